Source: an optimization exercise on an open RTL-to-GDS flow (aim: small area, a short achievable clock period and few clock cycles per item). Production flows keep margins and buffers that such runs may drop.
Only simulation tests tie the RTL to the original design; equivalence was not proved.
Order is by start time. A run may have started before the one above it ended, and the first run may already hold edits.
Not every run is shown, and edits may drop behaviour that the tests do not exercise.

--- flow/run.sh ---
#!/bin/bash
# synth_recipe.tcl (not shown) runs the flow's synth.tcl, then flattens the netlist and writes it again
# the make line also repeats each setting of config.mk as NAME=value (left out here)
make -C /OpenROAD-flow-scripts/flow DESIGN_CONFIG=/design/flow/config.mk WORK_HOME=/design/flow/orfs CLKGATE_MAP_FILE= SYNTH_SCRIPT=/design/flow/synth_recipe.tcl finish
--- flow/config.mk ---
export PLATFORM = sky130hd
export DESIGN_NAME = ntt_core
export DESIGN_NICKNAME = ntt_core
export VERILOG_FILES = /design/flow/design.v
export SDC_FILE = /design/flow/constraint.sdc
export NUM_CORES = 4
export LEC_CHECK = 0
export CAP_MARGIN = 20
export CORE_MARGIN = 2
export CORE_UTILIZATION = 40
export PLACE_DENSITY = 0.6
export SLEW_MARGIN = 20
--- flow/constraint.sdc ---
create_clock -name core_clock -period 10.0 [get_ports {clk}]
set_input_delay 2.0000 -clock core_clock [delete_from_list [all_inputs] [get_ports {clk}]]
set_output_delay 2.0000 -clock core_clock [all_outputs]
set_load 0.01 [all_outputs]
--- flow/design.v ---
`timescale 1ns / 1ps
module mod_add #(
    parameter WIDTH = 24
)(
    input  wire [WIDTH-1:0] a,
    input  wire [WIDTH-1:0] b,
    input  wire [WIDTH-1:0] q,
    output wire [WIDTH-1:0] res
);
    wire [WIDTH:0] sum;
    assign sum = a + b;
    assign res = (sum >= q) ? (sum - q) : sum[WIDTH-1:0];
endmodule
`timescale 1ns / 1ps
module mod_sub #(
    parameter WIDTH = 24
)(
    input  wire [WIDTH-1:0] a,
    input  wire [WIDTH-1:0] b,
    input  wire [WIDTH-1:0] q,
    output wire [WIDTH-1:0] res
);
    wire [WIDTH:0] sub_res;
    assign sub_res = (a >= b) ? (a - b) : (a + q - b);
    assign res = sub_res[WIDTH-1:0];
endmodule
`timescale 1ns / 1ps
(* use_dsp48="no" *)
module g1_rom(
    g1,
    mid,
    clk
);
    output reg [23:0] g1;
    input      [8:0]  mid;
    input             clk;
    reg [23:0] lut_val;
    always @(*) begin
        case(mid)
            9'd1:   lut_val = 24'd8380416; 
            9'd2:   lut_val = 24'd4808194;   
            9'd4:   lut_val = 24'd3765607; 
            9'd8:   lut_val = 24'd5178923;  
            9'd16:  lut_val = 24'd7778734; 
            9'd32:  lut_val = 24'd5010068; 
            9'd64:  lut_val = 24'd3602218; 
            9'd128: lut_val = 24'd3073009; 
            default: lut_val = 24'd1;
        endcase
    end
    always @(posedge clk) begin
        g1 <= lut_val;
    end
endmodule
`timescale 1ns / 1ps
module Barrett_reduce #(
    parameter WIDTH = 24
)(
    input  wire               clk,
    input  wire [2*WIDTH-1:0] prod,
    input  wire [WIDTH-1:0]   q,
    input  wire [WIDTH+1:0]   mu,
    output reg  [WIDTH-1:0]   res
);
    (* use_dsp = "yes" *) reg [3*WIDTH+1:0] r1_big_prod;
    reg [2*WIDTH-1:0] r1_prod;
    reg [WIDTH-1:0]   r1_q;
    always @(posedge clk) begin
        r1_big_prod <= prod * mu;
        r1_prod     <= prod;
        r1_q        <= q;
    end
    (* use_dsp = "yes" *) reg [WIDTH+2:0] r2_q_times_qhat;
    reg [WIDTH+2:0]   r2_prod_low;
    reg [WIDTH-1:0]   r2_q;
    wire [WIDTH+2:0] q_hat;
    assign q_hat = r1_big_prod >> 48; 
    always @(posedge clk) begin
        r2_q_times_qhat <= q_hat * r1_q;
        r2_prod_low     <= r1_prod[WIDTH+2:0]; 
        r2_q            <= r1_q;
    end
    wire [WIDTH+2:0] r_raw;
    wire [WIDTH+2:0] r_corr;
    wire [WIDTH-1:0] r_final;
    assign r_raw = r2_prod_low - r2_q_times_qhat;
    assign r_corr  = (r_raw >= r2_q) ? (r_raw - r2_q) : r_raw;
    assign r_final = (r_corr >= r2_q) ? (r_corr - r2_q) : r_corr[WIDTH-1:0];
    always @(posedge clk) begin
        res <= r_final;
    end
endmodule
`timescale 1ns / 1ps
module ntt_core #(
    parameter WIDTH = 24
)(
    input  wire          clk,
    input  wire          rst_n,
    input  wire          start,
    output reg           done,
    output reg  [7:0]    ram_addr_a,
    output reg           ram_we_a,
    output reg  [WIDTH-1:0] ram_wdata_a,
    input  wire [WIDTH-1:0] ram_rdata_a,
    output reg  [7:0]    ram_addr_b,
    output reg           ram_we_b,
    output reg  [WIDTH-1:0] ram_wdata_b,
    input  wire [WIDTH-1:0] ram_rdata_b
);
    localparam [WIDTH-1:0] Q = 24'd8380417;
    localparam [WIDTH-1:0] G = 24'd1753;
    localparam [25:0]      MU = 26'd33587228;
    localparam [2:0]       MUL_LATENCY = 3'd5;
    localparam S_IDLE           = 6'd0;
    localparam S_PRE_READ       = 6'd1;
    localparam S_PRE_READ_WAIT  = 6'd2;
    localparam S_PRE_MUL_DAT    = 6'd3;
    localparam S_PRE_WAIT_DAT   = 6'd4;
    localparam S_PRE_MUL_G      = 6'd5;
    localparam S_PRE_WAIT_G     = 6'd6;
    localparam S_BR_CHECK       = 6'd7;
    localparam S_BR_READ_AB     = 6'd8;
    localparam S_BR_WAIT_AB     = 6'd9;
    localparam S_BR_WRITE_AB    = 6'd10;
    localparam S_STAGE_INIT     = 6'd11;
    localparam S_STAGE_INIT_WAIT= 6'd12;
    localparam S_LOOP_I         = 6'd13;
    localparam S_LOOP_J         = 6'd14;
    localparam S_READ_UV        = 6'd15;
    localparam S_READ_UV_WAIT   = 6'd16;
    localparam S_CALC_MUL_REQ   = 6'd17;
    localparam S_CALC_MUL_WAIT  = 6'd18;
    localparam S_CALC_ADD       = 6'd19;
    localparam S_WRITE_UV       = 6'd20;
    localparam S_UPD_GK_REQ     = 6'd21;
    localparam S_UPD_GK_WAIT    = 6'd22;
    localparam S_DONE           = 6'd23;
    reg [5:0] state;
    reg [2:0] wait_cnt;
    reg [8:0] cnt;
    reg [WIDTH-1:0] g_pow;
    reg [7:0] idx_u, idx_rev;
    reg [8:0] mid;
    reg [8:0] i, j;
    reg [WIDTH-1:0] g1, gk;
    reg [WIDTH-1:0] val_u, val_v, prod_y, res_u, res_v;
    reg [WIDTH-1:0] pre_cal_data;
    wire [WIDTH-1:0] mod_add_out, mod_sub_out;
    mod_add #( .WIDTH(WIDTH) ) u_mod_add ( .a(val_u), .b(prod_y), .q(Q), .res(mod_add_out) );
    mod_sub #( .WIDTH(WIDTH) ) u_mod_sub ( .a(val_u), .b(prod_y), .q(Q), .res(mod_sub_out) );
    wire [WIDTH-1:0] g1_rom_out;
    g1_rom u_g1_rom ( .clk(clk), .mid(mid), .g1(g1_rom_out) );
    reg  [WIDTH-1:0] mul_op1, mul_op2;
    wire [WIDTH-1:0] mul_res;
    (* use_dsp = "yes" *) reg [47:0] prod_reg;
    always @(posedge clk) prod_reg <= mul_op1 * mul_op2;
    Barrett_reduce #( .WIDTH(WIDTH) ) u_barrett (
        .clk(clk), .prod(prod_reg), .q(Q), .mu(MU), .res(mul_res)
    );
    function [7:0] bit_reverse(input [7:0] in);
        integer k;
        begin
            for (k = 0; k < 8; k = k + 1) bit_reverse[k] = in[7-k];
        end
    endfunction
    always @(posedge clk or negedge rst_n) begin
        if (!rst_n) begin
            state <= S_IDLE;
            done <= 0;
            ram_we_a <= 0; ram_addr_a <= 0; ram_wdata_a <= 0;
            ram_we_b <= 0; ram_addr_b <= 0; ram_wdata_b <= 0;
            cnt <= 0; g_pow <= 1;
            mid <= 1; mul_op1 <= 0; mul_op2 <= 0;
            val_u <= 0; val_v <= 0;
        end else begin
            case (state)
                S_IDLE: begin
                    done <= 0;
                    ram_we_a <= 0; ram_we_b <= 0;
                    if (start) begin
                        cnt <= 0;
                        g_pow <= 24'd1; 
                        state <= S_PRE_READ;
                    end
                end
                S_PRE_READ: begin
                    ram_we_a <= 0;
                    ram_addr_a <= cnt[7:0];
                    state <= S_PRE_READ_WAIT;
                end
                S_PRE_READ_WAIT: begin
                    state <= S_PRE_MUL_DAT;
                end
                S_PRE_MUL_DAT: begin
                    mul_op1 <= ram_rdata_a;
                    mul_op2 <= g_pow; 
                    wait_cnt <= MUL_LATENCY;
                    state <= S_PRE_WAIT_DAT;
                end
                S_PRE_WAIT_DAT: begin
                    if (wait_cnt == 0) begin
                        pre_cal_data <= mul_res;
                        mul_op1 <= g_pow; mul_op2 <= G;
                        wait_cnt <= MUL_LATENCY;
                        state <= S_PRE_MUL_G;
                    end else wait_cnt <= wait_cnt - 1;
                end
                S_PRE_MUL_G: begin
                    ram_we_a <= 1;
                    ram_addr_a <= cnt[7:0];
                    ram_wdata_a <= pre_cal_data;
                    state <= S_PRE_WAIT_G;
                end
                S_PRE_WAIT_G: begin
                    ram_we_a <= 0;
                    if (wait_cnt == 0) begin
                        g_pow <= mul_res;
                        cnt <= cnt + 1;
                        if (cnt == 255) begin
                            cnt <= 0;
                            state <= S_BR_CHECK; 
                        end else state <= S_PRE_READ;
                    end else wait_cnt <= wait_cnt - 1;
                end
                S_BR_CHECK: begin
                    ram_we_a <= 0; ram_we_b <= 0;
                    if (cnt > 255) begin
                        mid <= 1;
                        state <= S_STAGE_INIT;
                    end else begin
                        idx_u = cnt[7:0];
                        idx_rev = bit_reverse(idx_u);
                        if (idx_u < idx_rev) begin
                            state <= S_BR_READ_AB;
                        end else begin
                            cnt <= cnt + 1;
                            state <= S_BR_CHECK;
                        end
                    end
                end
                S_BR_READ_AB: begin
                    ram_addr_a <= idx_u;
                    ram_addr_b <= idx_rev;
                    state <= S_BR_WAIT_AB;
                end
                S_BR_WAIT_AB: begin
                    state <= S_BR_WRITE_AB;
                end
                S_BR_WRITE_AB: begin
                    ram_we_a <= 1;
                    ram_addr_a <= idx_u;
                    ram_wdata_a <= ram_rdata_b;
                    ram_we_b <= 1;
                    ram_addr_b <= idx_rev;
                    ram_wdata_b <= ram_rdata_a;
                    cnt <= cnt + 1;
                    state <= S_BR_CHECK;
                end
                S_STAGE_INIT: begin
                    ram_we_a <= 0; ram_we_b <= 0;
                    if (mid < 256) state <= S_STAGE_INIT_WAIT;
                    else state <= S_DONE;
                end
                S_STAGE_INIT_WAIT: begin
                    g1 <= g1_rom_out;
                    i <= 0;
                    state <= S_LOOP_I;
                end
                S_LOOP_I: begin
                    if (i < 256) begin
                        gk <= 24'd1;
                        j <= 0; state <= S_LOOP_J;
                    end else begin
                        mid <= mid << 1;
                        state <= S_STAGE_INIT;
                    end
                end
                S_LOOP_J: begin
                    if (j < mid) state <= S_READ_UV;
                    else begin 
                        i <= i + (mid << 1); 
                        state <= S_LOOP_I;
                    end
                end
                S_READ_UV: begin
                    ram_addr_a <= i + j;
                    ram_addr_b <= i + j + mid;
                    state <= S_READ_UV_WAIT;
                end
                S_READ_UV_WAIT: begin
                    state <= S_CALC_MUL_REQ;
                end
                S_CALC_MUL_REQ: begin
                    val_u <= ram_rdata_a;
                    val_v <= ram_rdata_b;
                    mul_op1 <= ram_rdata_b; 
                    mul_op2 <= gk; 
                    wait_cnt <= MUL_LATENCY;
                    state <= S_CALC_MUL_WAIT;
                end
                S_CALC_MUL_WAIT: begin
                    if (wait_cnt == 0) begin
                        prod_y <= mul_res;
                        state <= S_CALC_ADD;
                    end else wait_cnt <= wait_cnt - 1;
                end
                S_CALC_ADD: begin
                    res_u <= mod_add_out;
                    res_v <= mod_sub_out;
                    state <= S_WRITE_UV;
                end
                S_WRITE_UV: begin
                    ram_we_a <= 1;
                    ram_addr_a <= i + j;
                    ram_wdata_a <= res_u;
                    ram_we_b <= 1;
                    ram_addr_b <= i + j + mid;
                    ram_wdata_b <= res_v;
                    state <= S_UPD_GK_REQ;
                end
                S_UPD_GK_REQ: begin
                    ram_we_a <= 0; ram_we_b <= 0;
                    mul_op1 <= gk; mul_op2 <= g1; 
                    wait_cnt <= MUL_LATENCY;
                    state <= S_UPD_GK_WAIT;
                end
                S_UPD_GK_WAIT: begin
                    if (wait_cnt == 0) begin
                        gk <= mul_res;
                        j <= j + 1;
                        state <= S_LOOP_J;
                    end else wait_cnt <= wait_cnt - 1;
                end
                S_DONE: begin
                    done <= 1;
                    if (start == 0) state <= S_IDLE;
                end
                default: state <= S_IDLE;
            endcase
        end
    end
endmodule
==> results.json, run 1 <==
{
  "dp_hpwl_um": 118000,
  "hold_violations": 0,
  "fin_util_pct": 44.3,
  "synth_common_cells": "inv_1, fa_1, ha_1, nand2_1, and2_1",
  "slowest_stage": "dfrtp_1",
  "grt_pass1_vias": 40500,
  "via_per_inst": 5.34,
  "worstPathRequired_ns": 10.57,
  "ant_nets": 0,
  "regArea_um2": 13800,
  "critPathBufInv": 5,
  "io_buffers": 117,
  "cpLargestDelayFamily": "adder cells",
  "post_cts_buffers": 0,
  "syn-cell-area_um2": 54600,
  "coreArea_um2": 135000,
  "cap_viol_max_count": 0,
  "yosysWarnings": 3,
  "design.die.area_um2": 139000,
  "finish.net_count": 6930,
  "track_usage_pct": 21.8,
  "start_kind": "flip-flop",
  "die_h_um": 373,
  "synth-seq-area-share_pct": 25.4,
  "drt_iter0_drc": 3077,
  "critical_path.max_fanout": 25,
  "cts_tree": "done",
  "clock_path_buffers": 3,
  "tns_ns": 0,
  "largest_reg_flops": 48,
  "num-fill-cells": 13000,
  "htreeDepth": 3,
  "drive_gt1_share_pct": 4.31,
  "ys_seq_elements": 559,
  "clock_latency_ns": 0.65,
  "max_freq_mhz": 116,
  "place.gp.congestion": 0.891,
  "grt_max_degree": 75,
  "clkSinkCount": 559,
  "layout_worst_path_cycle_share_pct": 86.0,
  "synth.avg_cell_area_um2": 9.72,
  "worstSetupPathType": "reg -> reg",
  "initial_core_util_pct": 40.3,
  "yosys.cell_count.top_type": "inv_1",
  "yosys-top-cells-area": "fa_1, ha_1, edfxtp_1, dfrtp_1, dfxtp_1",
  "setup_viol": 0,
  "synth_top_area_share_pct": 24.3,
  "grt_pass1_wl_um": 236000,
  "cts-buffers-inserted": 67,
  "dieWidth_um": 373,
  "area_growth_pct": 9.93,
  "clock-root-buffer": "clkbuf_16",
  "relSlewSlack_pct": 26.3,
  "async_flop_share_pct": 33.3,
  "post_drt_wl_per_cell_um": 20.1,
  "yosysUniqueCellTypes": 103,
  "worstHoldPathType": "reg -> reg",
  "synth_cells": 5614,
  "drc": 0,
  "cp_data_arrival_time_ns": 9.17,
  "vias": 39800,
  "rsz0062_at_grt": "no",
  "routed_wl_um": 150000,
  "worst-slew-pin-transition_ns": 1.10,
  "critical_path.most_common_cell": "fa_1",
  "synth-edff-count": 171,
  "post-route-min-period_ns": 8.60,
  "crit_path_end_kind": "flip-flop",
  "pin_count": 118,
  "synth_top_area_cell": "fa_1",
  "drt-pass1-iter-count": 8,
  "hold_buffers": 0,
  "outcome": "finished clean",
  "ys.flop_type": "dfxtp_1",
  "cts_resized": 0,
  "drv_slew": 0,
  "row_count": 135,
  "path_clk_slew_ns": 0.07,
  "skew_ns": 0.0254,
  "overflow": 0,
  "cpPeakStageDelay_ns": 1.06,
  "antenna_found_initial": 10,
  "multiInputGateArea_um2": 36600
}
worst register-to-register path, delay by kind of cell, from the launching register on:
kind	cells	cell delay (ns)
buffers and inverters	5	0.26
AO/OA/AOI/OAI	13	2.93
adder cells (fa/ha/maj)	8	3.87
AND/OR/NAND/NOR	2	0.27
flip-flops	1	1.06
XOR/XNOR	1	0.13
kinds of logic after synthesis:
family / count (synthesis) / synth area share (%)
xor+xnor: 272 / 4.42
simple gates: 1527 / 13.6
mux: 11 / 0.213
fa+ha+maj: 1250 / 37.8
buf+inv: 1120 / 7.74
flops: 559 / 25.4
compound gates: 875 / 10.9
stage by stage:
stage	cell area [um^2]	setup slack (ns)	hold WS [ns]	std cells
3_3_place_gp	57600	1.52	0.311	7340
5_1_grt	60000	0.913	0.332	7463
4_1_cts	60000	1.43	0.326	7463
6_report	60000	1.40	0.324	7465
3_5_place_dp	57700	1.44	0.312	7341
2_1_floorplan	54600	2.51	0.310	5614
final cells by class:
cell class,instances,share of cell area [%]
inverters,892,5.58
multi-input cells,3935,61.1
well taps,1781,3.71
repair buffers,174,2.68
clock buffers,84,3.05
flip-flops and latches,559,23.1
diodes,2,0.00834
clock inverters,38,0.826
cells in the final DEF (no fill, tap or decap), drive strengths merged, types with 67 or more instances in the layout:
cell / Yosys / final
a21o: 80 / 80
a21oi: 211 / 211
a31oi: 67 / 67
and2: 323 / 323
clkbuf: 202 / 85
clkdlybuf4s50: 0 / 116
dfrtp: 184 / 184
dfxtp: 202 / 202
edfxtp: 171 / 171
fa: 661 / 661
ha: 589 / 589
inv: 891 / 901
nand2: 578 / 578
nor2: 255 / 255
nor3: 80 / 80
o21ai: 168 / 168
xnor2: 193 / 193
xor2: 79 / 79
path summary, 6_finish.rpt:
kind / end / cells after the start / slack (ns) / from
setup / recovery: prod_reg[45] / 29 / 1.40 / mul_op2[9]
hold / removal: u_barrett.r2_prod_low[24] / 0 / 0.32 / u_barrett.r1_prod[24]
setup reg to reg: prod_reg[45] / 29 / 1.40 / mul_op2[9]
hold reg to reg: u_barrett.r2_prod_low[24] / 0 / 0.32 / u_barrett.r1_prod[24]
max in group asynchronous: mul_op2[20] / 3 / 6.58 / rst_n
min in group asynchronous: ram_wdata_b[4] / 1 / 1.39 / rst_n
routing by layer:
layer | wire length (um) | global-route usage, % | share of wire [%] | vias up
li1 | - | - | - | 18400
met1 | 66100 | 30.2 | 44 | 20000
met2 | 69100 | 34.7 | 46 | 1167
met3 | 10500 | 4.13 | 7.0 | 246
met4 | 4520 | 6.24 | 3.0 | 11
met5 | 65 | 0 | 0.043 | -
Testbench counts, summed over its fixed seeds: cycles 592,992, transforms 24.
Power of run 1 is not shown: default switching activity piles up to over one toggle a cycle in this logic, so the estimate is an artifact.
==> inputs of run 2 (changes only) <==
==> flow/design.v (replaced) <==
`timescale 1ns / 1ps
module mod_add #(
    parameter WIDTH = 23
)(
    input  wire [WIDTH-1:0] a,
    input  wire [WIDTH-1:0] b,
    input  wire [WIDTH-1:0] q,
    output wire [WIDTH-1:0] res
);
    wire [WIDTH:0]   sum = {1'b0, a} + {1'b0, b};
    wire [WIDTH+1:0] red = {1'b0, sum} - {2'b0, q};
    assign res = red[WIDTH+1] ? sum[WIDTH-1:0] : red[WIDTH-1:0];
endmodule
`timescale 1ns / 1ps
module mod_sub #(
    parameter WIDTH = 23
)(
    input  wire [WIDTH-1:0] a,
    input  wire [WIDTH-1:0] b,
    input  wire [WIDTH-1:0] q,
    output wire [WIDTH-1:0] res
);
    wire [WIDTH:0] dif = {1'b0, a} - {1'b0, b};
    wire [WIDTH:0] cor = dif + {1'b0, q};
    assign res = dif[WIDTH] ? cor[WIDTH-1:0] : dif[WIDTH-1:0];
endmodule
`timescale 1ns / 1ps
module g1_rom(
    input  wire        clk,
    input  wire [7:0]  k,
    output reg  [22:0] z
);
    reg [22:0] z0;
    always @(*) begin
        case (k[6:0])
            7'd0: z0 = 23'd8191;
            7'd1: z0 = 23'd4337571;
            7'd2: z0 = 23'd4152377;
            7'd3: z0 = 23'd4140091;
            7'd4: z0 = 23'd7267856;
            7'd5: z0 = 23'd3795857;
            7'd6: z0 = 23'd3533777;
            7'd7: z0 = 23'd7792080;
            7'd8: z0 = 23'd7680160;
            7'd9: z0 = 23'd3490981;
            7'd10: z0 = 23'd5548051;
            7'd11: z0 = 23'd6297595;
            7'd12: z0 = 23'd6471454;
            7'd13: z0 = 23'd4037262;
            7'd14: z0 = 23'd7191630;
            7'd15: z0 = 23'd3557091;
            7'd16: z0 = 23'd6945356;
            7'd17: z0 = 23'd6549201;
            7'd18: z0 = 23'd1503747;
            7'd19: z0 = 23'd1971164;
            7'd20: z0 = 23'd1832143;
            7'd21: z0 = 23'd5759350;
            7'd22: z0 = 23'd2493053;
            7'd23: z0 = 23'd2172826;
            7'd24: z0 = 23'd683319;
            7'd25: z0 = 23'd4591870;
            7'd26: z0 = 23'd4334787;
            7'd27: z0 = 23'd5886079;
            7'd28: z0 = 23'd7516345;
            7'd29: z0 = 23'd7823867;
            7'd30: z0 = 23'd8371882;
            7'd31: z0 = 23'd966259;
            7'd32: z0 = 23'd6699798;
            7'd33: z0 = 23'd7856828;
            7'd34: z0 = 23'd5030987;
            7'd35: z0 = 23'd5162816;
            7'd36: z0 = 23'd4137859;
            7'd37: z0 = 23'd7653209;
            7'd38: z0 = 23'd715236;
            7'd39: z0 = 23'd5523664;
            7'd40: z0 = 23'd2005723;
            7'd41: z0 = 23'd6344840;
            7'd42: z0 = 23'd5932198;
            7'd43: z0 = 23'd7310896;
            7'd44: z0 = 23'd6914;
            7'd45: z0 = 23'd7119494;
            7'd46: z0 = 23'd5831596;
            7'd47: z0 = 23'd2666931;
            7'd48: z0 = 23'd7378650;
            7'd49: z0 = 23'd4874454;
            7'd50: z0 = 23'd7896224;
            7'd51: z0 = 23'd2725992;
            7'd52: z0 = 23'd7356083;
            7'd53: z0 = 23'd7999772;
            7'd54: z0 = 23'd6871435;
            7'd55: z0 = 23'd1905914;
            7'd56: z0 = 23'd1441970;
            7'd57: z0 = 23'd1670574;
            7'd58: z0 = 23'd2260648;
            7'd59: z0 = 23'd7029453;
            7'd60: z0 = 23'd3346691;
            7'd61: z0 = 23'd7589759;
            7'd62: z0 = 23'd2819343;
            7'd63: z0 = 23'd3448184;
            7'd64: z0 = 23'd4624468;
            7'd65: z0 = 23'd6265959;
            7'd66: z0 = 23'd794849;
            7'd67: z0 = 23'd7965277;
            7'd68: z0 = 23'd6855356;
            7'd69: z0 = 23'd301413;
            7'd70: z0 = 23'd937227;
            7'd71: z0 = 23'd1126296;
            7'd72: z0 = 23'd2272696;
            7'd73: z0 = 23'd2328044;
            7'd74: z0 = 23'd6506489;
            7'd75: z0 = 23'd4351935;
            7'd76: z0 = 23'd6279082;
            7'd77: z0 = 23'd5526218;
            7'd78: z0 = 23'd4706889;
            7'd79: z0 = 23'd884120;
            7'd80: z0 = 23'd4426025;
            7'd81: z0 = 23'd6201552;
            7'd82: z0 = 23'd7468004;
            7'd83: z0 = 23'd5783208;
            7'd84: z0 = 23'd1516428;
            7'd85: z0 = 23'd7145603;
            7'd86: z0 = 23'd6595502;
            7'd87: z0 = 23'd8228267;
            7'd88: z0 = 23'd6251266;
            7'd89: z0 = 23'd3876817;
            7'd90: z0 = 23'd7414660;
            7'd91: z0 = 23'd144757;
            7'd92: z0 = 23'd572134;
            7'd93: z0 = 23'd722827;
            7'd94: z0 = 23'd2573395;
            7'd95: z0 = 23'd6773559;
            7'd96: z0 = 23'd369934;
            7'd97: z0 = 23'd4452614;
            7'd98: z0 = 23'd8004947;
            7'd99: z0 = 23'd1970211;
            7'd100: z0 = 23'd4190295;
            7'd101: z0 = 23'd5268348;
            7'd102: z0 = 23'd3078951;
            7'd103: z0 = 23'd2724820;
            7'd104: z0 = 23'd876598;
            7'd105: z0 = 23'd6318032;
            7'd106: z0 = 23'd3014941;
            7'd107: z0 = 23'd1041205;
            7'd108: z0 = 23'd2427131;
            7'd109: z0 = 23'd539732;
            7'd110: z0 = 23'd5746653;
            7'd111: z0 = 23'd8246901;
            7'd112: z0 = 23'd6613043;
            7'd113: z0 = 23'd8242533;
            7'd114: z0 = 23'd5211196;
            7'd115: z0 = 23'd160064;
            7'd116: z0 = 23'd5969615;
            7'd117: z0 = 23'd4713638;
            7'd118: z0 = 23'd4110938;
            7'd119: z0 = 23'd1803100;
            7'd120: z0 = 23'd7777312;
            7'd121: z0 = 23'd4710889;
            7'd122: z0 = 23'd3075597;
            7'd123: z0 = 23'd8344869;
            7'd124: z0 = 23'd5722904;
            7'd125: z0 = 23'd1629220;
            7'd126: z0 = 23'd6949313;
            7'd127: z0 = 23'd645852;
            default: z0 = 23'd0;
        endcase
    end
    reg [22:0] z1;
    always @(*) begin
        case (k[6:0])
            7'd0: z1 = 23'd5978406;
            7'd1: z1 = 23'd2723744;
            7'd2: z1 = 23'd4914925;
            7'd3: z1 = 23'd138401;
            7'd4: z1 = 23'd2317728;
            7'd5: z1 = 23'd86223;
            7'd6: z1 = 23'd1582918;
            7'd7: z1 = 23'd7816947;
            7'd8: z1 = 23'd4370778;
            7'd9: z1 = 23'd1985283;
            7'd10: z1 = 23'd4449683;
            7'd11: z1 = 23'd2674846;
            7'd12: z1 = 23'd5754661;
            7'd13: z1 = 23'd4248338;
            7'd14: z1 = 23'd2780222;
            7'd15: z1 = 23'd550275;
            7'd16: z1 = 23'd6843584;
            7'd17: z1 = 23'd7958480;
            7'd18: z1 = 23'd4617553;
            7'd19: z1 = 23'd2718688;
            7'd20: z1 = 23'd2046968;
            7'd21: z1 = 23'd6118482;
            7'd22: z1 = 23'd4124652;
            7'd23: z1 = 23'd4254660;
            7'd24: z1 = 23'd7838993;
            7'd25: z1 = 23'd4347790;
            7'd26: z1 = 23'd6223809;
            7'd27: z1 = 23'd2003160;
            7'd28: z1 = 23'd2137261;
            7'd29: z1 = 23'd4876639;
            7'd30: z1 = 23'd1798979;
            7'd31: z1 = 23'd1007793;
            7'd32: z1 = 23'd3781677;
            7'd33: z1 = 23'd3994353;
            7'd34: z1 = 23'd3121527;
            7'd35: z1 = 23'd7946505;
            7'd36: z1 = 23'd4606122;
            7'd37: z1 = 23'd7408177;
            7'd38: z1 = 23'd5126575;
            7'd39: z1 = 23'd3601357;
            7'd40: z1 = 23'd4637696;
            7'd41: z1 = 23'd1691161;
            7'd42: z1 = 23'd7426014;
            7'd43: z1 = 23'd2343095;
            7'd44: z1 = 23'd3739825;
            7'd45: z1 = 23'd2032069;
            7'd46: z1 = 23'd7059465;
            7'd47: z1 = 23'd7237774;
            7'd48: z1 = 23'd3790019;
            7'd49: z1 = 23'd5272939;
            7'd50: z1 = 23'd6012205;
            7'd51: z1 = 23'd1826286;
            7'd52: z1 = 23'd6132153;
            7'd53: z1 = 23'd3162675;
            7'd54: z1 = 23'd2966326;
            7'd55: z1 = 23'd5661276;
            7'd56: z1 = 23'd5267893;
            7'd57: z1 = 23'd3750689;
            7'd58: z1 = 23'd7359120;
            7'd59: z1 = 23'd3418119;
            7'd60: z1 = 23'd457423;
            7'd61: z1 = 23'd5125748;
            7'd62: z1 = 23'd6242666;
            7'd63: z1 = 23'd2385895;
            7'd64: z1 = 23'd2829165;
            7'd65: z1 = 23'd5879857;
            7'd66: z1 = 23'd2221075;
            7'd67: z1 = 23'd1355859;
            7'd68: z1 = 23'd8301507;
            7'd69: z1 = 23'd410718;
            7'd70: z1 = 23'd397199;
            7'd71: z1 = 23'd4998893;
            7'd72: z1 = 23'd3338013;
            7'd73: z1 = 23'd8178470;
            7'd74: z1 = 23'd127680;
            7'd75: z1 = 23'd2762585;
            7'd76: z1 = 23'd3743225;
            7'd77: z1 = 23'd8078519;
            7'd78: z1 = 23'd4846089;
            7'd79: z1 = 23'd7865632;
            7'd80: z1 = 23'd6936100;
            7'd81: z1 = 23'd1919807;
            7'd82: z1 = 23'd1199658;
            7'd83: z1 = 23'd6039471;
            7'd84: z1 = 23'd1706095;
            7'd85: z1 = 23'd5899061;
            7'd86: z1 = 23'd5319963;
            7'd87: z1 = 23'd1454394;
            7'd88: z1 = 23'd5264279;
            7'd89: z1 = 23'd7922431;
            7'd90: z1 = 23'd8252630;
            7'd91: z1 = 23'd2346511;
            7'd92: z1 = 23'd5681279;
            7'd93: z1 = 23'd1672764;
            7'd94: z1 = 23'd2497089;
            7'd95: z1 = 23'd7378455;
            7'd96: z1 = 23'd3202193;
            7'd97: z1 = 23'd3264115;
            7'd98: z1 = 23'd3854033;
            7'd99: z1 = 23'd1048079;
            7'd100: z1 = 23'd4341843;
            7'd101: z1 = 23'd194510;
            7'd102: z1 = 23'd412555;
            7'd103: z1 = 23'd8152187;
            7'd104: z1 = 23'd3059983;
            7'd105: z1 = 23'd4979239;
            7'd106: z1 = 23'd5528863;
            7'd107: z1 = 23'd6681876;
            7'd108: z1 = 23'd5889224;
            7'd109: z1 = 23'd7543492;
            7'd110: z1 = 23'd621475;
            7'd111: z1 = 23'd598128;
            7'd112: z1 = 23'd2547668;
            7'd113: z1 = 23'd1321441;
            7'd114: z1 = 23'd572058;
            7'd115: z1 = 23'd4038431;
            7'd116: z1 = 23'd5974679;
            7'd117: z1 = 23'd8296669;
            7'd118: z1 = 23'd7696111;
            7'd119: z1 = 23'd1417091;
            7'd120: z1 = 23'd7069894;
            7'd121: z1 = 23'd3477672;
            7'd122: z1 = 23'd2913410;
            7'd123: z1 = 23'd4727692;
            7'd124: z1 = 23'd891563;
            7'd125: z1 = 23'd6680880;
            7'd126: z1 = 23'd5399788;
            7'd127: z1 = 23'd822261;
            default: z1 = 23'd0;
        endcase
    end
    always @(posedge clk) z <= k[7] ? z1 : z0;
endmodule
`timescale 1ns / 1ps
module mont_mul (
    input  wire        clk,
    input  wire [22:0] a,
    input  wire [22:0] b,
    output reg  [22:0] res
);
    localparam [23:0] Q = 24'd8380417;
    reg [34:0] pl;
    reg [33:0] ph;
    always @(posedge clk) begin
        pl <= a * b[11:0];
        ph <= a * b[22:12];
    end
    wire [45:0] p  = {11'd0, pl} + {ph, 12'd0};
    wire [22:0] lo = p[22:0];
    wire [22:0] m  = 23'd0 - lo - {lo[9:0], 13'd0};
    wire [23:0] lm = {1'b0, lo} + {1'b0, m};
    reg [22:0] hi_r, m_r;
    reg        c_r;
    always @(posedge clk) begin
        hi_r <= p[45:23];
        m_r  <= m;
        c_r  <= lm[23];
    end
    wire [23:0] t  = {1'b0, hi_r} + {1'b0, m_r} - {11'd0, m_r[22:10]} + {23'd0, c_r};
    wire [24:0] t2 = {1'b0, t} - {1'b0, Q};
    always @(posedge clk) res <= t2[24] ? t[22:0] : t2[22:0];
endmodule
`timescale 1ns / 1ps
module ntt_core #(
    parameter WIDTH = 24
)(
    input  wire          clk,
    input  wire          rst_n,
    input  wire          start,
    output reg           done,
    output reg  [7:0]    ram_addr_a,
    output reg           ram_we_a,
    output wire [WIDTH-1:0] ram_wdata_a,
    input  wire [WIDTH-1:0] ram_rdata_a,
    output reg  [7:0]    ram_addr_b,
    output reg           ram_we_b,
    output wire [WIDTH-1:0] ram_wdata_b,
    input  wire [WIDTH-1:0] ram_rdata_b
);
    localparam [22:0] Q = 23'd8380417;
    localparam [10:0] PERM_RD = 11'd1036;    
    localparam [10:0] PERM_WR = 11'd1040;    
    localparam [10:0] LAST    = 11'd1279;    
    localparam [1:0] S_IDLE = 2'd0, S_RUN = 2'd1, S_DONE = 2'd2;
    reg [1:0]  state;
    reg [10:0] cyc;
    function [7:0] bitrev8(input [7:0] x);
        integer i;
        begin
            for (i = 0; i < 8; i = i + 1) bitrev8[i] = x[7-i];
        end
    endfunction
    function [7:0] elem(input [7:0] G, input [1:0] t);
        begin
            case (G[7:6])
                2'd0: elem = {t, G[5:0]};
                2'd1: elem = {G[5:4], t, G[3:0]};
                2'd2: elem = {G[5:2], t, G[1:0]};
                default: elem = {G[5:0], t};
            endcase
        end
    endfunction
    function [7:0] zk1(input [7:0] G);
        begin
            case (G[7:6])
                2'd0: zk1 = 8'd1;
                2'd1: zk1 = {5'd0, 1'b1, G[5:4]};
                2'd2: zk1 = {3'd0, 1'b1, G[5:2]};
                default: zk1 = {1'b0, 1'b1, G[5:0]};
            endcase
        end
    endfunction
    function [7:0] pair_lo(input [6:0] i);
        reg [6:0] j;
        begin
            if (!i[6]) begin
                pair_lo = {1'b0, i[5:0], 1'b1};
            end else if (!i[5]) begin
                j = i - 7'd64;
                pair_lo = {j[4], 1'b0, j[3:0], 1'b1, j[4]};
            end else if (!i[4]) begin
                j = i - 7'd96;
                pair_lo = {j[3], j[2], 1'b0, j[1], j[0], 1'b1, j[2], j[3]};
            end else begin
                j = i - 7'd112;
                pair_lo = {j[2], j[1], j[0], 1'b0, 1'b1, j[0], j[1], j[2]};
            end
        end
    endfunction
    wire        going = (state == S_RUN) || (state == S_IDLE && start);
    wire [10:0] x     = (state == S_RUN) ? cyc + 11'd1 : 11'd1;
    wire [8:0]  xk    = x[10:2];
    wire [1:0]  xph   = x[1:0];
    wire [8:0]  xk1   = xk - 9'd1;
    wire [8:0]  xk3   = xk - 9'd3;
    wire [8:0]  xg    = (xph == 2'd1) ? xk : (xph == 2'd0) ? xk1 : xk3;
    wire [1:0]  tA    = {x[0], 1'b0};
    wire [1:0]  tB    = {x[0], 1'b1};
    wire        r4_rd = (xph == 2'd1) ? (xk <= 9'd255) :
                        (xph == 2'd0) ? (xk >= 9'd1 && xk <= 9'd256) : 1'b0;
    wire        r4_wr = (xph[1]) && (xk >= 9'd3) && (xk <= 9'd258);
    wire [10:0] prd   = x - PERM_RD;
    wire [10:0] pwr   = x - PERM_WR;
    wire        p_wr  = (x >= PERM_WR) && (x <= LAST);
    wire [7:0]  prd_k = pair_lo(prd[7:1]);
    wire [7:0]  pwr_k = pair_lo(pwr[7:1]);
    wire [7:0]  prd_a = prd[0] ? bitrev8(prd_k) : prd_k;
    wire [7:0]  pwr_a = pwr[0] ? pwr_k : bitrev8(pwr_k);
    wire        perm_x = (x >= PERM_RD);
    always @(posedge clk or negedge rst_n) begin
        if (!rst_n) begin
            ram_addr_a <= 8'd0;
            ram_addr_b <= 8'd0;
            ram_we_a   <= 1'b0;
            ram_we_b   <= 1'b0;
        end else begin
            if (perm_x) begin
                ram_addr_a <= pwr_a;
                ram_addr_b <= prd_a;
                ram_we_a   <= going && p_wr;
                ram_we_b   <= 1'b0;
            end else begin
                ram_addr_a <= elem(xg[7:0], tA);
                ram_addr_b <= elem(xg[7:0], tB);
                ram_we_a   <= going && r4_wr;
                ram_we_b   <= going && r4_wr;
            end
        end
    end
    always @(posedge clk or negedge rst_n) begin
        if (!rst_n) begin
            state <= S_IDLE;
            cyc   <= 11'd0;
            done  <= 1'b0;
        end else begin
            case (state)
                S_IDLE: begin
                    done <= 1'b0;
                    if (start) begin
                        state <= S_RUN;
                        cyc   <= 11'd1;
                    end
                end
                S_RUN: begin
                    cyc <= cyc + 11'd1;
                    if (cyc == LAST) begin
                        state <= S_DONE;
                        done  <= 1'b1;
                    end
                end
                default: begin
                    if (!start) begin
                        state <= S_IDLE;
                        done  <= 1'b0;
                    end
                end
            endcase
        end
    end
    wire [8:0]  zg   = x[1] ? (xk - 9'd2) : xk1;
    wire [7:0]  z1k  = zk1(zg[7:0]);
    wire [7:0]  zidx = x[1] ? {z1k[6:0], x[0]} : z1k;
    wire [22:0] zreg;
    g1_rom u_rom (.clk(clk), .k(zidx), .z(zreg));
    wire [1:0] ph   = cyc[1:0];
    wire       perm = (cyc >= PERM_RD);
    reg [22:0] rA, rB, dA, dB;
    reg [22:0] H1, H3, H0a, H0b, H2a, H2b;
    reg [22:0] wdA, wdB;
    assign ram_wdata_a = {1'b0, wdA};
    assign ram_wdata_b = {1'b0, wdB};
    always @(posedge clk) begin
        if (perm || ph == 2'd1 || ph == 2'd2) begin
            rA <= ram_rdata_a[22:0];
            rB <= ram_rdata_b[22:0];
        end
        if (perm || ph == 2'd2) begin
            dA <= rA;
            dB <= rB;
        end
        if (ph == 2'd1) begin
            H1 <= wdA;
            H3 <= wdB;
        end
        if (ph == 2'd0) begin
            H0a <= wdA;
            H2a <= wdB;
            H0b <= H0a;
            H2b <= H2a;
        end
    end
    reg [22:0] mop;
    always @(*) begin
        case (ph)
            2'd0: mop = rA;
            2'd1: mop = rB;
            2'd2: mop = H1;
            default: mop = H3;
        endcase
    end
    wire [22:0] mp;
    mont_mul u_mul (.clk(clk), .a(mop), .b(zreg), .res(mp));
    reg [22:0] bu;
    always @(*) begin
        if (perm) bu = dB;
        else case (ph)
            2'd0: bu = dB;
            2'd1: bu = H0b;
            2'd2: bu = H2b;
            default: bu = dA;
        endcase
    end
    wire [22:0] bv = perm ? 23'd0 : mp;
    wire [22:0] bsum, bdif;
    mod_add #(.WIDTH(23)) u_add (.a(bu), .b(bv), .q(Q), .res(bsum));
    mod_sub #(.WIDTH(23)) u_sub (.a(bu), .b(bv), .q(Q), .res(bdif));
    always @(posedge clk) begin
        wdA <= bsum;
        wdB <= bdif;
    end
endmodule
==> results.json, run 2 <==
{
  "outcome": "finished clean",
  "final_cell_mix": "inv_1, nand2_1, fa_1, ha_1, buf_4",
  "synth_top_area_cell": "fa_1",
  "synth_cells": 5458,
  "stdcell_count": 7198,
  "coreArea_um2": 118000,
  "hold_violations": 0,
  "htreeDepth": 2,
  "clock-root-buffer": "clkbuf_16",
  "yosysWarnings": 3,
  "design.die.area_um2": 122000,
  "max_freq_mhz": 110,
  "hold_buffers": 0,
  "async_flop_share_pct": 6.81,
  "worst-slew-pin-transition_ns": 1.25,
  "vias": 43400,
  "cts_tree": "done",
  "final_common_cell": "inv_1",
  "track_usage_pct": 32.0,
  "setup_viol": 0,
  "drive_gt1_share_pct": 9.35,
  "drt_iter0_drc": 5012,
  "synth-edff-count": 230,
  "finish.net_count": 6418,
  "relSlewSlack_pct": 15.9,
  "yosysUniqueCellTypes": 113,
  "dieWidth_um": 349,
  "area_growth_pct": 13.1,
  "initial_core_util_pct": 40.4,
  "worstSetupPathType": "reg -> reg",
  "drc": 0,
  "tns_ns": 0,
  "dp_hpwl_um": 148000,
  "synth_top_area_share_pct": 17.4,
  "die_h_um": 349,
  "grt_max_degree": 119,
  "worstPathRequired_ns": 10.54,
  "ant_nets": 0,
  "worstHoldPathType": "reg -> reg",
  "grt_pass1_wl_um": 290000,
  "clkSinkCount": 470,
  "synth-seq-area-share_pct": 24.9,
  "post_cts_buffers": 0,
  "place.gp.congestion": 1.08,
  "slowest_stage": "a211oi_1",
  "io_buffers": 113,
  "syn-cell-area_um2": 47700,
  "cts-buffers-inserted": 52,
  "synth_common_cells": "inv_1, nand2_1, fa_1, ha_1, a21oi_1",
  "cpPeakStageDelay_ns": 0.71,
  "ys_seq_elements": 470,
  "start_kind": "flip-flop",
  "layout_worst_path_cycle_share_pct": 90.9,
  "antenna_found_initial": 10,
  "critical_path.max_fanout": 24,
  "rsz0062_at_grt": "no",
  "reg2reg_depth": 29,
  "pin_count": 118,
  "reg_top3": "u_mul.pl: 35 flops, u_mul.ph: 34 flops",
  "dp.cells": 7094,
  "yosys.cell_count.top_type": "inv_1",
  "fin_util_pct": 45.7,
  "yosys-top-cells-area": "fa_1, edfxtp_1, ha_1, dfxtp_1, inv_1",
  "crit_path_end_kind": "flip-flop",
  "clock_path_buffers": 3,
  "cap_viol_max_count": 0,
  "clock_latency_ns": 0.67,
  "post_drt_wl_per_cell_um": 27.3,
  "overflow": 0,
  "largest_reg_flops": 35,
  "path_clk_slew_ns": 0.06,
  "grt_pass1_vias": 42700,
  "post-route-min-period_ns": 9.09,
  "row_count": 126,
  "via_per_inst": 6.04,
  "cts_resized": 0,
  "synth.avg_cell_area_um2": 8.74,
  "min_path_cells": 0,
  "drt-pass1-iter-count": 8,
  "drv_slew": 0,
  "skew_ns": 0.0574,
  "cp_data_arrival_time_ns": 9.63,
  "ys.flop_type": "edfxtp_1",
  "routed_wl_um": 197000
}
run 2: logic make-up after synthesis:
family | synth area share, %
compound gates | 19.0
flops | 24.9
other cells | 0.00786
buf+inv | 8.29
xor+xnor | 4.45
simple gates | 16.3
mux | 0.774
fa+ha+maj | 26.3
run 2: path summary, 6_finish.rpt:
path / startpoint / end / slack (ns)
hold reg to reg: u_mul.pl[0] / u_mul.m_r[0] / 0.40
max in group asynchronous: rst_n / cyc[1] / 7.90
min in group asynchronous: rst_n / ram_addr_a[1] / 1.75
setup reg to reg: cyc[0] / u_mul.pl[34] / 0.91
hold / removal: u_mul.pl[0] / u_mul.m_r[0] / 0.40
setup / recovery: cyc[0] / u_mul.pl[34] / 0.91
run 2: per-layer routing:
layer | vias up | GRT usage, % | routed length, um
li1 | 19200 | - | -
met3 | 641 | 6.37 | 16800
met5 | - | 0 | 77
met4 | 12 | 18.1 | 13400
met2 | 2159 | 50.2 | 87500
met1 | 21500 | 41.3 | 79000
run 2: worst max-delay path, delay by kind of cell (launching register included):
kind | cells | cell delay [ns]
multiplexers | 1 | 0.30
buffers and inverters | 7 | 1.27
XOR/XNOR | 1 | 0.08
AND/OR/NAND/NOR | 4 | 0.88
flip-flops | 1 | 0.36
adder cells (fa/ha/maj) | 7 | 3.34
AO/OA/AOI/OAI | 9 | 2.73
run 2: stage by stage:
stage / hold slack (ns) / area [um^2] / setup slack [ns]
after detailed placement: 0.399 / 52100 / 1.01
after global placement: 0.398 / 52100 / 1.06
final: 0.404 / 54000 / 0.915
after floorplan: 0.364 / 47700 / 0.512
after CTS: 0.407 / 54000 / 0.996
after global routing: 0.415 / 54000 / 0.561
run 2: cell type report:
cell class	instances	area [um^2]
clock inverter	27	303
sequential	470	11900
antenna	6	15.0
clock buffer	71	1510
timing repair buffer	431	3710
fill	11500	64300
tap	1536	1920
multi-input combinational	3990	32100
inverter	667	2510
Testbench counts for the RTL of run 2, summed over its fixed seeds: cycles 30,744, transforms 24.
Power of run 2 is left out for the same reason.
==> inputs of run 3 (changes only) <==
--- a/flow/design.v
+++ b/flow/design.v
@@ -308,22 +308,68 @@
     output reg  [22:0] res
 );
     localparam [23:0] Q = 24'd8380417;
-    reg [34:0] pl;
-    reg [33:0] ph;
+    localparam [45:0] K = 46'h2AAAAB000000;
+    wire [24:0] bx = {1'b0, b, 1'b0};
+    wire [45:0] row [0:12];
+    wire [11:0] neg;
+    genvar i;
+    generate
+        for (i = 0; i < 12; i = i + 1) begin : g_pp
+            wire b2 = bx[2*i+2];
+            wire b1 = bx[2*i+1];
+            wire b0 = bx[2*i];
+            wire one = b1 ^ b0;
+            wire two = (b2 & ~b1 & ~b0) | (~b2 & b1 & b0);
+            wire [23:0] mag = ({24{one}} & {1'b0, a}) | ({24{two}} & {a, 1'b0});
+            wire [23:0] y = mag ^ {24{b2}};
+            wire [24:0] r = {~b2, y};
+            assign neg[i] = b2;
+            if (i == 0) begin : g_r0
+                assign row[i] = {21'd0, r};
+            end else begin : g_ri
+                wire [46+2*i:0] sh = {21'd0, r, 1'b0, neg[i-1], {(2*i-2){1'b0}}};
+                assign row[i] = sh[45:0];
+            end
+        end
+    endgenerate
+    assign row[12] = K | ({45'd0, neg[11]} << 22);
+    function [91:0] csa(input [45:0] x, input [45:0] y, input [45:0] z);
+        reg [45:0] s, c;
+        begin
+            s = x ^ y ^ z;
+            c = (x & y) | (x & z) | (y & z);
+            csa = {s, c[44:0], 1'b0};
+        end
+    endfunction
+    wire [91:0] l1a = csa(row[0], row[1], row[2]);
+    wire [91:0] l1b = csa(row[3], row[4], row[5]);
+    wire [91:0] l1c = csa(row[6], row[7], row[8]);
+    wire [91:0] l1d = csa(row[9], row[10], row[11]);
+    wire [91:0] l2a = csa(l1a[91:46], l1a[45:0], l1b[91:46]);
+    wire [91:0] l2b = csa(l1b[45:0], l1c[91:46], l1c[45:0]);
+    wire [91:0] l2c = csa(l1d[91:46], l1d[45:0], row[12]);
+    wire [91:0] l3a = csa(l2a[91:46], l2a[45:0], l2b[91:46]);
+    wire [91:0] l3b = csa(l2b[45:0], l2c[91:46], l2c[45:0]);
+    wire [91:0] l4a = csa(l3a[91:46], l3a[45:0], l3b[91:46]);
+    wire [91:0] l5a = csa(l4a[91:46], l4a[45:0], l3b[45:0]);
+    reg [45:0] ps, pc;
     always @(posedge clk) begin
-        pl <= a * b[11:0];
-        ph <= a * b[22:12];
+        ps <= l5a[91:46];
+        pc <= l5a[45:0];
     end
-    wire [45:0] p  = {11'd0, pl} + {ph, 12'd0};
+    wire [45:0] p  = ps + pc;
     wire [22:0] lo = p[22:0];
-    wire [22:0] m  = 23'd0 - lo - {lo[9:0], 13'd0};
-    wire [23:0] lm = {1'b0, lo} + {1'b0, m};
+    wire [9:0]  sh = lo[22:13] + lo[9:0];             
+    wire [10:0] shc = {1'b0, lo[22:13]} + {1'b0, lo[9:0]};
+    wire [22:0] m  = 23'd0 - {sh, lo[12:0]};           
+    wire        s_zero = (lo[12:0] == 13'd0) && (sh == 10'd0);
+    wire        c  = !s_zero && (shc[10] || lo[9:0] == 10'd0);
     reg [22:0] hi_r, m_r;
     reg        c_r;
     always @(posedge clk) begin
         hi_r <= p[45:23];
         m_r  <= m;
-        c_r  <= lm[23];
+        c_r  <= c;
     end
     wire [23:0] t  = {1'b0, hi_r} + {1'b0, m_r} - {11'd0, m_r[22:10]} + {23'd0, c_r};
     wire [24:0] t2 = {1'b0, t} - {1'b0, Q};
@@ -466,59 +512,55 @@
             endcase
         end
     end
-    wire [8:0]  zg   = x[1] ? (xk - 9'd2) : xk1;
+    wire [10:0] x2   = cyc + 11'd2;
+    wire [8:0]  zg   = x2[1] ? (x2[10:2] - 9'd2) : (x2[10:2] - 9'd1);
     wire [7:0]  z1k  = zk1(zg[7:0]);
-    wire [7:0]  zidx = x[1] ? {z1k[6:0], x[0]} : z1k;
+    reg  [7:0]  zidx;
+    always @(posedge clk) zidx <= x2[1] ? {z1k[6:0], x2[0]} : z1k;
     wire [22:0] zreg;
     g1_rom u_rom (.clk(clk), .k(zidx), .z(zreg));
-    wire [1:0] ph   = cyc[1:0];
-    wire       perm = (cyc >= PERM_RD);
+    reg [3:0] ph;
+    reg       perm;
+    always @(posedge clk or negedge rst_n) begin
+        if (!rst_n) begin
+            ph   <= 4'b0001;
+            perm <= 1'b0;
+        end else if (state != S_RUN) begin
+            ph   <= 4'b0010;
+            perm <= 1'b0;
+        end else begin
+            ph   <= {ph[2:0], ph[3]};
+            if (cyc == PERM_RD - 11'd1) perm <= 1'b1;
+        end
+    end
     reg [22:0] rA, rB, dA, dB;
     reg [22:0] H1, H3, H0a, H0b, H2a, H2b;
     reg [22:0] wdA, wdB;
     assign ram_wdata_a = {1'b0, wdA};
     assign ram_wdata_b = {1'b0, wdB};
     always @(posedge clk) begin
-        if (perm || ph == 2'd1 || ph == 2'd2) begin
+        if (perm || ph[1] || ph[2]) begin
             rA <= ram_rdata_a[22:0];
             rB <= ram_rdata_b[22:0];
         end
-        if (perm || ph == 2'd2) begin
-            dA <= rA;
-            dB <= rB;
-        end
-        if (ph == 2'd1) begin
-            H1 <= wdA;
-            H3 <= wdB;
-        end
-        if (ph == 2'd0) begin
+        dA <= rA;
+        if (perm || ph[2]) dB <= rB;
+        H1 <= wdA;
+        if (ph[1]) H3 <= wdB;
+        if (ph[0]) begin
             H0a <= wdA;
             H2a <= wdB;
             H0b <= H0a;
             H2b <= H2a;
         end
     end
-    reg [22:0] mop;
-    always @(*) begin
-        case (ph)
-            2'd0: mop = rA;
-            2'd1: mop = rB;
-            2'd2: mop = H1;
-            default: mop = H3;
-        endcase
-    end
+    wire [22:0] mop = ({23{ph[0]}} & rA) | ({23{ph[1]}} & rB) |
+                      ({23{ph[2]}} & H1) | ({23{ph[3]}} & H3);
     wire [22:0] mp;
     mont_mul u_mul (.clk(clk), .a(mop), .b(zreg), .res(mp));
-    reg [22:0] bu;
-    always @(*) begin
-        if (perm) bu = dB;
-        else case (ph)
-            2'd0: bu = dB;
-            2'd1: bu = H0b;
-            2'd2: bu = H2b;
-            default: bu = dA;
-        endcase
-    end
+    wire [22:0] bu = perm ? dB :
+                     (({23{ph[0]}} & dB) | ({23{ph[1]}} & H0b) |
+                      ({23{ph[2]}} & H2b) | ({23{ph[3]}} & dA));
     wire [22:0] bv = perm ? 23'd0 : mp;
     wire [22:0] bsum, bdif;
     mod_add #(.WIDTH(23)) u_add (.a(bu), .b(bv), .q(Q), .res(bsum));
--- a/flow/config.mk
+++ b/flow/config.mk
@@ -9,4 +9,5 @@
 export CORE_MARGIN = 2
 export CORE_UTILIZATION = 40
 export PLACE_DENSITY = 0.6
+export SETUP_SLACK_MARGIN = 5
 export SLEW_MARGIN = 20
==> results.json, run 3 <==
{
  "setup_viol": 0,
  "skew_ns": 0.0758,
  "cap_viol_max_count": 0,
  "synth_top_area_cell": "dfxtp_1",
  "cpPeakStageDelay_ns": 0.49,
  "drt_iter0_drc": 6389,
  "synth.avg_cell_area_um2": 8.12,
  "tns_ns": 0,
  "rsz0062_at_grt": "yes",
  "coreArea_um2": 118000,
  "async_flop_share_pct": 6.86,
  "synth-edff-count": 184,
  "hold_buffers": 0,
  "ys_seq_elements": 539,
  "fin_util_pct": 47.4,
  "worst-slew-pin-transition_ns": 1.09,
  "layout_worst_path_cycle_share_pct": 50.1,
  "track_usage_pct": 35.4,
  "clock_latency_ns": 0.72,
  "path_clk_slew_ns": 0.06,
  "worstPathRequired_ns": 10.55,
  "routed_wl_um": 229000,
  "dp_hpwl_um": 150000,
  "via_per_inst": 6.48,
  "dieWidth_um": 349,
  "yosysUniqueCellTypes": 121,
  "reg2reg_depth": 19,
  "largest_reg_flops": 46,
  "antenna_found_initial": 15,
  "cts-buffers-inserted": 67,
  "min_path_cells": 0,
  "initial_core_util_pct": 40.4,
  "finish.net_count": 6364,
  "grt_pass1_wl_um": 318000,
  "num-fill-cells": 11500,
  "drive_gt1_share_pct": 14.4,
  "cp_data_arrival_time_ns": 5.55,
  "ys.flop_type": "dfxtp_1",
  "die_h_um": 349,
  "drv_slew": 0,
  "area_growth_pct": 17.5,
  "yosys.cell_count.top_type": "nand2_1",
  "grt_pass1_vias": 43800,
  "yosys-top-cells-area": "dfxtp_1, edfxtp_1, fa_1, ha_1, a21oi_1",
  "critical_path.max_fanout": 65,
  "grt_max_degree": 123,
  "relSlewSlack_pct": 27.4,
  "max_freq_mhz": 200,
  "vias": 48000,
  "pin_count": 118,
  "outcome": "finished clean",
  "synth_cells": 5878,
  "clkSinkCount": 539,
  "final_cell_mix": "a21oi_1, nand2_1, nor2_1, inv_1, o21ai_0",
  "slowest_stage": "dfrtp_4",
  "clock_path_buffers": 3,
  "syn-cell-area_um2": 47700,
  "worstHoldPathType": "reg -> reg",
  "synth-seq-area-share_pct": 26.9,
  "worstSetupPathType": "reg -> reg",
  "final_common_cell": "a21oi_1",
  "crit_chain": "ha_4 > xor2_2 > inv_2 > ha_1 > nand3_1 > nand2_2 > nand4b_1 > buf_4 > o211ai_1 > mux2i_1 > a221oi_4 > a32o_4 > clkinv_16 > nand2_2 > buf_4 > nor2_1 > o311ai_2 > o21ai_0 > a22oi_1",
  "post_drt_wl_per_cell_um": 30.9,
  "reg_top3": "u_mul.ps: 46 flops, u_mul.pc: 40 flops",
  "clock-root-buffer": "clkbuf_16",
  "htreeDepth": 3,
  "yosysWarnings": 3,
  "synth_top_area_share_pct": 13.3,
  "hold_violations": 0,
  "row_count": 126,
  "drc": 0,
  "ant_nets": 0,
  "place.gp.congestion": 1.03,
  "synth_common_cells": "nand2_1, a21oi_1, nor2_1, inv_1, o21ai_0",
  "crit_path_end_kind": "flip-flop",
  "cts_tree": "done",
  "start_kind": "flip-flop",
  "post-route-min-period_ns": 5.01,
  "drt-pass1-iter-count": 9,
  "design.die.area_um2": 122000,
  "overflow": 0,
  "io_buffers": 113
}
-- run 3: cell types whose count changed after synthesis, sizes merged, moves of 73 or more --
cell / previous run / this run
a22oi: 55 / 214
and2: 216 / 68
fa: 415 / 235
clkbuf: 220 / 404
nor2: 289 / 482
o22ai: 27 / 215
inv: 665 / 439
nand2: 640 / 503
ha: 340 / 267
dfxtp: 208 / 318
a21oi: 294 / 490
o21ai: 290 / 441
-- run 3: routing by layer --
layer  up-vias  routed length [um]  GRT usage [%]
li1      21000                   -              -
met5         -                  49              0
met1     23400               88900           46.1
met2      2898               99200           53.7
met3       736               22800           7.56
met4         8               17900           21.7
-- run 3: repair_timing --
action,CTS,global route
setup endpoints to repair,178,128
pin swaps,27,71
buffers inserted,57,76
cloned,12,17
resized for setup,254,243
-- run 3: layout make-up --
type	instances	area, um^2	share of cell area [%]
sequential	539	12900	22.9
clock inverter	40	409	0.730
antenna	12	30.0	0.0536
timing repair inverter	1	5.00	0.00893
timing repair buffer	393	4160	7.41
multi-input combinational	4366	33100	59.1
tap	1536	1920	3.43
clock buffer	83	1830	3.26
inverter	443	1710	3.05
-- run 3: cell families (layout without fill, tap and decap cells) --
family,Yosys count,in the layout,synth area share (%)
other,1,14,0.00786
AND/OR/NAND/NOR,1512,1518,14.5
flip-flops,539,539,26.9
XOR/XNOR,263,263,4.90
buffers and inverters,985,960,8.13
multiplexers,40,40,0.923
AO/OA/AOI/OAI,1993,1998,27.0
adder cells (fa/ha/maj),545,545,17.8
-- run 3: stage by stage --
stage | hold WS (ns) | setup WS, ns | area, um^2 | cells
floorplan | 0.349 | 4.84 | 48200 | 5879
CTS | 0.342 | 4.94 | 53900 | 7308
global placement | 0.355 | 2.77 | 50000 | 7116
global route | 0.375 | 4.86 | 56100 | 7407
finish | 0.359 | 4.99 | 56100 | 7413
detailed placement | 0.356 | 2.80 | 50000 | 7116
-- run 3: worst paths after layout --
path / start / endpoint / slack [ns]
worst min-delay path: rA[10] / dA[10] / 0.36
worst max register to register: cyc[1] / u_rom.z1[2] / 4.99
worst max-delay path: cyc[1] / u_rom.z1[2] / 4.99
max in group asynchronous: rst_n / ph[2] / 7.96
worst min register to register: rA[10] / dA[10] / 0.36
min in group asynchronous: rst_n / cyc[6] / 1.43
-- run 3: worst max-delay path, delay by kind of cell (launching register included) --
kind,cells,cell delay (ns)
simple gates,5,0.86
flops,1,0.49
compound gates,6,1.94
buf+inv,4,0.84
mux,1,0.13
fa+ha+maj,2,0.40
xor+xnor,1,0.19
Testbench counts for the RTL of run 3, summed over its fixed seeds: cycles 30,744, transforms 24.
Power of run 3 is left out for the same reason.
==> inputs of run 4 (changes only) <==
--- a/flow/design.v
+++ b/flow/design.v
@@ -28,7 +28,7 @@
 module g1_rom(
     input  wire        clk,
     input  wire [7:0]  k,
-    output reg  [22:0] z
+    output reg  [35:0] bd
 );
     reg [22:0] z0;
     always @(*) begin
@@ -298,32 +298,39 @@
             default: z1 = 23'd0;
         endcase
     end
-    always @(posedge clk) z <= k[7] ? z1 : z0;
+    wire [22:0] z = k[7] ? z1 : z0;
+    wire [24:0] bx = {1'b0, z, 1'b0};
+    integer i;
+    reg [35:0] enc;
+    always @(*) begin
+        for (i = 0; i < 12; i = i + 1) begin
+            enc[i]    = bx[2*i+1] ^ bx[2*i];
+            enc[12+i] = (bx[2*i+2] & ~bx[2*i+1] & ~bx[2*i]) | (~bx[2*i+2] & bx[2*i+1] & bx[2*i]);
+            enc[24+i] = bx[2*i+2];
+        end
+    end
+    always @(posedge clk) bd <= enc;
 endmodule
 `timescale 1ns / 1ps
 module mont_mul (
     input  wire        clk,
     input  wire [22:0] a,
-    input  wire [22:0] b,
+    input  wire [35:0] bd,       
     output reg  [22:0] res
 );
     localparam [23:0] Q = 24'd8380417;
     localparam [45:0] K = 46'h2AAAAB000000;
-    wire [24:0] bx = {1'b0, b, 1'b0};
     wire [45:0] row [0:12];
     wire [11:0] neg;
     genvar i;
     generate
         for (i = 0; i < 12; i = i + 1) begin : g_pp
-            wire b2 = bx[2*i+2];
-            wire b1 = bx[2*i+1];
-            wire b0 = bx[2*i];
-            wire one = b1 ^ b0;
-            wire two = (b2 & ~b1 & ~b0) | (~b2 & b1 & b0);
+            wire one = bd[i];
+            wire two = bd[12+i];
             wire [23:0] mag = ({24{one}} & {1'b0, a}) | ({24{two}} & {a, 1'b0});
-            wire [23:0] y = mag ^ {24{b2}};
-            wire [24:0] r = {~b2, y};
-            assign neg[i] = b2;
+            wire [23:0] y = mag ^ {24{neg[i]}};
+            wire [24:0] r = {~neg[i], y};
+            assign neg[i] = bd[24+i];
             if (i == 0) begin : g_r0
                 assign row[i] = {21'd0, r};
             end else begin : g_ri
@@ -371,8 +378,8 @@
         m_r  <= m;
         c_r  <= c;
     end
-    wire [23:0] t  = {1'b0, hi_r} + {1'b0, m_r} - {11'd0, m_r[22:10]} + {23'd0, c_r};
-    wire [24:0] t2 = {1'b0, t} - {1'b0, Q};
+    wire [24:0] t  = {2'b0, hi_r} + {2'b0, m_r} - {12'd0, m_r[22:10]} + {24'd0, c_r};
+    wire [24:0] t2 = {2'b0, hi_r} + {2'b0, m_r} - {12'd0, m_r[22:10]} + {24'd0, c_r} - {1'b0, Q};
     always @(posedge clk) res <= t2[24] ? t[22:0] : t2[22:0];
 endmodule
 `timescale 1ns / 1ps
@@ -393,95 +400,75 @@
     input  wire [WIDTH-1:0] ram_rdata_b
 );
     localparam [22:0] Q = 23'd8380417;
-    localparam [10:0] PERM_RD = 11'd1036;    
-    localparam [10:0] PERM_WR = 11'd1040;    
-    localparam [10:0] LAST    = 11'd1279;    
+    localparam [10:0] LAST    = 11'd1035;    
     localparam [1:0] S_IDLE = 2'd0, S_RUN = 2'd1, S_DONE = 2'd2;
     reg [1:0]  state;
     reg [10:0] cyc;
-    function [7:0] bitrev8(input [7:0] x);
-        integer i;
+    function [7:0] arr(input [7:0] G, input [1:0] t);
+        reg [5:0] n;
         begin
-            for (i = 0; i < 8; i = i + 1) bitrev8[i] = x[7-i];
+            n = G[5:0];
+            case (G[7:6])
+                2'd0: arr = {t, n};
+                2'd1: arr = {n[5], n[4], t, n[3], n[0], n[2], n[1]};
+                2'd2: arr = {n[5], n[4], n[3], n[0], t, n[2], n[1]};
+                default: arr = {n[5], n[0], n[4], n[3], n[2], n[1], t};
+            endcase
         end
     endfunction
-    function [7:0] elem(input [7:0] G, input [1:0] t);
+    function [7:0] maddr(input [2:0] s, input [7:0] j);
         begin
-            case (G[7:6])
-                2'd0: elem = {t, G[5:0]};
-                2'd1: elem = {G[5:4], t, G[3:0]};
-                2'd2: elem = {G[5:2], t, G[1:0]};
-                default: elem = {G[5:0], t};
+            case (s)
+                3'd0: maddr = j;
+                3'd1: maddr = {j[6], j[0], j[5], j[4], j[3], j[2], j[1], j[7]};
+                3'd2: maddr = {j[6], j[0], j[4], j[2], j[3], j[5], j[1], j[7]};
+                3'd3: maddr = {j[6], j[0], j[2], j[3], j[4], j[5], j[1], j[7]};
+                default: maddr = {j[0], j[1], j[2], j[3], j[4], j[5], j[6], j[7]};
             endcase
         end
     endfunction
     function [7:0] zk1(input [7:0] G);
+        reg [7:0] j;
         begin
+            j = arr(G, 2'd0);
             case (G[7:6])
                 2'd0: zk1 = 8'd1;
-                2'd1: zk1 = {5'd0, 1'b1, G[5:4]};
-                2'd2: zk1 = {3'd0, 1'b1, G[5:2]};
-                default: zk1 = {1'b0, 1'b1, G[5:0]};
+                2'd1: zk1 = {5'd0, 1'b1, j[7:6]};
+                2'd2: zk1 = {3'd0, 1'b1, j[7:4]};
+                default: zk1 = {1'b0, 1'b1, j[7:2]};
             endcase
         end
     endfunction
-    function [7:0] pair_lo(input [6:0] i);
-        reg [6:0] j;
-        begin
-            if (!i[6]) begin
-                pair_lo = {1'b0, i[5:0], 1'b1};
-            end else if (!i[5]) begin
-                j = i - 7'd64;
-                pair_lo = {j[4], 1'b0, j[3:0], 1'b1, j[4]};
-            end else if (!i[4]) begin
-                j = i - 7'd96;
-                pair_lo = {j[3], j[2], 1'b0, j[1], j[0], 1'b1, j[2], j[3]};
-            end else begin
-                j = i - 7'd112;
-                pair_lo = {j[2], j[1], j[0], 1'b0, 1'b1, j[0], j[1], j[2]};
-            end
-        end
-    endfunction
-    wire        going = (state == S_RUN) || (state == S_IDLE && start);
-    wire [10:0] x     = (state == S_RUN) ? cyc + 11'd1 : 11'd1;
-    wire [8:0]  xk    = x[10:2];
-    wire [1:0]  xph   = x[1:0];
-    wire [8:0]  xk1   = xk - 9'd1;
-    wire [8:0]  xk3   = xk - 9'd3;
-    wire [8:0]  xg    = (xph == 2'd1) ? xk : (xph == 2'd0) ? xk1 : xk3;
-    wire [1:0]  tA    = {x[0], 1'b0};
-    wire [1:0]  tB    = {x[0], 1'b1};
-    wire        r4_rd = (xph == 2'd1) ? (xk <= 9'd255) :
-                        (xph == 2'd0) ? (xk >= 9'd1 && xk <= 9'd256) : 1'b0;
+    wire [10:0] xa    = (state == S_RUN) ? cyc + 11'd2 : (start ? 11'd2 : 11'd1);
+    wire [8:0]  xk    = xa[10:2];
+    wire [1:0]  xph   = xa[1:0];
+    wire [8:0]  xg    = (xph == 2'd1) ? xk : (xph == 2'd0) ? xk - 9'd1 : xk - 9'd3;
+    wire [1:0]  tA    = {xa[0], 1'b0};
+    wire [1:0]  tB    = {xa[0], 1'b1};
     wire        r4_wr = (xph[1]) && (xk >= 9'd3) && (xk <= 9'd258);
-    wire [10:0] prd   = x - PERM_RD;
-    wire [10:0] pwr   = x - PERM_WR;
-    wire        p_wr  = (x >= PERM_WR) && (x <= LAST);
-    wire [7:0]  prd_k = pair_lo(prd[7:1]);
-    wire [7:0]  pwr_k = pair_lo(pwr[7:1]);
-    wire [7:0]  prd_a = prd[0] ? bitrev8(prd_k) : prd_k;
-    wire [7:0]  pwr_a = pwr[0] ? pwr_k : bitrev8(pwr_k);
-    wire        perm_x = (x >= PERM_RD);
+    reg  [7:0]  jA, jB;
+    reg  [2:0]  js;
+    reg         jwe;
     always @(posedge clk or negedge rst_n) begin
         if (!rst_n) begin
+            jwe        <= 1'b0;
             ram_addr_a <= 8'd0;
             ram_addr_b <= 8'd0;
             ram_we_a   <= 1'b0;
             ram_we_b   <= 1'b0;
         end else begin
-            if (perm_x) begin
-                ram_addr_a <= pwr_a;
-                ram_addr_b <= prd_a;
-                ram_we_a   <= going && p_wr;
-                ram_we_b   <= 1'b0;
-            end else begin
-                ram_addr_a <= elem(xg[7:0], tA);
-                ram_addr_b <= elem(xg[7:0], tB);
-                ram_we_a   <= going && r4_wr;
-                ram_we_b   <= going && r4_wr;
-            end
+            jwe        <= (state == S_RUN) && r4_wr;
+            ram_addr_a <= maddr(js, jA);
+            ram_addr_b <= maddr(js, jB);
+            ram_we_a   <= jwe && (state == S_RUN);
+            ram_we_b   <= jwe && (state == S_RUN);
         end
     end
+    always @(posedge clk) begin
+        jA <= arr(xg[7:0], tA);
+        jB <= arr(xg[7:0], tB);
+        js <= {1'b0, xg[7:6]} + {2'b0, xph[1]};    
+    end
     always @(posedge clk or negedge rst_n) begin
         if (!rst_n) begin
             state <= S_IDLE;
@@ -512,59 +499,55 @@
             endcase
         end
     end
-    wire [10:0] x2   = cyc + 11'd2;
-    wire [8:0]  zg   = x2[1] ? (x2[10:2] - 9'd2) : (x2[10:2] - 9'd1);
-    wire [7:0]  z1k  = zk1(zg[7:0]);
-    reg  [7:0]  zidx;
-    always @(posedge clk) zidx <= x2[1] ? {z1k[6:0], x2[0]} : z1k;
-    wire [22:0] zreg;
-    g1_rom u_rom (.clk(clk), .k(zidx), .z(zreg));
+    reg  [7:0]  zG;
+    reg  [1:0]  zph;
+    always @(posedge clk) begin
+        zG  <= xph[1] ? xk[7:0] - 8'd2 : xk[7:0] - 8'd1;
+        zph <= xph;
+    end
+    wire [7:0]  z1k  = zk1(zG);
+    wire [7:0]  zidx = zph[1] ? {z1k[6:0], zph[0]} : z1k;
+    wire [35:0] zbd;
+    g1_rom u_rom (.clk(clk), .k(zidx), .bd(zbd));
     reg [3:0] ph;
-    reg       perm;
     always @(posedge clk or negedge rst_n) begin
-        if (!rst_n) begin
-            ph   <= 4'b0001;
-            perm <= 1'b0;
-        end else if (state != S_RUN) begin
-            ph   <= 4'b0010;
-            perm <= 1'b0;
-        end else begin
-            ph   <= {ph[2:0], ph[3]};
-            if (cyc == PERM_RD - 11'd1) perm <= 1'b1;
-        end
+        if (!rst_n)
+            ph <= 4'b0001;
+        else if (state != S_RUN)
+            ph <= 4'b0010;
+        else
+            ph <= {ph[2:0], ph[3]};
     end
-    reg [22:0] rA, rB, dA, dB;
-    reg [22:0] H1, H3, H0a, H0b, H2a, H2b;
+    reg [22:0] rA, rB, dB;
+    reg [22:0] H3, H0a, H2a, H2b;
+    reg [22:0] mop, bu;
     reg [22:0] wdA, wdB;
     assign ram_wdata_a = {1'b0, wdA};
     assign ram_wdata_b = {1'b0, wdB};
     always @(posedge clk) begin
-        if (perm || ph[1] || ph[2]) begin
+        if (ph[1] || ph[2]) begin
             rA <= ram_rdata_a[22:0];
             rB <= ram_rdata_b[22:0];
         end
-        dA <= rA;
-        if (perm || ph[2]) dB <= rB;
-        H1 <= wdA;
+        if (ph[2]) dB <= rB;
         if (ph[1]) H3 <= wdB;
         if (ph[0]) begin
             H0a <= wdA;
             H2a <= wdB;
-            H0b <= H0a;
             H2b <= H2a;
         end
     end
-    wire [22:0] mop = ({23{ph[0]}} & rA) | ({23{ph[1]}} & rB) |
-                      ({23{ph[2]}} & H1) | ({23{ph[3]}} & H3);
+    always @(posedge clk) begin
+        mop <= ({23{ph[3]}} & rA) | ({23{ph[0]}} & rB) |
+               ({23{ph[1]}} & wdA) | ({23{ph[2]}} & H3);
+        bu  <= ({23{ph[3]}} & dB) | ({23{ph[0]}} & H0a) |
+               ({23{ph[1]}} & H2b) | ({23{ph[2]}} & rA);
+    end
     wire [22:0] mp;
-    mont_mul u_mul (.clk(clk), .a(mop), .b(zreg), .res(mp));
-    wire [22:0] bu = perm ? dB :
-                     (({23{ph[0]}} & dB) | ({23{ph[1]}} & H0b) |
-                      ({23{ph[2]}} & H2b) | ({23{ph[3]}} & dA));
-    wire [22:0] bv = perm ? 23'd0 : mp;
+    mont_mul u_mul (.clk(clk), .a(mop), .bd(zbd), .res(mp));
     wire [22:0] bsum, bdif;
-    mod_add #(.WIDTH(23)) u_add (.a(bu), .b(bv), .q(Q), .res(bsum));
-    mod_sub #(.WIDTH(23)) u_sub (.a(bu), .b(bv), .q(Q), .res(bdif));
+    mod_add #(.WIDTH(23)) u_add (.a(bu), .b(mp), .q(Q), .res(bsum));
+    mod_sub #(.WIDTH(23)) u_sub (.a(bu), .b(mp), .q(Q), .res(bdif));
     always @(posedge clk) begin
         wdA <= bsum;
         wdB <= bdif;
==> results.json, run 4 <==
{
  "syn-cell-area_um2": 42600,
  "synth-seq-area-share_pct": 28.0,
  "relSlewSlack_pct": 12.2,
  "synth_top_area_cell": "dfxtp_1",
  "place.gp.congestion": 1.07,
  "vias": 39000,
  "grt_pass1_wl_um": 262000,
  "outcome": "finished clean",
  "crit_path_end_kind": "flip-flop",
  "dieWidth_um": 330,
  "worstHoldPathType": "reg -> reg",
  "pin_count": 118,
  "grt_pass1_vias": 37100,
  "yosysWarnings": 3,
  "coreArea_um2": 105000,
  "reg2reg_setup_slack_ns": 4.83,
  "yosysUniqueCellTypes": 92,
  "drc": 0,
  "synth-edff-count": 161,
  "gr-usage-met3_pct": 6.92,
  "cap_viol_max_count": 0,
  "start_kind": "flip-flop",
  "post_drt_wl_per_cell_um": 29.2,
  "row_count": 119,
  "htreeDepth": 2,
  "grt_max_degree": 131,
  "path_clk_slew_ns": 0.06,
  "synth_common_cells": "inv_1, xnor2_1, a22oi_1, nand2_1, dfxtp_1",
  "worstPathRequired_ns": 10.48,
  "worstSetupPathType": "reg -> reg",
  "hold_buffers": 0,
  "final_common_cell": "inv_1",
  "track_usage_pct": 32.7,
  "n_antenna_cell": 0,
  "dp_hpwl_um": 128000,
  "synth_cells": 4842,
  "tns_ns": 0,
  "cts_tree": "done",
  "grt-busiest-layer": "met2",
  "ys_seq_elements": 505,
  "fin_util_pct": 46.0,
  "max_freq_mhz": 193,
  "via_per_inst": 6.23,
  "drv_slew": 0,
  "final_cell_mix": "inv_1, xnor2_1, a22oi_1, nand2_1, dfxtp_1",
  "rsz0062_at_grt": "yes",
  "synth_top_area_share_pct": 14.5,
  "critical_path.max_fanout": 108,
  "antenna_found_initial": 3,
  "layout_worst_path_cycle_share_pct": 51.7,
  "clkSinkCount": 505,
  "worst-slew-pin-transition_ns": 1.31,
  "cp_data_arrival_time_ns": 5.66,
  "io_buffers": 113,
  "post-route-min-period_ns": 5.17,
  "use_met2_pct": 48.9,
  "yosys.cell_count.top_type": "inv_1",
  "ys.flop_type": "dfxtp_1",
  "async_flop_share_pct": 7.13,
  "hold_violations": 0,
  "die_h_um": 330,
  "cts-buffers-inserted": 55,
  "initial_core_util_pct": 40.4,
  "area_growth_pct": 13.9,
  "drive_gt1_share_pct": 9.51,
  "ant_nets": 0,
  "finish.net_count": 5383,
  "yosys-top-cells-area": "dfxtp_1, edfxtp_1, fa_1, ha_1, xnor2_1",
  "grt_use_met1_pct": 44.0,
  "drt_iter0_drc": 4998,
  "drt-pass1-iter-count": 19,
  "skew_ns": 0.0586,
  "overflow": 0,
  "clock_path_buffers": 3,
  "design.die.area_um2": 109000,
  "reg_top3": "u_mul.ps: 46 flops, u_mul.pc: 40 flops, u_rom.bd: 35 flops",
  "synth.avg_cell_area_um2": 8.79,
  "routed_wl_um": 183000,
  "largest_reg_flops": 46,
  "clock-root-buffer": "clkbuf_16",
  "clock_latency_ns": 0.66,
  "setup_viol": 0
}
==> run 4: what timing repair did <==
item                       CTS  global route
setup endpoints to repair   55            60
setup buffers                6            17
gates cloned                 2             4
pin swaps                    3            15
hold endpoints to repair     0             0
resized for setup          117           119
==> run 4: per-stage QoR <==
stage	cells	setup WS [ns]	hold slack, ns	cell area (um^2)
2_1_floorplan	4843	5.05	0.368	42600
3_3_place_gp	6127	3.45	0.401	45200
3_5_place_dp	6129	3.38	0.406	45200
4_1_cts	6240	4.95	0.419	47700
5_1_grt	6262	4.94	0.423	48500
6_report	6262	4.83	0.417	48500
==> run 4: final cells by class <==
type | count | area [um^2]
inverters | 445 | 1720
flip-flops and latches | 505 | 11900
fillers | 10300 | 56900
repair inverters | 1 | 11.3
well taps | 1391 | 1740
clock buffers | 71 | 1560
multi-input cells | 3548 | 28600
clock inverters | 32 | 405
repair buffers | 269 | 2560
==> run 4: kinds of logic (layout without fill, tap and decap cells) <==
logic type | count (synthesis) | after routing | share of synthesized area [%]
other | 1 | 2 | 0.00881
adder cells (fa/ha/maj) | 507 | 507 | 19.0
buffers and inverters | 791 | 818 | 7.10
XOR/XNOR | 477 | 477 | 9.82
flip-flops | 505 | 505 | 28.0
multiplexers | 50 | 51 | 1.25
AO/OA/AOI/OAI | 1400 | 1400 | 22.6
AND/OR/NAND/NOR | 1111 | 1111 | 12.3
==> run 4: critical path: stages, from the launching register on <==
cell and delay, ns:
dfxtp_1 0.40, ha_4 0.33, buf_4 0.40, inv_1 0.07, buf_4 0.25, o31a_4 0.48
buf_12 0.22, xnor2_1 1.01, nand2_1 0.17, o21ai_0 0.12, a311oi_1 0.12, a311oi_1 0.42
a21oi_1 0.14, o21ai_2 0.36, ha_1 0.31
==> run 4: per-layer routing <==
metal	vias to the layer above	part of all wire [%]
met2	2207	43
met4	6	6.6
met1	19100	41
met3	545	9.6
li1	17200	-
met5	-	0.025
==> run 4: path summary, 6_finish.rpt <==
kind,start,endpoint,depth (start not counted)
max reg2reg,zG[7],u_rom.bd[11],14
max,zG[7],u_rom.bd[11],14
max in group asynchronous,rst_n,ph[1],1
min reg2reg,u_mul.ps[0],u_mul.m_r[0],0
min in group asynchronous,rst_n,ram_addr_b[5],1
min,u_mul.ps[0],u_mul.m_r[0],0
Testbench counts for the RTL of run 4, summed over its fixed seeds: cycles 24,888, transforms 24.
Power of run 4 is left out for the same reason.
==> inputs of run 5 (changes only) <==
--- a/flow/design.v
+++ b/flow/design.v
@@ -7,8 +7,13 @@
     input  wire [WIDTH-1:0] q,
     output wire [WIDTH-1:0] res
 );
-    wire [WIDTH:0]   sum = {1'b0, a} + {1'b0, b};
-    wire [WIDTH+1:0] red = {1'b0, sum} - {2'b0, q};
+    wire [WIDTH+1:0] x = {2'b0, a};
+    wire [WIDTH+1:0] y = {2'b0, b};
+    wire [WIDTH+1:0] z = ~{2'b0, q};                     
+    wire [WIDTH+1:0] cs = x ^ y ^ z;
+    wire [WIDTH+1:0] cc = (x & y) | (x & z) | (y & z);
+    wire [WIDTH+1:0] sum = x + y;
+    wire [WIDTH+1:0] red = cs + {cc[WIDTH:0], 1'b1};     
     assign res = red[WIDTH+1] ? sum[WIDTH-1:0] : red[WIDTH-1:0];
 endmodule
 `timescale 1ns / 1ps
@@ -20,9 +25,14 @@
     input  wire [WIDTH-1:0] q,
     output wire [WIDTH-1:0] res
 );
-    wire [WIDTH:0] dif = {1'b0, a} - {1'b0, b};
-    wire [WIDTH:0] cor = dif + {1'b0, q};
-    assign res = dif[WIDTH] ? cor[WIDTH-1:0] : dif[WIDTH-1:0];
+    wire [WIDTH+1:0] x = {2'b0, a};
+    wire [WIDTH+1:0] y = ~{2'b0, b};                     
+    wire [WIDTH+1:0] z = {2'b0, q};
+    wire [WIDTH+1:0] cs = x ^ y ^ z;
+    wire [WIDTH+1:0] cc = (x & y) | (x & z) | (y & z);
+    wire [WIDTH+1:0] dif = x - {2'b0, b};
+    wire [WIDTH+1:0] cor = cs + {cc[WIDTH:0], 1'b1};     
+    assign res = dif[WIDTH+1] ? cor[WIDTH-1:0] : dif[WIDTH-1:0];
 endmodule
 `timescale 1ns / 1ps
 module g1_rom(
@@ -364,23 +374,29 @@
         ps <= l5a[91:46];
         pc <= l5a[45:0];
     end
-    wire [45:0] p  = ps + pc;
-    wire [22:0] lo = p[22:0];
-    wire [9:0]  sh = lo[22:13] + lo[9:0];             
+    wire [45:0] p   = ps + pc;
+    wire [22:0] lo  = p[22:0];
     wire [10:0] shc = {1'b0, lo[22:13]} + {1'b0, lo[9:0]};
-    wire [22:0] m  = 23'd0 - {sh, lo[12:0]};           
-    wire        s_zero = (lo[12:0] == 13'd0) && (sh == 10'd0);
-    wire        c  = !s_zero && (shc[10] || lo[9:0] == 10'd0);
-    reg [22:0] hi_r, m_r;
-    reg        c_r;
+    reg [22:0] hi_r, s_r;
+    reg        e_r;
     always @(posedge clk) begin
         hi_r <= p[45:23];
-        m_r  <= m;
-        c_r  <= c;
+        s_r  <= {shc[9:0], lo[12:0]};
+        e_r  <= shc[10] & (lo[9:0] != 10'd0);
     end
-    wire [24:0] t  = {2'b0, hi_r} + {2'b0, m_r} - {12'd0, m_r[22:10]} + {24'd0, c_r};
-    wire [24:0] t2 = {2'b0, hi_r} + {2'b0, m_r} - {12'd0, m_r[22:10]} + {24'd0, c_r} - {1'b0, Q};
-    always @(posedge clk) res <= t2[24] ? t[22:0] : t2[22:0];
+    function [49:0] csa25(input [24:0] x, input [24:0] y, input [24:0] z);
+        reg [24:0] c;
+        begin
+            c = (x & y) | (x & z) | (y & z);
+            csa25 = {x ^ y ^ z, c[23:0], 1'b0};
+        end
+    endfunction
+    wire [49:0] u1 = csa25({2'd0, hi_r}, {12'd0, s_r[22:10]}, ~{2'd0, s_r});
+    wire [49:0] u2 = csa25(u1[49:25], u1[24:0], {23'd0, e_r, ~e_r});
+    wire [49:0] v1 = csa25(u2[49:25], u2[24:0], {2'd0, Q[22:0]});
+    wire [24:0] u  = u2[49:25] + u2[24:0];
+    wire [24:0] v  = v1[49:25] + v1[24:0];
+    always @(posedge clk) res <= u[24] ? v[22:0] : u[22:0];
 endmodule
 `timescale 1ns / 1ps
 module ntt_core #(
@@ -403,7 +419,6 @@
     localparam [10:0] LAST    = 11'd1035;    
     localparam [1:0] S_IDLE = 2'd0, S_RUN = 2'd1, S_DONE = 2'd2;
     reg [1:0]  state;
-    reg [10:0] cyc;
     function [7:0] arr(input [7:0] G, input [1:0] t);
         reg [5:0] n;
         begin
@@ -439,13 +454,14 @@
             endcase
         end
     endfunction
-    wire [10:0] xa    = (state == S_RUN) ? cyc + 11'd2 : (start ? 11'd2 : 11'd1);
-    wire [8:0]  xk    = xa[10:2];
-    wire [1:0]  xph   = xa[1:0];
-    wire [8:0]  xg    = (xph == 2'd1) ? xk : (xph == 2'd0) ? xk - 9'd1 : xk - 9'd3;
-    wire [1:0]  tA    = {xa[0], 1'b0};
-    wire [1:0]  tB    = {xa[0], 1'b1};
-    wire        r4_wr = (xph[1]) && (xk >= 9'd3) && (xk <= 9'd258);
+    reg  [10:0] cx;
+    reg  [8:0]  kq0, kq1, kq2, kq3;
+    wire        run   = (state == S_RUN);
+    wire [1:0]  xph   = run ? cx[1:0] : 2'd1;
+    wire [8:0]  xg    = !run ? 9'd0 : (xph == 2'd1) ? kq0 : (xph == 2'd0) ? kq1 : kq3;
+    wire [1:0]  tA    = {xph[0], 1'b0};
+    wire [1:0]  tB    = {xph[0], 1'b1};
+    wire        r4_wr = xph[1] && !kq3[8];
     reg  [7:0]  jA, jB;
     reg  [2:0]  js;
     reg         jwe;
@@ -457,40 +473,57 @@
             ram_we_a   <= 1'b0;
             ram_we_b   <= 1'b0;
         end else begin
-            jwe        <= (state == S_RUN) && r4_wr;
+            jwe        <= run && r4_wr;
             ram_addr_a <= maddr(js, jA);
             ram_addr_b <= maddr(js, jB);
-            ram_we_a   <= jwe && (state == S_RUN);
-            ram_we_b   <= jwe && (state == S_RUN);
+            ram_we_a   <= jwe && run;
+            ram_we_b   <= jwe && run;
         end
     end
     always @(posedge clk) begin
         jA <= arr(xg[7:0], tA);
         jB <= arr(xg[7:0], tB);
-        js <= {1'b0, xg[7:6]} + {2'b0, xph[1]};    
+        js <= xph[1] ? {1'b0, kq3[7:6]} + 3'd1 : {1'b0, xg[7:6]};    
     end
     always @(posedge clk or negedge rst_n) begin
         if (!rst_n) begin
             state <= S_IDLE;
-            cyc   <= 11'd0;
+            cx    <= 11'd2;
+            kq0   <= 9'd0;
+            kq1   <= 9'h1FF;
+            kq2   <= 9'h1FE;
+            kq3   <= 9'h1FD;
             done  <= 1'b0;
         end else begin
             case (state)
                 S_IDLE: begin
                     done <= 1'b0;
-                    if (start) begin
-                        state <= S_RUN;
-                        cyc   <= 11'd1;
-                    end
+                    cx   <= 11'd2;
+                    kq0  <= 9'd0;
+                    kq1  <= 9'h1FF;
+                    kq2  <= 9'h1FE;
+                    kq3  <= 9'h1FD;
+                    if (start) state <= S_RUN;
                 end
                 S_RUN: begin
-                    cyc <= cyc + 11'd1;
-                    if (cyc == LAST) begin
+                    cx <= cx + 11'd1;
+                    if (cx[1:0] == 2'd3) begin
+                        kq0 <= kq0 + 9'd1;
+                        kq1 <= kq1 + 9'd1;
+                        kq2 <= kq2 + 9'd1;
+                        kq3 <= kq3 + 9'd1;
+                    end
+                    if (cx == LAST + 11'd2) begin
                         state <= S_DONE;
                         done  <= 1'b1;
                     end
                 end
                 default: begin
+                    cx   <= 11'd2;
+                    kq0  <= 9'd0;
+                    kq1  <= 9'h1FF;
+                    kq2  <= 9'h1FE;
+                    kq3  <= 9'h1FD;
                     if (!start) begin
                         state <= S_IDLE;
                         done  <= 1'b0;
@@ -499,14 +532,13 @@
             endcase
         end
     end
-    reg  [7:0]  zG;
+    reg  [7:0]  zK;
     reg  [1:0]  zph;
     always @(posedge clk) begin
-        zG  <= xph[1] ? xk[7:0] - 8'd2 : xk[7:0] - 8'd1;
+        zK  <= zk1(xph[1] ? kq2[7:0] : kq1[7:0]);
         zph <= xph;
     end
-    wire [7:0]  z1k  = zk1(zG);
-    wire [7:0]  zidx = zph[1] ? {z1k[6:0], zph[0]} : z1k;
+    wire [7:0]  zidx = zph[1] ? {zK[6:0], zph[0]} : zK;
     wire [35:0] zbd;
     g1_rom u_rom (.clk(clk), .k(zidx), .bd(zbd));
     reg [3:0] ph;
@@ -514,7 +546,7 @@
         if (!rst_n)
             ph <= 4'b0001;
         else if (state != S_RUN)
-            ph <= 4'b0010;
+            ph <= 4'b0001;
         else
             ph <= {ph[2:0], ph[3]};
     end
==> results.json, run 5 <==
{
  "critical_path.max_fanout": 51,
  "relSlewSlack_pct": 14.1,
  "io_buffers": 113,
  "synth_top_area_cell": "dfxtp_1",
  "overflow": 0,
  "worstSetupPathType": "reg -> reg",
  "routed_wl_um": 174000,
  "cpPeakStageDelay_ns": 1.04,
  "drt-pass1-iter-count": 10,
  "min_path_cells": 0,
  "grt_max_degree": 162,
  "hold_violations": 0,
  "path_clk_slew_ns": 0.06,
  "yosys.cell_count.top_type": "inv_1",
  "pin_count": 118,
  "final_cell_mix": "inv_1, nand2_1, ha_1, a22oi_1, xnor2_1",
  "place.gp.congestion": 1.04,
  "track_usage_pct": 28.2,
  "htreeDepth": 2,
  "area_growth_pct": 10.6,
  "crit_path_end_kind": "flip-flop",
  "synth.avg_cell_area_um2": 8.89,
  "worst-slew-pin-transition_ns": 1.29,
  "skew_ns": 0.0539,
  "cts-buffers-inserted": 61,
  "row_count": 125,
  "slowest_stage": "nor2_2",
  "crit_chain": "mux2_4 > buf_4 > nor2_2 > nand3_1 > o21ai_0 > nor4_1 > a211oi_1 > a21oi_1 > or3_1 > nand2_1",
  "yosysWarnings": 3,
  "dp_hpwl_um": 121000,
  "finish.net_count": 5887,
  "critPathBufInv": 1,
  "worstHoldPathType": "reg -> reg",
  "dieWidth_um": 346,
  "syn-cell-area_um2": 46800,
  "hold_buffers": 0,
  "setup_viol": 0,
  "vias": 41100,
  "clock_latency_ns": 0.69,
  "largest_reg_flops": 46,
  "cp.depth": 10,
  "grt_pass1_wl_um": 257000,
  "async_flop_share_pct": 12.8,
  "synth-seq-area-share_pct": 27.2,
  "initial_core_util_pct": 40.3,
  "ys.flop_type": "dfxtp_1",
  "synth_cells": 5259,
  "reg_top3": "u_mul.ps: 46 flops, u_mul.pc: 40 flops, u_rom.bd: 35 flops",
  "yosys-top-cells-area": "dfxtp_1, fa_1, edfxtp_1, ha_1, xnor2_1",
  "synth_common_cells": "inv_1, nand2_1, ha_1, a22oi_1, xnor2_1",
  "clock-root-buffer": "clkbuf_16",
  "yosysUniqueCellTypes": 99,
  "rsz0062_at_grt": "yes",
  "final_common_cell": "inv_1",
  "cp_data_arrival_time_ns": 5.73,
  "drv_slew": 0,
  "die_h_um": 346,
  "cpLargestDelayFamily": "simple AND/OR/NAND/NOR gates",
  "clock_path_buffers": 3,
  "cap_viol_max_count": 0,
  "post-route-min-period_ns": 5.13,
  "coreArea_um2": 116000,
  "post_drt_wl_per_cell_um": 25.8,
  "outcome": "finished clean",
  "grt_pass1_vias": 39400,
  "via_per_inst": 6.07,
  "antenna_found_initial": 6,
  "drc": 0,
  "max_freq_mhz": 195,
  "tns_ns": 0,
  "clkSinkCount": 537,
  "synth_top_area_share_pct": 13.1,
  "worstPathRequired_ns": 10.61,
  "ant_nets": 0,
  "drt_iter0_drc": 5029,
  "layout_worst_path_cycle_share_pct": 51.3,
  "cts_tree": "done",
  "drive_gt1_share_pct": 7.01,
  "synth-edff-count": 161,
  "design.die.area_um2": 120000,
  "ys_seq_elements": 537,
  "start_kind": "flip-flop",
  "reg2reg_depth": 10
}
## run 5: changes by cell type after synthesis, sizes merged, moves of 21 or more
cell	previous run	this run
fa	234	271
o311ai	21	43
o21ai	216	250
a211oi	41	77
ha	273	383
dfstp	1	25
nor4	32	7
inv	441	546
nand2	348	396
buf	89	129
a21oi	265	308
nand2b	53	32
## run 5: cell families (layout without fill, tap and decap cells)
kind of cell | Yosys count | after routing | share of synthesized area, %
compound gates | 1545 | 1545 | 22.5
xor+xnor | 448 | 448 | 8.41
fa+ha+maj | 654 | 654 | 21.8
buf+inv | 915 | 890 | 7.71
flops | 537 | 537 | 27.2
mux | 79 | 79 | 1.89
other cells | 1 | 7 | 0.00802
simple gates | 1080 | 1080 | 10.4
## run 5: per-layer routing
layer | global-route usage, % | share of wire (%) | vias to the layer above
met2 | 43.6 | 44 | 2220
met4 | 13.3 | 5.8 | 2
met1 | 36.9 | 41 | 19900
met3 | 6.85 | 9.8 | 583
li1 | - | - | 18400
met5 | 0 | 0.0086 | -
## run 5: worst paths after layout
kind | from | end | slack (ns)
setup reg to reg | zK[4] | u_rom.bd[19] | 4.87
hold reg to reg | u_mul.ps[2] | u_mul.s_r[2] | 0.38
min in group asynchronous | rst_n | cx[0] | 1.51
max in group asynchronous | rst_n | ph[2] | 7.89
setup / recovery | zK[4] | u_rom.bd[19] | 4.87
hold / removal | u_mul.ps[2] | u_mul.s_r[2] | 0.38
## run 5: layout make-up
type / instances / area (um^2)
clock buffer: 75 / 1680
tap: 1524 / 1910
antenna: 5 / 12.5
clock inverter: 41 / 639
multi-input combinational: 3808 / 30700
timing repair buffer: 225 / 2000
fill: 11400 / 64300
sequential: 537 / 12700
inverter: 549 / 2070
## run 5: worst register-to-register path, cell delays in order (launching register included)
cell	delay, ns
dfxtp_1	0.65
mux2_4	0.69
buf_4	0.43
nor2_2	1.05
nand3_1	0.67
o21ai_0	0.46
nor4_1	0.15
a211oi_1	0.27
a21oi_1	0.19
or3_1	0.43
nand2_1	0.07
## run 5: metrics by stage
step / utilization (%) / instance area [um^2] / instances / hold slack (ns) / worst slack (ns)
floorplan: - / 46800 / 5260 / 0.355 / 6.03
global placement: 42.4 / 49200 / 6637 / 0.390 / 4.39
detailed placement: 42.4 / 49200 / 6637 / 0.380 / 4.46
CTS: 44.4 / 51600 / 6753 / 0.388 / 4.90
global route: 44.6 / 51700 / 6759 / 0.404 / 4.94
finish: 44.6 / 51700 / 6764 / 0.384 / 4.87
## run 5: what timing repair did
item,in CTS,in global routing
setup endpoints to repair,27,59
gates resized for setup,17,31
buffers inserted,0,5
pin swaps,0,1
Testbench counts for the RTL of run 5, summed over its fixed seeds: cycles 24,912, transforms 24.
Power of run 5 is left out for the same reason.
==> inputs of run 6 (changes only) <==
==> flow/flow/run.sh (new file) <==
#!/bin/bash
# The standard layout (standard.sh: standard synthesis, floorplan, place,
# CTS, route, finish), with the repair steps aiming at a setup slack margin of
# 6.3 ns instead of 0, so that they also work on paths shorter than the clock
# period. The constraints (constraint.sdc) are unchanged.
set -euo pipefail
bash standard.sh SETUP_SLACK_MARGIN=6.3 finish > standard.log 2>&1
==> flow/standard.sh (new file) <==
#!/bin/bash
# synth_recipe.tcl (not shown) runs the flow's synth.tcl, then flattens the netlist and writes it again
# the make line also repeats each setting of config.mk as NAME=value (left out here)
make -C /OpenROAD-flow-scripts/flow DESIGN_CONFIG=/design/flow/config.mk WORK_HOME=/design/flow/orfs CLKGATE_MAP_FILE= SYNTH_SCRIPT=/design/flow/synth_recipe.tcl "${@:-finish}"
--- a/flow/config.mk
+++ b/flow/config.mk
@@ -9,5 +9,4 @@
 export CORE_MARGIN = 2
 export CORE_UTILIZATION = 40
 export PLACE_DENSITY = 0.6
-export SETUP_SLACK_MARGIN = 5
 export SLEW_MARGIN = 20
removed: flow/run.sh
==> results.json, run 6 <==
{
  "outcome": "finished clean",
  "critPathLaunch": "u_mul.hi_r[1]",
  "htreeDepth": 2,
  "post_drt_wl_per_cell_um": 27.0,
  "worst-slew-pin-transition_ns": 1.03,
  "crit_path_end_kind": "flip-flop",
  "reg_top3": "u_mul.ps: 46 flops, u_mul.pc: 40 flops, u_rom.bd: 35 flops",
  "dp_hpwl_um": 121000,
  "rsz0062_at_grt": "yes",
  "io_buffers": 113,
  "row_count": 125,
  "relSlewSlack_pct": 31.6,
  "cts-buffers-inserted": 59,
  "drt_iter0_drc": 5674,
  "worstHoldPathType": "reg -> reg",
  "ys_seq_elements": 537,
  "clock_path_buffers": 3,
  "hold_start": "u_mul.ps[0]",
  "cap_viol_max_count": 0,
  "yosys-top-cells-area": "dfxtp_1, fa_1, edfxtp_1, ha_1, xnor2_1",
  "track_usage_pct": 29.3,
  "max_freq_mhz": 242,
  "stdcell_count": 6994,
  "layout_worst_path_cycle_share_pct": 41.4,
  "largest_reg_flops": 46,
  "setup_viol": 0,
  "synth_top_area_cell": "dfxtp_1",
  "area_growth_pct": 23.1,
  "final_common_cell": "inv_1",
  "drt-pass1-iter-count": 10,
  "yosys.cell_count.top_type": "inv_1",
  "ys.flop_type": "dfxtp_1",
  "reg2reg_setup_slack_ns": 5.86,
  "die_h_um": 346,
  "synth_top_family_by_area": "compound AO/OA/AOI/OAI gates",
  "cts_tree": "done",
  "design.die.area_um2": 120000,
  "worstPathRequired_ns": 10.56,
  "skew_ns": 0.0759,
  "reg2reg_depth": 15,
  "grt_pass1_vias": 40900,
  "synth-edff-count": 161,
  "critPathBufInv": 1,
  "drc": 0,
  "coreArea_um2": 116000,
  "cp.depth": 15,
  "synth_xor_area_share_pct": 8.41,
  "drive_gt1_share_pct": 18.1,
  "via_per_inst": 6.22,
  "async_flop_share_pct": 12.8,
  "critPathCapture": "u_mul.res[21]",
  "path_clk_slew_ns": 0.06,
  "clock-root-buffer": "clkbuf_16",
  "critical_path.max_fanout": 2,
  "hold_buffers": 0,
  "cpLargestDelayFamily": "adder cells",
  "antenna_found_initial": 12,
  "synth_top_area_share_pct": 13.1,
  "clock_latency_ns": 0.68,
  "r2r_end": "u_mul.res[21]",
  "r2r_start": "u_mul.hi_r[1]",
  "clkSinkCount": 537,
  "crit_chain": "fa_1 > fa_2 > ha_4 > ha_4 > inv_2 > fa_2 > nor2b_2 > o211ai_1 > a21oi_2 > o211ai_1 > a2111oi_2 > a2111o_1 > a31oi_1 > xor2_1 > mux2i_2",
  "synthAdderAreaFrac_pct": 21.8,
  "synth_compound_area_share_pct": 22.5,
  "place.gp.congestion": 1.05,
  "tns_ns": 0,
  "synth_cells": 5259,
  "hold_violations": 0,
  "muxShareOfSynthArea_pct": 1.89,
  "syn-cell-area_um2": 46800,
  "cpPeakStageDelay_ns": 0.58,
  "grt_max_degree": 140,
  "yosysWarnings": 3,
  "final_cell_mix": "inv_1, nand2_1, ha_1, xnor2_1, a22oi_1",
  "grt_pass1_wl_um": 268000,
  "routed_wl_um": 189000,
  "worstSetupPathType": "reg -> reg",
  "synthSimpleGateAreaFrac_pct": 10.4,
  "post-route-min-period_ns": 4.14,
  "vias": 43500,
  "cp_data_arrival_time_ns": 4.69,
  "synth.avg_cell_area_um2": 8.89,
  "slowest_stage": "fa_1",
  "dieWidth_um": 346,
  "synth-seq-area-share_pct": 27.2,
  "start_kind": "flip-flop",
  "drv_slew": 0,
  "synth_common_cells": "inv_1, nand2_1, ha_1, a22oi_1, xnor2_1",
  "overflow": 0,
  "pin_count": 118,
  "ant_nets": 0,
  "finish.net_count": 6122,
  "dp.cells": 6642,
  "initial_core_util_pct": 40.3,
  "yosysUniqueCellTypes": 99
}
## run 6: cell counts after synthesis
Identical to the previous run, type by type.
## run 6: worst min-delay path by stage
stage	to	slack (ns)	cells past startpoint
2_1_floorplan	u_mul.s_r[4]	0.35	0
3_3_place_gp	u_mul.s_r[0]	0.39	0
3_5_place_dp	u_mul.s_r[3]	0.38	0
4_1_cts	u_mul.s_r[0]	0.35	0
5_1_grt	u_mul.s_r[0]	0.37	0
6_report	u_mul.s_r[0]	0.37	0
## run 6: cells by family after synthesis
group,after synthesis
buffers and inverters,915
AOI/OAI and AO/OA,1545
xor gates and xnor gates,448
other,1
muxes,79
adders and majority gates,654
DFF,537
and+or+nand+nor,1080
## run 6: what timing repair did
item	4_1_cts	5_1_grt
pin swaps	61	127
resized for setup	423	451
buffers inserted	100	97
endpoints found under the setup margin	178	116
cloned	21	19
## run 6: cell type report
class | instances | area [um^2]
fill | 10800 | 58500
multi-input combinational | 3815 | 33000
sequential | 537 | 12900
timing repair buffer | 455 | 5550
inverter | 549 | 2100
tap | 1524 | 1910
clock buffer | 71 | 1560
clock inverter | 37 | 460
antenna | 6 | 15.0
## run 6: layer usage
| metal | global-route usage (%) | share of wire, % |
|---|---|---|
| met5 | 0 | 0.077 |
| met4 | 14.8 | 7.3 |
| met3 | 8.73 | 11 |
| met2 | 44.7 | 43 |
| met1 | 37.6 | 38 |
## run 6: metrics by stage
step / setup WS [ns] / utilization, % / cell area [um^2] / hold slack (ns)
2_1_floorplan: 6.25 / - / 46900 / 0.355
3_3_place_gp: 4.39 / 42.5 / 49300 / 0.387
3_5_place_dp: 4.40 / 42.5 / 49300 / 0.379
4_1_cts: 5.83 / 46.8 / 54300 / 0.350
5_1_grt: 5.69 / 49.6 / 57600 / 0.369
6_report: 5.86 / 49.6 / 57600 / 0.368
Power of run 6 is left out for the same reason.
==> inputs of run 7 (changes only) <==
--- a/flow/config.mk
+++ b/flow/config.mk
@@ -7,6 +7,6 @@
 export LEC_CHECK = 0
 export CAP_MARGIN = 20
 export CORE_MARGIN = 2
-export CORE_UTILIZATION = 40
-export PLACE_DENSITY = 0.6
+export CORE_UTILIZATION = 60
+export PLACE_DENSITY = 0.75
 export SLEW_MARGIN = 20
==> results.json, run 7 <==
{
  "outcome": "finished clean",
  "yosysWarnings": 3,
  "dp.cells": 6146,
  "coreArea_um2": 77300,
  "htreeDepth": 2,
  "post-route-min-period_ns": 4.11,
  "post_drt_wl_per_cell_um": 29.0,
  "synth.avg_cell_area_um2": 8.89,
  "crit_chain": "inv_2 > fa_1 > fa_2 > ha_4 > ha_4 > inv_2 > fa_2 > nor2b_4 > o211ai_1 > a21oi_2 > o211ai_1 > a2111oi_4 > a2111o_1 > a21oi_2 > xor2_1 > mux2i_1",
  "reg2reg_depth": 16,
  "routed_wl_um": 188000,
  "drt_iter0_drc": 7172,
  "hold_violations": 0,
  "worstPathRequired_ns": 10.56,
  "synth_top_family_by_area": "compound AO/OA/AOI/OAI gates",
  "synth_cells": 5259,
  "async_flop_share_pct": 12.8,
  "crit_path_end_kind": "flip-flop",
  "r2r_start": "u_mul.s_r[1]",
  "final_common_cell": "inv_1",
  "reg_top3": "u_mul.ps: 46 flops, u_mul.pc: 40 flops, u_rom.bd: 35 flops",
  "grt_max_degree": 140,
  "syn-cell-area_um2": 46800,
  "antenna_found_initial": 8,
  "synth-edff-count": 161,
  "synth_top_area_share_pct": 13.1,
  "via_per_inst": 6.93,
  "synthAdderAreaFrac_pct": 21.8,
  "worstSetupPathType": "reg -> reg",
  "hold_start": "u_mul.ps[4]",
  "ant_nets": 0,
  "dieWidth_um": 283,
  "drive_gt1_share_pct": 17.6,
  "slowest_stage": "fa_1",
  "relSlewSlack_pct": 23.3,
  "synthSimpleGateAreaFrac_pct": 10.4,
  "skew_ns": 0.0665,
  "overflow": 0,
  "place.gp.congestion": 1.09,
  "finish.net_count": 6096,
  "design.die.area_um2": 80200,
  "synth_top_area_cell": "dfxtp_1",
  "muxShareOfSynthArea_pct": 1.89,
  "track_usage_pct": 43.4,
  "row_count": 102,
  "min_path_cells": 0,
  "reg2reg_setup_slack_ns": 5.89,
  "grt_pass1_wl_um": 266000,
  "largest_reg_flops": 46,
  "synth_xor_area_share_pct": 8.41,
  "rsz0062_at_grt": "yes",
  "synth_compound_area_share_pct": 22.5,
  "initial_core_util_pct": 60.5,
  "yosysUniqueCellTypes": 99,
  "synth_common_cells": "inv_1, nand2_1, ha_1, a22oi_1, xnor2_1",
  "yosys.cell_count.top_type": "inv_1",
  "cts-buffers-inserted": 57,
  "final_cell_area_um2": 56300,
  "clock_path_buffers": 3,
  "critPathBufInv": 2,
  "max_freq_mhz": 243,
  "drv_slew": 0,
  "dpl_cell_area_um2": 48600,
  "stdcell_count": 6483,
  "worst-slew-pin-transition_ns": 1.15,
  "cts_tree": "done",
  "tns_ns": 0,
  "dp_hpwl_um": 117000,
  "pin_count": 118,
  "area_growth_pct": 20.4,
  "ys_seq_elements": 537,
  "final_cell_mix": "inv_1, nand2_1, ha_1, xnor2_1, a22oi_1",
  "layout_worst_path_cycle_share_pct": 41.1,
  "worstHoldPathType": "reg -> reg",
  "synth-seq-area-share_pct": 27.2,
  "path_clk_slew_ns": 0.06,
  "ys.flop_type": "dfxtp_1",
  "r2r_end": "u_mul.res[19]",
  "clock-root-buffer": "clkbuf_16",
  "die_h_um": 283,
  "clock_latency_ns": 0.67,
  "cpLargestDelayFamily": "adder cells",
  "yosys-top-cells-area": "dfxtp_1, fa_1, edfxtp_1, ha_1, xnor2_1",
  "grt_pass1_vias": 41800,
  "io_buffers": 113,
  "hold_ws_ns": 0.393,
  "drt-pass1-iter-count": 13,
  "drc": 0,
  "start_kind": "flip-flop",
  "whs_endpoint": "u_mul.s_r[4]",
  "vias": 44900,
  "cap_viol_max_count": 0,
  "cpPeakStageDelay_ns": 0.58,
  "clkSinkCount": 537,
  "critical_path.max_fanout": 3,
  "setup_viol": 0,
  "cp_data_arrival_time_ns": 4.67
}
[run 7: cell type report]
cell class / instances / area, um^2
multi-input cells: 3811 / 32700
inverters: 549 / 2120
flip-flops and latches: 537 / 12900
repair buffers: 434 / 5120
clock buffers: 76 / 1640
clock inverters: 32 / 432
fillers: 5527 / 21000
repair inverters: 1 / 7.51
well taps: 1040 / 1300
diodes: 3 / 7.51
[run 7: how the worst max path moves through the flow]
| stage | from | to | cells after the start |
|---|---|---|---|
| final | u_mul.s_r[1] | u_mul.res[19] | 16 |
| after detailed placement | zph[1] | u_rom.bd[21] | 15 |
| after floorplan | u_mul.s_r[1] | u_mul.res[22] | 15 |
| after global routing | u_mul.s_r[1] | u_mul.res[19] | 16 |
| after global placement | zph[1] | u_rom.bd[21] | 15 |
| after CTS | u_mul.s_r[11] | u_mul.res[21] | 15 |
[run 7: cells by family after synthesis]
| group | Yosys count |
|---|---|
| buffers and inverters | 915 |
| adder cells (fa/ha/maj) | 654 |
| AND/OR/NAND/NOR | 1080 |
| other | 1 |
| flip-flops | 537 |
| XOR/XNOR | 448 |
| multiplexers | 79 |
| AO/OA/AOI/OAI | 1545 |
[run 7: metal layers]
layer	wire [um]	GRT usage (%)	part of all wire (%)
met2	77100	62.8	41
met4	16500	25.5	8.8
met3	26600	15.1	14
met1	67800	56.0	36
met5	274	1.37	0.15
[run 7: metrics by stage]
step	util (%)	worst slack [ns]
CTS	69.1	6.02
global placement	62.8	4.36
global route	72.8	5.74
finish	72.8	5.89
detailed placement	62.8	4.37
floorplan	-	6.25
[run 7: what timing repair did]
action / CTS / global route
buffers inserted: 94 / 94
setup endpoints to repair: 182 / 125
endpoints found under the hold margin: 0 / 0
gates resized for setup: 410 / 384
hold buffers: 0 / 0
pin swaps: 58 / 153
gates cloned: 22 / 15
Power of run 7 is left out for the same reason.
==> inputs of run 8 (changes only) <==
--- a/flow/design.v
+++ b/flow/design.v
@@ -392,11 +392,11 @@
         end
     endfunction
     wire [49:0] u1 = csa25({2'd0, hi_r}, {12'd0, s_r[22:10]}, ~{2'd0, s_r});
-    wire [49:0] u2 = csa25(u1[49:25], u1[24:0], {23'd0, e_r, ~e_r});
-    wire [49:0] v1 = csa25(u2[49:25], u2[24:0], {2'd0, Q[22:0]});
-    wire [24:0] u  = u2[49:25] + u2[24:0];
-    wire [24:0] v  = v1[49:25] + v1[24:0];
-    always @(posedge clk) res <= u[24] ? v[22:0] : u[22:0];
+    wire [24:0] uc = {u1[24:1], e_r};
+    wire [49:0] v1 = csa25(u1[49:25], uc, {2'd0, Q[22:0]});
+    wire [25:0] u  = {u1[49:25], 1'b1} + {uc, 1'b1};
+    wire [25:0] v  = {v1[49:25], 1'b1} + {v1[24:0], 1'b1};
+    always @(posedge clk) res <= u[25] ? v[23:1] : u[23:1];
 endmodule
 `timescale 1ns / 1ps
 module ntt_core #(
==> flow/flow/run.sh (replaced) <==
#!/bin/bash
# The standard layout (standard.sh: standard synthesis, floorplan, place,
# CTS, route, finish), with the repair steps aiming at a setup slack margin of
# 6.5 ns instead of 0, so that they also work on paths shorter than the clock
# period. The constraints (constraint.sdc) are unchanged.
set -euo pipefail
bash standard.sh SETUP_SLACK_MARGIN=6.5 finish > standard.log 2>&1
--- a/flow/config.mk
+++ b/flow/config.mk
@@ -7,6 +7,6 @@
 export LEC_CHECK = 0
 export CAP_MARGIN = 20
 export CORE_MARGIN = 2
-export CORE_UTILIZATION = 60
-export PLACE_DENSITY = 0.75
+export CORE_UTILIZATION = 40
+export PLACE_DENSITY = 0.6
 export SLEW_MARGIN = 20
==> results.json, run 8 <==
{
  "start_kind": "flip-flop",
  "synth_cells": 5205,
  "overflow": 0,
  "hold_violations": 0,
  "crit_chain": "buf_12 > mux2i_1 > buf_6 > clkinvlp_4 > buf_4 > ha_1 > buf_6 > nand2_1 > a21oi_1 > o311ai_0 > o21ai_1 > a21oi_2 > o21ai_2 > ha_1",
  "synth_top_area_cell": "dfxtp_1",
  "finish.net_count": 6122,
  "post-route-min-period_ns": 3.78,
  "grt_pass1_vias": 42000,
  "yosysUniqueCellTypes": 101,
  "design.die.area_um2": 119000,
  "drt_iter0_drc": 5747,
  "antenna_found_initial": 11,
  "yosys-top-cells-area": "dfxtp_1, fa_1, edfxtp_1, ha_1, xnor2_1",
  "skew_ns": 0.0402,
  "critPathBufInv": 5,
  "dieWidth_um": 345,
  "final_cell_mix": "inv_1, nand2_1, xnor2_1, ha_1, a22oi_1",
  "path_clk_slew_ns": 0.06,
  "hold_ws_ns": 0.409,
  "coreArea_um2": 116000,
  "hold_buffers": 0,
  "cap_viol_max_count": 0,
  "cts-buffers-inserted": 58,
  "async_flop_share_pct": 12.8,
  "tns_ns": 0,
  "synth-edff-count": 161,
  "relSlewSlack_pct": 23.6,
  "final_common_cell": "inv_1",
  "pin_count": 118,
  "synth-seq-area-share_pct": 27.4,
  "synth_top_area_share_pct": 13.2,
  "crit_path_end_kind": "flip-flop",
  "outcome": "finished clean",
  "htreeDepth": 2,
  "critical_path.max_fanout": 19,
  "worstPathRequired_ns": 10.55,
  "post_drt_wl_per_cell_um": 27.7,
  "setup_viol": 0,
  "drt-pass1-iter-count": 10,
  "dp_hpwl_um": 121000,
  "routed_wl_um": 195000,
  "layout_worst_path_cycle_share_pct": 37.8,
  "track_usage_pct": 30.3,
  "yosys.cell_count.top_type": "inv_1",
  "via_per_inst": 6.26,
  "max_freq_mhz": 265,
  "ys_seq_elements": 537,
  "drive_gt1_share_pct": 24.8,
  "row_count": 125,
  "io_buffers": 113,
  "synth_common_cells": "inv_1, nand2_1, a22oi_1, ha_1, xnor2_1",
  "cp_data_arrival_time_ns": 4.33,
  "cpLargestDelayFamily": "compound AO/OA/AOI/OAI gates",
  "syn-cell-area_um2": 46500,
  "ys.flop_type": "dfxtp_1",
  "slowest_stage": "nand2_1",
  "ant_nets": 0,
  "area_growth_pct": 27.9,
  "cts_tree": "done",
  "num-fill-cells": 10300,
  "largest_reg_flops": 46,
  "grt_max_degree": 72,
  "reg_top3": "u_mul.ps: 46 flops, u_mul.pc: 40 flops, u_rom.bd: 35 flops",
  "clock_latency_ns": 0.66,
  "synth.avg_cell_area_um2": 8.94,
  "drv_slew": 0,
  "vias": 43900,
  "clock-root-buffer": "clkbuf_16",
  "clkSinkCount": 537,
  "worst-slew-pin-transition_ns": 1.15,
  "grt_pass1_wl_um": 274000,
  "drc": 0,
  "worstSetupPathType": "reg -> reg",
  "yosysWarnings": 3,
  "cpPeakStageDelay_ns": 0.44,
  "place.gp.congestion": 1.06,
  "rsz0062_at_grt": "yes",
  "worstHoldPathType": "reg -> reg",
  "initial_core_util_pct": 40.2,
  "clock_path_buffers": 3,
  "die_h_um": 345
}
[run 8: cells by family (layout without fill, tap and decap cells)]
kind of cell / Yosys count / after routing / share of synthesized area [%]
other: 1 / 8 / 0.00806
AOI/OAI and AO/OA: 1540 / 1547 / 22.5
and+or+nand+nor: 1064 / 1064 / 10.4
DFF: 537 / 537 / 27.4
muxes: 71 / 72 / 1.77
adders and majority gates: 632 / 632 / 21.4
xor gates and xnor gates: 461 / 461 / 8.68
buffers and inverters: 899 / 1174 / 7.86
[run 8: area by class of cell]
cell class | instances | area [um^2] | share of cell area (%)
antenna | 6 | 15.0 | 0.0252
tap | 1524 | 1910 | 3.20
multi-input combinational | 3778 | 34100 | 57.4
inverter | 528 | 2050 | 3.44
clock buffer | 70 | 1600 | 2.69
sequential | 537 | 13000 | 21.8
timing repair buffer | 536 | 6480 | 10.9
clock inverter | 40 | 355 | 0.597
[run 8: metrics by stage]
| step | util (%) | std cells | worst slack [ns] | area, um^2 |
|---|---|---|---|---|
| 2_1_floorplan | - | 5206 | 6.48 | 46700 |
| 3_3_place_gp | 42.2 | 6573 | 4.74 | 48800 |
| 3_5_place_dp | 42.2 | 6573 | 4.74 | 48800 |
| 4_1_cts | 48.2 | 6880 | 6.28 | 55800 |
| 5_1_grt | 51.4 | 7014 | 6.17 | 59500 |
| 6_report | 51.4 | 7019 | 6.22 | 59500 |
[run 8: path summary, 6_finish.rpt]
check                             start           end  slack (ns)  depth (start not counted)
worst max-delay path             zph[1]  u_rom.bd[11]        6.22                         14
worst min-delay path            H2a[11]       H2b[11]        0.41                          0
worst max register to register   zph[1]  u_rom.bd[11]        6.22                         14
worst min register to register  H2a[11]       H2b[11]        0.41                          0
max in group asynchronous         rst_n         ph[2]        7.83                          2
min in group asynchronous         rst_n         cx[4]        1.56                          2
[run 8: per-layer routing]
metal  vias to the layer above  part of all wire, %  GRT usage, %
li1                      18900                    -             -
met1                     21200                   37          37.6
met2                      2920                   44          46.8
met3                       908                   11          8.55
met4                         6                  8.0          18.2
met5                         -                0.021             0
[run 8: repair_timing]
item | CTS | global route
resized for setup | 821 | 503
endpoints found under the setup margin | 240 | 152
pin swaps | 209 | 281
buffers inserted | 161 | 115
gates cloned | 36 | 18
Testbench counts for the RTL of run 8, summed over its fixed seeds: cycles 24,912, transforms 24.
Power of run 8 is left out for the same reason.
==> inputs of run 9 (changes only) <==
--- a/flow/config.mk
+++ b/flow/config.mk
@@ -10,3 +10,4 @@
 export CORE_UTILIZATION = 40
 export PLACE_DENSITY = 0.6
 export SLEW_MARGIN = 20
+export TNS_END_PERCENT = 10
==> results.json, run 9 <==
{
  "path_clk_slew_ns": 0.07,
  "drive_gt1_share_pct": 14.9,
  "cpLargestDelayFamily": "adder cells",
  "track_usage_pct": 29.9,
  "hold_violations": 0,
  "antenna_found_initial": 4,
  "worstPathRequired_ns": 10.52,
  "grt_pass1_wl_um": 272000,
  "cp_data_arrival_time_ns": 4.37,
  "final_cell_mix": "inv_1, a22oi_1, nand2_1, xnor2_1, ha_1",
  "dpl_cell_area_um2": 48800,
  "pin_count": 118,
  "outcome": "finished clean",
  "r2r_end": "u_mul.ps[22]",
  "min_path_cells": 0,
  "synth-seq-area-share_pct": 27.4,
  "async_flop_share_pct": 12.8,
  "drt-pass1-iter-count": 9,
  "htreeDepth": 2,
  "largest_reg_flops": 46,
  "coreArea_um2": 116000,
  "reg2reg_setup_slack_ns": 6.14,
  "final_cell_area_um2": 55200,
  "final_common_cell": "inv_1",
  "grt_pass1_vias": 40900,
  "hold_start": "H2a[15]",
  "max_freq_mhz": 259,
  "post_drt_wl_per_cell_um": 27.0,
  "ys_seq_elements": 537,
  "setup_viol": 0,
  "clock_latency_ns": 0.68,
  "drt_iter0_drc": 5417,
  "ys.flop_type": "dfxtp_1",
  "fin_util_pct": 47.7,
  "whs_endpoint": "H2b[15]",
  "critPathBufInv": 2,
  "cts_tree": "done",
  "die_h_um": 345,
  "dp_hpwl_um": 122000,
  "via_per_inst": 6.18,
  "worstHoldPathType": "reg -> reg",
  "finish.net_count": 5978,
  "cts-buffers-inserted": 61,
  "syn-cell-area_um2": 46500,
  "critical_path.most_common_cell": "fa_1",
  "clock-root-buffer": "clkbuf_16",
  "layout_worst_path_cycle_share_pct": 38.6,
  "crit_chain": "a22oi_1 > xnor2_1 > fa_1 > inv_1 > fa_1 > fa_1 > fa_1 > inv_1 > fa_1",
  "crit_path_end_kind": "flip-flop",
  "clock_path_buffers": 3,
  "place.gp.congestion": 1.07,
  "drv_slew": 0,
  "hold_ws_ns": 0.393,
  "relSlewSlack_pct": 31.7,
  "io_buffers": 113,
  "synth_common_cells": "inv_1, nand2_1, a22oi_1, ha_1, xnor2_1",
  "synth_cells": 5205,
  "design.die.area_um2": 119000,
  "cpPeakStageDelay_ns": 0.70,
  "area_growth_pct": 18.6,
  "worstSetupPathType": "reg -> reg",
  "slowest_stage": "dfxtp_2",
  "synth-edff-count": 161,
  "tns_ns": 0,
  "rsz0062_at_grt": "yes",
  "row_count": 125,
  "yosysUniqueCellTypes": 101,
  "clkSinkCount": 537,
  "synth_top_area_cell": "dfxtp_1",
  "initial_core_util_pct": 40.2,
  "grt_max_degree": 84,
  "yosysWarnings": 3,
  "synth.avg_cell_area_um2": 8.94,
  "post-route-min-period_ns": 3.86,
  "ant_nets": 0,
  "yosys-top-cells-area": "dfxtp_1, fa_1, edfxtp_1, ha_1, xnor2_1",
  "yosys.cell_count.top_type": "inv_1",
  "start_kind": "flip-flop",
  "dieWidth_um": 345,
  "worst-slew-pin-transition_ns": 1.02,
  "reg_top3": "u_mul.ps: 46 flops, u_mul.pc: 40 flops, u_rom.bd: 35 flops",
  "routed_wl_um": 185000,
  "overflow": 0,
  "drc": 0,
  "r2r_start": "u_rom.bd[4]",
  "reg2reg_depth": 9,
  "cap_viol_max_count": 0,
  "vias": 42500,
  "synth_top_area_share_pct": 13.2,
  "skew_ns": 0.0489,
  "critical_path.max_fanout": 23
}
-- run 9: layout make-up --
class / instances / area [um^2]
Multi-Input combinational cell: 3777 / 32000
Inverter: 528 / 2030
Fill cell: 10900 / 60500
Clock buffer: 75 / 1680
Timing Repair Buffer: 390 / 4170
Sequential cell: 537 / 12900
Tap cell: 1524 / 1910
Antenna cell: 1 / 2.50
Clock inverter: 41 / 601
-- run 9: worst max-delay path by stage --
stage,from,end,slack (ns),depth (start not counted)
finish,u_rom.bd[4],u_mul.ps[22],6.14,9
global route,u_mul.ps[5],u_mul.e_r,6.06,20
CTS,u_rom.bd[15],u_mul.ps[22],6.22,9
detailed placement,zph[1],u_rom.bd[20],4.27,12
global placement,zph[1],u_rom.bd[20],4.23,12
floorplan,mop[7],u_mul.ps[23],6.38,11
-- run 9: logic make-up (layout without fill, tap and decap cells) --
family	count (synthesis)	in the layout	synth area share [%]
AND/OR/NAND/NOR	1064	1064	10.4
buffers and inverters	899	1034	7.86
adder cells (fa/ha/maj)	632	632	21.4
XOR/XNOR	461	461	8.68
flip-flops	537	537	27.4
AO/OA/AOI/OAI	1540	1547	22.5
other	1	3	0.00806
multiplexers	71	71	1.77
-- run 9: repair_timing --
item	CTS	global route
pin swaps	64	56
setup endpoints to repair	243	222
resized for setup	431	142
hold buffers	0	0
gates cloned	18	4
setup buffers	127	27
-- run 9: worst register-to-register path, stage by stage, from the launching register on --
cell and delay (ns):
dfxtp_2 0.70, a22oi_1 0.20, xnor2_1 0.19, fa_1 0.59, inv_1 0.10, fa_1 0.56, fa_1 0.44, fa_1 0.49
inv_1 0.05, fa_1 0.41
-- run 9: per-layer routing --
layer / vias to the layer above / GRT usage, % / wire length, um
met5: - / 0 / 13
met4: 2 / 16.6 / 12400
met3: 732 / 7.95 / 20400
met2: 2596 / 46.0 / 80600
met1: 20600 / 38.1 / 71900
li1: 18600 / - / -
-- run 9: through the flow --
step / setup WS, ns / std cells
after global placement: 4.23 / 6580
after floorplan: 6.38 / 5206
after CTS: 6.22 / 6841
after detailed placement: 4.27 / 6580
final: 6.14 / 6873
after global routing: 6.06 / 6873
Power of run 9 is left out for the same reason.
==> inputs of run 10 (changes only) <==
==> flow/design.v (replaced) <==
`timescale 1ns / 1ps
module mod_add #(
    parameter WIDTH = 23
)(
    input  wire [WIDTH-1:0] a,
    input  wire [WIDTH-1:0] b,
    input  wire [WIDTH-1:0] q,
    output wire [WIDTH-1:0] res
);
    wire [WIDTH+1:0] x = {2'b0, a};
    wire [WIDTH+1:0] y = {2'b0, b};
    wire [WIDTH+1:0] z = ~{2'b0, q};                     
    wire [WIDTH+1:0] cs = x ^ y ^ z;
    wire [WIDTH+1:0] cc = (x & y) | (x & z) | (y & z);
    wire [WIDTH+1:0] sum = x + y;
    wire [WIDTH+1:0] red = cs + {cc[WIDTH:0], 1'b1};     
    assign res = red[WIDTH+1] ? sum[WIDTH-1:0] : red[WIDTH-1:0];
endmodule
`timescale 1ns / 1ps
module mod_sub #(
    parameter WIDTH = 23
)(
    input  wire [WIDTH-1:0] a,
    input  wire [WIDTH-1:0] b,
    input  wire [WIDTH-1:0] q,
    output wire [WIDTH-1:0] res
);
    wire [WIDTH+1:0] x = {2'b0, a};
    wire [WIDTH+1:0] y = ~{2'b0, b};                     
    wire [WIDTH+1:0] z = {2'b0, q};
    wire [WIDTH+1:0] cs = x ^ y ^ z;
    wire [WIDTH+1:0] cc = (x & y) | (x & z) | (y & z);
    wire [WIDTH+1:0] dif = x - {2'b0, b};
    wire [WIDTH+1:0] cor = cs + {cc[WIDTH:0], 1'b1};     
    assign res = dif[WIDTH+1] ? cor[WIDTH-1:0] : dif[WIDTH-1:0];
endmodule
`timescale 1ns / 1ps
module g1_rom(
    input  wire        clk,
    input  wire [7:0]  k,
    output reg  [35:0] bd
);
    wire [22:0] z =
        k[7] ?
            k[6] ?
                k[5] ?
                    k[4] ?
                        (k[3] ? (k[2] ? (k[1] ? (k[0] ? 23'd822261 : 23'd5399788) : (k[0] ? 23'd6680880 : 23'd891563)) : (k[1] ? (k[0] ? 23'd4727692 : 23'd2913410) : (k[0] ? 23'd3477672 : 23'd7069894))) : (k[2] ? (k[1] ? (k[0] ? 23'd1417091 : 23'd7696111) : (k[0] ? 23'd8296669 : 23'd5974679)) : (k[1] ? (k[0] ? 23'd4038431 : 23'd572058) : (k[0] ? 23'd1321441 : 23'd2547668))))
                      :
                        (k[3] ? (k[2] ? (k[1] ? (k[0] ? 23'd598128 : 23'd621475) : (k[0] ? 23'd7543492 : 23'd5889224)) : (k[1] ? (k[0] ? 23'd6681876 : 23'd5528863) : (k[0] ? 23'd4979239 : 23'd3059983))) : (k[2] ? (k[1] ? (k[0] ? 23'd8152187 : 23'd412555) : (k[0] ? 23'd194510 : 23'd4341843)) : (k[1] ? (k[0] ? 23'd1048079 : 23'd3854033) : (k[0] ? 23'd3264115 : 23'd3202193))))
                  :
                    k[4] ?
                        (k[3] ? (k[2] ? (k[1] ? (k[0] ? 23'd7378455 : 23'd2497089) : (k[0] ? 23'd1672764 : 23'd5681279)) : (k[1] ? (k[0] ? 23'd2346511 : 23'd8252630) : (k[0] ? 23'd7922431 : 23'd5264279))) : (k[2] ? (k[1] ? (k[0] ? 23'd1454394 : 23'd5319963) : (k[0] ? 23'd5899061 : 23'd1706095)) : (k[1] ? (k[0] ? 23'd6039471 : 23'd1199658) : (k[0] ? 23'd1919807 : 23'd6936100))))
                      :
                        (k[3] ? (k[2] ? (k[1] ? (k[0] ? 23'd7865632 : 23'd4846089) : (k[0] ? 23'd8078519 : 23'd3743225)) : (k[1] ? (k[0] ? 23'd2762585 : 23'd127680) : (k[0] ? 23'd8178470 : 23'd3338013))) : (k[2] ? (k[1] ? (k[0] ? 23'd4998893 : 23'd397199) : (k[0] ? 23'd410718 : 23'd8301507)) : (k[1] ? (k[0] ? 23'd1355859 : 23'd2221075) : (k[0] ? 23'd5879857 : 23'd2829165))))
              :
                k[5] ?
                    k[4] ?
                        (k[3] ? (k[2] ? (k[1] ? (k[0] ? 23'd2385895 : 23'd6242666) : (k[0] ? 23'd5125748 : 23'd457423)) : (k[1] ? (k[0] ? 23'd3418119 : 23'd7359120) : (k[0] ? 23'd3750689 : 23'd5267893))) : (k[2] ? (k[1] ? (k[0] ? 23'd5661276 : 23'd2966326) : (k[0] ? 23'd3162675 : 23'd6132153)) : (k[1] ? (k[0] ? 23'd1826286 : 23'd6012205) : (k[0] ? 23'd5272939 : 23'd3790019))))
                      :
                        (k[3] ? (k[2] ? (k[1] ? (k[0] ? 23'd7237774 : 23'd7059465) : (k[0] ? 23'd2032069 : 23'd3739825)) : (k[1] ? (k[0] ? 23'd2343095 : 23'd7426014) : (k[0] ? 23'd1691161 : 23'd4637696))) : (k[2] ? (k[1] ? (k[0] ? 23'd3601357 : 23'd5126575) : (k[0] ? 23'd7408177 : 23'd4606122)) : (k[1] ? (k[0] ? 23'd7946505 : 23'd3121527) : (k[0] ? 23'd3994353 : 23'd3781677))))
                  :
                    k[4] ?
                        (k[3] ? (k[2] ? (k[1] ? (k[0] ? 23'd1007793 : 23'd1798979) : (k[0] ? 23'd4876639 : 23'd2137261)) : (k[1] ? (k[0] ? 23'd2003160 : 23'd6223809) : (k[0] ? 23'd4347790 : 23'd7838993))) : (k[2] ? (k[1] ? (k[0] ? 23'd4254660 : 23'd4124652) : (k[0] ? 23'd6118482 : 23'd2046968)) : (k[1] ? (k[0] ? 23'd2718688 : 23'd4617553) : (k[0] ? 23'd7958480 : 23'd6843584))))
                      :
                        (k[3] ? (k[2] ? (k[1] ? (k[0] ? 23'd550275 : 23'd2780222) : (k[0] ? 23'd4248338 : 23'd5754661)) : (k[1] ? (k[0] ? 23'd2674846 : 23'd4449683) : (k[0] ? 23'd1985283 : 23'd4370778))) : (k[2] ? (k[1] ? (k[0] ? 23'd7816947 : 23'd1582918) : (k[0] ? 23'd86223 : 23'd2317728)) : (k[1] ? (k[0] ? 23'd138401 : 23'd4914925) : (k[0] ? 23'd2723744 : 23'd5978406))))
          :
            k[6] ?
                k[5] ?
                    k[4] ?
                        (k[3] ? (k[2] ? (k[1] ? (k[0] ? 23'd645852 : 23'd6949313) : (k[0] ? 23'd1629220 : 23'd5722904)) : (k[1] ? (k[0] ? 23'd8344869 : 23'd3075597) : (k[0] ? 23'd4710889 : 23'd7777312))) : (k[2] ? (k[1] ? (k[0] ? 23'd1803100 : 23'd4110938) : (k[0] ? 23'd4713638 : 23'd5969615)) : (k[1] ? (k[0] ? 23'd160064 : 23'd5211196) : (k[0] ? 23'd8242533 : 23'd6613043))))
                      :
                        (k[3] ? (k[2] ? (k[1] ? (k[0] ? 23'd8246901 : 23'd5746653) : (k[0] ? 23'd539732 : 23'd2427131)) : (k[1] ? (k[0] ? 23'd1041205 : 23'd3014941) : (k[0] ? 23'd6318032 : 23'd876598))) : (k[2] ? (k[1] ? (k[0] ? 23'd2724820 : 23'd3078951) : (k[0] ? 23'd5268348 : 23'd4190295)) : (k[1] ? (k[0] ? 23'd1970211 : 23'd8004947) : (k[0] ? 23'd4452614 : 23'd369934))))
                  :
                    k[4] ?
                        (k[3] ? (k[2] ? (k[1] ? (k[0] ? 23'd6773559 : 23'd2573395) : (k[0] ? 23'd722827 : 23'd572134)) : (k[1] ? (k[0] ? 23'd144757 : 23'd7414660) : (k[0] ? 23'd3876817 : 23'd6251266))) : (k[2] ? (k[1] ? (k[0] ? 23'd8228267 : 23'd6595502) : (k[0] ? 23'd7145603 : 23'd1516428)) : (k[1] ? (k[0] ? 23'd5783208 : 23'd7468004) : (k[0] ? 23'd6201552 : 23'd4426025))))
                      :
                        (k[3] ? (k[2] ? (k[1] ? (k[0] ? 23'd884120 : 23'd4706889) : (k[0] ? 23'd5526218 : 23'd6279082)) : (k[1] ? (k[0] ? 23'd4351935 : 23'd6506489) : (k[0] ? 23'd2328044 : 23'd2272696))) : (k[2] ? (k[1] ? (k[0] ? 23'd1126296 : 23'd937227) : (k[0] ? 23'd301413 : 23'd6855356)) : (k[1] ? (k[0] ? 23'd7965277 : 23'd794849) : (k[0] ? 23'd6265959 : 23'd4624468))))
              :
                k[5] ?
                    k[4] ?
                        (k[3] ? (k[2] ? (k[1] ? (k[0] ? 23'd3448184 : 23'd2819343) : (k[0] ? 23'd7589759 : 23'd3346691)) : (k[1] ? (k[0] ? 23'd7029453 : 23'd2260648) : (k[0] ? 23'd1670574 : 23'd1441970))) : (k[2] ? (k[1] ? (k[0] ? 23'd1905914 : 23'd6871435) : (k[0] ? 23'd7999772 : 23'd7356083)) : (k[1] ? (k[0] ? 23'd2725992 : 23'd7896224) : (k[0] ? 23'd4874454 : 23'd7378650))))
                      :
                        (k[3] ? (k[2] ? (k[1] ? (k[0] ? 23'd2666931 : 23'd5831596) : (k[0] ? 23'd7119494 : 23'd6914)) : (k[1] ? (k[0] ? 23'd7310896 : 23'd5932198) : (k[0] ? 23'd6344840 : 23'd2005723))) : (k[2] ? (k[1] ? (k[0] ? 23'd5523664 : 23'd715236) : (k[0] ? 23'd7653209 : 23'd4137859)) : (k[1] ? (k[0] ? 23'd5162816 : 23'd5030987) : (k[0] ? 23'd7856828 : 23'd6699798))))
                  :
                    k[4] ?
                        (k[3] ? (k[2] ? (k[1] ? (k[0] ? 23'd966259 : 23'd8371882) : (k[0] ? 23'd7823867 : 23'd7516345)) : (k[1] ? (k[0] ? 23'd5886079 : 23'd4334787) : (k[0] ? 23'd4591870 : 23'd683319))) : (k[2] ? (k[1] ? (k[0] ? 23'd2172826 : 23'd2493053) : (k[0] ? 23'd5759350 : 23'd1832143)) : (k[1] ? (k[0] ? 23'd1971164 : 23'd1503747) : (k[0] ? 23'd6549201 : 23'd6945356))))
                      :
                        (k[3] ? (k[2] ? (k[1] ? (k[0] ? 23'd3557091 : 23'd7191630) : (k[0] ? 23'd4037262 : 23'd6471454)) : (k[1] ? (k[0] ? 23'd6297595 : 23'd5548051) : (k[0] ? 23'd3490981 : 23'd7680160))) : (k[2] ? (k[1] ? (k[0] ? 23'd7792080 : 23'd3533777) : (k[0] ? 23'd3795857 : 23'd7267856)) : (k[1] ? (k[0] ? 23'd4140091 : 23'd4152377) : (k[0] ? 23'd4337571 : 23'd8191))));
    wire [24:0] bx = {1'b0, z, 1'b0};
    integer i;
    reg [35:0] enc;
    always @(*) begin
        for (i = 0; i < 12; i = i + 1) begin
            enc[i]    = bx[2*i+1] ^ bx[2*i];
            enc[12+i] = (bx[2*i+2] & ~bx[2*i+1] & ~bx[2*i]) | (~bx[2*i+2] & bx[2*i+1] & bx[2*i]);
            enc[24+i] = bx[2*i+2];
        end
    end
    always @(posedge clk) bd <= enc;
endmodule
`timescale 1ns / 1ps
module mont_mul (
    input  wire        clk,
    input  wire [22:0] a,
    input  wire [35:0] bd,       
    output reg  [22:0] res
);
    localparam [23:0] Q = 24'd8380417;
    localparam [45:0] K = 46'h2AAAAB000000;
    wire [45:0] row [0:12];
    wire [11:0] neg;
    genvar i;
    generate
        for (i = 0; i < 12; i = i + 1) begin : g_pp
            wire one = bd[i];
            wire two = bd[12+i];
            wire [23:0] mag = ({24{one}} & {1'b0, a}) | ({24{two}} & {a, 1'b0});
            wire [23:0] y = mag ^ {24{neg[i]}};
            wire [24:0] r = {~neg[i], y};
            assign neg[i] = bd[24+i];
            if (i == 0) begin : g_r0
                assign row[i] = {21'd0, r};
            end else begin : g_ri
                wire [46+2*i:0] sh = {21'd0, r, 1'b0, neg[i-1], {(2*i-2){1'b0}}};
                assign row[i] = sh[45:0];
            end
        end
    endgenerate
    assign row[12] = K | ({45'd0, neg[11]} << 22);
    function [91:0] csa(input [45:0] x, input [45:0] y, input [45:0] z);
        reg [45:0] s, c;
        begin
            s = x ^ y ^ z;
            c = (x & y) | (x & z) | (y & z);
            csa = {s, c[44:0], 1'b0};
        end
    endfunction
    wire [91:0] l1a = csa(row[0], row[1], row[2]);
    wire [91:0] l1b = csa(row[3], row[4], row[5]);
    wire [91:0] l1c = csa(row[6], row[7], row[8]);
    wire [91:0] l1d = csa(row[9], row[10], row[11]);
    wire [91:0] l2a = csa(l1a[91:46], l1a[45:0], l1b[91:46]);
    wire [91:0] l2b = csa(l1b[45:0], l1c[91:46], l1c[45:0]);
    wire [91:0] l2c = csa(l1d[91:46], l1d[45:0], row[12]);
    wire [91:0] l3a = csa(l2a[91:46], l2a[45:0], l2b[91:46]);
    wire [91:0] l3b = csa(l2b[45:0], l2c[91:46], l2c[45:0]);
    wire [91:0] l4a = csa(l3a[91:46], l3a[45:0], l3b[91:46]);
    wire [91:0] l5a = csa(l4a[91:46], l4a[45:0], l3b[45:0]);
    reg [45:0] ps, pc;
    always @(posedge clk) begin
        ps <= l5a[91:46];
        pc <= l5a[45:0];
    end
    wire [45:0] p   = ps + pc;
    wire [22:0] lo  = p[22:0];
    wire [10:0] shc = {1'b0, lo[22:13]} + {1'b0, lo[9:0]};
    reg [22:0] hi_r, s_r;
    reg        e_r;
    always @(posedge clk) begin
        hi_r <= p[45:23];
        s_r  <= {shc[9:0], lo[12:0]};
        e_r  <= shc[10] & (lo[9:0] != 10'd0);
    end
    function [49:0] csa25(input [24:0] x, input [24:0] y, input [24:0] z);
        reg [24:0] c;
        begin
            c = (x & y) | (x & z) | (y & z);
            csa25 = {x ^ y ^ z, c[23:0], 1'b0};
        end
    endfunction
    wire [49:0] u1 = csa25({2'd0, hi_r}, {12'd0, s_r[22:10]}, ~{2'd0, s_r});
    wire [24:0] uc = {u1[24:1], e_r};
    wire [49:0] v1 = csa25(u1[49:25], uc, {2'd0, Q[22:0]});
    wire [25:0] u  = {u1[49:25], 1'b1} + {uc, 1'b1};
    wire [25:0] v  = {v1[49:25], 1'b1} + {v1[24:0], 1'b1};
    always @(posedge clk) res <= u[25] ? v[23:1] : u[23:1];
endmodule
`timescale 1ns / 1ps
module ntt_core #(
    parameter WIDTH = 24
)(
    input  wire          clk,
    input  wire          rst_n,
    input  wire          start,
    output reg           done,
    output reg  [7:0]    ram_addr_a,
    output reg           ram_we_a,
    output wire [WIDTH-1:0] ram_wdata_a,
    input  wire [WIDTH-1:0] ram_rdata_a,
    output reg  [7:0]    ram_addr_b,
    output reg           ram_we_b,
    output wire [WIDTH-1:0] ram_wdata_b,
    input  wire [WIDTH-1:0] ram_rdata_b
);
    localparam [22:0] Q = 23'd8380417;
    localparam [10:0] LAST    = 11'd1035;    
    localparam [1:0] S_IDLE = 2'd0, S_RUN = 2'd1, S_DONE = 2'd2;
    reg [1:0]  state;
    function [7:0] arr(input [7:0] G, input [1:0] t);
        reg [5:0] n;
        begin
            n = G[5:0];
            case (G[7:6])
                2'd0: arr = {t, n};
                2'd1: arr = {n[5], n[4], t, n[3], n[0], n[2], n[1]};
                2'd2: arr = {n[5], n[4], n[3], n[0], t, n[2], n[1]};
                default: arr = {n[5], n[0], n[4], n[3], n[2], n[1], t};
            endcase
        end
    endfunction
    function [7:0] maddr(input [2:0] s, input [7:0] j);
        begin
            case (s)
                3'd0: maddr = j;
                3'd1: maddr = {j[6], j[0], j[5], j[4], j[3], j[2], j[1], j[7]};
                3'd2: maddr = {j[6], j[0], j[4], j[2], j[3], j[5], j[1], j[7]};
                3'd3: maddr = {j[6], j[0], j[2], j[3], j[4], j[5], j[1], j[7]};
                default: maddr = {j[0], j[1], j[2], j[3], j[4], j[5], j[6], j[7]};
            endcase
        end
    endfunction
    function [7:0] zk1(input [7:0] G);
        reg [7:0] j;
        begin
            j = arr(G, 2'd0);
            case (G[7:6])
                2'd0: zk1 = 8'd1;
                2'd1: zk1 = {5'd0, 1'b1, j[7:6]};
                2'd2: zk1 = {3'd0, 1'b1, j[7:4]};
                default: zk1 = {1'b0, 1'b1, j[7:2]};
            endcase
        end
    endfunction
    reg  [10:0] cx;
    reg  [8:0]  kq0, kq1, kq2, kq3;
    wire        run   = (state == S_RUN);
    wire [1:0]  xph   = run ? cx[1:0] : 2'd1;
    wire [8:0]  xg    = !run ? 9'd0 : (xph == 2'd1) ? kq0 : (xph == 2'd0) ? kq1 : kq3;
    wire [1:0]  tA    = {xph[0], 1'b0};
    wire [1:0]  tB    = {xph[0], 1'b1};
    wire        r4_wr = xph[1] && !kq3[8];
    reg  [7:0]  jA, jB;
    reg  [2:0]  js;
    reg         jwe;
    always @(posedge clk or negedge rst_n) begin
        if (!rst_n) begin
            jwe        <= 1'b0;
            ram_addr_a <= 8'd0;
            ram_addr_b <= 8'd0;
            ram_we_a   <= 1'b0;
            ram_we_b   <= 1'b0;
        end else begin
            jwe        <= run && r4_wr;
            ram_addr_a <= maddr(js, jA);
            ram_addr_b <= maddr(js, jB);
            ram_we_a   <= jwe && run;
            ram_we_b   <= jwe && run;
        end
    end
    always @(posedge clk) begin
        jA <= arr(xg[7:0], tA);
        jB <= arr(xg[7:0], tB);
        js <= xph[1] ? {1'b0, kq3[7:6]} + 3'd1 : {1'b0, xg[7:6]};    
    end
    always @(posedge clk or negedge rst_n) begin
        if (!rst_n) begin
            state <= S_IDLE;
            cx    <= 11'd2;
            kq0   <= 9'd0;
            kq1   <= 9'h1FF;
            kq2   <= 9'h1FE;
            kq3   <= 9'h1FD;
            done  <= 1'b0;
        end else begin
            case (state)
                S_IDLE: begin
                    done <= 1'b0;
                    cx   <= 11'd2;
                    kq0  <= 9'd0;
                    kq1  <= 9'h1FF;
                    kq2  <= 9'h1FE;
                    kq3  <= 9'h1FD;
                    if (start) state <= S_RUN;
                end
                S_RUN: begin
                    cx <= cx + 11'd1;
                    if (cx[1:0] == 2'd3) begin
                        kq0 <= kq0 + 9'd1;
                        kq1 <= kq1 + 9'd1;
                        kq2 <= kq2 + 9'd1;
                        kq3 <= kq3 + 9'd1;
                    end
                    if (cx == LAST + 11'd2) begin
                        state <= S_DONE;
                        done  <= 1'b1;
                    end
                end
                default: begin
                    cx   <= 11'd2;
                    kq0  <= 9'd0;
                    kq1  <= 9'h1FF;
                    kq2  <= 9'h1FE;
                    kq3  <= 9'h1FD;
                    if (!start) begin
                        state <= S_IDLE;
                        done  <= 1'b0;
                    end
                end
            endcase
        end
    end
    wire [7:0]  z1k  = zk1(xph[1] ? kq2[7:0] : kq1[7:0]);
    reg  [7:0]  zidx;
    always @(posedge clk) zidx <= xph[1] ? {z1k[6:0], xph[0]} : z1k;
    wire [35:0] zbd;
    g1_rom u_rom (.clk(clk), .k(zidx), .bd(zbd));
    reg [3:0] ph;
    always @(posedge clk or negedge rst_n) begin
        if (!rst_n)
            ph <= 4'b0001;
        else if (state != S_RUN)
            ph <= 4'b0001;
        else
            ph <= {ph[2:0], ph[3]};
    end
    reg [22:0] rA, rB, dB;
    reg [22:0] H3, H0a, H2a, H2b;
    reg [22:0] mop, bu;
    reg [22:0] wdA, wdB;
    assign ram_wdata_a = {1'b0, wdA};
    assign ram_wdata_b = {1'b0, wdB};
    always @(posedge clk) begin
        if (ph[1] || ph[2]) begin
            rA <= ram_rdata_a[22:0];
            rB <= ram_rdata_b[22:0];
        end
        if (ph[2]) dB <= rB;
        if (ph[1]) H3 <= wdB;
        if (ph[0]) begin
            H0a <= wdA;
            H2a <= wdB;
            H2b <= H2a;
        end
    end
    always @(posedge clk) begin
        mop <= ({23{ph[3]}} & rA) | ({23{ph[0]}} & rB) |
               ({23{ph[1]}} & wdA) | ({23{ph[2]}} & H3);
        bu  <= ({23{ph[3]}} & dB) | ({23{ph[0]}} & H0a) |
               ({23{ph[1]}} & H2b) | ({23{ph[2]}} & rA);
    end
    wire [22:0] mp;
    mont_mul u_mul (.clk(clk), .a(mop), .bd(zbd), .res(mp));
    wire [22:0] bsum, bdif;
    mod_add #(.WIDTH(23)) u_add (.a(bu), .b(mp), .q(Q), .res(bsum));
    mod_sub #(.WIDTH(23)) u_sub (.a(bu), .b(mp), .q(Q), .res(bdif));
    always @(posedge clk) begin
        wdA <= bsum;
        wdB <= bdif;
    end
endmodule
==> results.json, run 10 <==
{
  "routed_wl_um": 168000,
  "fin_ws_ns": 5.90,
  "reg2reg_depth": 17,
  "cap_viol_max_count": 0,
  "antenna_found_initial": 9,
  "final_cell_mix": "inv_1, nand2_1, ha_1, a22oi_1, xnor2_1",
  "min_path_cells": 0,
  "dpl_cell_area_um2": 48100,
  "hold_violations": 0,
  "finish.net_count": 5789,
  "post_drt_wl_per_cell_um": 25.2,
  "row_count": 124,
  "reg2reg_setup_slack_ns": 5.90,
  "synth_cells": 5081,
  "yosysUniqueCellTypes": 96,
  "preCtsSetupSlack_ns": 5.08,
  "drt-pass1-iter-count": 6,
  "track_usage_pct": 27.2,
  "ys.flop_type": "dfxtp_1",
  "design.die.area_um2": 117000,
  "slowest_stage": "fa_1",
  "crit_path_end_kind": "flip-flop",
  "syn-cell-area_um2": 45800,
  "grt_max_degree": 88,
  "r2r_end": "u_mul.res[2]",
  "htreeDepth": 2,
  "reg_top3": "u_mul.ps: 46 flops, u_mul.pc: 40 flops, u_rom.bd: 35 flops",
  "largest_reg_flops": 46,
  "crit_chain": "fa_1 > inv_2 > ha_4 > fa_2 > and3b_2 > nor4_4 > o31a_1 > o31a_1 > o211ai_2 > a211oi_2 > o21bai_2 > a21oi_2 > o31ai_4 > buf_6 > buf_6 > buf_16 > mux2i_4",
  "vias": 39800,
  "yosys-top-cells-area": "dfxtp_1, fa_1, edfxtp_1, ha_1, xnor2_1",
  "yosys.cell_count.top_type": "inv_1",
  "io_buffers": 113,
  "cts_tree": "done",
  "synth-seq-area-share_pct": 27.8,
  "synth_top_area_share_pct": 13.4,
  "worst-slew-pin-transition_ns": 1.13,
  "drv_slew": 0,
  "ant_nets": 0,
  "place.gp.congestion": 1.04,
  "rsz0062_at_grt": "yes",
  "cp.depth": 17,
  "worstPathRequired_ns": 10.53,
  "area_growth_pct": 16.2,
  "initial_core_util_pct": 40.2,
  "synth_common_cells": "inv_1, ha_1, nand2_1, a22oi_1, xnor2_1",
  "skew_ns": 0.0323,
  "die_h_um": 342,
  "r2r_start": "u_mul.s_r[10]",
  "layout_worst_path_cycle_share_pct": 41.0,
  "clock-root-buffer": "clkbuf_16",
  "drive_gt1_share_pct": 13.0,
  "clkSinkCount": 536,
  "cp_data_arrival_time_ns": 4.63,
  "post-route-min-period_ns": 4.10,
  "critPathBufInv": 4,
  "yosysWarnings": 3,
  "drt_iter0_drc": 4374,
  "coreArea_um2": 114000,
  "worstSetupPathType": "reg -> reg",
  "dp_hpwl_um": 114000,
  "outcome": "finished clean",
  "num-fill-cells": 10800,
  "clock_latency_ns": 0.66,
  "max_freq_mhz": 244,
  "drc": 0,
  "whs_endpoint": "u_mul.s_r[3]",
  "tns_ns": 0,
  "pin_count": 118,
  "grt_pass1_vias": 38000,
  "synth.avg_cell_area_um2": 9.02,
  "setup_viol": 0,
  "dieWidth_um": 342,
  "final_cell_area_um2": 53300,
  "via_per_inst": 5.97,
  "relSlewSlack_pct": 23.7,
  "final_common_cell": "inv_1",
  "cpPeakStageDelay_ns": 0.52,
  "cts-buffers-inserted": 58,
  "async_flop_share_pct": 12.9,
  "critical_path.max_fanout": 5,
  "start_kind": "flip-flop",
  "hold_buffers": 0,
  "worstHoldPathType": "reg -> reg",
  "synth_top_area_cell": "dfxtp_1",
  "overflow": 0,
  "grt_pass1_wl_um": 243000,
  "clock_path_buffers": 3,
  "hold_start": "u_mul.ps[3]",
  "ys_seq_elements": 536,
  "synth-edff-count": 161,
  "cpLargestDelayFamily": "compound AO/OA/AOI/OAI gates",
  "path_clk_slew_ns": 0.06
}
-- run 10: final cells by class --
| class | count | area, um^2 | share of cell area [%] |
|---|---|---|---|
| antenna | 1 | 2.50 | 0.00470 |
| clock buffer | 68 | 1550 | 2.91 |
| clock inverter | 42 | 542 | 1.02 |
| inverter | 525 | 2000 | 3.75 |
| multi-input combinational | 3668 | 30800 | 57.9 |
| sequential | 536 | 12900 | 24.2 |
| tap | 1512 | 1890 | 3.55 |
| timing repair buffer | 305 | 3530 | 6.62 |
-- run 10: stage by stage --
step / utilization [%] / std cells / hold slack [ns]
after floorplan: - / 5082 / 0.355
after global placement: 42.2 / 6437 / 0.370
after detailed placement: 42.2 / 6438 / 0.367
after CTS: 45.2 / 6596 / 0.372
after global routing: 46.7 / 6656 / 0.366
final: 46.7 / 6657 / 0.365
-- run 10: worst max path at each step --
stage                        startpoint             to  slack, ns
after floorplan           u_mul.s_r[11]  u_mul.res[22]       6.36
after global placement          zidx[1]   u_rom.bd[11]       5.00
after detailed placement        zidx[0]    u_rom.bd[8]       5.08
after CTS                 u_mul.s_r[11]  u_mul.res[22]       5.86
after global routing        u_mul.pc[5]      u_mul.e_r       5.81
final                     u_mul.s_r[10]   u_mul.res[2]       5.90
-- run 10: cell families after synthesis --
logic type	after synthesis	share of synthesized area, %
flops	536	27.8
buf+inv	881	7.55
xor+xnor	451	8.62
other cells	1	0.00818
simple gates	1006	9.98
mux	100	2.93
compound gates	1461	21.1
fa+ha+maj	645	22.0
-- run 10: what timing repair did --
action / in CTS / in global routing
pin swaps: 32 / 65
buffers inserted: 40 / 48
cloned: 8 / 12
endpoints found under the setup margin: 244 / 239
gates resized for setup: 205 / 262
-- run 10: layer usage --
layer	up-vias	routed length, um	GRT usage, %	share of wire [%]
li1	17800	-	-	-
met1	19300	68100	36.6	41
met2	2124	73800	41.6	44
met3	528	15400	5.23	9.2
met4	8	10700	13.6	6.4
met5	-	50	0	0.030
-- run 10: worst reg2reg max path: cells and delay by family, from the launching register on --
| family | cells | cell delay (ns) |
|---|---|---|
| compound gates | 7 | 1.42 |
| fa+ha+maj | 3 | 1.02 |
| buf+inv | 4 | 0.48 |
| flops | 1 | 0.35 |
| mux | 1 | 0.36 |
| simple gates | 2 | 0.35 |
Testbench counts for the RTL of run 10, summed over its fixed seeds: cycles 24,912, transforms 24.
Power of run 10 is left out for the same reason.
==> inputs of run 11 (changes only) <==
--- a/flow/config.mk
+++ b/flow/config.mk
@@ -10,4 +10,4 @@
 export CORE_UTILIZATION = 40
 export PLACE_DENSITY = 0.6
 export SLEW_MARGIN = 20
-export TNS_END_PERCENT = 10
+export TNS_END_PERCENT = 3
==> results.json, run 11 <==
{
  "outcome": "finished clean",
  "synth-seq-area-share_pct": 27.8,
  "setup_viol": 0,
  "preCtsSetupSlack_ns": 4.92,
  "drive_gt1_share_pct": 11.2,
  "grt_pass1_wl_um": 241000,
  "clock-root-buffer": "clkbuf_16",
  "synthAdderAreaFrac_pct": 22.0,
  "cap_viol_max_count": 0,
  "place.gp.congestion": 1.01,
  "max_freq_mhz": 241,
  "clkSinkCount": 536,
  "cts_tree": "done",
  "drt_iter0_drc": 4180,
  "crit_path_end_kind": "flip-flop",
  "coreArea_um2": 114000,
  "routed_wl_um": 163000,
  "drv_slew": 0,
  "via_per_inst": 5.87,
  "multiInputGateArea_um2": 30700,
  "grt_pass1_vias": 37500,
  "layout_worst_path_cycle_share_pct": 41.5,
  "ant_nets": 0,
  "synth-edff-count": 161,
  "grt_max_degree": 161,
  "vias": 38900,
  "ys_seq_elements": 536,
  "synth_top_family_by_area": "adder cells",
  "area_growth_pct": 13.4,
  "worstPathRequired_ns": 10.53,
  "synth_top_area_cell": "dfxtp_1",
  "synth_xor_area_share_pct": 8.62,
  "start_kind": "flip-flop",
  "finish.net_count": 5755,
  "num-fill-cells": 11000,
  "worstHoldPathType": "reg -> reg",
  "synth.avg_cell_area_um2": 9.02,
  "hold_violations": 0,
  "pin_count": 118,
  "die_h_um": 342,
  "yosysWarnings": 3,
  "htreeDepth": 2,
  "relSlewSlack_pct": 25.4,
  "yosys-top-cells-area": "dfxtp_1, fa_1, edfxtp_1, ha_1, xnor2_1",
  "design.die.area_um2": 117000,
  "synthSimpleGateAreaFrac_pct": 9.98,
  "cp_data_arrival_time_ns": 4.68,
  "r2r_start": "zidx[0]",
  "largest_reg_flops": 46,
  "drt-pass1-iter-count": 6,
  "clock_latency_ns": 0.69,
  "row_count": 124,
  "dieWidth_um": 342,
  "critPathLaunch": "zidx[0]",
  "clock_path_buffers": 3,
  "final_cell_mix": "inv_1, a22oi_1, nand2_1, xnor2_1, ha_1",
  "cpLargestDelayFamily": "compound AO/OA/AOI/OAI gates",
  "drc": 0,
  "worst-slew-pin-transition_ns": 1.12,
  "ys.flop_type": "dfxtp_1",
  "io_buffers": 113,
  "async_flop_share_pct": 12.9,
  "synth_common_cells": "inv_1, ha_1, nand2_1, a22oi_1, xnor2_1",
  "antenna_found_initial": 6,
  "rsz0062_at_grt": "yes",
  "muxShareOfSynthArea_pct": 2.93,
  "synth_cells": 5081,
  "regArea_um2": 12800,
  "initial_core_util_pct": 40.2,
  "fin_ws_ns": 5.85,
  "overflow": 0,
  "cts-buffers-inserted": 60,
  "syn-cell-area_um2": 45800,
  "yosysUniqueCellTypes": 96,
  "path_clk_slew_ns": 0.06,
  "crit_chain": "buf_12 > inv_1 > buf_4 > ha_1 > buf_6 > inv_1 > nor2_1 > a21oi_1 > o21ai_0 > a211oi_1 > a211oi_1 > a31oi_1 > or2_1 > and2_1",
  "post_drt_wl_per_cell_um": 24.5,
  "reg_top3": "u_mul.ps: 46 flops, u_mul.pc: 40 flops, u_rom.bd: 35 flops",
  "synth_top_area_share_pct": 13.4,
  "synth_compound_area_share_pct": 21.1,
  "post-route-min-period_ns": 4.15,
  "cpPeakStageDelay_ns": 0.77,
  "dp_hpwl_um": 113000,
  "tns_ns": 0,
  "critical_path.max_fanout": 14,
  "final_common_cell": "inv_1",
  "slowest_stage": "nor2_1",
  "hold_start": "u_mul.ps[0]",
  "track_usage_pct": 27.0,
  "skew_ns": 0.0520,
  "yosys.cell_count.top_type": "inv_1",
  "critPathBufInv": 5,
  "hold_buffers": 0,
  "worstSetupPathType": "reg -> reg"
}
run 11: cell counts after synthesis:
No cell type changed its count.
run 11: final cells by class:
| class | count | share of cell area (%) |
|---|---|---|
| diodes | 4 | 0.0193 |
| well taps | 1512 | 3.64 |
| inverters | 525 | 3.86 |
| clock inverters | 35 | 0.672 |
| repair buffers | 270 | 4.92 |
| flip-flops and latches | 536 | 24.7 |
| clock buffers | 79 | 3.20 |
| multi-input cells | 3667 | 59.0 |
run 11: logic make-up after synthesis:
group	Yosys count
buffers and inverters	881
flip-flops	536
other	1
AND/OR/NAND/NOR	1006
AO/OA/AOI/OAI	1461
multiplexers	100
XOR/XNOR	451
adder cells (fa/ha/maj)	645
run 11: final timing paths:
| kind | cells after the start | end | slack (ns) |
|---|---|---|---|
| min reg2reg | 0 | u_mul.s_r[0] | 0.38 |
| min in group asynchronous | 2 | kq2[0] | 1.54 |
| max reg2reg | 14 | u_rom.bd[2] | 5.85 |
| min | 0 | u_mul.s_r[0] | 0.38 |
| max in group asynchronous | 2 | ph[3] | 7.81 |
| max | 14 | u_rom.bd[2] | 5.85 |
run 11: worst reg2reg max path: cells and delay by family (launching register included):
kind | cells | cell delay, ns
compound gates | 5 | 1.29
fa+ha+maj | 1 | 0.32
buf+inv | 5 | 0.84
flops | 1 | 0.38
simple gates | 3 | 1.20
run 11: stage by stage:
stage	cell area, um^2	hold slack (ns)	cells	utilization, %
floorplan	45900	0.355	5082	-
global placement	48100	0.374	6436	42.2
detailed placement	48100	0.371	6436	42.2
CTS	51200	0.380	6588	44.9
global route	52000	0.386	6624	45.6
finish	52000	0.380	6628	45.6
run 11: timing repair:
item | CTS | global route
buffers inserted | 33 | 35
gates resized for setup | 187 | 118
pin swaps | 35 | 37
setup endpoints to repair | 243 | 247
gates cloned | 5 | 1
run 11: routing by layer:
layer / track usage, % / wire [um] / up-vias
met5: 0 / 13 / -
met4: 13.1 / 8580 / 2
met3: 4.19 / 13500 / 422
met2: 42.1 / 72500 / 1919
met1: 36.5 / 68000 / 18800
li1: - / - / 17700
Power of run 11 is left out for the same reason.
==> inputs of run 12 (changes only) <==
--- a/flow/design.v
+++ b/flow/design.v
@@ -233,7 +233,10 @@
         end
     endfunction
     reg  [10:0] cx;
-    reg  [8:0]  kq0, kq1, kq2, kq3;
+    reg  [8:0]  kq0;
+    wire [8:0]  kq1   = kq0 - 9'd1;
+    wire [8:0]  kq2   = kq0 - 9'd2;
+    wire [8:0]  kq3   = kq0 - 9'd3;
     wire        run   = (state == S_RUN);
     wire [1:0]  xph   = run ? cx[1:0] : 2'd1;
     wire [8:0]  xg    = !run ? 9'd0 : (xph == 2'd1) ? kq0 : (xph == 2'd0) ? kq1 : kq3;
@@ -246,19 +249,17 @@
     always @(posedge clk or negedge rst_n) begin
         if (!rst_n) begin
             jwe        <= 1'b0;
-            ram_addr_a <= 8'd0;
-            ram_addr_b <= 8'd0;
             ram_we_a   <= 1'b0;
             ram_we_b   <= 1'b0;
         end else begin
             jwe        <= run && r4_wr;
-            ram_addr_a <= maddr(js, jA);
-            ram_addr_b <= maddr(js, jB);
             ram_we_a   <= jwe && run;
             ram_we_b   <= jwe && run;
         end
     end
     always @(posedge clk) begin
+        ram_addr_a <= maddr(js, jA);
+        ram_addr_b <= maddr(js, jB);
         jA <= arr(xg[7:0], tA);
         jB <= arr(xg[7:0], tB);
         js <= xph[1] ? {1'b0, kq3[7:6]} + 3'd1 : {1'b0, xg[7:6]};    
@@ -268,9 +269,6 @@
             state <= S_IDLE;
             cx    <= 11'd2;
             kq0   <= 9'd0;
-            kq1   <= 9'h1FF;
-            kq2   <= 9'h1FE;
-            kq3   <= 9'h1FD;
             done  <= 1'b0;
         end else begin
             case (state)
@@ -278,18 +276,12 @@
                     done <= 1'b0;
                     cx   <= 11'd2;
                     kq0  <= 9'd0;
-                    kq1  <= 9'h1FF;
-                    kq2  <= 9'h1FE;
-                    kq3  <= 9'h1FD;
                     if (start) state <= S_RUN;
                 end
                 S_RUN: begin
                     cx <= cx + 11'd1;
                     if (cx[1:0] == 2'd3) begin
                         kq0 <= kq0 + 9'd1;
-                        kq1 <= kq1 + 9'd1;
-                        kq2 <= kq2 + 9'd1;
-                        kq3 <= kq3 + 9'd1;
                     end
                     if (cx == LAST + 11'd2) begin
                         state <= S_DONE;
@@ -299,9 +291,6 @@
                 default: begin
                     cx   <= 11'd2;
                     kq0  <= 9'd0;
-                    kq1  <= 9'h1FF;
-                    kq2  <= 9'h1FE;
-                    kq3  <= 9'h1FD;
                     if (!start) begin
                         state <= S_IDLE;
                         done  <= 1'b0;
@@ -331,12 +320,10 @@
     assign ram_wdata_a = {1'b0, wdA};
     assign ram_wdata_b = {1'b0, wdB};
     always @(posedge clk) begin
-        if (ph[1] || ph[2]) begin
-            rA <= ram_rdata_a[22:0];
-            rB <= ram_rdata_b[22:0];
-        end
-        if (ph[2]) dB <= rB;
-        if (ph[1]) H3 <= wdB;
+        rA <= ram_rdata_a[22:0];
+        rB <= ram_rdata_b[22:0];
+        dB <= rB;
+        H3 <= wdB;
         if (ph[0]) begin
             H0a <= wdA;
             H2a <= wdB;
@@ -344,7 +331,7 @@
         end
     end
     always @(posedge clk) begin
-        mop <= ({23{ph[3]}} & rA) | ({23{ph[0]}} & rB) |
+        mop <= ({23{ph[3]}} & rA) | ({23{ph[0]}} & dB) |
                ({23{ph[1]}} & wdA) | ({23{ph[2]}} & H3);
         bu  <= ({23{ph[3]}} & dB) | ({23{ph[0]}} & H0a) |
                ({23{ph[1]}} & H2b) | ({23{ph[2]}} & rA);
--- a/flow/config.mk
+++ b/flow/config.mk
@@ -10,4 +10,4 @@
 export CORE_UTILIZATION = 40
 export PLACE_DENSITY = 0.6
 export SLEW_MARGIN = 20
-export TNS_END_PERCENT = 3
+export TNS_END_PERCENT = 10
==> results.json, run 12 <==
{
  "outcome": "finished clean",
  "htreeDepth": 2,
  "antenna_found_initial": 9,
  "place.gp.congestion": 1.05,
  "ant_nets": 0,
  "cp_data_arrival_time_ns": 1.71,
  "multiInputGateArea_um2": 31300,
  "hold_buffers": 0,
  "worstSetupPathType": "reg -> out",
  "regArea_um2": 11300,
  "cpLargestDelayFamily": "buffers and inverters",
  "grt_pass1_vias": 37600,
  "synth_top_area_cell": "dfxtp_1",
  "track_usage_pct": 27.0,
  "drc": 0,
  "cap_viol_max_count": 0,
  "grt_pass1_wl_um": 235000,
  "layout_worst_path_cycle_share_pct": 37.1,
  "hold_violations": 0,
  "clkSinkCount": 512,
  "synth.avg_cell_area_um2": 8.81,
  "dp_hpwl_um": 108000,
  "n_antenna_cell": 0,
  "initial_core_util_pct": 40.2,
  "worstHoldPathType": "reg -> reg",
  "post_drt_wl_per_cell_um": 25.1,
  "async_flop_share_pct": 5.66,
  "worstPathRequired_ns": 8.00,
  "slowest_stage": "clkdlybuf4s50_1",
  "critical_path.max_fanout": 3,
  "cts-buffers-inserted": 54,
  "cpPeakStageDelay_ns": 0.60,
  "path_clk_slew_ns": 0.07,
  "ys_seq_elements": 512,
  "preCtsSetupSlack_ns": 5.38,
  "final_common_cell": "inv_1",
  "yosys.cell_count.top_type": "inv_1",
  "critPathBufInv": 1,
  "setup_viol": 0,
  "crit_path_end_kind": "primary output",
  "skew_ns": 0.0260,
  "num-fill-cells": 10500,
  "max_freq_mhz": 269,
  "io_buffers": 113,
  "tns_ns": 0,
  "dieWidth_um": 337,
  "drt_iter0_drc": 5114,
  "clock_latency_ns": 0.64,
  "largest_reg_flops": 46,
  "ys.flop_type": "dfxtp_1",
  "worst-slew-pin-transition_ns": 0.893,
  "via_per_inst": 6.00,
  "crit_chain": "clkdlybuf4s50_1",
  "reg_top3": "u_mul.ps: 46 flops, u_mul.pc: 40 flops, u_rom.bd: 35 flops",
  "yosys-top-cells-area": "dfxtp_1, fa_1, ha_1, xnor2_1, a22oi_1",
  "synth_top_area_share_pct": 18.7,
  "yosysWarnings": 3,
  "cts_tree": "done",
  "rsz0062_at_grt": "yes",
  "synth-seq-area-share_pct": 25.0,
  "drv_slew": 0,
  "overflow": 0,
  "final_cell_mix": "inv_1, dfxtp_1, a22oi_1, xnor2_1, ha_1",
  "synth_cells": 5029,
  "synth-edff-count": 69,
  "syn-cell-area_um2": 44300,
  "synth_common_cells": "inv_1, dfxtp_1, ha_1, a22oi_1, xnor2_1",
  "coreArea_um2": 110000,
  "clock_path_buffers": 3,
  "yosysUniqueCellTypes": 100,
  "grt_max_degree": 97,
  "routed_wl_um": 166000,
  "fin_ws_ns": 6.29,
  "area_growth_pct": 18.0,
  "die_h_um": 337,
  "vias": 39600,
  "start_kind": "flip-flop",
  "post-route-min-period_ns": 3.71,
  "clock-root-buffer": "clkbuf_16",
  "row_count": 122,
  "drt-pass1-iter-count": 8,
  "finish.net_count": 5760,
  "relSlewSlack_pct": 40.0,
  "design.die.area_um2": 113000,
  "drive_gt1_share_pct": 14.5,
  "pin_count": 118
}
## run 12: changes by cell type after synthesis, moves of 26 or more
| cell | before | now |
|---|---|---|
| a21oi_1 | 296 | 270 |
| buf_2 | 67 | 100 |
| o21ai_0 | 306 | 227 |
| edfxtp_1 | 161 | 69 |
| nand2_1 | 358 | 322 |
| dfxtp_1 | 306 | 414 |
## run 12: what timing repair did
action | 4_1_cts | 5_1_grt
setup buffers | 31 | 104
endpoints found under the setup margin | 226 | 220
gates cloned | 6 | 17
pin swaps | 32 | 88
resized for setup | 264 | 325
## run 12: kinds of logic (layout without fill, tap and decap cells)
family	count (synthesis)	count (layout)	synth area share, %
flops	512	512	25.0
mux	93	93	2.84
xor+xnor	460	460	9.10
fa+ha+maj	647	647	22.9
compound gates	1412	1412	21.6
other cells	1	2	0.00847
buf+inv	888	965	7.96
simple gates	1016	1016	10.6
## run 12: final cells by class
class                           instances  area share (%)
Multi-Input combinational cell       3630            59.9
Sequential cell                       512            21.6
Timing Repair Buffer                  349            7.62
Inverter                              516            3.78
Tap cell                             1488            3.56
Clock buffer                           74            2.94
Clock inverter                         26           0.610
## run 12: worst paths after layout
path	cells past startpoint	slack, ns	from	endpoint
max in group asynchronous	2	7.86	rst_n	ph[0]
hold reg to reg	0	0.33	rB[16]	dB[16]
hold / removal	0	0.33	rB[16]	dB[16]
setup / recovery	1	6.29	wdA[5]	ram_wdata_a[5]
min in group asynchronous	2	1.81	rst_n	ram_we_b
setup reg to reg	11	6.31	mop[11]	u_mul.ps[23]
## run 12: stage by stage
step	hold WS (ns)	area, um^2	std cells	util [%]
floorplan	0.310	44400	5030	-
finish	0.325	52300	6595	47.4
detailed placement	0.312	46400	6337	42.1
global route	0.335	52300	6595	47.4
global placement	0.311	46400	6337	42.1
CTS	0.326	49700	6474	45.1
## run 12: layer usage
| layer | GRT usage [%] | vias up | part of all wire (%) | wire length [um] |
|---|---|---|---|---|
| li1 | - | 17600 | - | - |
| met1 | 36.1 | 19100 | 40 | 66800 |
| met2 | 40.9 | 2306 | 43 | 71100 |
| met3 | 6.30 | 588 | 10 | 17400 |
| met4 | 13.5 | 6 | 6.2 | 10300 |
| met5 | 0 | - | 0.024 | 40 |
Testbench counts for the RTL of run 12, summed over its fixed seeds: cycles 24,912, transforms 24.
Power of run 12 is left out for the same reason.
==> inputs of run 13 (changes only) <==
--- a/flow/config.mk
+++ b/flow/config.mk
@@ -7,7 +7,8 @@
 export LEC_CHECK = 0
 export CAP_MARGIN = 20
 export CORE_MARGIN = 2
-export CORE_UTILIZATION = 40
-export PLACE_DENSITY = 0.6
+export CORE_UTILIZATION = 55
+export CTS_BUF_LIST = sky130_fd_sc_hd__clkbuf_8
+export PLACE_DENSITY = 0.7
 export SLEW_MARGIN = 20
 export TNS_END_PERCENT = 10
==> results.json, run 13 <==
{
  "reg_top3": "u_mul.ps: 46 flops, u_mul.pc: 40 flops, u_rom.bd: 35 flops",
  "place.gp.congestion": 1.08,
  "hold_start": "rB[19]",
  "yosysUniqueCellTypes": 100,
  "cpLargestDelayFamily": "adder cells",
  "die_h_um": 288,
  "reg2reg_depth": 14,
  "synthAdderAreaFrac_pct": 22.9,
  "r2r_start": "u_mul.hi_r[0]",
  "overflow": 0,
  "area_growth_pct": 15.2,
  "cts_tree": "done",
  "drt_iter0_drc": 5067,
  "clock_path_buffers": 3,
  "worstHoldPathType": "reg -> reg",
  "hold_violations": 0,
  "synth_top_area_share_pct": 18.7,
  "ant_nets": 0,
  "synth-edff-count": 69,
  "outcome": "finished clean",
  "layout_worst_path_cycle_share_pct": 37.7,
  "finish.net_count": 5748,
  "crit_path_end_kind": "flip-flop",
  "crit_chain": "fa_1 > inv_2 > ha_4 > fa_2 > nand3b_1 > nor4b_4 > o31a_1 > o21ai_2 > a2bb2oi_4 > o2bb2ai_4 > o31ai_4 > buf_6 > buf_12 > mux2i_4",
  "cpPeakStageDelay_ns": 0.55,
  "async_flop_share_pct": 5.66,
  "cap_viol_max_count": 0,
  "via_per_inst": 6.37,
  "path_clk_slew_ns": 0.06,
  "relSlewSlack_pct": 28.0,
  "critical_path.max_fanout": 5,
  "drv_slew": 0,
  "muxShareOfSynthArea_pct": 2.84,
  "yosys-top-cells-area": "dfxtp_1, fa_1, ha_1, xnor2_1, a22oi_1",
  "min_path_cells": 0,
  "drc": 0,
  "synth_top_family_by_area": "adder cells",
  "coreArea_um2": 80200,
  "htreeDepth": 3,
  "clock-root-buffer": "clkbuf_8",
  "synth_cells": 5029,
  "post_drt_wl_per_cell_um": 25.6,
  "slowest_stage": "fa_1",
  "dieWidth_um": 288,
  "hold_ws_ns": 0.305,
  "pin_count": 118,
  "track_usage_pct": 36.8,
  "critPathLaunch": "u_mul.hi_r[0]",
  "dp_hpwl_um": 106000,
  "cp.depth": 14,
  "initial_core_util_pct": 55.3,
  "skew_ns": 0.0560,
  "routed_wl_um": 159000,
  "final_common_cell": "inv_1",
  "rsz0062_at_grt": "yes",
  "clock_latency_ns": 0.71,
  "worst-slew-pin-transition_ns": 1.07,
  "start_kind": "flip-flop",
  "design.die.area_um2": 82800,
  "cp_data_arrival_time_ns": 4.31,
  "clkSinkCount": 512,
  "synth_xor_area_share_pct": 9.10,
  "final_cell_mix": "inv_1, dfxtp_1, xnor2_1, ha_1, a22oi_1",
  "synthSimpleGateAreaFrac_pct": 10.6,
  "drt-pass1-iter-count": 9,
  "yosys.cell_count.top_type": "inv_1",
  "row_count": 104,
  "grt_max_degree": 164,
  "hold_buffers": 0,
  "io_buffers": 113,
  "largest_reg_flops": 46,
  "ys_seq_elements": 512,
  "synth_compound_area_share_pct": 21.6,
  "setup_viol": 0,
  "critPathBufInv": 3,
  "synth_common_cells": "inv_1, dfxtp_1, ha_1, a22oi_1, xnor2_1",
  "grt_pass1_vias": 38200,
  "antenna_found_initial": 5,
  "vias": 39400,
  "tns_ns": 0,
  "post-route-min-period_ns": 3.77,
  "yosysWarnings": 3,
  "worstSetupPathType": "reg -> reg",
  "synth.avg_cell_area_um2": 8.81,
  "cts-buffers-inserted": 87,
  "syn-cell-area_um2": 44300,
  "worstPathRequired_ns": 10.54,
  "grt_pass1_wl_um": 233000,
  "synth_top_area_cell": "dfxtp_1",
  "drive_gt1_share_pct": 13.4,
  "ys.flop_type": "dfxtp_1",
  "max_freq_mhz": 265,
  "synth-seq-area-share_pct": 25.0
}
-- run 13: cell counts after synthesis --
No cell type changed its count.
-- run 13: cells by family after synthesis --
| group | after synthesis |
|---|---|
| AOI/OAI and AO/OA | 1412 |
| other | 1 |
| muxes | 93 |
| adders and majority gates | 647 |
| xor gates and xnor gates | 460 |
| DFF | 512 |
| buffers and inverters | 888 |
| and+or+nand+nor | 1016 |
-- run 13: area by class of cell --
class	instances	area (um^2)
Antenna cell	3	7.51
Clock buffer	101	1390
Clock inverter	61	559
Fill cell	6589	29100
Inverter	516	1960
Multi-Input combinational cell	3630	31000
Sequential cell	512	11300
Tap cell	1060	1330
Timing Repair Buffer	302	3530
Timing Repair inverter	2	15.0
-- run 13: timing repair --
item | 4_1_cts | 5_1_grt
pin swaps | 71 | 63
setup endpoints to repair | 226 | 214
buffers inserted | 59 | 34
cloned | 17 | 5
gates resized for setup | 350 | 144
-- run 13: worst register-to-register path: stages (launching register included) --
cell and delay (ns):
dfxtp_2 0.32, fa_1 0.55, inv_2 0.05, ha_4 0.16, fa_2 0.39, nand3b_1 0.21, nor4b_4 0.17, o31a_1 0.34
o21ai_2 0.26, a2bb2oi_4 0.11, o2bb2ai_4 0.15, o31ai_4 0.18, buf_6 0.19, buf_12 0.15, mux2i_4 0.37
-- run 13: path summary, 6_finish.rpt --
| check | to | slack [ns] |
|---|---|---|
| min in group asynchronous | kq0[1] | 1.69 |
| max in group asynchronous | cx[1] | 7.97 |
| max reg2reg | u_mul.res[1] | 6.23 |
| max | u_mul.res[1] | 6.23 |
| min reg2reg | dB[19] | 0.31 |
| min | dB[19] | 0.31 |
-- run 13: metrics by stage --
step | std cells | util (%) | area [um^2] | worst slack (ns)
2_1_floorplan | 5030 | - | 44400 | 6.38
3_3_place_gp | 5907 | 57.1 | 45800 | 5.49
3_5_place_dp | 5907 | 57.1 | 45800 | 5.47
4_1_cts | 6145 | 62.4 | 50000 | 6.26
5_1_grt | 6185 | 63.7 | 51000 | 6.15
6_report | 6187 | 63.7 | 51100 | 6.23
-- run 13: routing by layer --
metal / share of wire (%) / global-route usage [%] / vias up
met4: 7.2 / 21.5 / 4
met3: 12 / 11.3 / 639
met5: 0.013 / 0 / -
met2: 43 / 55.1 / 2422
li1: - / - / 17500
met1: 39 / 46.9 / 18800
Power of run 13 is left out for the same reason.
==> inputs of run 14 (changes only) <==
--- a/flow/design.v
+++ b/flow/design.v
@@ -38,7 +38,7 @@
 module g1_rom(
     input  wire        clk,
     input  wire [7:0]  k,
-    output reg  [35:0] bd
+    output reg  [39:0] bd
 );
     wire [22:0] z =
         k[7] ?
@@ -89,12 +89,16 @@
                         (k[3] ? (k[2] ? (k[1] ? (k[0] ? 23'd3557091 : 23'd7191630) : (k[0] ? 23'd4037262 : 23'd6471454)) : (k[1] ? (k[0] ? 23'd6297595 : 23'd5548051) : (k[0] ? 23'd3490981 : 23'd7680160))) : (k[2] ? (k[1] ? (k[0] ? 23'd7792080 : 23'd3533777) : (k[0] ? 23'd3795857 : 23'd7267856)) : (k[1] ? (k[0] ? 23'd4140091 : 23'd4152377) : (k[0] ? 23'd4337571 : 23'd8191))));
     wire [24:0] bx = {1'b0, z, 1'b0};
     integer i;
-    reg [35:0] enc;
+    reg [39:0] enc;
+    reg [2:0]  y;
     always @(*) begin
-        for (i = 0; i < 12; i = i + 1) begin
-            enc[i]    = bx[2*i+1] ^ bx[2*i];
-            enc[12+i] = (bx[2*i+2] & ~bx[2*i+1] & ~bx[2*i]) | (~bx[2*i+2] & bx[2*i+1] & bx[2*i]);
-            enc[24+i] = bx[2*i+2];
+        for (i = 0; i < 8; i = i + 1) begin
+            y = {bx[3*i+2], bx[3*i+1], bx[3*i]} ^ {3{bx[3*i+3]}};
+            enc[i]    = ~y[2] & (y[1] ^ y[0]);
+            enc[8+i]  = (~y[2] & y[1] & y[0]) | (y[2] & ~y[1] & ~y[0]);
+            enc[16+i] = y[2] & (y[1] ^ y[0]);
+            enc[24+i] = y[2] & y[1] & y[0];
+            enc[32+i] = bx[3*i+3];
         end
     end
     always @(posedge clk) bd <= enc;
@@ -103,31 +107,32 @@
 module mont_mul (
     input  wire        clk,
     input  wire [22:0] a,
-    input  wire [35:0] bd,       
+    input  wire [24:0] a3,       
+    input  wire [39:0] bd,       
     output reg  [22:0] res
 );
     localparam [23:0] Q = 24'd8380417;
-    localparam [45:0] K = 46'h2AAAAB000000;
-    wire [45:0] row [0:12];
-    wire [11:0] neg;
+    localparam [45:0] K = 46'h36DB6E000000;
+    wire [45:0] row [0:8];
+    wire [7:0]  neg = bd[39:32];
     genvar i;
     generate
-        for (i = 0; i < 12; i = i + 1) begin : g_pp
-            wire one = bd[i];
-            wire two = bd[12+i];
-            wire [23:0] mag = ({24{one}} & {1'b0, a}) | ({24{two}} & {a, 1'b0});
-            wire [23:0] y = mag ^ {24{neg[i]}};
-            wire [24:0] r = {~neg[i], y};
-            assign neg[i] = bd[24+i];
+        for (i = 0; i < 8; i = i + 1) begin : g_pp
+            wire [24:0] mag = ({25{bd[i]}}    & {2'b0, a})       |
+                              ({25{bd[8+i]}}  & {1'b0, a, 1'b0}) |
+                              ({25{bd[16+i]}} & a3)              |
+                              ({25{bd[24+i]}} & {a, 2'b0});
+            wire [24:0] y = mag ^ {25{neg[i]}};
+            wire [25:0] r = {~neg[i], y};
             if (i == 0) begin : g_r0
-                assign row[i] = {21'd0, r};
+                assign row[i] = {20'd0, r};
             end else begin : g_ri
-                wire [46+2*i:0] sh = {21'd0, r, 1'b0, neg[i-1], {(2*i-2){1'b0}}};
+                wire [46+3*i:0] sh = {20'd0, r, 2'b0, neg[i-1], {(3*i-3){1'b0}}};
                 assign row[i] = sh[45:0];
             end
         end
     endgenerate
-    assign row[12] = K | ({45'd0, neg[11]} << 22);
+    assign row[8] = K | ({45'd0, neg[7]} << 21);
     function [91:0] csa(input [45:0] x, input [45:0] y, input [45:0] z);
         reg [45:0] s, c;
         begin
@@ -139,18 +144,14 @@
     wire [91:0] l1a = csa(row[0], row[1], row[2]);
     wire [91:0] l1b = csa(row[3], row[4], row[5]);
     wire [91:0] l1c = csa(row[6], row[7], row[8]);
-    wire [91:0] l1d = csa(row[9], row[10], row[11]);
     wire [91:0] l2a = csa(l1a[91:46], l1a[45:0], l1b[91:46]);
     wire [91:0] l2b = csa(l1b[45:0], l1c[91:46], l1c[45:0]);
-    wire [91:0] l2c = csa(l1d[91:46], l1d[45:0], row[12]);
     wire [91:0] l3a = csa(l2a[91:46], l2a[45:0], l2b[91:46]);
-    wire [91:0] l3b = csa(l2b[45:0], l2c[91:46], l2c[45:0]);
-    wire [91:0] l4a = csa(l3a[91:46], l3a[45:0], l3b[91:46]);
-    wire [91:0] l5a = csa(l4a[91:46], l4a[45:0], l3b[45:0]);
+    wire [91:0] l4a = csa(l3a[91:46], l3a[45:0], l2b[45:0]);
     reg [45:0] ps, pc;
     always @(posedge clk) begin
-        ps <= l5a[91:46];
-        pc <= l5a[45:0];
+        ps <= l4a[91:46];
+        pc <= l4a[45:0];
     end
     wire [45:0] p   = ps + pc;
     wire [22:0] lo  = p[22:0];
@@ -302,7 +303,7 @@
     wire [7:0]  z1k  = zk1(xph[1] ? kq2[7:0] : kq1[7:0]);
     reg  [7:0]  zidx;
     always @(posedge clk) zidx <= xph[1] ? {z1k[6:0], xph[0]} : z1k;
-    wire [35:0] zbd;
+    wire [39:0] zbd;
     g1_rom u_rom (.clk(clk), .k(zidx), .bd(zbd));
     reg [3:0] ph;
     always @(posedge clk or negedge rst_n) begin
@@ -316,6 +317,7 @@
     reg [22:0] rA, rB, dB;
     reg [22:0] H3, H0a, H2a, H2b;
     reg [22:0] mop, bu;
+    reg [24:0] mop3;
     reg [22:0] wdA, wdB;
     assign ram_wdata_a = {1'b0, wdA};
     assign ram_wdata_b = {1'b0, wdB};
@@ -330,14 +332,16 @@
             H2b <= H2a;
         end
     end
+    wire [22:0] mopn = ({23{ph[3]}} & rA) | ({23{ph[0]}} & dB) |
+                       ({23{ph[1]}} & wdA) | ({23{ph[2]}} & H3);
     always @(posedge clk) begin
-        mop <= ({23{ph[3]}} & rA) | ({23{ph[0]}} & dB) |
-               ({23{ph[1]}} & wdA) | ({23{ph[2]}} & H3);
+        mop  <= mopn;
+        mop3 <= {2'b0, mopn} + {1'b0, mopn, 1'b0};
         bu  <= ({23{ph[3]}} & dB) | ({23{ph[0]}} & H0a) |
                ({23{ph[1]}} & H2b) | ({23{ph[2]}} & rA);
     end
     wire [22:0] mp;
-    mont_mul u_mul (.clk(clk), .a(mop), .bd(zbd), .res(mp));
+    mont_mul u_mul (.clk(clk), .a(mop), .a3(mop3), .bd(zbd), .res(mp));
     wire [22:0] bsum, bdif;
     mod_add #(.WIDTH(23)) u_add (.a(bu), .b(mp), .q(Q), .res(bsum));
     mod_sub #(.WIDTH(23)) u_sub (.a(bu), .b(mp), .q(Q), .res(bdif));
--- a/flow/config.mk
+++ b/flow/config.mk
@@ -7,8 +7,7 @@
 export LEC_CHECK = 0
 export CAP_MARGIN = 20
 export CORE_MARGIN = 2
-export CORE_UTILIZATION = 55
-export CTS_BUF_LIST = sky130_fd_sc_hd__clkbuf_8
-export PLACE_DENSITY = 0.7
+export CORE_UTILIZATION = 40
+export PLACE_DENSITY = 0.6
 export SLEW_MARGIN = 20
 export TNS_END_PERCENT = 10
==> results.json, run 14 <==
{
  "initial_core_util_pct": 40.3,
  "drv_slew": 0,
  "met1_length_um": 70500,
  "htreeDepth": 2,
  "final_common_cell": "dfxtp_1",
  "finish.net_count": 5648,
  "post-route-min-period_ns": 3.81,
  "synth_top_area_cell": "dfxtp_1",
  "worst-slew-pin-transition_ns": 1.11,
  "reg_top3": "u_mul.ps: 46 flops, u_mul.pc: 40 flops, u_rom.bd: 39 flops",
  "crit_chain": "inv_2 > fa_1 > inv_1 > ha_4 > fa_2 > and3_4 > o2111ai_1 > a21o_1 > a31o_4 > a21oi_4 > a41oi_2 > a21oi_2 > xor2_2 > mux2_4 > a21o_4",
  "drc": 0,
  "pin_count": 118,
  "drt_iter0_drc": 5277,
  "grt_pass1_wl_um": 246000,
  "cpLargestDelayFamily": "compound AO/OA/AOI/OAI gates",
  "vias": 40300,
  "num-fill-cells": 10400,
  "ys_seq_elements": 540,
  "ys.flop_type": "dfxtp_1",
  "drt-pass1-iter-count": 9,
  "async_flop_share_pct": 5.37,
  "io_buffers": 113,
  "dp_hpwl_um": 117000,
  "synth.avg_cell_area_um2": 8.65,
  "max_freq_mhz": 262,
  "critical_path.max_fanout": 3,
  "setup_viol": 0,
  "syn-cell-area_um2": 43900,
  "path_clk_slew_ns": 0.06,
  "routed_wl_um": 169000,
  "clock_path_buffers": 3,
  "synth_cells": 5067,
  "routed.top_layer": "met5",
  "dieWidth_um": 335,
  "grt_pass1_vias": 37900,
  "wl_met3_um": 17600,
  "slowest_stage": "fa_2",
  "yosys.cell_count.top_type": "dfxtp_1",
  "met2_length_um": 71600,
  "antenna_found_initial": 7,
  "drive_gt1_share_pct": 13.8,
  "worstHoldPathType": "reg -> reg",
  "regArea_um2": 11700,
  "clkSinkCount": 540,
  "cp_data_arrival_time_ns": 4.34,
  "via_per_inst": 6.20,
  "grt_max_degree": 90,
  "crit_path_end_kind": "flip-flop",
  "skew_ns": 0.0493,
  "hold_buffers": 0,
  "place.gp.congestion": 1.04,
  "yosysWarnings": 3,
  "overflow": 0,
  "clock_latency_ns": 0.66,
  "largest_reg_flops": 46,
  "ant_nets": 0,
  "clock-root-buffer": "clkbuf_16",
  "worstSetupPathType": "reg -> reg",
  "yosysUniqueCellTypes": 93,
  "synth_top_area_share_pct": 20.2,
  "post_drt_wl_per_cell_um": 26.0,
  "rsz0062_at_grt": "yes",
  "synth_common_cells": "dfxtp_1, inv_1, ha_1, nand2_1, nor2_1",
  "cts_tree": "done",
  "cts-buffers-inserted": 57,
  "tns_ns": 0,
  "area_growth_pct": 16.5,
  "critPathBufInv": 2,
  "cap_viol_max_count": 0,
  "design.die.area_um2": 112000,
  "outcome": "finished clean",
  "cpPeakStageDelay_ns": 0.55,
  "layout_worst_path_cycle_share_pct": 38.1,
  "coreArea_um2": 109000,
  "start_kind": "flip-flop",
  "yosys-top-cells-area": "dfxtp_1, ha_1, fa_1, xnor2_1, edfxtp_1",
  "multiInputGateArea_um2": 30700,
  "row_count": 121,
  "synth-seq-area-share_pct": 26.6,
  "track_usage_pct": 28.7,
  "hold_violations": 0,
  "relSlewSlack_pct": 25.6,
  "die_h_um": 335,
  "synth-edff-count": 69,
  "worstPathRequired_ns": 10.53,
  "final_cell_mix": "dfxtp_1, inv_1, nand2_1, ha_1, xnor2_1"
}
-- run 14: cell types whose count changed in the layout (fill, tap and decap cells not counted), moves of 41 or more --
cell	delta
a22oi_1	-217
a221oi_1	+158
a22o_1	+158
inv_1	-119
clkbuf_8	-96
fa_1	-87
clkbuf_16	+61
dfxtp_1	+60
nor2_1	+46
buf_4	+41
-- run 14: kinds of logic after synthesis --
kind of cell               share of synthesized area (%)
AOI/OAI and AO/OA                                   24.9
and+or+nand+nor                                     11.1
buffers and inverters                               7.56
adders and majority gates                           19.1
DFF                                                 26.6
xor gates and xnor gates                            8.17
muxes                                               2.69
other                                            0.00855
-- run 14: worst paths after layout --
| check | from | to | slack, ns | cells past startpoint |
|---|---|---|---|---|
| setup / recovery | u_mul.s_r[18] | u_mul.res[22] | 6.19 | 15 |
| hold / removal | rB[10] | dB[10] | 0.33 | 0 |
| setup reg to reg | u_mul.s_r[18] | u_mul.res[22] | 6.19 | 15 |
| hold reg to reg | rB[10] | dB[10] | 0.33 | 0 |
| max in group asynchronous | rst_n | ph[0] | 7.88 | 2 |
| min in group asynchronous | rst_n | kq0[7] | 1.79 | 2 |
-- run 14: per-stage QoR --
stage          util (%)  setup WS (ns)  cells  instance area, um^2  hold slack, ns
2_1_floorplan         -           6.37   5068                44000           0.310
3_3_place_gp       42.1           4.98   6274                45900           0.312
5_1_grt            46.9           6.08   6498                51100           0.329
4_1_cts            45.7           6.28   6452                49800           0.327
3_5_place_dp       42.1           5.13   6274                45900           0.312
6_report           46.9           6.19   6499                51100           0.327
-- run 14: cell type report --
cell class | instances | area share (%)
clock buffer | 71 | 3.04
inverter | 435 | 3.27
tap | 1414 | 3.46
sequential | 540 | 22.9
timing repair buffer | 305 | 6.30
antenna | 1 | 0.00490
clock inverter | 36 | 0.958
multi-input combinational | 3697 | 60.0
-- run 14: per-layer routing --
metal | GRT usage [%] | up-vias
li1 | - | 18000
met1 | 39.4 | 19400
met2 | 42.9 | 2315
met3 | 5.99 | 506
met4 | 13.4 | 10
met5 | 0 | -
-- run 14: worst register-to-register path: stages (launching register included) --
cell and delay (ns):
dfxtp_1 0.33, inv_2 0.05, fa_1 0.50, inv_1 0.10, ha_4 0.19, fa_2 0.55
and3_4 0.21, o2111ai_1 0.12, a21o_1 0.22, a31o_4 0.28, a21oi_4 0.15, a41oi_2 0.15
a21oi_2 0.20, xor2_2 0.11, mux2_4 0.28, a21o_4 0.25
-- run 14: timing repair --
item                       in CTS  in global routing
setup endpoints to repair     243                228
cloned                          8                 11
gates resized for setup       316                170
setup buffers                  63                 35
pin swaps                      43                 66
Testbench counts for the RTL of run 14, summed over its fixed seeds: cycles 24,912, transforms 24.
Power of run 14 is left out for the same reason.
==> inputs of run 15 (changes only) <==
--- a/flow/design.v
+++ b/flow/design.v
@@ -268,14 +268,14 @@
     always @(posedge clk or negedge rst_n) begin
         if (!rst_n) begin
             state <= S_IDLE;
-            cx    <= 11'd2;
+            cx    <= 11'd3;
             kq0   <= 9'd0;
             done  <= 1'b0;
         end else begin
             case (state)
                 S_IDLE: begin
                     done <= 1'b0;
-                    cx   <= 11'd2;
+                    cx   <= 11'd3;
                     kq0  <= 9'd0;
                     if (start) state <= S_RUN;
                 end
@@ -290,7 +290,7 @@
                     end
                 end
                 default: begin
-                    cx   <= 11'd2;
+                    cx   <= 11'd3;
                     kq0  <= 9'd0;
                     if (!start) begin
                         state <= S_IDLE;
@@ -310,7 +310,7 @@
         if (!rst_n)
             ph <= 4'b0001;
         else if (state != S_RUN)
-            ph <= 4'b0001;
+            ph <= 4'b0010;
         else
             ph <= {ph[2:0], ph[3]};
     end
==> results.json, run 15 <==
{
  "yosysWarnings": 3,
  "worst-slew-pin-transition_ns": 1.19,
  "ys.flop_type": "dfxtp_1",
  "critical_path.most_common_cell": "o21ai_0",
  "design.die.area_um2": 114000,
  "synth-edff-count": 69,
  "pin_count": 118,
  "track_usage_pct": 29.0,
  "place.gp.congestion": 1.07,
  "tns_ns": 0,
  "yosys.cell_count.top_type": "dfxtp_1",
  "critical_path.max_fanout": 43,
  "worstSetupPathType": "reg -> reg",
  "start_kind": "flip-flop",
  "antenna_found_initial": 3,
  "yosys-top-cells-area": "dfxtp_1, ha_1, fa_1, xnor2_1, edfxtp_1",
  "relSlewSlack_pct": 19.5,
  "crit_path_end_kind": "flip-flop",
  "cts_tree": "done",
  "coreArea_um2": 110000,
  "layout_worst_path_cycle_share_pct": 38.5,
  "setup_viol": 0,
  "htreeDepth": 2,
  "synth_top_area_share_pct": 19.9,
  "synth_common_cells": "dfxtp_1, inv_1, ha_1, nand2_1, xnor2_1",
  "clock-root-buffer": "clkbuf_16",
  "die_h_um": 337,
  "fin_ws_ns": 6.15,
  "skew_ns": 0.0505,
  "ant_nets": 0,
  "syn-cell-area_um2": 44400,
  "hold_buffers": 0,
  "max_freq_mhz": 259,
  "dp_hpwl_um": 119000,
  "drv_slew": 0,
  "multiInputGateArea_um2": 30800,
  "clock_path_buffers": 3,
  "post_drt_wl_per_cell_um": 26.1,
  "reg_top3": "u_mul.ps: 46 flops, u_mul.pc: 40 flops, u_rom.bd: 39 flops",
  "critPathBufInv": 3,
  "worstHoldPathType": "reg -> reg",
  "drt_iter0_drc": 4930,
  "largest_reg_flops": 46,
  "async_flop_share_pct": 5.37,
  "overflow": 0,
  "ys_seq_elements": 540,
  "rsz0062_at_grt": "yes",
  "area_growth_pct": 15.2,
  "final_common_cell": "inv_1",
  "clock_latency_ns": 0.69,
  "drt-pass1-iter-count": 7,
  "dp.cells": 6366,
  "path_clk_slew_ns": 0.06,
  "vias": 40600,
  "stdcell_count": 6579,
  "grt_pass1_vias": 38100,
  "regArea_um2": 11900,
  "synth.avg_cell_area_um2": 8.73,
  "worstPathRequired_ns": 10.55,
  "drive_gt1_share_pct": 13.5,
  "cap_viol_max_count": 0,
  "yosysUniqueCellTypes": 105,
  "slowest_stage": "mux4_2",
  "synth-seq-area-share_pct": 26.2,
  "cpLargestDelayFamily": "simple AND/OR/NAND/NOR gates",
  "final_cell_mix": "inv_1, dfxtp_1, ha_1, nand2_1, xnor2_1",
  "synth_top_area_cell": "dfxtp_1",
  "io_buffers": 113,
  "crit_chain": "buf_12 > inv_2 > buf_6 > ha_2 > nand2b_1 > o21ai_0 > o21ai_0 > nor2_2 > a21oi_1 > mux4_2 > or4b_1 > o31ai_1",
  "hold_ws_ns": 0.327,
  "row_count": 122,
  "num-fill-cells": 10700,
  "preCtsSetupSlack_ns": 4.96,
  "hold_violations": 0,
  "synth_cells": 5088,
  "finish.net_count": 5651,
  "clkSinkCount": 540,
  "cpPeakStageDelay_ns": 0.64,
  "grt_max_degree": 86,
  "via_per_inst": 6.17,
  "routed_wl_um": 172000,
  "post-route-min-period_ns": 3.85,
  "cts-buffers-inserted": 59,
  "drc": 0,
  "cp_data_arrival_time_ns": 4.41,
  "grt_pass1_wl_um": 250000,
  "dieWidth_um": 337,
  "initial_core_util_pct": 40.2,
  "outcome": "finished clean"
}
[run 15: layer usage]
metal | vias up | wire length (um) | global-route usage, %
met2 | 2394 | 74300 | 45.0
met1 | 19400 | 69600 | 38.2
met5 | - | 7 | 0
met3 | 591 | 17900 | 6.42
met4 | 2 | 10200 | 14.1
li1 | 18200 | - | -
[run 15: layout make-up]
type	instances	share of cell area [%]
inverter	433	3.23
antenna	1	0.00489
sequential	540	23.2
timing repair buffer	288	5.77
tap	1488	3.64
clock inverter	39	0.917
multi-input combinational	3717	60.1
clock buffer	73	3.14
[run 15: what timing repair did]
| action | in CTS | in global routing |
|---|---|---|
| setup buffers | 55 | 37 |
| gates cloned | 5 | 3 |
| setup endpoints to repair | 236 | 227 |
| gates resized for setup | 267 | 199 |
| pin swaps | 29 | 45 |
[run 15: worst reg2reg max path, delay by kind of cell (launching register included)]
kind / cells / cell delay, ns
fa+ha+maj: 1 / 0.44
buf+inv: 3 / 0.71
mux: 1 / 0.65
simple gates: 3 / 1.05
compound gates: 4 / 0.58
flops: 1 / 0.33
[run 15: worst paths after layout]
path | depth (start not counted) | start | to | slack, ns
setup reg to reg | 12 | zidx[2] | u_rom.bd[30] | 6.15
max in group asynchronous | 2 | rst_n | ph[1] | 7.92
hold reg to reg | 0 | rB[13] | dB[13] | 0.33
setup / recovery | 12 | zidx[2] | u_rom.bd[30] | 6.15
hold / removal | 0 | rB[13] | dB[13] | 0.33
min in group asynchronous | 2 | rst_n | kq0[8] | 1.72
[run 15: cell families after synthesis]
kind of cell	synth area share [%]
buffers and inverters	7.50
and+or+nand+nor	11.6
adders and majority gates	18.8
other	0.00844
muxes	2.98
AOI/OAI and AO/OA	24.9
DFF	26.2
xor gates and xnor gates	7.99
[run 15: metrics by stage]
stage | util [%] | area [um^2]
4_1_cts | 45.4 | 50100
2_1_floorplan | - | 44400
3_3_place_gp | 42.0 | 46300
3_5_place_dp | 42.0 | 46300
5_1_grt | 46.4 | 51200
6_report | 46.4 | 51200
Testbench counts for the RTL of run 15, summed over its fixed seeds: cycles 24,888, transforms 24.
Power of run 15 is left out for the same reason.
==> inputs of run 16 (changes only) <==
==> flow/flow/run.sh (replaced) <==
#!/bin/bash
# The standard layout (standard.sh: standard synthesis, floorplan, place,
# CTS, route, finish) with two changes to how it is made:
#  - the repair steps aim at a setup slack margin of 6.5 ns instead of 0, so that
#    they also work on paths shorter than the clock period;
#  - the port buffers that the standard flow inserts are buf_2 cells.
# The constraints (constraint.sdc) are unchanged.
set -euo pipefail
bash standard.sh SETUP_SLACK_MARGIN=6.5 "BUFFER_PORTS_ARGS=-buffer_cell sky130_fd_sc_hd__buf_2" finish > standard.log 2>&1
==> results.json, run 16 <==
{
  "synth-seq-area-share_pct": 26.2,
  "initial_core_util_pct": 40.2,
  "yosysUniqueCellTypes": 105,
  "yosys.cell_count.top_type": "dfxtp_1",
  "synth.avg_cell_area_um2": 8.73,
  "worstHoldPathType": "reg -> reg",
  "gr-usage-met3_pct": 6.41,
  "clock_latency_ns": 0.66,
  "cts-buffers-inserted": 58,
  "ys.flop_type": "dfxtp_1",
  "drive_gt1_share_pct": 15.4,
  "overflow": 0,
  "cp_data_arrival_time_ns": 4.31,
  "htreeDepth": 2,
  "io_buffers": 113,
  "worstPathRequired_ns": 10.58,
  "via_per_inst": 6.15,
  "row_count": 122,
  "synth_cells": 5088,
  "path_clk_slew_ns": 0.06,
  "final_common_cell": "inv_1",
  "final_cell_mix": "inv_1, dfxtp_1, ha_1, nand2_1, xnor2_1",
  "vias": 40400,
  "area_growth_pct": 13.7,
  "crit_path_end_kind": "flip-flop",
  "grt_pass1_vias": 38400,
  "design.die.area_um2": 114000,
  "post-route-min-period_ns": 3.73,
  "routed_wl_um": 171000,
  "synth-edff-count": 69,
  "cts_tree": "done",
  "hold_violations": 0,
  "synth_common_cells": "dfxtp_1, inv_1, ha_1, nand2_1, xnor2_1",
  "hold_buffers": 0,
  "fin_ws_ns": 6.27,
  "dp_hpwl_um": 118000,
  "ys_seq_elements": 540,
  "grt_pass1_wl_um": 250000,
  "setup_viol": 0,
  "clock-root-buffer": "clkbuf_16",
  "dp.cells": 6367,
  "finish.net_count": 5650,
  "drc": 0,
  "max_freq_mhz": 268,
  "cap_viol_max_count": 0,
  "drt-pass1-iter-count": 8,
  "clkSinkCount": 540,
  "clock_path_buffers": 3,
  "ant_nets": 0,
  "async_flop_share_pct": 5.37,
  "tns_ns": 0,
  "grt-busiest-layer": "met2",
  "yosysWarnings": 3,
  "dieWidth_um": 337,
  "critical_path.max_fanout": 19,
  "place.gp.congestion": 1.05,
  "track_usage_pct": 28.9,
  "start_kind": "flip-flop",
  "post_drt_wl_per_cell_um": 25.9,
  "synth_top_area_share_pct": 19.9,
  "drv_slew": 0,
  "relSlewSlack_pct": 26.1,
  "grt_use_met1_pct": 38.0,
  "synth_top_area_cell": "dfxtp_1",
  "rsz0062_at_grt": "yes",
  "antenna_found_initial": 7,
  "skew_ns": 0.0341,
  "worst-slew-pin-transition_ns": 1.10,
  "drt_iter0_drc": 4845,
  "yosys-top-cells-area": "dfxtp_1, ha_1, fa_1, xnor2_1, edfxtp_1",
  "grt_max_degree": 84,
  "layout_worst_path_cycle_share_pct": 37.3,
  "worstSetupPathType": "reg -> reg",
  "reg_top3": "u_mul.ps: 46 flops, u_mul.pc: 40 flops, u_rom.bd: 39 flops",
  "preCtsSetupSlack_ns": 4.85,
  "pin_count": 118,
  "use_met2_pct": 44.1,
  "largest_reg_flops": 46,
  "die_h_um": 337,
  "coreArea_um2": 110000,
  "stdcell_count": 6577,
  "hold_ws_ns": 0.328,
  "outcome": "finished clean",
  "syn-cell-area_um2": 44400
}
## run 16: cell count changes in the layout (fill, tap and decap cells not counted), sizes merged
cell | before | now
buf | 169 | 282
bufbuf | 3 | 2
bufinv | 6 | 1
clkbuf | 76 | 84
clkdlybuf4s50 | 112 | 0
clkinv | 23 | 20
clkinvlp | 9 | 10
diode | 1 | 3
dlygate4sd2 | 1 | 0
inv | 434 | 430
## run 16: kinds of logic after synthesis
family	count (synthesis)	synth area share [%]
AND/OR/NAND/NOR	1096	11.6
multiplexers	92	2.98
XOR/XNOR	405	7.99
flip-flops	540	26.2
buffers and inverters	832	7.50
adder cells (fa/ha/maj)	561	18.8
AO/OA/AOI/OAI	1561	24.9
other	1	0.00844
## run 16: metal layers
layer | share of wire, % | wire [um]
met4 | 6.4 | 10900
met1 | 41 | 69500
met5 | 0.016 | 27
met3 | 9.9 | 16800
met2 | 43 | 73400
## run 16: cell type report
type / count / area, um^2
Antenna cell: 3 / 7.51
Clock inverter: 28 / 282
Sequential cell: 540 / 11800
Fill cell: 10600 / 59900
Clock buffer: 80 / 1670
Multi-Input combinational cell: 3717 / 30800
Timing Repair Buffer: 288 / 2440
Inverter: 433 / 1660
Tap cell: 1488 / 1860
## run 16: what timing repair did
item / in CTS / in global routing
setup buffers: 54 / 37
setup endpoints to repair: 161 / 163
pin swaps: 37 / 57
resized for setup: 250 / 217
gates cloned: 4 / 4
## run 16: path summary, 6_finish.rpt
| path | slack (ns) | start | endpoint | cells after the start |
|---|---|---|---|---|
| min in group asynchronous | 1.38 | rst_n | cx[4] | 1 |
| setup reg to reg | 6.27 | zidx[0] | u_rom.bd[26] | 13 |
| hold / removal | 0.33 | rB[4] | dB[4] | 0 |
| setup / recovery | 6.27 | zidx[0] | u_rom.bd[26] | 13 |
| max in group asynchronous | 8.13 | rst_n | ph[3] | 1 |
| hold reg to reg | 0.33 | rB[4] | dB[4] | 0 |
## run 16: critical path: stages, from the launching register on
cell and delay [ns]:
dfxtp_4 0.39, buf_12 0.15, clkinvlp_4 0.18, ha_1 0.37
buf_8 0.18, a21o_2 0.34, nor2_1 0.52, a31oi_1 0.09
o221a_2 0.31, a21oi_1 0.12, mux4_2 0.44, nand2_1 0.16
or3_1 0.32, o21ai_1 0.08
## run 16: per-stage QoR
step	area [um^2]	util [%]
6_report	50500	45.8
5_1_grt	50500	45.8
3_5_place_dp	45800	41.5
2_1_floorplan	44400	-
4_1_cts	49300	44.7
3_3_place_gp	45800	41.5
Power of run 16 is left out for the same reason.
==> inputs of run 17 (changes only) <==
--- a/flow/design.v
+++ b/flow/design.v
@@ -172,10 +172,11 @@
     endfunction
     wire [49:0] u1 = csa25({2'd0, hi_r}, {12'd0, s_r[22:10]}, ~{2'd0, s_r});
     wire [24:0] uc = {u1[24:1], e_r};
-    wire [49:0] v1 = csa25(u1[49:25], uc, {2'd0, Q[22:0]});
     wire [25:0] u  = {u1[49:25], 1'b1} + {uc, 1'b1};
-    wire [25:0] v  = {v1[49:25], 1'b1} + {v1[24:0], 1'b1};
-    always @(posedge clk) res <= u[25] ? v[23:1] : u[23:1];
+    reg  [24:0] u_r;
+    always @(posedge clk) u_r <= u[25:1];
+    wire [24:0] v  = u_r + {2'd0, Q[22:0]};
+    always @(posedge clk) res <= u_r[24] ? v[22:0] : u_r[22:0];
 endmodule
 `timescale 1ns / 1ps
 module ntt_core #(
@@ -195,7 +196,7 @@
     input  wire [WIDTH-1:0] ram_rdata_b
 );
     localparam [22:0] Q = 23'd8380417;
-    localparam [10:0] LAST    = 11'd1035;    
+    localparam [10:0] LAST    = 11'd1039;    
     localparam [1:0] S_IDLE = 2'd0, S_RUN = 2'd1, S_DONE = 2'd2;
     reg [1:0]  state;
     function [7:0] arr(input [7:0] G, input [1:0] t);
@@ -238,14 +239,17 @@
     wire [8:0]  kq1   = kq0 - 9'd1;
     wire [8:0]  kq2   = kq0 - 9'd2;
     wire [8:0]  kq3   = kq0 - 9'd3;
+    wire [8:0]  kq4   = kq0 - 9'd4;
     wire        run   = (state == S_RUN);
     wire [1:0]  xph   = run ? cx[1:0] : 2'd1;
-    wire [8:0]  xg    = !run ? 9'd0 : (xph == 2'd1) ? kq0 : (xph == 2'd0) ? kq1 : kq3;
-    wire [1:0]  tA    = {xph[0], 1'b0};
-    wire [1:0]  tB    = {xph[0], 1'b1};
-    wire        r4_wr = xph[1] && !kq3[8];
+    wire        xrd   = (xph == 2'd1) || (xph == 2'd2);
+    wire [8:0]  gA    = !run ? 9'd0 : xrd ? kq1 : kq4;
+    wire [8:0]  gB    = !run ? 9'd0 : xrd ? kq0 : kq4;
+    wire [1:0]  tA    = {xph == 2'd3, xph == 2'd2};
+    wire [1:0]  tB    = {xph != 2'd0, xph != 2'd1};
+    wire        wr    = !xrd && !kq4[8];
     reg  [7:0]  jA, jB;
-    reg  [2:0]  js;
+    reg  [2:0]  jsA, jsB;
     reg         jwe;
     always @(posedge clk or negedge rst_n) begin
         if (!rst_n) begin
@@ -253,29 +257,30 @@
             ram_we_a   <= 1'b0;
             ram_we_b   <= 1'b0;
         end else begin
-            jwe        <= run && r4_wr;
+            jwe        <= run && wr;
             ram_we_a   <= jwe && run;
             ram_we_b   <= jwe && run;
         end
     end
     always @(posedge clk) begin
-        ram_addr_a <= maddr(js, jA);
-        ram_addr_b <= maddr(js, jB);
-        jA <= arr(xg[7:0], tA);
-        jB <= arr(xg[7:0], tB);
-        js <= xph[1] ? {1'b0, kq3[7:6]} + 3'd1 : {1'b0, xg[7:6]};    
+        ram_addr_a <= maddr(jsA, jA);
+        ram_addr_b <= maddr(jsB, jB);
+        jA  <= arr(gA[7:0], tA);
+        jB  <= arr(gB[7:0], tB);
+        jsA <= {1'b0, gA[7:6]} + {2'b0, !xrd};
+        jsB <= {1'b0, gB[7:6]} + {2'b0, !xrd};
     end
     always @(posedge clk or negedge rst_n) begin
         if (!rst_n) begin
             state <= S_IDLE;
-            cx    <= 11'd3;
+            cx    <= 11'd2;
             kq0   <= 9'd0;
             done  <= 1'b0;
         end else begin
             case (state)
                 S_IDLE: begin
                     done <= 1'b0;
-                    cx   <= 11'd3;
+                    cx   <= 11'd2;
                     kq0  <= 9'd0;
                     if (start) state <= S_RUN;
                 end
@@ -290,7 +295,7 @@
                     end
                 end
                 default: begin
-                    cx   <= 11'd3;
+                    cx   <= 11'd2;
                     kq0  <= 9'd0;
                     if (!start) begin
                         state <= S_IDLE;
@@ -300,9 +305,9 @@
             endcase
         end
     end
-    wire [7:0]  z1k  = zk1(xph[1] ? kq2[7:0] : kq1[7:0]);
+    wire [7:0]  z1k  = zk1(xph == 2'd3 ? kq2[7:0] : xph == 2'd2 ? kq3[7:0] : kq1[7:0]);
     reg  [7:0]  zidx;
-    always @(posedge clk) zidx <= xph[1] ? {z1k[6:0], xph[0]} : z1k;
+    always @(posedge clk) zidx <= xph[1] ? {z1k[6:0], ~xph[0]} : z1k;
     wire [39:0] zbd;
     g1_rom u_rom (.clk(clk), .k(zidx), .bd(zbd));
     reg [3:0] ph;
@@ -310,12 +315,12 @@
         if (!rst_n)
             ph <= 4'b0001;
         else if (state != S_RUN)
-            ph <= 4'b0010;
+            ph <= 4'b0001;
         else
             ph <= {ph[2:0], ph[3]};
     end
-    reg [22:0] rA, rB, dB;
-    reg [22:0] H3, H0a, H2a, H2b;
+    reg [22:0] rA, rB;
+    reg [22:0] H3, H0a, H0b, H2a, H2b;
     reg [22:0] mop, bu;
     reg [24:0] mop3;
     reg [22:0] wdA, wdB;
@@ -324,21 +329,21 @@
     always @(posedge clk) begin
         rA <= ram_rdata_a[22:0];
         rB <= ram_rdata_b[22:0];
-        dB <= rB;
-        H3 <= wdB;
-        if (ph[0]) begin
-            H0a <= wdA;
-            H2a <= wdB;
+        if (ph[2]) H3 <= wdB;                
+        if (ph[1]) begin
+            H0a <= wdA;                      
+            H0b <= H0a;
+            H2a <= wdB;                      
             H2b <= H2a;
         end
     end
-    wire [22:0] mopn = ({23{ph[3]}} & rA) | ({23{ph[0]}} & dB) |
-                       ({23{ph[1]}} & wdA) | ({23{ph[2]}} & H3);
+    wire [22:0] mopn = ({23{ph[3]}} & rB) | ({23{ph[0]}} & rB) |
+                       ({23{ph[1]}} & H3) | ({23{ph[2]}} & wdA);
     always @(posedge clk) begin
         mop  <= mopn;
         mop3 <= {2'b0, mopn} + {1'b0, mopn, 1'b0};
-        bu  <= ({23{ph[3]}} & dB) | ({23{ph[0]}} & H0a) |
-               ({23{ph[1]}} & H2b) | ({23{ph[2]}} & rA);
+        bu   <= ({23{ph[3]}} & rA)  | ({23{ph[0]}} & rA) |
+                ({23{ph[1]}} & H2b) | ({23{ph[2]}} & H0b);
     end
     wire [22:0] mp;
     mont_mul u_mul (.clk(clk), .a(mop), .a3(mop3), .bd(zbd), .res(mp));
==> results.json, run 17 <==
{
  "synthSimpleGateAreaFrac_pct": 10.8,
  "worstSetupPathType": "reg -> reg",
  "yosysWarnings": 3,
  "relSlewSlack_pct": 25.2,
  "max_freq_mhz": 243,
  "track_usage_pct": 28.2,
  "area_growth_pct": 15.0,
  "reg2reg_depth": 17,
  "largest_reg_flops": 46,
  "drc": 0,
  "r2r_start": "ph[3]",
  "grt_pass1_wl_um": 243000,
  "vias": 39500,
  "slowest_stage": "a222oi_1",
  "clkSinkCount": 571,
  "critical_path.most_common_cell": "a21oi_4",
  "yosysUniqueCellTypes": 96,
  "drt-pass1-iter-count": 9,
  "grt_pass1_vias": 37500,
  "synthAdderAreaFrac_pct": 17.9,
  "synth_top_area_cell": "dfxtp_1",
  "critical_path.max_fanout": 5,
  "row_count": 121,
  "synth_top_family_by_area": "compound AO/OA/AOI/OAI gates",
  "via_per_inst": 6.18,
  "ant_nets": 0,
  "clock_latency_ns": 0.68,
  "r2r_end": "mop3[17]",
  "drt_iter0_drc": 5007,
  "critPathLaunch": "ph[3]",
  "die_h_um": 335,
  "cap_viol_max_count": 0,
  "post_drt_wl_per_cell_um": 25.8,
  "ys_seq_elements": 571,
  "design.die.area_um2": 112000,
  "synth_common_cells": "inv_1, dfxtp_1, ha_1, nor2_1",
  "drv_slew": 0,
  "synth_xor_area_share_pct": 8.02,
  "hold_buffers": 0,
  "syn-cell-area_um2": 43900,
  "finish.net_count": 5506,
  "grt_max_degree": 97,
  "drive_gt1_share_pct": 15.6,
  "final_common_cell": "inv_1",
  "worstPathRequired_ns": 10.56,
  "yosys-top-cells-area": "dfxtp_1, ha_1, edfxtp_1, fa_1, xnor2_1",
  "io_buffers": 113,
  "final_cell_mix": "inv_1, dfxtp_1, xnor2_1, ha_1, nor2_1",
  "yosys.cell_count.top_type": "inv_1",
  "clock-root-buffer": "clkbuf_16",
  "reg2reg_setup_slack_ns": 5.89,
  "routed_wl_um": 165000,
  "synth-edff-count": 115,
  "antenna_found_initial": 11,
  "synth.avg_cell_area_um2": 8.88,
  "num-fill-cells": 10400,
  "cts-buffers-inserted": 61,
  "dp_hpwl_um": 110000,
  "start_kind": "flip-flop",
  "worst-slew-pin-transition_ns": 1.09,
  "path_clk_slew_ns": 0.06,
  "dieWidth_um": 335,
  "coreArea_um2": 109000,
  "tns_ns": 0,
  "cp_data_arrival_time_ns": 4.67,
  "pin_count": 118,
  "place.gp.congestion": 1.03,
  "critPathCapture": "mop3[17]",
  "worstHoldPathType": "reg -> reg",
  "layout_worst_path_cycle_share_pct": 41.1,
  "synth_compound_area_share_pct": 23.5,
  "htreeDepth": 2,
  "crit_chain": "or2_4 > buf_12 > a222oi_1 > inv_1 > ha_4 > fa_2 > a21o_1 > a21oi_2 > nor2b_2 > o31ai_4 > a21oi_4 > buf_4 > buf_6 > a21oi_4 > o21bai_1 > a21oi_1 > xnor2_1",
  "overflow": 0,
  "min_path_cells": 0,
  "outcome": "finished clean",
  "muxShareOfSynthArea_pct": 3.38,
  "initial_core_util_pct": 40.3,
  "cpPeakStageDelay_ns": 0.67,
  "setup_viol": 0,
  "reg_top3": "u_mul.ps: 46 flops, u_mul.pc: 40 flops, u_rom.bd: 39 flops",
  "synth_top_area_share_pct": 19.5,
  "crit_path_end_kind": "flip-flop",
  "hold_violations": 0,
  "clock_path_buffers": 3,
  "post-route-min-period_ns": 4.11,
  "ys.flop_type": "dfxtp_1",
  "skew_ns": 0.0362,
  "synth_cells": 4947,
  "synth-seq-area-share_pct": 29.0,
  "rsz0062_at_grt": "yes",
  "async_flop_share_pct": 5.08,
  "cts_tree": "done"
}
## run 17: cell types whose count changed in the layout (fill, tap and decap cells not counted), sizes merged, moves of 21 or more
cell    before  now
edfxtp      69  115
a222oi      16   62
a22oi      123   41
a21o        69   45
ha         381  360
o21ai      245  321
a211oi      68   45
nand2      339  298
## run 17: final cells by class
cell class                 count  area [um^2]  share of cell area, %
sequential                   571        12800                   25.4
tap                         1414         1770                   3.50
inverter                     454         1730                   3.43
multi-input combinational   3533        29200                   57.9
clock buffer                  85         1800                   3.57
timing repair buffer         307         2650                   5.25
antenna                        2         5.00                0.00991
clock inverter                30          478                  0.946
## run 17: how the worst min path moves through the flow
stage | slack [ns] | start | to
finish | 0.39 | u_mul.ps[0] | u_mul.s_r[0]
global route | 0.41 | u_mul.ps[2] | u_mul.s_r[2]
CTS | 0.40 | u_mul.ps[0] | u_mul.s_r[0]
detailed placement | 0.39 | u_mul.ps[0] | u_mul.s_r[0]
global placement | 0.39 | u_mul.ps[0] | u_mul.s_r[0]
floorplan | 0.35 | u_mul.ps[2] | u_mul.s_r[2]
## run 17: metrics by stage
step / cell area [um^2] / hold WS, ns / setup WS (ns) / cells / utilization [%]
2_1_floorplan: 44000 / 0.350 / 6.30 / 4948 / -
3_3_place_gp: 45300 / 0.386 / 5.04 / 6149 / 41.6
3_5_place_dp: 45300 / 0.390 / 5.03 / 6149 / 41.6
4_1_cts: 49400 / 0.398 / 5.98 / 6336 / 45.4
5_1_grt: 50500 / 0.413 / 5.76 / 6394 / 46.4
6_report: 50500 / 0.394 / 5.89 / 6396 / 46.4
## run 17: logic make-up after synthesis
family,after synthesis
muxes,92
and+or+nand+nor,1027
AOI/OAI and AO/OA,1477
adders and majority gates,528
other,1
buffers and inverters,849
xor gates and xnor gates,402
DFF,571
## run 17: repair_timing
action / CTS / global route
cloned: 12 / 4
resized for setup: 232 / 162
buffers inserted: 60 / 53
endpoints found under the setup margin: 182 / 189
pin swaps: 27 / 58
## run 17: layer usage
metal | GRT usage [%] | wire length (um)
met1 | 37.4 | 67100
met2 | 43.4 | 71500
met3 | 6.35 | 16900
met4 | 13.8 | 9320
met5 | 0 | 69
## run 17: worst max-delay path: cells and delay by family (launching register included)
| family | cells | cell delay [ns] |
|---|---|---|
| xor+xnor | 1 | 0.15 |
| flops | 1 | 0.40 |
| simple gates | 2 | 0.35 |
| compound gates | 8 | 1.83 |
| fa+ha+maj | 2 | 0.64 |
| buf+inv | 4 | 0.62 |
Testbench counts for the RTL of run 17, summed over its fixed seeds: cycles 25,008, transforms 24.
Power of run 17 is left out for the same reason.
==> inputs of run 18 (changes only) <==
--- a/flow/design.v
+++ b/flow/design.v
@@ -40,7 +40,7 @@
     input  wire [7:0]  k,
     output reg  [39:0] bd
 );
-    wire [22:0] z =
+    wire [22:0] zt =
         k[7] ?
             k[6] ?
                 k[5] ?
@@ -87,6 +87,8 @@
                         (k[3] ? (k[2] ? (k[1] ? (k[0] ? 23'd966259 : 23'd8371882) : (k[0] ? 23'd7823867 : 23'd7516345)) : (k[1] ? (k[0] ? 23'd5886079 : 23'd4334787) : (k[0] ? 23'd4591870 : 23'd683319))) : (k[2] ? (k[1] ? (k[0] ? 23'd2172826 : 23'd2493053) : (k[0] ? 23'd5759350 : 23'd1832143)) : (k[1] ? (k[0] ? 23'd1971164 : 23'd1503747) : (k[0] ? 23'd6549201 : 23'd6945356))))
                       :
                         (k[3] ? (k[2] ? (k[1] ? (k[0] ? 23'd3557091 : 23'd7191630) : (k[0] ? 23'd4037262 : 23'd6471454)) : (k[1] ? (k[0] ? 23'd6297595 : 23'd5548051) : (k[0] ? 23'd3490981 : 23'd7680160))) : (k[2] ? (k[1] ? (k[0] ? 23'd7792080 : 23'd3533777) : (k[0] ? 23'd3795857 : 23'd7267856)) : (k[1] ? (k[0] ? 23'd4140091 : 23'd4152377) : (k[0] ? 23'd4337571 : 23'd8191))));
+    reg  [22:0] z;
+    always @(posedge clk) z <= zt;
     wire [24:0] bx = {1'b0, z, 1'b0};
     integer i;
     reg [39:0] enc;
@@ -172,11 +174,10 @@
     endfunction
     wire [49:0] u1 = csa25({2'd0, hi_r}, {12'd0, s_r[22:10]}, ~{2'd0, s_r});
     wire [24:0] uc = {u1[24:1], e_r};
+    wire [49:0] v1 = csa25(u1[49:25], uc, {2'd0, Q[22:0]});
     wire [25:0] u  = {u1[49:25], 1'b1} + {uc, 1'b1};
-    reg  [24:0] u_r;
-    always @(posedge clk) u_r <= u[25:1];
-    wire [24:0] v  = u_r + {2'd0, Q[22:0]};
-    always @(posedge clk) res <= u_r[24] ? v[22:0] : u_r[22:0];
+    wire [25:0] v  = {v1[49:25], 1'b1} + {v1[24:0], 1'b1};
+    always @(posedge clk) res <= u[25] ? v[23:1] : u[23:1];
 endmodule
 `timescale 1ns / 1ps
 module ntt_core #(
@@ -196,7 +197,7 @@
     input  wire [WIDTH-1:0] ram_rdata_b
 );
     localparam [22:0] Q = 23'd8380417;
-    localparam [10:0] LAST    = 11'd1039;    
+    localparam [10:0] LAST    = 11'd1035;    
     localparam [1:0] S_IDLE = 2'd0, S_RUN = 2'd1, S_DONE = 2'd2;
     reg [1:0]  state;
     function [7:0] arr(input [7:0] G, input [1:0] t);
@@ -239,17 +240,14 @@
     wire [8:0]  kq1   = kq0 - 9'd1;
     wire [8:0]  kq2   = kq0 - 9'd2;
     wire [8:0]  kq3   = kq0 - 9'd3;
-    wire [8:0]  kq4   = kq0 - 9'd4;
     wire        run   = (state == S_RUN);
     wire [1:0]  xph   = run ? cx[1:0] : 2'd1;
-    wire        xrd   = (xph == 2'd1) || (xph == 2'd2);
-    wire [8:0]  gA    = !run ? 9'd0 : xrd ? kq1 : kq4;
-    wire [8:0]  gB    = !run ? 9'd0 : xrd ? kq0 : kq4;
-    wire [1:0]  tA    = {xph == 2'd3, xph == 2'd2};
-    wire [1:0]  tB    = {xph != 2'd0, xph != 2'd1};
-    wire        wr    = !xrd && !kq4[8];
+    wire [8:0]  xg    = !run ? 9'd0 : (xph == 2'd1) ? kq0 : (xph == 2'd0) ? kq1 : kq3;
+    wire [1:0]  tA    = {xph[0], 1'b0};
+    wire [1:0]  tB    = {xph[0], 1'b1};
+    wire        r4_wr = xph[1] && !kq3[8];
     reg  [7:0]  jA, jB;
-    reg  [2:0]  jsA, jsB;
+    reg  [2:0]  js;
     reg         jwe;
     always @(posedge clk or negedge rst_n) begin
         if (!rst_n) begin
@@ -257,30 +255,29 @@
             ram_we_a   <= 1'b0;
             ram_we_b   <= 1'b0;
         end else begin
-            jwe        <= run && wr;
+            jwe        <= run && r4_wr;
             ram_we_a   <= jwe && run;
             ram_we_b   <= jwe && run;
         end
     end
     always @(posedge clk) begin
-        ram_addr_a <= maddr(jsA, jA);
-        ram_addr_b <= maddr(jsB, jB);
-        jA  <= arr(gA[7:0], tA);
-        jB  <= arr(gB[7:0], tB);
-        jsA <= {1'b0, gA[7:6]} + {2'b0, !xrd};
-        jsB <= {1'b0, gB[7:6]} + {2'b0, !xrd};
+        ram_addr_a <= maddr(js, jA);
+        ram_addr_b <= maddr(js, jB);
+        jA <= arr(xg[7:0], tA);
+        jB <= arr(xg[7:0], tB);
+        js <= xph[1] ? {1'b0, kq3[7:6]} + 3'd1 : {1'b0, xg[7:6]};    
     end
     always @(posedge clk or negedge rst_n) begin
         if (!rst_n) begin
             state <= S_IDLE;
-            cx    <= 11'd2;
+            cx    <= 11'd3;
             kq0   <= 9'd0;
             done  <= 1'b0;
         end else begin
             case (state)
                 S_IDLE: begin
                     done <= 1'b0;
-                    cx   <= 11'd2;
+                    cx   <= 11'd3;
                     kq0  <= 9'd0;
                     if (start) state <= S_RUN;
                 end
@@ -295,7 +292,7 @@
                     end
                 end
                 default: begin
-                    cx   <= 11'd2;
+                    cx   <= 11'd3;
                     kq0  <= 9'd0;
                     if (!start) begin
                         state <= S_IDLE;
@@ -305,9 +302,11 @@
             endcase
         end
     end
-    wire [7:0]  z1k  = zk1(xph == 2'd3 ? kq2[7:0] : xph == 2'd2 ? kq3[7:0] : kq1[7:0]);
+    wire [1:0]  zph  = xph + 2'd1;
+    wire [8:0]  zg   = (xph == 2'd3) ? kq0 : (xph == 2'd0) ? kq1 : kq2;
+    wire [7:0]  z1k  = zk1(zg[7:0]);
     reg  [7:0]  zidx;
-    always @(posedge clk) zidx <= xph[1] ? {z1k[6:0], ~xph[0]} : z1k;
+    always @(posedge clk) zidx <= zph[1] ? {z1k[6:0], zph[0]} : z1k;
     wire [39:0] zbd;
     g1_rom u_rom (.clk(clk), .k(zidx), .bd(zbd));
     reg [3:0] ph;
@@ -315,12 +314,12 @@
         if (!rst_n)
             ph <= 4'b0001;
         else if (state != S_RUN)
-            ph <= 4'b0001;
+            ph <= 4'b0010;
         else
             ph <= {ph[2:0], ph[3]};
     end
-    reg [22:0] rA, rB;
-    reg [22:0] H3, H0a, H0b, H2a, H2b;
+    reg [22:0] rA, rB, dB;
+    reg [22:0] H3, H0a, H2a, H2b;
     reg [22:0] mop, bu;
     reg [24:0] mop3;
     reg [22:0] wdA, wdB;
@@ -329,21 +328,21 @@
     always @(posedge clk) begin
         rA <= ram_rdata_a[22:0];
         rB <= ram_rdata_b[22:0];
-        if (ph[2]) H3 <= wdB;                
-        if (ph[1]) begin
-            H0a <= wdA;                      
-            H0b <= H0a;
-            H2a <= wdB;                      
+        dB <= rB;
+        H3 <= wdB;
+        if (ph[0]) begin
+            H0a <= wdA;
+            H2a <= wdB;
             H2b <= H2a;
         end
     end
-    wire [22:0] mopn = ({23{ph[3]}} & rB) | ({23{ph[0]}} & rB) |
-                       ({23{ph[1]}} & H3) | ({23{ph[2]}} & wdA);
+    wire [22:0] mopn = ({23{ph[3]}} & rA) | ({23{ph[0]}} & dB) |
+                       ({23{ph[1]}} & wdA) | ({23{ph[2]}} & H3);
     always @(posedge clk) begin
         mop  <= mopn;
         mop3 <= {2'b0, mopn} + {1'b0, mopn, 1'b0};
-        bu   <= ({23{ph[3]}} & rA)  | ({23{ph[0]}} & rA) |
-                ({23{ph[1]}} & H2b) | ({23{ph[2]}} & H0b);
+        bu  <= ({23{ph[3]}} & dB) | ({23{ph[0]}} & H0a) |
+               ({23{ph[1]}} & H2b) | ({23{ph[2]}} & rA);
     end
     wire [22:0] mp;
     mont_mul u_mul (.clk(clk), .a(mop), .a3(mop3), .bd(zbd), .res(mp));
==> results.json, run 18 <==
{
  "outcome": "finished clean",
  "synthSimpleGateAreaFrac_pct": 11.4,
  "layout_worst_path_cycle_share_pct": 38.1,
  "largest_reg_flops": 46,
  "drt-pass1-iter-count": 8,
  "critical_path.max_fanout": 25,
  "drc": 0,
  "hold_violations": 0,
  "worst-slew-pin-transition_ns": 1.30,
  "synth.avg_cell_area_um2": 8.61,
  "hold_buffers": 0,
  "slowest_stage": "nor3_1",
  "cts-buffers-inserted": 59,
  "dp_hpwl_um": 122000,
  "syn-cell-area_um2": 44400,
  "grt_pass1_wl_um": 251000,
  "yosys-top-cells-area": "dfxtp_1, ha_1, fa_1, xnor2_1, edfxtp_1",
  "setup_viol": 0,
  "final_cell_area_um2": 50000,
  "worstPathRequired_ns": 10.48,
  "finish.net_count": 5675,
  "skew_ns": 0.0647,
  "crit_path_end_kind": "flip-flop",
  "synth_top_family_by_area": "compound AO/OA/AOI/OAI gates",
  "area_growth_pct": 12.7,
  "critPathBufInv": 3,
  "reg2reg_depth": 12,
  "cpPeakStageDelay_ns": 0.77,
  "yosys.cell_count.top_type": "dfxtp_1",
  "overflow": 0,
  "vias": 41000,
  "start_kind": "flip-flop",
  "clock_path_buffers": 3,
  "ys_seq_elements": 563,
  "drive_gt1_share_pct": 13.7,
  "reg_top3": "u_mul.ps: 46 flops, u_mul.pc: 40 flops, u_rom.bd: 39 flops",
  "relSlewSlack_pct": 13.3,
  "synthAdderAreaFrac_pct": 18.5,
  "max_freq_mhz": 262,
  "antenna_found_initial": 7,
  "rsz0062_at_grt": "yes",
  "drt_iter0_drc": 5020,
  "dieWidth_um": 337,
  "dpl_cell_area_um2": 46000,
  "cp.depth": 12,
  "clock_latency_ns": 0.68,
  "initial_core_util_pct": 40.2,
  "io_buffers": 113,
  "design.die.area_um2": 114000,
  "row_count": 122,
  "post-route-min-period_ns": 3.81,
  "crit_chain": "buf_6 > clkinvlp_4 > ha_1 > buf_4 > and2_1 > nor3_1 > o21ai_0 > o21ai_0 > o21ai_0 > o21ai_0 > nor2_1 > a21oi_1",
  "ant_nets": 0,
  "muxShareOfSynthArea_pct": 1.91,
  "drv_slew": 0,
  "synth_xor_area_share_pct": 7.91,
  "tns_ns": 0,
  "synth_common_cells": "dfxtp_1, inv_1, ha_1, nand2_1, nor2_1",
  "worstHoldPathType": "reg -> reg",
  "synth_compound_area_share_pct": 25.8,
  "critical_path.most_common_cell": "o21ai_0",
  "synth_top_area_share_pct": 21.0,
  "coreArea_um2": 110000,
  "htreeDepth": 2,
  "reg2reg_setup_slack_ns": 6.19,
  "cp_data_arrival_time_ns": 4.29,
  "via_per_inst": 6.19,
  "final_common_cell": "inv_1",
  "num-fill-cells": 10700,
  "ys.flop_type": "dfxtp_1",
  "hold_ws_ns": 0.323,
  "async_flop_share_pct": 5.15,
  "cap_viol_max_count": 0,
  "die_h_um": 337,
  "grt_pass1_vias": 38300,
  "yosysUniqueCellTypes": 100,
  "routed_wl_um": 172000,
  "worstSetupPathType": "reg -> reg",
  "preCtsSetupSlack_ns": 5.57,
  "min_path_cells": 0,
  "final_cell_mix": "inv_1, dfxtp_1, nand2_1, nor2_1, ha_1",
  "clock-root-buffer": "clkbuf_16",
  "cpLargestDelayFamily": "compound AO/OA/AOI/OAI gates",
  "track_usage_pct": 29.0,
  "synth-seq-area-share_pct": 27.3,
  "place.gp.congestion": 1.05,
  "post_drt_wl_per_cell_um": 26.0,
  "fin_ws_ns": 6.19,
  "synth_top_area_cell": "dfxtp_1",
  "clkSinkCount": 563,
  "synth-edff-count": 69,
  "path_clk_slew_ns": 0.06,
  "pin_count": 118,
  "synth_cells": 5159,
  "cts_tree": "done",
  "grt_max_degree": 181,
  "yosysWarnings": 3
}
-- run 18: changes by cell type after synthesis, sizes merged, moves of 24 or more --
| cell | previous run | this run |
|---|---|---|
| a222oi | 62 | 16 |
| a21oi | 288 | 322 |
| a22oi | 41 | 122 |
| nand2 | 298 | 347 |
| clkbuf | 283 | 338 |
| buf | 112 | 62 |
| edfxtp | 115 | 69 |
| mux4 | 43 | 15 |
| dfxtp | 427 | 465 |
| a21o | 45 | 69 |
-- run 18: metrics by stage --
step / cells / utilization, %
floorplan: 5160 / -
global placement: 6440 / 41.7
detailed placement: 6440 / 41.7
CTS: 6584 / 44.5
global route: 6614 / 45.3
finish: 6615 / 45.3
-- run 18: kinds of logic (layout without fill, tap and decap cells) --
| kind of cell | after synthesis | count (layout) |
|---|---|---|
| other | 1 | 3 |
| AO/OA/AOI/OAI | 1650 | 1655 |
| XOR/XNOR | 401 | 401 |
| buffers and inverters | 838 | 798 |
| AND/OR/NAND/NOR | 1094 | 1095 |
| adder cells (fa/ha/maj) | 548 | 548 |
| flip-flops | 563 | 563 |
| multiplexers | 64 | 64 |
-- run 18: what timing repair did --
action / in CTS / in global routing
buffers inserted: 27 / 27
setup endpoints to repair: 158 / 176
pin swaps: 32 / 62
hold endpoints to repair: 0 / 0
resized for setup: 173 / 183
cloned: 6 / 3
-- run 18: path summary, 6_finish.rpt --
path	from	to
setup / recovery	zidx[0]	u_rom.z[16]
hold / removal	rB[15]	dB[15]
setup reg to reg	zidx[0]	u_rom.z[16]
hold reg to reg	rB[15]	dB[15]
max in group asynchronous	rst_n	ph[2]
min in group asynchronous	rst_n	state[0]
-- run 18: cell type report --
cell class	count	area, um^2	share of cell area [%]
clock buffers	84	1710	3.42
repair buffers	249	1840	3.68
inverters	438	1660	3.32
diodes	1	2.50	0.00500
flip-flops and latches	563	12200	24.4
clock inverters	27	367	0.733
multi-input cells	3765	30400	60.7
well taps	1488	1860	3.72
-- run 18: layer usage --
| metal | global-route usage [%] | vias up | share of wire [%] |
|---|---|---|---|
| met5 | 0 | - | 0.027 |
| met4 | 13.7 | 8 | 5.7 |
| met3 | 5.55 | 532 | 9.5 |
| met2 | 44.1 | 2288 | 43 |
| met1 | 39.6 | 19800 | 42 |
| li1 | - | 18300 | - |
-- run 18: worst reg2reg max path, stage by stage (launching register included) --
cell	delay [ns]
dfxtp_1	0.32
buf_6	0.33
clkinvlp_4	0.27
ha_1	0.24
buf_4	0.23
and2_1	0.30
nor3_1	0.78
o21ai_0	0.19
o21ai_0	0.11
o21ai_0	0.21
o21ai_0	0.24
nor2_1	0.06
a21oi_1	0.40
Testbench counts for the RTL of run 18, summed over its fixed seeds: cycles 24,888, transforms 24.
Power of run 18 is left out for the same reason.
==> inputs of run 19 (changes only) <==
--- a/flow/design.v
+++ b/flow/design.v
@@ -40,7 +40,7 @@
     input  wire [7:0]  k,
     output reg  [39:0] bd
 );
-    wire [22:0] zt =
+    wire [22:0] z =
         k[7] ?
             k[6] ?
                 k[5] ?
@@ -87,8 +87,6 @@
                         (k[3] ? (k[2] ? (k[1] ? (k[0] ? 23'd966259 : 23'd8371882) : (k[0] ? 23'd7823867 : 23'd7516345)) : (k[1] ? (k[0] ? 23'd5886079 : 23'd4334787) : (k[0] ? 23'd4591870 : 23'd683319))) : (k[2] ? (k[1] ? (k[0] ? 23'd2172826 : 23'd2493053) : (k[0] ? 23'd5759350 : 23'd1832143)) : (k[1] ? (k[0] ? 23'd1971164 : 23'd1503747) : (k[0] ? 23'd6549201 : 23'd6945356))))
                       :
                         (k[3] ? (k[2] ? (k[1] ? (k[0] ? 23'd3557091 : 23'd7191630) : (k[0] ? 23'd4037262 : 23'd6471454)) : (k[1] ? (k[0] ? 23'd6297595 : 23'd5548051) : (k[0] ? 23'd3490981 : 23'd7680160))) : (k[2] ? (k[1] ? (k[0] ? 23'd7792080 : 23'd3533777) : (k[0] ? 23'd3795857 : 23'd7267856)) : (k[1] ? (k[0] ? 23'd4140091 : 23'd4152377) : (k[0] ? 23'd4337571 : 23'd8191))));
-    reg  [22:0] z;
-    always @(posedge clk) z <= zt;
     wire [24:0] bx = {1'b0, z, 1'b0};
     integer i;
     reg [39:0] enc;
@@ -302,11 +300,9 @@
             endcase
         end
     end
-    wire [1:0]  zph  = xph + 2'd1;
-    wire [8:0]  zg   = (xph == 2'd3) ? kq0 : (xph == 2'd0) ? kq1 : kq2;
-    wire [7:0]  z1k  = zk1(zg[7:0]);
+    wire [7:0]  z1k  = zk1(xph[1] ? kq2[7:0] : kq1[7:0]);
     reg  [7:0]  zidx;
-    always @(posedge clk) zidx <= zph[1] ? {z1k[6:0], zph[0]} : z1k;
+    always @(posedge clk) zidx <= xph[1] ? {z1k[6:0], xph[0]} : z1k;
     wire [39:0] zbd;
     g1_rom u_rom (.clk(clk), .k(zidx), .bd(zbd));
     reg [3:0] ph;
--- a/flow/config.mk
+++ b/flow/config.mk
@@ -10,4 +10,4 @@
 export CORE_UTILIZATION = 40
 export PLACE_DENSITY = 0.6
 export SLEW_MARGIN = 20
-export TNS_END_PERCENT = 10
+export TNS_END_PERCENT = 25
==> results.json, run 19 <==
{
  "outcome": "finished clean",
  "skew_ns": 0.0523,
  "synth.avg_cell_area_um2": 8.73,
  "io_buffers": 113,
  "synth_common_cells": "dfxtp_1, inv_1, ha_1, nand2_1, xnor2_1",
  "worstSetupPathType": "reg -> reg",
  "finish.net_count": 5664,
  "drv_slew": 0,
  "track_usage_pct": 28.4,
  "coreArea_um2": 110000,
  "synth_top_area_cell": "dfxtp_1",
  "worst-slew-pin-transition_ns": 1.05,
  "cp_data_arrival_time_ns": 4.23,
  "yosysUniqueCellTypes": 105,
  "cap_viol_max_count": 0,
  "fin_ws_ns": 6.32,
  "hold_buffers": 0,
  "place.gp.congestion": 1.04,
  "synth_cells": 5088,
  "start_kind": "flip-flop",
  "rsz0062_at_grt": "yes",
  "antenna_found_initial": 10,
  "row_count": 122,
  "synth-edff-count": 69,
  "syn-cell-area_um2": 44400,
  "ant_nets": 0,
  "dp_hpwl_um": 116000,
  "tns_ns": 0,
  "drive_gt1_share_pct": 16.8,
  "vias": 40500,
  "grt_use_met1_pct": 36.9,
  "gr-usage-met3_pct": 7.27,
  "die_h_um": 337,
  "hold_ws_ns": 0.326,
  "initial_core_util_pct": 40.2,
  "hold_violations": 0,
  "yosys.cell_count.top_type": "dfxtp_1",
  "critical_path.max_fanout": 7,
  "clkSinkCount": 540,
  "crit_path_end_kind": "flip-flop",
  "reg_top3": "u_mul.ps: 46 flops, u_mul.pc: 40 flops, u_rom.bd: 39 flops",
  "largest_reg_flops": 46,
  "num-fill-cells": 10600,
  "post_drt_wl_per_cell_um": 25.5,
  "async_flop_share_pct": 5.37,
  "cts-buffers-inserted": 58,
  "relSlewSlack_pct": 28.7,
  "final_cell_mix": "inv_1, dfxtp_1, ha_1, xnor2_1, nand2_1",
  "layout_worst_path_cycle_share_pct": 36.8,
  "ys.flop_type": "dfxtp_1",
  "preCtsSetupSlack_ns": 4.98,
  "drc": 0,
  "use_met2_pct": 43.4,
  "dieWidth_um": 337,
  "post-route-min-period_ns": 3.68,
  "clock-root-buffer": "clkbuf_16",
  "worstHoldPathType": "reg -> reg",
  "via_per_inst": 6.14,
  "cts_tree": "done",
  "setup_viol": 0,
  "yosys-top-cells-area": "dfxtp_1, ha_1, fa_1, xnor2_1, edfxtp_1",
  "grt_pass1_vias": 37800,
  "grt-busiest-layer": "met2",
  "drt_iter0_drc": 4738,
  "overflow": 0,
  "max_freq_mhz": 272,
  "pin_count": 118,
  "grt_pass1_wl_um": 245000,
  "routed_wl_um": 168000,
  "design.die.area_um2": 114000,
  "htreeDepth": 2,
  "ys_seq_elements": 540,
  "synth_top_area_share_pct": 19.9,
  "clock_path_buffers": 3,
  "area_growth_pct": 15.0,
  "synth-seq-area-share_pct": 26.2,
  "yosysWarnings": 3,
  "worstPathRequired_ns": 10.55,
  "path_clk_slew_ns": 0.07,
  "drt-pass1-iter-count": 9,
  "grt_max_degree": 176,
  "clock_latency_ns": 0.70,
  "final_common_cell": "inv_1"
}
==> run 19: changes by cell type in the layout (fill, tap and decap cells not counted), moves of 20 or more <==
cell / delta
nor2_1: -32
a21oi_1: -33
o21ai_0: -73
dfxtp_4: +22
buf_4: +28
xnor2_1: +20
dfxtp_1: -35
==> run 19: per-layer routing <==
layer	share of wire (%)	wire, um
met2	43	72700
met5	0.058	97
met4	6.0	10100
met1	40	66700
met3	11	18200
==> run 19: metrics by stage <==
step	util [%]	instances	cell area [um^2]
after floorplan	-	5089	44400
after global placement	41.4	6356	45700
after detailed placement	41.4	6356	45700
after CTS	44.9	6533	49500
after global routing	46.3	6590	51100
final	46.3	6591	51100
==> run 19: what timing repair did <==
item	in CTS	in global routing
gates resized for setup	283	271
endpoints found under the setup margin	162	157
setup buffers	64	56
gates cloned	3	1
pin swaps	37	72
==> run 19: cell type report <==
class / count / area (um^2) / area share, %
timing repair buffer: 302 / 2480 / 4.86
clock inverter: 38 / 477 / 0.934
sequential: 540 / 11800 / 23.2
antenna: 1 / 2.50 / 0.00490
multi-input combinational: 3717 / 31100 / 61.0
tap: 1488 / 1860 / 3.65
clock buffer: 72 / 1600 / 3.12
inverter: 433 / 1660 / 3.26
==> run 19: path summary, 6_finish.rpt <==
check / slack [ns] / depth (start not counted) / to / from
worst max-delay path: 6.32 / 15 / u_mul.res[3] / u_mul.s_r[11]
worst min-delay path: 0.33 / 0 / dB[0] / rB[0]
worst max register to register: 6.32 / 15 / u_mul.res[3] / u_mul.s_r[11]
worst min register to register: 0.33 / 0 / dB[0] / rB[0]
max in group asynchronous: 8.17 / 1 / ph[3] / rst_n
min in group asynchronous: 1.32 / 1 / cx[9] / rst_n
==> run 19: worst max-delay path, stage by stage, from the launching register on <==
cell and delay [ns]:
dfxtp_4 0.38, inv_2 0.04, fa_1 0.48, buf_4 0.17
fa_2 0.40, inv_2 0.08, a31oi_4 0.10, o21ai_2 0.21
a21o_1 0.22, a21oi_2 0.10, a21o_1 0.20, a21o_1 0.22
o31ai_4 0.35, buf_6 0.17, buf_16 0.14, mux2i_4 0.30
==> run 19: logic make-up after synthesis <==
family | share of synthesized area [%]
AO/OA/AOI/OAI | 24.9
AND/OR/NAND/NOR | 11.6
buffers and inverters | 7.50
adder cells (fa/ha/maj) | 18.8
flip-flops | 26.2
XOR/XNOR | 7.99
multiplexers | 2.98
other | 0.00844
Testbench counts for the RTL of run 19, summed over its fixed seeds: cycles 24,888, transforms 24.
Power of run 19 is left out for the same reason.
==> inputs of run 20 (changes only) <==
--- a/flow/design.v
+++ b/flow/design.v
@@ -40,7 +40,7 @@
     input  wire [7:0]  k,
     output reg  [39:0] bd
 );
-    wire [22:0] z =
+    wire [22:0] zt =
         k[7] ?
             k[6] ?
                 k[5] ?
@@ -87,6 +87,8 @@
                         (k[3] ? (k[2] ? (k[1] ? (k[0] ? 23'd966259 : 23'd8371882) : (k[0] ? 23'd7823867 : 23'd7516345)) : (k[1] ? (k[0] ? 23'd5886079 : 23'd4334787) : (k[0] ? 23'd4591870 : 23'd683319))) : (k[2] ? (k[1] ? (k[0] ? 23'd2172826 : 23'd2493053) : (k[0] ? 23'd5759350 : 23'd1832143)) : (k[1] ? (k[0] ? 23'd1971164 : 23'd1503747) : (k[0] ? 23'd6549201 : 23'd6945356))))
                       :
                         (k[3] ? (k[2] ? (k[1] ? (k[0] ? 23'd3557091 : 23'd7191630) : (k[0] ? 23'd4037262 : 23'd6471454)) : (k[1] ? (k[0] ? 23'd6297595 : 23'd5548051) : (k[0] ? 23'd3490981 : 23'd7680160))) : (k[2] ? (k[1] ? (k[0] ? 23'd7792080 : 23'd3533777) : (k[0] ? 23'd3795857 : 23'd7267856)) : (k[1] ? (k[0] ? 23'd4140091 : 23'd4152377) : (k[0] ? 23'd4337571 : 23'd8191))));
+    reg  [22:0] z;
+    always @(posedge clk) z <= zt;
     wire [24:0] bx = {1'b0, z, 1'b0};
     integer i;
     reg [39:0] enc;
@@ -300,9 +302,11 @@
             endcase
         end
     end
-    wire [7:0]  z1k  = zk1(xph[1] ? kq2[7:0] : kq1[7:0]);
+    wire [1:0]  zph  = xph + 2'd1;
+    wire [8:0]  zg   = (xph == 2'd3) ? kq0 : (xph == 2'd0) ? kq1 : kq2;
+    wire [7:0]  z1k  = zk1(zg[7:0]);
     reg  [7:0]  zidx;
-    always @(posedge clk) zidx <= xph[1] ? {z1k[6:0], xph[0]} : z1k;
+    always @(posedge clk) zidx <= zph[1] ? {z1k[6:0], zph[0]} : z1k;
     wire [39:0] zbd;
     g1_rom u_rom (.clk(clk), .k(zidx), .bd(zbd));
     reg [3:0] ph;
--- a/flow/config.mk
+++ b/flow/config.mk
@@ -8,6 +8,7 @@
 export CAP_MARGIN = 20
 export CORE_MARGIN = 2
 export CORE_UTILIZATION = 40
+export CTS_BUF_LIST = sky130_fd_sc_hd__clkbuf_8
 export PLACE_DENSITY = 0.6
 export SLEW_MARGIN = 20
-export TNS_END_PERCENT = 25
+export TNS_END_PERCENT = 10
==> results.json, run 20 <==
{
  "cts-buffers-inserted": 92,
  "syn-cell-area_um2": 44400,
  "coreArea_um2": 110000,
  "synth_compound_area_share_pct": 25.8,
  "yosys-top-cells-area": "dfxtp_1, ha_1, fa_1, xnor2_1, edfxtp_1",
  "multiInputGateArea_um2": 30200,
  "clkSinkCount": 563,
  "r2r_start": "zidx[0]",
  "ys.flop_type": "dfxtp_1",
  "finish.net_count": 5696,
  "critPathLaunch": "zidx[0]",
  "hold_buffers": 0,
  "stdcell_count": 6662,
  "synth_top_area_cell": "dfxtp_1",
  "max_freq_mhz": 269,
  "path_clk_slew_ns": 0.06,
  "cp_data_arrival_time_ns": 4.29,
  "critical_path.max_fanout": 25,
  "routed_wl_um": 172000,
  "drt-pass1-iter-count": 9,
  "rsz0062_at_grt": "yes",
  "track_usage_pct": 29.1,
  "setup_viol": 0,
  "io_buffers": 113,
  "worstSetupPathType": "reg -> reg",
  "final_common_cell": "inv_1",
  "ys_seq_elements": 563,
  "hold_violations": 0,
  "worstHoldPathType": "reg -> reg",
  "num-fill-cells": 10800,
  "dp_hpwl_um": 122000,
  "synth.avg_cell_area_um2": 8.61,
  "post_drt_wl_per_cell_um": 25.8,
  "relSlewSlack_pct": 14.5,
  "dp.cells": 6440,
  "final_cell_area_um2": 49800,
  "drive_gt1_share_pct": 13.8,
  "cap_viol_max_count": 0,
  "reg2reg_setup_slack_ns": 6.29,
  "tns_ns": 0,
  "synth_top_area_share_pct": 21.0,
  "skew_ns": 0.0469,
  "worst-slew-pin-transition_ns": 1.28,
  "synth_xor_area_share_pct": 7.91,
  "grt_pass1_vias": 38500,
  "drv_slew": 0,
  "grt_pass1_wl_um": 251000,
  "clock_path_buffers": 3,
  "worstPathRequired_ns": 10.57,
  "yosysUniqueCellTypes": 100,
  "layout_worst_path_cycle_share_pct": 37.1,
  "drc": 0,
  "synth_common_cells": "dfxtp_1, inv_1, ha_1, nand2_1, nor2_1",
  "die_h_um": 337,
  "place.gp.congestion": 1.05,
  "initial_core_util_pct": 40.2,
  "outcome": "finished clean",
  "final_cell_mix": "inv_1, dfxtp_1, nand2_1, nor2_1, ha_1",
  "start_kind": "flip-flop",
  "via_per_inst": 6.15,
  "design.die.area_um2": 114000,
  "antenna_found_initial": 9,
  "synth-seq-area-share_pct": 27.3,
  "async_flop_share_pct": 5.15,
  "vias": 41000,
  "dpl_cell_area_um2": 46000,
  "yosysWarnings": 3,
  "clock_latency_ns": 0.73,
  "synthAdderAreaFrac_pct": 18.5,
  "cts_tree": "done",
  "synthSimpleGateAreaFrac_pct": 11.4,
  "fin_ws_ns": 6.29,
  "pin_count": 118,
  "largest_reg_flops": 46,
  "post-route-min-period_ns": 3.71,
  "r2r_end": "u_rom.z[16]",
  "synth_top_family_by_area": "compound AO/OA/AOI/OAI gates",
  "drt_iter0_drc": 4916,
  "regArea_um2": 12200,
  "yosys.cell_count.top_type": "dfxtp_1",
  "htreeDepth": 3,
  "ant_nets": 0,
  "reg2reg_depth": 13,
  "crit_path_end_kind": "flip-flop",
  "overflow": 0,
  "muxShareOfSynthArea_pct": 1.91,
  "area_growth_pct": 12.2,
  "clock-root-buffer": "clkbuf_8",
  "critPathCapture": "u_rom.z[16]",
  "grt_max_degree": 181,
  "dieWidth_um": 337,
  "synth-edff-count": 69,
  "synth_cells": 5159,
  "preCtsSetupSlack_ns": 5.57,
  "reg_top3": "u_mul.ps: 46 flops, u_mul.pc: 40 flops, u_rom.bd: 39 flops",
  "row_count": 122
}
==> run 20: changes by cell type after synthesis, moves of 15 or more <==
cell and change:
buf_2 -62, buf_4 -18, nor3_1 -15, a21oi_1 +34, mux4_2 -15, clkbuf_1 +73, dfxtp_1 +23, nor2_1 +25
o211ai_1 -15, o21a_1 -17, a31oi_1 +15, o21ai_0 +84, o21bai_1 -19, xnor2_1 -18
==> run 20: worst min path at each step <==
stage,from,end,cells past startpoint
after detailed placement,rB[19],dB[19],0
after global placement,rB[6],dB[6],0
after global routing,rB[17],dB[17],0
after CTS,rB[19],dB[19],0
after floorplan,rB[0],dB[0],0
final,rB[21],dB[21],0
==> run 20: worst max-delay path: stages (launching register included) <==
cell	delay (ns)
dfxtp_1	0.33
buf_8	0.29
clkinvlp_4	0.24
ha_1	0.24
buf_4	0.23
and2_1	0.30
buf_4	0.22
nor2_2	0.49
nand2_1	0.11
a31oi_1	0.42
o211ai_1	0.13
o21ai_0	0.13
nor2_1	0.06
a21oi_1	0.38
==> run 20: logic make-up after synthesis <==
kind of cell | count (synthesis)
buffers and inverters | 838
other | 1
XOR/XNOR | 401
flip-flops | 563
AND/OR/NAND/NOR | 1094
multiplexers | 64
AO/OA/AOI/OAI | 1650
adder cells (fa/ha/maj) | 548
==> run 20: metrics by stage <==
stage          hold slack (ns)  util, %
6_report                 0.324     45.1
3_5_place_dp             0.312     41.7
5_1_grt                  0.329     45.1
4_1_cts                  0.326     44.3
2_1_floorplan            0.310        -
3_3_place_gp             0.313     41.7
==> run 20: routing by layer <==
| layer | share of wire (%) | GRT usage, % | wire length [um] | vias to the layer above |
|---|---|---|---|---|
| met4 | 5.9 | 14.6 | 10200 | 8 |
| met1 | 42 | 39.3 | 72000 | 19700 |
| li1 | - | - | - | 18400 |
| met2 | 43 | 43.6 | 73200 | 2329 |
| met5 | 0.028 | 0 | 48 | - |
| met3 | 9.6 | 6.25 | 16600 | 559 |
==> run 20: final cells by class <==
type | count | area share [%]
diodes | 3 | 0.0151
clock buffers | 115 | 3.18
clock inverters | 53 | 0.922
inverters | 438 | 3.32
multi-input cells | 3763 | 60.7
flip-flops and latches | 563 | 24.5
well taps | 1488 | 3.74
repair buffers | 239 | 3.55
==> run 20: repair_timing <==
action | CTS | global route
resized for setup | 142 | 193
endpoints found under the setup margin | 164 | 180
gates cloned | 6 | 1
pin swaps | 21 | 62
buffers inserted | 22 | 22
Testbench counts for the RTL of run 20, summed over its fixed seeds: cycles 24,888, transforms 24.
Power of run 20 is left out for the same reason.
==> inputs of run 21 (changes only) <==
--- a/flow/design.v
+++ b/flow/design.v
@@ -40,7 +40,7 @@
     input  wire [7:0]  k,
     output reg  [39:0] bd
 );
-    wire [22:0] zt =
+    wire [22:0] z =
         k[7] ?
             k[6] ?
                 k[5] ?
@@ -87,8 +87,6 @@
                         (k[3] ? (k[2] ? (k[1] ? (k[0] ? 23'd966259 : 23'd8371882) : (k[0] ? 23'd7823867 : 23'd7516345)) : (k[1] ? (k[0] ? 23'd5886079 : 23'd4334787) : (k[0] ? 23'd4591870 : 23'd683319))) : (k[2] ? (k[1] ? (k[0] ? 23'd2172826 : 23'd2493053) : (k[0] ? 23'd5759350 : 23'd1832143)) : (k[1] ? (k[0] ? 23'd1971164 : 23'd1503747) : (k[0] ? 23'd6549201 : 23'd6945356))))
                       :
                         (k[3] ? (k[2] ? (k[1] ? (k[0] ? 23'd3557091 : 23'd7191630) : (k[0] ? 23'd4037262 : 23'd6471454)) : (k[1] ? (k[0] ? 23'd6297595 : 23'd5548051) : (k[0] ? 23'd3490981 : 23'd7680160))) : (k[2] ? (k[1] ? (k[0] ? 23'd7792080 : 23'd3533777) : (k[0] ? 23'd3795857 : 23'd7267856)) : (k[1] ? (k[0] ? 23'd4140091 : 23'd4152377) : (k[0] ? 23'd4337571 : 23'd8191))));
-    reg  [22:0] z;
-    always @(posedge clk) z <= zt;
     wire [24:0] bx = {1'b0, z, 1'b0};
     integer i;
     reg [39:0] enc;
@@ -302,11 +300,9 @@
             endcase
         end
     end
-    wire [1:0]  zph  = xph + 2'd1;
-    wire [8:0]  zg   = (xph == 2'd3) ? kq0 : (xph == 2'd0) ? kq1 : kq2;
-    wire [7:0]  z1k  = zk1(zg[7:0]);
+    wire [7:0]  z1k  = zk1(xph[1] ? kq2[7:0] : kq1[7:0]);
     reg  [7:0]  zidx;
-    always @(posedge clk) zidx <= zph[1] ? {z1k[6:0], zph[0]} : z1k;
+    always @(posedge clk) zidx <= xph[1] ? {z1k[6:0], xph[0]} : z1k;
     wire [39:0] zbd;
     g1_rom u_rom (.clk(clk), .k(zidx), .bd(zbd));
     reg [3:0] ph;
--- a/flow/config.mk
+++ b/flow/config.mk
@@ -7,8 +7,8 @@
 export LEC_CHECK = 0
 export CAP_MARGIN = 20
 export CORE_MARGIN = 2
-export CORE_UTILIZATION = 40
+export CORE_UTILIZATION = 55
 export CTS_BUF_LIST = sky130_fd_sc_hd__clkbuf_8
-export PLACE_DENSITY = 0.6
+export PLACE_DENSITY = 0.7
 export SLEW_MARGIN = 20
 export TNS_END_PERCENT = 10
==> results.json, run 21 <==
{
  "drv_slew": 0,
  "critical_path.max_fanout": 25,
  "setup_viol": 0,
  "yosysUniqueCellTypes": 105,
  "syn-cell-area_um2": 44400,
  "reg2reg_depth": 9,
  "synth.avg_cell_area_um2": 8.73,
  "place.gp.congestion": 1.07,
  "post-route-min-period_ns": 3.88,
  "synth_top_area_cell": "dfxtp_1",
  "async_flop_share_pct": 5.37,
  "grt_max_degree": 182,
  "via_per_inst": 6.64,
  "cpPeakStageDelay_ns": 1.02,
  "start_kind": "flip-flop",
  "tns_ns": 0,
  "reg_top3": "u_mul.ps: 46 flops, u_mul.pc: 40 flops, u_rom.bd: 39 flops",
  "ys.flop_type": "dfxtp_1",
  "largest_reg_flops": 46,
  "r2r_end": "u_mul.ps[25]",
  "clock_path_buffers": 3,
  "drt-pass1-iter-count": 10,
  "critPathBufInv": 2,
  "coreArea_um2": 80300,
  "critPathCapture": "u_mul.ps[25]",
  "crit_path_end_kind": "flip-flop",
  "routed_wl_um": 171000,
  "cts-buffers-inserted": 86,
  "vias": 41200,
  "critPathLaunch": "u_rom.bd[21]",
  "min_path_cells": 0,
  "final_cell_mix": "inv_1, dfxtp_1, ha_1, nand2_1, xnor2_1",
  "finish.net_count": 5682,
  "track_usage_pct": 39.6,
  "htreeDepth": 3,
  "ant_nets": 0,
  "crit_chain": "a22o_1 > a221oi_1 > xnor2_1 > fa_1 > inv_1 > fa_1 > fa_1 > inv_1 > fa_1",
  "area_growth_pct": 11.8,
  "antenna_found_initial": 11,
  "die_h_um": 288,
  "cp.depth": 9,
  "cp_data_arrival_time_ns": 4.46,
  "synth-edff-count": 69,
  "yosysWarnings": 3,
  "overflow": 0,
  "drt_iter0_drc": 5645,
  "worstSetupPathType": "reg -> reg",
  "io_buffers": 113,
  "path_clk_slew_ns": 0.06,
  "pin_count": 118,
  "ys_seq_elements": 540,
  "critical_path.most_common_cell": "fa_1",
  "synth_cells": 5088,
  "rsz0062_at_grt": "yes",
  "synth-seq-area-share_pct": 26.2,
  "final_common_cell": "inv_1",
  "yosys.cell_count.top_type": "dfxtp_1",
  "worstPathRequired_ns": 10.59,
  "worst-slew-pin-transition_ns": 1.16,
  "grt_pass1_vias": 39000,
  "relSlewSlack_pct": 20.8,
  "synth_common_cells": "dfxtp_1, inv_1, ha_1, nand2_1, xnor2_1",
  "design.die.area_um2": 83000,
  "post_drt_wl_per_cell_um": 27.5,
  "synth_top_area_share_pct": 19.9,
  "worstHoldPathType": "reg -> reg",
  "row_count": 104,
  "dieWidth_um": 288,
  "clkSinkCount": 540,
  "drc": 0,
  "clock-root-buffer": "clkbuf_8",
  "initial_core_util_pct": 55.3,
  "cpLargestDelayFamily": "adder cells",
  "clock_latency_ns": 0.75,
  "max_freq_mhz": 258,
  "layout_worst_path_cycle_share_pct": 38.8,
  "reg2reg_setup_slack_ns": 6.12,
  "dp_hpwl_um": 118000,
  "r2r_start": "u_rom.bd[21]",
  "drive_gt1_share_pct": 14.8,
  "cap_viol_max_count": 0,
  "slowest_stage": "dfxtp_1",
  "cts_tree": "done",
  "outcome": "finished clean",
  "hold_violations": 0,
  "yosys-top-cells-area": "dfxtp_1, ha_1, fa_1, xnor2_1, edfxtp_1",
  "grt_pass1_wl_um": 247000,
  "skew_ns": 0.0389
}
[run 21: area by class of cell]
class	instances	area, um^2
Tap cell	1060	1330
Antenna cell	4	10.0
Sequential cell	540	11700
Fill cell	6986	30600
Inverter	433	1660
Timing Repair Buffer	292	2340
Multi-Input combinational cell	3717	30700
Clock inverter	56	562
Clock buffer	99	1360
[run 21: repair_timing]
action                                 in CTS  in global routing
pin swaps                                  22                 39
buffers inserted                           49                 46
setup endpoints to repair                 174                167
endpoints found under the hold margin       0                  0
hold buffers                                0                  0
gates cloned                                3                  4
resized for setup                         216                154
[run 21: cell families after synthesis]
kind of cell    count (synthesis)  synth area share, %
fa+ha+maj                     561                 18.8
buf+inv                       832                 7.50
flops                         540                 26.2
simple gates                 1096                 11.6
xor+xnor                      405                 7.99
mux                            92                 2.98
compound gates               1561                 24.9
other cells                     1              0.00844
[run 21: worst register-to-register path, stage by stage, from the launching register on]
cell      delay [ns]
dfxtp_1         1.02
a22o_1          0.28
a221oi_1        0.06
xnor2_1         0.21
fa_1            0.56
inv_1           0.08
fa_1            0.50
fa_1            0.49
inv_1           0.05
fa_1            0.47
[run 21: worst min path at each step]
stage | slack [ns] | startpoint | endpoint
after floorplan | 0.31 | rB[0] | dB[0]
after global placement | 0.31 | rB[21] | dB[21]
after detailed placement | 0.31 | rB[1] | dB[1]
after CTS | 0.33 | rB[16] | dB[16]
after global routing | 0.33 | rB[21] | dB[21]
final | 0.32 | rB[16] | dB[16]
[run 21: metrics by stage]
step | instance area, um^2 | util (%) | hold WS [ns] | instances | worst slack [ns]
5_1_grt | 49600 | 61.8 | 0.332 | 6199 | 6.06
4_1_cts | 48500 | 60.4 | 0.326 | 6147 | 6.22
3_5_place_dp | 45300 | 56.4 | 0.312 | 5940 | 4.80
2_1_floorplan | 44400 | - | 0.310 | 5089 | 6.33
3_3_place_gp | 45300 | 56.4 | 0.311 | 5940 | 4.76
6_report | 49600 | 61.8 | 0.325 | 6201 | 6.12
[run 21: routing by layer]
| metal | vias up | share of wire (%) | track usage (%) |
|---|---|---|---|
| li1 | 18200 | - | - |
| met1 | 19600 | 39 | 51.2 |
| met2 | 2679 | 42 | 58.9 |
| met3 | 697 | 12 | 11.3 |
| met4 | 10 | 6.8 | 23.3 |
| met5 | - | 0.033 | 0 |
Testbench counts for the RTL of run 21, summed over its fixed seeds: cycles 24,888, transforms 24.
Power of run 21 is left out for the same reason.
==> inputs of run 22 (changes only) <==
--- a/flow/design.v
+++ b/flow/design.v
@@ -38,9 +38,10 @@
 module g1_rom(
     input  wire        clk,
     input  wire [7:0]  k,
-    output reg  [39:0] bd
+    output reg  [22:0] z,
+    output reg  [24:0] z3
 );
-    wire [22:0] z =
+    wire [22:0] zt =
         k[7] ?
             k[6] ?
                 k[5] ?
@@ -87,41 +88,32 @@
                         (k[3] ? (k[2] ? (k[1] ? (k[0] ? 23'd966259 : 23'd8371882) : (k[0] ? 23'd7823867 : 23'd7516345)) : (k[1] ? (k[0] ? 23'd5886079 : 23'd4334787) : (k[0] ? 23'd4591870 : 23'd683319))) : (k[2] ? (k[1] ? (k[0] ? 23'd2172826 : 23'd2493053) : (k[0] ? 23'd5759350 : 23'd1832143)) : (k[1] ? (k[0] ? 23'd1971164 : 23'd1503747) : (k[0] ? 23'd6549201 : 23'd6945356))))
                       :
                         (k[3] ? (k[2] ? (k[1] ? (k[0] ? 23'd3557091 : 23'd7191630) : (k[0] ? 23'd4037262 : 23'd6471454)) : (k[1] ? (k[0] ? 23'd6297595 : 23'd5548051) : (k[0] ? 23'd3490981 : 23'd7680160))) : (k[2] ? (k[1] ? (k[0] ? 23'd7792080 : 23'd3533777) : (k[0] ? 23'd3795857 : 23'd7267856)) : (k[1] ? (k[0] ? 23'd4140091 : 23'd4152377) : (k[0] ? 23'd4337571 : 23'd8191))));
-    wire [24:0] bx = {1'b0, z, 1'b0};
-    integer i;
-    reg [39:0] enc;
-    reg [2:0]  y;
-    always @(*) begin
-        for (i = 0; i < 8; i = i + 1) begin
-            y = {bx[3*i+2], bx[3*i+1], bx[3*i]} ^ {3{bx[3*i+3]}};
-            enc[i]    = ~y[2] & (y[1] ^ y[0]);
-            enc[8+i]  = (~y[2] & y[1] & y[0]) | (y[2] & ~y[1] & ~y[0]);
-            enc[16+i] = y[2] & (y[1] ^ y[0]);
-            enc[24+i] = y[2] & y[1] & y[0];
-            enc[32+i] = bx[3*i+3];
-        end
+    reg  [22:0] zr;
+    always @(posedge clk) begin
+        zr <= zt;
+        z  <= zr;
+        z3 <= {2'b0, zr} + {1'b0, zr, 1'b0};
     end
-    always @(posedge clk) bd <= enc;
 endmodule
 `timescale 1ns / 1ps
 module mont_mul (
     input  wire        clk,
-    input  wire [22:0] a,
-    input  wire [24:0] a3,       
-    input  wire [39:0] bd,       
+    input  wire [39:0] ad,       
+    input  wire [22:0] b,
+    input  wire [24:0] b3,       
     output reg  [22:0] res
 );
     localparam [23:0] Q = 24'd8380417;
     localparam [45:0] K = 46'h36DB6E000000;
     wire [45:0] row [0:8];
-    wire [7:0]  neg = bd[39:32];
+    wire [7:0]  neg = ad[39:32];
     genvar i;
     generate
         for (i = 0; i < 8; i = i + 1) begin : g_pp
-            wire [24:0] mag = ({25{bd[i]}}    & {2'b0, a})       |
-                              ({25{bd[8+i]}}  & {1'b0, a, 1'b0}) |
-                              ({25{bd[16+i]}} & a3)              |
-                              ({25{bd[24+i]}} & {a, 2'b0});
+            wire [24:0] mag = ({25{ad[i]}}    & {2'b0, b})       |
+                              ({25{ad[8+i]}}  & {1'b0, b, 1'b0}) |
+                              ({25{ad[16+i]}} & b3)              |
+                              ({25{ad[24+i]}} & {b, 2'b0});
             wire [24:0] y = mag ^ {25{neg[i]}};
             wire [25:0] r = {~neg[i], y};
             if (i == 0) begin : g_r0
@@ -172,10 +164,11 @@
     endfunction
     wire [49:0] u1 = csa25({2'd0, hi_r}, {12'd0, s_r[22:10]}, ~{2'd0, s_r});
     wire [24:0] uc = {u1[24:1], e_r};
-    wire [49:0] v1 = csa25(u1[49:25], uc, {2'd0, Q[22:0]});
     wire [25:0] u  = {u1[49:25], 1'b1} + {uc, 1'b1};
-    wire [25:0] v  = {v1[49:25], 1'b1} + {v1[24:0], 1'b1};
-    always @(posedge clk) res <= u[25] ? v[23:1] : u[23:1];
+    reg  [24:0] u_r;
+    always @(posedge clk) u_r <= u[25:1];
+    wire [24:0] v  = u_r + {2'd0, Q[22:0]};
+    always @(posedge clk) res <= u_r[24] ? v[22:0] : u_r[22:0];
 endmodule
 `timescale 1ns / 1ps
 module ntt_core #(
@@ -195,7 +188,7 @@
     input  wire [WIDTH-1:0] ram_rdata_b
 );
     localparam [22:0] Q = 23'd8380417;
-    localparam [10:0] LAST    = 11'd1035;    
+    localparam [10:0] LAST    = 11'd1039;    
     localparam [1:0] S_IDLE = 2'd0, S_RUN = 2'd1, S_DONE = 2'd2;
     reg [1:0]  state;
     function [7:0] arr(input [7:0] G, input [1:0] t);
@@ -238,14 +231,17 @@
     wire [8:0]  kq1   = kq0 - 9'd1;
     wire [8:0]  kq2   = kq0 - 9'd2;
     wire [8:0]  kq3   = kq0 - 9'd3;
+    wire [8:0]  kq4   = kq0 - 9'd4;
     wire        run   = (state == S_RUN);
     wire [1:0]  xph   = run ? cx[1:0] : 2'd1;
-    wire [8:0]  xg    = !run ? 9'd0 : (xph == 2'd1) ? kq0 : (xph == 2'd0) ? kq1 : kq3;
-    wire [1:0]  tA    = {xph[0], 1'b0};
-    wire [1:0]  tB    = {xph[0], 1'b1};
-    wire        r4_wr = xph[1] && !kq3[8];
+    wire        xrd   = (xph == 2'd1) || (xph == 2'd2);
+    wire [8:0]  gA    = !run ? 9'd0 : xrd ? kq1 : kq4;
+    wire [8:0]  gB    = !run ? 9'd0 : xrd ? kq0 : kq4;
+    wire [1:0]  tA    = {xph == 2'd3, xph == 2'd2};
+    wire [1:0]  tB    = {xph != 2'd0, xph != 2'd1};
+    wire        wr    = !xrd && !kq4[8];
     reg  [7:0]  jA, jB;
-    reg  [2:0]  js;
+    reg  [2:0]  jsA, jsB;
     reg         jwe;
     always @(posedge clk or negedge rst_n) begin
         if (!rst_n) begin
@@ -253,29 +249,30 @@
             ram_we_a   <= 1'b0;
             ram_we_b   <= 1'b0;
         end else begin
-            jwe        <= run && r4_wr;
+            jwe        <= run && wr;
             ram_we_a   <= jwe && run;
             ram_we_b   <= jwe && run;
         end
     end
     always @(posedge clk) begin
-        ram_addr_a <= maddr(js, jA);
-        ram_addr_b <= maddr(js, jB);
-        jA <= arr(xg[7:0], tA);
-        jB <= arr(xg[7:0], tB);
-        js <= xph[1] ? {1'b0, kq3[7:6]} + 3'd1 : {1'b0, xg[7:6]};    
+        ram_addr_a <= maddr(jsA, jA);
+        ram_addr_b <= maddr(jsB, jB);
+        jA  <= arr(gA[7:0], tA);
+        jB  <= arr(gB[7:0], tB);
+        jsA <= {1'b0, gA[7:6]} + {2'b0, !xrd};
+        jsB <= {1'b0, gB[7:6]} + {2'b0, !xrd};
     end
     always @(posedge clk or negedge rst_n) begin
         if (!rst_n) begin
             state <= S_IDLE;
-            cx    <= 11'd3;
+            cx    <= 11'd2;
             kq0   <= 9'd0;
             done  <= 1'b0;
         end else begin
             case (state)
                 S_IDLE: begin
                     done <= 1'b0;
-                    cx   <= 11'd3;
+                    cx   <= 11'd2;
                     kq0  <= 9'd0;
                     if (start) state <= S_RUN;
                 end
@@ -290,7 +287,7 @@
                     end
                 end
                 default: begin
-                    cx   <= 11'd3;
+                    cx   <= 11'd2;
                     kq0  <= 9'd0;
                     if (!start) begin
                         state <= S_IDLE;
@@ -300,48 +297,69 @@
             endcase
         end
     end
-    wire [7:0]  z1k  = zk1(xph[1] ? kq2[7:0] : kq1[7:0]);
+    reg  [8:0]  zg;
+    reg  [1:0]  zp;
+    always @(posedge clk) begin
+        zg <= (xph == 2'd0) ? kq3 : (xph == 2'd1) ? kq2 : kq0;
+        zp <= xph + 2'd1;
+    end
+    wire [7:0]  z1k  = zk1(zg[7:0]);
     reg  [7:0]  zidx;
-    always @(posedge clk) zidx <= xph[1] ? {z1k[6:0], xph[0]} : z1k;
-    wire [39:0] zbd;
-    g1_rom u_rom (.clk(clk), .k(zidx), .bd(zbd));
+    always @(posedge clk)
+        zidx <= (zp == 2'd1) ? {z1k[6:0], 1'b1} : (zp == 2'd2) ? {z1k[6:0], 1'b0} : z1k;
+    wire [22:0] zv;
+    wire [24:0] zv3;
+    g1_rom u_rom (.clk(clk), .k(zidx), .z(zv), .z3(zv3));
     reg [3:0] ph;
     always @(posedge clk or negedge rst_n) begin
         if (!rst_n)
             ph <= 4'b0001;
         else if (state != S_RUN)
-            ph <= 4'b0010;
+            ph <= 4'b0001;
         else
             ph <= {ph[2:0], ph[3]};
     end
-    reg [22:0] rA, rB, dB;
-    reg [22:0] H3, H0a, H2a, H2b;
-    reg [22:0] mop, bu;
-    reg [24:0] mop3;
+    reg [22:0] rA, rB;
+    reg [22:0] H3, H0a, H0b, H2a, H2b;
+    reg [39:0] mad;
+    reg [22:0] bu;
     reg [22:0] wdA, wdB;
     assign ram_wdata_a = {1'b0, wdA};
     assign ram_wdata_b = {1'b0, wdB};
     always @(posedge clk) begin
         rA <= ram_rdata_a[22:0];
         rB <= ram_rdata_b[22:0];
-        dB <= rB;
-        H3 <= wdB;
-        if (ph[0]) begin
-            H0a <= wdA;
-            H2a <= wdB;
+        if (ph[2]) H3 <= wdB;                
+        if (ph[1]) begin
+            H0a <= wdA;                      
+            H0b <= H0a;
+            H2a <= wdB;                      
             H2b <= H2a;
         end
     end
-    wire [22:0] mopn = ({23{ph[3]}} & rA) | ({23{ph[0]}} & dB) |
-                       ({23{ph[1]}} & wdA) | ({23{ph[2]}} & H3);
+    wire [22:0] mopn = ({23{ph[3]}} & rB) | ({23{ph[0]}} & rB) |
+                       ({23{ph[1]}} & H3) | ({23{ph[2]}} & wdA);
+    wire [24:0] mx = {1'b0, mopn, 1'b0};
+    reg  [39:0] menc;
+    reg  [2:0]  my;
+    integer di;
+    always @(*) begin
+        for (di = 0; di < 8; di = di + 1) begin
+            my = {mx[3*di+2], mx[3*di+1], mx[3*di]} ^ {3{mx[3*di+3]}};
+            menc[di]    = ~my[2] & (my[1] ^ my[0]);
+            menc[8+di]  = (~my[2] & my[1] & my[0]) | (my[2] & ~my[1] & ~my[0]);
+            menc[16+di] = my[2] & (my[1] ^ my[0]);
+            menc[24+di] = my[2] & my[1] & my[0];
+            menc[32+di] = mx[3*di+3];
+        end
+    end
     always @(posedge clk) begin
-        mop  <= mopn;
-        mop3 <= {2'b0, mopn} + {1'b0, mopn, 1'b0};
-        bu  <= ({23{ph[3]}} & dB) | ({23{ph[0]}} & H0a) |
-               ({23{ph[1]}} & H2b) | ({23{ph[2]}} & rA);
+        mad <= menc;
+        bu  <= ({23{ph[3]}} & rA)  | ({23{ph[0]}} & rA) |
+               ({23{ph[1]}} & H2b) | ({23{ph[2]}} & H0b);
     end
     wire [22:0] mp;
-    mont_mul u_mul (.clk(clk), .a(mop), .a3(mop3), .bd(zbd), .res(mp));
+    mont_mul u_mul (.clk(clk), .ad(mad), .b(zv), .b3(zv3), .res(mp));
     wire [22:0] bsum, bdif;
     mod_add #(.WIDTH(23)) u_add (.a(bu), .b(mp), .q(Q), .res(bsum));
     mod_sub #(.WIDTH(23)) u_sub (.a(bu), .b(mp), .q(Q), .res(bdif));
--- a/flow/config.mk
+++ b/flow/config.mk
@@ -7,8 +7,7 @@
 export LEC_CHECK = 0
 export CAP_MARGIN = 20
 export CORE_MARGIN = 2
-export CORE_UTILIZATION = 55
-export CTS_BUF_LIST = sky130_fd_sc_hd__clkbuf_8
-export PLACE_DENSITY = 0.7
+export CORE_UTILIZATION = 40
+export PLACE_DENSITY = 0.6
 export SLEW_MARGIN = 20
 export TNS_END_PERCENT = 10
==> results.json, run 22 <==
{
  "synth_common_cells": "dfxtp_1, inv_1, nand2_1, ha_1, nor2_1",
  "grt_max_degree": 142,
  "synth-seq-area-share_pct": 29.9,
  "grt_pass1_vias": 37900,
  "synth-edff-count": 115,
  "skew_ns": 0.0711,
  "reg2reg_setup_slack_ns": 6.36,
  "cpLargestDelayFamily": "compound AO/OA/AOI/OAI gates",
  "start_kind": "flip-flop",
  "critical_path.max_fanout": 21,
  "tns_ns": 0,
  "coreArea_um2": 111000,
  "io_buffers": 113,
  "n_antenna_cell": 0,
  "layout_worst_path_cycle_share_pct": 36.4,
  "cts_tree": "done",
  "drive_gt1_share_pct": 13.0,
  "critPathBufInv": 3,
  "die_h_um": 339,
  "drt_iter0_drc": 4881,
  "area_growth_pct": 12.2,
  "clock_path_buffers": 3,
  "num-fill-cells": 10800,
  "hold_start": "u_rom.zr[9]",
  "crit_path_end_kind": "flip-flop",
  "htreeDepth": 3,
  "synth_top_area_share_pct": 20.5,
  "pin_count": 118,
  "initial_core_util_pct": 40.4,
  "largest_reg_flops": 46,
  "overflow": 0,
  "multiInputGateArea_um2": 29100,
  "clock-root-buffer": "clkbuf_16",
  "ys_seq_elements": 604,
  "cap_viol_max_count": 0,
  "min_path_cells": 0,
  "grt_pass1_wl_um": 244000,
  "final_cell_area_um2": 50300,
  "drv_slew": 0,
  "relSlewSlack_pct": 22.9,
  "max_freq_mhz": 274,
  "r2r_start": "zidx[0]",
  "drt-pass1-iter-count": 9,
  "synth_cells": 5114,
  "design.die.area_um2": 115000,
  "clkSinkCount": 604,
  "yosysUniqueCellTypes": 102,
  "preCtsSetupSlack_ns": 5.44,
  "dpl_cell_area_um2": 46300,
  "track_usage_pct": 27.5,
  "hold_violations": 0,
  "final_cell_mix": "inv_1, dfxtp_1, nand2_1, nor2_1, xnor2_1",
  "ant_nets": 0,
  "worst-slew-pin-transition_ns": 1.15,
  "cp_data_arrival_time_ns": 4.16,
  "cpPeakStageDelay_ns": 0.57,
  "rsz0062_at_grt": "yes",
  "reg2reg_depth": 11,
  "yosys-top-cells-area": "dfxtp_1, ha_1, edfxtp_1, fa_1, xnor2_1",
  "regArea_um2": 13500,
  "worstPathRequired_ns": 10.52,
  "ys.flop_type": "dfxtp_1",
  "yosys.cell_count.top_type": "dfxtp_1",
  "row_count": 122,
  "stdcell_count": 6569,
  "crit_chain": "buf_8 > clkinv_2 > buf_4 > ha_1 > nor2_1 > nor2_1 > o21ai_0 > a211oi_1 > a211oi_2 > a21oi_1 > a21o_1",
  "synth.avg_cell_area_um2": 8.77,
  "yosysWarnings": 3,
  "final_common_cell": "inv_1",
  "dp_hpwl_um": 117000,
  "dieWidth_um": 339,
  "dp.cells": 6387,
  "synth_top_area_cell": "dfxtp_1",
  "slowest_stage": "nor2_1",
  "vias": 39800,
  "outcome": "finished clean",
  "setup_viol": 0,
  "reg_top3": "u_mul.ps: 46 flops, u_mul.pc: 40 flops, mad: 39 flops",
  "r2r_end": "u_rom.zr[21]",
  "finish.net_count": 5591,
  "antenna_found_initial": 3,
  "critical_path.most_common_cell": "nor2_1",
  "worstSetupPathType": "reg -> reg",
  "fin_ws_ns": 6.36,
  "place.gp.congestion": 1.04,
  "post_drt_wl_per_cell_um": 24.9,
  "via_per_inst": 6.05,
  "clock_latency_ns": 0.66,
  "async_flop_share_pct": 4.80,
  "cts-buffers-inserted": 68,
  "path_clk_slew_ns": 0.06,
  "post-route-min-period_ns": 3.64,
  "routed_wl_um": 164000,
  "whs_endpoint": "u_rom.z[9]",
  "syn-cell-area_um2": 44800,
  "drc": 0,
  "worstHoldPathType": "reg -> reg"
}
## run 22: changes by cell type after synthesis, moves of 46 or more
cell      delta
edfxtp_1    +46
a22oi_1     -80
o21ai_0     +80
a21oi_1     +49
buf_2       -53
clkbuf_1    +58
## run 22: per-layer routing
| metal | GRT usage (%) | part of all wire [%] | up-vias |
|---|---|---|---|
| met4 | 13.5 | 5.8 | 4 |
| li1 | - | - | 18200 |
| met3 | 5.14 | 9.1 | 508 |
| met2 | 43.0 | 44 | 2093 |
| met1 | 36.4 | 41 | 19000 |
| met5 | 0 | 0.017 | - |
## run 22: how the worst max path moves through the flow
stage | from | to | cells after the start
global route | u_mul.s_r[11] | u_mul.u_r[19] | 13
detailed placement | zidx[0] | u_rom.zr[12] | 13
floorplan | mad[37] | u_mul.ps[21] | 9
global placement | zidx[0] | u_rom.zr[12] | 13
finish | zidx[0] | u_rom.zr[21] | 11
CTS | mad[3] | u_mul.ps[25] | 8
## run 22: final cells by class
class | instances | area share [%]
Multi-Input combinational cell | 3668 | 57.8
Sequential cell | 604 | 26.8
Clock buffer | 84 | 3.72
Tap cell | 1488 | 3.70
Timing Repair Buffer | 257 | 3.69
Inverter | 429 | 3.25
Clock inverter | 39 | 1.01
## run 22: timing repair
| action | 4_1_cts | 5_1_grt |
|---|---|---|
| setup buffers | 15 | 35 |
| gates cloned | 4 | 0 |
| hold buffers | 0 | 0 |
| resized for setup | 123 | 162 |
| endpoints found under the setup margin | 117 | 144 |
| pin swaps | 14 | 29 |
## run 22: cells by family after synthesis
group | Yosys count | share of synthesized area, %
xor gates and xnor gates | 413 | 8.07
DFF | 604 | 29.9
other | 1 | 0.00837
AOI/OAI and AO/OA | 1610 | 25.2
muxes | 58 | 1.78
and+or+nand+nor | 1072 | 10.8
adders and majority gates | 513 | 17.1
buffers and inverters | 843 | 7.22
## run 22: worst reg2reg max path, delay by kind of cell (launching register included)
kind / cells / cell delay, ns
AO/OA/AOI/OAI: 5 / 1.26
AND/OR/NAND/NOR: 2 / 0.92
buffers and inverters: 3 / 0.68
flip-flops: 1 / 0.34
adder cells (fa/ha/maj): 1 / 0.31
## run 22: per-stage QoR
step	utilization, %	hold slack, ns
2_1_floorplan	-	0.337
3_3_place_gp	41.7	0.370
3_5_place_dp	41.7	0.374
4_1_cts	44.5	0.354
5_1_grt	45.3	0.358
6_report	45.3	0.342
Testbench counts for the RTL of run 22, summed over its fixed seeds: cycles 25,008, transforms 24.
Power of run 22 is left out for the same reason.
==> inputs of run 23 (changes only) <==
--- a/flow/config.mk
+++ b/flow/config.mk
@@ -8,6 +8,7 @@
 export CAP_MARGIN = 20
 export CORE_MARGIN = 2
 export CORE_UTILIZATION = 40
+export CTS_BUF_LIST = sky130_fd_sc_hd__clkbuf_8
 export PLACE_DENSITY = 0.6
 export SLEW_MARGIN = 20
 export TNS_END_PERCENT = 10
==> results.json, run 23 <==
{
  "synth-edff-count": 115,
  "worstSetupPathType": "reg -> reg",
  "antenna_found_initial": 6,
  "rsz0062_at_grt": "yes",
  "synthSimpleGateAreaFrac_pct": 10.8,
  "muxShareOfSynthArea_pct": 1.78,
  "ant_nets": 0,
  "layout_worst_path_cycle_share_pct": 36.9,
  "worstPathRequired_ns": 10.56,
  "via_per_inst": 6.03,
  "clock-root-buffer": "clkbuf_8",
  "ys.flop_type": "dfxtp_1",
  "grt_pass1_wl_um": 244000,
  "place.gp.congestion": 1.04,
  "yosysWarnings": 3,
  "path_clk_slew_ns": 0.06,
  "clock_path_buffers": 3,
  "die_h_um": 339,
  "synthAdderAreaFrac_pct": 17.1,
  "grt_max_degree": 142,
  "pin_count": 118,
  "vias": 39900,
  "routed_wl_um": 163000,
  "io_buffers": 113,
  "clkSinkCount": 604,
  "tns_ns": 0,
  "synth_compound_area_share_pct": 25.2,
  "design.die.area_um2": 115000,
  "worstHoldPathType": "reg -> reg",
  "synth_common_cells": "dfxtp_1, inv_1, nand2_1, ha_1, nor2_1",
  "track_usage_pct": 27.5,
  "drive_gt1_share_pct": 12.9,
  "critical_path.max_fanout": 21,
  "post_drt_wl_per_cell_um": 24.7,
  "post-route-min-period_ns": 3.69,
  "largest_reg_flops": 46,
  "area_growth_pct": 11.4,
  "setup_viol": 0,
  "overflow": 0,
  "htreeDepth": 3,
  "syn-cell-area_um2": 44800,
  "start_kind": "flip-flop",
  "skew_ns": 0.0883,
  "finish.net_count": 5606,
  "synth.avg_cell_area_um2": 8.77,
  "crit_path_end_kind": "flip-flop",
  "drt-pass1-iter-count": 7,
  "final_common_cell": "inv_1",
  "coreArea_um2": 111000,
  "yosys-top-cells-area": "dfxtp_1, ha_1, edfxtp_1, fa_1, xnor2_1",
  "async_flop_share_pct": 4.80,
  "dieWidth_um": 339,
  "worst-slew-pin-transition_ns": 1.21,
  "reg_top3": "u_mul.ps: 46 flops, u_mul.pc: 40 flops, mad: 39 flops",
  "drc": 0,
  "grt_pass1_vias": 38200,
  "final_cell_mix": "inv_1, dfxtp_1, nand2_1, xnor2_1, nor2_1",
  "yosysUniqueCellTypes": 102,
  "dp_hpwl_um": 117000,
  "cts-buffers-inserted": 102,
  "hold_violations": 0,
  "cts_tree": "done",
  "relSlewSlack_pct": 19.2,
  "outcome": "finished clean",
  "synth_cells": 5114,
  "max_freq_mhz": 271,
  "yosys.cell_count.top_type": "dfxtp_1",
  "synth_xor_area_share_pct": 8.07,
  "cap_viol_max_count": 0,
  "drt_iter0_drc": 4685,
  "initial_core_util_pct": 40.4,
  "synth-seq-area-share_pct": 29.9,
  "synth_top_area_share_pct": 20.5,
  "row_count": 122,
  "synth_top_area_cell": "dfxtp_1",
  "clock_latency_ns": 0.78,
  "drv_slew": 0,
  "cp_data_arrival_time_ns": 4.24,
  "synth_top_family_by_area": "compound AO/OA/AOI/OAI gates",
  "ys_seq_elements": 604
}
## run 23: cell counts after synthesis
Identical to the previous run, type by type.
## run 23: worst max-delay path, stage by stage (launching register included)
cell and delay, ns:
dfxtp_1 0.32, buf_8 0.19, clkinv_2 0.12, buf_4 0.26
ha_1 0.18, buf_4 0.27, nor2b_1 0.52, nor2_1 0.23
nand2_1 0.24, nand2_1 0.22, a21oi_1 0.39, o21ai_0 0.13
o211ai_1 0.29, o31ai_1 0.13
## run 23: final timing paths
| kind | from | end | slack [ns] | depth (start not counted) |
|---|---|---|---|---|
| min in group asynchronous | rst_n | kq0[2] | 1.31 | 1 |
| worst max-delay path | zidx[0] | u_rom.zr[9] | 6.31 | 13 |
| worst min register to register | u_rom.zr[14] | u_rom.z[14] | 0.36 | 0 |
| worst max register to register | zidx[0] | u_rom.zr[9] | 6.31 | 13 |
| max in group asynchronous | rst_n | ph[1] | 8.17 | 1 |
| worst min-delay path | u_rom.zr[14] | u_rom.z[14] | 0.36 | 0 |
## run 23: per-layer routing
layer / routed length [um] / track usage [%] / vias to the layer above
met5: 40 / 0 / -
met4: 9700 / 14.1 / 6
met3: 14600 / 5.29 / 519
met2: 71800 / 42.8 / 2096
met1: 67100 / 36.1 / 19100
li1: - / - / 18200
## run 23: cells by family (layout without fill, tap and decap cells)
group           Yosys count  count (layout)
compound gates         1610            1610
simple gates           1072            1072
buf+inv                 843             856
flops                   604             604
fa+ha+maj               513             513
xor+xnor                413             413
mux                      58              58
other cells               1               6
## run 23: final cells by class
cell class	count	area, um^2
multi-input cells	3668	29000
fillers	10900	61100
well taps	1488	1860
flip-flops and latches	604	13500
inverters	429	1620
clock inverters	71	663
repair buffers	238	1700
clock buffers	118	1620
diodes	4	10.0
## run 23: repair_timing
action                                  4_1_cts  5_1_grt
pin swaps                                    13       24
endpoints found under the setup margin      115      146
hold buffers                                  0        0
gates resized for setup                     119      123
gates cloned                                  2        1
setup buffers                                19       13
## run 23: per-stage QoR
stage,hold WS (ns),util [%],instances,instance area [um^2],worst slack (ns)
global route,0.377,45.0,6617,49900,6.37
global placement,0.370,41.7,6387,46300,5.38
floorplan,0.337,-,5115,44800,6.53
finish,0.363,45.0,6620,49900,6.31
CTS,0.372,44.4,6597,49300,6.32
detailed placement,0.374,41.7,6387,46300,5.44
Power of run 23 is left out for the same reason.
==> inputs of run 24 (changes only) <==
==> flow/flow/run.sh (replaced) <==
#!/bin/bash
# The standard layout (standard.sh: standard synthesis, floorplan, place,
# CTS, route, finish) with two changes to how it is made:
#  - the repair steps aim at a setup slack margin of 6.8 ns instead of 0, so that
#    they also work on paths shorter than the clock period;
#  - the port buffers that the standard flow inserts are buf_2 cells.
# The constraints (constraint.sdc) are unchanged.
set -euo pipefail
bash standard.sh SETUP_SLACK_MARGIN=6.8 "BUFFER_PORTS_ARGS=-buffer_cell sky130_fd_sc_hd__buf_2" finish > standard.log 2>&1
==> results.json, run 24 <==
{
  "vias": 40300,
  "rsz0062_at_grt": "yes",
  "synth-seq-area-share_pct": 29.9,
  "syn-cell-area_um2": 44800,
  "ys.flop_type": "dfxtp_1",
  "post_drt_wl_per_cell_um": 25.1,
  "crit_path_end_kind": "flip-flop",
  "ys_seq_elements": 604,
  "critical_path.most_common_cell": "o211ai_1",
  "worstSetupPathType": "reg -> reg",
  "clkSinkCount": 604,
  "synth_cells": 5114,
  "synth-edff-count": 115,
  "reg_top3": "u_mul.ps: 46 flops, u_mul.pc: 40 flops, mad: 39 flops",
  "design.die.area_um2": 115000,
  "track_usage_pct": 27.7,
  "drv_slew": 0,
  "overflow": 0,
  "yosys-top-cells-area": "dfxtp_1, ha_1, edfxtp_1, fa_1, xnor2_1",
  "drive_gt1_share_pct": 17.0,
  "finish.net_count": 5659,
  "critPathBufInv": 2,
  "cts_tree": "done",
  "path_clk_slew_ns": 0.07,
  "pin_count": 118,
  "start_kind": "flip-flop",
  "cts-buffers-inserted": 102,
  "slowest_stage": "nand2_1",
  "cpLargestDelayFamily": "simple AND/OR/NAND/NOR gates",
  "htreeDepth": 3,
  "grt_pass1_vias": 37800,
  "worst-slew-pin-transition_ns": 1.23,
  "die_h_um": 339,
  "crit_chain": "inv_1 > buf_4 > nand2_1 > and3_1 > a211o_1 > o311ai_0 > o211ai_1 > o211ai_1 > o21ai_2",
  "routed_wl_um": 167000,
  "clock-root-buffer": "clkbuf_8",
  "clock_path_buffers": 3,
  "drt_iter0_drc": 4702,
  "synth_top_area_share_pct": 20.5,
  "antenna_found_initial": 3,
  "drt-pass1-iter-count": 9,
  "worstHoldPathType": "reg -> reg",
  "grt_pass1_wl_um": 245000,
  "place.gp.congestion": 1.03,
  "area_growth_pct": 14.6,
  "yosysUniqueCellTypes": 102,
  "tns_ns": 0,
  "grt_max_degree": 193,
  "coreArea_um2": 111000,
  "max_freq_mhz": 293,
  "yosys.cell_count.top_type": "dfxtp_1",
  "yosysWarnings": 3,
  "cap_viol_max_count": 0,
  "fin_ws_ns": 6.59,
  "setup_viol": 0,
  "synth.avg_cell_area_um2": 8.77,
  "ant_nets": 0,
  "preCtsSetupSlack_ns": 4.87,
  "synth_top_area_cell": "dfxtp_1",
  "clock_latency_ns": 0.77,
  "post-route-min-period_ns": 3.41,
  "num-fill-cells": 10800,
  "largest_reg_flops": 46,
  "row_count": 122,
  "synth_common_cells": "dfxtp_1, inv_1, nand2_1, ha_1, nor2_1",
  "worstPathRequired_ns": 10.56,
  "io_buffers": 113,
  "layout_worst_path_cycle_share_pct": 34.1,
  "initial_core_util_pct": 40.4,
  "hold_buffers": 0,
  "final_cell_area_um2": 51400,
  "async_flop_share_pct": 4.80,
  "dpl_cell_area_um2": 46400,
  "relSlewSlack_pct": 17.1,
  "dieWidth_um": 339,
  "drc": 0,
  "cpPeakStageDelay_ns": 0.69,
  "outcome": "finished clean",
  "final_common_cell": "inv_1",
  "critical_path.max_fanout": 47,
  "via_per_inst": 6.03,
  "dp_hpwl_um": 118000,
  "final_cell_mix": "inv_1, dfxtp_1, nand2_1, xnor2_1, nor2_1",
  "cp_data_arrival_time_ns": 3.97,
  "hold_violations": 0,
  "skew_ns": 0.0776
}
run 24: cell count changes in the layout (fill, tap and decap cells not counted), sizes merged:
| cell | previous run | this run |
|---|---|---|
| buf | 233 | 287 |
| bufinv | 10 | 13 |
| clkbuf | 122 | 119 |
| clkinv | 27 | 35 |
| clkinvlp | 9 | 13 |
| diode | 4 | 2 |
| inv | 454 | 442 |
run 24: repair_timing:
action                                  in CTS  in global routing
gates cloned                                 2                  4
pin swaps                                   29                 84
gates resized for setup                    270                231
setup buffers                               23                 63
endpoints found under the setup margin     224                222
run 24: layout make-up:
cell class	instances	area, um^2	area share, %
clock inverter	74	762	1.48
antenna	2	5.00	0.00975
clock buffer	116	1600	3.11
tap	1488	1860	3.63
timing repair buffer	291	2200	4.29
inverter	429	1670	3.25
multi-input combinational	3668	29600	57.7
sequential	604	13600	26.5
run 24: metal layers:
layer  GRT usage (%)  up-vias  wire [um]
met4            13.8        4       9570
met3            5.22      503      14700
li1                -    18300          -
met2            42.7     2010      73800
met1            37.2    19400      69400
met5               0        -         22
run 24: logic make-up after synthesis:
group | Yosys count | share of synthesized area (%)
compound gates | 1610 | 25.2
xor+xnor | 413 | 8.07
fa+ha+maj | 513 | 17.1
buf+inv | 843 | 7.22
flops | 604 | 29.9
mux | 58 | 1.78
other cells | 1 | 0.00837
simple gates | 1072 | 10.8
run 24: worst paths after layout:
path                             start           end  slack (ns)  cells past startpoint
max                            zidx[2]  u_rom.zr[19]        6.59                      9
min                        u_mul.ps[2]  u_mul.s_r[2]        0.33                      0
max reg2reg                    zidx[2]  u_rom.zr[19]        6.59                      9
min reg2reg                u_mul.ps[2]  u_mul.s_r[2]        0.33                      0
max in group asynchronous        rst_n         ph[2]        8.16                      1
min in group asynchronous        rst_n        kq0[0]        1.28                      1
run 24: through the flow:
stage                     util [%]  hold slack [ns]  instances
final                         46.3            0.327       6672
after global routing          46.3            0.340       6671
after CTS                     45.0            0.329       6602
after detailed placement      41.8            0.378       6387
after global placement        41.8            0.364       6385
after floorplan                  -            0.337       5115
Power of run 24 is left out for the same reason.
==> inputs of run 25 (changes only) <==
==> flow/flow/run.sh (replaced) <==
#!/bin/bash
# The standard layout (standard.sh: standard synthesis, floorplan, place,
# CTS, route, finish) with two changes to how it is made:
#  - the repair steps aim at a setup slack margin of 7.1 ns instead of 0, so that
#    they also work on paths shorter than the clock period;
#  - the port buffers that the standard flow inserts are buf_2 cells.
# The constraints (constraint.sdc) are unchanged.
set -euo pipefail
bash standard.sh SETUP_SLACK_MARGIN=7.1 "BUFFER_PORTS_ARGS=-buffer_cell sky130_fd_sc_hd__buf_2" finish > standard.log 2>&1
==> results.json, run 25 <==
{
  "routed_wl_um": 169000,
  "clock-root-buffer": "clkbuf_8",
  "critPathBufInv": 2,
  "finish.net_count": 5711,
  "crit_path_end_kind": "flip-flop",
  "post-route-min-period_ns": 3.45,
  "hold_violations": 0,
  "final_cell_mix": "inv_1, dfxtp_1, nand2_1, xnor2_1, nor2_1",
  "io_buffers": 113,
  "dp_hpwl_um": 117000,
  "initial_core_util_pct": 40.4,
  "ys_seq_elements": 604,
  "drive_gt1_share_pct": 19.4,
  "vias": 40800,
  "overflow": 0,
  "stdcell_count": 6721,
  "synth_top_area_cell": "dfxtp_1",
  "cpPeakStageDelay_ns": 0.57,
  "place.gp.congestion": 1.05,
  "fin_util_pct": 47.3,
  "largest_reg_flops": 46,
  "grt_pass1_wl_um": 249000,
  "synthSimpleGateAreaFrac_pct": 10.8,
  "yosys-top-cells-area": "dfxtp_1, ha_1, edfxtp_1, fa_1, xnor2_1",
  "reg_top3": "u_mul.ps: 46 flops, u_mul.pc: 40 flops, mad: 39 flops",
  "skew_ns": 0.0511,
  "drc": 0,
  "grt_pass1_vias": 38700,
  "drt_iter0_drc": 4724,
  "reg2reg_setup_slack_ns": 6.55,
  "final_common_cell": "inv_1",
  "design.die.area_um2": 115000,
  "htreeDepth": 3,
  "grt_max_degree": 108,
  "ys.flop_type": "dfxtp_1",
  "synth_compound_area_share_pct": 25.2,
  "critical_path.most_common_cell": "a21oi_2",
  "post_drt_wl_per_cell_um": 25.2,
  "min_path_cells": 0,
  "worst-slew-pin-transition_ns": 1.19,
  "drv_slew": 0,
  "die_h_um": 339,
  "crit_chain": "inv_4 > ha_4 > inv_2 > fa_2 > nor2b_4 > or4_4 > o211ai_1 > a21oi_2 > a211o_1 > a311o_1 > a21oi_2 > or4b_1 > nand4_1",
  "setup_viol": 0,
  "synth_xor_area_share_pct": 8.07,
  "regArea_um2": 13600,
  "antenna_found_initial": 5,
  "path_clk_slew_ns": 0.06,
  "num-fill-cells": 10600,
  "clock_latency_ns": 0.74,
  "multiInputGateArea_um2": 30000,
  "via_per_inst": 6.07,
  "cpLargestDelayFamily": "compound AO/OA/AOI/OAI gates",
  "slowest_stage": "fa_2",
  "row_count": 122,
  "start_kind": "flip-flop",
  "synth_top_area_share_pct": 20.5,
  "area_growth_pct": 17.1,
  "relSlewSlack_pct": 20.9,
  "clkSinkCount": 604,
  "synth_common_cells": "dfxtp_1, inv_1, nand2_1, ha_1, nor2_1",
  "synth-edff-count": 115,
  "worstSetupPathType": "reg -> reg",
  "clock_path_buffers": 3,
  "syn-cell-area_um2": 44800,
  "drt-pass1-iter-count": 7,
  "cts-buffers-inserted": 99,
  "yosysWarnings": 3,
  "outcome": "finished clean",
  "cp.depth": 13,
  "worstPathRequired_ns": 10.59,
  "max_freq_mhz": 290,
  "dp.cells": 6392,
  "synth.avg_cell_area_um2": 8.77,
  "rsz0062_at_grt": "yes",
  "critPathLaunch": "u_mul.res[5]",
  "pin_count": 118,
  "yosysUniqueCellTypes": 102,
  "hold_buffers": 0,
  "synthAdderAreaFrac_pct": 17.1,
  "synth-seq-area-share_pct": 29.9,
  "r2r_start": "u_mul.res[5]",
  "tns_ns": 0,
  "yosys.cell_count.top_type": "dfxtp_1",
  "synth_cells": 5114,
  "cp_data_arrival_time_ns": 4.05,
  "worstHoldPathType": "reg -> reg",
  "r2r_end": "wdB[19]",
  "critPathCapture": "wdB[19]",
  "track_usage_pct": 28.1,
  "dieWidth_um": 339,
  "layout_worst_path_cycle_share_pct": 34.5,
  "async_flop_share_pct": 4.80,
  "cts_tree": "done",
  "ant_nets": 0,
  "muxShareOfSynthArea_pct": 1.78,
  "synth_top_family_by_area": "compound AO/OA/AOI/OAI gates",
  "cap_viol_max_count": 0,
  "critical_path.max_fanout": 4,
  "reg2reg_depth": 13,
  "coreArea_um2": 111000
}
## run 25: area by class of cell
cell class	instances	area share, %
multi-input cells	3668	57.2
flip-flops and latches	604	26.0
repair buffers	346	5.66
well taps	1488	3.55
clock buffers	126	3.30
inverters	429	3.18
clock inverters	57	1.12
diodes	3	0.0143
## run 25: routing by layer
metal / global-route usage (%) / up-vias / routed length (um)
li1: - / 18500 / -
met1: 36.9 / 19500 / 68300
met2: 43.3 / 2250 / 74100
met3: 6.21 / 583 / 16500
met4: 14.2 / 8 / 10400
met5: 0 / - / 59
## run 25: worst min path at each step
stage                           start          to  slack (ns)
after floorplan           u_rom.zr[0]  u_rom.z[0]        0.34
after global placement    u_rom.zr[4]  u_rom.z[4]        0.37
after detailed placement  u_rom.zr[4]  u_rom.z[4]        0.37
after CTS                 u_rom.zr[4]  u_rom.z[4]        0.38
after global routing      u_rom.zr[4]  u_rom.z[4]        0.39
final                     u_rom.zr[4]  u_rom.z[4]        0.38
## run 25: worst reg2reg max path, stage by stage, from the launching register on
cell and delay, ns:
dfxtp_4 0.37, inv_4 0.09, ha_4 0.14, inv_2 0.04, fa_2 0.57, nor2b_4 0.05
or4_4 0.42, o211ai_1 0.35, a21oi_2 0.13, a211o_1 0.38, a311o_1 0.40, a21oi_2 0.18
or4b_1 0.14, nand4_1 0.10
## run 25: kinds of logic after synthesis
kind of cell | count (synthesis)
muxes | 58
buffers and inverters | 843
other | 1
and+or+nand+nor | 1072
DFF | 604
adders and majority gates | 513
AOI/OAI and AO/OA | 1610
xor gates and xnor gates | 413
## run 25: timing repair
item	4_1_cts	5_1_grt
cloned	6	5
setup endpoints to repair	255	264
pin swaps	58	74
setup buffers	78	52
resized for setup	418	193
## run 25: metrics by stage
step           hold WS [ns]  instance area (um^2)  setup WS (ns)
4_1_cts               0.381                 51200           6.62
3_5_place_dp          0.372                 46600           4.96
5_1_grt               0.390                 52500           6.47
6_report              0.380                 52500           6.55
3_3_place_gp          0.374                 46600           4.92
2_1_floorplan         0.337                 45100           6.71
Power of run 25 is left out for the same reason.
==> inputs of run 26 (changes only) <==
--- a/flow/design.v
+++ b/flow/design.v
@@ -41,58 +41,61 @@
     output reg  [22:0] z,
     output reg  [24:0] z3
 );
-    wire [22:0] zt =
-        k[7] ?
-            k[6] ?
-                k[5] ?
-                    k[4] ?
-                        (k[3] ? (k[2] ? (k[1] ? (k[0] ? 23'd822261 : 23'd5399788) : (k[0] ? 23'd6680880 : 23'd891563)) : (k[1] ? (k[0] ? 23'd4727692 : 23'd2913410) : (k[0] ? 23'd3477672 : 23'd7069894))) : (k[2] ? (k[1] ? (k[0] ? 23'd1417091 : 23'd7696111) : (k[0] ? 23'd8296669 : 23'd5974679)) : (k[1] ? (k[0] ? 23'd4038431 : 23'd572058) : (k[0] ? 23'd1321441 : 23'd2547668))))
-                      :
-                        (k[3] ? (k[2] ? (k[1] ? (k[0] ? 23'd598128 : 23'd621475) : (k[0] ? 23'd7543492 : 23'd5889224)) : (k[1] ? (k[0] ? 23'd6681876 : 23'd5528863) : (k[0] ? 23'd4979239 : 23'd3059983))) : (k[2] ? (k[1] ? (k[0] ? 23'd8152187 : 23'd412555) : (k[0] ? 23'd194510 : 23'd4341843)) : (k[1] ? (k[0] ? 23'd1048079 : 23'd3854033) : (k[0] ? 23'd3264115 : 23'd3202193))))
-                  :
-                    k[4] ?
-                        (k[3] ? (k[2] ? (k[1] ? (k[0] ? 23'd7378455 : 23'd2497089) : (k[0] ? 23'd1672764 : 23'd5681279)) : (k[1] ? (k[0] ? 23'd2346511 : 23'd8252630) : (k[0] ? 23'd7922431 : 23'd5264279))) : (k[2] ? (k[1] ? (k[0] ? 23'd1454394 : 23'd5319963) : (k[0] ? 23'd5899061 : 23'd1706095)) : (k[1] ? (k[0] ? 23'd6039471 : 23'd1199658) : (k[0] ? 23'd1919807 : 23'd6936100))))
-                      :
-                        (k[3] ? (k[2] ? (k[1] ? (k[0] ? 23'd7865632 : 23'd4846089) : (k[0] ? 23'd8078519 : 23'd3743225)) : (k[1] ? (k[0] ? 23'd2762585 : 23'd127680) : (k[0] ? 23'd8178470 : 23'd3338013))) : (k[2] ? (k[1] ? (k[0] ? 23'd4998893 : 23'd397199) : (k[0] ? 23'd410718 : 23'd8301507)) : (k[1] ? (k[0] ? 23'd1355859 : 23'd2221075) : (k[0] ? 23'd5879857 : 23'd2829165))))
+    wire [22:0] zt0 =
+        k[6] ?
+            k[5] ?
+                k[4] ?
+                    (k[3] ? (k[2] ? (k[1] ? (k[0] ? 23'd645852 : 23'd6949313) : (k[0] ? 23'd1629220 : 23'd5722904)) : (k[1] ? (k[0] ? 23'd8344869 : 23'd3075597) : (k[0] ? 23'd4710889 : 23'd7777312))) : (k[2] ? (k[1] ? (k[0] ? 23'd1803100 : 23'd4110938) : (k[0] ? 23'd4713638 : 23'd5969615)) : (k[1] ? (k[0] ? 23'd160064 : 23'd5211196) : (k[0] ? 23'd8242533 : 23'd6613043))))
+                  :
+                    (k[3] ? (k[2] ? (k[1] ? (k[0] ? 23'd8246901 : 23'd5746653) : (k[0] ? 23'd539732 : 23'd2427131)) : (k[1] ? (k[0] ? 23'd1041205 : 23'd3014941) : (k[0] ? 23'd6318032 : 23'd876598))) : (k[2] ? (k[1] ? (k[0] ? 23'd2724820 : 23'd3078951) : (k[0] ? 23'd5268348 : 23'd4190295)) : (k[1] ? (k[0] ? 23'd1970211 : 23'd8004947) : (k[0] ? 23'd4452614 : 23'd369934))))
               :
-                k[5] ?
-                    k[4] ?
-                        (k[3] ? (k[2] ? (k[1] ? (k[0] ? 23'd2385895 : 23'd6242666) : (k[0] ? 23'd5125748 : 23'd457423)) : (k[1] ? (k[0] ? 23'd3418119 : 23'd7359120) : (k[0] ? 23'd3750689 : 23'd5267893))) : (k[2] ? (k[1] ? (k[0] ? 23'd5661276 : 23'd2966326) : (k[0] ? 23'd3162675 : 23'd6132153)) : (k[1] ? (k[0] ? 23'd1826286 : 23'd6012205) : (k[0] ? 23'd5272939 : 23'd3790019))))
-                      :
-                        (k[3] ? (k[2] ? (k[1] ? (k[0] ? 23'd7237774 : 23'd7059465) : (k[0] ? 23'd2032069 : 23'd3739825)) : (k[1] ? (k[0] ? 23'd2343095 : 23'd7426014) : (k[0] ? 23'd1691161 : 23'd4637696))) : (k[2] ? (k[1] ? (k[0] ? 23'd3601357 : 23'd5126575) : (k[0] ? 23'd7408177 : 23'd4606122)) : (k[1] ? (k[0] ? 23'd7946505 : 23'd3121527) : (k[0] ? 23'd3994353 : 23'd3781677))))
-                  :
-                    k[4] ?
-                        (k[3] ? (k[2] ? (k[1] ? (k[0] ? 23'd1007793 : 23'd1798979) : (k[0] ? 23'd4876639 : 23'd2137261)) : (k[1] ? (k[0] ? 23'd2003160 : 23'd6223809) : (k[0] ? 23'd4347790 : 23'd7838993))) : (k[2] ? (k[1] ? (k[0] ? 23'd4254660 : 23'd4124652) : (k[0] ? 23'd6118482 : 23'd2046968)) : (k[1] ? (k[0] ? 23'd2718688 : 23'd4617553) : (k[0] ? 23'd7958480 : 23'd6843584))))
-                      :
-                        (k[3] ? (k[2] ? (k[1] ? (k[0] ? 23'd550275 : 23'd2780222) : (k[0] ? 23'd4248338 : 23'd5754661)) : (k[1] ? (k[0] ? 23'd2674846 : 23'd4449683) : (k[0] ? 23'd1985283 : 23'd4370778))) : (k[2] ? (k[1] ? (k[0] ? 23'd7816947 : 23'd1582918) : (k[0] ? 23'd86223 : 23'd2317728)) : (k[1] ? (k[0] ? 23'd138401 : 23'd4914925) : (k[0] ? 23'd2723744 : 23'd5978406))))
+                k[4] ?
+                    (k[3] ? (k[2] ? (k[1] ? (k[0] ? 23'd6773559 : 23'd2573395) : (k[0] ? 23'd722827 : 23'd572134)) : (k[1] ? (k[0] ? 23'd144757 : 23'd7414660) : (k[0] ? 23'd3876817 : 23'd6251266))) : (k[2] ? (k[1] ? (k[0] ? 23'd8228267 : 23'd6595502) : (k[0] ? 23'd7145603 : 23'd1516428)) : (k[1] ? (k[0] ? 23'd5783208 : 23'd7468004) : (k[0] ? 23'd6201552 : 23'd4426025))))
+                  :
+                    (k[3] ? (k[2] ? (k[1] ? (k[0] ? 23'd884120 : 23'd4706889) : (k[0] ? 23'd5526218 : 23'd6279082)) : (k[1] ? (k[0] ? 23'd4351935 : 23'd6506489) : (k[0] ? 23'd2328044 : 23'd2272696))) : (k[2] ? (k[1] ? (k[0] ? 23'd1126296 : 23'd937227) : (k[0] ? 23'd301413 : 23'd6855356)) : (k[1] ? (k[0] ? 23'd7965277 : 23'd794849) : (k[0] ? 23'd6265959 : 23'd4624468))))
           :
-            k[6] ?
-                k[5] ?
-                    k[4] ?
-                        (k[3] ? (k[2] ? (k[1] ? (k[0] ? 23'd645852 : 23'd6949313) : (k[0] ? 23'd1629220 : 23'd5722904)) : (k[1] ? (k[0] ? 23'd8344869 : 23'd3075597) : (k[0] ? 23'd4710889 : 23'd7777312))) : (k[2] ? (k[1] ? (k[0] ? 23'd1803100 : 23'd4110938) : (k[0] ? 23'd4713638 : 23'd5969615)) : (k[1] ? (k[0] ? 23'd160064 : 23'd5211196) : (k[0] ? 23'd8242533 : 23'd6613043))))
-                      :
-                        (k[3] ? (k[2] ? (k[1] ? (k[0] ? 23'd8246901 : 23'd5746653) : (k[0] ? 23'd539732 : 23'd2427131)) : (k[1] ? (k[0] ? 23'd1041205 : 23'd3014941) : (k[0] ? 23'd6318032 : 23'd876598))) : (k[2] ? (k[1] ? (k[0] ? 23'd2724820 : 23'd3078951) : (k[0] ? 23'd5268348 : 23'd4190295)) : (k[1] ? (k[0] ? 23'd1970211 : 23'd8004947) : (k[0] ? 23'd4452614 : 23'd369934))))
-                  :
-                    k[4] ?
-                        (k[3] ? (k[2] ? (k[1] ? (k[0] ? 23'd6773559 : 23'd2573395) : (k[0] ? 23'd722827 : 23'd572134)) : (k[1] ? (k[0] ? 23'd144757 : 23'd7414660) : (k[0] ? 23'd3876817 : 23'd6251266))) : (k[2] ? (k[1] ? (k[0] ? 23'd8228267 : 23'd6595502) : (k[0] ? 23'd7145603 : 23'd1516428)) : (k[1] ? (k[0] ? 23'd5783208 : 23'd7468004) : (k[0] ? 23'd6201552 : 23'd4426025))))
-                      :
-                        (k[3] ? (k[2] ? (k[1] ? (k[0] ? 23'd884120 : 23'd4706889) : (k[0] ? 23'd5526218 : 23'd6279082)) : (k[1] ? (k[0] ? 23'd4351935 : 23'd6506489) : (k[0] ? 23'd2328044 : 23'd2272696))) : (k[2] ? (k[1] ? (k[0] ? 23'd1126296 : 23'd937227) : (k[0] ? 23'd301413 : 23'd6855356)) : (k[1] ? (k[0] ? 23'd7965277 : 23'd794849) : (k[0] ? 23'd6265959 : 23'd4624468))))
+            k[5] ?
+                k[4] ?
+                    (k[3] ? (k[2] ? (k[1] ? (k[0] ? 23'd3448184 : 23'd2819343) : (k[0] ? 23'd7589759 : 23'd3346691)) : (k[1] ? (k[0] ? 23'd7029453 : 23'd2260648) : (k[0] ? 23'd1670574 : 23'd1441970))) : (k[2] ? (k[1] ? (k[0] ? 23'd1905914 : 23'd6871435) : (k[0] ? 23'd7999772 : 23'd7356083)) : (k[1] ? (k[0] ? 23'd2725992 : 23'd7896224) : (k[0] ? 23'd4874454 : 23'd7378650))))
+                  :
+                    (k[3] ? (k[2] ? (k[1] ? (k[0] ? 23'd2666931 : 23'd5831596) : (k[0] ? 23'd7119494 : 23'd6914)) : (k[1] ? (k[0] ? 23'd7310896 : 23'd5932198) : (k[0] ? 23'd6344840 : 23'd2005723))) : (k[2] ? (k[1] ? (k[0] ? 23'd5523664 : 23'd715236) : (k[0] ? 23'd7653209 : 23'd4137859)) : (k[1] ? (k[0] ? 23'd5162816 : 23'd5030987) : (k[0] ? 23'd7856828 : 23'd6699798))))
+              :
+                k[4] ?
+                    (k[3] ? (k[2] ? (k[1] ? (k[0] ? 23'd966259 : 23'd8371882) : (k[0] ? 23'd7823867 : 23'd7516345)) : (k[1] ? (k[0] ? 23'd5886079 : 23'd4334787) : (k[0] ? 23'd4591870 : 23'd683319))) : (k[2] ? (k[1] ? (k[0] ? 23'd2172826 : 23'd2493053) : (k[0] ? 23'd5759350 : 23'd1832143)) : (k[1] ? (k[0] ? 23'd1971164 : 23'd1503747) : (k[0] ? 23'd6549201 : 23'd6945356))))
+                  :
+                    (k[3] ? (k[2] ? (k[1] ? (k[0] ? 23'd3557091 : 23'd7191630) : (k[0] ? 23'd4037262 : 23'd6471454)) : (k[1] ? (k[0] ? 23'd6297595 : 23'd5548051) : (k[0] ? 23'd3490981 : 23'd7680160))) : (k[2] ? (k[1] ? (k[0] ? 23'd7792080 : 23'd3533777) : (k[0] ? 23'd3795857 : 23'd7267856)) : (k[1] ? (k[0] ? 23'd4140091 : 23'd4152377) : (k[0] ? 23'd4337571 : 23'd8191))));
+    wire [22:0] zt1 =
+        k[6] ?
+            k[5] ?
+                k[4] ?
+                    (k[3] ? (k[2] ? (k[1] ? (k[0] ? 23'd822261 : 23'd5399788) : (k[0] ? 23'd6680880 : 23'd891563)) : (k[1] ? (k[0] ? 23'd4727692 : 23'd2913410) : (k[0] ? 23'd3477672 : 23'd7069894))) : (k[2] ? (k[1] ? (k[0] ? 23'd1417091 : 23'd7696111) : (k[0] ? 23'd8296669 : 23'd5974679)) : (k[1] ? (k[0] ? 23'd4038431 : 23'd572058) : (k[0] ? 23'd1321441 : 23'd2547668))))
+                  :
+                    (k[3] ? (k[2] ? (k[1] ? (k[0] ? 23'd598128 : 23'd621475) : (k[0] ? 23'd7543492 : 23'd5889224)) : (k[1] ? (k[0] ? 23'd6681876 : 23'd5528863) : (k[0] ? 23'd4979239 : 23'd3059983))) : (k[2] ? (k[1] ? (k[0] ? 23'd8152187 : 23'd412555) : (k[0] ? 23'd194510 : 23'd4341843)) : (k[1] ? (k[0] ? 23'd1048079 : 23'd3854033) : (k[0] ? 23'd3264115 : 23'd3202193))))
               :
-                k[5] ?
-                    k[4] ?
-                        (k[3] ? (k[2] ? (k[1] ? (k[0] ? 23'd3448184 : 23'd2819343) : (k[0] ? 23'd7589759 : 23'd3346691)) : (k[1] ? (k[0] ? 23'd7029453 : 23'd2260648) : (k[0] ? 23'd1670574 : 23'd1441970))) : (k[2] ? (k[1] ? (k[0] ? 23'd1905914 : 23'd6871435) : (k[0] ? 23'd7999772 : 23'd7356083)) : (k[1] ? (k[0] ? 23'd2725992 : 23'd7896224) : (k[0] ? 23'd4874454 : 23'd7378650))))
-                      :
-                        (k[3] ? (k[2] ? (k[1] ? (k[0] ? 23'd2666931 : 23'd5831596) : (k[0] ? 23'd7119494 : 23'd6914)) : (k[1] ? (k[0] ? 23'd7310896 : 23'd5932198) : (k[0] ? 23'd6344840 : 23'd2005723))) : (k[2] ? (k[1] ? (k[0] ? 23'd5523664 : 23'd715236) : (k[0] ? 23'd7653209 : 23'd4137859)) : (k[1] ? (k[0] ? 23'd5162816 : 23'd5030987) : (k[0] ? 23'd7856828 : 23'd6699798))))
-                  :
-                    k[4] ?
-                        (k[3] ? (k[2] ? (k[1] ? (k[0] ? 23'd966259 : 23'd8371882) : (k[0] ? 23'd7823867 : 23'd7516345)) : (k[1] ? (k[0] ? 23'd5886079 : 23'd4334787) : (k[0] ? 23'd4591870 : 23'd683319))) : (k[2] ? (k[1] ? (k[0] ? 23'd2172826 : 23'd2493053) : (k[0] ? 23'd5759350 : 23'd1832143)) : (k[1] ? (k[0] ? 23'd1971164 : 23'd1503747) : (k[0] ? 23'd6549201 : 23'd6945356))))
-                      :
-                        (k[3] ? (k[2] ? (k[1] ? (k[0] ? 23'd3557091 : 23'd7191630) : (k[0] ? 23'd4037262 : 23'd6471454)) : (k[1] ? (k[0] ? 23'd6297595 : 23'd5548051) : (k[0] ? 23'd3490981 : 23'd7680160))) : (k[2] ? (k[1] ? (k[0] ? 23'd7792080 : 23'd3533777) : (k[0] ? 23'd3795857 : 23'd7267856)) : (k[1] ? (k[0] ? 23'd4140091 : 23'd4152377) : (k[0] ? 23'd4337571 : 23'd8191))));
-    reg  [22:0] zr;
+                k[4] ?
+                    (k[3] ? (k[2] ? (k[1] ? (k[0] ? 23'd7378455 : 23'd2497089) : (k[0] ? 23'd1672764 : 23'd5681279)) : (k[1] ? (k[0] ? 23'd2346511 : 23'd8252630) : (k[0] ? 23'd7922431 : 23'd5264279))) : (k[2] ? (k[1] ? (k[0] ? 23'd1454394 : 23'd5319963) : (k[0] ? 23'd5899061 : 23'd1706095)) : (k[1] ? (k[0] ? 23'd6039471 : 23'd1199658) : (k[0] ? 23'd1919807 : 23'd6936100))))
+                  :
+                    (k[3] ? (k[2] ? (k[1] ? (k[0] ? 23'd7865632 : 23'd4846089) : (k[0] ? 23'd8078519 : 23'd3743225)) : (k[1] ? (k[0] ? 23'd2762585 : 23'd127680) : (k[0] ? 23'd8178470 : 23'd3338013))) : (k[2] ? (k[1] ? (k[0] ? 23'd4998893 : 23'd397199) : (k[0] ? 23'd410718 : 23'd8301507)) : (k[1] ? (k[0] ? 23'd1355859 : 23'd2221075) : (k[0] ? 23'd5879857 : 23'd2829165))))
+          :
+            k[5] ?
+                k[4] ?
+                    (k[3] ? (k[2] ? (k[1] ? (k[0] ? 23'd2385895 : 23'd6242666) : (k[0] ? 23'd5125748 : 23'd457423)) : (k[1] ? (k[0] ? 23'd3418119 : 23'd7359120) : (k[0] ? 23'd3750689 : 23'd5267893))) : (k[2] ? (k[1] ? (k[0] ? 23'd5661276 : 23'd2966326) : (k[0] ? 23'd3162675 : 23'd6132153)) : (k[1] ? (k[0] ? 23'd1826286 : 23'd6012205) : (k[0] ? 23'd5272939 : 23'd3790019))))
+                  :
+                    (k[3] ? (k[2] ? (k[1] ? (k[0] ? 23'd7237774 : 23'd7059465) : (k[0] ? 23'd2032069 : 23'd3739825)) : (k[1] ? (k[0] ? 23'd2343095 : 23'd7426014) : (k[0] ? 23'd1691161 : 23'd4637696))) : (k[2] ? (k[1] ? (k[0] ? 23'd3601357 : 23'd5126575) : (k[0] ? 23'd7408177 : 23'd4606122)) : (k[1] ? (k[0] ? 23'd7946505 : 23'd3121527) : (k[0] ? 23'd3994353 : 23'd3781677))))
+              :
+                k[4] ?
+                    (k[3] ? (k[2] ? (k[1] ? (k[0] ? 23'd1007793 : 23'd1798979) : (k[0] ? 23'd4876639 : 23'd2137261)) : (k[1] ? (k[0] ? 23'd2003160 : 23'd6223809) : (k[0] ? 23'd4347790 : 23'd7838993))) : (k[2] ? (k[1] ? (k[0] ? 23'd4254660 : 23'd4124652) : (k[0] ? 23'd6118482 : 23'd2046968)) : (k[1] ? (k[0] ? 23'd2718688 : 23'd4617553) : (k[0] ? 23'd7958480 : 23'd6843584))))
+                  :
+                    (k[3] ? (k[2] ? (k[1] ? (k[0] ? 23'd550275 : 23'd2780222) : (k[0] ? 23'd4248338 : 23'd5754661)) : (k[1] ? (k[0] ? 23'd2674846 : 23'd4449683) : (k[0] ? 23'd1985283 : 23'd4370778))) : (k[2] ? (k[1] ? (k[0] ? 23'd7816947 : 23'd1582918) : (k[0] ? 23'd86223 : 23'd2317728)) : (k[1] ? (k[0] ? 23'd138401 : 23'd4914925) : (k[0] ? 23'd2723744 : 23'd5978406))));
+    reg  [22:0] zr0, zr1;
+    reg         zh;
+    wire [22:0] zs = zh ? zr1 : zr0;
     always @(posedge clk) begin
-        zr <= zt;
-        z  <= zr;
-        z3 <= {2'b0, zr} + {1'b0, zr, 1'b0};
+        zr0 <= zt0;
+        zr1 <= zt1;
+        zh  <= k[7];
+        z   <= zs;
+        z3  <= {2'b0, zs} + {1'b0, zs, 1'b0};
     end
 endmodule
 `timescale 1ns / 1ps
==> flow/flow/run.sh (replaced) <==
#!/bin/bash
# The standard layout (standard.sh: standard synthesis, floorplan, place,
# CTS, route, finish) with two changes to how it is made:
#  - the repair steps aim at a setup slack margin of 6.8 ns instead of 0, so that
#    they also work on paths shorter than the clock period;
#  - the port buffers that the standard flow inserts are buf_2 cells.
# The constraints (constraint.sdc) are unchanged.
set -euo pipefail
bash standard.sh SETUP_SLACK_MARGIN=6.8 "BUFFER_PORTS_ARGS=-buffer_cell sky130_fd_sc_hd__buf_2" finish > standard.log 2>&1
==> results.json, run 26 <==
{
  "tns_ns": 0,
  "cp_data_arrival_time_ns": 4.21,
  "synth.avg_cell_area_um2": 8.88,
  "ant_nets": 0,
  "path_clk_slew_ns": 0.06,
  "coreArea_um2": 111000,
  "drt_iter0_drc": 5076,
  "antenna_found_initial": 7,
  "drc": 0,
  "drt-pass1-iter-count": 8,
  "routed_wl_um": 166000,
  "cts_tree": "done",
  "vias": 39700,
  "clock_path_buffers": 3,
  "synth_cells": 5052,
  "track_usage_pct": 27.5,
  "post-route-min-period_ns": 3.53,
  "max_freq_mhz": 283,
  "worstSetupPathType": "reg -> reg",
  "dp_hpwl_um": 116000,
  "grt_pass1_vias": 37800,
  "final_common_cell": "inv_1",
  "critPathLaunch": "zidx[3]",
  "clock_latency_ns": 0.79,
  "post_drt_wl_per_cell_um": 25.1,
  "outcome": "finished clean",
  "via_per_inst": 6.01,
  "htreeDepth": 3,
  "critPathCapture": "u_rom.zr1[5]",
  "drv_slew": 0,
  "cap_viol_max_count": 0,
  "grt_max_degree": 208,
  "synth_top_area_share_pct": 21.6,
  "worstHoldPathType": "reg -> reg",
  "clkSinkCount": 628,
  "ys.flop_type": "dfxtp_1",
  "async_flop_share_pct": 4.62,
  "pin_count": 118,
  "hold_buffers": 0,
  "yosys.cell_count.top_type": "dfxtp_1",
  "yosysWarnings": 3,
  "critical_path.max_fanout": 61,
  "cts-buffers-inserted": 106,
  "synth-seq-area-share_pct": 30.9,
  "r2r_start": "zidx[3]",
  "setup_viol": 0,
  "relSlewSlack_pct": 12.9,
  "syn-cell-area_um2": 44900,
  "layout_worst_path_cycle_share_pct": 35.3,
  "overflow": 0,
  "crit_path_end_kind": "flip-flop",
  "worstPathRequired_ns": 10.67,
  "drive_gt1_share_pct": 17.2,
  "yosys-top-cells-area": "dfxtp_1, ha_1, edfxtp_1, fa_1, xnor2_1",
  "grt_pass1_wl_um": 243000,
  "reg2reg_depth": 7,
  "initial_core_util_pct": 40.4,
  "synth_top_area_cell": "dfxtp_1",
  "io_buffers": 113,
  "yosysUniqueCellTypes": 97,
  "design.die.area_um2": 115000,
  "reg2reg_setup_slack_ns": 6.47,
  "worst-slew-pin-transition_ns": 1.30,
  "finish.net_count": 5600,
  "hold_violations": 0,
  "largest_reg_flops": 46,
  "dieWidth_um": 339,
  "skew_ns": 0.0613,
  "synth_common_cells": "dfxtp_1, inv_1, nand2_1, ha_1, xnor2_1",
  "row_count": 122,
  "synth-edff-count": 115,
  "ys_seq_elements": 628,
  "num-fill-cells": 10600,
  "area_growth_pct": 14.3,
  "clock-root-buffer": "clkbuf_8",
  "place.gp.congestion": 1.04,
  "rsz0062_at_grt": "yes",
  "final_cell_mix": "inv_1, dfxtp_1, nand2_1, xnor2_1, nor2_1",
  "start_kind": "flip-flop",
  "reg_top3": "u_mul.ps: 46 flops, u_mul.pc: 40 flops, mad: 39 flops",
  "min_path_cells": 0,
  "fin_util_pct": 46.2,
  "die_h_um": 339,
  "r2r_end": "u_rom.zr1[5]"
}
run 26: cell count changes in the layout (fill, tap and decap cells not counted), moves of 15 or more:
| cell | previous run | this run |
|---|---|---|
| xnor2_1 | 322 | 338 |
| dfxtp_4 | 51 | 30 |
| mux2_2 | 14 | 34 |
| a221oi_2 | 54 | 10 |
| buf_12 | 22 | 7 |
| a221oi_1 | 117 | 173 |
| nor3_1 | 80 | 65 |
| buf_4 | 171 | 129 |
| o21ai_0 | 281 | 248 |
| dfxtp_2 | 48 | 80 |
| o211ai_1 | 57 | 36 |
| nand2_1 | 328 | 344 |
run 26: logic make-up (layout without fill, tap and decap cells):
logic type,count (synthesis),in the layout,share of synthesized area [%]
compound gates,1543,1548,24.1
xor+xnor,418,418,8.16
fa+ha+maj,513,513,17.1
buf+inv,818,885,6.95
flops,628,628,30.9
mux,81,81,2.38
other cells,1,6,0.00836
simple gates,1050,1050,10.4
run 26: final cells by class:
class | instances | area [um^2] | share of cell area, %
multi-input cells | 3612 | 29300 | 57.2
flip-flops and latches | 628 | 14100 | 27.5
repair buffers | 269 | 1990 | 3.89
well taps | 1488 | 1860 | 3.63
clock buffers | 126 | 1730 | 3.38
inverters | 420 | 1610 | 3.15
clock inverters | 70 | 628 | 1.22
diodes | 4 | 10.0 | 0.0195
run 26: layer usage:
layer | wire length, um | track usage [%]
met5 | 24 | 0
met4 | 9700 | 14.9
met3 | 15100 | 5.19
met2 | 73800 | 42.9
met1 | 67300 | 36.0
run 26: critical path: stages, from the launching register on:
cell and delay [ns]:
dfxtp_4 0.47, buf_12 0.25, inv_2 0.09, buf_6 0.46, buf_6 0.41, mux2_2 0.38
o21ai_0 0.79, mux4_2 0.44
run 26: through the flow:
stage / std cells / cell area (um^2) / hold slack [ns] / worst slack, ns
floorplan: 5053 / 45000 / 0.310 / 6.61
global placement: 6329 / 46400 / 0.315 / 5.20
detailed placement: 6329 / 46400 / 0.316 / 5.23
CTS: 6566 / 50100 / 0.322 / 6.58
global route: 6615 / 51300 / 0.330 / 6.48
finish: 6617 / 51300 / 0.322 / 6.47
run 26: timing repair:
action | 4_1_cts | 5_1_grt
hold endpoints to repair | 0 | 0
endpoints found under the setup margin | 273 | 251
buffers inserted | 35 | 44
gates resized for setup | 288 | 202
gates cloned | 6 | 2
pin swaps | 47 | 93
run 26: worst min-delay path by stage:
stage / from / end
after floorplan: zidx[7] / u_rom.zh
after global placement: zidx[7] / u_rom.zh
after detailed placement: zidx[7] / u_rom.zh
after CTS: zidx[7] / u_rom.zh
after global routing: zidx[7] / u_rom.zh
final: zidx[7] / u_rom.zh
Testbench counts for the RTL of run 26, summed over its fixed seeds: cycles 25,008, transforms 24.
Power of run 26 is left out for the same reason.
==> inputs of run 27 (changes only) <==
==> flow/design.v: back to that of run 22 <==
--- a/flow/config.mk
+++ b/flow/config.mk
@@ -11,4 +11,4 @@
 export CTS_BUF_LIST = sky130_fd_sc_hd__clkbuf_8
 export PLACE_DENSITY = 0.6
 export SLEW_MARGIN = 20
-export TNS_END_PERCENT = 10
+export TNS_END_PERCENT = 5
==> results.json, run 27 <==
{
  "cp_data_arrival_time_ns": 4.07,
  "hold_buffers": 0,
  "stdcell_count": 6668,
  "yosysWarnings": 3,
  "cap_viol_max_count": 0,
  "setup_viol": 0,
  "final_cell_mix": "inv_1, dfxtp_1, nand2_1, xnor2_1, nor2_1",
  "synth.avg_cell_area_um2": 8.77,
  "worstPathRequired_ns": 10.63,
  "dp.cells": 6387,
  "clock_latency_ns": 0.78,
  "post_drt_wl_per_cell_um": 24.8,
  "dieWidth_um": 339,
  "clkSinkCount": 604,
  "post-route-min-period_ns": 3.44,
  "final_common_cell": "inv_1",
  "largest_reg_flops": 46,
  "cts-buffers-inserted": 102,
  "layout_worst_path_cycle_share_pct": 34.4,
  "routed_wl_um": 166000,
  "worst-slew-pin-transition_ns": 1.12,
  "drive_gt1_share_pct": 16.9,
  "synth-seq-area-share_pct": 29.9,
  "worstSetupPathType": "reg -> reg",
  "synth_cells": 5114,
  "grt_pass1_vias": 38600,
  "antenna_found_initial": 5,
  "drv_slew": 0,
  "track_usage_pct": 27.7,
  "rsz0062_at_grt": "yes",
  "pin_count": 118,
  "hold_start": "u_rom.zr[14]",
  "grt_pass1_wl_um": 246000,
  "overflow": 0,
  "htreeDepth": 3,
  "ys.flop_type": "dfxtp_1",
  "clock-root-buffer": "clkbuf_8",
  "area_growth_pct": 14.6,
  "design.die.area_um2": 115000,
  "io_buffers": 113,
  "skew_ns": 0.0876,
  "max_freq_mhz": 290,
  "finish.net_count": 5654,
  "via_per_inst": 6.03,
  "place.gp.congestion": 1.04,
  "tns_ns": 0,
  "hold_violations": 0,
  "critPathLaunch": "zidx[0]",
  "synth_top_area_share_pct": 20.5,
  "async_flop_share_pct": 4.80,
  "vias": 40200,
  "cts_tree": "done",
  "r2r_start": "zidx[0]",
  "die_h_um": 339,
  "num-fill-cells": 10800,
  "clock_path_buffers": 3,
  "row_count": 122,
  "start_kind": "flip-flop",
  "yosys.cell_count.top_type": "dfxtp_1",
  "synth-edff-count": 115,
  "synth_top_area_cell": "dfxtp_1",
  "ant_nets": 0,
  "grt_max_degree": 142,
  "drc": 0,
  "relSlewSlack_pct": 24.9,
  "worstHoldPathType": "reg -> reg",
  "hold_ws_ns": 0.366,
  "path_clk_slew_ns": 0.06,
  "reg_top3": "u_mul.ps: 46 flops, u_mul.pc: 40 flops, mad: 39 flops",
  "ys_seq_elements": 604,
  "synth_common_cells": "dfxtp_1, inv_1, nand2_1, ha_1, nor2_1",
  "initial_core_util_pct": 40.4,
  "coreArea_um2": 111000,
  "syn-cell-area_um2": 44800,
  "yosys-top-cells-area": "dfxtp_1, ha_1, edfxtp_1, fa_1, xnor2_1",
  "dp_hpwl_um": 117000,
  "critical_path.max_fanout": 18,
  "outcome": "finished clean",
  "drt_iter0_drc": 4530,
  "yosysUniqueCellTypes": 102,
  "crit_path_end_kind": "flip-flop",
  "drt-pass1-iter-count": 8
}
run 27: cell count changes in the layout (fill, tap and decap cells not counted), moves of 11 or more:
cell / before / now
a221oi_1: 173 / 136
dfxtp_4: 30 / 46
xnor2_1: 338 / 320
dfxtp_2: 80 / 65
dfxtp_1: 374 / 349
o21ai_0: 248 / 295
nor3_1: 65 / 79
a221oi_2: 10 / 34
or2_2: 6 / 17
inv_1: 407 / 422
mux2_2: 34 / 14
buf_6: 11 / 25
o211ai_1: 36 / 57
run 27: logic make-up (layout without fill, tap and decap cells):
family	after synthesis	in the layout	synth area share, %
DFF	604	604	29.9
muxes	58	58	1.78
AOI/OAI and AO/OA	1610	1610	25.2
buffers and inverters	843	904	7.22
other	1	6	0.00837
adders and majority gates	513	513	17.1
and+or+nand+nor	1072	1072	10.8
xor gates and xnor gates	413	413	8.07
run 27: final timing paths:
path                           endpoint  slack [ns]  cells past startpoint
max reg2reg                u_rom.zr[20]        6.56                     11
max in group asynchronous         ph[1]        8.18                      1
min in group asynchronous        kq0[1]        1.30                      1
max                        u_rom.zr[20]        6.56                     11
min reg2reg                 u_rom.z[14]        0.37                      0
min                         u_rom.z[14]        0.37                      0
run 27: worst max-delay path, cell delays in order (launching register included):
cell,delay (ns)
dfxtp_4,0.40
buf_12,0.19
ha_1,0.17
buf_4,0.36
nand2_1,0.24
a21oi_1,0.72
nor2_1,0.21
a21oi_1,0.23
o221ai_1,0.22
a21oi_1,0.20
a21oi_1,0.14
a21oi_1,0.24
run 27: area by class of cell:
class / count / area [um^2] / share of cell area (%)
inverter: 429 / 1630 / 3.18
tap: 1488 / 1860 / 3.62
multi-input combinational: 3668 / 29600 / 57.6
clock buffer: 118 / 1620 / 3.16
antenna: 4 / 10.0 / 0.0195
timing repair buffer: 286 / 2320 / 4.52
clock inverter: 71 / 663 / 1.29
sequential: 604 / 13600 / 26.6
run 27: per-layer routing:
metal | GRT usage (%) | vias up | wire length [um]
met3 | 5.59 | 508 | 14500
met4 | 14.5 | 4 | 9940
met5 | 0 | - | 24
met1 | 36.2 | 19200 | 67900
met2 | 43.3 | 2087 | 73200
li1 | - | 18300 | -
run 27: per-stage QoR:
| step | util [%] | setup WS (ns) | area, um^2 |
|---|---|---|---|
| floorplan | - | 6.53 | 44800 |
| global placement | 41.7 | 5.38 | 46300 |
| detailed placement | 41.7 | 5.44 | 46300 |
| CTS | 45.4 | 6.65 | 50400 |
| global route | 46.3 | 6.54 | 51400 |
| finish | 46.3 | 6.56 | 51400 |
run 27: timing repair:
| item | 4_1_cts | 5_1_grt |
|---|---|---|
| cloned | 3 | 2 |
| pin swaps | 48 | 50 |
| gates resized for setup | 358 | 172 |
| endpoints found under the setup margin | 219 | 225 |
| setup buffers | 48 | 30 |
Testbench counts for the RTL of run 27, summed over its fixed seeds: cycles 25,008, transforms 24.
Power of run 27 is left out for the same reason.
==> inputs of run 28 (changes only) <==
--- a/flow/config.mk
+++ b/flow/config.mk
@@ -9,6 +9,6 @@
 export CORE_MARGIN = 2
 export CORE_UTILIZATION = 40
 export CTS_BUF_LIST = sky130_fd_sc_hd__clkbuf_8
-export PLACE_DENSITY = 0.6
+export PLACE_DENSITY = 0.7
 export SLEW_MARGIN = 20
-export TNS_END_PERCENT = 5
+export TNS_END_PERCENT = 10
==> results.json, run 28 <==
{
  "crit_path_end_kind": "flip-flop",
  "drc": 0,
  "grt_max_degree": 82,
  "cpPeakStageDelay_ns": 0.57,
  "reg_top3": "u_mul.ps: 46 flops, u_mul.pc: 40 flops, mad: 39 flops",
  "cts_tree": "done",
  "clock_path_buffers": 3,
  "htreeDepth": 3,
  "place.gp.congestion": 1.06,
  "clkSinkCount": 604,
  "hold_violations": 0,
  "drt-pass1-iter-count": 9,
  "drt_iter0_drc": 5577,
  "cap_viol_max_count": 0,
  "multiInputGateArea_um2": 29900,
  "worstHoldPathType": "reg -> reg",
  "hold_buffers": 0,
  "final_cell_mix": "inv_1, dfxtp_1, nand2_1, xnor2_1, nor2_1",
  "ys.flop_type": "dfxtp_1",
  "max_freq_mhz": 287,
  "grt-busiest-layer": "met2",
  "synth_cells": 5114,
  "hold_ws_ns": 0.370,
  "regArea_um2": 13700,
  "vias": 41400,
  "grt_pass1_vias": 38900,
  "grt_use_met1_pct": 34.6,
  "yosys-top-cells-area": "dfxtp_1, ha_1, edfxtp_1, fa_1, xnor2_1",
  "synth_top_area_share_pct": 20.5,
  "synth-seq-area-share_pct": 29.9,
  "drv_slew": 0,
  "overflow": 0,
  "yosys.cell_count.top_type": "dfxtp_1",
  "clock-root-buffer": "clkbuf_8",
  "finish.net_count": 5701,
  "slowest_stage": "a21oi_1",
  "worst-slew-pin-transition_ns": 1.21,
  "async_flop_share_pct": 4.80,
  "worstPathRequired_ns": 10.57,
  "min_path_cells": 0,
  "cp_data_arrival_time_ns": 4.06,
  "clock_latency_ns": 0.77,
  "num-fill-cells": 10300,
  "reg2reg_depth": 10,
  "initial_core_util_pct": 40.4,
  "critPathCapture": "u_rom.zr[5]",
  "final_common_cell": "inv_1",
  "drive_gt1_share_pct": 18.6,
  "outcome": "finished clean",
  "use_met2_pct": 42.3,
  "synth.avg_cell_area_um2": 8.77,
  "setup_viol": 0,
  "yosysWarnings": 3,
  "die_h_um": 339,
  "path_clk_slew_ns": 0.06,
  "dieWidth_um": 339,
  "largest_reg_flops": 46,
  "hold_start": "u_rom.zr[18]",
  "coreArea_um2": 111000,
  "ys_seq_elements": 604,
  "synth-edff-count": 115,
  "r2r_start": "zidx[1]",
  "post-route-min-period_ns": 3.48,
  "critical_path.max_fanout": 31,
  "r2r_end": "u_rom.zr[5]",
  "synth_top_area_cell": "dfxtp_1",
  "via_per_inst": 6.16,
  "crit_chain": "buf_12 > ha_2 > buf_4 > nand2_1 > nand2_1 > o21ai_0 > a211oi_1 > a21oi_1 > a21oi_1 > a21oi_1",
  "relSlewSlack_pct": 19.2,
  "io_buffers": 113,
  "dp_hpwl_um": 116000,
  "layout_worst_path_cycle_share_pct": 34.8,
  "critPathLaunch": "zidx[1]",
  "reg2reg_setup_slack_ns": 6.52,
  "grt_pass1_wl_um": 243000,
  "gr-usage-met3_pct": 6.43,
  "skew_ns": 0.0564,
  "antenna_found_initial": 8,
  "start_kind": "flip-flop",
  "critical_path.most_common_cell": "a21oi_1",
  "area_growth_pct": 15.8,
  "yosysUniqueCellTypes": 102,
  "synth_common_cells": "dfxtp_1, inv_1, nand2_1, ha_1, nor2_1",
  "design.die.area_um2": 115000,
  "track_usage_pct": 27.2,
  "pin_count": 118,
  "cts-buffers-inserted": 100,
  "post_drt_wl_per_cell_um": 24.9,
  "tns_ns": 0,
  "row_count": 122,
  "rsz0062_at_grt": "yes",
  "worstSetupPathType": "reg -> reg",
  "ant_nets": 0,
  "routed_wl_um": 167000,
  "syn-cell-area_um2": 44800
}
run 28: cell counts after synthesis:
Identical to the previous run, type by type.
run 28: final cells by class:
cell class | count | share of cell area, %
multi-input combinational | 3669 | 57.7
sequential | 604 | 26.3
inverter | 429 | 3.26
tap | 1488 | 3.59
timing repair buffer | 334 | 4.97
clock buffer | 111 | 2.94
antenna | 5 | 0.0241
clock inverter | 77 | 1.20
run 28: logic make-up (layout without fill, tap and decap cells):
group                      Yosys count  count (layout)  share of synthesized area [%]
adders and majority gates          513             513                           17.1
other                                1               7                        0.00837
muxes                               58              58                           1.78
AOI/OAI and AO/OA                 1610            1611                           25.2
buffers and inverters              843             951                           7.22
and+or+nand+nor                   1072            1072                           10.8
xor gates and xnor gates           413             413                           8.07
DFF                                604             604                           29.9
run 28: what timing repair did:
item	in CTS	in global routing
gates cloned	2	2
pin swaps	51	105
setup endpoints to repair	217	231
gates resized for setup	331	267
buffers inserted	58	78
run 28: critical path: cells and delay by family, from the launching register on:
kind,cells,cell delay (ns)
fa+ha+maj,1,0.22
buf+inv,2,0.72
flops,1,0.35
compound gates,5,1.31
simple gates,2,0.71
run 28: worst min-delay path by stage:
stage,slack [ns],to
2_1_floorplan,0.34,u_rom.z[0]
3_3_place_gp,0.37,u_rom.z[0]
3_5_place_dp,0.38,u_rom.z[0]
4_1_cts,0.38,u_rom.z[13]
5_1_grt,0.38,u_rom.z[18]
6_report,0.37,u_rom.z[18]
run 28: per-layer routing:
layer | routed length (um) | vias to the layer above
li1 | - | 18400
met1 | 65200 | 19800
met2 | 73800 | 2464
met3 | 16900 | 632
met4 | 11300 | 4
met5 | 34 | -
run 28: stage by stage:
step / cell area [um^2] / worst slack (ns) / util [%] / std cells
CTS: 50200 / 6.54 / 45.2 / 6627
detailed placement: 46300 / 5.18 / 41.7 / 6379
global placement: 46300 / 5.14 / 41.7 / 6378
global route: 51900 / 6.49 / 46.8 / 6714
finish: 51900 / 6.52 / 46.8 / 6717
floorplan: 45000 / 6.67 / - / 5115
Power of run 28 is left out for the same reason.
==> inputs of run 29 (changes only) <==
--- a/flow/config.mk
+++ b/flow/config.mk
@@ -8,7 +8,9 @@
 export CAP_MARGIN = 20
 export CORE_MARGIN = 2
 export CORE_UTILIZATION = 40
-export CTS_BUF_LIST = sky130_fd_sc_hd__clkbuf_8
-export PLACE_DENSITY = 0.7
+export CTS_BUF_LIST = sky130_fd_sc_hd__clkbuf_16
+export CTS_CLUSTER_DIAMETER = 150
+export CTS_CLUSTER_SIZE = 30
+export PLACE_DENSITY = 0.6
 export SLEW_MARGIN = 20
 export TNS_END_PERCENT = 10
==> results.json, run 29 <==
{
  "initial_core_util_pct": 40.4,
  "post_drt_wl_per_cell_um": 25.5,
  "num-fill-cells": 10900,
  "design.die.area_um2": 115000,
  "antenna_found_initial": 4,
  "dieWidth_um": 339,
  "yosys.cell_count.top_type": "dfxtp_1",
  "track_usage_pct": 27.5,
  "dp.cells": 6387,
  "pin_count": 118,
  "worst-slew-pin-transition_ns": 1.25,
  "cpLargestDelayFamily": "compound AO/OA/AOI/OAI gates",
  "drt-pass1-iter-count": 9,
  "area_growth_pct": 11.0,
  "synth-seq-area-share_pct": 29.9,
  "rsz0062_at_grt": "yes",
  "drt_iter0_drc": 4922,
  "cpPeakStageDelay_ns": 0.61,
  "row_count": 122,
  "final_cell_mix": "inv_1, dfxtp_1, nand2_1, xnor2_1, nor2_1",
  "start_kind": "flip-flop",
  "synthAdderAreaFrac_pct": 17.1,
  "synth_top_family_by_area": "compound AO/OA/AOI/OAI gates",
  "muxShareOfSynthArea_pct": 1.78,
  "finish.net_count": 5592,
  "relSlewSlack_pct": 16.9,
  "synthSimpleGateAreaFrac_pct": 10.8,
  "setup_viol": 0,
  "coreArea_um2": 111000,
  "vias": 40000,
  "cts_tree": "done",
  "ys_seq_elements": 604,
  "synth_cells": 5114,
  "overflow": 0,
  "largest_reg_flops": 46,
  "routed_wl_um": 167000,
  "path_clk_slew_ns": 0.11,
  "critical_path.max_fanout": 21,
  "grt_max_degree": 193,
  "reg_top3": "u_mul.ps: 46 flops, u_mul.pc: 40 flops, mad: 39 flops",
  "yosysUniqueCellTypes": 102,
  "synth-edff-count": 115,
  "post-route-min-period_ns": 3.44,
  "yosysWarnings": 3,
  "skew_ns": 0.0438,
  "yosys-top-cells-area": "dfxtp_1, ha_1, edfxtp_1, fa_1, xnor2_1",
  "stdcell_count": 6536,
  "ant_nets": 0,
  "synth_top_area_cell": "dfxtp_1",
  "hold_buffers": 0,
  "syn-cell-area_um2": 44800,
  "worstPathRequired_ns": 10.45,
  "worstSetupPathType": "reg -> reg",
  "synth.avg_cell_area_um2": 8.77,
  "die_h_um": 339,
  "htreeDepth": 1,
  "drv_slew": 0,
  "clock-root-buffer": "clkbuf_16",
  "layout_worst_path_cycle_share_pct": 34.4,
  "synth_compound_area_share_pct": 25.2,
  "place.gp.congestion": 1.03,
  "ys.flop_type": "dfxtp_1",
  "grt_pass1_vias": 37100,
  "clkSinkCount": 604,
  "max_freq_mhz": 291,
  "critPathBufInv": 4,
  "cts-buffers-inserted": 26,
  "crit_chain": "buf_12 > clkinv_8 > ha_1 > buf_8 > nor2b_2 > buf_4 > nor3_4 > nand3b_1 > o21ai_0 > o211ai_1 > o21ai_1 > nor2_1 > a21oi_1",
  "crit_path_end_kind": "flip-flop",
  "grt_pass1_wl_um": 244000,
  "hold_violations": 0,
  "dpl_cell_area_um2": 46400,
  "synth_top_area_share_pct": 20.5,
  "io_buffers": 113,
  "clock_path_buffers": 3,
  "clock_latency_ns": 0.64,
  "cap_viol_max_count": 0,
  "drc": 0,
  "cp_data_arrival_time_ns": 3.89,
  "outcome": "finished clean",
  "dp_hpwl_um": 118000,
  "async_flop_share_pct": 4.80,
  "synth_common_cells": "dfxtp_1, inv_1, nand2_1, ha_1, nor2_1",
  "synth_xor_area_share_pct": 8.07,
  "via_per_inst": 6.11,
  "final_cell_area_um2": 49700,
  "final_common_cell": "inv_1",
  "slowest_stage": "o211ai_1",
  "drive_gt1_share_pct": 14.4,
  "tns_ns": 0,
  "worstHoldPathType": "reg -> reg"
}
==> run 29: cell counts after synthesis <==
No cell type changed its count.
==> run 29: path summary, 6_finish.rpt <==
| check | from | to | slack (ns) | depth (start not counted) |
|---|---|---|---|---|
| min in group asynchronous | rst_n | kq0[1] | 1.41 | 1 |
| max in group asynchronous | rst_n | ph[1] | 8.06 | 1 |
| min | u_rom.zr[19] | u_rom.z[19] | 0.38 | 0 |
| max | zidx[1] | u_rom.zr[22] | 6.56 | 13 |
| min reg2reg | u_rom.zr[19] | u_rom.z[19] | 0.38 | 0 |
| max reg2reg | zidx[1] | u_rom.zr[22] | 6.56 | 13 |
==> run 29: through the flow <==
stage                     util, %  hold WS, ns  setup WS [ns]
after global placement       41.8        0.364           4.84
after detailed placement     41.8        0.378           4.87
final                        44.8        0.380           6.56
after global routing         44.8        0.389           6.48
after floorplan                 -        0.337           6.67
after CTS                    43.8        0.383           6.64
==> run 29: metal layers <==
metal,vias up,GRT usage (%),share of wire [%]
met5,-,0,0.0096
met4,4,12.9,5.7
met3,451,4.46,8.4
met2,2060,42.5,44
met1,19300,37.5,42
li1,18100,-,-
==> run 29: cells by family (layout without fill, tap and decap cells) <==
logic type      Yosys count  after routing
other cells               1              3
simple gates           1072           1072
xor+xnor                413            413
compound gates         1610           1610
mux                      58             58
flops                   604            604
buf+inv                 843            775
fa+ha+maj               513            513
==> run 29: layout make-up <==
type / count / area, um^2 / area share [%]
Multi-Input combinational cell: 3668 / 29500 / 59.3
Inverter: 429 / 1670 / 3.35
Antenna cell: 1 / 2.50 / 0.00503
Tap cell: 1488 / 1860 / 3.74
Clock inverter: 20 / 168 / 0.337
Sequential cell: 604 / 13600 / 27.3
Clock buffer: 26 / 651 / 1.31
Timing Repair Buffer: 300 / 2290 / 4.61
==> run 29: timing repair <==
| action | in CTS | in global routing |
|---|---|---|
| resized for setup | 280 | 163 |
| cloned | 3 | 4 |
| hold endpoints to repair | 0 | 0 |
| setup buffers | 31 | 63 |
| endpoints found under the setup margin | 206 | 208 |
| pin swaps | 42 | 66 |
Power of run 29 is left out for the same reason.
==> inputs of run 30 (changes only) <==
--- a/flow/config.mk
+++ b/flow/config.mk
@@ -9,8 +9,8 @@
 export CORE_MARGIN = 2
 export CORE_UTILIZATION = 40
 export CTS_BUF_LIST = sky130_fd_sc_hd__clkbuf_16
-export CTS_CLUSTER_DIAMETER = 150
-export CTS_CLUSTER_SIZE = 30
+export CTS_CLUSTER_DIAMETER = 120
+export CTS_CLUSTER_SIZE = 20
 export PLACE_DENSITY = 0.6
 export SLEW_MARGIN = 20
 export TNS_END_PERCENT = 10
==> results.json, run 30 <==
{
  "hold_start": "u_rom.zr[12]",
  "critical_path.max_fanout": 21,
  "clkSinkCount": 604,
  "dp_hpwl_um": 118000,
  "synth_cells": 5114,
  "yosys.cell_count.top_type": "dfxtp_1",
  "outcome": "finished clean",
  "place.gp.congestion": 1.03,
  "worstSetupPathType": "reg -> reg",
  "synth-seq-area-share_pct": 29.9,
  "crit_chain": "buf_12 > clkinv_8 > ha_1 > buf_8 > nor2b_2 > buf_4 > nor2_1 > nand2_1 > o21ai_0 > a21oi_1 > o211ai_1 > o221ai_1 > o21ai_1",
  "layout_worst_path_cycle_share_pct": 34.5,
  "dpl_cell_area_um2": 46400,
  "synth_top_area_cell": "dfxtp_1",
  "rsz0062_at_grt": "yes",
  "cap_viol_max_count": 0,
  "row_count": 122,
  "drive_gt1_share_pct": 14.8,
  "coreArea_um2": 111000,
  "clock_path_buffers": 3,
  "r2r_start": "zidx[1]",
  "ys.flop_type": "dfxtp_1",
  "dp.cells": 6387,
  "reg2reg_setup_slack_ns": 6.55,
  "post-route-min-period_ns": 3.45,
  "stdcell_count": 6544,
  "worstHoldPathType": "reg -> reg",
  "pin_count": 118,
  "finish.net_count": 5595,
  "area_growth_pct": 11.8,
  "drt-pass1-iter-count": 7,
  "ant_nets": 0,
  "design.die.area_um2": 115000,
  "clock_latency_ns": 0.62,
  "relSlewSlack_pct": 16.4,
  "cp_data_arrival_time_ns": 3.88,
  "slowest_stage": "o21ai_1",
  "worstPathRequired_ns": 10.43,
  "overflow": 0,
  "hold_violations": 0,
  "final_cell_area_um2": 50100,
  "synth_common_cells": "dfxtp_1, inv_1, nand2_1, ha_1, nor2_1",
  "cpPeakStageDelay_ns": 0.45,
  "vias": 39900,
  "synth_top_area_share_pct": 20.5,
  "start_kind": "flip-flop",
  "crit_path_end_kind": "flip-flop",
  "final_cell_mix": "inv_1, dfxtp_1, nand2_1, xnor2_1, nor2_1",
  "final_common_cell": "inv_1",
  "setup_viol": 0,
  "yosysWarnings": 3,
  "skew_ns": 0.0416,
  "die_h_um": 339,
  "tns_ns": 0,
  "synth-edff-count": 115,
  "reg_top3": "u_mul.ps: 46 flops, u_mul.pc: 40 flops, mad: 39 flops",
  "track_usage_pct": 27.8,
  "largest_reg_flops": 46,
  "dieWidth_um": 339,
  "drc": 0,
  "antenna_found_initial": 2,
  "yosysUniqueCellTypes": 102,
  "syn-cell-area_um2": 44800,
  "cts-buffers-inserted": 38,
  "grt_max_degree": 193,
  "grt_pass1_vias": 37300,
  "synth.avg_cell_area_um2": 8.77,
  "r2r_end": "u_rom.zr[4]",
  "path_clk_slew_ns": 0.09,
  "ys_seq_elements": 604,
  "async_flop_share_pct": 4.80,
  "whs_endpoint": "u_rom.z[12]",
  "worst-slew-pin-transition_ns": 1.25,
  "via_per_inst": 6.10,
  "grt_pass1_wl_um": 245000,
  "htreeDepth": 2,
  "routed_wl_um": 166000,
  "hold_buffers": 0,
  "reg2reg_depth": 13,
  "max_freq_mhz": 290,
  "clock-root-buffer": "clkbuf_16",
  "cts_tree": "done",
  "initial_core_util_pct": 40.4,
  "min_path_cells": 0,
  "post_drt_wl_per_cell_um": 25.4,
  "io_buffers": 113,
  "drv_slew": 0,
  "drt_iter0_drc": 4981,
  "yosys-top-cells-area": "dfxtp_1, ha_1, edfxtp_1, fa_1, xnor2_1"
}
run 30: worst max-delay path, delay by kind of cell, from the launching register on:
kind                       cells  cell delay [ns]
AOI/OAI and AO/OA              5             1.13
buffers and inverters          4             0.79
and+or+nand+nor                3             0.58
DFF                            1             0.41
adders and majority gates      1             0.33
run 30: routing by layer:
metal	vias to the layer above	GRT usage (%)	part of all wire (%)
met1	19200	37.7	42
met4	4	13.4	5.6
met3	456	4.39	8.6
li1	18100	-	-
met2	2070	43.0	44
met5	-	0	0.013
run 30: area by class of cell:
| type | instances | area, um^2 |
|---|---|---|
| fillers | 10800 | 60900 |
| clock inverters | 23 | 156 |
| clock buffers | 39 | 976 |
| flip-flops and latches | 604 | 13600 |
| multi-input cells | 3668 | 29600 |
| diodes | 2 | 5.00 |
| repair buffers | 291 | 2250 |
| inverters | 429 | 1670 |
| well taps | 1488 | 1860 |
run 30: logic make-up (layout without fill, tap and decap cells):
group	Yosys count	after routing	synth area share (%)
compound gates	1610	1610	25.2
xor+xnor	413	413	8.07
fa+ha+maj	513	513	17.1
buf+inv	843	782	7.22
flops	604	604	29.9
mux	58	58	1.78
other cells	1	4	0.00837
simple gates	1072	1072	10.8
run 30: worst max-delay path by stage:
stage / from / to
after floorplan: mad[20] / u_mul.ps[29]
after global placement: zidx[1] / u_rom.zr[4]
after detailed placement: zidx[1] / u_rom.zr[4]
after CTS: mad[19] / u_mul.ps[21]
after global routing: u_mul.ps[7] / u_mul.e_r
final: zidx[1] / u_rom.zr[4]
run 30: through the flow:
step           hold WS, ns  utilization, %  worst slack, ns
2_1_floorplan        0.337               -             6.67
3_3_place_gp         0.364            41.8             4.84
3_5_place_dp         0.378            41.8             4.87
4_1_cts              0.380            44.3             6.67
5_1_grt              0.389            45.1             6.49
6_report             0.379            45.1             6.55
run 30: what timing repair did:
| action | CTS | global route |
|---|---|---|
| pin swaps | 60 | 49 |
| endpoints found under the setup margin | 200 | 199 |
| setup buffers | 36 | 47 |
| gates cloned | 4 | 5 |
| endpoints found under the hold margin | 0 | 0 |
| gates resized for setup | 343 | 126 |
Power of run 30 is left out for the same reason.
==> inputs of run 31 (changes only) <==
--- a/flow/config.mk
+++ b/flow/config.mk
@@ -9,8 +9,8 @@
 export CORE_MARGIN = 2
 export CORE_UTILIZATION = 40
 export CTS_BUF_LIST = sky130_fd_sc_hd__clkbuf_16
-export CTS_CLUSTER_DIAMETER = 120
-export CTS_CLUSTER_SIZE = 20
+export CTS_CLUSTER_DIAMETER = 90
+export CTS_CLUSTER_SIZE = 30
 export PLACE_DENSITY = 0.6
 export SLEW_MARGIN = 20
 export TNS_END_PERCENT = 10
==> results.json, run 31 <==
{
  "drt_iter0_drc": 4949,
  "reg2reg_setup_slack_ns": 6.57,
  "cts-buffers-inserted": 31,
  "dp_hpwl_um": 118000,
  "synth.avg_cell_area_um2": 8.77,
  "overflow": 0,
  "design.die.area_um2": 115000,
  "cpPeakStageDelay_ns": 0.52,
  "setup_viol": 0,
  "cap_viol_max_count": 0,
  "met1_length_um": 69700,
  "min_path_cells": 0,
  "final_cell_mix": "inv_1, dfxtp_1, nand2_1, xnor2_1, nor2_1",
  "cp.depth": 12,
  "ys_seq_elements": 604,
  "drv_slew": 0,
  "async_flop_share_pct": 4.80,
  "cpLargestDelayFamily": "simple AND/OR/NAND/NOR gates",
  "layout_worst_path_cycle_share_pct": 34.3,
  "reg_top3": "u_mul.ps: 46 flops, u_mul.pc: 40 flops, mad: 39 flops",
  "synth-edff-count": 115,
  "die_h_um": 339,
  "crit_path_end_kind": "flip-flop",
  "area_growth_pct": 11.9,
  "track_usage_pct": 27.6,
  "worstHoldPathType": "reg -> reg",
  "cts_tree": "done",
  "vias": 39900,
  "drc": 0,
  "yosys.cell_count.top_type": "dfxtp_1",
  "relSlewSlack_pct": 18.8,
  "synth_cells": 5114,
  "syn-cell-area_um2": 44800,
  "tns_ns": 0,
  "final_common_cell": "inv_1",
  "met2_length_um": 73500,
  "crit_chain": "buf_12 > clkinv_8 > ha_1 > buf_4 > nand2_1 > nand2_1 > nand2_1 > o31ai_1 > mux4_2 > o21ai_0 > nand2_1 > o21ai_0",
  "reg2reg_depth": 12,
  "via_per_inst": 6.09,
  "wl_met3_um": 13900,
  "worstSetupPathType": "reg -> reg",
  "drt-pass1-iter-count": 6,
  "synth_top_area_share_pct": 20.5,
  "rsz0062_at_grt": "yes",
  "post-route-min-period_ns": 3.43,
  "critical_path.max_fanout": 16,
  "yosysUniqueCellTypes": 102,
  "grt_pass1_wl_um": 245000,
  "clock_latency_ns": 0.68,
  "clock_path_buffers": 3,
  "hold_buffers": 0,
  "drive_gt1_share_pct": 15.1,
  "synth_top_area_cell": "dfxtp_1",
  "htreeDepth": 1,
  "worst-slew-pin-transition_ns": 1.20,
  "routed.top_layer": "met5",
  "largest_reg_flops": 46,
  "hold_ws_ns": 0.379,
  "row_count": 122,
  "pin_count": 118,
  "io_buffers": 113,
  "place.gp.congestion": 1.03,
  "critical_path.most_common_cell": "nand2_1",
  "max_freq_mhz": 291,
  "yosysWarnings": 3,
  "start_kind": "flip-flop",
  "coreArea_um2": 111000,
  "yosys-top-cells-area": "dfxtp_1, ha_1, edfxtp_1, fa_1, xnor2_1",
  "finish.net_count": 5602,
  "skew_ns": 0.0458,
  "hold_violations": 0,
  "post_drt_wl_per_cell_um": 25.4,
  "routed_wl_um": 167000,
  "ys.flop_type": "dfxtp_1",
  "grt_pass1_vias": 37300,
  "antenna_found_initial": 4,
  "ant_nets": 0,
  "clock-root-buffer": "clkbuf_16",
  "synth-seq-area-share_pct": 29.9,
  "grt_max_degree": 193,
  "dieWidth_um": 339,
  "cp_data_arrival_time_ns": 4.02,
  "initial_core_util_pct": 40.4,
  "slowest_stage": "nand2_1",
  "path_clk_slew_ns": 0.11,
  "synth_common_cells": "dfxtp_1, inv_1, nand2_1, ha_1, nor2_1",
  "outcome": "finished clean",
  "critPathBufInv": 3,
  "clkSinkCount": 604,
  "worstPathRequired_ns": 10.59
}
[run 31: cell count changes in the layout (fill, tap and decap cells not counted), moves of 3 or more]
cell / before / now
fa_1: 159 / 162
inv_1: 410 / 396
buf_4: 139 / 152
clkinv_8: 1 / 5
dfxtp_2: 38 / 45
dfxtp_1: 374 / 371
clkinvlp_4: 9 / 13
a221oi_2: 39 / 33
clkbuf_16: 42 / 35
a221oi_1: 132 / 138
fa_2: 8 / 5
dfxtp_4: 48 / 44
[run 31: cell type report]
type | instances | area, um^2
Antenna cell | 3 | 7.51
Clock buffer | 32 | 801
Clock inverter | 25 | 314
Fill cell | 10800 | 60800
Inverter | 429 | 1680
Multi-Input combinational cell | 3668 | 29500
Sequential cell | 604 | 13600
Tap cell | 1488 | 1860
Timing Repair Buffer | 305 | 2330
[run 31: cell families after synthesis]
logic type	Yosys count	synth area share (%)
buf+inv	843	7.22
compound gates	1610	25.2
other cells	1	0.00837
flops	604	29.9
fa+ha+maj	513	17.1
xor+xnor	413	8.07
simple gates	1072	10.8
mux	58	1.78
[run 31: final timing paths]
path / from / end
min in group asynchronous: rst_n / cx[8]
min: u_rom.zr[0] / u_rom.z[0]
max in group asynchronous: rst_n / ph[1]
max: zidx[1] / u_rom.zr[16]
min reg2reg: u_rom.zr[0] / u_rom.z[0]
max reg2reg: zidx[1] / u_rom.zr[16]
[run 31: layer usage]
metal  vias to the layer above  GRT usage (%)
li1                      18200              -
met4                         4           13.1
met2                      1942           43.0
met5                         -              0
met3                       469           4.48
met1                     19300           37.3
[run 31: through the flow]
step           instance area, um^2  setup WS [ns]  utilization (%)  instances
2_1_floorplan                45000           6.67                -       5115
3_3_place_gp                 46400           4.84             41.8       6385
3_5_place_dp                 46400           4.87             41.8       6387
4_1_cts                      49200           6.67             44.3       6487
5_1_grt                      50200           6.36             45.2       6551
6_report                     50200           6.57             45.2       6554
[run 31: repair_timing]
action | 4_1_cts | 5_1_grt
setup buffers | 40 | 59
gates resized for setup | 345 | 119
hold endpoints to repair | 0 | 0
pin swaps | 57 | 59
gates cloned | 3 | 4
endpoints found under the setup margin | 209 | 209
Power of run 31 is left out for the same reason.
==> inputs of run 32 (changes only) <==
==> flow/flow/run.sh (replaced) <==
#!/bin/bash
# The standard layout (standard.sh: standard synthesis, floorplan, place,
# CTS, route, finish) with two changes to how it is made:
#  - the repair steps aim at a setup slack margin of 6.9 ns instead of 0, so that
#    they also work on paths shorter than the clock period;
#  - the port buffers that the standard flow inserts are buf_2 cells.
# The constraints (constraint.sdc) are unchanged.
set -euo pipefail
bash standard.sh SETUP_SLACK_MARGIN=6.9 "BUFFER_PORTS_ARGS=-buffer_cell sky130_fd_sc_hd__buf_2" finish > standard.log 2>&1
--- a/flow/config.mk
+++ b/flow/config.mk
@@ -9,8 +9,8 @@
 export CORE_MARGIN = 2
 export CORE_UTILIZATION = 40
 export CTS_BUF_LIST = sky130_fd_sc_hd__clkbuf_16
-export CTS_CLUSTER_DIAMETER = 90
-export CTS_CLUSTER_SIZE = 30
+export CTS_CLUSTER_DIAMETER = 120
+export CTS_CLUSTER_SIZE = 20
 export PLACE_DENSITY = 0.6
 export SLEW_MARGIN = 20
 export TNS_END_PERCENT = 10
==> results.json, run 32 <==
{
  "via_per_inst": 6.09,
  "synth-seq-area-share_pct": 29.9,
  "overflow": 0,
  "grt_max_degree": 194,
  "dp_hpwl_um": 120000,
  "pin_count": 118,
  "ys_seq_elements": 604,
  "stdcell_count": 6590,
  "yosysWarnings": 3,
  "drv_slew": 0,
  "initial_core_util_pct": 40.4,
  "multiInputGateArea_um2": 29900,
  "preCtsSetupSlack_ns": 5.37,
  "post-route-min-period_ns": 3.47,
  "largest_reg_flops": 46,
  "finish.net_count": 5638,
  "area_growth_pct": 13.8,
  "critical_path.max_fanout": 41,
  "dieWidth_um": 339,
  "track_usage_pct": 28.2,
  "regArea_um2": 13600,
  "clock_latency_ns": 0.64,
  "place.gp.congestion": 1.03,
  "cts_tree": "done",
  "worstSetupPathType": "reg -> reg",
  "final_common_cell": "inv_1",
  "layout_worst_path_cycle_share_pct": 34.7,
  "final_cell_mix": "inv_1, dfxtp_1, nand2_1, xnor2_1, nor2_1",
  "drt_iter0_drc": 4936,
  "synth-edff-count": 115,
  "cp_data_arrival_time_ns": 3.90,
  "die_h_um": 339,
  "clock_path_buffers": 3,
  "hold_buffers": 0,
  "antenna_found_initial": 6,
  "worstHoldPathType": "reg -> reg",
  "worst-slew-pin-transition_ns": 1.13,
  "vias": 40100,
  "async_flop_share_pct": 4.80,
  "yosys-top-cells-area": "dfxtp_1, ha_1, edfxtp_1, fa_1, xnor2_1",
  "grt_pass1_wl_um": 249000,
  "crit_path_end_kind": "flip-flop",
  "cap_viol_max_count": 0,
  "tns_ns": 0,
  "syn-cell-area_um2": 44800,
  "setup_viol": 0,
  "rsz0062_at_grt": "yes",
  "synth_top_area_cell": "dfxtp_1",
  "path_clk_slew_ns": 0.08,
  "routed_wl_um": 170000,
  "clock-root-buffer": "clkbuf_16",
  "worstPathRequired_ns": 10.43,
  "num-fill-cells": 10700,
  "clkSinkCount": 604,
  "synth_common_cells": "dfxtp_1, inv_1, nand2_1, ha_1, nor2_1",
  "fin_ws_ns": 6.53,
  "ant_nets": 0,
  "synth.avg_cell_area_um2": 8.77,
  "synth_cells": 5114,
  "grt_pass1_vias": 37900,
  "yosys.cell_count.top_type": "dfxtp_1",
  "drive_gt1_share_pct": 16.9,
  "post_drt_wl_per_cell_um": 25.9,
  "synth_top_area_share_pct": 20.5,
  "htreeDepth": 2,
  "dp.cells": 6395,
  "skew_ns": 0.0517,
  "reg_top3": "u_mul.ps: 46 flops, u_mul.pc: 40 flops, mad: 39 flops",
  "yosysUniqueCellTypes": 102,
  "outcome": "finished clean",
  "fin_util_pct": 45.9,
  "row_count": 122,
  "cts-buffers-inserted": 38,
  "drc": 0,
  "io_buffers": 113,
  "drt-pass1-iter-count": 8,
  "ys.flop_type": "dfxtp_1",
  "coreArea_um2": 111000,
  "max_freq_mhz": 288,
  "hold_violations": 0,
  "start_kind": "flip-flop",
  "relSlewSlack_pct": 23.7,
  "design.die.area_um2": 115000
}
-- run 32: cell counts after synthesis --
Identical to the previous run, type by type.
-- run 32: worst paths after layout --
path | start | endpoint | slack, ns | cells past startpoint
worst min register to register | u_rom.zr[1] | u_rom.z[1] | 0.36 | 0
worst min-delay path | u_rom.zr[1] | u_rom.z[1] | 0.36 | 0
max in group asynchronous | rst_n | ph[1] | 8.06 | 1
worst max register to register | zidx[4] | u_rom.zr[15] | 6.53 | 9
min in group asynchronous | rst_n | kq0[2] | 1.42 | 1
worst max-delay path | zidx[4] | u_rom.zr[15] | 6.53 | 9
-- run 32: kinds of logic (layout without fill, tap and decap cells) --
| group | count (synthesis) | in the layout | share of synthesized area (%) |
|---|---|---|---|
| other | 1 | 5 | 0.00837 |
| AO/OA/AOI/OAI | 1610 | 1610 | 25.2 |
| XOR/XNOR | 413 | 413 | 8.07 |
| flip-flops | 604 | 604 | 29.9 |
| adder cells (fa/ha/maj) | 513 | 513 | 17.1 |
| AND/OR/NAND/NOR | 1072 | 1072 | 10.8 |
| buffers and inverters | 843 | 827 | 7.22 |
| multiplexers | 58 | 58 | 1.78 |
-- run 32: layout make-up --
cell class              instances  area share (%)
multi-input cells            3668            58.6
flip-flops and latches        604            26.7
repair buffers                334            5.42
well taps                    1488            3.65
inverters                     429            3.28
clock buffers                  38            1.86
clock inverters                26           0.466
diodes                          3          0.0147
-- run 32: per-layer routing --
| metal | part of all wire (%) | GRT usage [%] | routed length, um |
|---|---|---|---|
| met5 | 0.015 | 0 | 26 |
| met1 | 41 | 37.3 | 70000 |
| met4 | 5.9 | 12.8 | 10100 |
| met2 | 45 | 44.7 | 75900 |
| met3 | 8.4 | 5.26 | 14300 |
-- run 32: repair_timing --
action                                  4_1_cts  5_1_grt
endpoints found under the setup margin      220      231
setup buffers                                50       66
pin swaps                                    52      122
gates resized for setup                     335      246
hold endpoints to repair                      0        0
gates cloned                                  4        5
-- run 32: per-stage QoR --
| step | hold WS (ns) | cell area, um^2 |
|---|---|---|
| 2_1_floorplan | 0.337 | 45000 |
| 3_3_place_gp | 0.372 | 46500 |
| 3_5_place_dp | 0.374 | 46500 |
| 4_1_cts | 0.347 | 49400 |
| 5_1_grt | 0.366 | 51000 |
| 6_report | 0.356 | 51000 |
-- run 32: critical path, stage by stage (launching register included) --
cell and delay, ns:
dfxtp_4 0.63, clkinv_2 0.43, buf_4 0.44, nor2_1 0.34, o21ai_0 0.15, o21ai_0 0.10, o21ai_0 0.14, a221oi_2 0.54
a211oi_1 0.10, a21o_1 0.33
Power of run 32 is left out for the same reason.
==> inputs of run 33 (changes only) <==
==> flow/flow/run.sh (replaced) <==
#!/bin/bash
# The standard layout (standard.sh: standard synthesis, floorplan, place,
# CTS, route, finish) with two changes to how it is made:
#  - the repair steps aim at a setup slack margin of 6.8 ns instead of 0, so that
#    they also work on paths shorter than the clock period;
#  - the port buffers that the standard flow inserts are buf_2 cells.
# The constraints (constraint.sdc) are unchanged.
set -euo pipefail
bash standard.sh SETUP_SLACK_MARGIN=6.8 "BUFFER_PORTS_ARGS=-buffer_cell sky130_fd_sc_hd__buf_2" finish > standard.log 2>&1
--- a/flow/config.mk
+++ b/flow/config.mk
@@ -13,4 +13,4 @@
 export CTS_CLUSTER_SIZE = 20
 export PLACE_DENSITY = 0.6
 export SLEW_MARGIN = 20
-export TNS_END_PERCENT = 10
+export TNS_END_PERCENT = 20
==> results.json, run 33 <==
{
  "drive_gt1_share_pct": 16.5,
  "die_h_um": 339,
  "tns_ns": 0,
  "clock_latency_ns": 0.61,
  "worstHoldPathType": "reg -> reg",
  "setup_viol": 0,
  "grt_pass1_vias": 38000,
  "grt_pass1_wl_um": 245000,
  "ys_seq_elements": 604,
  "clock-root-buffer": "clkbuf_16",
  "finish.net_count": 5617,
  "cap_viol_max_count": 0,
  "ys.flop_type": "dfxtp_1",
  "outcome": "finished clean",
  "clkSinkCount": 604,
  "largest_reg_flops": 46,
  "cts_tree": "done",
  "via_per_inst": 6.12,
  "rsz0062_at_grt": "yes",
  "critical_path.max_fanout": 21,
  "worst-slew-pin-transition_ns": 1.11,
  "post-route-min-period_ns": 3.43,
  "dieWidth_um": 339,
  "synth_common_cells": "dfxtp_1, inv_1, nand2_1, ha_1, nor2_1",
  "relSlewSlack_pct": 25.7,
  "hold_buffers": 0,
  "critPathLaunch": "zidx[0]",
  "final_cell_mix": "inv_1, dfxtp_1, nand2_1, xnor2_1, nor2_1",
  "reg_top3": "u_mul.ps: 46 flops, u_mul.pc: 40 flops, mad: 39 flops",
  "async_flop_share_pct": 4.80,
  "area_growth_pct": 13.1,
  "yosys-top-cells-area": "dfxtp_1, ha_1, edfxtp_1, fa_1, xnor2_1",
  "stdcell_count": 6568,
  "cp_data_arrival_time_ns": 3.87,
  "clock_path_buffers": 3,
  "yosysUniqueCellTypes": 102,
  "drt_iter0_drc": 4739,
  "skew_ns": 0.0407,
  "synth.avg_cell_area_um2": 8.77,
  "ant_nets": 0,
  "place.gp.congestion": 1.02,
  "worstPathRequired_ns": 10.44,
  "htreeDepth": 2,
  "vias": 40200,
  "path_clk_slew_ns": 0.08,
  "track_usage_pct": 27.5,
  "overflow": 0,
  "initial_core_util_pct": 40.4,
  "preCtsSetupSlack_ns": 4.94,
  "start_kind": "flip-flop",
  "synth_top_area_cell": "dfxtp_1",
  "r2r_start": "zidx[0]",
  "cts-buffers-inserted": 38,
  "max_freq_mhz": 291,
  "drt-pass1-iter-count": 9,
  "syn-cell-area_um2": 44800,
  "final_common_cell": "inv_1",
  "synth-edff-count": 115,
  "layout_worst_path_cycle_share_pct": 34.3,
  "pin_count": 118,
  "dp.cells": 6389,
  "drc": 0,
  "antenna_found_initial": 8,
  "crit_path_end_kind": "flip-flop",
  "dp_hpwl_um": 118000,
  "post_drt_wl_per_cell_um": 25.4,
  "coreArea_um2": 111000,
  "design.die.area_um2": 115000,
  "row_count": 122,
  "routed_wl_um": 167000,
  "hold_violations": 0,
  "synth_top_area_share_pct": 20.5,
  "yosys.cell_count.top_type": "dfxtp_1",
  "fin_ws_ns": 6.57,
  "yosysWarnings": 3,
  "num-fill-cells": 10700,
  "synth_cells": 5114,
  "hold_start": "u_rom.zr[0]",
  "drv_slew": 0,
  "synth-seq-area-share_pct": 29.9,
  "worstSetupPathType": "reg -> reg",
  "io_buffers": 113,
  "grt_max_degree": 91
}
-- run 33: worst paths after layout --
path	end	slack, ns	depth (start not counted)
min in group asynchronous	kq0[0]	1.45	1
min	u_rom.z[0]	0.36	0
max in group asynchronous	ph[1]	8.01	1
min reg2reg	u_rom.z[0]	0.36	0
max reg2reg	u_rom.zr[10]	6.57	11
max	u_rom.zr[10]	6.57	11
-- run 33: what timing repair did --
action / CTS / global route
pin swaps: 52 / 97
setup buffers: 60 / 45
resized for setup: 344 / 181
cloned: 2 / 3
setup endpoints to repair: 188 / 182
-- run 33: per-stage QoR --
step | hold WS, ns | instance area, um^2 | utilization (%)
6_report | 0.362 | 50700 | 45.7
5_1_grt | 0.373 | 50700 | 45.7
4_1_cts | 0.363 | 49600 | 44.7
3_5_place_dp | 0.351 | 46500 | 41.9
3_3_place_gp | 0.351 | 46500 | 41.9
2_1_floorplan | 0.337 | 45200 | -
-- run 33: worst max-delay path: stages (launching register included) --
cell and delay (ns):
dfxtp_1 0.36, buf_12 0.22, clkinv_1 0.18, buf_6 0.23, ha_4 0.28, clkinvlp_4 0.19
nand2_2 0.29, a31oi_4 0.39, o21ai_0 0.11, o2111ai_1 0.14, o21ai_0 0.27, mux4_2 0.60
-- run 33: logic make-up after synthesis --
group / Yosys count / share of synthesized area [%]
and+or+nand+nor: 1072 / 10.8
other: 1 / 0.00837
DFF: 604 / 29.9
buffers and inverters: 843 / 7.22
muxes: 58 / 1.78
adders and majority gates: 513 / 17.1
xor gates and xnor gates: 413 / 8.07
AOI/OAI and AO/OA: 1610 / 25.2
-- run 33: routing by layer --
metal	GRT usage (%)	wire length (um)
met1	36.9	69700
met2	42.9	73400
met4	13.2	9510
met5	0	57
met3	4.76	13800
-- run 33: layout make-up --
cell class,instances,area [um^2],area share [%]
diodes,2,5.00,0.00987
clock buffers,39,976,1.92
clock inverters,25,158,0.311
inverters,429,1650,3.26
multi-input cells,3668,29900,59.0
flip-flops and latches,604,13600,26.8
well taps,1488,1860,3.67
repair buffers,313,2540,5.01
Power of run 33 is left out for the same reason.

## static timing again, ports no longer ideal
Ports are ideal in the flow. The routed layouts listed here were re-timed in OpenROAD. Step 1, drivers: a clkbuf_16 drives clk and a buf_2 each remaining input, both assumed. Step 2, shift: input delay + t, output delay - t, t = (earliest + latest rising clock arrival at the registers) / 2. This alone moves slack from input paths to output paths. a / b / c = ideal / step 1 / step 2; a / b = the first two.
run | t (ns) | setup slack, ns | worst setup path after step 2 | pins driven straight from the clock port
run 1 | 0.712 | 1.402 / 1.402 / 1.402 | register to register | 1
run 2 | 0.709 | 0.915 / 0.915 / 0.915 | register to register | 1
run 3 | 0.763 | 4.992 / 4.992 / 4.992 | register to register | 1
run 4 | 0.694 | 4.828 / 4.828 / 4.828 | register to register | 1
run 5 | 0.729 | 4.872 / 4.872 / 4.872 | register to register | 1
run 6 | 0.720 | 5.864 / 5.864 / 5.864 | register to register | 1
run 7 | 0.707 | 5.890 / 5.890 / 5.890 | register to register | 1
run 8 | 0.718 | 6.220 / 6.220 / 6.220 | register to register | 1
run 9 | 0.731 | 6.144 / 6.144 / 6.144 | register to register | 1
run 10 | 0.715 | 5.903 / 5.904 / 5.904 | register to register | 1
run 11 | 0.745 | 5.846 / 5.846 / 5.846 | register to register | 1
run 12 | 0.708 | 6.286 / 6.207 / 6.306 | register to register | 1
run 13 | 0.746 | 6.232 / 6.189 / 6.232 | register to register | 1
run 14 | 0.707 | 6.190 / 6.190 / 6.190 | register to register | 1
run 15 | 0.733 | 6.145 / 6.145 / 6.145 | register to register | 1
run 16 | 0.714 | 6.266 / 6.266 / 6.266 | register to register | 1
run 17 | 0.728 | 5.892 / 5.892 / 5.892 | register to register | 1
run 18 | 0.724 | 6.185 / 6.185 / 6.185 | register to register | 1
run 19 | 0.742 | 6.318 / 6.318 / 6.318 | register to register | 1
run 20 | 0.774 | 6.288 / 6.288 / 6.288 | register to register | 1
run 21 | 0.798 | 6.125 / 6.125 / 6.125 | register to register | 1
run 22 | 0.702 | 6.356 / 6.356 / 6.356 | register to register | 1
run 23 | 0.810 | 6.312 / 6.312 / 6.312 | register to register | 1
run 24 | 0.811 | 6.587 / 6.587 / 6.587 | register to register | 1
run 25 | 0.794 | 6.546 / 6.546 / 6.546 | register to register | 1
run 26 | 0.834 | 6.469 / 6.469 / 6.469 | register to register | 1
run 27 | 0.811 | 6.557 / 6.557 / 6.557 | register to register | 1
run 28 | 0.807 | 6.517 / 6.517 / 6.517 | register to register | 1
run 29 | 0.691 | 6.561 / 6.561 / 6.561 | register to register | 1
run 30 | 0.673 | 6.554 / 6.554 / 6.554 | register to register | 1
run 31 | 0.739 | 6.569 / 6.569 / 6.569 | register to register | 1
run 32 | 0.690 | 6.532 / 6.532 / 6.532 | register to register | 1
run 33 | 0.663 | 6.566 / 6.566 / 6.566 | register to register | 1
After both steps setup and hold are still met in every run listed.
